From an optimization exercise on the open Yosys and OpenROAD flow, aimed at small area, a short achievable clock period and few clock cycles; shortcuts taken in it are not production practice. Where RTL was checked, it was by simulation tests only, not by an equivalence proof against the original. Order is by start time. A run may have started before the one above it ended, and the first run may already hold edits. The series may have gaps, and a smaller design here may also do less where the tests do not look. Function not checked in runs 15 and 17: the RTL went through the layout flow alone.

==> design.v <==
typedef enum logic[3:0]{  
   F_A           = 4'b0000,
   F_A_PLUS_1    = 4'b0001,
   F_A_PLUS_B    = 4'b0010,
   F_A_PLUS_B_1  = 4'b0011,
   F_A_MINUS_B_1 = 4'b0100,
   F_A_MINUS_B   = 4'b0101,
   F_A_MINUS_1   = 4'b0110,
   F_B           = 4'b0111,
   F_A_NOT       = 4'b1000,
   F_A_AND_B     = 4'b1001,
   F_A_OR_B      = 4'b1010,
   F_A_XOR_B     = 4'b1011,
   F_A_SHL       = 4'b1100,
   F_A_ROL       = 4'b1101,
   F_A_LSHR      = 4'b1110,
   F_A_ASHR      = 4'b1111,
   F_UNDEF       = 4'bxxxx
   } alu_op_t;  
typedef enum logic [1:0]{  
   MUX_REG       = 2'b00,
   MUX_SP        = 2'b01,
   MUX_PC        = 2'b10,
   MUX_MDR       = 2'b11,
   MUX_UNDEF     = 2'bxx
} alu_mux_t;  
typedef enum logic [2:0]{  
   DEST_REG      = 3'b000,
   DEST_SP       = 3'b001,
   DEST_PC       = 3'b010,
   DEST_MDR      = 3'b011,
   DEST_MAR      = 3'b100,
   DEST_IR       = 3'b101,
   DEST_NONE     = 3'b111,
   DEST_UNDEF    = 3'bxxx
} dest_sel_t;  
typedef enum logic{  
   MEM_RD        = 1'b0,
   NO_RD         = 1'b1
} rd_cond_code_t;  
typedef enum logic{  
   MEM_WR        = 1'b0,
   NO_WR         = 1'b1
} wr_cond_code_t;  
typedef enum logic{  
   LOAD_CC       = 1'b0,
   NO_LOAD       = 1'b1
} cond_code_t;  
typedef enum logic [9:0] {
   FETCH  = 10'b00_0000_0000,
   FETCH1 = 10'b00_0000_0001,
   FETCH2 = 10'b00_0000_0010,
   DECODE = 10'b00_0000_0100,
   STOP   = 10'b00_1100_0000,
   STOP1  = 10'b00_1100_0001,
   MOV    = 10'b00_1110_1000,
   LDA    = 10'b00_0001_0000,
   LDA1   = 10'b00_0001_0001,
   LDA2   = 10'b00_0001_0010,
   LDA3   = 10'b00_0001_0011,
   LDA4   = 10'b00_0001_0100,
   LDR    = 10'b00_0010_0000,
   LDR1   = 10'b00_0010_0001,
   LDR2   = 10'b00_0010_0010,
   LDI    = 10'b00_0011_0000,
   LDI1   = 10'b00_0011_0001,
   LDI2   = 10'b00_0011_0010,
   STA    = 10'b00_0001_1000,
   STA1   = 10'b00_0001_1001,
   STA2   = 10'b00_0001_1010,
   STA3   = 10'b00_0001_1011,
   STA4   = 10'b00_0001_1100,
   STR    = 10'b00_0010_1000,
   STR1   = 10'b00_0010_1001,
   STR2   = 10'b00_0010_1010,
   BRA    = 10'b00_1010_0000,
   BRA1   = 10'b00_1010_0001,
   BRA2   = 10'b00_1010_0010,
   BRN    = 10'b00_1011_0000,
   BRN1   = 10'b00_1011_0001,
   BRN2   = 10'b00_1011_0010,
   BRN3   = 10'b00_1011_0011,
   BRZ    = 10'b00_1010_1000,
   BRZ1   = 10'b00_1010_1001,
   BRZ2   = 10'b00_1010_1010,
   BRZ3   = 10'b00_1010_1011,
   BRC    = 10'b01_0010_0000,
   BRC1   = 10'b01_0010_0001,
   BRC2   = 10'b01_0010_0010,
   BRC3   = 10'b01_0010_0011,
   BRV    = 10'b00_1011_1000,
   BRV1   = 10'b00_1011_1001,
   BRV2   = 10'b00_1011_1010,
   BRV3   = 10'b00_1011_1011,
   BRW    = 10'b00_1100_0110,
   ADD    = 10'b00_0011_1000,
   SUB    = 10'b00_0100_0000,
   INCR   = 10'b00_0101_0000,
   DECR   = 10'b00_0101_1000,
   NEG    = 10'b00_0100_1000,
   NEG1   = 10'b00_0100_1001,
   AND    = 10'b00_0110_1000,
   NOT    = 10'b00_0110_0000,
   OR     = 10'b00_0111_0000,
   XOR    = 10'b00_0111_1000,
   CMI    = 10'b01_0001_0000,
   CMI1   = 10'b01_0001_0001,
   CMI2   = 10'b01_0001_0010,
   CMR    = 10'b01_0001_1000,
   ASHR   = 10'b00_1001_1000,
   LSHL   = 10'b00_1000_0000,
   LSHR   = 10'b00_1001_0000,
   ROL    = 10'b00_1000_1000,
   JSR    = 10'b00_1101_1000,
   JSR1   = 10'b00_1101_1001,
   JSR2   = 10'b00_1101_1010,
   JSR3   = 10'b00_1101_1011,
   JSR4   = 10'b00_1101_1100,
   JSR5   = 10'b00_1101_1101,
   JSRW   = 10'b00_1100_0100,
   LDSF   = 10'b01_0000_0000,
   LDSF1  = 10'b01_0000_0001,
   LDSF2  = 10'b01_0000_0010,
   LDSF3  = 10'b01_0000_0011,
   LDSF4  = 10'b01_0000_0100,
   LDSP   = 10'b00_1111_0000,
   POP    = 10'b00_1101_0000,
   POP1   = 10'b00_1101_0001,
   POP2   = 10'b00_1101_0010,
   PUSH   = 10'b00_1100_1000,
   PUSH1  = 10'b00_1100_1001,
   PUSH2  = 10'b00_1100_1010,
   RTN    = 10'b00_1110_0000,
   RTN1   = 10'b00_1110_0001,
   RTN2   = 10'b00_1110_0010,
   RTNW   = 10'b00_1100_0101,
   STSF   = 10'b01_0000_1000,
   STSF1  = 10'b01_0000_1001,
   STSF2  = 10'b01_0000_1010,
   STSF3  = 10'b01_0000_1011,
   STSF4  = 10'b01_0000_1100,
   STSP   = 10'b00_1111_1000,
   ADDSP  = 10'b00_0011_1100,
   ADDSP1 = 10'b00_0011_1101,
   ADDSP2 = 10'b00_0011_1110,
   UNDEF  = 10'bxx_xxxx_xxxx
} opcode_t;
typedef struct packed 
{
   alu_op_t alu_op;
   alu_mux_t srcA;
   alu_mux_t srcB;
   dest_sel_t dest;
   cond_code_t lcc_L;
   rd_cond_code_t re_L;
   wr_cond_code_t we_L;
} controlPts;
module mux4to1 #(parameter WIDTH = 16) (
   input [WIDTH-1:0]      inA,
   input [WIDTH-1:0]      inB,
   input [WIDTH-1:0]      inC,
   input [WIDTH-1:0]      inD,
   output logic [WIDTH-1:0] out,
   input alu_mux_t sel);
   always_comb
     case(sel)
       MUX_REG: out = inA;
       MUX_SP: out = inB;
       MUX_PC: out = inC;
       MUX_MDR: out = inD;
       default: out = 'bx;
     endcase
endmodule
module mux8to1 #(parameter WIDTH = 16) (
   input  logic [WIDTH-1:0] inA, inB, inC, inD, inE, inF, inG, inH,
   output logic [WIDTH-1:0] out,
   input  logic [2:0] sel);
   always_comb
     case(sel)
       'b000: out = inA;
       'b001: out = inB;
       'b010: out = inC;
       'b011: out = inD;
       'b100: out = inE;
       'b101: out = inF;
       'b110: out = inG;
       'b111: out = inH;
       default: out = 'bx;
     endcase
endmodule
module mux32to1 #(parameter WIDTH = 16) (
   input  logic [WIDTH-1:0] inA, inB, inC, inD, inE, inF, inG, inH, inI, inJ, inK, inL, inM, inN, inO,
   input  logic [WIDTH-1:0] inP, inQ, inR, inS, inT, inU, inV, inW, inX, inY, inZ, inAA, inAB, inAC, inAD, inAE, inAF,
   output logic [WIDTH-1:0] out,
   input  logic [4:0] sel);
   always_comb
     case(sel)
       'b00000: out = inA;
       'b00001: out = inB;
       'b00010: out = inC;
       'b00011: out = inD;
       'b00100: out = inE;
       'b00101: out = inF;
       'b00110: out = inG;
       'b00111: out = inH;
       'b01000: out = inI;
       'b01001: out = inJ;
       'b01010: out = inK;
       'b01011: out = inL;
       'b01100: out = inM;
       'b01101: out = inN;
       'b01110: out = inO;
       'b01111: out = inP;
       'b10000: out = inQ;
       'b10001: out = inR;
       'b10010: out = inS;
       'b10011: out = inT;
       'b10100: out = inU;
       'b10101: out = inV;
       'b10110: out = inW;
       'b10111: out = inX;
       'b11000: out = inY;
       'b11001: out = inZ;
       'b11010: out = inAA;
       'b11011: out = inAB;
       'b11100: out = inAC;
       'b11101: out = inAD;
       'b11110: out = inAE;
       'b11111: out = inAF;
       default: out = 1'b0;
     endcase
endmodule
module demux #(parameter OUT_WIDTH = 8, IN_WIDTH = 3, DEFAULT = 0)(
   input                      in,
   input [IN_WIDTH-1:0]       sel,
   output logic [OUT_WIDTH-1:0] out);
   always_comb begin
      out = (DEFAULT==0)?'b0:(~('b0));
      out[sel] = in;
   end
endmodule
module register #(parameter WIDTH = 16) (
   output logic [WIDTH-1:0] out,
   input [WIDTH-1:0]      in,
   input                  load_L,
   input                  clock,
   input                  reset_L);
   always_ff @ (posedge clock, negedge reset_L) begin
      if(~reset_L)
         out <= 'h0000;
      else if (~load_L)
         out <= in;
   end
endmodule
module alu (
   output logic [15:0] out,
   output logic [3:0]  condCodes,
   input [15:0]      inA,
   input [15:0]      inB,
   input  alu_op_t      opcode);
   logic Z, C, N, V;
   always_comb begin
      Z = 0;
      C = 0;
      N = 0;
      V = 0;
      case (opcode)
         F_A : begin
            out = inA;                                 
         end
         F_A_PLUS_1 : begin
            {C, out} = inA + 1;                        
            V = (inA[15] & ~out[15]);
         end
         F_A_PLUS_B : begin
            {C, out} = inA + inB;                      
            V = (inA[15] & inB[15] & ~out[15]) | (~inA[15] & ~inB[15] & out[15]);
         end
         F_A_PLUS_B_1 : begin
            {C, out} = inA + inB + 1;                  
            V = (inA[15] & inB[15] & ~out[15]) | (~inA[15] & ~inB[15] & out[15]);
         end
         F_A_MINUS_B_1 : begin
            out = inA - inB - 1;                       
            C = ((inB + 1) >= inA);
            V = (inA[15] & ~inB[15] & ~out[15]) | (~inA[15] & inB[15] & out[15]);
         end
         F_A_MINUS_B : begin
            out = inA - inB;                           
            C = (inB >= inA);
            V = (inA[15] & ~inB[15] & ~out[15]) | (~inA[15] & inB[15] & out[15]);
         end
         F_A_MINUS_1 : begin
            {C, out} = inA - 1;                        
            V =  (~inA[15] & out[15]);
         end
         F_B : begin
            out = inB;                                 
         end
         F_A_NOT : begin
            out = ~inA;                                
         end
         F_A_AND_B : begin
            out = inA & inB;                           
         end
         F_A_OR_B : begin
            out = inA | inB;                           
         end
         F_A_XOR_B : begin
            out = inA ^ inB;                           
         end
         F_A_SHL : begin
            {C, out} = {inA[15:0], 1'b0};              
         end
         F_A_ROL : begin
            {C, out} = {inA[15:0], inA[15]};           
         end
         F_A_LSHR : begin
            {C, out} = {inA[0], 1'b0, inA[15:1]};     
         end
         F_A_ASHR : begin
            {C, out} = {inA[0], inA[15], inA[15:1]};  
         end
         default: out = inA;      	
      endcase
      N = out[15];
      Z = (out == 16'h0000)?1:0;
      condCodes = {Z, C, N, V};
   end
endmodule
module reg_file(
   output logic [15:0] outA,
   output logic [15:0] outB,
   output logic [127:0] outView,
   output logic      w_flag,
   input [15:0]      in,
   input [2:0]       selA,
   input [2:0]       selB,
   input             load_L, 
   input             increment_offset,
   input             decrement_offset,
   input             reset_L,
   input             clock);
   logic [15:0] r0, r1, r2, r3, r4, r5, r6, r7, r8, r9, r10, r11, r12, r13, r14, r15, r16, r17, r18, r19, r20, r21, r22, r23,r24, r25, r26, r27, r28, r29, r30, r31;
   logic [4:0]	offset;
   logic [4:0]	offset4;
   logic [31:0]  reg_enable_lines_L;
   logic [4:0] counter;
   assign counter= offset+increment_offset-decrement_offset;
   register #(.WIDTH(16)) reg0(.out(r0), .in(in), .load_L(reg_enable_lines_L[0]),
                               .clock(clock), .reset_L(reset_L));
   register #(.WIDTH(16)) reg1(.out(r1), .in(in), .load_L(reg_enable_lines_L[1]),
                               .clock(clock), .reset_L(reset_L));
   register #(.WIDTH(16)) reg2(.out(r2), .in(in), .load_L(reg_enable_lines_L[2]),
                               .clock(clock), .reset_L(reset_L));
   register #(.WIDTH(16)) reg3(.out(r3), .in(in), .load_L(reg_enable_lines_L[3]),
                               .clock(clock), .reset_L(reset_L));
   register #(.WIDTH(16)) reg4(.out(r4), .in(in), .load_L(reg_enable_lines_L[4]),
                               .clock(clock), .reset_L(reset_L));
   register #(.WIDTH(16)) reg5(.out(r5), .in(in), .load_L(reg_enable_lines_L[5]),
                               .clock(clock), .reset_L(reset_L));
   register #(.WIDTH(16)) reg6(.out(r6), .in(in), .load_L(reg_enable_lines_L[6]),
                               .clock(clock), .reset_L(reset_L));
   register #(.WIDTH(16)) reg7(.out(r7), .in(in), .load_L(reg_enable_lines_L[7]),
                               .clock(clock), .reset_L(reset_L));
   register #(.WIDTH(16)) reg8(.out(r8), .in(in), .load_L(reg_enable_lines_L[8]),
                               .clock(clock), .reset_L(reset_L));
   register #(.WIDTH(16)) reg9(.out(r9), .in(in), .load_L(reg_enable_lines_L[9]),
                               .clock(clock), .reset_L(reset_L));
   register #(.WIDTH(16)) reg10(.out(r10), .in(in), .load_L(reg_enable_lines_L[10]),
                               .clock(clock), .reset_L(reset_L));
   register #(.WIDTH(16)) reg11(.out(r11), .in(in), .load_L(reg_enable_lines_L[11]),
                               .clock(clock), .reset_L(reset_L));
   register #(.WIDTH(16)) reg12(.out(r12), .in(in), .load_L(reg_enable_lines_L[12]),
                               .clock(clock), .reset_L(reset_L));
   register #(.WIDTH(16)) reg13(.out(r13), .in(in), .load_L(reg_enable_lines_L[13]),
                               .clock(clock), .reset_L(reset_L));
   register #(.WIDTH(16)) reg14(.out(r14), .in(in), .load_L(reg_enable_lines_L[14]),
                               .clock(clock), .reset_L(reset_L));
   register #(.WIDTH(16)) reg15(.out(r15), .in(in), .load_L(reg_enable_lines_L[15]),
                               .clock(clock), .reset_L(reset_L));
   register #(.WIDTH(16)) reg16(.out(r16), .in(in), .load_L(reg_enable_lines_L[16]),
                               .clock(clock), .reset_L(reset_L));
   register #(.WIDTH(16)) reg17(.out(r17), .in(in), .load_L(reg_enable_lines_L[17]),
                               .clock(clock), .reset_L(reset_L));
   register #(.WIDTH(16)) reg18(.out(r18), .in(in), .load_L(reg_enable_lines_L[18]),
                               .clock(clock), .reset_L(reset_L));
   register #(.WIDTH(16)) reg19(.out(r19), .in(in), .load_L(reg_enable_lines_L[19]),
                               .clock(clock), .reset_L(reset_L));
   register #(.WIDTH(16)) reg20(.out(r20), .in(in), .load_L(reg_enable_lines_L[20]),
                               .clock(clock), .reset_L(reset_L));
   register #(.WIDTH(16)) reg21(.out(r21), .in(in), .load_L(reg_enable_lines_L[21]),
                               .clock(clock), .reset_L(reset_L));
   register #(.WIDTH(16)) reg22(.out(r22), .in(in), .load_L(reg_enable_lines_L[22]),
                               .clock(clock), .reset_L(reset_L));
   register #(.WIDTH(16)) reg23(.out(r23), .in(in), .load_L(reg_enable_lines_L[23]),
                               .clock(clock), .reset_L(reset_L));
   register #(.WIDTH(16)) reg24(.out(r24), .in(in), .load_L(reg_enable_lines_L[24]),
                               .clock(clock), .reset_L(reset_L));
   register #(.WIDTH(16)) reg25(.out(r25), .in(in), .load_L(reg_enable_lines_L[25]),
                               .clock(clock), .reset_L(reset_L));
   register #(.WIDTH(16)) reg26(.out(r26), .in(in), .load_L(reg_enable_lines_L[26]),
                               .clock(clock), .reset_L(reset_L));
   register #(.WIDTH(16)) reg27(.out(r27), .in(in), .load_L(reg_enable_lines_L[27]),
                               .clock(clock), .reset_L(reset_L));
   register #(.WIDTH(16)) reg28(.out(r28), .in(in), .load_L(reg_enable_lines_L[28]),
                               .clock(clock), .reset_L(reset_L));
   register #(.WIDTH(16)) reg29(.out(r29), .in(in), .load_L(reg_enable_lines_L[29]),
                               .clock(clock), .reset_L(reset_L));
   register #(.WIDTH(16)) reg30(.out(r30), .in(in), .load_L(reg_enable_lines_L[30]),
                               .clock(clock), .reset_L(reset_L));
   register #(.WIDTH(16)) reg31(.out(r31), .in(in), .load_L(reg_enable_lines_L[31]),
                               .clock(clock), .reset_L(reset_L));
   register #(.WIDTH(5)) regOffset(.out(offset), .in(counter), .load_L(1'b0),
                               .clock(clock), .reset_L(reset_L));
   demux #(.OUT_WIDTH(32), .IN_WIDTH(5), .DEFAULT(1))
         reg_en_decoder (.in(load_L), .sel(selA+offset4), .out(reg_enable_lines_L));
   mux32to1 #(.WIDTH(16)) muxA(.inA(r0), .inB(r1), .inC(r2), .inD(r3), .inE(r4), .inF(r5), .inG(r6), .inH(r7), 
				.inI(r8), .inJ(r9), .inK(r10), .inL(r11), .inM(r12), .inN(r13), .inO(r14), .inP(r15), 
				.inQ(r16), .inR(r17), .inS(r18), .inT(r19), .inU(r20), .inV(r21), .inW(r22), .inX(r23), 
				.inY(r24), .inZ(r25), .inAA(r26), .inAB(r27), .inAC(r28), .inAD(r29), .inAE(r30), .inAF(r31),
                              .out(outA), .sel(selA+offset4));
   mux32to1 #(.WIDTH(16)) muxB(.inA(r0), .inB(r1), .inC(r2), .inD(r3), .inE(r4), .inF(r5), .inG(r6), .inH(r7), 
				.inI(r8), .inJ(r9), .inK(r10), .inL(r11), .inM(r12), .inN(r13), .inO(r14), .inP(r15), 
				.inQ(r16), .inR(r17), .inS(r18), .inT(r19), .inU(r20), .inV(r21), .inW(r22), .inX(r23), 
				.inY(r24), .inZ(r25), .inAA(r26), .inAB(r27), .inAC(r28), .inAD(r29), .inAE(r30), .inAF(r31),
                              .out(outB), .sel(selB+offset4));
   assign offset4 = 4*offset;
   always_comb begin
     if(offset4 == 5'b00000) begin
       outView = {r7, r6, r5, r4, r3, r2, r1, r0};
		 w_flag = 0;
		 end
     else if(offset4 == 5'b00100) begin
       outView = {r11, r10, r9, r8, r7, r6, r5, r4};
		 w_flag = 0;
		 end
     else if(offset4 == 5'b01000) begin
       outView = {r15, r14, r13, r12, r11, r10, r9, r8};
		 w_flag = 0;
		 end
     else if(offset4 == 5'b01100) begin
       outView = {r19, r18, r17, r16, r15, r14, r13, r12};
		 w_flag = 0;
		 end
     else if(offset4 == 5'b10000) begin
       outView = {r23, r22, r21, r20, r19, r18, r17, r16};
		 w_flag = 0;
		 end
     else if(offset4 == 5'b10100) begin
       outView = {r27, r26, r25, r24, r23, r22, r21, r20};
		 w_flag = 0;
		 end
     else if(offset4 == 5'b11000) begin
       outView = {r31, r30, r29, r28, r27, r26, r25, r24};
       w_flag = 1;
     end 
     else begin
       outView = {r3, r2, r1, r0, r31, r30, r29, r28};
       w_flag = 1;
     end
   end
endmodule
module datapath (
   output [15:0] ir,
   output [15:0] sp,
   output [3:0]  condCodes,
   output [15:0] aluSrcA,
   output [15:0] aluSrcB,
   output [127:0] viewReg,  
   output [15:0] aluResult,
   output [15:0] pc,
   output [15:0] memAddr,
   output [15:0] memData,
   output [2:0]  regSelA,
   output [2:0]  regSelB,
   input controlPts  cPts,
   input         clock,
   input         reset_L,
   input	 increment_offset,
   input         decrement_offset,
   output logic w_flag,
   input  [15:0] memRData);
   logic [15:0] regA, regB;
   logic [15:0] memOut, MDRout;
   logic [3:0]  newCC;
   logic loadReg_L, loadSP_L, loadPC_L, loadMDR_L, writeMD_L, loadMAR_L, loadIR_L;
   logic [15:0] newMDR;
   assign loadMDR_L = writeMD_L & cPts.re_L;
   assign regSelA = ir[5:3];
   assign regSelB = ir[2:0];
   assign memData = MDRout;
   reg_file rfile(
           .outA(regA),
           .outB(regB),
           .outView(viewReg),
           .in(aluResult),
           .load_L(loadReg_L),
           .selA(ir[5:3]),
           .selB(ir[2:0]),
           .increment_offset(increment_offset),
           .decrement_offset(decrement_offset),
           .clock(clock),
           .reset_L(reset_L),
           .w_flag(w_flag));
   assign newMDR = (~writeMD_L) ? aluResult : memRData;
   mux4to1 #(.WIDTH(16)) MuxA(.inA(regA), .inB(sp), .inC(pc), .inD(MDRout),
                              .out(aluSrcA), .sel(cPts.srcA)),  
                         MuxB(.inA(regB), .inB(sp), .inC(pc), .inD(MDRout),
                              .out(aluSrcB), .sel(cPts.srcB)); 
   alu alu_dp(.out(aluResult), .condCodes(newCC), .inA(aluSrcA), .inB(aluSrcB),
              .opcode(cPts.alu_op));
   demux #(.OUT_WIDTH(6), .IN_WIDTH(3), .DEFAULT(1))
         reg_load_decoder (.in(1'b0), .sel(cPts.dest),
                .out({loadIR_L, loadMAR_L, writeMD_L, loadPC_L, loadSP_L, loadReg_L}));
   register #(.WIDTH(16)) pcReg(     .out(pc), .in(aluResult), .load_L(loadPC_L),
                                     .clock(clock), .reset_L(reset_L));
   register #(.WIDTH(16)) memDataReg(.out(MDRout), .in(newMDR), .load_L(loadMDR_L),
                                     .clock(clock), .reset_L(reset_L));
   register #(.WIDTH(16)) memAddrReg(.out(memAddr), .in(aluResult), .load_L(loadMAR_L),
                                     .clock(clock), .reset_L(reset_L));
   register #(.WIDTH(16)) instrReg(  .out(ir), .in(aluResult), .load_L(loadIR_L),
                                     .clock(clock), .reset_L(reset_L));
   register #(.WIDTH(16)) spReg(     .out(sp), .in(aluResult), .load_L(loadSP_L),
                                     .clock(clock), .reset_L(reset_L));
   register #(.WIDTH(4)) condCodeReg(.out(condCodes), .in(newCC), .load_L(cPts.lcc_L),
                                     .clock(clock), .reset_L(reset_L));
endmodule 
module controlpath (
   input [3:0]       CCin,
   input [15:0]      IRIn,
   output controlPts out,
   output opcode_t currState,
   output opcode_t nextState,
   input             clock,
   input             reset_L,
   output logic	     increment_offset,
   output logic	     decrement_offset,
   input             w_flag);
   always_ff @(posedge clock or negedge reset_L)
     if (~reset_L)
       currState <= FETCH;
     else
       currState <= nextState;
   always_comb begin
      increment_offset=0;
      decrement_offset=0;
      case (currState)
        FETCH: begin
           out = {F_A, MUX_PC, 2'bxx, DEST_MAR, NO_LOAD, NO_RD, NO_WR};
           nextState = FETCH1;
         end
        FETCH1: begin
           out = {F_A_PLUS_1, MUX_PC, 2'bxx, DEST_PC, NO_LOAD, MEM_RD, NO_WR};
           nextState = FETCH2;
         end
        FETCH2: begin
           out = {F_A, MUX_MDR, 2'bxx, DEST_IR, NO_LOAD, NO_RD, NO_WR};
           nextState = DECODE;
        end
        DECODE: begin
           out = {4'bxxxx, 2'bxx, 2'bxx, DEST_NONE, NO_LOAD, NO_RD, NO_WR};
           nextState = opcode_t'(IRIn[15:6]);
        end
        LDI: begin
           out = {F_A, MUX_PC, 2'bxx, DEST_MAR, NO_LOAD, NO_RD, NO_WR};
           nextState = LDI1;
        end
        LDI1: begin
           out = {F_A_PLUS_1, MUX_PC, 2'bxx, DEST_PC, NO_LOAD, MEM_RD, NO_WR};
           nextState = LDI2;
        end
        LDI2: begin
           out = {F_A, MUX_MDR, 2'bxx, DEST_REG, LOAD_CC, NO_RD, NO_WR};
           nextState = FETCH;
        end
        ADD: begin
           out = {F_A_PLUS_B, MUX_REG, MUX_REG, DEST_REG, LOAD_CC, NO_RD, NO_WR};
           nextState = FETCH;
        end
        SUB: begin
           out = {F_A_MINUS_B, MUX_REG, MUX_REG, DEST_REG, LOAD_CC, NO_RD, NO_WR};
           nextState = FETCH;
        end
        INCR: begin
           out = {F_A_PLUS_1, MUX_REG, 2'bxx, DEST_REG, LOAD_CC, NO_RD, NO_WR};
           nextState = FETCH;
        end
        DECR: begin
           out = {F_A_MINUS_1, MUX_REG, 2'bxx, DEST_REG, LOAD_CC, NO_RD, NO_WR};
           nextState = FETCH;
        end
        LDR: begin
         out = {F_B, 2'bxx, MUX_REG, DEST_MAR, NO_LOAD, NO_RD, NO_WR};
           nextState = LDR1;
        end
        LDR1: begin
           out = {4'bxxxx, 2'bxx,2'bxx, DEST_NONE, NO_LOAD, MEM_RD, NO_WR};
           nextState = LDR2;
        end
        LDR2: begin
           out = {F_A, MUX_MDR,2'bxx, DEST_REG, LOAD_CC, NO_RD, NO_WR};
           nextState = FETCH;
        end
        BRA: begin
           out = {F_A, MUX_PC,2'bxx, DEST_MAR, NO_LOAD, NO_RD, NO_WR};
           nextState = BRA1;
        end
        BRA1: begin
           out = {4'bxxxx, 2'bxx,2'bxx, DEST_NONE, NO_LOAD, MEM_RD, NO_WR};
           nextState = BRA2;
        end
        BRA2: begin
           out = {F_A, MUX_MDR,2'bxx, DEST_PC, NO_LOAD, NO_RD, NO_WR};
           nextState = FETCH;
        end
        BRN: begin
           out = {F_A, MUX_PC,2'bxx, DEST_MAR, NO_LOAD, NO_RD, NO_WR};
           if (CCin[1]) 
             nextState = BRN2;
           else 
             nextState = BRN1;
        end
        BRN1: begin
           out = {F_A_PLUS_1, MUX_PC,2'bxx, DEST_PC, NO_LOAD, NO_RD, NO_WR};
           nextState = FETCH;
        end
        BRN2: begin
           out = {4'bxxxx, 2'bxx,2'bxx, DEST_NONE, NO_LOAD, MEM_RD, NO_WR};
           nextState = BRN3;
        end
        BRN3: begin
           out = {F_A, MUX_MDR,2'bxx, DEST_PC, NO_LOAD, NO_RD, NO_WR};
           nextState = FETCH;
        end
        BRZ: begin
           out = {F_A, MUX_PC,2'bxx, DEST_MAR, NO_LOAD, NO_RD, NO_WR};
           if (CCin[3]) 
             nextState = BRZ2;
           else 
             nextState = BRZ1;
        end
        BRZ1: begin
           out = {F_A_PLUS_1, MUX_PC,2'bxx, DEST_PC, NO_LOAD, NO_RD, NO_WR};
           nextState = FETCH;
        end
        BRZ2: begin
           out = {4'bxxxx, 2'bxx,2'bxx, DEST_NONE, NO_LOAD, MEM_RD, NO_WR};
           nextState = BRZ3;
        end
        BRZ3: begin
           out = {F_A, MUX_MDR,2'bxx, DEST_PC, NO_LOAD, NO_RD, NO_WR};
           nextState = FETCH;
        end       
        STOP: begin
           out = {F_A_MINUS_1, MUX_PC, 2'bxx, DEST_PC, NO_LOAD, NO_RD, NO_WR};
           nextState = STOP1;
        end
        STOP1: begin
           out = {8'bxx, DEST_NONE, NO_LOAD, NO_RD, NO_WR};  
           nextState = STOP1;  
        end
        BRC: begin
           out = {F_A, MUX_PC,2'bxx, DEST_MAR, NO_LOAD, NO_RD, NO_WR};
           if (CCin[2]) 
             nextState = BRC2;
           else 
             nextState = BRC1;
        end
        BRC1: begin
           out = {F_A_PLUS_1, MUX_PC,2'bxx, DEST_PC, NO_LOAD, NO_RD, NO_WR};
           nextState = FETCH;
        end
        BRC2: begin
           out = {4'bxxxx, 2'bxx,2'bxx, DEST_NONE, NO_LOAD, MEM_RD, NO_WR};
           nextState = BRC3;
        end
        BRC3: begin
           out = {F_A, MUX_MDR,2'bxx, DEST_PC, NO_LOAD, NO_RD, NO_WR};
           nextState = FETCH;
        end
        BRV: begin
           out = {F_A, MUX_PC,2'bxx, DEST_MAR, NO_LOAD, NO_RD, NO_WR};
           if (CCin[0]) 
             nextState = BRV2;
           else 
             nextState = BRV1;
        end
        BRV1: begin
           out = {F_A_PLUS_1, MUX_PC,2'bxx, DEST_PC, NO_LOAD, NO_RD, NO_WR};
           nextState = FETCH;
        end
        BRV2: begin
           out = {4'bxxxx, 2'bxx,2'bxx, DEST_NONE, NO_LOAD, MEM_RD, NO_WR};
           nextState = BRV3;
        end
        BRV3: begin
           out = {F_A, MUX_MDR,2'bxx, DEST_PC, NO_LOAD, NO_RD, NO_WR};
           nextState = FETCH;
        end 
        BRW: begin
           out = {F_A, MUX_PC,2'bxx, DEST_MAR, NO_LOAD, NO_RD, NO_WR};
           if (w_flag)            
             nextState = BRV2;
           else
             nextState = BRV1;
        end
        AND: begin
           out = {F_A_AND_B, MUX_REG, MUX_REG, DEST_REG, LOAD_CC, NO_RD, NO_WR};
           nextState = FETCH;
        end
        NOT: begin
           out = {F_A_NOT, MUX_REG,2'bxx, DEST_REG, LOAD_CC, NO_RD, NO_WR};
           nextState = FETCH;
        end
        OR: begin
           out = {F_A_OR_B, MUX_REG, MUX_REG, DEST_REG, LOAD_CC, NO_RD, NO_WR};
           nextState = FETCH;
        end
        XOR: begin
           out = {F_A_XOR_B, MUX_REG, MUX_REG, DEST_REG, LOAD_CC, NO_RD, NO_WR};
           nextState = FETCH;
        end
        CMI: begin
           out = {F_A, MUX_PC, 2'bxx, DEST_MAR, NO_LOAD, NO_RD, NO_WR};
           nextState = CMI1;
        end
        CMI1: begin
           out = {F_A_PLUS_1, MUX_PC, 2'bxx, DEST_PC, NO_LOAD, MEM_RD, NO_WR};
           nextState = CMI2;
        end
        CMI2: begin
           out = {F_A_MINUS_B, MUX_REG, MUX_MDR, DEST_NONE, LOAD_CC, NO_RD, NO_WR};
           nextState = FETCH;
        end
        CMR: begin
           out = {F_A_MINUS_B, MUX_REG, MUX_REG, DEST_NONE, LOAD_CC, NO_RD, NO_WR};
           nextState = FETCH;
        end
        ASHR: begin
           out = {F_A_ASHR, MUX_REG,2'bxx, DEST_REG, LOAD_CC, NO_RD, NO_WR};
           nextState = FETCH;
        end
        LSHL: begin
           out = {F_A_SHL, MUX_REG,2'bxx, DEST_REG, LOAD_CC, NO_RD, NO_WR};
           nextState = FETCH;
        end
        LSHR: begin
           out = {F_A_LSHR, MUX_REG,2'bxx, DEST_REG, LOAD_CC, NO_RD, NO_WR};
           nextState = FETCH;
        end
        ROL: begin
           out = {F_A_ROL, MUX_REG,2'bxx, DEST_REG, LOAD_CC, NO_RD, NO_WR};
           nextState = FETCH;
        end
        MOV: begin
           out = {F_B, 2'bxx, MUX_REG, DEST_REG, NO_LOAD, NO_RD, NO_WR};
           nextState = FETCH;
        end
        LDA: begin
           out = {F_A, MUX_PC, 2'bxx, DEST_MAR, NO_LOAD, NO_RD, NO_WR};
           nextState = LDA1;
        end
        LDA1: begin
           out = {F_A_PLUS_1, MUX_PC, 2'bxx, DEST_PC, NO_LOAD, MEM_RD, NO_WR};
           nextState = LDA2;
        end
        LDA2: begin
           out = {F_A, MUX_MDR, 2'bxx, DEST_MAR, NO_LOAD, NO_RD, NO_WR};
           nextState = LDA3;
        end
        LDA3: begin
           out = {4'bxxxx, 2'bxx, 2'bxx, DEST_NONE, NO_LOAD, MEM_RD, NO_WR};
           nextState = LDA4;
        end
        LDA4: begin
           out = {F_A, MUX_MDR, 2'bxx, DEST_REG, LOAD_CC, NO_RD, NO_WR};
           nextState = FETCH;
        end
        STA: begin
           out = {F_A, MUX_PC, 2'bxx, DEST_MAR, NO_LOAD, NO_RD, NO_WR};
           nextState = STA1;
        end
        STA1: begin
           out = {F_A_PLUS_1, MUX_PC, 2'bxx, DEST_PC, NO_LOAD, MEM_RD, NO_WR};
           nextState = STA2;
        end
        STA2: begin
           out = {F_A, MUX_MDR, 2'bxx, DEST_MAR, NO_LOAD, NO_RD, NO_WR};
           nextState = STA3;
        end
        STA3: begin
           out = {F_B, 2'bxx, MUX_REG, DEST_MDR, NO_LOAD, NO_RD, NO_WR};
           nextState = STA4;
        end
        STA4: begin
           out = {4'bxxxx, 2'bxx, 2'bxx, DEST_NONE, NO_LOAD, NO_RD, MEM_WR};
           nextState = FETCH;
        end
        STR: begin
           out = {F_A, MUX_REG,2'bxx, DEST_MAR, NO_LOAD, NO_RD, NO_WR};
           nextState = STR1;
        end
        STR1: begin
           out = {F_B, 2'bxx, MUX_REG, DEST_MDR, NO_LOAD, NO_RD, NO_WR};
           nextState = STR2;
        end
        STR2: begin
           out = {4'bxxxx, 2'bxx,2'bxx, DEST_NONE, NO_LOAD, NO_LOAD, NO_RD, MEM_WR};
           nextState = FETCH;
        end
        JSR: begin
           out = {F_A_MINUS_1, MUX_SP,2'bxx, DEST_SP, NO_LOAD, NO_RD, NO_WR};
           nextState = JSR1;
        end
        JSR1: begin
           out = {F_A, MUX_SP,2'bxx, DEST_MAR, NO_LOAD, NO_RD, NO_WR};
           nextState = JSR2;
        end
        JSR2: begin
           out = {F_A_PLUS_1, MUX_PC,2'bxx, DEST_MDR, NO_LOAD, NO_RD, NO_WR};
           nextState = JSR3;
        end
        JSR3: begin
           out = {F_A, MUX_PC, 2'bxx, DEST_MAR, NO_LOAD, NO_RD, MEM_WR};
           nextState = JSR4;
        end
        JSR4: begin
           out = {4'bxxxx, 2'bxx,2'bxx, DEST_NONE, NO_LOAD, MEM_RD, NO_WR};
           nextState = JSR5;
        end
        JSR5: begin
           out = {F_A, MUX_MDR,2'bxx, DEST_PC, NO_LOAD, NO_RD, NO_WR};
           nextState = FETCH;
        end
        JSRW: begin
           out = {F_A_MINUS_1, MUX_SP,2'bxx, DEST_SP, NO_LOAD, NO_RD, NO_WR};
	   increment_offset=1;
           nextState = JSR1;
        end
        LDSF: begin
           out = {F_A, MUX_PC, 2'bxx, DEST_MAR, NO_LOAD, NO_RD, NO_WR};
           nextState = LDSF1;
        end
        LDSF1: begin
           out = {F_A_PLUS_1, MUX_PC, 2'bxx, DEST_PC, NO_LOAD, MEM_RD, NO_WR};
           nextState = LDSF2;
        end
        LDSF2: begin
           out = {F_A_PLUS_B, MUX_MDR, MUX_SP, DEST_MAR, NO_LOAD, NO_RD, NO_WR};
           nextState = LDSF3;
        end
        LDSF3: begin
           out = {4'bxxxx, 2'bxx,2'bxx, DEST_NONE, NO_LOAD, MEM_RD, NO_WR};
           nextState = LDSF4;
        end
        LDSF4: begin
           out = {F_A, MUX_MDR, 2'bxx, DEST_REG, NO_LOAD, NO_RD, NO_WR};
           nextState = FETCH;
        end
        LDSP: begin
           out = {F_A, MUX_REG, 2'bxx, DEST_SP, NO_LOAD, NO_RD, NO_WR};
           nextState = FETCH;
        end
        POP: begin
           out = {F_A, MUX_SP, 2'bxx, DEST_MAR, NO_LOAD, NO_RD, NO_WR};
           nextState = POP1;
        end
        POP1: begin
           out = {F_A_PLUS_1, MUX_SP, 2'bxx, DEST_SP, NO_LOAD, MEM_RD, NO_WR};
           nextState = POP2;
        end
        POP2: begin
           out = {F_A, MUX_MDR, 2'bxx, DEST_REG, NO_LOAD, NO_RD, NO_WR};
           nextState = FETCH;
        end
        PUSH: begin
           out = {F_A_MINUS_1, MUX_SP, 2'bxx, DEST_MAR, NO_LOAD, NO_RD, NO_WR};
           nextState = PUSH1;
        end
        PUSH1: begin
           out = {F_A, MUX_REG, 2'bxx, DEST_MDR, NO_LOAD, NO_RD, NO_WR};
           nextState = PUSH2;
        end
        PUSH2: begin
           out = {F_A_MINUS_1, MUX_SP, 2'bxx, DEST_SP, NO_LOAD, NO_RD, MEM_WR};
           nextState = FETCH;
        end
        RTN: begin
           out = {F_A, MUX_SP, 2'bxx, DEST_MAR, NO_LOAD, NO_RD, NO_WR};
           nextState = RTN1;
        end
        RTN1: begin
           out = {F_A_PLUS_1, MUX_SP, 2'bxx, DEST_SP, NO_LOAD, MEM_RD, NO_WR};
           nextState = RTN2;
        end
        RTN2: begin
           out = {F_A, MUX_MDR, 2'bxx, DEST_PC, NO_LOAD, NO_RD, NO_WR};
           nextState = FETCH;
        end
        RTNW: begin
           out = {F_A, MUX_SP, 2'bxx, DEST_MAR, NO_LOAD, NO_RD, NO_WR};
           decrement_offset=1;
	   nextState = RTN1;
        end
        STSF: begin
           out = {F_A, MUX_PC, 2'bxx, DEST_MAR, NO_LOAD, NO_RD, NO_WR};
           nextState = STSF1;
        end
        STSF1: begin
           out = {F_A_PLUS_1, MUX_PC, 2'bxx, DEST_PC, NO_LOAD, MEM_RD, NO_WR};
           nextState = STSF2;
        end
        STSF2: begin
           out = {F_A_PLUS_B, MUX_MDR, MUX_SP, DEST_MAR, NO_LOAD, NO_RD, NO_WR};
           nextState = STSF3;
        end
        STSF3: begin
           out = {F_A, MUX_REG, 2'bxx, DEST_MDR, NO_LOAD, NO_RD, NO_WR};
           nextState = STSF4;
        end
        STSF4: begin
           out = {4'bxxxx, 2'bxx, 2'bxx, DEST_NONE, NO_LOAD, NO_LOAD, NO_RD, MEM_WR};
           nextState = FETCH;
        end
        ADDSP: begin
           out = {F_A, MUX_PC, 2'bxx, DEST_MAR, NO_LOAD, NO_RD, NO_WR};
           nextState = ADDSP1;
        end
        ADDSP1: begin
           out = {F_A_PLUS_1, MUX_PC, 2'bxx, DEST_PC, NO_LOAD, MEM_RD, NO_WR};
           nextState = ADDSP2;
        end
        ADDSP2: begin
           out = {F_A_PLUS_B, MUX_MDR, MUX_SP, DEST_SP, NO_LOAD, NO_RD, NO_WR};
           nextState = FETCH;
        end
        STSP: begin
           out = {F_A, MUX_SP, 2'bxx, DEST_REG, NO_LOAD, NO_RD, NO_WR};
           nextState = FETCH;
        end
        NEG: begin
           out = {F_A_NOT, MUX_REG, 2'bxx, DEST_REG, NO_LOAD, NO_RD, NO_WR};
           nextState = NEG1;
        end
        NEG1: begin
           out = {F_A_PLUS_1, MUX_REG, 2'bxx, DEST_REG, NO_LOAD, NO_RD, NO_WR};
           nextState = FETCH;
        end
        default: begin
           out = 14'bx;
           nextState = FETCH;
        end
     endcase
   end
endmodule
module p18240_core (
  input  logic        clock,
  input  logic        reset_L,
  output logic [15:0] mem_addr,
  output logic [15:0] mem_wdata,
  output logic        mem_re,
  output logic        mem_we,
  input  logic [15:0] mem_rdata,
  output logic        halted);
  controlPts cPts;                        
  logic [3:0]  condCodes;                 
  logic [2:0]  regSelA, regSelB;          
  logic [15:0] aluSrc1, aluSrc2, aluOut, pc, ir, sp, memAddr, memData;
  logic [127:0] regView;
  logic increment_offset, decrement_offset, w_flag;
  opcode_t currState, nextState;
  controlpath cp(
                 .out(cPts),
                 .CCin(condCodes),
                 .IRIn(ir),
                 .clock(clock),
                 .reset_L(reset_L),
                 .currState(currState),
                 .nextState(nextState),
                 .increment_offset(increment_offset),
                 .decrement_offset(decrement_offset),
                 .w_flag(w_flag));
  datapath dp(
              .ir(ir),
              .sp(sp),
              .condCodes(condCodes),
              .aluSrcA(aluSrc1),
              .aluSrcB(aluSrc2),
              .viewReg(regView),
              .aluResult(aluOut),
              .pc(pc),
              .memAddr(memAddr),
              .memData(memData),
              .regSelA(regSelA),
              .regSelB(regSelB),
              .cPts(cPts),
              .clock(clock),
              .reset_L(reset_L),
              .increment_offset(increment_offset),
              .decrement_offset(decrement_offset),
              .w_flag(w_flag),
              .memRData(mem_rdata));
  assign mem_addr  = memAddr;
  assign mem_wdata = memData;
  assign mem_re    = (cPts.re_L == MEM_RD);
  assign mem_we    = (cPts.we_L == MEM_WR);
  assign halted    = (currState == STOP1);
endmodule
==> run.sh <==
#!/bin/bash
# synth_recipe.tcl (not shown) runs the flow's synth.tcl, then flattens the netlist and writes it again
# the make line also repeats each setting of config.mk as NAME=value (left out here)
make -C /OpenROAD-flow-scripts/flow DESIGN_CONFIG=/design/flow/config.mk WORK_HOME=/design/flow/orfs CLKGATE_MAP_FILE= SYNTH_SCRIPT=/design/flow/synth_recipe.tcl finish
==> config.mk <==
export PLATFORM = sky130hd
export DESIGN_NAME = p18240_core
export DESIGN_NICKNAME = p18240_core
export VERILOG_FILES = /design/flow/design.v
export SDC_FILE = /design/flow/constraint.sdc
export NUM_CORES = 4
export LEC_CHECK = 0
export CAP_MARGIN = 20
export CORE_MARGIN = 2
export CORE_UTILIZATION = 40
export PLACE_DENSITY = 0.6
export SLEW_MARGIN = 20
==> constraint.sdc <==
create_clock -name core_clock -period 10.0 [get_ports {clock}]
set_input_delay 2.0000 -clock core_clock [delete_from_list [all_inputs] [get_ports {clock}]]
set_output_delay 2.0000 -clock core_clock [all_outputs]
set_load 0.01 [all_outputs]
==> flow_metrics.env, run 1 <==
export IMPL_postCtsHoldBufs=0
export IMPL_worstSetupPathType="reg -> reg"
export IMPL_syn_inst=4088
export IMPL_hold_viol_final=0
export IMPL_vias=37400
export IMPL_port_buffers=52
export IMPL_max_stage_delay_ns=0.66
export IMPL_area_delta_synth_final_pct=12.7
export IMPL_clkSinkCount=609
export IMPL_skew_ns=0.0499
export IMPL_viasPerCell=7.04
export IMPL_grt_pass1_wl_um=259000
export IMPL_cts_resized=0
export IMPL_cp_max_fo=47
export IMPL_ant_nets=0
export IMPL_fill_cells=8879
export IMPL_final_min_clock_period_ns=8.74
export IMPL_fmax_mhz=114
export IMPL_clock_root_buffer="clkbuf_16"
export IMPL_die_h_um=310
export IMPL_hold_path_class="reg -> reg"
export IMPL_maxSlewHeadroom_pct=12.4
export IMPL_grt_usage_pct=37.7
export IMPL_holdWs_ns=0.483
export IMPL_clk_latency_ns=0.67
export IMPL_r2r_slack_ns=1.26
export IMPL_rsz0062_at_grt="no"
export IMPL_dieArea_um2=95900
export IMPL_syn_nets=4177
export IMPL_cts_max_level=3
export IMPL_dp_final_hpwl_um=122000
export IMPL_yosys_warnings=10
export IMPL_routed_wl_um=184000
export IMPL_synth_seq_cells=609
export IMPL_avgSynthCellArea_um2=9.14
export IMPL_clkTransAtPathRegs_ns=0.07
export IMPL_crit_required_ns=10.53
export IMPL_grt_start_max_net_pins=184
export IMPL_start_util_pct=40.2
export IMPL_cts_tree="done"
export IMPL_grt_pass1_vias=34700
export IMPL_routabilityCongestion=1.04
export IMPL_start_kind="register"
export IMPL_route_detailed_drc=0
export IMPL_core_area_um2=92900
export IMPL_crit_top_cell="o21bai_1"
export IMPL_status="complete, no violations"
export IMPL_tns_ns=0
export IMPL_synth_top_cell_by_area="dfrtp_1"
export IMPL_drive_above_1_share_pct=17.2
export IMPL_cts_buffer_depth=3
export IMPL_post_synth_top_area_fraction_pct=40.8
export IMPL_drt_iter0_drc=6425
export IMPL_nNetsFinal=4084
export IMPL_syn_area_um2=37400
export IMPL_ys_top_cells_by_area="dfrtp_1 (41%), mux2_2 (7.7%), nand2_1 (4.7%)"
export IMPL_wl_per_cell_um=34.6
export IMPL_setup_viol=0
export IMPL_post_cts_setup_buffers=0
export IMPL_synth_flop_cell="dfrtp_1"
export IMPL_synthArstFlopShare_pct=100
export IMPL_tightestPinTransition_ns=1.31
export IMPL_grt_ovfl_total=0
export IMPL_io_pin_count=53
export IMPL_antenna_found_initial=8
export IMPL_synth_edf_count=0
export IMPL_maxCapViolCount=0
export IMPL_seq_area_frac_synth_pct=40.8
export IMPL_synth_distinct_cells=119
export IMPL_drtPass1Iterations=10
export IMPL_num_rows=112
export IMPL_cts_made_buffers=71
export IMPL_crit_slowest_cell="ha_4"
export IMPL_arrival_ns=9.27
export IMPL_fin_crit_sh_pct=87.4
export IMPL_critPathCaptureType="register"
export IMPL_die_w_um=310
export IMPL_report_final_slew_viol_count=0
per-layer routing:
layer	share of wire (%)	vias up	GRT usage, %	routed length (um)
met2	41	3086	53.9	75200
met5	0.015	-	0	27
met3	14	1064	14.2	25200
met1	36	18100	46.4	66600
li1	-	15100	-	-
met4	9.3	4	27.5	17100
cells in the mapped netlist (68+ instances only):
| cell type | instances |
|---|---|
| nand4_1 | 75 |
| buf_2 | 82 |
| dfrtp_1 | 609 |
| a22oi_1 | 210 |
| nor2_1 | 222 |
| mux2_2 | 257 |
| mux2i_1 | 81 |
| inv_1 | 80 |
| a21oi_1 | 220 |
| nor3_1 | 74 |
| ha_1 | 68 |
| nand2_1 | 464 |
| clkbuf_1 | 262 |
| nand3_1 | 151 |
| o21ai_0 | 308 |
logic make-up (layout without fill, tap and decap cells):
kind of cell             count (synthesis)  count (layout)  synth area share, %
AO/OA/AOI/OAI                         1269            1269                 23.3
XOR/XNOR                                25              25                0.586
adder cells (fa/ha/maj)                 71              71                 2.44
buffers and inverters                  477             441                 5.41
flip-flops                             609             609                 40.8
multiplexers                           338             338                 9.92
other                                    0               8                    0
AND/OR/NAND/NOR                       1299            1299                 17.6
per-stage QoR:
stage | setup WS [ns] | instances | utilization [%] | cell area, um2
2_1_floorplan | 2.56 | 4088 | - | 37400
3_3_place_gp | 1.72 | 5174 | 42.6 | 39600
3_5_place_dp | 1.52 | 5174 | 42.6 | 39600
4_1_cts | 1.48 | 5304 | 45.2 | 42000
5_1_grt | 0.858 | 5306 | 45.3 | 42100
6_report | 1.26 | 5314 | 45.3 | 42100
placed cells by master, fill, tap and decap left out, types with 44 or more instances in the layout:
| cell type | instances |
|---|---|
| nand3_1 | 151 |
| mux2_2 | 257 |
| nor3_1 | 65 |
| clkdlybuf4s50_1 | 51 |
| dfrtp_1 | 609 |
| o21ai_0 | 308 |
| buf_4 | 172 |
| mux2i_1 | 81 |
| a22oi_1 | 210 |
| nor2_1 | 214 |
| nand4_1 | 75 |
| nand2_1 | 464 |
| a222oi_1 | 44 |
| a21oi_1 | 219 |
| a221oi_1 | 58 |
| ha_1 | 63 |
| inv_1 | 79 |
| clkbuf_16 | 71 |
worst max-delay path: cells and delay by family, from the launching register on:
| kind | cells | cell delay [ns] |
|---|---|---|
| AOI/OAI and AO/OA | 18 | 4.69 |
| adders and majority gates | 5 | 1.85 |
| and+or+nand+nor | 4 | 0.91 |
| buffers and inverters | 2 | 0.56 |
| DFF | 1 | 0.43 |
| xor gates and xnor gates | 1 | 0.15 |
path summary, 6_finish.rpt:
check                      cells past startpoint                      start                    end
max                                           30  dp.rfile.regOffset.out[0]  dp.condCodeReg.out[3]
min                                            2         dp.instrReg.out[9]     dp.instrReg.out[9]
max reg2reg                                   30  dp.rfile.regOffset.out[0]  dp.condCodeReg.out[3]
min reg2reg                                    2         dp.instrReg.out[9]     dp.instrReg.out[9]
max in group asynchronous                      3                    reset_L        cp.currState[6]
min in group asynchronous                      1                    reset_L  dp.rfile.reg14.out[1]
area by class of cell:
class	instances	area [um2]	area share (%)
Antenna cell	8	20.0	0.0475
Clock buffer	101	2080	4.94
Clock inverter	29	389	0.924
Inverter	83	313	0.743
Multi-Input combinational cell	3002	20600	48.9
Sequential cell	609	15200	36.2
Tap cell	1254	1570	3.73
Timing Repair Buffer	228	1910	4.54
Testbench counts, summed over its fixed seeds: cycles 102,261.
Power of run 1 is left out: the tool's default activity adds up to more than one toggle a clock period on the data nets, which glitch-free logic cannot reach.
==> run 2, diff against run 1 <==
==> design.v (replaced) <==
module p18240_core (
  input  logic        clock,
  input  logic        reset_L,
  output logic [15:0] mem_addr,
  output logic [15:0] mem_wdata,
  output logic        mem_re,
  output logic        mem_we,
  input  logic [15:0] mem_rdata,
  output logic        halted);
  localparam logic [1:0] S_F = 2'd0, S_FW = 2'd1, S_E1 = 2'd2, S_E2 = 2'd3;
  logic [1:0]  state, state_n;
  logic        halt_q, halt_n;
  logic [15:0] pc, pc_n, sp, sp_n, t, t_n;
  logic [3:0]  cc, cc_n;                   
  logic [2:0]  off, off_n;                 
  logic [9:0]  op;                         
  logic [4:0]  pa, pb;                     
  logic        ir_load;
  logic [15:0] rf [0:31];
  logic [15:0] ra, rb, rf_wd;
  logic        rf_we;
  assign ra = rf[pa];
  assign rb = rf[pb];
  always_ff @(posedge clock or negedge reset_L)
    if (~reset_L) begin
      for (int i = 0; i < 32; i++) rf[i] <= 16'h0000;
    end else if (rf_we)
      rf[pa] <= rf_wd;
  logic d_lda, d_sta, d_ldr, d_str, d_ldi, d_add, d_addsp, d_sub, d_neg, d_incr,
        d_decr, d_not, d_and, d_or, d_xor, d_lshl, d_rol, d_lshr, d_ashr, d_bra,
        d_brz, d_brn, d_brv, d_stop, d_jsrw, d_rtnw, d_brw, d_push, d_pop, d_jsr,
        d_rtn, d_mov, d_ldsp, d_stsp, d_ldsf, d_stsf, d_cmi, d_cmr, d_brc;
  assign d_lda   = op == 10'h010;
  assign d_sta   = op == 10'h018;
  assign d_ldr   = op == 10'h020;
  assign d_str   = op == 10'h028;
  assign d_ldi   = op == 10'h030;
  assign d_add   = op == 10'h038;
  assign d_addsp = op == 10'h03C;
  assign d_sub   = op == 10'h040;
  assign d_neg   = op == 10'h048;
  assign d_incr  = op == 10'h050;
  assign d_decr  = op == 10'h058;
  assign d_not   = op == 10'h060;
  assign d_and   = op == 10'h068;
  assign d_or    = op == 10'h070;
  assign d_xor   = op == 10'h078;
  assign d_lshl  = op == 10'h080;
  assign d_rol   = op == 10'h088;
  assign d_lshr  = op == 10'h090;
  assign d_ashr  = op == 10'h098;
  assign d_bra   = op == 10'h0A0;
  assign d_brz   = op == 10'h0A8;
  assign d_brn   = op == 10'h0B0;
  assign d_brv   = op == 10'h0B8;
  assign d_stop  = op == 10'h0C0;
  assign d_jsrw  = op == 10'h0C4;
  assign d_rtnw  = op == 10'h0C5;
  assign d_brw   = op == 10'h0C6;
  assign d_push  = op == 10'h0C8;
  assign d_pop   = op == 10'h0D0;
  assign d_jsr   = op == 10'h0D8;
  assign d_rtn   = op == 10'h0E0;
  assign d_mov   = op == 10'h0E8;
  assign d_ldsp  = op == 10'h0F0;
  assign d_stsp  = op == 10'h0F8;
  assign d_ldsf  = op == 10'h100;
  assign d_stsf  = op == 10'h108;
  assign d_cmi   = op == 10'h110;
  assign d_cmr   = op == 10'h118;
  assign d_brc   = op == 10'h120;
  logic is_br, br_taken;
  assign is_br = d_bra | d_brz | d_brn | d_brv | d_brc | d_brw;
  assign br_taken = d_bra | (d_brz & cc[3]) | (d_brc & cc[2]) | (d_brn & cc[1]) |
                    (d_brv & cc[0]) | (d_brw & off[2] & off[1]);
  logic [15:0] x, y, ysrc, alu_out, sum;
  logic        xinv, yen, yinv, cin, cout;
  logic        alu_c, alu_v;
  assign ysrc = (state == S_FW) ? t : rb;
  always_comb begin
    xinv = d_neg;
    yen  = d_add | d_sub | d_cmr | d_cmi;
    yinv = d_sub | d_cmr | d_cmi | d_decr;
    cin  = d_sub | d_cmr | d_cmi | d_incr | d_neg;
  end
  assign x = ra ^ {16{xinv}};
  assign y = (ysrc & {16{yen}}) ^ {16{yinv}};
  assign {cout, sum} = {1'b0, x} + {1'b0, y} + {16'h0000, cin};
  always_comb begin
    alu_c = 1'b0;
    alu_v = 1'b0;
    if (d_and)       alu_out = ra & rb;
    else if (d_or)   alu_out = ra | rb;
    else if (d_xor)  alu_out = ra ^ rb;
    else if (d_not)  alu_out = ~ra;
    else if (d_lshl) begin alu_out = {ra[14:0], 1'b0};   alu_c = ra[15]; end
    else if (d_rol)  begin alu_out = {ra[14:0], ra[15]}; alu_c = ra[15]; end
    else if (d_lshr) begin alu_out = {1'b0, ra[15:1]};   alu_c = ra[0];  end
    else if (d_ashr) begin alu_out = {ra[15], ra[15:1]}; alu_c = ra[0];  end
    else if (d_mov)  alu_out = rb;
    else if (d_stsp) alu_out = sp;
    else begin
      alu_out = sum;
      if (d_add) begin
        alu_c = cout;
        alu_v = (x[15] == y[15]) & (sum[15] != x[15]);
      end else if (d_incr) begin
        alu_c = cout;
        alu_v = ra[15] & ~sum[15];
      end else if (d_decr) begin
        alu_c = ~cout;
        alu_v = ~ra[15] & sum[15];
      end else begin                       
        alu_c = ~cout | (sum == 16'h0000);
        alu_v = (x[15] == y[15]) & (sum[15] != x[15]);
      end
    end
  end
  logic [15:0] pc_inc, pc_inc2, sp_inc, sp_dec, sp_imm;
  assign pc_inc  = pc + 16'd1;
  assign pc_inc2 = pc + 16'd2;
  assign sp_inc  = sp + 16'd1;
  assign sp_dec  = sp - 16'd1;
  assign sp_imm  = sp + mem_rdata;
  logic fetch, fetch_skip;
  always_comb begin
    state_n   = state;
    halt_n    = halt_q;
    pc_n      = pc;
    sp_n      = sp;
    t_n       = t;
    cc_n      = cc;
    off_n     = off;
    rf_we     = 1'b0;
    rf_wd     = alu_out;
    mem_re    = 1'b0;
    mem_we    = 1'b0;
    mem_addr  = pc;
    mem_wdata = rb;
    fetch     = 1'b0;
    fetch_skip = 1'b0;
    case (state)
      S_F: fetch = 1'b1;
      S_FW: begin
        fetch = 1'b1;
        rf_wd = t;
        if (d_ldi | d_lda | d_ldr) begin
          rf_we = 1'b1;
          cc_n  = {t == 16'h0000, 1'b0, t[15], 1'b0};
        end else if (d_pop | d_ldsf) begin
          rf_we = 1'b1;
        end else if (d_cmi) begin
          cc_n  = {sum == 16'h0000, alu_c, sum[15], alu_v};
        end
      end
      S_E1: begin
        if (d_ldi | d_cmi | d_lda | d_sta) begin
          mem_re = 1'b1;
          t_n    = mem_rdata;
          pc_n   = pc_inc;
          state_n = (d_lda | d_sta) ? S_E2 : S_FW;
        end else if (d_ldsf | d_stsf) begin
          mem_re = 1'b1;
          t_n    = sp_imm;
          pc_n   = pc_inc;
          state_n = S_E2;
        end else if (d_addsp) begin
          mem_re = 1'b1;
          sp_n   = sp_imm;
          pc_n   = pc_inc;
          state_n = S_F;
        end else if (d_ldr) begin
          mem_re   = 1'b1;
          mem_addr = rb;
          t_n      = mem_rdata;
          state_n  = S_FW;
        end else if (d_str) begin
          mem_we   = 1'b1;
          mem_addr = ra;
          state_n  = S_F;
        end else if (d_push) begin
          mem_we    = 1'b1;
          mem_addr  = sp_dec;
          mem_wdata = ra;
          sp_n      = sp_dec;
          state_n   = S_F;
        end else if (d_pop) begin
          mem_re   = 1'b1;
          mem_addr = sp;
          t_n      = mem_rdata;
          sp_n     = sp_inc;
          state_n  = S_FW;
        end else if (d_rtn | d_rtnw) begin
          mem_re   = 1'b1;
          mem_addr = sp;
          pc_n     = mem_rdata;
          sp_n     = sp_inc;
          if (d_rtnw) off_n = off - 3'd1;
          state_n  = S_F;
        end else if (d_jsr | d_jsrw) begin
          mem_we    = 1'b1;
          mem_addr  = sp_dec;
          mem_wdata = pc_inc;
          sp_n      = sp_dec;
          if (d_jsrw) off_n = off + 3'd1;
          state_n   = S_E2;
        end else if (is_br & br_taken) begin
          mem_re  = 1'b1;
          pc_n    = mem_rdata;
          state_n = S_F;
        end else if (d_stop) begin
          halt_n  = 1'b1;               
        end else begin
          fetch = 1'b1;
          fetch_skip = is_br;              
          if (d_add | d_sub | d_incr | d_decr | d_not | d_and | d_or | d_xor |
              d_lshl | d_rol | d_lshr | d_ashr) begin
            rf_we = 1'b1;
            cc_n  = {alu_out == 16'h0000, alu_c, alu_out[15], alu_v};
          end else if (d_neg | d_mov | d_stsp) begin
            rf_we = 1'b1;
          end else if (d_cmr) begin
            cc_n  = {alu_out == 16'h0000, alu_c, alu_out[15], alu_v};
          end else if (d_ldsp) begin
            sp_n  = ra;
          end
        end
      end
      S_E2: begin
        if (d_lda | d_ldsf) begin
          mem_re   = 1'b1;
          mem_addr = t;
          state_n  = S_FW;
          t_n      = mem_rdata;
        end else if (d_sta) begin
          mem_we   = 1'b1;
          mem_addr = t;
          state_n  = S_F;
        end else if (d_stsf) begin
          mem_we    = 1'b1;
          mem_addr  = t;
          mem_wdata = ra;
          state_n   = S_F;
        end else begin                     
          mem_re  = 1'b1;
          pc_n    = mem_rdata;
          state_n = S_F;
        end
      end
    endcase
    if (fetch) begin
      mem_re   = 1'b1;
      mem_addr = fetch_skip ? pc_inc : pc;
      pc_n     = fetch_skip ? pc_inc2 : pc_inc;
      state_n  = S_E1;
    end
    if (halt_q) begin
      mem_re  = 1'b0;
      mem_we  = 1'b0;
      rf_we   = 1'b0;
      state_n = state;
      pc_n    = pc;
      sp_n    = sp;
      cc_n    = cc;
      off_n   = off;
    end
  end
  assign ir_load = fetch & ~halt_q;
  assign halted  = halt_q;
  always_ff @(posedge clock or negedge reset_L)
    if (~reset_L) begin
      state  <= S_F;
      halt_q <= 1'b0;
      pc     <= 16'h0000;
      sp     <= 16'h0000;
      cc     <= 4'h0;
      off    <= 3'd0;
    end else begin
      state  <= state_n;
      halt_q <= halt_n;
      pc     <= pc_n;
      sp     <= sp_n;
      cc     <= cc_n;
      off    <= off_n;
    end
  always_ff @(posedge clock) begin
    t <= t_n;
    if (ir_load) begin
      op <= mem_rdata[15:6];
      pa <= {off + {2'b00, mem_rdata[5]}, mem_rdata[4:3]};
      pb <= {off + {2'b00, mem_rdata[2]}, mem_rdata[1:0]};
    end
  end
endmodule
==> run 2 against run 1 <==
Net effect: register-to-register slack better by 0.87 ns; die area increased by 3.2%; clock skew is 0.0097 ns lower.
==> flow_metrics.env, run 2 <==
export IMPL_status="complete, no violations"
export IMPL_routabilityCongestion=1.07
export IMPL_drt_iter0_drc=7126
export IMPL_grt_pass1_vias=39000
export IMPL_antenna_found_initial=16
export IMPL_final_cell_mix="nand2_1 (708), dfrtp_1 (554), nor2_1 (377), o21ai_1 (376), nand3_1 (270)"
export IMPL_hold_viol_final=0
export IMPL_dp_final_hpwl_um=166000
export IMPL_crit_required_ns=8.00
export IMPL_clkSinkCount=590
export IMPL_report_final_slew_viol_count=0
export IMPL_viasPerCell=7.03
export IMPL_synth_flop_cell="dfrtp_1"
export IMPL_dieArea_um2=99000
export IMPL_die_w_um=315
export IMPL_port_buffers=52
export IMPL_critPathBufInv=3
export IMPL_route_detailed_drc=0
export IMPL_num_rows=113
export IMPL_crit_slowest_cell="nor2_2"
export IMPL_arrival_ns=6.35
export IMPL_grt_ovfl_total=0
export IMPL_grt_pass1_wl_um=322000
export IMPL_drive_above_1_share_pct=10.1
export IMPL_cts_made_buffers=72
export IMPL_maxCapViolCount=0
export IMPL_final_min_clock_period_ns=8.35
export IMPL_syn_area_um2=38600
export IMPL_synth_seq_cells=590
export IMPL_hold_path_class="reg -> reg"
export IMPL_crit_path_cell_trace="nand2_1 -> nor2_2 -> buf_4 -> a22oi_1 -> nand4_1 -> nor4_1 -> nor2_2 -> inv_1 -> a2111oi_0 -> a221oi_1 -> o22ai_1 -> clkdlybuf4s50_1"
export IMPL_avgSynthCellArea_um2=8.08
export IMPL_postCtsHoldBufs=0
export IMPL_tightestPinTransition_ns=1.34
export IMPL_clkTransAtPathRegs_ns=0.07
export IMPL_seq_area_um2=14900
export IMPL_cts_tree="done"
export IMPL_tns_ns=0
export IMPL_max_stage_delay_ns=1.02
export IMPL_post_cts_setup_buffers=0
export IMPL_nNetsFinal=4786
export IMPL_yosys_warnings=2
export IMPL_syn_inst=4777
export IMPL_fmax_mhz=120
export IMPL_ys_top_cells_by_count="nand2_1 (710), dfrtp_1 (554), nor2_1 (403), o21ai_1 (378), nand3_1 (270)"
export IMPL_die_h_um=315
export IMPL_fill_cells=9740
export IMPL_setup_viol=0
export IMPL_cts_resized=0
export IMPL_fin_crit_sh_pct=83.5
export IMPL_synth_top_cell_by_area="dfrtp_1"
export IMPL_start_util_pct=40.5
export IMPL_final_common_cell="nand2_1"
export IMPL_skew_ns=0.0403
export IMPL_start_kind="register"
export IMPL_ant_nets=0
export IMPL_synth_most_common_cell="nand2_1"
export IMPL_largest_register_ffs=512
export IMPL_drtPass1Iterations=8
export IMPL_ys_top_cells_by_area="dfrtp_1 (36%), nand2_1 (6.9%), o21ai_1 (4.9%)"
export IMPL_clock_root_buffer="clkbuf_16"
export IMPL_worstSetupPathType="reg -> out"
export IMPL_wl_per_cell_um=39.0
export IMPL_cts_buffer_depth=3
export IMPL_regMostFlops="rf"
export IMPL_syn_nets=4875
export IMPL_multi_input_area_um2=21900
export IMPL_critPathCaptureType="primary output"
export IMPL_io_pin_count=53
export IMPL_vias=42300
export IMPL_cp_top_family="simple AND/OR/NAND/NOR gates"
export IMPL_synth_distinct_cells=102
export IMPL_seq_area_frac_synth_pct=38.7
export IMPL_synthArstFlopShare_pct=93.9
export IMPL_synth_edf_count=36
export IMPL_grt_start_max_net_pins=148
export IMPL_routed_wl_um=234000
export IMPL_core_area_um2=95300
export IMPL_maxSlewHeadroom_pct=10.5
export IMPL_grt_usage_pct=46.5
export IMPL_rsz0062_at_grt="no"
export IMPL_cts_max_level=3
export IMPL_crit_top_cell="nor2_2"
export IMPL_clk_latency_ns=0.69
export IMPL_cp_max_fo=11
export IMPL_post_synth_top_area_fraction_pct=35.9
export IMPL_area_delta_synth_final_pct=11.7
## run 2: cell count changes in the layout (fill, tap and decap cells not counted), moves of 55 or more
cell     change
o21ai_0    -129
xnor2_1     +63
dfrtp_1     -55
mux2_2     -238
nand3_1    +119
o21ai_1    +351
nand2_1    +244
nor2_1     +163
and3_1     +141
## run 2: area by class of cell
| class | count | area share (%) |
|---|---|---|
| antenna | 8 | 0.0464 |
| clock buffer | 99 | 4.72 |
| clock inverter | 31 | 0.902 |
| inverter | 75 | 0.653 |
| multi-input combinational | 3714 | 50.8 |
| sequential | 590 | 34.7 |
| tap | 1265 | 3.67 |
| timing repair buffer | 235 | 4.53 |
## run 2: kinds of logic (layout without fill, tap and decap cells)
group	after synthesis	count (layout)	synth area share, %
other	0	8	0
AND/OR/NAND/NOR	2006	2006	25.0
multiplexers	58	58	1.60
buffers and inverters	473	440	5.25
adder cells (fa/ha/maj)	80	80	2.67
AO/OA/AOI/OAI	1439	1439	23.8
XOR/XNOR	131	131	2.97
flip-flops	590	590	38.7
## run 2: path summary, 6_finish.rpt
check	start	to	depth (start not counted)	slack [ns]
max reg2reg	pb[0]	rf[19][7]	21	2.13
max	pa[1]	mem_addr[11]	12	1.65
min	cc[0]	cc[0]	1	0.50
min in group asynchronous	reset_L	rf[16][0]	1	1.32
max in group asynchronous	reset_L	rf[14][11]	2	7.19
min reg2reg	cc[0]	cc[0]	1	0.50
## run 2: worst reg2reg max path: cells and delay by family (launching register included)
family	cells	cell delay [ns]
XOR/XNOR	2	0.50
flip-flops	1	0.95
adder cells (fa/ha/maj)	1	0.28
buffers and inverters	2	0.51
AND/OR/NAND/NOR	6	2.25
AO/OA/AOI/OAI	10	3.25
## run 2: through the flow
step	util (%)	cell area, um2	instances	worst slack (ns)	hold slack, ns
2_1_floorplan	-	38600	4777	4.02	0.456
3_3_place_gp	42.6	40600	5877	2.18	0.470
3_5_place_dp	42.6	40600	5878	2.36	0.490
4_1_cts	45.2	43000	6008	2.01	0.505
5_1_grt	45.2	43100	6010	1.72	0.519
6_report	45.2	43100	6017	1.65	0.504
## run 2: layer usage
layer	track usage, %	share of wire (%)	vias up
met5	0	0.023	-
met4	27.1	7.4	8
met3	16.2	13	910
met2	64.1	40	3414
met1	62.6	40	20600
li1	-	-	17400
Testbench counts for the RTL of run 2, summed over its fixed seeds: cycles 26,403.
Power of run 2 is not shown: the default activity estimate is doubtful for this run.
==> run 3, diff against run 2 <==
==> design.v (replaced) <==
module p18240_core (
  input  logic        clock,
  input  logic        reset_L,
  output logic [15:0] mem_addr,
  output logic [15:0] mem_wdata,
  output logic        mem_re,
  output logic        mem_we,
  input  logic [15:0] mem_rdata,
  output logic        halted);
  localparam logic [2:0] S_F = 3'd0, S_FW = 3'd1, S_E1 = 3'd2, S_E2 = 3'd3, S_R = 3'd4;
  logic [2:0]  state, state_n;
  logic        halt_q, halt_n;
  logic [15:0] pc, pc_n, sp, sp_n, t, t_n;
  logic [3:0]  cc, cc_n;                   
  logic [2:0]  off, off_n;                 
  logic [2:0]  rcnt, rcnt_n;               
  logic        rot;                        
  logic        rot_n;
  logic        fetch, fetch_skip;
  typedef struct packed {
    logic [2:0] a, b;        
    logic one;               
    logic imm;               
    logic spimm;             
    logic addsp, ldr, str, push, pop, rtn, rtnw, jsr, jsrw, stop;
    logic e2rd;              
    logic sta, stsf;         
    logic br, bra, brz, brc, brn, brv, brw;
    logic wr_t;              
    logic cc_t;              
    logic cmi;
    logic wr_a;              
    logic wr_cc;             
    logic ldsp;
    logic xinv, yen, yinv, cin;
    logic r_sum, r_and, r_or, r_xor, r_sl, r_rol, r_sr, r_ashr, r_movb, r_sp;
    logic c_add, c_sub, c_inc, c_dec;  
  } ctrl_t;
  ctrl_t c, dec;
  always_comb begin
    logic [9:0] o;
    o = mem_rdata[15:6];
    dec = '0;
    dec.a = mem_rdata[5:3];
    dec.b = mem_rdata[2:0];
    case (o)
      10'h010: begin dec.imm = 1; dec.e2rd = 1; dec.wr_t = 1; dec.cc_t = 1; end  
      10'h018: begin dec.imm = 1; dec.sta = 1; end                              
      10'h020: begin dec.ldr = 1; dec.wr_t = 1; dec.cc_t = 1; end               
      10'h028: begin dec.str = 1; end                                           
      10'h030: begin dec.imm = 1; dec.wr_t = 1; dec.cc_t = 1; end               
      10'h038: begin dec.one = 1; dec.wr_a = 1; dec.wr_cc = 1; dec.yen = 1;     
                     dec.r_sum = 1; dec.c_add = 1; end
      10'h03C: begin dec.addsp = 1; end                                         
      10'h040: begin dec.one = 1; dec.wr_a = 1; dec.wr_cc = 1; dec.yen = 1;     
                     dec.yinv = 1; dec.cin = 1; dec.r_sum = 1; dec.c_sub = 1; end
      10'h048: begin dec.one = 1; dec.wr_a = 1; dec.xinv = 1; dec.cin = 1;      
                     dec.r_sum = 1; end
      10'h050: begin dec.one = 1; dec.wr_a = 1; dec.wr_cc = 1; dec.cin = 1;     
                     dec.r_sum = 1; dec.c_inc = 1; end
      10'h058: begin dec.one = 1; dec.wr_a = 1; dec.wr_cc = 1; dec.yinv = 1;    
                     dec.r_sum = 1; dec.c_dec = 1; end
      10'h060: begin dec.one = 1; dec.wr_a = 1; dec.wr_cc = 1; dec.xinv = 1;    
                     dec.r_sum = 1; end
      10'h068: begin dec.one = 1; dec.wr_a = 1; dec.wr_cc = 1; dec.r_and = 1; end  
      10'h070: begin dec.one = 1; dec.wr_a = 1; dec.wr_cc = 1; dec.r_or = 1; end   
      10'h078: begin dec.one = 1; dec.wr_a = 1; dec.wr_cc = 1; dec.r_xor = 1; end  
      10'h080: begin dec.one = 1; dec.wr_a = 1; dec.wr_cc = 1; dec.r_sl = 1; end   
      10'h088: begin dec.one = 1; dec.wr_a = 1; dec.wr_cc = 1; dec.r_sl = 1;       
                     dec.r_rol = 1; end
      10'h090: begin dec.one = 1; dec.wr_a = 1; dec.wr_cc = 1; dec.r_sr = 1; end   
      10'h098: begin dec.one = 1; dec.wr_a = 1; dec.wr_cc = 1; dec.r_sr = 1;       
                     dec.r_ashr = 1; end
      10'h0A0: begin dec.br = 1; dec.bra = 1; end
      10'h0A8: begin dec.br = 1; dec.brz = 1; end
      10'h0B0: begin dec.br = 1; dec.brn = 1; end
      10'h0B8: begin dec.br = 1; dec.brv = 1; end
      10'h120: begin dec.br = 1; dec.brc = 1; end
      10'h0C6: begin dec.br = 1; dec.brw = 1; end
      10'h0C0: begin dec.stop = 1; end
      10'h0C4: begin dec.jsr = 1; dec.jsrw = 1; end                             
      10'h0C5: begin dec.rtn = 1; dec.rtnw = 1; end                             
      10'h0C8: begin dec.push = 1; end
      10'h0D0: begin dec.pop = 1; dec.wr_t = 1; end
      10'h0D8: begin dec.jsr = 1; end
      10'h0E0: begin dec.rtn = 1; end
      10'h0E8: begin dec.one = 1; dec.wr_a = 1; dec.r_movb = 1; end             
      10'h0F0: begin dec.one = 1; dec.ldsp = 1; end                             
      10'h0F8: begin dec.one = 1; dec.wr_a = 1; dec.r_sp = 1; end               
      10'h100: begin dec.spimm = 1; dec.e2rd = 1; dec.wr_t = 1; end             
      10'h108: begin dec.spimm = 1; dec.stsf = 1; end                           
      10'h110: begin dec.imm = 1; dec.cmi = 1; dec.yinv = 1; dec.cin = 1;       
                     dec.yen = 1; dec.c_sub = 1; end
      10'h118: begin dec.one = 1; dec.wr_cc = 1; dec.yen = 1; dec.yinv = 1;     
                     dec.cin = 1; dec.r_sum = 1; dec.c_sub = 1; end
      default: begin dec.one = 1; end                                           
    endcase
  end
  always_ff @(posedge clock)
    if (fetch) c <= dec;
  logic [15:0] q [0:31];
  logic [31:0] v;
  logic [15:0] ra, rb, rf_wd;
  logic        rf_we;
  assign ra = v[c.a] ? q[c.a] : 16'h0000;
  assign rb = v[c.b] ? q[c.b] : 16'h0000;
  always_ff @(posedge clock) begin
    for (int p = 0; p < 32; p++) begin
      if (rot)
        q[p] <= q[(p + 4) % 32];
      else if (p < 8 && rf_we && c.a == p)
        q[p] <= rf_wd;
    end
  end
  always_ff @(posedge clock or negedge reset_L)
    if (~reset_L)
      v <= 32'h0;
    else if (rot)
      v <= {v[3:0], v[31:4]};
    else if (rf_we)
      v[c.a] <= 1'b1;
  logic [15:0] x, y, ysrc, sum, res, lres;
  logic        cout, zsum, zres, alu_c, alu_v;
  assign ysrc = (state == S_FW) ? t : rb;
  assign x = ra ^ {16{c.xinv}};
  assign y = (ysrc & {16{c.yen}}) ^ {16{c.yinv}};
  assign {cout, sum} = {1'b0, x} + {1'b0, y} + {16'h0000, c.cin};
  always_comb begin
    zsum = ((x[0] ^ y[0]) == c.cin);
    for (int i = 1; i < 16; i++)
      zsum = zsum & ((x[i] ^ y[i]) == (x[i-1] | y[i-1]));
  end
  always_comb begin
    lres = ({16{c.r_and}}  & (ra & rb))
         | ({16{c.r_or}}   & (ra | rb))
         | ({16{c.r_xor}}  & (ra ^ rb))
         | ({16{c.r_sl}}   & {ra[14:0], c.r_rol & ra[15]})
         | ({16{c.r_sr}}   & {c.r_ashr & ra[15], ra[15:1]})
         | ({16{c.r_movb}} & rb)
         | ({16{c.r_sp}}   & sp);
  end
  assign res  = c.r_sum ? sum : lres;
  assign zres = c.r_sum ? zsum : (lres == 16'h0000);
  always_comb begin
    alu_c = (c.c_add & cout) | (c.c_inc & cout) | (c.c_dec & ~cout) |
            (c.c_sub & (~cout | zsum)) |
            (c.r_sl & ra[15]) | (c.r_sr & ra[0]);
    alu_v = ((c.c_add | c.c_sub) & (x[15] == y[15]) & (sum[15] != x[15])) |
            (c.c_inc & ra[15] & ~sum[15]) |
            (c.c_dec & ~ra[15] & sum[15]);
  end
  logic [15:0] pc_inc, pc_inc2, sp_inc, sp_dec, sp_imm;
  logic        taken;
  assign pc_inc  = pc + 16'd1;
  assign pc_inc2 = pc + 16'd2;
  assign sp_inc  = sp + 16'd1;
  assign sp_dec  = sp - 16'd1;
  assign sp_imm  = sp + mem_rdata;
  assign taken = c.bra | (c.brz & cc[3]) | (c.brc & cc[2]) | (c.brn & cc[1]) |
                 (c.brv & cc[0]) | (c.brw & off[2] & off[1]);
  always_comb begin
    state_n   = state;
    halt_n    = halt_q;
    pc_n      = pc;
    sp_n      = sp;
    t_n       = t;
    cc_n      = cc;
    off_n     = off;
    rcnt_n    = rcnt;
    rf_we     = 1'b0;
    rf_wd     = res;
    mem_re    = 1'b0;
    mem_we    = 1'b0;
    mem_addr  = pc;
    mem_wdata = rb;
    fetch     = 1'b0;
    fetch_skip = 1'b0;
    case (state)
      S_F: fetch = 1'b1;
      S_FW: begin
        fetch = 1'b1;
        rf_wd = t;
        rf_we = c.wr_t;
        if (c.cc_t) cc_n = {t == 16'h0000, 1'b0, t[15], 1'b0};
        if (c.cmi)  cc_n = {zsum, alu_c, sum[15], alu_v};
      end
      S_E1: begin
        if (c.imm) begin
          mem_re  = 1'b1;
          t_n     = mem_rdata;
          pc_n    = pc_inc;
          state_n = (c.e2rd | c.sta) ? S_E2 : S_FW;
        end else if (c.spimm) begin
          mem_re  = 1'b1;
          t_n     = sp_imm;
          pc_n    = pc_inc;
          state_n = S_E2;
        end else if (c.addsp) begin
          mem_re  = 1'b1;
          sp_n    = sp_imm;
          pc_n    = pc_inc;
          state_n = S_F;
        end else if (c.ldr) begin
          mem_re   = 1'b1;
          mem_addr = rb;
          t_n      = mem_rdata;
          state_n  = S_FW;
        end else if (c.str) begin
          mem_we   = 1'b1;
          mem_addr = ra;
          state_n  = S_F;
        end else if (c.push) begin
          mem_we    = 1'b1;
          mem_addr  = sp_dec;
          mem_wdata = ra;
          sp_n      = sp_dec;
          state_n   = S_F;
        end else if (c.pop) begin
          mem_re   = 1'b1;
          mem_addr = sp;
          t_n      = mem_rdata;
          sp_n     = sp_inc;
          state_n  = S_FW;
        end else if (c.rtn) begin
          mem_re   = 1'b1;
          mem_addr = sp;
          pc_n     = mem_rdata;
          sp_n     = sp_inc;
          if (c.rtnw) begin
            off_n  = off - 3'd1;
            rcnt_n = 3'd5;
            state_n = S_R;
          end else
            state_n = S_F;
        end else if (c.jsr) begin
          mem_we    = 1'b1;
          mem_addr  = sp_dec;
          mem_wdata = pc_inc;
          sp_n      = sp_dec;
          if (c.jsrw) begin
            off_n = off + 3'd1;
          end
          state_n   = S_E2;
        end else if (c.br & taken) begin
          mem_re  = 1'b1;
          pc_n    = mem_rdata;
          state_n = S_F;
        end else if (c.stop) begin
          halt_n  = 1'b1;                
        end else begin
          fetch = 1'b1;
          fetch_skip = c.br;             
          rf_we = c.wr_a;
          if (c.wr_cc) cc_n = {zres, alu_c, res[15], alu_v};
          if (c.ldsp)  sp_n = ra;
        end
      end
      S_E2: begin
        if (c.e2rd) begin
          mem_re   = 1'b1;
          mem_addr = t;
          t_n      = mem_rdata;
          state_n  = S_FW;
        end else if (c.sta | c.stsf) begin
          mem_we    = 1'b1;
          mem_addr  = t;
          mem_wdata = c.stsf ? ra : rb;
          state_n   = S_F;
        end else begin                   
          mem_re  = 1'b1;
          pc_n    = mem_rdata;
          state_n = S_F;
        end
      end
      default: begin                     
        rcnt_n = rcnt - 3'd1;
        if (rcnt == 3'd0) fetch = 1'b1;
      end
    endcase
    if (fetch) begin
      mem_re   = 1'b1;
      mem_addr = fetch_skip ? pc_inc : pc;
      pc_n     = fetch_skip ? pc_inc2 : pc_inc;
      state_n  = S_E1;
    end
    if (halt_q) begin
      mem_re  = 1'b0;
      mem_we  = 1'b0;
      rf_we   = 1'b0;
      fetch   = 1'b0;
      state_n = state;
      pc_n    = pc;
      sp_n    = sp;
      cc_n    = cc;
      off_n   = off;
    end
  end
  assign halted = halt_q;
  assign rot_n = (state_n == S_R) | (fetch & (dec.jsrw | dec.rtnw));
  always_ff @(posedge clock or negedge reset_L)
    if (~reset_L) begin
      state  <= S_F;
      halt_q <= 1'b0;
      pc     <= 16'h0000;
      sp     <= 16'h0000;
      cc     <= 4'h0;
      off    <= 3'd0;
      rcnt   <= 3'd0;
      rot    <= 1'b0;
    end else begin
      state  <= state_n;
      halt_q <= halt_n;
      pc     <= pc_n;
      sp     <= sp_n;
      cc     <= cc_n;
      off    <= off_n;
      rcnt   <= rcnt_n;
      rot    <= rot_n;
    end
  always_ff @(posedge clock)
    t <= t_n;
endmodule
--- a/config.mk
+++ b/config.mk
@@ -7,2 +7,3 @@
 export LEC_CHECK = 0
+export ABC_CLOCK_PERIOD_IN_PS = 4000
 export CAP_MARGIN = 20
@@ -11,2 +12,3 @@
 export PLACE_DENSITY = 0.6
+export SETUP_SLACK_MARGIN = 5
 export SLEW_MARGIN = 20
==> run 3 against run 2 <==
Net effect: non-clock buffer count rose by 66; area after synthesis fell by 15%; flip-flop and latch count rose by 69; first-iteration DRC count fell by 57%; sequential share of layout area rose by 13 points; via count fell by 41%; synthesized cell count fell by 41%; hold slack got worse by 0.11 ns; register-to-register slack improved by 2.8 ns; cell count fell by 31%; fmax rose by 49%; die area fell by 15%; critical path type unchanged; largest cell class is now registers; highest routed layer is now met4.
==> flow_metrics.env, run 3 <==
export IMPL_ant_nets=0
export IMPL_vias=25100
export IMPL_hold_viol_final=0
export IMPL_synth_flop_cell="edfxtp_1"
export IMPL_ys_top_cells_by_count="edfxtp_1 (580), nand2_1 (283), a21oi_1 (170), nor2_1 (168), inv_1 (160)"
export IMPL_crit_required_ns=8.00
export IMPL_setup_viol=0
export IMPL_synth_distinct_cells=92
export IMPL_grt_start_max_net_pins=230
export IMPL_yosys_warnings=2
export IMPL_skew_ns=0.0513
export IMPL_dp_slack_ns=3.42
export IMPL_tightestPinTransition_ns=1.16
export IMPL_fmax_mhz=179
export IMPL_syn_inst=2818
export IMPL_fin_crit_sh_pct=55.9
export IMPL_clkSinkCount=659
export IMPL_maxCapViolCount=0
export IMPL_wl_per_cell_um=27.7
export IMPL_critPathCaptureType="primary output"
export IMPL_route_detailed_drc=0
export IMPL_synthSimpleGateAreaFrac_pct=10.5
export IMPL_start_kind="register"
export IMPL_multi_input_area_um2=13700
export IMPL_post_synth_top_area_fraction_pct=53.1
export IMPL_cp_max_fo=7
export IMPL_rsz0062_at_grt="yes"
export IMPL_regMostFlops="q"
export IMPL_routed_wl_um=114000
export IMPL_viasPerCell=6.09
export IMPL_core_area_um2=81600
export IMPL_largest_register_ffs=512
export IMPL_area_delta_synth_final_pct=23.2
export IMPL_whs_path_depth=0
export IMPL_ys_top_cells_by_area="edfxtp_1 (53%), dfrtp_1 (6.0%), ha_1 (3.4%)"
export IMPL_clkTransAtPathRegs_ns=0.06
export IMPL_tns_ns=0
export IMPL_synth_top_cell_by_area="edfxtp_1"
export IMPL_maxSlewHeadroom_pct=22.2
export IMPL_postCtsHoldBufs=0
export IMPL_num_rows=105
export IMPL_port_buffers=52
export IMPL_avgSynthCellArea_um2=11.6
export IMPL_grt_pass1_vias=23600
export IMPL_routabilityCongestion=0.956
export IMPL_grt_ovfl_total=0
export IMPL_clock_root_buffer="clkbuf_16"
export IMPL_final_cell_mix="edfxtp_1 (580), nand2_1 (258), buf_4 (180), inv_1 (150), a21oi_1 (149)"
export IMPL_report_final_slew_viol_count=0
export IMPL_status="complete, no violations"
export IMPL_syn_area_um2=32800
export IMPL_drtPass1Iterations=5
export IMPL_seq_area_frac_synth_pct=59.1
export IMPL_synthMuxAreaShare_pct=3.56
export IMPL_synth_compound_area_share_pct=15.3
export IMPL_drt_iter0_drc=3096
export IMPL_dp_final_hpwl_um=75400
export IMPL_synth_seq_cells=659
export IMPL_cts_buffer_depth=3
export IMPL_final_common_cell="edfxtp_1"
export IMPL_synth_xor_area_share_pct=3.63
export IMPL_grt_usage_pct=26.1
export IMPL_grt_pass1_wl_um=164000
export IMPL_cts_made_buffers=71
export IMPL_synth_top_family_by_area="compound AO/OA/AOI/OAI gates"
export IMPL_die_w_um=290
export IMPL_die_h_um=290
export IMPL_synth_most_common_cell="edfxtp_1"
export IMPL_worstSetupPathType="reg -> out"
export IMPL_largestRegisters="q: 512 flops, c: 52 flops, v: 32 flops"
export IMPL_fill_cells=7105
export IMPL_synth_edf_count=580
export IMPL_rr_worst_depth=25
export IMPL_clk_latency_ns=0.66
export IMPL_syn_nets=2930
export IMPL_seq_area_um2=19400
export IMPL_io_pin_count=53
export IMPL_arrival_ns=3.59
export IMPL_antenna_found_initial=3
export IMPL_start_util_pct=40.2
export IMPL_cts_max_level=3
export IMPL_dieArea_um2=84300
export IMPL_cts_tree="done"
export IMPL_fin_ws_ns=4.41
export IMPL_hold_path_class="reg -> reg"
export IMPL_drive_above_1_share_pct=24.0
export IMPL_synthArstFlopShare_pct=12.0
export IMPL_synth_adder_area_share_pct=3.71
export IMPL_nNetsFinal=3115
export IMPL_final_min_clock_period_ns=5.59
==> run 3: cell types whose count changed in the layout (fill, tap and decap cells not counted), moves of 157 or more <==
cell      delta
and3_1     -157
dfrtp_1    -488
edfxtp_1   +544
nand2_1    -450
nand3_1    -219
nor2_1     -235
o21ai_1    -365
==> run 3: area by class of cell <==
| cell class | instances | share of cell area [%] |
|---|---|---|
| multi-input cells | 1806 | 34.0 |
| flip-flops and latches | 659 | 48.0 |
| diodes | 1 | 0.00619 |
| repair buffers | 301 | 7.28 |
| clock buffers | 84 | 4.57 |
| inverters | 164 | 1.57 |
| well taps | 1070 | 3.31 |
| clock inverters | 44 | 1.23 |
==> run 3: logic make-up after synthesis <==
logic type / after synthesis
AO/OA/AOI/OAI: 740
XOR/XNOR: 135
adder cells (fa/ha/maj): 95
buffers and inverters: 355
flip-flops: 659
multiplexers: 97
AND/OR/NAND/NOR: 737
==> run 3: repair_timing <==
action	4_1_cts	5_1_grt
resized for setup	417	179
endpoints found under the setup margin	157	138
gates cloned	8	5
setup buffers	119	69
pin swaps	66	73
==> run 3: worst max-delay path, stage by stage (launching register included) <==
cell	delay [ns]
edfxtp_1	0.51
inv_2	0.13
ha_4	0.19
ha_4	0.19
or4_4	0.58
a31oi_4	0.29
and2_4	0.24
o2bb2ai_4	0.06
o31ai_2	0.25
a222oi_1	0.11
a21oi_1	0.22
buf_2	0.17
==> run 3: final timing paths <==
check	from	to	slack (ns)
max reg2reg	c[50]	q[4][14]	4.89
min	q[31][14]	q[27][14]	0.39
max in group asynchronous	reset_L	sp[5]	7.45
min reg2reg	q[31][14]	q[27][14]	0.39
max	c[51]	mem_addr[14]	4.41
min in group asynchronous	reset_L	state[0]	1.27
==> run 3: stage by stage <==
step / hold slack (ns) / utilization, % / cells / cell area [um2]
3_5_place_dp: 0.405 / 42.0 / 3797 / 34300
2_1_floorplan: 0.400 / - / 2818 / 32800
3_3_place_gp: 0.400 / 42.0 / 3797 / 34300
6_report: 0.393 / 49.5 / 4129 / 40400
4_1_cts: 0.395 / 47.7 / 4052 / 38900
5_1_grt: 0.401 / 49.5 / 4128 / 40400
==> run 3: routing by layer <==
layer	share of wire (%)	GRT usage [%]	wire, um
met5	0	0	0
met4	4.3	9.93	4880
met3	9.7	5.30	11100
met2	43	37.7	48800
met1	43	38.6	49600
Testbench counts for the RTL of run 3, summed over its fixed seeds: cycles 27,278.
Power of run 3 is not shown: the default activity estimate is doubtful for this run.
==> run 4, diff against run 3 <==
--- a/design.v
+++ b/design.v
@@ -9,4 +9,4 @@
   output logic        halted);
-  localparam logic [2:0] S_F = 3'd0, S_FW = 3'd1, S_E1 = 3'd2, S_E2 = 3'd3, S_R = 3'd4;
-  logic [2:0]  state, state_n;
+  localparam logic [1:0] S_F = 2'd0, S_FW = 2'd1, S_E1 = 2'd2, S_E2 = 2'd3;
+  logic [1:0]  state, state_n;
   logic        halt_q, halt_n;
@@ -15,5 +15,6 @@
   logic [2:0]  off, off_n;                 
-  logic [2:0]  rcnt, rcnt_n;               
-  logic        rot;                        
-  logic        rot_n;
+  logic        tog, tog_n;                 
+  logic [2:0]  k, k_n;                     
+  logic        pend, pend_n;               
+  logic        swreq, aligned, swap, rbk;
   logic        fetch, fetch_skip;
@@ -43,4 +44,4 @@
     dec = '0;
-    dec.a = mem_rdata[5:3];
-    dec.b = mem_rdata[2:0];
+    dec.a = {mem_rdata[5] ^ tog_n, mem_rdata[4:3]};    
+    dec.b = {mem_rdata[2] ^ tog_n, mem_rdata[1:0]};
     case (o)
@@ -100,14 +101,28 @@
     if (fetch) c <= dec;
-  logic [15:0] q [0:31];
-  logic [31:0] v;
+  logic [15:0] w [0:7];                    
+  logic [7:0]  wv;
+  logic [63:0] sg [0:5];                   
+  logic [3:0]  sv [0:5];
   logic [15:0] ra, rb, rf_wd;
   logic        rf_we;
-  assign ra = v[c.a] ? q[c.a] : 16'h0000;
-  assign rb = v[c.b] ? q[c.b] : 16'h0000;
+  assign ra = wv[c.a] ? w[c.a] : 16'h0000;
+  assign rb = wv[c.b] ? w[c.b] : 16'h0000;
+  assign swreq   = pend | ((state == S_E1) & (c.jsrw | c.rtnw) & ~halt_q);
+  assign aligned = c.jsrw ? (k == 3'd0) : (k == 3'd1);
+  assign swap    = swreq & aligned;
+  assign rbk     = c.jsrw ? tog : ~tog;    
+  assign tog_n   = tog ^ swap;
+  assign pend_n  = swreq & ~swap;
+  always_comb
+    if (swap)           k_n = c.jsrw ? 3'd0 : 3'd5;
+    else if (k == 3'd0) k_n = 3'd5;
+    else                k_n = k - 3'd1;
   always_ff @(posedge clock) begin
-    for (int p = 0; p < 32; p++) begin
-      if (rot)
-        q[p] <= q[(p + 4) % 32];
-      else if (p < 8 && rf_we && c.a == p)
-        q[p] <= rf_wd;
+    for (int i = 0; i < 5; i++) sg[i] <= sg[i+1];
+    sg[5] <= swap ? {w[{rbk, 2'd3}], w[{rbk, 2'd2}], w[{rbk, 2'd1}], w[{rbk, 2'd0}]} : sg[0];
+    for (int i = 0; i < 8; i++) begin
+      if (swap && rbk == i[2])
+        w[i] <= sg[0][16*i[1:0] +: 16];
+      else if (rf_we && c.a == i[2:0])
+        w[i] <= rf_wd;
     end
@@ -115,8 +130,15 @@
   always_ff @(posedge clock or negedge reset_L)
-    if (~reset_L)
-      v <= 32'h0;
-    else if (rot)
-      v <= {v[3:0], v[31:4]};
-    else if (rf_we)
-      v[c.a] <= 1'b1;
+    if (~reset_L) begin
+      for (int i = 0; i < 6; i++) sv[i] <= 4'h0;
+      wv <= 8'h00;
+    end else begin
+      for (int i = 0; i < 5; i++) sv[i] <= sv[i+1];
+      sv[5] <= swap ? wv[{rbk, 2'b00} +: 4] : sv[0];
+      for (int i = 0; i < 8; i++) begin
+        if (swap && rbk == i[2])
+          wv[i] <= sv[0][i[1:0]];
+        else if (rf_we && c.a == i[2:0])
+          wv[i] <= 1'b1;
+      end
+    end
   logic [15:0] x, y, ysrc, sum, res, lres;
@@ -168,3 +190,2 @@
     off_n     = off;
-    rcnt_n    = rcnt;
     rf_we     = 1'b0;
@@ -178,3 +199,3 @@
     case (state)
-      S_F: fetch = 1'b1;
+      S_F: fetch = ~pend | aligned;      
       S_FW: begin
@@ -228,8 +249,4 @@
           sp_n     = sp_inc;
-          if (c.rtnw) begin
-            off_n  = off - 3'd1;
-            rcnt_n = 3'd5;
-            state_n = S_R;
-          end else
-            state_n = S_F;
+          if (c.rtnw) off_n = off - 3'd1;
+          state_n  = S_F;
         end else if (c.jsr) begin
@@ -239,5 +256,3 @@
           sp_n      = sp_dec;
-          if (c.jsrw) begin
-            off_n = off + 3'd1;
-          end
+          if (c.jsrw) off_n = off + 3'd1;
           state_n   = S_E2;
@@ -274,6 +289,2 @@
       end
-      default: begin                     
-        rcnt_n = rcnt - 3'd1;
-        if (rcnt == 3'd0) fetch = 1'b1;
-      end
     endcase
@@ -298,3 +309,2 @@
   assign halted = halt_q;
-  assign rot_n = (state_n == S_R) | (fetch & (dec.jsrw | dec.rtnw));
   always_ff @(posedge clock or negedge reset_L)
@@ -307,4 +317,5 @@
       off    <= 3'd0;
-      rcnt   <= 3'd0;
-      rot    <= 1'b0;
+      tog    <= 1'b0;
+      k      <= 3'd0;
+      pend   <= 1'b0;
     end else begin
@@ -316,4 +327,5 @@
       off    <= off_n;
-      rcnt   <= rcnt_n;
-      rot    <= rot_n;
+      tog    <= tog_n;
+      k      <= k_n;
+      pend   <= pend_n;
     end
==> run 4 against run 3 <==
Net effect: via count is 9.2% higher; core utilization increased by 1.2 points; register-to-register slack worse by 0.22 ns; routed wire length rose by 6.8%; die area is 5.2% lower; design area is 3.0% lower; critical endpoint is now mem_addr[13].
==> flow_metrics.env, run 4 <==
export IMPL_drt_iter0_drc=3568
export IMPL_status="complete, no violations"
export IMPL_crit_required_ns=8.00
export IMPL_tns_ns=0
export IMPL_dieArea_um2=80000
export IMPL_dp_final_hpwl_um=81000
export IMPL_final_min_clock_period_ns=5.41
export IMPL_cts_max_level=3
export IMPL_grt_ovfl_total=0
export IMPL_final_cell_mix="nand2_1 (390), dfxtp_1 (384), buf_4 (265), nor2_1 (199), edfxtp_1 (196)"
export IMPL_report_final_slew_viol_count=0
export IMPL_viasPerCell=6.09
export IMPL_fmax_mhz=185
export IMPL_synth_distinct_cells=101
export IMPL_routabilityCongestion=1.00
export IMPL_maxSlewHeadroom_pct=25.9
export IMPL_start_util_pct=40.3
export IMPL_synth_top_cell_by_area="dfxtp_1"
export IMPL_grt_start_max_net_pins=91
export IMPL_syn_area_um2=31100
export IMPL_start_kind="register"
export IMPL_maxCapViolCount=0
export IMPL_synth_seq_cells=659
export IMPL_finalNonFillerCells=4507
export IMPL_cp_max_fo=10
export IMPL_synth_flop_cell="dfxtp_1"
export IMPL_cts_made_buffers=69
export IMPL_grt_pass1_vias=25400
export IMPL_setup_viol=0
export IMPL_core_area_um2=77200
export IMPL_ant_nets=0
export IMPL_rsz0062_at_grt="yes"
export IMPL_skew_ns=0.0229
export IMPL_final_common_cell="nand2_1"
export IMPL_nNetsFinal=3522
export IMPL_grt_pass1_wl_um=175000
export IMPL_avgSynthCellArea_um2=9.86
export IMPL_die_h_um=283
export IMPL_num_rows=102
export IMPL_vias=27500
export IMPL_hold_viol_final=0
export IMPL_tightestPinTransition_ns=1.10
export IMPL_clkTransAtPathRegs_ns=0.08
export IMPL_arrival_ns=3.41
export IMPL_seq_area_frac_synth_pct=50.0
export IMPL_regMostFlops="sg"
export IMPL_clk_latency_ns=0.64
export IMPL_critPathCaptureType="primary output"
export IMPL_hold_path_class="reg -> reg"
export IMPL_post_synth_top_area_fraction_pct=24.7
export IMPL_postCtsHoldBufs=0
export IMPL_dp_cells=4100
export IMPL_cts_buffer_depth=3
export IMPL_largest_register_ffs=384
export IMPL_worstSetupPathType="reg -> out"
export IMPL_ys_top_cells_by_count="nand2_1 (400), dfxtp_1 (384), nor2_1 (221), edfxtp_1 (196), o21ai_0 (161)"
export IMPL_clkSinkCount=659
export IMPL_route_detailed_drc=0
export IMPL_clock_root_buffer="clkbuf_16"
export IMPL_drive_above_1_share_pct=24.3
export IMPL_area_delta_synth_final_pct=26.2
export IMPL_antenna_found_initial=3
export IMPL_syn_nets=3262
export IMPL_largestRegisters="sg: 384 flops, w: 128 flops, c: 52 flops"
export IMPL_fin_crit_sh_pct=54.1
export IMPL_port_buffers=52
export IMPL_ys_top_cells_by_area="dfxtp_1 (25%), edfxtp_1 (19%), dfrtp_1 (6.4%)"
export IMPL_routed_wl_um=122000
export IMPL_syn_inst=3152
export IMPL_holdWs_ns=0.312
export IMPL_drtPass1Iterations=7
export IMPL_synth_edf_count=196
export IMPL_die_w_um=283
export IMPL_synth_most_common_cell="nand2_1"
export IMPL_grt_usage_pct=30.1
export IMPL_synthArstFlopShare_pct=12.0
export IMPL_yosys_warnings=4
export IMPL_io_pin_count=53
export IMPL_cts_tree="done"
export IMPL_wl_per_cell_um=27.1
-- run 4: cell types whose count changed in the layout (fill, tap and decap cells not counted), sizes merged, moves of 20 or more --
cell,before,now
a21o,35,64
a21oi,171,93
a31oi,29,93
buf,272,366
dfxtp,0,384
edfxtp,580,196
inv,161,111
mux2i,30,65
nand2,284,400
nand4,14,34
nor2,168,222
nor3,47,80
o21a,13,40
xor2,69,48
-- run 4: routing by layer --
metal | share of wire (%) | wire length [um] | global-route usage [%] | up-vias
li1 | - | - | - | 12000
met1 | 39 | 48100 | 39.5 | 13200
met5 | 0.011 | 13 | 0 | -
met3 | 10 | 12500 | 6.59 | 521
met2 | 43 | 52100 | 44.8 | 1728
met4 | 7.7 | 9420 | 19.3 | 2
-- run 4: kinds of logic after synthesis --
family	count (synthesis)	synth area share, %
buffers and inverters	320	4.17
AOI/OAI and AO/OA	823	18.6
muxes	119	4.68
adders and majority gates	92	3.80
xor gates and xnor gates	113	3.18
and+or+nand+nor	1026	15.5
DFF	659	50.0
-- run 4: path summary, 6_finish.rpt --
check / start / to / slack [ns] / depth (start not counted)
worst max-delay path: sp[12] / mem_addr[13] / 4.59 / 8
worst min-delay path: sg[1][30] / sg[0][30] / 0.31 / 0
worst max register to register: sp[1] / sp[14] / 4.67 / 33
worst min register to register: sg[1][30] / sg[0][30] / 0.31 / 0
max in group asynchronous: reset_L / sp[4] / 7.45 / 2
min in group asynchronous: reset_L / sp[15] / 1.29 / 1
-- run 4: area by class of cell --
type	count	area (um2)
antenna	1	2.50
clock buffer	97	2050
clock inverter	28	318
fill	6955	38000
inverter	112	463
multi-input combinational	2175	15800
sequential	659	15600
tap	1040	1300
timing repair buffer	395	3700
-- run 4: critical path, stage by stage (launching register included) --
cell	delay, ns
dfrtp_1	0.62
or4_4	0.69
nor4_4	0.28
xnor2_1	0.16
a221oi_2	0.30
a211oi_2	0.07
a211o_1	0.31
a31oi_1	0.18
buf_2	0.18
-- run 4: through the flow --
stage | utilization (%) | setup slack (ns) | cell area (um2)
5_1_grt | 50.8 | 4.57 | 39200
3_5_place_dp | 42.3 | 3.79 | 32600
6_report | 50.8 | 4.59 | 39200
2_1_floorplan | - | 5.12 | 31100
4_1_cts | 49.1 | 4.65 | 37900
3_3_place_gp | 42.3 | 3.87 | 32600
-- run 4: timing repair --
action / 4_1_cts / 5_1_grt
hold endpoints to repair: 0 / 0
gates cloned: 14 / 3
pin swaps: 78 / 92
setup buffers: 202 / 62
setup endpoints to repair: 133 / 256
gates resized for setup: 416 / 149
Testbench counts for the RTL of run 4, summed over its fixed seeds: cycles 26,823.
Power of run 4 is not shown: the default activity estimate is doubtful for this run.
==> run 5, diff against run 4 <==
--- a/config.mk
+++ b/config.mk
@@ -12,3 +12,3 @@
 export PLACE_DENSITY = 0.6
-export SETUP_SLACK_MARGIN = 5
+export SETUP_SLACK_MARGIN = 2.5
 export SLEW_MARGIN = 20
==> run 5 against run 4 <==
Net effect: core utilization decreased by 5.5 points; critical endpoint is now mem_wdata[11]; clock skew decreased by 0.0018 ns; critical path type unchanged; largest cell class is now registers; via count down 8.0%; sequential share of layout area up 4.7 points; die area unchanged; routed wire length decreased by 9.1%; still clean on timing, DRC and antenna; hold slack better by 0.0037 ns; design area is 11% lower.
==> flow_metrics.env, run 5 <==
export IMPL_status="complete, no violations"
export IMPL_final_min_clock_period_ns=6.62
export IMPL_cts_buffer_depth=3
export IMPL_grt_pass1_wl_um=162000
export IMPL_largest_register_ffs=384
export IMPL_whs_path_depth=0
export IMPL_multi_input_area_um2=14400
export IMPL_yosys_warnings=4
export IMPL_grt_start_max_net_pins=91
export IMPL_core_area_um2=77200
export IMPL_routed_wl_um=111000
export IMPL_post_cts_setup_buffers=0
export IMPL_maxCapViolCount=0
export IMPL_largestRegisters="sg: 384 flops, w: 128 flops, c: 52 flops"
export IMPL_routabilityCongestion=1.00
export IMPL_regMostFlops="sg"
export IMPL_drtPass1Iterations=6
export IMPL_synth_flop_cell="dfxtp_1"
export IMPL_tns_ns=0
export IMPL_fill_cells=7332
export IMPL_cts_max_level=3
export IMPL_port_buffers=52
export IMPL_io_pin_count=53
export IMPL_cts_resized=0
export IMPL_viasPerCell=5.98
export IMPL_diodes=0
export IMPL_maxSlewHeadroom_pct=28.1
export IMPL_synth_seq_cells=659
export IMPL_synth_distinct_cells=101
export IMPL_seq_area_frac_synth_pct=50.0
export IMPL_setup_viol=0
export IMPL_fmax_mhz=151
export IMPL_seq_area_um2=15500
export IMPL_post_synth_top_area_fraction_pct=24.7
export IMPL_r2r_slack_ns=3.64
export IMPL_syn_nets=3262
export IMPL_ys_top_cells_by_count="nand2_1 (400), dfxtp_1 (384), nor2_1 (221), edfxtp_1 (196), o21ai_0 (161)"
export IMPL_crit_required_ns=8.00
export IMPL_utilization_pct=45.3
export IMPL_ant_nets=0
export IMPL_cp_max_fo=66
export IMPL_hold_viol_final=0
export IMPL_avgSynthCellArea_um2=9.86
export IMPL_postCtsHoldBufs=0
export IMPL_fin_crit_sh_pct=66.2
export IMPL_drt_iter0_drc=3277
export IMPL_route_detailed_drc=0
export IMPL_arrival_ns=4.62
export IMPL_die_h_um=283
export IMPL_holdPathEnd="sg[0][30]"
export IMPL_tightestPinTransition_ns=1.07
export IMPL_rsz0062_at_grt="no"
export IMPL_drive_above_1_share_pct=9.92
export IMPL_crit_reg2reg_launch="c[49]"
export IMPL_die_w_um=283
export IMPL_dp_final_hpwl_um=81000
export IMPL_clock_root_buffer="clkbuf_16"
export IMPL_syn_area_um2=31100
export IMPL_ys_top_cells_by_area="dfxtp_1 (25%), edfxtp_1 (19%), dfrtp_1 (6.4%)"
export IMPL_synth_edf_count=196
export IMPL_vias=25300
export IMPL_final_cell_mix="nand2_1 (399), dfxtp_1 (384), nor2_1 (218), edfxtp_1 (196), o21ai_0 (152)"
export IMPL_start_kind="register"
export IMPL_antenna_found_initial=5
export IMPL_cts_made_buffers=69
export IMPL_final_common_cell="nand2_1"
export IMPL_grt_ovfl_total=0
export IMPL_r2r_end="w[2][14]"
export IMPL_grt_pass1_vias=23500
export IMPL_clk_latency_ns=0.63
export IMPL_dieArea_um2=80000
export IMPL_hp_start="sg[1][30]"
export IMPL_wl_per_cell_um=26.3
export IMPL_report_final_slew_viol_count=0
export IMPL_clkSinkCount=659
export IMPL_clkTransAtPathRegs_ns=0.07
export IMPL_start_util_pct=40.3
export IMPL_synth_most_common_cell="nand2_1"
export IMPL_synth_top_cell_by_area="dfxtp_1"
export IMPL_syn_inst=3152
export IMPL_critPathCaptureType="primary output"
export IMPL_grt_usage_pct=27.7
export IMPL_hold_path_class="reg -> reg"
export IMPL_area_delta_synth_final_pct=12.6
export IMPL_synthArstFlopShare_pct=12.0
export IMPL_holdWs_ns=0.316
export IMPL_nNetsFinal=3241
export IMPL_worstSetupPathType="reg -> out"
export IMPL_cts_tree="done"
export IMPL_num_rows=102
export IMPL_skew_ns=0.0210
export IMPL_rr_worst_depth=19
## run 5: logic make-up after synthesis
logic type                 share of synthesized area [%]
AOI/OAI and AO/OA                                   18.6
xor gates and xnor gates                            3.18
adders and majority gates                           3.80
buffers and inverters                               4.17
DFF                                                 50.0
muxes                                               4.68
and+or+nand+nor                                     15.5
## run 5: worst max path at each step
stage / to / slack (ns) / start / cells after the start
6_report: mem_wdata[11] / 3.38 / c[50] / 9
3_5_place_dp: w[2][14] / 3.79 / c[49] / 19
5_1_grt: w[6][14] / 3.12 / c[49] / 19
4_1_cts: mem_wdata[11] / 3.42 / c[50] / 9
3_3_place_gp: cc[3] / 3.87 / c[47] / 15
2_1_floorplan: w[0][14] / 5.12 / c[47] / 21
## run 5: final cells by class
| cell class | instances | area share, % |
|---|---|---|
| flip-flops and latches | 659 | 44.4 |
| well taps | 1040 | 3.72 |
| clock buffers | 97 | 5.85 |
| inverters | 112 | 1.20 |
| clock inverters | 28 | 0.908 |
| multi-input cells | 2173 | 41.0 |
| repair buffers | 116 | 2.85 |
## run 5: routing by layer
layer | track usage (%) | routed length, um | share of wire, % | up-vias
li1 | - | - | - | 11400
met5 | 0 | 22 | 0.020 | -
met1 | 37.8 | 47200 | 43 | 12200
met4 | 14.8 | 6360 | 5.7 | 4
met2 | 41.8 | 48000 | 43 | 1280
met3 | 4.97 | 9360 | 8.4 | 311
## run 5: metrics by stage
| step | cell area, um2 | setup slack, ns | std cells |
|---|---|---|---|
| after detailed placement | 32600 | 3.79 | 4100 |
| final | 35000 | 3.38 | 4225 |
| after CTS | 35000 | 3.42 | 4225 |
| after floorplan | 31100 | 5.12 | 3152 |
| after global routing | 35000 | 3.12 | 4225 |
| after global placement | 32600 | 3.87 | 4100 |
## run 5: worst max-delay path, cell delays in order, from the launching register on
cell	delay (ns)
edfxtp_1	0.32
buf_4	0.65
mux4_2	0.38
mux2_2	0.60
nand3_1	0.60
a32o_1	0.41
a21oi_1	0.14
o21ai_0	0.12
o31ai_1	0.12
clkdlybuf4s50_1	0.62
Power of run 5 is not shown: the default activity estimate is doubtful for this run.
==> run 6, diff against run 5 <==
==> design.v (replaced) <==
module p18240_core (
  input  logic        clock,
  input  logic        reset_L,
  output logic [15:0] mem_addr,
  output logic [15:0] mem_wdata,
  output logic        mem_re,
  output logic        mem_we,
  input  logic [15:0] mem_rdata,
  output logic        halted);
  function automatic logic [16:0] add16(input logic [15:0] a, input logic [15:0] b,
                                        input logic ci);
    logic [16:0] g, p, gn, pn;
    g[0] = ci;
    p[0] = 1'b0;
    for (int i = 0; i < 16; i++) begin
      g[i+1] = a[i] & b[i];
      p[i+1] = a[i] ^ b[i];
    end
    for (int d = 1; d < 17; d = d * 2) begin
      gn = g;
      pn = p;
      for (int j = d; j < 17; j++) begin
        gn[j] = g[j] | (p[j] & g[j-d]);
        pn[j] = p[j] & p[j-d];
      end
      g = gn;
      p = pn;
    end
    for (int i = 0; i < 16; i++)
      add16[i] = a[i] ^ b[i] ^ g[i];
    add16[16] = g[16];
  endfunction
  logic        st_f, st_fw, st_e1, st_e2;    
  logic        halt_q;
  logic [15:0] pc, pc_n, sp, sp_n, t, t_n;
  logic [3:0]  cc;                           
  logic [2:0]  off;                          
  logic        tog, tog_n;                   
  logic [2:0]  k, k_n;                       
  logic        pend, pend_n;                 
  logic        swreq, aligned, swap, rbk;
  logic        fetch, taken;
  typedef struct packed {
    logic [7:0] a, b;        
    logic one;               
    logic br;                
    logic imm;               
    logic spimm;             
    logic addsp, ldr, str, push, pop, rtn, rtnw, jsr, jsrw, stop, ldsp;
    logic to_fw;             
    logic to_e2;             
    logic e2rd;              
    logic e2we;              
    logic wd_ra;             
    logic bra, brz, brc, brn, brv, brw;
    logic wr_a;              
    logic wr_t;              
    logic cc_e1, cc_fw;      
    logic xinv, yen, yinv, cin;
    logic r_sum, r_and, r_or, r_xor, r_sl, r_rol, r_sr, r_ashr, r_movb, r_sp, r_t;
    logic c_add, c_sub, c_inc, c_dec;  
  } ctrl_t;
  ctrl_t c, dec;
  always_comb begin
    logic [9:0] o;
    o = mem_rdata[15:6];
    dec = '0;
    dec.a[{mem_rdata[5] ^ tog_n, mem_rdata[4:3]}] = 1'b1;
    dec.b[{mem_rdata[2] ^ tog_n, mem_rdata[1:0]}] = 1'b1;
    case (o)
      10'h010: begin dec.imm = 1; dec.to_e2 = 1; dec.e2rd = 1;                  
                     dec.wr_t = 1; dec.cc_fw = 1; dec.r_t = 1; end
      10'h018: begin dec.imm = 1; dec.to_e2 = 1; dec.e2we = 1; end              
      10'h020: begin dec.ldr = 1; dec.to_fw = 1;                                
                     dec.wr_t = 1; dec.cc_fw = 1; dec.r_t = 1; end
      10'h028: begin dec.str = 1; end                                           
      10'h030: begin dec.imm = 1; dec.to_fw = 1;                                
                     dec.wr_t = 1; dec.cc_fw = 1; dec.r_t = 1; end
      10'h038: begin dec.one = 1; dec.wr_a = 1; dec.cc_e1 = 1; dec.yen = 1;     
                     dec.r_sum = 1; dec.c_add = 1; end
      10'h03C: begin dec.addsp = 1; end                                         
      10'h040: begin dec.one = 1; dec.wr_a = 1; dec.cc_e1 = 1; dec.yen = 1;     
                     dec.yinv = 1; dec.cin = 1; dec.r_sum = 1; dec.c_sub = 1; end
      10'h048: begin dec.one = 1; dec.wr_a = 1; dec.xinv = 1; dec.cin = 1;      
                     dec.r_sum = 1; end
      10'h050: begin dec.one = 1; dec.wr_a = 1; dec.cc_e1 = 1; dec.cin = 1;     
                     dec.r_sum = 1; dec.c_inc = 1; end
      10'h058: begin dec.one = 1; dec.wr_a = 1; dec.cc_e1 = 1; dec.yinv = 1;    
                     dec.r_sum = 1; dec.c_dec = 1; end
      10'h060: begin dec.one = 1; dec.wr_a = 1; dec.cc_e1 = 1; dec.xinv = 1;    
                     dec.r_sum = 1; end
      10'h068: begin dec.one = 1; dec.wr_a = 1; dec.cc_e1 = 1; dec.r_and = 1; end  
      10'h070: begin dec.one = 1; dec.wr_a = 1; dec.cc_e1 = 1; dec.r_or = 1; end   
      10'h078: begin dec.one = 1; dec.wr_a = 1; dec.cc_e1 = 1; dec.r_xor = 1; end  
      10'h080: begin dec.one = 1; dec.wr_a = 1; dec.cc_e1 = 1; dec.r_sl = 1; end   
      10'h088: begin dec.one = 1; dec.wr_a = 1; dec.cc_e1 = 1; dec.r_sl = 1;       
                     dec.r_rol = 1; end
      10'h090: begin dec.one = 1; dec.wr_a = 1; dec.cc_e1 = 1; dec.r_sr = 1; end   
      10'h098: begin dec.one = 1; dec.wr_a = 1; dec.cc_e1 = 1; dec.r_sr = 1;       
                     dec.r_ashr = 1; end
      10'h0A0: begin dec.one = 1; dec.br = 1; dec.bra = 1; end
      10'h0A8: begin dec.one = 1; dec.br = 1; dec.brz = 1; end
      10'h0B0: begin dec.one = 1; dec.br = 1; dec.brn = 1; end
      10'h0B8: begin dec.one = 1; dec.br = 1; dec.brv = 1; end
      10'h120: begin dec.one = 1; dec.br = 1; dec.brc = 1; end
      10'h0C6: begin dec.one = 1; dec.br = 1; dec.brw = 1; end
      10'h0C0: begin dec.stop = 1; end
      10'h0C4: begin dec.jsr = 1; dec.jsrw = 1; dec.to_e2 = 1; end              
      10'h0C5: begin dec.rtn = 1; dec.rtnw = 1; end                             
      10'h0C8: begin dec.push = 1; dec.wd_ra = 1; end                           
      10'h0D0: begin dec.pop = 1; dec.to_fw = 1; dec.wr_t = 1; dec.r_t = 1; end  
      10'h0D8: begin dec.jsr = 1; dec.to_e2 = 1; end                            
      10'h0E0: begin dec.rtn = 1; end                                           
      10'h0E8: begin dec.one = 1; dec.wr_a = 1; dec.r_movb = 1; end             
      10'h0F0: begin dec.one = 1; dec.ldsp = 1; end                             
      10'h0F8: begin dec.one = 1; dec.wr_a = 1; dec.r_sp = 1; end               
      10'h100: begin dec.spimm = 1; dec.to_e2 = 1; dec.e2rd = 1;                
                     dec.wr_t = 1; dec.r_t = 1; end
      10'h108: begin dec.spimm = 1; dec.to_e2 = 1; dec.e2we = 1;                
                     dec.wd_ra = 1; end
      10'h110: begin dec.imm = 1; dec.to_fw = 1; dec.cc_fw = 1; dec.yen = 1;    
                     dec.yinv = 1; dec.cin = 1; dec.r_sum = 1; dec.c_sub = 1; end
      10'h118: begin dec.one = 1; dec.cc_e1 = 1; dec.yen = 1; dec.yinv = 1;     
                     dec.cin = 1; dec.r_sum = 1; dec.c_sub = 1; end
      default: begin dec.one = 1; end                                           
    endcase
  end
  always_ff @(posedge clock)
    if (fetch) c <= dec;
  logic [15:0] w [0:7];                      
  logic [7:0]  wv;
  logic [63:0] sg [0:5];                     
  logic [3:0]  sv [0:5];
  logic [15:0] ra, rb, res;
  logic [7:0]  asel, bsel;
  logic        rf_we;
  assign asel = c.a & wv;
  assign bsel = c.b & wv;
  always_comb begin
    ra = 16'h0000;
    rb = 16'h0000;
    for (int i = 0; i < 8; i++) begin
      ra = ra | (w[i] & {16{asel[i]}});
      rb = rb | (w[i] & {16{bsel[i]}});
    end
  end
  assign swreq   = pend | (st_e1 & (c.jsrw | c.rtnw));
  assign aligned = c.jsrw ? (k == 3'd0) : (k == 3'd1);
  assign swap    = swreq & aligned;
  assign rbk     = c.jsrw ? tog : ~tog;      
  assign tog_n   = tog ^ swap;
  assign pend_n  = swreq & ~swap;
  always_comb
    if (swap)           k_n = c.jsrw ? 3'd0 : 3'd5;
    else if (k == 3'd0) k_n = 3'd5;
    else                k_n = k - 3'd1;
  always_ff @(posedge clock) begin
    for (int i = 0; i < 5; i++) sg[i] <= sg[i+1];
    sg[5] <= swap ? {w[{rbk, 2'd3}], w[{rbk, 2'd2}], w[{rbk, 2'd1}], w[{rbk, 2'd0}]} : sg[0];
    for (int i = 0; i < 8; i++) begin
      if (swap && rbk == i[2])
        w[i] <= sg[0][16*i[1:0] +: 16];
      else if (rf_we && c.a[i])
        w[i] <= res;
    end
  end
  always_ff @(posedge clock or negedge reset_L)
    if (~reset_L) begin
      for (int i = 0; i < 6; i++) sv[i] <= 4'h0;
      wv <= 8'h00;
    end else begin
      for (int i = 0; i < 5; i++) sv[i] <= sv[i+1];
      sv[5] <= swap ? wv[{rbk, 2'b00} +: 4] : sv[0];
      for (int i = 0; i < 8; i++) begin
        if (swap && rbk == i[2])
          wv[i] <= sv[0][i[1:0]];
        else if (rf_we && c.a[i])
          wv[i] <= 1'b1;
      end
    end
  logic [15:0] x, y, ysrc, sum, lres;
  logic        cout, zsum, zres, alu_c, alu_v;
  assign ysrc = st_fw ? t : rb;              
  assign x = ra ^ {16{c.xinv}};
  assign y = (ysrc & {16{c.yen}}) ^ {16{c.yinv}};
  assign {cout, sum} = add16(x, y, c.cin);
  always_comb begin
    zsum = ((x[0] ^ y[0]) == c.cin);
    for (int i = 1; i < 16; i++)
      zsum = zsum & ((x[i] ^ y[i]) == (x[i-1] | y[i-1]));
  end
  always_comb begin
    lres = ({16{c.r_and}}  & (ra & rb))
         | ({16{c.r_or}}   & (ra | rb))
         | ({16{c.r_xor}}  & (ra ^ rb))
         | ({16{c.r_sl}}   & {ra[14:0], c.r_rol & ra[15]})
         | ({16{c.r_sr}}   & {c.r_ashr & ra[15], ra[15:1]})
         | ({16{c.r_movb}} & rb)
         | ({16{c.r_sp}}   & sp)
         | ({16{c.r_t}}    & t);
  end
  assign res  = c.r_sum ? sum : lres;
  assign zres = c.r_sum ? zsum : (lres == 16'h0000);
  always_comb begin
    alu_c = (c.c_add & cout) | (c.c_inc & cout) | (c.c_dec & ~cout) |
            (c.c_sub & (~cout | zsum)) |
            (c.r_sl & ra[15]) | (c.r_sr & ra[0]);
    alu_v = ((c.c_add | c.c_sub) & (x[15] == y[15]) & (sum[15] != x[15])) |
            (c.c_inc & ra[15] & ~sum[15]) |
            (c.c_dec & ~ra[15] & sum[15]);
  end
  logic [15:0] pc_inc, pc_inc2, sp_inc, sp_dec, sp_imm;
  assign pc_inc  = pc + 16'd1;
  assign pc_inc2 = pc + 16'd2;
  assign sp_inc  = sp + 16'd1;
  assign sp_dec  = sp - 16'd1;
  assign sp_imm  = add16(sp, mem_rdata, 1'b0);
  assign taken = c.bra | (c.brz & cc[3]) | (c.brc & cc[2]) | (c.brn & cc[1]) |
                 (c.brv & cc[0]) | (c.brw & off[2] & off[1]);
  logic btaken, skip;
  assign btaken = c.br & taken;
  assign skip   = st_e1 & c.br;              
  assign fetch  = st_fw | (st_f & (~pend | aligned)) | (st_e1 & c.one & ~btaken);
  assign mem_we = (st_e1 & (c.str | c.push | c.jsr)) | (st_e2 & c.e2we);
  assign mem_re = ~mem_we & ~(st_e1 & c.stop) & ~(st_f & pend & ~aligned);
  always_comb begin
    mem_addr = ({16{st_f | st_fw | (st_e1 & (c.one & ~c.br | c.imm | c.spimm | c.addsp | btaken))
                    | (st_e2 & c.jsr)}} & pc)
             | ({16{st_e1 & c.br & ~taken}}        & pc_inc)
             | ({16{st_e1 & c.str}}                & ra)
             | ({16{st_e1 & c.ldr}}                & rb)
             | ({16{st_e1 & (c.pop | c.rtn)}}      & sp)
             | ({16{st_e1 & (c.push | c.jsr)}}     & sp_dec)
             | ({16{st_e2 & ~c.jsr}}               & t);
    mem_wdata = c.wd_ra ? ra : (c.jsr ? pc_inc : rb);
  end
  assign rf_we = (st_e1 & c.wr_a) | (st_fw & c.wr_t);
  always_comb begin
    if (fetch)
      pc_n = skip ? pc_inc2 : pc_inc;
    else if (st_e1 & (c.imm | c.spimm | c.addsp))
      pc_n = pc_inc;
    else if ((st_e1 & (c.rtn | btaken)) | (st_e2 & c.jsr))
      pc_n = mem_rdata;
    else
      pc_n = pc;
    if (st_e1 & c.addsp)               sp_n = sp_imm;
    else if (st_e1 & (c.pop | c.rtn))  sp_n = sp_inc;
    else if (st_e1 & (c.push | c.jsr)) sp_n = sp_dec;
    else if (st_e1 & c.ldsp)           sp_n = ra;
    else                               sp_n = sp;
    if (st_e1 & c.spimm)               t_n = sp_imm;
    else if ((st_e1 & (c.imm | c.ldr | c.pop)) | (st_e2 & c.e2rd))
                                       t_n = mem_rdata;
    else                               t_n = t;
  end
  assign halted = halt_q;
  always_ff @(posedge clock or negedge reset_L)
    if (~reset_L) begin
      st_f   <= 1'b1;
      st_fw  <= 1'b0;
      st_e1  <= 1'b0;
      st_e2  <= 1'b0;
      halt_q <= 1'b0;
      pc     <= 16'h0000;
      sp     <= 16'h0000;
      cc     <= 4'h0;
      off    <= 3'd0;
      tog    <= 1'b0;
      k      <= 3'd0;
      pend   <= 1'b0;
    end else begin
      st_e1  <= fetch | (st_e1 & c.stop);
      st_fw  <= (st_e1 & c.to_fw) | (st_e2 & c.e2rd);
      st_e2  <= st_e1 & c.to_e2;
      st_f   <= (st_e1 & (c.addsp | c.str | c.push | c.rtn | btaken)) |
                (st_e2 & ~c.e2rd) | (st_f & ~fetch);
      halt_q <= halt_q | (st_e1 & c.stop);
      pc     <= pc_n;
      sp     <= sp_n;
      if ((st_e1 & c.cc_e1) | (st_fw & c.cc_fw))
        cc   <= {zres, alu_c, res[15], alu_v};
      if (st_e1 & c.jsrw) off <= off + 3'd1;
      if (st_e1 & c.rtnw) off <= off - 3'd1;
      tog    <= tog_n;
      k      <= k_n;
      pend   <= pend_n;
    end
  always_ff @(posedge clock)
    t <= t_n;
endmodule
--- a/config.mk
+++ b/config.mk
@@ -12,3 +12,3 @@
 export PLACE_DENSITY = 0.6
-export SETUP_SLACK_MARGIN = 2.5
+export SETUP_SLACK_MARGIN = 5
 export SLEW_MARGIN = 20
==> run 6 against run 5 <==
Net effect: clock skew up 0.0077 ns; global-route usage up 0.62 points; routed wire length down 2.9%; synthesized cell count down 9.7%; design area down 0.69%; core utilization up 2.5 points; still clean; critical path type unchanged; die area down 5.8%; first-iteration DRC count up 3.4%; critical path depth unchanged; area after synthesis down 5.9%.
==> flow_metrics.env, run 6 <==
export IMPL_clkTransAtPathRegs_ns=0.06
export IMPL_syn_nets=2959
export IMPL_synth_top_cell_by_area="dfxtp_1"
export IMPL_tns_ns=0
export IMPL_num_rows=99
export IMPL_drive_above_1_share_pct=16.3
export IMPL_grt_pass1_vias=22800
export IMPL_drt_iter0_drc=3390
export IMPL_critPathCaptureType="primary output"
export IMPL_grt_ovfl_total=0
export IMPL_grt_usage_pct=28.3
export IMPL_cts_buffer_depth=3
export IMPL_worstSetupPathType="reg -> out"
export IMPL_clock_root_buffer="clkbuf_16"
export IMPL_synth_seq_cells=673
export IMPL_die_h_um=274
export IMPL_synthArstFlopShare_pct=12.0
export IMPL_syn_inst=2847
export IMPL_fill_cells=6657
export IMPL_clk_latency_ns=0.63
export IMPL_synth_most_common_cell="dfxtp_1"
export IMPL_crit_path_cell_trace="buf_12 -> and2_4 -> a22o_1 -> or4_4 -> a222oi_1 -> o221ai_1 -> a21oi_1 -> o21ai_1 -> buf_2"
export IMPL_final_min_clock_period_ns=5.13
export IMPL_ant_nets=0
export IMPL_routed_wl_um=108000
export IMPL_whs_path_depth=0
export IMPL_r2r_slack_ns=5.17
export IMPL_post_synth_top_area_fraction_pct=26.3
export IMPL_antenna_found_initial=7
export IMPL_setup_viol=0
export IMPL_cts_max_level=3
export IMPL_routabilityCongestion=0.999
export IMPL_crit_required_ns=8.00
export IMPL_final_common_cell="dfxtp_1"
export IMPL_grt_pass1_wl_um=156000
export IMPL_maxSlewHeadroom_pct=27.2
export IMPL_hp_start="sg[1][27]"
export IMPL_nNetsFinal=3065
export IMPL_rr_worst_depth=18
export IMPL_cp_max_fo=3
export IMPL_viasPerCell=6.01
export IMPL_regMostFlops="sg"
export IMPL_final_cell_mix="dfxtp_1 (384), nand2_1 (285), edfxtp_1 (208), nand3_1 (166), o21ai_0 (158)"
export IMPL_grt_start_max_net_pins=81
export IMPL_holdPathEnd="sg[0][27]"
export IMPL_tightestPinTransition_ns=1.09
export IMPL_synth_edf_count=208
export IMPL_synth_distinct_cells=90
export IMPL_seq_area_um2=16000
export IMPL_synth_flop_cell="dfxtp_1"
export IMPL_vias=23900
export IMPL_postCtsHoldBufs=0
export IMPL_port_buffers=52
export IMPL_fin_crit_sh_pct=51.3
export IMPL_dieArea_um2=75300
export IMPL_core_area_um2=72700
export IMPL_cts_tree="done"
export IMPL_ys_top_cells_by_area="dfxtp_1 (26%), edfxtp_1 (21%), dfrtp_1 (6.8%)"
export IMPL_hold_path_class="reg -> reg"
export IMPL_crit_reg2reg_launch="wv[6]"
export IMPL_r2r_end="w[3][10]"
export IMPL_max_stage_delay_ns=0.60
export IMPL_largest_register_ffs=384
export IMPL_skew_ns=0.0287
export IMPL_yosys_warnings=4
export IMPL_arrival_ns=3.13
export IMPL_fmax_mhz=195
export IMPL_crit_slowest_cell="or4_4"
export IMPL_avgSynthCellArea_um2=10.3
export IMPL_route_detailed_drc=0
export IMPL_seq_area_frac_synth_pct=54.6
export IMPL_start_kind="register"
export IMPL_maxCapViolCount=0
export IMPL_die_w_um=274
export IMPL_drtPass1Iterations=7
export IMPL_ys_top_cells_by_count="dfxtp_1 (384), nand2_1 (292), edfxtp_1 (208), o21ai_0 (172), nand3_1 (168)"
export IMPL_utilization_pct=47.8
export IMPL_syn_area_um2=29200
export IMPL_report_final_slew_viol_count=0
export IMPL_multi_input_area_um2=12600
export IMPL_largestRegisters="sg: 384 flops, w: 128 flops, c: 64 flops"
export IMPL_wl_per_cell_um=27.1
export IMPL_hold_viol_final=0
export IMPL_status="complete, no violations"
export IMPL_start_util_pct=40.2
export IMPL_dp_final_hpwl_um=73400
export IMPL_cts_made_buffers=71
export IMPL_area_delta_synth_final_pct=18.9
export IMPL_io_pin_count=53
export IMPL_clkSinkCount=673
export IMPL_rsz0062_at_grt="yes"
-- run 6: cell count changes after synthesis, moves of 21 or more --
cell / before / now
a21o_1: 64 / 26
a22oi_1: 25 / 65
a31oi_1: 91 / 11
mux2_2: 37 / 13
mux2i_1: 64 / 85
nand2_1: 400 / 292
nand3_1: 68 / 168
nand4_1: 34 / 56
nor2_1: 221 / 160
nor3_1: 77 / 41
o21a_1: 40 / 91
o221ai_1: 35 / 14
or3_1: 33 / 9
-- run 6: critical path, delay by kind of cell (launching register included) --
kind                   cells  cell delay [ns]
buffers and inverters      2             0.29
AOI/OAI and AO/OA          5             1.01
DFF                        1             0.42
and+or+nand+nor            2             0.78
-- run 6: logic make-up after synthesis --
logic type,Yosys count,share of synthesized area (%)
DFF,673,54.6
xor gates and xnor gates,115,3.44
AOI/OAI and AO/OA,691,16.2
and+or+nand+nor,877,14.3
adders and majority gates,94,4.10
muxes,98,3.41
buffers and inverters,299,3.99
-- run 6: area by class of cell --
class	instances	area share (%)
diodes	2	0.0144
clock buffers	101	6.21
clock inverters	31	0.738
inverters	100	1.12
multi-input cells	1876	36.2
flip-flops and latches	673	46.0
well taps	959	3.45
repair buffers	231	6.19
-- run 6: how the worst max path moves through the flow --
stage                     startpoint           end  cells past startpoint
after floorplan                sp[5]  mem_addr[15]                      9
after global placement         wv[0]   mem_addr[2]                      8
after detailed placement       wv[0]   mem_addr[2]                      8
after CTS                      cc[1]   mem_addr[8]                      8
after global routing           cc[1]   mem_addr[3]                     10
final                          wv[7]  mem_addr[12]                      9
-- run 6: metrics by stage --
stage / std cells / instance area, um2 / hold WS [ns] / setup WS [ns]
final: 3973 / 34800 / 0.315 / 4.87
after global routing: 3971 / 34800 / 0.309 / 4.80
after CTS: 3959 / 34500 / 0.313 / 4.83
after detailed placement: 3704 / 30600 / 0.312 / 4.06
after global placement: 3702 / 30500 / 0.310 / 4.15
after floorplan: 2847 / 29200 / 0.310 / 5.77
-- run 6: per-layer routing --
layer,wire (um),track usage [%],share of wire (%),vias up
met2,43600,39.4,40,1386
met5,9,0,0.0084,-
met4,4820,11.5,4.5,2
met3,12300,7.04,11,302
met1,47000,41.6,44,11700
li1,-,-,-,10500
-- run 6: repair_timing --
item,in CTS,in global routing
gates resized for setup,216,56
pin swaps,36,23
hold endpoints to repair,0,0
cloned,6,0
setup buffers,117,10
setup endpoints to repair,124,58
Testbench counts for the RTL of run 6, summed over its fixed seeds: cycles 26,823.
Power of run 6 is not shown: the default activity estimate is doubtful for this run.
==> run 7, diff against run 6 <==
--- a/design.v
+++ b/design.v
@@ -59,3 +59,3 @@
     logic xinv, yen, yinv, cin;
-    logic r_sum, r_and, r_or, r_xor, r_sl, r_rol, r_sr, r_ashr, r_movb, r_sp, r_t;
+    logic r_sum, r_and, r_or, r_xor, r_sl, r_rol, r_sr, r_ashr, r_movb, r_sp;
     logic c_add, c_sub, c_inc, c_dec;  
@@ -71,9 +71,9 @@
       10'h010: begin dec.imm = 1; dec.to_e2 = 1; dec.e2rd = 1;                  
-                     dec.wr_t = 1; dec.cc_fw = 1; dec.r_t = 1; end
+                     dec.wr_t = 1; dec.cc_fw = 1; dec.r_movb = 1; end
       10'h018: begin dec.imm = 1; dec.to_e2 = 1; dec.e2we = 1; end              
       10'h020: begin dec.ldr = 1; dec.to_fw = 1;                                
-                     dec.wr_t = 1; dec.cc_fw = 1; dec.r_t = 1; end
+                     dec.wr_t = 1; dec.cc_fw = 1; dec.r_movb = 1; end
       10'h028: begin dec.str = 1; end                                           
       10'h030: begin dec.imm = 1; dec.to_fw = 1;                                
-                     dec.wr_t = 1; dec.cc_fw = 1; dec.r_t = 1; end
+                     dec.wr_t = 1; dec.cc_fw = 1; dec.r_movb = 1; end
       10'h038: begin dec.one = 1; dec.wr_a = 1; dec.cc_e1 = 1; dec.yen = 1;     
@@ -110,3 +110,3 @@
       10'h0C8: begin dec.push = 1; dec.wd_ra = 1; end                           
-      10'h0D0: begin dec.pop = 1; dec.to_fw = 1; dec.wr_t = 1; dec.r_t = 1; end  
+      10'h0D0: begin dec.pop = 1; dec.to_fw = 1; dec.wr_t = 1; dec.r_movb = 1; end  
       10'h0D8: begin dec.jsr = 1; dec.to_e2 = 1; end                            
@@ -117,3 +117,3 @@
       10'h100: begin dec.spimm = 1; dec.to_e2 = 1; dec.e2rd = 1;                
-                     dec.wr_t = 1; dec.r_t = 1; end
+                     dec.wr_t = 1; dec.r_movb = 1; end
       10'h108: begin dec.spimm = 1; dec.to_e2 = 1; dec.e2we = 1;                
@@ -137,6 +137,6 @@
   assign asel = c.a & wv;
-  assign bsel = c.b & wv;
+  assign bsel = c.b & wv & {8{~st_fw}};
   always_comb begin
     ra = 16'h0000;
-    rb = 16'h0000;
+    rb = t & {16{st_fw}};
     for (int i = 0; i < 8; i++) begin
@@ -180,7 +180,6 @@
     end
-  logic [15:0] x, y, ysrc, sum, lres;
+  logic [15:0] x, y, sum, lres;
   logic        cout, zsum, zres, alu_c, alu_v;
-  assign ysrc = st_fw ? t : rb;              
   assign x = ra ^ {16{c.xinv}};
-  assign y = (ysrc & {16{c.yen}}) ^ {16{c.yinv}};
+  assign y = (rb & {16{c.yen}}) ^ {16{c.yinv}};
   assign {cout, sum} = add16(x, y, c.cin);
@@ -198,4 +197,3 @@
          | ({16{c.r_movb}} & rb)
-         | ({16{c.r_sp}}   & sp)
-         | ({16{c.r_t}}    & t);
+         | ({16{c.r_sp}}   & sp);
   end
==> run 7 against run 6 <==
Net effect: register-to-register slack lost 0.09 ns; first-iteration DRC count shrank 16%; critical path depth shrank 2; critical path type unchanged; worst setup slack lost 0.034 ns.
==> flow_metrics.env, run 7 <==
export IMPL_status="complete, no violations"
export IMPL_cp_max_fo=6
export IMPL_start_util_pct=40.3
export IMPL_regMostFlops="sg"
export IMPL_stdcell_area_um2=34300
export IMPL_rr_worst_depth=19
export IMPL_hold_viol_final=0
export IMPL_ys_top_cells_by_area="dfxtp_1 (27%), edfxtp_1 (22%), dfrtp_1 (7.0%)"
export IMPL_diodes=0
export IMPL_crit_slowest_cell="or4_4"
export IMPL_max_stage_delay_ns=0.63
export IMPL_fin_ws_ns=4.84
export IMPL_routed_wl_um=101000
export IMPL_drt_iter0_drc=2862
export IMPL_crit_reg2reg_launch="st_fw"
export IMPL_dp_cells=3553
export IMPL_hold_path_class="reg -> reg"
export IMPL_tns_ns=0
export IMPL_syn_inst=2698
export IMPL_r2r_slack_ns=5.08
export IMPL_synth_seq_cells=673
export IMPL_area_delta_synth_final_pct=19.2
export IMPL_report_final_slew_viol_count=0
export IMPL_synth_distinct_cells=84
export IMPL_clock_root_buffer="clkbuf_16"
export IMPL_maxSlewHeadroom_pct=19.0
export IMPL_rsz0062_at_grt="yes"
export IMPL_arrival_ns=3.16
export IMPL_syn_nets=2810
export IMPL_fin_crit_sh_pct=51.6
export IMPL_ys_top_cells_by_count="dfxtp_1 (384), nand2_1 (352), edfxtp_1 (208), o21ai_0 (159), clkbuf_1 (140)"
export IMPL_grt_pass1_wl_um=146000
export IMPL_io_pin_count=53
export IMPL_avgSynthCellArea_um2=10.7
export IMPL_tightestPinTransition_ns=1.21
export IMPL_drtPass1Iterations=8
export IMPL_cts_tree="done"
export IMPL_post_synth_top_area_fraction_pct=26.7
export IMPL_critPathCaptureType="primary output"
export IMPL_port_buffers=52
export IMPL_maxCapViolCount=0
export IMPL_largest_register_ffs=384
export IMPL_dp_final_hpwl_um=67200
export IMPL_grt_start_max_net_pins=90
export IMPL_holdPathEnd="sg[3][17]"
export IMPL_routabilityCongestion=0.969
export IMPL_r2r_end="w[5][12]"
export IMPL_core_area_um2=71400
export IMPL_whs_path_depth=0
export IMPL_seq_area_frac_synth_pct=55.5
export IMPL_ant_nets=0
export IMPL_viasPerCell=5.90
export IMPL_num_rows=98
export IMPL_dieArea_um2=74000
export IMPL_cp_top_family="compound AO/OA/AOI/OAI gates"
export IMPL_cts_max_level=3
export IMPL_synthArstFlopShare_pct=12.0
export IMPL_skew_ns=0.0359
export IMPL_synth_flop_cell="dfxtp_1"
export IMPL_die_w_um=272
export IMPL_synth_edf_count=208
export IMPL_grt_ovfl_total=0
export IMPL_crit_path_cell_trace="buf_6 -> and2_4 -> a22o_1 -> or4_4 -> a222oi_1 -> o211ai_1 -> buf_2"
export IMPL_grt_usage_pct=26.6
export IMPL_nNetsFinal=2932
export IMPL_die_h_um=272
export IMPL_wl_per_cell_um=26.5
export IMPL_worstSetupPathType="reg -> out"
export IMPL_fmax_mhz=194
export IMPL_cts_made_buffers=71
export IMPL_route_detailed_drc=0
export IMPL_crit_required_ns=8.00
export IMPL_hp_start="sg[4][17]"
export IMPL_final_common_cell="dfxtp_1"
export IMPL_clkTransAtPathRegs_ns=0.06
export IMPL_finalNonFillerCells=3827
export IMPL_start_kind="register"
export IMPL_setup_viol=0
export IMPL_final_cell_mix="dfxtp_1 (384), nand2_1 (341), edfxtp_1 (208), o21ai_0 (149), buf_4 (146)"
export IMPL_synth_most_common_cell="dfxtp_1"
export IMPL_placedInstanceArea_um2=29900
export IMPL_antenna_found_initial=5
export IMPL_final_min_clock_period_ns=5.16
export IMPL_critPathBufInv=2
export IMPL_dp_slack_ns=4.28
export IMPL_cts_buffer_depth=3
export IMPL_largestRegisters="sg: 384 flops, w: 128 flops, c: 64 flops"
export IMPL_clkSinkCount=673
export IMPL_drive_above_1_share_pct=16.8
export IMPL_grt_pass1_vias=21700
export IMPL_yosys_warnings=4
export IMPL_syn_area_um2=28700
export IMPL_synth_top_cell_by_area="dfxtp_1"
export IMPL_clk_latency_ns=0.63
export IMPL_vias=22600
## run 7: cell types whose count changed in the layout (fill, tap and decap cells not counted), moves of 34 or more
cell | before | now
nand3_1 | 166 | 31
o21a_1 | 90 | 26
nand2_1 | 285 | 341
nand4_1 | 56 | 20
nor2_1 | 151 | 117
a22o_1 | 12 | 54
a21o_1 | 26 | 91
## run 7: kinds of logic after synthesis
kind of cell | synth area share, %
flops | 55.5
buf+inv | 4.01
fa+ha+maj | 4.21
simple gates | 11.6
mux | 3.10
compound gates | 17.8
xor+xnor | 3.72
## run 7: worst register-to-register path: stages, from the launching register on
cell	delay (ns)
dfrtp_2	0.42
buf_12	0.15
and3b_4	0.29
buf_4	0.17
buf_4	0.14
a222oi_1	0.38
nand3_2	0.12
buf_6	0.17
buf_4	0.18
nand2_1	0.11
xor2_2	0.25
ha_1	0.30
a211oi_1	0.34
o21bai_1	0.16
a221oi_2	0.35
nand2_1	0.17
a31oi_1	0.23
xor2_1	0.32
a211oi_1	0.21
a21o_1	0.22
## run 7: layout make-up
type | count | area [um2]
fillers | 6546 | 37100
flip-flops and latches | 673 | 16000
multi-input cells | 1753 | 12200
clock buffers | 90 | 2010
repair buffers | 227 | 2000
well taps | 950 | 1190
clock inverters | 40 | 463
inverters | 94 | 407
## run 7: worst max path at each step
stage          startpoint      endpoint  depth (start not counted)
2_1_floorplan       sp[1]  mem_addr[12]                         10
3_3_place_gp        sp[1]  mem_addr[12]                         10
3_5_place_dp        sp[1]  mem_addr[12]                         10
4_1_cts             st_fw  mem_wdata[6]                         10
5_1_grt             c[26]   mem_addr[7]                          7
6_report            c[57]  mem_addr[14]                          7
## run 7: per-stage QoR
step / utilization (%) / hold WS, ns
2_1_floorplan: - / 0.310
3_3_place_gp: 42.0 / 0.310
3_5_place_dp: 42.0 / 0.312
4_1_cts: 47.2 / 0.306
5_1_grt: 48.0 / 0.312
6_report: 48.0 / 0.303
## run 7: metal layers
| layer | vias to the layer above | GRT usage (%) | part of all wire, % |
|---|---|---|---|
| met3 | 285 | 5.84 | 9.9 |
| met4 | 4 | 13.1 | 5.1 |
| met1 | 11000 | 37.4 | 43 |
| met2 | 1289 | 38.7 | 42 |
| li1 | 10000 | - | - |
| met5 | - | 0 | 0.028 |
## run 7: what timing repair did
action,CTS,global route
buffers inserted,92,43
setup endpoints to repair,117,70
pin swaps,49,36
gates cloned,5,4
gates resized for setup,208,71
hold buffers,0,0
Testbench counts for the RTL of run 7, summed over its fixed seeds: cycles 26,823.
Power of run 7 is not shown: the default activity estimate is doubtful for this run.
==> run 8, diff against run 7 <==
--- a/config.mk
+++ b/config.mk
@@ -11,2 +11,4 @@
 export CORE_UTILIZATION = 40
+export CTS_BUF_LIST = sky130_fd_sc_hd__clkbuf_8
+export CTS_CLUSTER_SIZE = 24
 export PLACE_DENSITY = 0.6
==> run 8 against run 7 <==
Net effect: critical path depth increased by 1; count of clock-buffer cells in the layout up 42; sequential share of layout area is 0.70 points lower; routed wire length rose by 2.8%; non-clock buffer count grew 50; synthesized cell count is the same; design area up 1.5%; cell count up 3.2%; register-to-register slack got worse by 0.02 ns; largest cell class unchanged.
==> flow_metrics.env, run 8 <==
export IMPL_status="complete, no violations"
export IMPL_hold_viol_final=0
export IMPL_synth_top_cell_by_area="dfxtp_1"
export IMPL_syn_nets=2810
export IMPL_vias=23400
export IMPL_crit_top_cell="buf_12"
export IMPL_critPathCaptureType="primary output"
export IMPL_routabilityCongestion=0.969
export IMPL_hp_start="sg[5][49]"
export IMPL_drt_iter0_drc=3289
export IMPL_hold_path_class="reg -> reg"
export IMPL_crit_path_cell_trace="and2_4 -> buf_12 -> buf_12 -> a22o_1 -> or4_4 -> a222oi_1 -> o211ai_1 -> buf_2"
export IMPL_dp_final_hpwl_um=67200
export IMPL_report_final_slew_viol_count=0
export IMPL_drive_above_1_share_pct=20.9
export IMPL_maxSlewHeadroom_pct=21.8
export IMPL_port_buffers=52
export IMPL_nNetsFinal=3018
export IMPL_clkSinkCount=673
export IMPL_synthArstFlopShare_pct=12.0
export IMPL_rsz0062_at_grt="yes"
export IMPL_maxCapViolCount=0
export IMPL_arrival_ns=3.34
export IMPL_clkTransAtPathRegs_ns=0.06
export IMPL_syn_area_um2=28700
export IMPL_tightestPinTransition_ns=1.17
export IMPL_post_synth_top_area_fraction_pct=26.7
export IMPL_viasPerCell=5.93
export IMPL_seq_area_frac_synth_pct=55.5
export IMPL_cts_buffer_depth=3
export IMPL_drtPass1Iterations=9
export IMPL_grt_pass1_vias=22500
export IMPL_synth_most_common_cell="dfxtp_1"
export IMPL_tns_ns=0
export IMPL_area_delta_synth_final_pct=21.1
export IMPL_placedInstanceArea_um2=29900
export IMPL_r2r_slack_ns=5.06
export IMPL_syn_inst=2698
export IMPL_regMostFlops="sg"
export IMPL_rr_worst_depth=19
export IMPL_wl_per_cell_um=26.4
export IMPL_crit_end="mem_addr[14]"
export IMPL_io_pin_count=53
export IMPL_crit_required_ns=8.00
export IMPL_final_common_cell="dfxtp_1"
export IMPL_die_w_um=272
export IMPL_start_kind="register"
export IMPL_grt_start_max_net_pins=90
export IMPL_clk_latency_ns=0.78
export IMPL_worstSetupPathType="reg -> out"
export IMPL_setup_viol=0
export IMPL_synth_flop_cell="dfxtp_1"
export IMPL_routed_wl_um=104000
export IMPL_synth_edf_count=208
export IMPL_start_util_pct=40.3
export IMPL_route_detailed_drc=0
export IMPL_crit_slowest_cell="a222oi_1"
export IMPL_dp_slack_ns=4.28
export IMPL_grt_usage_pct=27.5
export IMPL_stdcell_area_um2=34800
export IMPL_ys_top_cells_by_area="dfxtp_1 (27%), edfxtp_1 (22%), dfrtp_1 (7.0%)"
export IMPL_synth_seq_cells=673
export IMPL_cp_depth=8
export IMPL_fin_crit_sh_pct=53.4
export IMPL_final_cell_mix="dfxtp_1 (384), nand2_1 (341), edfxtp_1 (208), buf_4 (177), o21ai_0 (146)"
export IMPL_largestRegisters="sg: 384 flops, w: 128 flops, c: 64 flops"
export IMPL_fin_ws_ns=4.66
export IMPL_die_h_um=272
export IMPL_cts_tree="done"
export IMPL_fmax_mhz=187
export IMPL_avgSynthCellArea_um2=10.7
export IMPL_largest_register_ffs=384
export IMPL_grt_ovfl_total=0
export IMPL_cts_max_level=3
export IMPL_skew_ns=0.0668
export IMPL_crit_reg2reg_launch="c[57]"
export IMPL_num_rows=98
export IMPL_antenna_found_initial=7
export IMPL_cp_max_fo=10
export IMPL_ys_top_cells_by_count="dfxtp_1 (384), nand2_1 (352), edfxtp_1 (208), o21ai_0 (159), clkbuf_1 (140)"
export IMPL_cp_top_family="compound AO/OA/AOI/OAI gates"
export IMPL_dieArea_um2=74000
export IMPL_r2r_end="w[0][14]"
export IMPL_final_min_clock_period_ns=5.34
export IMPL_clock_root_buffer="clkbuf_8"
export IMPL_critPathBufInv=3
export IMPL_utilization_pct=48.7
export IMPL_yosys_warnings=4
export IMPL_synth_distinct_cells=84
export IMPL_core_area_um2=71400
export IMPL_cts_made_buffers=106
export IMPL_worstSetupStartpoint="c[56]"
export IMPL_max_stage_delay_ns=0.56
export IMPL_grt_pass1_wl_um=150000
export IMPL_ant_nets=0
-- run 8: cell types whose count changed in the layout (fill, tap and decap cells not counted), moves of 9 or more --
cell,change
buf_2,+12
buf_4,+31
clkbuf_8,+129
inv_1,+33
buf_6,+15
clkinv_4,-9
clkbuf_16,-79
clkbuf_1,-10
-- run 8: worst reg2reg max path, delay by kind of cell (launching register included) --
kind	cells	cell delay, ns
compound gates	6	1.58
flops	1	0.43
buf+inv	6	0.90
xor+xnor	2	0.44
fa+ha+maj	1	0.31
simple gates	4	1.01
-- run 8: logic make-up (layout without fill, tap and decap cells) --
group / after synthesis / count (layout) / synth area share (%)
buffers and inverters: 277 / 571 / 4.01
other: 0 / 1 / 0
AO/OA/AOI/OAI: 725 / 725 / 17.8
multiplexers: 87 / 87 / 3.10
flip-flops: 673 / 673 / 55.5
adder cells (fa/ha/maj): 95 / 95 / 4.21
AND/OR/NAND/NOR: 719 / 725 / 11.6
XOR/XNOR: 122 / 122 / 3.72
-- run 8: area by class of cell --
type	count	area, um2
antenna	1	2.50
fill	6557	36600
multi-input combinational	1754	12400
sequential	673	16000
tap	950	1190
timing repair buffer	277	2430
inverter	94	414
clock buffer	132	1820
clock inverter	68	503
-- run 8: per-stage QoR --
step / hold WS [ns] / std cells
5_1_grt: 0.304 / 3949
3_5_place_dp: 0.312 / 3553
4_1_cts: 0.289 / 3899
3_3_place_gp: 0.310 / 3553
6_report: 0.288 / 3949
2_1_floorplan: 0.310 / 2698
-- run 8: worst min-delay path by stage --
stage,cells past startpoint,endpoint,slack (ns)
finish,0,sg[4][49],0.29
global route,0,sg[4][49],0.30
CTS,0,sg[4][49],0.29
global placement,0,sg[1][6],0.31
floorplan,0,sg[0][0],0.31
detailed placement,0,sg[0][53],0.31
-- run 8: per-layer routing --
layer  vias to the layer above  track usage [%]  routed length (um)
li1                      10200                -                   -
met1                     11400             38.0               43600
met2                      1475             39.3               43000
met3                       365             7.05               11300
met4                         4             15.1                6300
met5                         -                0                  27
-- run 8: timing repair --
item | 4_1_cts | 5_1_grt
gates resized for setup | 283 | 97
setup buffers | 138 | 48
hold buffers | 0 | 0
gates cloned | 8 | 1
pin swaps | 74 | 65
setup endpoints to repair | 119 | 73
Power of run 8 is not shown: the default activity estimate is doubtful for this run.
==> run 9, diff against run 8 <==
--- a/design.v
+++ b/design.v
@@ -136,4 +136,24 @@
   logic        rf_we;
-  assign asel = c.a & wv;
-  assign bsel = c.b & wv & {8{~st_fw}};
+  logic [7:0] wv_n, asel_n, bsel_n;
+  always_comb begin
+    for (int i = 0; i < 8; i++) begin
+      if (swap && rbk == i[2])
+        wv_n[i] = sv[0][i[1:0]];
+      else if (rf_we && c.a[i])
+        wv_n[i] = 1'b1;
+      else
+        wv_n[i] = wv[i];
+    end
+    if (fetch) begin
+      asel_n = dec.a & wv_n;
+      bsel_n = dec.b & wv_n;
+    end else begin
+      asel_n = asel;
+      bsel_n = (st_e1 & c.to_fw) | (st_e2 & c.e2rd) ? 8'h00 : bsel;
+    end
+  end
+  always_ff @(posedge clock) begin
+    asel <= asel_n;
+    bsel <= bsel_n;
+  end
   always_comb begin
@@ -173,8 +193,3 @@
       sv[5] <= swap ? wv[{rbk, 2'b00} +: 4] : sv[0];
-      for (int i = 0; i < 8; i++) begin
-        if (swap && rbk == i[2])
-          wv[i] <= sv[0][i[1:0]];
-        else if (rf_we && c.a[i])
-          wv[i] <= 1'b1;
-      end
+      wv <= wv_n;
     end
--- a/config.mk
+++ b/config.mk
@@ -11,4 +11,2 @@
 export CORE_UTILIZATION = 40
-export CTS_BUF_LIST = sky130_fd_sc_hd__clkbuf_8
-export CTS_CLUSTER_SIZE = 24
 export PLACE_DENSITY = 0.6
==> run 9 against run 8 <==
Net effect: register-to-register slack improved by 0.18 ns; critical path type unchanged; cell count fell by 1.6%; global-route usage fell by 1.5 points.
==> flow_metrics.env, run 9 <==
export IMPL_status="complete, no violations"
export IMPL_vias=23100
export IMPL_synth_edf_count=216
export IMPL_drive_above_1_share_pct=13.6
export IMPL_dieArea_um2=74300
export IMPL_max_stage_delay_ns=0.43
export IMPL_post_synth_top_area_fraction_pct=26.6
export IMPL_worstSetupPathType="reg -> out"
export IMPL_io_pin_count=53
export IMPL_synth_adder_area_share_pct=4.15
export IMPL_holdWs_ns=0.290
export IMPL_area_delta_synth_final_pct=18.2
export IMPL_synth_compound_area_share_pct=16.6
export IMPL_cts_max_level=3
export IMPL_avgSynthCellArea_um2=10.4
export IMPL_arrival_ns=3.04
export IMPL_crit_path_cell_trace="buf_4 -> clkbuf_16 -> a22oi_1 -> nand4_1 -> buf_4 -> a222oi_1 -> nand2_1 -> nor2_1 -> o311ai_0 -> dlymetal6s2s_1"
export IMPL_report_final_slew_viol_count=0
export IMPL_tns_ns=0
export IMPL_wl_per_cell_um=25.4
export IMPL_synth_flop_cell="dfxtp_1"
export IMPL_synth_most_common_cell="dfxtp_1"
export IMPL_rr_worst_depth=17
export IMPL_route_detailed_drc=0
export IMPL_clkTransAtPathRegs_ns=0.06
export IMPL_fmax_mhz=198
export IMPL_grt_usage_pct=26.1
export IMPL_clock_root_buffer="clkbuf_16"
export IMPL_syn_nets=2896
export IMPL_crit_slowest_cell="edfxtp_1"
export IMPL_ant_nets=0
export IMPL_skew_ns=0.0416
export IMPL_start_kind="register"
export IMPL_clkSinkCount=681
export IMPL_cts_made_buffers=71
export IMPL_die_h_um=273
export IMPL_drt_iter0_drc=2968
export IMPL_setup_viol=0
export IMPL_synthArstFlopShare_pct=11.9
export IMPL_largest_register_ffs=384
export IMPL_cts_buffer_depth=3
export IMPL_routabilityCongestion=0.937
export IMPL_cts_tree="done"
export IMPL_start_util_pct=40.4
export IMPL_syn_inst=2784
export IMPL_ys_top_cells_by_area="dfxtp_1 (27%), edfxtp_1 (22%), dfrtp_1 (6.9%)"
export IMPL_ys_top_cells_by_count="dfxtp_1 (384), nand2_1 (368), edfxtp_1 (216), nor2_1 (183), o21ai_0 (175)"
export IMPL_hold_path_class="reg -> reg"
export IMPL_routed_wl_um=98800
export IMPL_synth_top_family_by_area="compound AO/OA/AOI/OAI gates"
export IMPL_final_common_cell="dfxtp_1"
export IMPL_synth_distinct_cells=78
export IMPL_seq_area_frac_synth_pct=56.1
export IMPL_maxCapViolCount=0
export IMPL_dp_final_hpwl_um=67500
export IMPL_core_area_um2=71500
export IMPL_maxSlewHeadroom_pct=25.9
export IMPL_rsz0062_at_grt="yes"
export IMPL_die_w_um=273
export IMPL_antenna_found_initial=4
export IMPL_grt_start_max_net_pins=101
export IMPL_clk_latency_ns=0.65
export IMPL_viasPerCell=5.94
export IMPL_num_rows=98
export IMPL_syn_area_um2=28900
export IMPL_port_buffers=52
export IMPL_synthMuxAreaShare_pct=2.99
export IMPL_crit_top_cell="buf_4"
export IMPL_fin_crit_sh_pct=50.4
export IMPL_tightestPinTransition_ns=1.11
export IMPL_grt_pass1_wl_um=145000
export IMPL_critPathCaptureType="primary output"
export IMPL_synth_seq_cells=681
export IMPL_drtPass1Iterations=9
export IMPL_largestRegisters="sg: 384 flops, w: 128 flops, c: 56 flops"
export IMPL_synth_xor_area_share_pct=3.58
export IMPL_grt_pass1_vias=22000
export IMPL_final_cell_mix="dfxtp_1 (384), nand2_1 (364), edfxtp_1 (216), nor2_1 (175), o21ai_0 (170)"
export IMPL_synth_top_cell_by_area="dfxtp_1"
export IMPL_yosys_warnings=4
export IMPL_nNetsFinal=2990
export IMPL_grt_ovfl_total=0
export IMPL_hold_viol_final=0
export IMPL_whs_path_depth=0
export IMPL_final_min_clock_period_ns=5.04
export IMPL_crit_required_ns=8.00
export IMPL_synthSimpleGateAreaFrac_pct=12.9
export IMPL_cp_max_fo=7
export IMPL_regMostFlops="sg"
run 9: cell types whose count changed after synthesis, moves of 21 or more:
| cell | delta |
|---|---|
| nor2_1 | +63 |
| o21a_1 | +47 |
| nand3_1 | +27 |
| a211oi_1 | -21 |
| a21o_1 | -83 |
| a22o_1 | -35 |
| a22oi_1 | +45 |
| clkbuf_1 | +24 |
| nand4_1 | +22 |
run 9: repair_timing:
item | in CTS | in global routing
hold buffers | 0 | 0
cloned | 0 | 1
resized for setup | 98 | 66
endpoints found under the setup margin | 51 | 31
pin swaps | 32 | 30
endpoints found under the hold margin | 0 | 0
setup buffers | 79 | 25
run 9: critical path: cells and delay by family (launching register included):
family	cells	cell delay (ns)
flip-flops	1	0.43
AO/OA/AOI/OAI	3	0.70
buffers and inverters	4	0.74
AND/OR/NAND/NOR	3	0.53
run 9: per-layer routing:
layer,vias to the layer above,global-route usage [%],part of all wire (%)
li1,10200,-,-
met1,11300,35.2,42
met2,1330,40.1,44
met3,299,5.79,9.1
met4,6,11.6,4.6
met5,-,0,0.039
run 9: per-stage QoR:
step           util, %  setup slack [ns]  std cells  cell area (um2)
2_1_floorplan        -              5.83       2784            28900
6_report          47.7              4.96       3887            34100
5_1_grt           47.7              4.91       3886            34100
4_1_cts           47.3              4.77       3860            33800
3_3_place_gp      42.3              4.65       3648            30200
3_5_place_dp      42.4              4.65       3650            30300
run 9: kinds of logic after synthesis:
kind of cell,after synthesis
compound gates,703
simple gates,826
flops,681
mux,85
fa+ha+maj,94
xor+xnor,117
buf+inv,278
run 9: final timing paths:
path | startpoint | to | slack, ns
worst min-delay path | sg[4][41] | sg[3][41] | 0.29
worst min register to register | sg[4][41] | sg[3][41] | 0.29
worst max register to register | bsel[0] | cc[2] | 5.24
min in group asynchronous | reset_L | cc[2] | 1.22
worst max-delay path | asel[7] | mem_addr[11] | 4.96
max in group asynchronous | reset_L | pc[3] | 7.40
run 9: cell type report:
class / count / area, um2
antenna: 1 / 2.50
inverter: 94 / 355
fill: 6497 / 37400
clock inverter: 32 / 435
sequential: 681 / 16200
clock buffer: 99 / 2070
multi-input combinational: 1825 / 12000
timing repair buffer: 205 / 1830
tap: 950 / 1190
Testbench counts for the RTL of run 9, summed over its fixed seeds: cycles 26,823.
Power of run 9 is not shown: the default activity estimate is doubtful for this run.
==> run 10, diff against run 9 <==
--- a/config.mk
+++ b/config.mk
@@ -7,2 +7,3 @@
 export LEC_CHECK = 0
+export ABC_AREA = 1
 export ABC_CLOCK_PERIOD_IN_PS = 4000
==> run 10 against run 9 <==
Net effect: global-route usage down 1.2 points; die area increased by 3.9%; hold slack improved by 0.029 ns; area after synthesis grew 4.0%; register-to-register slack improved by 0.67 ns; routed wire length fell by 1.9%; worst setup slack better by 0.11 ns.
==> flow_metrics.env, run 10 <==
export IMPL_die_h_um=278
export IMPL_grt_pass1_vias=23600
export IMPL_tns_ns=0
export IMPL_hold_path_class="reg -> reg"
export IMPL_synth_adder_area_share_pct=3.99
export IMPL_synthMuxAreaShare_pct=0
export IMPL_wl_per_cell_um=20.7
export IMPL_ys_top_cells_by_area="dfxtp_1 (26%), edfxtp_1 (22%), nand2_1 (15%)"
export IMPL_regMostFlops="sg"
export IMPL_synth_top_family_by_area="simple AND/OR/NAND/NOR gates"
export IMPL_nNetsFinal=3774
export IMPL_synth_flop_cell="dfxtp_1"
export IMPL_synth_most_common_cell="nand2_1"
export IMPL_syn_nets=3683
export IMPL_clkSinkCount=681
export IMPL_arrival_ns=2.93
export IMPL_route_detailed_drc=0
export IMPL_fmax_mhz=203
export IMPL_multi_input_area_um2=12500
export IMPL_synth_xor_area_share_pct=2.54
export IMPL_core_area_um2=74300
export IMPL_vias=25100
export IMPL_cts_tree="done"
export IMPL_crit_required_ns=8.00
export IMPL_largest_register_ffs=384
export IMPL_setup_viol=0
export IMPL_dieArea_um2=77200
export IMPL_syn_area_um2=30000
export IMPL_start_kind="register"
export IMPL_clock_root_buffer="clkbuf_16"
export IMPL_synth_distinct_cells=60
export IMPL_status="complete, no violations"
export IMPL_grt_usage_pct=24.9
export IMPL_tightestPinTransition_ns=1.04
export IMPL_fin_crit_sh_pct=49.3
export IMPL_r2r_slack_ns=5.91
export IMPL_area_delta_synth_final_pct=17.2
export IMPL_grt_start_max_net_pins=58
export IMPL_worstSetupPathType="reg -> out"
export IMPL_port_buffers=52
export IMPL_ant_nets=0
export IMPL_cts_max_level=3
export IMPL_viasPerCell=5.36
export IMPL_synth_compound_area_share_pct=9.35
export IMPL_hold_viol_final=0
export IMPL_rsz0062_at_grt="yes"
export IMPL_drt_iter0_drc=3046
export IMPL_die_w_um=278
export IMPL_grt_pass1_wl_um=146000
export IMPL_io_pin_count=53
export IMPL_critPathCaptureType="primary output"
export IMPL_dp_final_hpwl_um=69500
export IMPL_avgSynthCellArea_um2=8.40
export IMPL_antenna_found_initial=2
export IMPL_synthArstFlopShare_pct=11.9
export IMPL_ys_top_cells_by_count="nand2_1 (1188), dfxtp_1 (384), inv_1 (328), nor2_1 (269), o21ai_0 (221)"
export IMPL_yosys_warnings=4
export IMPL_routabilityCongestion=0.991
export IMPL_drtPass1Iterations=8
export IMPL_final_min_clock_period_ns=4.93
export IMPL_synthSimpleGateAreaFrac_pct=23.9
export IMPL_seq_area_frac_synth_pct=54.0
export IMPL_final_cell_mix="nand2_1 (1175), dfxtp_1 (384), inv_1 (309), nor2_1 (262), edfxtp_1 (216)"
export IMPL_skew_ns=0.0312
export IMPL_synth_seq_cells=681
export IMPL_synth_top_cell_by_area="dfxtp_1"
export IMPL_maxSlewHeadroom_pct=30.6
export IMPL_final_common_cell="nand2_1"
export IMPL_diodes=0
export IMPL_largestRegisters="sg: 384 flops, w: 128 flops, c: 56 flops"
export IMPL_syn_inst=3571
export IMPL_cp_max_fo=12
export IMPL_cts_made_buffers=72
export IMPL_seq_area_um2=16200
export IMPL_cts_buffer_depth=3
export IMPL_clkTransAtPathRegs_ns=0.06
export IMPL_report_final_slew_viol_count=0
export IMPL_fill_cells=7213
export IMPL_num_rows=100
export IMPL_clk_latency_ns=0.62
export IMPL_post_synth_top_area_fraction_pct=25.6
export IMPL_routed_wl_um=97000
export IMPL_synth_edf_count=216
export IMPL_start_util_pct=40.4
export IMPL_grt_ovfl_total=0
export IMPL_drive_above_1_share_pct=9.89
export IMPL_maxCapViolCount=0
[run 10: timing repair]
action                                  CTS  global route
gates resized for setup                  86            55
endpoints found under the setup margin   32            25
hold buffers                              0             0
endpoints found under the hold margin     0             0
pin swaps                                 6            11
buffers inserted                         55            20
cloned                                    2             1
[run 10: worst max-delay path, cell delays in order, from the launching register on]
cell	delay [ns]
dfrtp_4	0.54
nand2_1	0.44
inv_1	0.28
a22oi_1	0.26
o2111ai_1	0.23
clkdlybuf4s50_1	0.57
[run 10: final timing paths]
path / depth (start not counted) / start / end
setup / recovery: 5 / st_e1 / mem_addr[1]
hold / removal: 0 / sg[2][18] / sg[1][18]
setup reg to reg: 18 / bsel[0] / w[4][14]
hold reg to reg: 0 / sg[2][18] / sg[1][18]
max in group asynchronous: 2 / reset_L / pc[6]
min in group asynchronous: 1 / reset_L / off[2]
[run 10: cell families after synthesis]
logic type,Yosys count
flip-flops,681
AND/OR/NAND/NOR,1754
adder cells (fa/ha/maj),94
AO/OA/AOI/OAI,480
XOR/XNOR,85
buffers and inverters,477
[run 10: metrics by stage]
stage | util, % | setup WS [ns] | instances | cell area (um2) | hold slack [ns]
after floorplan | - | 6.25 | 3571 | 30000 | 0.310
after global placement | 42.3 | 4.57 | 4478 | 31400 | 0.310
after detailed placement | 42.3 | 4.54 | 4478 | 31400 | 0.312
after CTS | 46.8 | 4.92 | 4668 | 34800 | 0.318
after global routing | 47.3 | 4.93 | 4690 | 35200 | 0.314
final | 47.3 | 5.07 | 4690 | 35200 | 0.319
[run 10: cell type report]
cell class                 instances  share of cell area, %
clock buffer                     108                   6.54
clock inverter                    25                  0.626
inverter                         341                   3.73
multi-input combinational       2414                   35.4
sequential                       681                   46.1
tap                              969                   3.45
timing repair buffer             150                   4.11
timing repair inverter             2                 0.0284
[run 10: layer usage]
| metal | track usage [%] | wire length, um | vias up |
|---|---|---|---|
| met3 | 4.33 | 8650 | 237 |
| met4 | 9.27 | 3690 | 4 |
| li1 | - | - | 11800 |
| met1 | 35.0 | 42300 | 11800 |
| met5 | 0 | 36 | - |
| met2 | 38.3 | 42300 | 1276 |
Power of run 10 is not shown: the default activity estimate is doubtful for this run.
==> run 11, diff against run 10 <==
==> flow/run.sh (new file) <==
#!/bin/bash
set -euo pipefail
bash standard.sh SETUP_SLACK_MARGIN=6.5 finish > standard.log 2>&1
==> standard.sh (new file) <==
#!/bin/bash
# synth_recipe.tcl (not shown) runs the flow's synth.tcl, then flattens the netlist and writes it again
# the make line also repeats each setting of config.mk as NAME=value (left out here)
make -C /OpenROAD-flow-scripts/flow DESIGN_CONFIG=/design/flow/config.mk WORK_HOME=/design/flow/orfs CLKGATE_MAP_FILE= SYNTH_SCRIPT=/design/flow/synth_recipe.tcl "${@:-finish}"
--- a/config.mk
+++ b/config.mk
@@ -7,3 +7,2 @@
 export LEC_CHECK = 0
-export ABC_AREA = 1
 export ABC_CLOCK_PERIOD_IN_PS = 4000
@@ -13,3 +12,2 @@
 export PLACE_DENSITY = 0.6
-export SETUP_SLACK_MARGIN = 5
 export SLEW_MARGIN = 20
removed: run.sh
==> run 11 against run 10 <==
Net effect: still clean; clock skew up 0.0039 ns; worst setup slack got worse by 0.096 ns; first-iteration DRC count fell by 7.6%; global-route usage is 2.3 points higher; routed wire length rose by 6.6%; design area rose by 7.6%; count of clock-buffer cells in the layout shrank 4; flip-flop and latch count stayed put; die area fell by 3.8%; critical path type unchanged.
==> flow_metrics.env, run 11 <==
export IMPL_start_kind="register"
export IMPL_ys_top_cells_by_area="dfxtp_1 (27%), edfxtp_1 (22%), dfrtp_1 (6.9%)"
export IMPL_utilization_pct=52.9
export IMPL_drt_iter0_drc=2813
export IMPL_seq_area_frac_synth_pct=56.1
export IMPL_clkTransAtPathRegs_ns=0.07
export IMPL_die_h_um=273
export IMPL_clkSinkCount=681
export IMPL_synthSimpleGateAreaFrac_pct=12.9
export IMPL_synth_distinct_cells=78
export IMPL_cts_made_buffers=72
export IMPL_cts_tree="done"
export IMPL_dp_final_hpwl_um=65300
export IMPL_grt_ovfl_total=0
export IMPL_synth_seq_cells=681
export IMPL_tns_ns=0
export IMPL_routabilityCongestion=0.929
export IMPL_skew_ns=0.0351
export IMPL_fill_cells=6100
export IMPL_wl_per_cell_um=25.4
export IMPL_cp_max_fo=4
export IMPL_cts_max_level=3
export IMPL_drive_above_1_share_pct=29.6
export IMPL_area_delta_synth_final_pct=31.2
export IMPL_grt_pass1_wl_um=151000
export IMPL_hold_viol_final=0
export IMPL_avgSynthCellArea_um2=10.4
export IMPL_grt_start_max_net_pins=109
export IMPL_antenna_found_initial=2
export IMPL_wl_met1_um=41300
export IMPL_max_stage_delay_ns=0.53
export IMPL_dr_wl_met2_um=44900
export IMPL_fin_crit_sh_pct=50.3
export IMPL_dieArea_um2=74300
export IMPL_worstSetupPathType="reg -> out"
export IMPL_r2r_slack_ns=5.44
export IMPL_port_buffers=52
export IMPL_synth_edf_count=216
export IMPL_syn_area_um2=28900
export IMPL_clock_root_buffer="clkbuf_16"
export IMPL_wl_met3_um=10700
export IMPL_top_layer="met5"
export IMPL_synth_most_common_cell="dfxtp_1"
export IMPL_crit_slowest_cell="a222oi_1"
export IMPL_synthArstFlopShare_pct=11.9
export IMPL_cts_buffer_depth=3
export IMPL_start_util_pct=40.4
export IMPL_clk_latency_ns=0.65
export IMPL_report_final_slew_viol_count=0
export IMPL_grt_pass1_vias=23400
export IMPL_drtPass1Iterations=12
export IMPL_largest_register_ffs=384
export IMPL_regMostFlops="sg"
export IMPL_setup_viol=0
export IMPL_routed_wl_um=103000
export IMPL_placedInstanceArea_um2=30600
export IMPL_stdcell_area_um2=37900
export IMPL_syn_inst=2784
export IMPL_post_synth_top_area_fraction_pct=26.6
export IMPL_arrival_ns=3.03
export IMPL_grt_usage_pct=27.2
export IMPL_final_common_cell="dfxtp_1"
export IMPL_holdWs_ns=0.318
export IMPL_fmax_mhz=199
export IMPL_synth_compound_area_share_pct=16.6
export IMPL_synthMuxAreaShare_pct=2.99
export IMPL_synth_adder_area_share_pct=4.15
export IMPL_synth_top_cell_by_area="dfxtp_1"
export IMPL_vias=23900
export IMPL_route_detailed_drc=0
export IMPL_io_pin_count=53
export IMPL_ant_nets=0
export IMPL_maxCapViolCount=0
export IMPL_largestRegisters="sg: 384 flops, w: 128 flops, c: 56 flops"
export IMPL_cp_top_family="compound AO/OA/AOI/OAI gates"
export IMPL_synth_flop_cell="dfxtp_1"
export IMPL_synth_top_family_by_area="compound AO/OA/AOI/OAI gates"
export IMPL_tightestPinTransition_ns=1.17
export IMPL_nNetsFinal=3176
export IMPL_crit_path_cell_trace="buf_12 -> a22oi_2 -> nand4_1 -> buf_6 -> a222oi_1 -> o211ai_1 -> a21oi_1 -> o21ai_2 -> buf_2"
export IMPL_synth_xor_area_share_pct=3.58
export IMPL_syn_nets=2896
export IMPL_maxSlewHeadroom_pct=22.2
export IMPL_ys_top_cells_by_count="dfxtp_1 (384), nand2_1 (368), edfxtp_1 (216), nor2_1 (183), o21ai_0 (175)"
export IMPL_final_cell_mix="dfxtp_1 (384), nand2_1 (314), buf_4 (218), edfxtp_1 (216), nor2_1 (147)"
export IMPL_final_min_clock_period_ns=5.03
export IMPL_hold_path_class="reg -> reg"
export IMPL_critPathBufInv=3
export IMPL_crit_required_ns=8.00
export IMPL_yosys_warnings=4
export IMPL_rsz0062_at_grt="yes"
export IMPL_postCtsHoldBufs=0
export IMPL_viasPerCell=5.88
export IMPL_num_rows=98
export IMPL_status="complete, no violations"
export IMPL_critPathCaptureType="primary output"
export IMPL_die_w_um=273
export IMPL_core_area_um2=71500
==> run 11: cell count changes after synthesis, sizes merged, moves of 40 or more <==
cell and delta:
xnor2 +41, o21ai -40, o21a +71, inv -247, nor2 -89, a22oi +106
mux2i +76, nand2 -829, o211ai -47, clkbuf +81, nand3 -119
==> run 11: routing by layer <==
metal,vias up,track usage [%]
met3,368,6.45
met1,11600,35.7
li1,10600,-
met4,2,15.3
met2,1406,41.3
met5,-,0
==> run 11: cells by family (layout without fill, tap and decap cells) <==
logic type,after synthesis,count (layout)
adders and majority gates,94,94
xor gates and xnor gates,117,117
other,0,1
and+or+nand+nor,826,827
muxes,85,85
DFF,681,681
buffers and inverters,278,616
AOI/OAI and AO/OA,703,703
==> run 11: repair_timing <==
action,4_1_cts,5_1_grt
buffers inserted,232,62
setup endpoints to repair,272,227
resized for setup,587,188
cloned,5,0
pin swaps,181,130
==> run 11: through the flow <==
stage | std cells | setup slack [ns]
after floorplan | 2784 | 5.97
after global placement | 3639 | 4.84
after detailed placement | 3640 | 4.84
after CTS | 4010 | 5.00
after global routing | 4073 | 4.87
final | 4074 | 4.97
==> run 11: path summary, 6_finish.rpt <==
check                                from            to  cells past startpoint
max in group asynchronous         reset_L         pc[3]                      2
worst min-delay path            sg[3][42]     sg[2][42]                      0
min in group asynchronous         reset_L        off[0]                      1
worst max register to register    bsel[2]         cc[2]                     18
worst min register to register  sg[3][42]     sg[2][42]                      0
worst max-delay path              asel[0]  mem_addr[12]                      9
==> run 11: layout make-up <==
| type | count | area, um2 | share of cell area, % |
|---|---|---|---|
| flip-flops and latches | 681 | 16200 | 42.9 |
| clock inverters | 29 | 357 | 0.942 |
| clock buffers | 104 | 2110 | 5.56 |
| diodes | 1 | 2.50 | 0.00661 |
| inverters | 94 | 362 | 0.955 |
| multi-input cells | 1826 | 14100 | 37.2 |
| well taps | 950 | 1190 | 3.14 |
| repair buffers | 389 | 3530 | 9.33 |
Power of run 11 is not shown: the default activity estimate is doubtful for this run.
==> run 12, diff against run 11 <==
==> run.sh (new file) <==
#!/bin/bash
# synth_recipe.tcl (not shown) runs the flow's synth.tcl, then flattens the netlist and writes it again
# the make line also repeats each setting of config.mk as NAME=value (left out here)
make -C /OpenROAD-flow-scripts/flow DESIGN_CONFIG=/design/flow/config.mk WORK_HOME=/design/flow/orfs CLKGATE_MAP_FILE= SYNTH_SCRIPT=/design/flow/synth_recipe.tcl finish
--- a/config.mk
+++ b/config.mk
@@ -11,3 +11,6 @@
 export CORE_UTILIZATION = 40
+export CTS_CLUSTER_DIAMETER = 60
+export CTS_CLUSTER_SIZE = 30
 export PLACE_DENSITY = 0.6
+export SETUP_SLACK_MARGIN = 5
 export SLEW_MARGIN = 20
removed: flow/run.sh
removed: standard.sh
==> run 12 against run 11 <==
Net effect: flip-flop and latch count stayed put; routed wire length down 5.2%; hold slack is essentially flat; area after synthesis stayed put; highest routed layer unchanged; critical path depth did not move; via count decreased by 4.5%; core utilization decreased by 6.2 points; global-route usage decreased by 1.3 points; synthesized cell count is the same; non-clock buffer count shrank 181.
==> flow_metrics.env, run 12 <==
export IMPL_status="complete, no violations"
export IMPL_num_rows=98
export IMPL_holdPathEnd="sg[4][13]"
export IMPL_drt_iter0_drc=2718
export IMPL_wl_per_cell_um=25.4
export IMPL_port_buffers=52
export IMPL_syn_nets=2896
export IMPL_maxCapViolCount=0
export IMPL_synth_distinct_cells=78
export IMPL_max_stage_delay_ns=0.61
export IMPL_crit_slowest_cell="a222oi_1"
export IMPL_avgSynthCellArea_um2=10.4
export IMPL_fill_cells=6560
export IMPL_post_synth_top_area_fraction_pct=26.6
export IMPL_hold_viol_final=0
export IMPL_tns_ns=0
export IMPL_regMostFlops="sg"
export IMPL_largestRegisters="sg: 384 flops, w: 128 flops, c: 56 flops"
export IMPL_utilization_pct=46.8
export IMPL_synth_edf_count=216
export IMPL_antenna_found_initial=7
export IMPL_nNetsFinal=2969
export IMPL_stdcell_area_um2=33400
export IMPL_grt_pass1_vias=21900
export IMPL_final_cell_mix="dfxtp_1 (384), nand2_1 (363), edfxtp_1 (216), nor2_1 (173), o21ai_0 (169)"
export IMPL_routed_wl_um=98000
export IMPL_yosys_warnings=4
export IMPL_ant_nets=0
export IMPL_cts_made_buffers=46
export IMPL_synth_most_common_cell="dfxtp_1"
export IMPL_synthArstFlopShare_pct=11.9
export IMPL_syn_inst=2784
export IMPL_final_common_cell="dfxtp_1"
export IMPL_io_pin_count=53
export IMPL_drive_above_1_share_pct=13.1
export IMPL_grt_start_max_net_pins=101
export IMPL_die_h_um=273
export IMPL_syn_area_um2=28900
export IMPL_route_detailed_drc=0
export IMPL_r2r_slack_ns=5.20
export IMPL_synth_top_cell_by_area="dfxtp_1"
export IMPL_tightestPinTransition_ns=1.08
export IMPL_grt_usage_pct=25.9
export IMPL_routabilityCongestion=0.937
export IMPL_ys_top_cells_by_area="dfxtp_1 (27%), edfxtp_1 (22%), dfrtp_1 (6.9%)"
export IMPL_setup_viol=0
export IMPL_cts_tree="done"
export IMPL_crit_path_cell_trace="buf_6 -> a22oi_1 -> nand4_1 -> buf_6 -> a222oi_1 -> nand2_1 -> a21oi_2 -> o221ai_2 -> buf_2"
export IMPL_cts_buffer_depth=3
export IMPL_placedInstanceArea_um2=30300
export IMPL_crit_reg2reg_launch="bsel[0]"
export IMPL_crit_required_ns=8.00
export IMPL_start_util_pct=40.4
export IMPL_report_final_slew_viol_count=0
export IMPL_dp_final_hpwl_um=67500
export IMPL_synth_flop_cell="dfxtp_1"
export IMPL_hold_path_class="reg -> reg"
export IMPL_cp_max_fo=5
export IMPL_r2r_end="cc[2]"
export IMPL_start_kind="register"
export IMPL_final_min_clock_period_ns=5.11
export IMPL_postCtsHoldBufs=0
export IMPL_clock_root_buffer="clkbuf_16"
export IMPL_largest_register_ffs=384
export IMPL_vias=22900
export IMPL_die_w_um=273
export IMPL_rr_worst_depth=17
export IMPL_worstSetupStartpoint="asel[3]"
export IMPL_rsz0062_at_grt="yes"
export IMPL_seq_area_frac_synth_pct=56.1
export IMPL_drtPass1Iterations=10
export IMPL_ys_top_cells_by_count="dfxtp_1 (384), nand2_1 (368), edfxtp_1 (216), nor2_1 (183), o21ai_0 (175)"
export IMPL_fin_crit_sh_pct=51.1
export IMPL_crit_top_cell="buf_6"
export IMPL_cts_max_level=2
export IMPL_clk_latency_ns=0.64
export IMPL_clkSinkCount=681
export IMPL_grt_pass1_wl_um=144000
export IMPL_worstSetupPathType="reg -> out"
export IMPL_skew_ns=0.0370
export IMPL_clkTransAtPathRegs_ns=0.11
export IMPL_synth_seq_cells=681
export IMPL_grt_ovfl_total=0
export IMPL_viasPerCell=5.93
export IMPL_hp_start="sg[5][13]"
export IMPL_critPathCaptureType="primary output"
export IMPL_seq_area_um2=16200
export IMPL_area_delta_synth_final_pct=15.9
export IMPL_dieArea_um2=74300
export IMPL_core_area_um2=71500
export IMPL_maxSlewHeadroom_pct=27.8
export IMPL_multi_input_area_um2=12000
export IMPL_arrival_ns=3.11
export IMPL_fmax_mhz=196
export IMPL_whs_path_depth=0
run 12: worst max path at each step:
stage	slack, ns	cells after the start	to
global placement	4.65	6	mem_addr[8]
finish	4.89	9	mem_addr[13]
CTS	4.87	8	mem_addr[11]
floorplan	5.83	17	cc[2]
detailed placement	4.65	6	mem_addr[11]
global route	4.92	9	mem_addr[13]
run 12: critical path, delay by kind of cell (launching register included):
family / cells / cell delay, ns
DFF: 1 / 0.51
AOI/OAI and AO/OA: 4 / 1.09
buffers and inverters: 3 / 0.54
and+or+nand+nor: 2 / 0.32
run 12: final cells by class:
type                       count  area share, %
inverter                      94           1.06
sequential                   681           48.5
multi-input combinational   1826           36.0
tap                          950           3.55
clock buffer                  52           3.79
clock inverter                34           1.66
antenna                        8         0.0599
timing repair buffer         208           5.36
run 12: per-stage QoR:
stage          setup slack (ns)  instances  hold slack, ns
4_1_cts                    4.87       3819           0.321
6_report                   4.89       3853           0.319
2_1_floorplan              5.83       2784           0.310
3_5_place_dp               4.65       3650           0.312
5_1_grt                    4.92       3845           0.324
3_3_place_gp               4.65       3648           0.310
run 12: kinds of logic (layout without fill, tap and decap cells):
logic type / Yosys count / count (layout) / share of synthesized area [%]
xor gates and xnor gates: 117 / 117 / 3.58
buffers and inverters: 278 / 388 / 3.63
other: 0 / 8 / 0
muxes: 85 / 85 / 2.99
and+or+nand+nor: 826 / 827 / 12.9
adders and majority gates: 94 / 94 / 4.15
DFF: 681 / 681 / 56.1
AOI/OAI and AO/OA: 703 / 703 / 16.6
run 12: timing repair:
item	4_1_cts	5_1_grt
pin swaps	30	27
resized for setup	112	65
buffers inserted	82	26
gates cloned	1	0
setup endpoints to repair	60	43
run 12: metal layers:
metal / GRT usage (%) / vias to the layer above / routed length, um / part of all wire, %
met1: 34.5 / 11100 / 40800 / 42
met3: 5.97 / 274 / 8930 / 9.1
met4: 11.5 / 6 / 4760 / 4.9
li1: - / 10200 / - / -
met2: 40.1 / 1324 / 43400 / 44
met5: 0 / - / 42 / 0.043
Power of run 12 is not shown: the default activity estimate is doubtful for this run.
==> run 13, diff against run 12 <==
--- a/design.v
+++ b/design.v
@@ -44,2 +44,3 @@
     logic [7:0] a, b;        
+    logic [2:0] ai;          
     logic one;               
@@ -54,3 +55,3 @@
     logic wd_ra;             
-    logic bra, brz, brc, brn, brv, brw;
+    logic [2:0] cond;        
     logic wr_a;              
@@ -59,3 +60,3 @@
     logic xinv, yen, yinv, cin;
-    logic r_sum, r_and, r_or, r_xor, r_sl, r_rol, r_sr, r_ashr, r_movb, r_sp;
+    logic r_sum, r_and, r_or, r_xor, r_sl, r_sr, r_fill, r_movb, r_sp;
     logic c_add, c_sub, c_inc, c_dec;  
@@ -68,2 +69,3 @@
     dec.a[{mem_rdata[5] ^ tog_n, mem_rdata[4:3]}] = 1'b1;
+    dec.ai = {mem_rdata[5] ^ tog_n, mem_rdata[4:3]};
     dec.b[{mem_rdata[2] ^ tog_n, mem_rdata[1:0]}] = 1'b1;
@@ -96,12 +98,12 @@
       10'h088: begin dec.one = 1; dec.wr_a = 1; dec.cc_e1 = 1; dec.r_sl = 1;       
-                     dec.r_rol = 1; end
+                     dec.r_fill = 1; end
       10'h090: begin dec.one = 1; dec.wr_a = 1; dec.cc_e1 = 1; dec.r_sr = 1; end   
       10'h098: begin dec.one = 1; dec.wr_a = 1; dec.cc_e1 = 1; dec.r_sr = 1;       
-                     dec.r_ashr = 1; end
-      10'h0A0: begin dec.one = 1; dec.br = 1; dec.bra = 1; end
-      10'h0A8: begin dec.one = 1; dec.br = 1; dec.brz = 1; end
-      10'h0B0: begin dec.one = 1; dec.br = 1; dec.brn = 1; end
-      10'h0B8: begin dec.one = 1; dec.br = 1; dec.brv = 1; end
-      10'h120: begin dec.one = 1; dec.br = 1; dec.brc = 1; end
-      10'h0C6: begin dec.one = 1; dec.br = 1; dec.brw = 1; end
+                     dec.r_fill = 1; end
+      10'h0A0: begin dec.one = 1; dec.br = 1; dec.cond = 3'd0; end
+      10'h0A8: begin dec.one = 1; dec.br = 1; dec.cond = 3'd1; end
+      10'h0B0: begin dec.one = 1; dec.br = 1; dec.cond = 3'd3; end
+      10'h0B8: begin dec.one = 1; dec.br = 1; dec.cond = 3'd4; end
+      10'h120: begin dec.one = 1; dec.br = 1; dec.cond = 3'd2; end
+      10'h0C6: begin dec.one = 1; dec.br = 1; dec.cond = 3'd5; end
       10'h0C0: begin dec.stop = 1; end
@@ -141,3 +143,3 @@
         wv_n[i] = sv[0][i[1:0]];
-      else if (rf_we && c.a[i])
+      else if (rf_we && c.ai == i[2:0])
         wv_n[i] = 1'b1;
@@ -182,3 +184,3 @@
         w[i] <= sg[0][16*i[1:0] +: 16];
-      else if (rf_we && c.a[i])
+      else if (rf_we && c.ai == i[2:0])
         w[i] <= res;
@@ -209,4 +211,4 @@
          | ({16{c.r_xor}}  & (ra ^ rb))
-         | ({16{c.r_sl}}   & {ra[14:0], c.r_rol & ra[15]})
-         | ({16{c.r_sr}}   & {c.r_ashr & ra[15], ra[15:1]})
+         | ({16{c.r_sl}}   & {ra[14:0], c.r_fill & ra[15]})
+         | ({16{c.r_sr}}   & {c.r_fill & ra[15], ra[15:1]})
          | ({16{c.r_movb}} & rb)
@@ -224,10 +226,16 @@
   end
-  logic [15:0] pc_inc, pc_inc2, sp_inc, sp_dec, sp_imm;
+  logic [15:0] pc_inc, pc_inc2, sp_pm, sp_imm;
   assign pc_inc  = pc + 16'd1;
   assign pc_inc2 = pc + 16'd2;
-  assign sp_inc  = sp + 16'd1;
-  assign sp_dec  = sp - 16'd1;
+  assign sp_pm   = sp + ((c.push | c.jsr) ? 16'hFFFF : 16'h0001);   
   assign sp_imm  = add16(sp, mem_rdata, 1'b0);
-  assign taken = c.bra | (c.brz & cc[3]) | (c.brc & cc[2]) | (c.brn & cc[1]) |
-                 (c.brv & cc[0]) | (c.brw & off[2] & off[1]);
+  always_comb
+    case (c.cond)
+      3'd0:    taken = 1'b1;
+      3'd1:    taken = cc[3];
+      3'd2:    taken = cc[2];
+      3'd3:    taken = cc[1];
+      3'd4:    taken = cc[0];
+      default: taken = off[2] & off[1];
+    endcase
   logic btaken, skip;
@@ -245,3 +253,3 @@
              | ({16{st_e1 & (c.pop | c.rtn)}}      & sp)
-             | ({16{st_e1 & (c.push | c.jsr)}}     & sp_dec)
+             | ({16{st_e1 & (c.push | c.jsr)}}     & sp_pm)
              | ({16{st_e2 & ~c.jsr}}               & t);
@@ -260,4 +268,4 @@
     if (st_e1 & c.addsp)               sp_n = sp_imm;
-    else if (st_e1 & (c.pop | c.rtn))  sp_n = sp_inc;
-    else if (st_e1 & (c.push | c.jsr)) sp_n = sp_dec;
+    else if (st_e1 & (c.pop | c.rtn))  sp_n = sp_pm;
+    else if (st_e1 & (c.push | c.jsr)) sp_n = sp_pm;
     else if (st_e1 & c.ldsp)           sp_n = ra;
--- a/config.mk
+++ b/config.mk
@@ -11,4 +11,2 @@
 export CORE_UTILIZATION = 40
-export CTS_CLUSTER_DIAMETER = 60
-export CTS_CLUSTER_SIZE = 30
 export PLACE_DENSITY = 0.6
==> run 13 against run 12 <==
Net effect: routed wire length is 3.9% lower; hold slack improved by 0.0017 ns; worst setup slack got worse by 0.50 ns; clock skew shrank 0.014 ns; count of clock-buffer cells in the layout is 42 higher; largest cell class unchanged.
==> flow_metrics.env, run 13 <==
export IMPL_die_h_um=271
export IMPL_synth_distinct_cells=85
export IMPL_multi_input_area_um2=12300
export IMPL_grt_pass1_vias=21900
export IMPL_syn_nets=2817
export IMPL_ys_top_cells_by_count="dfxtp_1 (384), nand2_1 (270), nor2_1 (212), edfxtp_1 (207), o21ai_0 (197)"
export IMPL_skew_ns=0.0228
export IMPL_report_final_slew_viol_count=0
export IMPL_viasPerCell=5.91
export IMPL_hold_path_class="reg -> reg"
export IMPL_core_area_um2=71100
export IMPL_cts_made_buffers=71
export IMPL_wl_per_cell_um=25.0
export IMPL_grt_start_max_net_pins=84
export IMPL_maxCapViolCount=0
export IMPL_route_detailed_drc=0
export IMPL_synth_top_cell_by_area="dfxtp_1"
export IMPL_synthArstFlopShare_pct=12.1
export IMPL_ant_nets=0
export IMPL_drtPass1Iterations=7
export IMPL_drt_iter0_drc=2603
export IMPL_vias=22300
export IMPL_grt_pass1_wl_um=141000
export IMPL_yosys_warnings=4
export IMPL_cts_tree="done"
export IMPL_synth_edf_count=207
export IMPL_synth_seq_cells=672
export IMPL_routabilityCongestion=0.969
export IMPL_final_min_clock_period_ns=5.61
export IMPL_dieArea_um2=73600
export IMPL_syn_area_um2=28600
export IMPL_synth_flop_cell="dfxtp_1"
export IMPL_largestRegisters="sg: 384 flops, w: 128 flops, c: 47 flops"
export IMPL_status="complete, no violations"
export IMPL_grt_usage_pct=25.3
export IMPL_die_w_um=271
export IMPL_ys_top_cells_by_area="dfxtp_1 (27%), edfxtp_1 (22%), dfrtp_1 (7.0%)"
export IMPL_cts_buffer_depth=3
export IMPL_avgSynthCellArea_um2=10.6
export IMPL_tns_ns=0
export IMPL_setup_viol=0
export IMPL_start_util_pct=40.2
export IMPL_seq_area_frac_synth_pct=55.7
export IMPL_tightestPinTransition_ns=1.18
export IMPL_r2r_slack_ns=5.37
export IMPL_clk_latency_ns=0.63
export IMPL_start_kind="register"
export IMPL_area_delta_synth_final_pct=17.3
export IMPL_syn_inst=2692
export IMPL_worstSetupPathType="reg -> out"
export IMPL_routed_wl_um=94200
export IMPL_maxSlewHeadroom_pct=19.3
export IMPL_rsz0062_at_grt="yes"
export IMPL_drive_above_1_share_pct=13.2
export IMPL_fmax_mhz=178
export IMPL_critPathCaptureType="primary output"
export IMPL_final_cell_mix="dfxtp_1 (384), nand2_1 (269), edfxtp_1 (207), nor2_1 (204), o21ai_0 (176)"
export IMPL_clkTransAtPathRegs_ns=0.06
export IMPL_nNetsFinal=2889
export IMPL_grt_ovfl_total=0
export IMPL_dp_final_hpwl_um=64400
export IMPL_synth_most_common_cell="dfxtp_1"
export IMPL_io_pin_count=53
export IMPL_post_synth_top_area_fraction_pct=26.9
export IMPL_cts_max_level=3
export IMPL_final_common_cell="dfxtp_1"
export IMPL_num_rows=98
export IMPL_fin_crit_sh_pct=56.1
export IMPL_regMostFlops="sg"
export IMPL_antenna_found_initial=1
export IMPL_clock_root_buffer="clkbuf_16"
export IMPL_hold_viol_final=0
export IMPL_fill_cells=6581
export IMPL_port_buffers=52
export IMPL_seq_area_um2=15900
export IMPL_crit_required_ns=8.00
export IMPL_arrival_ns=3.61
export IMPL_cp_max_fo=11
export IMPL_largest_register_ffs=384
export IMPL_clkSinkCount=672
[run 13: cell count changes after synthesis, sizes merged, moves of 10 or more]
| cell | change |
|---|---|
| nand2 | -98 |
| nand2b | +11 |
| clkbuf | -30 |
| nand3 | -13 |
| nand4 | -15 |
| nor2 | +30 |
| o22a | +10 |
| a22o | +15 |
| ha | +12 |
| a21o | +13 |
| a22oi | -10 |
[run 13: critical path: stages (launching register included)]
cell,delay (ns)
edfxtp_1,0.43
buf_12,0.16
nor2_4,0.12
clkinvlp_4,0.11
buf_12,0.16
buf_4,0.17
ha_4,0.29
nand3_1,0.08
or4b_4,0.56
a31oi_4,0.18
a21oi_2,0.08
mux2i_1,0.14
a221o_1,0.35
buf_2,0.15
[run 13: through the flow]
step | setup slack [ns] | utilization [%] | hold WS (ns) | cells | area (um2)
2_1_floorplan | 5.07 | - | 0.310 | 2692 | 28600
3_3_place_gp | 3.89 | 42.3 | 0.309 | 3583 | 30100
3_5_place_dp | 3.79 | 42.3 | 0.312 | 3583 | 30100
4_1_cts | 4.28 | 46.8 | 0.320 | 3757 | 33300
5_1_grt | 4.29 | 47.1 | 0.325 | 3772 | 33500
6_report | 4.39 | 47.1 | 0.320 | 3773 | 33500
[run 13: cell families (layout without fill, tap and decap cells)]
kind of cell             Yosys count  after routing  synth area share, %
flip-flops                       672            672                 55.7
AND/OR/NAND/NOR                  736            736                 11.9
multiplexers                      86             86                 3.05
adder cells (fa/ha/maj)          107            107                 4.79
other                              0              1                    0
buffers and inverters            251            381                 3.47
XOR/XNOR                         106            106                 3.30
AO/OA/AOI/OAI                    734            734                 17.8
[run 13: cell type report]
type	count	share of cell area (%)
Clock buffer	94	5.93
Tap cell	950	3.55
Inverter	93	1.05
Multi-Input combinational cell	1769	36.8
Antenna cell	1	0.00747
Clock inverter	37	1.08
Sequential cell	672	47.6
Timing Repair Buffer	157	4.02
[run 13: routing by layer]
| layer | GRT usage (%) | wire length, um | part of all wire (%) | vias to the layer above |
|---|---|---|---|---|
| li1 | - | - | - | 9940 |
| met4 | 12.9 | 4770 | 5.1 | 2 |
| met1 | 33.9 | 39000 | 41 | 10800 |
| met5 | 0 | 11 | 0.012 | - |
| met3 | 4.51 | 8520 | 9.0 | 267 |
| met2 | 39.3 | 41900 | 44 | 1266 |
[run 13: worst paths after layout]
path / from / endpoint / depth (start not counted)
min: sg[5][25] / sg[4][25] / 0
min in group asynchronous: reset_L / pc[6] / 1
max: c[32] / mem_addr[15] / 13
max in group asynchronous: reset_L / pc[4] / 2
max reg2reg: bsel[2] / w[2][15] / 15
min reg2reg: sg[5][25] / sg[4][25] / 0
[run 13: what timing repair did]
item / CTS / global route
resized for setup: 180 / 33
buffers inserted: 42 / 14
pin swaps: 31 / 29
hold buffers: 0 / 0
cloned: 1 / 0
setup endpoints to repair: 43 / 31
Testbench counts for the RTL of run 13, summed over its fixed seeds: cycles 26,823.
Power of run 13 is not shown: the default activity estimate is doubtful for this run.
==> run 14, diff against run 13 <==
--- a/design.v
+++ b/design.v
@@ -226,6 +226,7 @@
   end
-  logic [15:0] pc_inc, pc_inc2, sp_pm, sp_imm;
+  logic [15:0] pc_inc, pc_inc2, sp_inc, sp_dec, sp_imm;
   assign pc_inc  = pc + 16'd1;
   assign pc_inc2 = pc + 16'd2;
-  assign sp_pm   = sp + ((c.push | c.jsr) ? 16'hFFFF : 16'h0001);   
+  assign sp_inc  = sp + 16'd1;
+  assign sp_dec  = sp - 16'd1;
   assign sp_imm  = add16(sp, mem_rdata, 1'b0);
@@ -253,3 +254,3 @@
              | ({16{st_e1 & (c.pop | c.rtn)}}      & sp)
-             | ({16{st_e1 & (c.push | c.jsr)}}     & sp_pm)
+             | ({16{st_e1 & (c.push | c.jsr)}}     & sp_dec)
              | ({16{st_e2 & ~c.jsr}}               & t);
@@ -268,4 +269,4 @@
     if (st_e1 & c.addsp)               sp_n = sp_imm;
-    else if (st_e1 & (c.pop | c.rtn))  sp_n = sp_pm;
-    else if (st_e1 & (c.push | c.jsr)) sp_n = sp_pm;
+    else if (st_e1 & (c.pop | c.rtn))  sp_n = sp_inc;
+    else if (st_e1 & (c.push | c.jsr)) sp_n = sp_dec;
     else if (st_e1 & c.ldsp)           sp_n = ra;
==> run 14 against run 13 <==
Net effect: fmax up 7.2%; worst setup slack better by 0.38 ns; sequential share of layout area is 0.36 points lower; still clean; global-route usage grew 0.30 points; critical path depth shrank 3; clock skew grew 0.0055 ns; cell count is 1.7% higher; register-to-register slack lost 0.27 ns; non-clock buffer count is 76 higher; synthesized cell count increased by 0.63%.
==> flow_metrics.env, run 14 <==
export IMPL_io_pin_count=53
export IMPL_setup_viol=0
export IMPL_port_buffers=52
export IMPL_ys_top_cells_by_count="dfxtp_1 (384), nand2_1 (285), nor2_1 (266), edfxtp_1 (207), o21ai_0 (163)"
export IMPL_synth_distinct_cells=89
export IMPL_final_cell_mix="dfxtp_1 (384), nand2_1 (280), nor2_1 (264), edfxtp_1 (207), buf_4 (154)"
export IMPL_ant_nets=0
export IMPL_start_util_pct=40.5
export IMPL_cts_tree="done"
export IMPL_rsz0062_at_grt="yes"
export IMPL_grt_pass1_vias=21900
export IMPL_maxSlewHeadroom_pct=29.9
export IMPL_dieArea_um2=73200
export IMPL_nNetsFinal=2955
export IMPL_postCtsHoldBufs=0
export IMPL_num_rows=97
export IMPL_drive_above_1_share_pct=16.1
export IMPL_largest_register_ffs=384
export IMPL_clock_root_buffer="clkbuf_16"
export IMPL_final_min_clock_period_ns=5.23
export IMPL_routabilityCongestion=0.992
export IMPL_hold_viol_final=0
export IMPL_core_area_um2=70100
export IMPL_synth_edf_count=207
export IMPL_grt_ovfl_total=0
export IMPL_antenna_found_initial=1
export IMPL_worstSetupPathType="reg -> out"
export IMPL_grt_usage_pct=25.6
export IMPL_arrival_ns=3.23
export IMPL_tns_ns=0
export IMPL_routed_wl_um=96200
export IMPL_hold_path_class="reg -> reg"
export IMPL_final_common_cell="dfxtp_1"
export IMPL_synth_seq_cells=672
export IMPL_die_h_um=271
export IMPL_regMostFlops="sg"
export IMPL_viasPerCell=5.91
export IMPL_clkSinkCount=672
export IMPL_report_final_slew_viol_count=0
export IMPL_wl_per_cell_um=25.1
export IMPL_clk_latency_ns=0.62
export IMPL_synth_flop_cell="dfxtp_1"
export IMPL_clkTransAtPathRegs_ns=0.06
export IMPL_cts_max_level=3
export IMPL_diodes=0
export IMPL_start_kind="register"
export IMPL_synth_most_common_cell="dfxtp_1"
export IMPL_fin_crit_sh_pct=52.3
export IMPL_largestRegisters="sg: 384 flops, w: 128 flops, c: 47 flops"
export IMPL_area_delta_synth_final_pct=18.9
export IMPL_synthArstFlopShare_pct=12.1
export IMPL_maxCapViolCount=0
export IMPL_die_w_um=271
export IMPL_grt_start_max_net_pins=106
export IMPL_dp_final_hpwl_um=66100
export IMPL_syn_area_um2=28400
export IMPL_cts_buffer_depth=3
export IMPL_grt_pass1_wl_um=141000
export IMPL_crit_required_ns=8.00
export IMPL_drt_iter0_drc=3227
export IMPL_drtPass1Iterations=8
export IMPL_seq_area_frac_synth_pct=56.0
export IMPL_avgSynthCellArea_um2=10.5
export IMPL_cp_max_fo=6
export IMPL_syn_inst=2709
export IMPL_yosys_warnings=4
export IMPL_vias=22700
export IMPL_post_synth_top_area_fraction_pct=27.0
export IMPL_fill_cells=6528
export IMPL_cts_made_buffers=68
export IMPL_fmax_mhz=191
export IMPL_status="complete, no violations"
export IMPL_syn_nets=2821
export IMPL_tightestPinTransition_ns=1.04
export IMPL_skew_ns=0.0283
export IMPL_synth_top_cell_by_area="dfxtp_1"
export IMPL_critPathCaptureType="primary output"
export IMPL_ys_top_cells_by_area="dfxtp_1 (27%), edfxtp_1 (22%), dfrtp_1 (7.0%)"
export IMPL_route_detailed_drc=0
run 14: cell count changes in the layout (fill, tap and decap cells not counted), moves of 12 or more:
cell      before  now
xnor2_1       38   51
nor2_1       204  264
nand2b_1      30   14
buf_4         91  154
a22o_1        34   16
a22oi_2        4   17
o21a_1        66   52
o21ai_0      176  152
a21o_1        21    9
run 14: cell families after synthesis:
kind of cell,count (synthesis),share of synthesized area [%]
mux,91,3.26
flops,672,56.0
xor+xnor,117,3.70
buf+inv,260,3.60
fa+ha+maj,94,4.22
simple gates,816,13.0
compound gates,659,16.2
run 14: critical path: stages, from the launching register on:
cell	delay, ns
edfxtp_1	0.41
buf_8	0.16
buf_6	0.11
buf_6	0.11
a22oi_2	0.18
nand4_1	0.17
buf_6	0.18
a222oi_1	0.60
o221ai_1	0.24
a221o_1	0.31
buf_2	0.15
run 14: cell type report:
class / count / area, um2 / area share, %
flip-flops and latches: 672 / 16000 / 47.2
multi-input cells: 1778 / 12100 / 35.7
clock buffers: 98 / 2040 / 6.04
repair buffers: 233 / 2000 / 5.92
well taps: 940 / 1180 / 3.48
inverters: 90 / 340 / 1.01
clock inverters: 25 / 213 / 0.629
run 14: stage by stage:
stage	utilization, %	setup WS (ns)	hold WS (ns)	area [um2]	instances
after floorplan	-	5.75	0.310	28400	2709
after global placement	42.5	4.79	0.310	29800	3569
after detailed placement	42.5	4.74	0.312	29800	3569
after CTS	47.6	4.74	0.318	33400	3806
after global routing	48.2	4.74	0.319	33800	3836
final	48.2	4.77	0.313	33800	3836
run 14: worst paths after layout:
check | depth (start not counted) | slack (ns) | to | startpoint
worst min-delay path | 0 | 0.31 | sg[2][63] | sg[3][63]
worst max register to register | 18 | 5.10 | w[0][15] | bsel[6]
worst max-delay path | 10 | 4.77 | mem_addr[12] | asel[0]
worst min register to register | 0 | 0.31 | sg[2][63] | sg[3][63]
max in group asynchronous | 2 | 7.51 | sp[10] | reset_L
min in group asynchronous | 1 | 1.30 | pc[14] | reset_L
run 14: timing repair:
action                                  4_1_cts  5_1_grt
pin swaps                                    43       42
gates resized for setup                     157       72
cloned                                        2        0
setup buffers                               112       30
endpoints found under the setup margin       34       37
run 14: routing by layer:
layer	up-vias	global-route usage, %	routed length, um
met4	2	12.5	5050
met3	329	5.30	9340
li1	10000	-	-
met1	11000	34.0	39000
met5	-	0	10
met2	1348	39.8	42900
Testbench counts for the RTL of run 14, summed over its fixed seeds: cycles 26,823.
Power of run 14 is not shown: the default activity estimate is doubtful for this run.
==> run 15, diff against run 14 <==
--- a/design.v
+++ b/design.v
@@ -32,3 +32,3 @@
   endfunction
-  logic        st_f, st_fw, st_e1, st_e2;    
+  logic        st_f, st_fw, st_e1, st_e2, st_a;    
   logic        halt_q;
@@ -226,7 +226,6 @@
   end
-  logic [15:0] pc_inc, pc_inc2, sp_inc, sp_dec, sp_imm;
+  logic [15:0] pc_inc, pc_inc2, sp_pm, sp_imm;
   assign pc_inc  = pc + 16'd1;
   assign pc_inc2 = pc + 16'd2;
-  assign sp_inc  = sp + 16'd1;
-  assign sp_dec  = sp - 16'd1;
+  assign sp_pm   = sp + ((c.push | c.jsr) ? 16'hFFFF : 16'h0001);   
   assign sp_imm  = add16(sp, mem_rdata, 1'b0);
@@ -245,5 +244,9 @@
   assign fetch  = st_fw | (st_f & (~pend | aligned)) | (st_e1 & c.one & ~btaken);
+  logic [15:0] ma, wd;
+  logic        fwd_b, hazard;
+  assign fwd_b  = st_fw & c.wr_t & ({mem_rdata[2] ^ tog_n, mem_rdata[1:0]} == c.ai);
+  assign hazard = fetch & (dec.str | dec.push | (dec.ldr & ~fwd_b));
   assign mem_we = (st_e1 & (c.str | c.push | c.jsr)) | (st_e2 & c.e2we);
-  assign mem_re = ~mem_we & ~(st_e1 & c.stop) & ~(st_f & pend & ~aligned);
-  always_comb begin
+  assign mem_re = ~mem_we & ~(st_e1 & c.stop) & ~(st_f & pend & ~aligned) & ~st_a;
+  always_comb
     mem_addr = ({16{st_f | st_fw | (st_e1 & (c.one & ~c.br | c.imm | c.spimm | c.addsp | btaken))
@@ -251,8 +254,13 @@
              | ({16{st_e1 & c.br & ~taken}}        & pc_inc)
-             | ({16{st_e1 & c.str}}                & ra)
-             | ({16{st_e1 & c.ldr}}                & rb)
+             | ({16{st_e1 & (c.str | c.ldr)}}      & ma)
              | ({16{st_e1 & (c.pop | c.rtn)}}      & sp)
-             | ({16{st_e1 & (c.push | c.jsr)}}     & sp_dec)
+             | ({16{st_e1 & (c.push | c.jsr)}}     & sp_pm)
              | ({16{st_e2 & ~c.jsr}}               & t);
-    mem_wdata = c.wd_ra ? ra : (c.jsr ? pc_inc : rb);
+  assign mem_wdata = wd;
+  always_ff @(posedge clock) begin
+    if (fetch & dec.ldr & fwd_b)       ma <= t;
+    else if (st_a)                     ma <= c.ldr ? rb : ra;
+    if (fetch & dec.jsr)               wd <= pc_n + 16'd1;        
+    else if (st_a)                     wd <= c.str ? rb : ra;     
+    else if (st_e1 & c.e2we)           wd <= c.wd_ra ? ra : rb;   
   end
@@ -269,4 +277,4 @@
     if (st_e1 & c.addsp)               sp_n = sp_imm;
-    else if (st_e1 & (c.pop | c.rtn))  sp_n = sp_inc;
-    else if (st_e1 & (c.push | c.jsr)) sp_n = sp_dec;
+    else if (st_e1 & (c.pop | c.rtn))  sp_n = sp_pm;
+    else if (st_e1 & (c.push | c.jsr)) sp_n = sp_pm;
     else if (st_e1 & c.ldsp)           sp_n = ra;
@@ -285,2 +293,3 @@
       st_e2  <= 1'b0;
+      st_a   <= 1'b0;
       halt_q <= 1'b0;
@@ -294,3 +303,4 @@
     end else begin
-      st_e1  <= fetch | (st_e1 & c.stop);
+      st_e1  <= (fetch & ~hazard) | (st_e1 & c.stop) | st_a;
+      st_a   <= hazard;
       st_fw  <= (st_e1 & c.to_fw) | (st_e2 & c.e2rd);
==> flow/run.sh (new file) <==
#!/bin/bash
set -euo pipefail
bash standard.sh SETUP_SLACK_MARGIN=6.5 finish > standard.log 2>&1
==> standard.sh (new file) <==
#!/bin/bash
# synth_recipe.tcl (not shown) runs the flow's synth.tcl, then flattens the netlist and writes it again
# the make line also repeats each setting of config.mk as NAME=value (left out here)
make -C /OpenROAD-flow-scripts/flow DESIGN_CONFIG=/design/flow/config.mk WORK_HOME=/design/flow/orfs CLKGATE_MAP_FILE= SYNTH_SCRIPT=/design/flow/synth_recipe.tcl "${@:-finish}"
--- a/config.mk
+++ b/config.mk
@@ -12,3 +12,2 @@
 export PLACE_DENSITY = 0.6
-export SETUP_SLACK_MARGIN = 5
 export SLEW_MARGIN = 20
removed: run.sh
==> run 15 against run 14 <==
Net effect: hold slack improved by 0.0048 ns; clock skew decreased by 0.0028 ns; non-clock buffer count increased by 74; cell count increased by 8.3%; die area increased by 7.1%; synthesized cell count increased by 6.9%; critical endpoint is now mem_addr[15]; fmax decreased by 0.76%.
==> flow_metrics.env, run 15 <==
export IMPL_hold_viol_final=0
export IMPL_gr_usage_met2_pct=42.7
export IMPL_ys_top_cells_by_area="dfxtp_1 (25%), edfxtp_1 (24%), dfrtp_1 (6.6%)"
export IMPL_critPathBufInv=2
export IMPL_grt_ovfl_total=0
export IMPL_grt_start_max_net_pins=87
export IMPL_drive_above_1_share_pct=25.3
export IMPL_cts_tree="done"
export IMPL_seq_area_frac_synth_pct=55.5
export IMPL_grt_pass1_vias=24200
export IMPL_drt_iter0_drc=3315
export IMPL_core_area_um2=75700
export IMPL_port_buffers=52
export IMPL_final_common_cell="dfxtp_1"
export IMPL_crit_path_cell_trace="nor2_4 -> inv_6 -> ha_4 -> o21a_1 -> o21a_1 -> and3_4 -> a21oi_2 -> a211o_1 -> o21ai_2 -> and2_4 -> o2111a_1 -> a211o_1 -> buf_2"
export IMPL_synth_most_common_cell="dfxtp_1"
export IMPL_nNetsFinal=3238
export IMPL_antenna_found_initial=3
export IMPL_grt_usage_pct=27.4
export IMPL_worstSetupPathType="reg -> out"
export IMPL_avgSynthCellArea_um2=10.5
export IMPL_clk_latency_ns=0.64
export IMPL_final_min_clock_period_ns=5.27
export IMPL_met3_usage_pct=5.90
export IMPL_synthArstFlopShare_pct=11.6
export IMPL_cts_made_buffers=76
export IMPL_cp_top_family="compound AO/OA/AOI/OAI gates"
export IMPL_syn_area_um2=30500
export IMPL_dp_cells=3796
export IMPL_tightestPinTransition_ns=1.21
export IMPL_die_w_um=280
export IMPL_synth_edf_count=239
export IMPL_dieArea_um2=78400
export IMPL_tns_ns=0
export IMPL_grt_most_used_layer="met2"
export IMPL_largest_register_ffs=384
export IMPL_synth_distinct_cells=94
export IMPL_clock_root_buffer="clkbuf_16"
export IMPL_status="complete, no violations"
export IMPL_crit_slowest_cell="edfxtp_1"
export IMPL_routed_wl_um=110000
export IMPL_post_synth_top_area_fraction_pct=25.2
export IMPL_io_pin_count=53
export IMPL_dp_final_hpwl_um=73300
export IMPL_synth_top_cell_by_area="dfxtp_1"
export IMPL_wl_per_cell_um=26.5
export IMPL_vias=25100
export IMPL_setup_viol=0
export IMPL_regMostFlops="sg"
export IMPL_synth_flop_cell="dfxtp_1"
export IMPL_syn_nets=3023
export IMPL_area_delta_synth_final_pct=27.2
export IMPL_viasPerCell=6.05
export IMPL_crit_required_ns=8.00
export IMPL_finalNonFillerCells=4154
export IMPL_rsz0062_at_grt="yes"
export IMPL_synth_top_family_by_area="compound AO/OA/AOI/OAI gates"
export IMPL_skew_ns=0.0255
export IMPL_route_detailed_drc=0
export IMPL_grt_pass1_wl_um=160000
export IMPL_fmax_mhz=190
export IMPL_synthSimpleGateAreaFrac_pct=12.1
export IMPL_arrival_ns=3.27
export IMPL_cp_max_fo=8
export IMPL_ant_nets=0
export IMPL_maxCapViolCount=0
export IMPL_max_stage_delay_ns=0.44
export IMPL_cts_max_level=3
export IMPL_die_h_um=280
export IMPL_diodes=0
export IMPL_start_kind="register"
export IMPL_grtUsageMet1_pct=36.6
export IMPL_num_rows=101
export IMPL_critPathCaptureType="primary output"
export IMPL_hold_path_class="reg -> reg"
export IMPL_yosys_warnings=4
export IMPL_routabilityCongestion=1.00
export IMPL_start_util_pct=40.3
export IMPL_drtPass1Iterations=8
export IMPL_largestRegisters="sg: 384 flops, w: 128 flops, c: 47 flops"
export IMPL_fin_crit_sh_pct=52.7
export IMPL_ys_top_cells_by_count="dfxtp_1 (384), nand2_1 (326), edfxtp_1 (239), o21ai_0 (209), nor2_1 (202)"
export IMPL_final_cell_mix="dfxtp_1 (384), nand2_1 (293), edfxtp_1 (239), buf_4 (197), nor2_1 (169)"
export IMPL_report_final_slew_viol_count=0
export IMPL_maxSlewHeadroom_pct=19.2
export IMPL_synthMuxAreaShare_pct=3.33
export IMPL_synth_xor_area_share_pct=3.30
export IMPL_synth_compound_area_share_pct=17.7
export IMPL_cts_buffer_depth=3
export IMPL_syn_inst=2897
export IMPL_synth_seq_cells=705
export IMPL_synth_adder_area_share_pct=4.56
export IMPL_clkSinkCount=705
export IMPL_clkTransAtPathRegs_ns=0.06
-- run 15: layout make-up --
type | instances | area (um2)
clock buffers | 102 | 2230
well taps | 978 | 1220
flip-flops and latches | 705 | 16900
fillers | 6656 | 36900
inverters | 104 | 427
multi-input cells | 1917 | 14800
repair buffers | 307 | 2740
clock inverters | 40 | 398
repair inverters | 1 | 11.3
-- run 15: timing repair --
action / in CTS / in global routing
setup endpoints to repair: 294 / 213
pin swaps: 133 / 131
resized for setup: 445 / 183
buffers inserted: 138 / 72
hold endpoints to repair: 0 / 0
hold buffers: 0 / 0
cloned: 5 / 1
-- run 15: kinds of logic (layout without fill, tap and decap cells) --
group	Yosys count	in the layout
simple gates	807	809
fa+ha+maj	109	109
flops	705	705
compound gates	783	784
mux	100	100
xor+xnor	115	115
buf+inv	278	554
-- run 15: path summary, 6_finish.rpt --
check / depth (start not counted) / end / slack, ns / start
setup / recovery: 13 / mem_addr[15] / 4.73 / c[36]
hold / removal: 0 / sg[2][4] / 0.32 / sg[3][4]
setup reg to reg: 20 / w[2][14] / 5.75 / st_fw
hold reg to reg: 0 / sg[2][4] / 0.32 / sg[3][4]
max in group asynchronous: 2 / st_fw / 7.41 / reset_L
min in group asynchronous: 1 / pc[5] / 1.32 / reset_L
-- run 15: worst register-to-register path, cell delays in order, from the launching register on --
cell      delay, ns
dfrtp_2        0.49
buf_6          0.21
a22oi_2        0.20
nand3_1        0.10
a221o_2        0.39
nand2_2        0.12
xor2_2         0.22
ha_4           0.24
buf_6          0.11
buf_6          0.10
buf_6          0.10
buf_6          0.11
a21oi_4        0.19
o21bai_4       0.10
a21oi_4        0.23
buf_6          0.14
a211oi_4       0.08
nor4_4         0.32
o21ai_4        0.12
and3_4         0.26
a21o_1         0.16
-- run 15: per-stage QoR --
stage | hold slack, ns | instance area, um2 | setup WS, ns | util, %
detailed placement | 0.312 | 32400 | 4.74 | 42.8
global route | 0.325 | 38800 | 4.63 | 51.2
CTS | 0.317 | 37400 | 4.78 | 49.4
finish | 0.318 | 38800 | 4.73 | 51.2
global placement | 0.310 | 32400 | 4.76 | 42.8
floorplan | 0.310 | 31100 | 5.54 | -
-- run 15: metal layers --
layer / vias to the layer above / part of all wire (%)
met5: - / 0.032
met4: 6 / 5.2
met3: 365 / 9.6
met2: 1440 / 45
met1: 12300 / 41
li1: 11000 / -
Power of run 15 is not shown: the default activity estimate is doubtful for this run.
==> run 16, diff against run 15 <==
--- a/design.v
+++ b/design.v
@@ -32,3 +32,3 @@
   endfunction
-  logic        st_f, st_fw, st_e1, st_e2, st_a;    
+  logic        st_f, st_fw, st_e1, st_e2;    
   logic        halt_q;
@@ -244,9 +244,5 @@
   assign fetch  = st_fw | (st_f & (~pend | aligned)) | (st_e1 & c.one & ~btaken);
-  logic [15:0] ma, wd;
-  logic        fwd_b, hazard;
-  assign fwd_b  = st_fw & c.wr_t & ({mem_rdata[2] ^ tog_n, mem_rdata[1:0]} == c.ai);
-  assign hazard = fetch & (dec.str | dec.push | (dec.ldr & ~fwd_b));
   assign mem_we = (st_e1 & (c.str | c.push | c.jsr)) | (st_e2 & c.e2we);
-  assign mem_re = ~mem_we & ~(st_e1 & c.stop) & ~(st_f & pend & ~aligned) & ~st_a;
-  always_comb
+  assign mem_re = ~mem_we & ~(st_e1 & c.stop) & ~(st_f & pend & ~aligned);
+  always_comb begin
     mem_addr = ({16{st_f | st_fw | (st_e1 & (c.one & ~c.br | c.imm | c.spimm | c.addsp | btaken))
@@ -254,3 +250,4 @@
              | ({16{st_e1 & c.br & ~taken}}        & pc_inc)
-             | ({16{st_e1 & (c.str | c.ldr)}}      & ma)
+             | ({16{st_e1 & c.str}}                & ra)
+             | ({16{st_e1 & c.ldr}}                & rb)
              | ({16{st_e1 & (c.pop | c.rtn)}}      & sp)
@@ -258,9 +255,3 @@
              | ({16{st_e2 & ~c.jsr}}               & t);
-  assign mem_wdata = wd;
-  always_ff @(posedge clock) begin
-    if (fetch & dec.ldr & fwd_b)       ma <= t;
-    else if (st_a)                     ma <= c.ldr ? rb : ra;
-    if (fetch & dec.jsr)               wd <= pc_n + 16'd1;        
-    else if (st_a)                     wd <= c.str ? rb : ra;     
-    else if (st_e1 & c.e2we)           wd <= c.wd_ra ? ra : rb;   
+    mem_wdata = c.wd_ra ? ra : (c.jsr ? pc_inc : rb);
   end
@@ -293,3 +284,2 @@
       st_e2  <= 1'b0;
-      st_a   <= 1'b0;
       halt_q <= 1'b0;
@@ -303,4 +293,3 @@
     end else begin
-      st_e1  <= (fetch & ~hazard) | (st_e1 & c.stop) | st_a;
-      st_a   <= hazard;
+      st_e1  <= fetch | (st_e1 & c.stop);
       st_fw  <= (st_e1 & c.to_fw) | (st_e2 & c.e2rd);
==> run.sh (new file) <==
#!/bin/bash
# synth_recipe.tcl (not shown) runs the flow's synth.tcl, then flattens the netlist and writes it again
# the make line also repeats each setting of config.mk as NAME=value (left out here)
make -C /OpenROAD-flow-scripts/flow DESIGN_CONFIG=/design/flow/config.mk WORK_HOME=/design/flow/orfs CLKGATE_MAP_FILE= SYNTH_SCRIPT=/design/flow/synth_recipe.tcl finish
--- a/config.mk
+++ b/config.mk
@@ -10,4 +10,5 @@
 export CORE_MARGIN = 2
-export CORE_UTILIZATION = 40
-export PLACE_DENSITY = 0.6
+export CORE_UTILIZATION = 55
+export PLACE_DENSITY = 0.7
+export SETUP_SLACK_MARGIN = 5
 export SLEW_MARGIN = 20
removed: flow/run.sh
removed: standard.sh
==> run 16 against run 15 <==
Net effect: non-clock buffer count decreased by 117; flip-flop and latch count fell by 33; synthesized cell count fell by 7.1%; clock skew up 0.0076 ns; design area shrank 14%; die area shrank 31%; register-to-register slack lost 1.2 ns; via count is 10% lower; critical path depth did not move; worst setup slack lost 0.24 ns; count of clock-buffer cells in the layout down 15; largest cell class unchanged; cell count decreased by 15%.
==> flow_metrics.env, run 16 <==
export IMPL_routed_wl_um=89200
export IMPL_cp_max_fo=5
export IMPL_vias=22600
export IMPL_rsz0062_at_grt="yes"
export IMPL_final_common_cell="dfxtp_1"
export IMPL_port_buffers=52
export IMPL_ant_nets=0
export IMPL_fmax_mhz=182
export IMPL_dp_final_hpwl_um=59900
export IMPL_synth_flop_cell="dfxtp_1"
export IMPL_start_util_pct=55.7
export IMPL_dp_cells=3313
export IMPL_clkSinkCount=672
export IMPL_crit_required_ns=8.00
export IMPL_finalNonFillerCells=3530
export IMPL_clkTransAtPathRegs_ns=0.07
export IMPL_nNetsFinal=2920
export IMPL_cts_max_level=3
export IMPL_die_h_um=232
export IMPL_drt_iter0_drc=3108
export IMPL_antenna_found_initial=2
export IMPL_tns_ns=0
export IMPL_io_pin_count=53
export IMPL_worstSetupPathType="reg -> out"
export IMPL_die_w_um=232
export IMPL_regMostFlops="sg"
export IMPL_final_cell_mix="dfxtp_1 (384), nand2_1 (267), edfxtp_1 (207), nor2_1 (206), o21ai_0 (177)"
export IMPL_avgSynthCellArea_um2=10.6
export IMPL_hold_path_class="reg -> reg"
export IMPL_largest_register_ffs=384
export IMPL_status="complete, no violations"
export IMPL_setup_viol=0
export IMPL_synth_seq_cells=672
export IMPL_critPathCaptureType="primary output"
export IMPL_synth_top_cell_by_area="dfxtp_1"
export IMPL_grt_pass1_wl_um=134000
export IMPL_clk_latency_ns=0.63
export IMPL_postCtsHoldBufs=0
export IMPL_report_final_slew_viol_count=0
export IMPL_area_delta_synth_final_pct=16.9
export IMPL_synth_most_common_cell="dfxtp_1"
export IMPL_arrival_ns=3.51
export IMPL_core_area_um2=51300
export IMPL_grt_usage_pct=33.1
export IMPL_grt_start_max_net_pins=71
export IMPL_synth_edf_count=207
export IMPL_seq_area_frac_synth_pct=55.7
export IMPL_wl_per_cell_um=25.3
export IMPL_tightestPinTransition_ns=1.03
export IMPL_maxSlewHeadroom_pct=30.8
export IMPL_ys_top_cells_by_count="dfxtp_1 (384), nand2_1 (270), nor2_1 (212), edfxtp_1 (207), o21ai_0 (197)"
export IMPL_fin_crit_sh_pct=55.1
export IMPL_maxCapViolCount=0
export IMPL_ys_top_cells_by_area="dfxtp_1 (27%), edfxtp_1 (22%), dfrtp_1 (7.0%)"
export IMPL_drive_above_1_share_pct=14.7
export IMPL_skew_ns=0.0331
export IMPL_yosys_warnings=4
export IMPL_clock_root_buffer="clkbuf_16"
export IMPL_start_kind="register"
export IMPL_stdcell_area_um2=33400
export IMPL_route_detailed_drc=0
export IMPL_synth_distinct_cells=85
export IMPL_drtPass1Iterations=9
export IMPL_dieArea_um2=53800
export IMPL_syn_nets=2817
export IMPL_viasPerCell=6.40
export IMPL_syn_area_um2=28600
export IMPL_r2r_slack_ns=4.52
export IMPL_routabilityCongestion=1.04
export IMPL_hold_viol_final=0
export IMPL_syn_inst=2692
export IMPL_num_rows=83
export IMPL_grt_pass1_vias=22100
export IMPL_grt_ovfl_total=0
export IMPL_synthArstFlopShare_pct=12.1
export IMPL_largestRegisters="sg: 384 flops, w: 128 flops, c: 47 flops"
export IMPL_cts_made_buffers=68
export IMPL_cts_tree="done"
export IMPL_cts_buffer_depth=3
export IMPL_placedInstanceArea_um2=29700
export IMPL_final_min_clock_period_ns=5.51
export IMPL_post_synth_top_area_fraction_pct=26.9
[run 16: cell count changes in the layout (fill, tap and decap cells not counted), moves of 26 or more]
| cell | change |
|---|---|
| buf_6 | -43 |
| nor2_1 | +37 |
| buf_4 | -67 |
| a22o_1 | +28 |
| nand2_1 | -26 |
| o21ai_0 | +29 |
| edfxtp_1 | -32 |
[run 16: path summary, 6_finish.rpt]
check,depth (start not counted),to,startpoint
min in group asynchronous,1,st_fw,reset_L
max,13,mem_addr[15],c[32]
max in group asynchronous,2,sp[1],reset_L
min,0,sg[1][11],sg[2][11]
max reg2reg,32,sp[15],c[32]
min reg2reg,0,sg[1][11],sg[2][11]
[run 16: stage by stage]
step / hold WS, ns / util, % / setup WS, ns
floorplan: 0.310 / - / 5.07
global placement: 0.310 / 57.9 / 3.59
detailed placement: 0.312 / 57.9 / 3.58
CTS: 0.298 / 64.6 / 4.47
global route: 0.318 / 65.1 / 4.39
finish: 0.311 / 65.1 / 4.49
[run 16: what timing repair did]
| action | CTS | global route |
|---|---|---|
| resized for setup | 174 | 52 |
| pin swaps | 35 | 37 |
| gates cloned | 2 | 0 |
| setup buffers | 71 | 18 |
| endpoints found under the setup margin | 42 | 35 |
[run 16: cell families after synthesis]
| logic type | Yosys count | share of synthesized area (%) |
|---|---|---|
| simple gates | 736 | 11.9 |
| compound gates | 734 | 17.8 |
| flops | 672 | 55.7 |
| buf+inv | 251 | 3.47 |
| fa+ha+maj | 107 | 4.79 |
| xor+xnor | 106 | 3.30 |
| mux | 86 | 3.05 |
[run 16: per-layer routing]
layer  track usage, %  vias to the layer above  routed length [um]
met5                0                        -                   0
met1             44.1                    10800               35300
li1                 -                     9974                   -
met3             8.79                      361               10200
met4             16.2                        0                4690
met2             50.3                     1455               39000
[run 16: final cells by class]
class	instances	area [um2]
Fill cell	3998	17900
Sequential cell	672	15900
Multi-Input combinational cell	1769	12300
Clock buffer	87	1960
Timing Repair Buffer	190	1540
Tap cell	680	851
Clock inverter	37	392
Inverter	93	362
Timing Repair inverter	1	8.76
Antenna cell	1	2.50
[run 16: critical path: stages, from the launching register on]
cell      delay, ns
edfxtp_1       0.43
buf_12         0.15
nor2_4         0.11
buf_12         0.15
inv_12         0.05
ha_4           0.29
o21ai_4        0.07
o21ai_2        0.19
or4b_4         0.52
a31oi_4        0.19
a21oi_2        0.08
mux2i_1        0.15
a221o_1        0.33
buf_2          0.15
Testbench counts for the RTL of run 16, summed over its fixed seeds: cycles 26,823.
Power of run 16 is not shown: the default activity estimate is doubtful for this run.
==> run 17, diff against run 16 <==
--- a/design.v
+++ b/design.v
@@ -32,3 +32,3 @@
   endfunction
-  logic        st_f, st_fw, st_e1, st_e2;    
+  logic        st_f, st_fw, st_e1, st_e2, st_a;    
   logic        halt_q;
@@ -226,6 +226,7 @@
   end
-  logic [15:0] pc_inc, pc_inc2, sp_pm, sp_imm;
+  logic [15:0] pc_inc, pc_inc2, sp_inc, sp_dec, sp_imm;
   assign pc_inc  = pc + 16'd1;
   assign pc_inc2 = pc + 16'd2;
-  assign sp_pm   = sp + ((c.push | c.jsr) ? 16'hFFFF : 16'h0001);   
+  assign sp_inc  = sp + 16'd1;
+  assign sp_dec  = sp - 16'd1;
   assign sp_imm  = add16(sp, mem_rdata, 1'b0);
@@ -244,5 +245,9 @@
   assign fetch  = st_fw | (st_f & (~pend | aligned)) | (st_e1 & c.one & ~btaken);
+  logic [15:0] ma, wd;
+  logic        fwd_b, hazard;
+  assign fwd_b  = st_fw & c.wr_t & ({mem_rdata[2] ^ tog_n, mem_rdata[1:0]} == c.ai);
+  assign hazard = fetch & (dec.str | dec.push | (dec.ldr & ~fwd_b));
   assign mem_we = (st_e1 & (c.str | c.push | c.jsr)) | (st_e2 & c.e2we);
-  assign mem_re = ~mem_we & ~(st_e1 & c.stop) & ~(st_f & pend & ~aligned);
-  always_comb begin
+  assign mem_re = ~mem_we & ~(st_e1 & c.stop) & ~(st_f & pend & ~aligned) & ~st_a;
+  always_comb
     mem_addr = ({16{st_f | st_fw | (st_e1 & (c.one & ~c.br | c.imm | c.spimm | c.addsp | btaken))
@@ -250,8 +255,13 @@
              | ({16{st_e1 & c.br & ~taken}}        & pc_inc)
-             | ({16{st_e1 & c.str}}                & ra)
-             | ({16{st_e1 & c.ldr}}                & rb)
+             | ({16{st_e1 & (c.str | c.ldr)}}      & ma)
              | ({16{st_e1 & (c.pop | c.rtn)}}      & sp)
-             | ({16{st_e1 & (c.push | c.jsr)}}     & sp_pm)
+             | ({16{st_e1 & (c.push | c.jsr)}}     & sp_dec)
              | ({16{st_e2 & ~c.jsr}}               & t);
-    mem_wdata = c.wd_ra ? ra : (c.jsr ? pc_inc : rb);
+  assign mem_wdata = wd;
+  always_ff @(posedge clock) begin
+    if (fetch & dec.ldr & fwd_b)       ma <= t;
+    else if (st_a)                     ma <= c.ldr ? rb : ra;
+    if (fetch & dec.jsr)               wd <= pc_n + 16'd1;        
+    else if (st_a)                     wd <= c.str ? rb : ra;     
+    else if (st_e1 & c.e2we)           wd <= c.wd_ra ? ra : rb;   
   end
@@ -268,4 +278,4 @@
     if (st_e1 & c.addsp)               sp_n = sp_imm;
-    else if (st_e1 & (c.pop | c.rtn))  sp_n = sp_pm;
-    else if (st_e1 & (c.push | c.jsr)) sp_n = sp_pm;
+    else if (st_e1 & (c.pop | c.rtn))  sp_n = sp_inc;
+    else if (st_e1 & (c.push | c.jsr)) sp_n = sp_dec;
     else if (st_e1 & c.ldsp)           sp_n = ra;
@@ -284,2 +294,3 @@
       st_e2  <= 1'b0;
+      st_a   <= 1'b0;
       halt_q <= 1'b0;
@@ -293,3 +304,4 @@
     end else begin
-      st_e1  <= fetch | (st_e1 & c.stop);
+      st_e1  <= (fetch & ~hazard) | (st_e1 & c.stop) | st_a;
+      st_a   <= hazard;
       st_fw  <= (st_e1 & c.to_fw) | (st_e2 & c.e2rd);
==> flow/run.sh (new file) <==
#!/bin/bash
set -euo pipefail
bash standard.sh SETUP_SLACK_MARGIN=6.5 finish > standard.log 2>&1
==> standard.sh (new file) <==
#!/bin/bash
# synth_recipe.tcl (not shown) runs the flow's synth.tcl, then flattens the netlist and writes it again
# the make line also repeats each setting of config.mk as NAME=value (left out here)
make -C /OpenROAD-flow-scripts/flow DESIGN_CONFIG=/design/flow/config.mk WORK_HOME=/design/flow/orfs CLKGATE_MAP_FILE= SYNTH_SCRIPT=/design/flow/synth_recipe.tcl "${@:-finish}"
--- a/config.mk
+++ b/config.mk
@@ -10,5 +10,4 @@
 export CORE_MARGIN = 2
-export CORE_UTILIZATION = 55
-export PLACE_DENSITY = 0.7
-export SETUP_SLACK_MARGIN = 5
+export CORE_UTILIZATION = 40
+export PLACE_DENSITY = 0.6
 export SLEW_MARGIN = 20
removed: run.sh
==> run 17 against run 16 <==
Net effect: still clean; via count up 13%; register-to-register slack better by 1.3 ns; worst setup slack improved by 0.49 ns; non-clock buffer count up 185; first-iteration DRC count is 5.1% higher; critical path depth down 5; fmax increased by 9.7%; core utilization decreased by 13 points; global-route usage down 6.2 points; design area up 18%; flip-flop and latch count up 33; critical path type unchanged.
==> flow_metrics.env, run 17 <==
export IMPL_status="complete, no violations"
export IMPL_io_pin_count=53
export IMPL_skew_ns=0.0281
export IMPL_drt_iter0_drc=3267
export IMPL_grt_ovfl_total=0
export IMPL_critPathCaptureType="primary output"
export IMPL_synth_flop_cell="dfxtp_1"
export IMPL_avgSynthCellArea_um2=10.4
export IMPL_synthArstFlopShare_pct=11.6
export IMPL_die_w_um=279
export IMPL_diodes=0
export IMPL_final_common_cell="dfxtp_1"
export IMPL_finalNonFillerCells=4225
export IMPL_hold_viol_final=0
export IMPL_tns_ns=0
export IMPL_cp_max_fo=6
export IMPL_maxCapViolCount=0
export IMPL_ant_nets=0
export IMPL_grt_start_max_net_pins=92
export IMPL_hold_path_class="reg -> reg"
export IMPL_antenna_found_initial=0
export IMPL_cts_tree="done"
export IMPL_arrival_ns=3.02
export IMPL_synth_top_cell_by_area="dfxtp_1"
export IMPL_grt_usage_pct=27.0
export IMPL_synth_distinct_cells=93
export IMPL_yosys_warnings=4
export IMPL_core_area_um2=75600
export IMPL_cts_max_level=3
export IMPL_fin_crit_sh_pct=50.2
export IMPL_viasPerCell=6.02
export IMPL_final_cell_mix="dfxtp_1 (384), nand2_1 (312), edfxtp_1 (239), buf_4 (228), nor2_1 (180)"
export IMPL_synth_edf_count=239
export IMPL_start_kind="register"
export IMPL_grt_pass1_vias=24900
export IMPL_rsz0062_at_grt="yes"
export IMPL_regMostFlops="sg"
export IMPL_crit_required_ns=8.00
export IMPL_utilization_pct=52.0
export IMPL_route_detailed_drc=0
export IMPL_cts_buffer_depth=3
export IMPL_largestRegisters="sg: 384 flops, w: 128 flops, c: 47 flops"
export IMPL_start_util_pct=40.2
export IMPL_cts_made_buffers=73
export IMPL_max_stage_delay_ns=0.53
export IMPL_area_delta_synth_final_pct=29.5
export IMPL_drtPass1Iterations=13
export IMPL_clkTransAtPathRegs_ns=0.06
export IMPL_clock_root_buffer="clkbuf_16"
export IMPL_syn_inst=2925
export IMPL_syn_area_um2=30400
export IMPL_wl_per_cell_um=25.4
export IMPL_dp_slack_ns=4.51
export IMPL_report_final_slew_viol_count=0
export IMPL_largest_register_ffs=384
export IMPL_setup_viol=0
export IMPL_maxSlewHeadroom_pct=20.4
export IMPL_ys_top_cells_by_area="dfxtp_1 (25%), edfxtp_1 (24%), dfrtp_1 (6.7%)"
export IMPL_synth_most_common_cell="dfxtp_1"
export IMPL_die_h_um=279
export IMPL_routed_wl_um=107000
export IMPL_cp_top_family="simple AND/OR/NAND/NOR gates"
export IMPL_clkSinkCount=705
export IMPL_final_min_clock_period_ns=5.02
export IMPL_crit_path_cell_trace="or3_4 -> nor3_4 -> or4b_4 -> nor4_4 -> o21ai_2 -> nand2_1 -> o2111ai_1 -> buf_2"
export IMPL_dieArea_um2=78100
export IMPL_grt_pass1_wl_um=159000
export IMPL_port_buffers=52
export IMPL_clk_latency_ns=0.63
export IMPL_vias=25400
export IMPL_crit_slowest_cell="or4b_4"
export IMPL_drive_above_1_share_pct=27.2
export IMPL_routabilityCongestion=0.993
export IMPL_synth_seq_cells=705
export IMPL_syn_nets=3038
export IMPL_seq_area_frac_synth_pct=55.7
export IMPL_nNetsFinal=3303
export IMPL_dp_cells=3812
export IMPL_post_synth_top_area_fraction_pct=25.3
export IMPL_ys_top_cells_by_count="dfxtp_1 (384), nand2_1 (353), edfxtp_1 (239), nor2_1 (230), o21ai_0 (181)"
export IMPL_postCtsHoldBufs=0
export IMPL_critPathBufInv=1
export IMPL_num_rows=101
export IMPL_dp_final_hpwl_um=69600
export IMPL_worstSetupPathType="reg -> out"
export IMPL_fill_cells=6587
export IMPL_fin_ws_ns=4.98
export IMPL_fmax_mhz=199
export IMPL_tightestPinTransition_ns=1.19
run 17: through the flow:
| step | instance area, um2 | hold slack, ns |
|---|---|---|
| 3_3_place_gp | 32300 | 0.310 |
| 5_1_grt | 39300 | 0.327 |
| 2_1_floorplan | 31000 | 0.310 |
| 3_5_place_dp | 32300 | 0.312 |
| 4_1_cts | 38200 | 0.316 |
| 6_report | 39300 | 0.311 |
run 17: final timing paths:
kind / cells after the start / slack (ns) / from / endpoint
max in group asynchronous: 2 / 7.49 / reset_L / st_e1
worst max-delay path: 8 / 4.98 / sp[1] / mem_addr[15]
min in group asynchronous: 1 / 1.35 / reset_L / pc[14]
worst max register to register: 18 / 5.86 / bsel[7] / w[2][15]
worst min-delay path: 0 / 0.31 / sg[3][32] / sg[2][32]
worst min register to register: 0 / 0.31 / sg[3][32] / sg[2][32]
run 17: per-layer routing:
metal  wire length, um  track usage [%]
met2             47100             41.2
met1             43200             36.1
met4              6070             13.5
met3             10900             6.12
met5                 0                0
run 17: timing repair:
| item | 4_1_cts | 5_1_grt |
|---|---|---|
| buffers inserted | 214 | 56 |
| endpoints found under the setup margin | 290 | 222 |
| pin swaps | 151 | 107 |
| cloned | 10 | 1 |
| gates resized for setup | 514 | 165 |
run 17: cell families (layout without fill, tap and decap cells):
logic type,count (synthesis),after routing,synth area share [%]
AND/OR/NAND/NOR,886,887,13.4
AO/OA/AOI/OAI,727,727,16.6
flip-flops,705,705,55.7
buffers and inverters,303,624,3.83
XOR/XNOR,117,117,3.43
adder cells (fa/ha/maj),96,96,4.02
multiplexers,91,91,3.02
run 17: final cells by class:
class	instances	area [um2]	share of cell area (%)
inverter	117	475	1.21
clock buffer	105	2190	5.56
multi-input combinational	1918	14600	37.0
tap	978	1220	3.11
timing repair buffer	375	3640	9.27
clock inverter	27	288	0.732
sequential	705	16900	43.1
Power of run 17 is not shown: the default activity estimate is doubtful for this run.
==> run 18, diff against run 17 <==
--- a/design.v
+++ b/design.v
@@ -32,3 +32,3 @@
   endfunction
-  logic        st_f, st_fw, st_e1, st_e2, st_a;    
+  logic        st_f, st_fw, st_e1, st_e2;    
   logic        halt_q;
@@ -245,23 +245,34 @@
   assign fetch  = st_fw | (st_f & (~pend | aligned)) | (st_e1 & c.one & ~btaken);
-  logic [15:0] ma, wd;
-  logic        fwd_b, hazard;
-  assign fwd_b  = st_fw & c.wr_t & ({mem_rdata[2] ^ tog_n, mem_rdata[1:0]} == c.ai);
-  assign hazard = fetch & (dec.str | dec.push | (dec.ldr & ~fwd_b));
   assign mem_we = (st_e1 & (c.str | c.push | c.jsr)) | (st_e2 & c.e2we);
-  assign mem_re = ~mem_we & ~(st_e1 & c.stop) & ~(st_f & pend & ~aligned) & ~st_a;
-  always_comb
-    mem_addr = ({16{st_f | st_fw | (st_e1 & (c.one & ~c.br | c.imm | c.spimm | c.addsp | btaken))
-                    | (st_e2 & c.jsr)}} & pc)
-             | ({16{st_e1 & c.br & ~taken}}        & pc_inc)
-             | ({16{st_e1 & (c.str | c.ldr)}}      & ma)
-             | ({16{st_e1 & (c.pop | c.rtn)}}      & sp)
-             | ({16{st_e1 & (c.push | c.jsr)}}     & sp_dec)
-             | ({16{st_e2 & ~c.jsr}}               & t);
-  assign mem_wdata = wd;
-  always_ff @(posedge clock) begin
-    if (fetch & dec.ldr & fwd_b)       ma <= t;
-    else if (st_a)                     ma <= c.ldr ? rb : ra;
-    if (fetch & dec.jsr)               wd <= pc_n + 16'd1;        
-    else if (st_a)                     wd <= c.str ? rb : ra;     
-    else if (st_e1 & c.e2we)           wd <= c.wd_ra ? ra : rb;   
+  assign mem_re = ~mem_we & ~(st_e1 & c.stop) & ~(st_f & pend & ~aligned);
+  logic as_pc, as_br, as_ra, as_rb, as_sp, as_spd, as_t;
+  always_ff @(posedge clock or negedge reset_L)
+    if (~reset_L)
+      {as_pc, as_br, as_ra, as_rb, as_sp, as_spd, as_t} <= 7'b1000000;
+    else if (fetch) begin
+      as_pc  <= ~(dec.br | dec.str | dec.ldr | dec.pop | dec.rtn | dec.push | dec.jsr);
+      as_br  <= dec.br;
+      as_ra  <= dec.str;
+      as_rb  <= dec.ldr;
+      as_sp  <= dec.pop | dec.rtn;
+      as_spd <= dec.push | dec.jsr;
+      as_t   <= 1'b0;
+    end else begin
+      as_pc  <= ~(st_e1 & c.to_e2 & ~c.jsr);
+      as_br  <= 1'b0;
+      as_ra  <= 1'b0;
+      as_rb  <= 1'b0;
+      as_sp  <= 1'b0;
+      as_spd <= 1'b0;
+      as_t   <= st_e1 & c.to_e2 & ~c.jsr;    
+    end
+  always_comb begin
+    mem_addr = ({16{as_pc | (as_br & taken)}} & pc)
+             | ({16{as_br & ~taken}}          & pc_inc)
+             | ({16{as_ra}}                   & ra)
+             | ({16{as_rb}}                   & rb)
+             | ({16{as_sp}}                   & sp)
+             | ({16{as_spd}}                  & sp_dec)
+             | ({16{as_t}}                    & t);
+    mem_wdata = c.wd_ra ? ra : (c.jsr ? pc_inc : rb);
   end
@@ -294,3 +305,2 @@
       st_e2  <= 1'b0;
-      st_a   <= 1'b0;
       halt_q <= 1'b0;
@@ -304,4 +314,3 @@
     end else begin
-      st_e1  <= (fetch & ~hazard) | (st_e1 & c.stop) | st_a;
-      st_a   <= hazard;
+      st_e1  <= fetch | (st_e1 & c.stop);
       st_fw  <= (st_e1 & c.to_fw) | (st_e2 & c.e2rd);
==> run.sh (new file) <==
#!/bin/bash
# synth_recipe.tcl (not shown) runs the flow's synth.tcl, then flattens the netlist and writes it again
# the make line also repeats each setting of config.mk as NAME=value (left out here)
make -C /OpenROAD-flow-scripts/flow DESIGN_CONFIG=/design/flow/config.mk WORK_HOME=/design/flow/orfs CLKGATE_MAP_FILE= SYNTH_SCRIPT=/design/flow/synth_recipe.tcl finish
--- a/config.mk
+++ b/config.mk
@@ -12,2 +12,3 @@
 export PLACE_DENSITY = 0.6
+export SETUP_SLACK_MARGIN = 5
 export SLEW_MARGIN = 20
removed: flow/run.sh
removed: standard.sh
==> run 18 against run 17 <==
Net effect: routed wire length decreased by 6.0%; count of clock-buffer cells in the layout decreased by 5; non-clock buffer count decreased by 170; register-to-register slack got worse by 0.70 ns; area after synthesis decreased by 4.9%; synthesized cell count decreased by 4.9%; global-route usage decreased by 0.23 points; core utilization decreased by 4.6 points; critical path depth increased by 1; via count decreased by 8.1%; critical path type unchanged; largest cell class unchanged; highest routed layer is now met5.
==> flow_metrics.env, run 18 <==
export IMPL_hp_start="sg[4][43]"
export IMPL_antenna_found_initial=2
export IMPL_synth_distinct_cells=81
export IMPL_clock_root_buffer="clkbuf_16"
export IMPL_crit_reg2reg_launch="asel[2]"
export IMPL_drive_above_1_share_pct=13.0
export IMPL_fin_crit_sh_pct=50.6
export IMPL_cts_tree="done"
export IMPL_r2r_slack_ns=5.16
export IMPL_maxSlewHeadroom_pct=20.4
export IMPL_final_min_clock_period_ns=5.06
export IMPL_worstSetupStartpoint="asel[2]"
export IMPL_yosys_warnings=4
export IMPL_avgSynthCellArea_um2=10.4
export IMPL_largestRegisters="sg: 384 flops, w: 128 flops, c: 47 flops"
export IMPL_r2r_end="w[5][11]"
export IMPL_wl_per_cell_um=25.9
export IMPL_grt_usage_pct=26.8
export IMPL_final_cell_mix="dfxtp_1 (384), nand2_1 (313), nor2_1 (223), edfxtp_1 (207), o21ai_0 (174)"
export IMPL_synth_edf_count=207
export IMPL_skew_ns=0.0546
export IMPL_crit_slowest_cell="edfxtp_1"
export IMPL_die_h_um=273
export IMPL_clkTransAtPathRegs_ns=0.06
export IMPL_io_pin_count=53
export IMPL_cts_made_buffers=73
export IMPL_final_common_cell="dfxtp_1"
export IMPL_nNetsFinal=2993
export IMPL_status="complete, no violations"
export IMPL_arrival_ns=3.06
export IMPL_synth_most_common_cell="dfxtp_1"
export IMPL_rsz0062_at_grt="yes"
export IMPL_setup_viol=0
export IMPL_area_delta_synth_final_pct=17.4
export IMPL_critPathCaptureType="primary output"
export IMPL_ant_nets=0
export IMPL_synthArstFlopShare_pct=13.0
export IMPL_tightestPinTransition_ns=1.18
export IMPL_cts_max_level=3
export IMPL_clk_latency_ns=0.64
export IMPL_syn_area_um2=28900
export IMPL_cp_max_fo=9
export IMPL_crit_required_ns=8.00
export IMPL_drt_iter0_drc=3181
export IMPL_viasPerCell=6.00
export IMPL_clkSinkCount=679
export IMPL_cts_buffer_depth=3
export IMPL_routed_wl_um=101000
export IMPL_synth_top_cell_by_area="dfxtp_1"
export IMPL_route_detailed_drc=0
export IMPL_grt_ovfl_total=0
export IMPL_fmax_mhz=198
export IMPL_seq_area_frac_synth_pct=55.8
export IMPL_dp_final_hpwl_um=68800
export IMPL_drtPass1Iterations=7
export IMPL_holdPathEnd="sg[3][43]"
export IMPL_crit_path_cell_trace="buf_4 -> buf_4 -> a22oi_1 -> nand4_1 -> buf_6 -> a222oi_1 -> o211ai_1 -> a221o_1 -> dlygate4sd2_1"
export IMPL_grt_pass1_wl_um=148000
export IMPL_start_util_pct=40.4
export IMPL_ys_top_cells_by_area="dfxtp_1 (27%), edfxtp_1 (22%), dfrtp_1 (7.5%)"
export IMPL_post_synth_top_area_fraction_pct=26.6
export IMPL_worstSetupPathType="reg -> out"
export IMPL_crit_top_cell="buf_4"
export IMPL_syn_inst=2782
export IMPL_start_kind="register"
export IMPL_hold_path_class="reg -> reg"
export IMPL_hold_viol_final=0
export IMPL_max_stage_delay_ns=0.40
export IMPL_core_area_um2=71500
export IMPL_tns_ns=0
export IMPL_routabilityCongestion=0.937
export IMPL_synth_flop_cell="dfxtp_1"
export IMPL_synth_seq_cells=679
export IMPL_die_w_um=273
export IMPL_dieArea_um2=74300
export IMPL_largest_register_ffs=384
export IMPL_port_buffers=52
export IMPL_report_final_slew_viol_count=0
export IMPL_num_rows=98
export IMPL_rr_worst_depth=16
export IMPL_whs_path_depth=0
export IMPL_vias=23300
export IMPL_regMostFlops="sg"
export IMPL_postCtsHoldBufs=0
export IMPL_utilization_pct=47.4
export IMPL_ys_top_cells_by_count="dfxtp_1 (384), nand2_1 (315), nor2_1 (225), edfxtp_1 (207), o21ai_0 (184)"
export IMPL_syn_nets=2894
export IMPL_grt_start_max_net_pins=87
export IMPL_maxCapViolCount=0
export IMPL_grt_pass1_vias=22500
run 18: cell count changes after synthesis, sizes merged, moves of 11 or more:
cell	delta
a21oi	-21
a22o	+27
a22oi	-19
buf	+12
clkbuf	-17
edfxtp	-32
inv	-16
nand2	-38
nand4	-13
o21a	+11
run 18: cells by family after synthesis:
| kind of cell | after synthesis | synth area share [%] |
|---|---|---|
| and+or+nand+nor | 824 | 12.9 |
| DFF | 679 | 55.8 |
| buffers and inverters | 282 | 3.73 |
| xor gates and xnor gates | 114 | 3.46 |
| muxes | 87 | 3.05 |
| AOI/OAI and AO/OA | 701 | 16.9 |
| adders and majority gates | 95 | 4.19 |
run 18: how the worst max path moves through the flow:
| stage | to | slack (ns) | cells past startpoint |
|---|---|---|---|
| detailed placement | t[13] | 4.62 | 10 |
| floorplan | t[13] | 5.75 | 9 |
| finish | mem_addr[10] | 4.94 | 9 |
| global route | mem_addr[4] | 4.89 | 10 |
| CTS | mem_addr[13] | 4.95 | 10 |
| global placement | t[13] | 4.60 | 10 |
run 18: layout make-up:
class                   instances  area [um2]
flip-flops and latches        679       16100
fillers                      6541       37600
well taps                     950        1190
repair buffers                205        1700
diodes                          1        2.50
multi-input cells            1821       12100
inverters                     101         379
clock inverters                31         325
clock buffers                 100        2040
run 18: through the flow:
step	area (um2)	worst slack [ns]	hold slack, ns	std cells
6_report	33900	4.94	0.315	3888
5_1_grt	33900	4.89	0.323	3887
4_1_cts	33500	4.95	0.314	3856
3_5_place_dp	30200	4.62	0.312	3635
3_3_place_gp	30200	4.60	0.310	3635
2_1_floorplan	28900	5.75	0.310	2782
run 18: what timing repair did:
item	CTS	global route
resized for setup	105	33
endpoints found under the setup margin	40	40
cloned	0	0
pin swaps	26	27
buffers inserted	90	30
run 18: metal layers:
layer,global-route usage [%],wire length [um],part of all wire (%)
met1,35.9,41400,41
met2,41.3,44600,44
met3,5.57,9380,9.3
met4,12.7,5360,5.3
met5,0,11,0.011
run 18: worst max-delay path, delay by kind of cell, from the launching register on:
family	cells	cell delay, ns
compound gates	4	0.95
buf+inv	4	0.87
flops	1	0.40
simple gates	1	0.19
Testbench counts for the RTL of run 18, summed over its fixed seeds: cycles 26,823.
Power of run 18 is not shown: the default activity estimate is doubtful for this run.
==> run 19, diff against run 18 <==
==> flow/run.sh (new file) <==
#!/bin/bash
set -euo pipefail
bash standard.sh SETUP_SLACK_MARGIN=5.7 finish > standard.log 2>&1
==> standard.sh (new file) <==
#!/bin/bash
# synth_recipe.tcl (not shown) runs the flow's synth.tcl, then flattens the netlist and writes it again
# the make line also repeats each setting of config.mk as NAME=value (left out here)
make -C /OpenROAD-flow-scripts/flow DESIGN_CONFIG=/design/flow/config.mk WORK_HOME=/design/flow/orfs CLKGATE_MAP_FILE= SYNTH_SCRIPT=/design/flow/synth_recipe.tcl "${@:-finish}"
--- a/config.mk
+++ b/config.mk
@@ -12,3 +12,2 @@
 export PLACE_DENSITY = 0.6
-export SETUP_SLACK_MARGIN = 5
 export SLEW_MARGIN = 20
removed: run.sh
==> run 19 against run 18 <==
Net effect: critical path type unchanged; sequential share of layout area down 1.6 points; synthesized cell count unchanged; count of clock-buffer cells in the layout unchanged; critical path depth down 1; area after synthesis unchanged; worst setup slack better by 0.14 ns; cell count up 1.3%; clock skew down 0.00074 ns.
==> flow_metrics.env, run 19 <==
export IMPL_ys_top_cells_by_count="dfxtp_1 (384), nand2_1 (315), nor2_1 (225), edfxtp_1 (207), o21ai_0 (184)"
export IMPL_clk_latency_ns=0.64
export IMPL_dp_final_hpwl_um=68800
export IMPL_rsz0062_at_grt="yes"
export IMPL_synth_edf_count=207
export IMPL_hold_path_class="reg -> reg"
export IMPL_synth_distinct_cells=81
export IMPL_whs_path_depth=0
export IMPL_avgSynthCellArea_um2=10.4
export IMPL_drtPass1Iterations=8
export IMPL_routabilityCongestion=0.937
export IMPL_synth_top_cell_by_area="dfxtp_1"
export IMPL_regMostFlops="sg"
export IMPL_cts_made_buffers=73
export IMPL_fill_cells=6434
export IMPL_utilization_pct=49.0
export IMPL_cp_max_fo=3
export IMPL_synth_top_family_by_area="compound AO/OA/AOI/OAI gates"
export IMPL_drive_above_1_share_pct=19.1
export IMPL_synthSimpleGateAreaFrac_pct=12.9
export IMPL_max_stage_delay_ns=0.59
export IMPL_setup_viol=0
export IMPL_wl_per_cell_um=26.3
export IMPL_grt_ovfl_total=0
export IMPL_drt_iter0_drc=3272
export IMPL_finalNonFillerCells=3939
export IMPL_syn_inst=2782
export IMPL_synth_seq_cells=679
export IMPL_post_synth_top_area_fraction_pct=26.6
export IMPL_tightestPinTransition_ns=1.10
export IMPL_start_util_pct=40.4
export IMPL_io_pin_count=53
export IMPL_cts_tree="done"
export IMPL_grt_start_max_net_pins=87
export IMPL_fin_crit_sh_pct=49.2
export IMPL_viasPerCell=6.01
export IMPL_cp_top_family="compound AO/OA/AOI/OAI gates"
export IMPL_rr_worst_depth=18
export IMPL_hold_viol_final=0
export IMPL_grtUsageMet1_pct=36.1
export IMPL_clkTransAtPathRegs_ns=0.06
export IMPL_largest_register_ffs=384
export IMPL_largestRegisters="sg: 384 flops, w: 128 flops, c: 47 flops"
export IMPL_syn_nets=2894
export IMPL_die_w_um=273
export IMPL_num_rows=98
export IMPL_critPathBufInv=2
export IMPL_stdcell_area_um2=35100
export IMPL_crit_reg2reg_launch="bsel[5]"
export IMPL_die_h_um=273
export IMPL_crit_required_ns=8.00
export IMPL_cts_max_level=3
export IMPL_ys_top_cells_by_area="dfxtp_1 (27%), edfxtp_1 (22%), dfrtp_1 (7.5%)"
export IMPL_synth_flop_cell="dfxtp_1"
export IMPL_report_final_slew_viol_count=0
export IMPL_routed_wl_um=103000
export IMPL_crit_slowest_cell="or4_4"
export IMPL_antenna_found_initial=0
export IMPL_seq_area_frac_synth_pct=55.8
export IMPL_synth_xor_area_share_pct=3.46
export IMPL_holdPathEnd="sg[3][43]"
export IMPL_final_cell_mix="dfxtp_1 (384), nand2_1 (307), nor2_1 (215), edfxtp_1 (207), o21ai_0 (146)"
export IMPL_synthMuxAreaShare_pct=3.05
export IMPL_r2r_end="w[4][14]"
export IMPL_worstSetupPathType="reg -> out"
export IMPL_skew_ns=0.0539
export IMPL_nNetsFinal=3044
export IMPL_dieArea_um2=74300
export IMPL_final_min_clock_period_ns=4.92
export IMPL_met3_usage_pct=6.49
export IMPL_clkSinkCount=679
export IMPL_maxSlewHeadroom_pct=26.5
export IMPL_tns_ns=0
export IMPL_cts_buffer_depth=3
export IMPL_port_buffers=52
export IMPL_arrival_ns=2.92
export IMPL_core_area_um2=71500
export IMPL_synth_most_common_cell="dfxtp_1"
export IMPL_synthArstFlopShare_pct=13.0
export IMPL_syn_area_um2=28900
export IMPL_dp_cells=3635
export IMPL_grt_pass1_vias=23000
export IMPL_grt_pass1_wl_um=152000
export IMPL_synth_adder_area_share_pct=4.19
export IMPL_critPathCaptureType="primary output"
export IMPL_r2r_slack_ns=5.79
export IMPL_status="complete, no violations"
export IMPL_area_delta_synth_final_pct=21.5
export IMPL_final_common_cell="dfxtp_1"
export IMPL_start_kind="register"
export IMPL_hp_start="sg[4][43]"
export IMPL_gr_usage_met2_pct=42.4
export IMPL_ant_nets=0
export IMPL_placedInstanceArea_um2=30200
export IMPL_maxCapViolCount=0
export IMPL_fmax_mhz=203
export IMPL_yosys_warnings=4
export IMPL_crit_path_cell_trace="a22o_1 -> or4_4 -> buf_8 -> a222oi_1 -> o211ai_1 -> a21oi_2 -> o21ai_2 -> buf_2"
export IMPL_route_detailed_drc=0
export IMPL_vias=23700
export IMPL_grt_usage_pct=27.4
export IMPL_clock_root_buffer="clkbuf_16"
export IMPL_grt_most_used_layer="met2"
export IMPL_synth_compound_area_share_pct=16.9
==> run 19: cell count changes in the layout (fill, tap and decap cells not counted), sizes merged <==
| cell | change |
|---|---|
| inv | -1 |
| buf | +80 |
| clkbuf | -4 |
| clkinvlp | +1 |
| dlygate4sd2 | -9 |
| clkdlybuf4s15 | +1 |
| dlymetal6s2s | -2 |
| clkdlybuf4s50 | -15 |
==> run 19: logic make-up after synthesis <==
logic type      after synthesis
simple gates                824
fa+ha+maj                    95
flops                       679
buf+inv                     282
mux                          87
xor+xnor                    114
compound gates              701
==> run 19: what timing repair did <==
item / 4_1_cts / 5_1_grt
setup buffers: 150 / 20
resized for setup: 369 / 107
pin swaps: 77 / 55
hold buffers: 0 / 0
endpoints found under the setup margin: 137 / 136
==> run 19: worst max-delay path by stage <==
stage | startpoint | endpoint | slack [ns] | cells past startpoint
6_report | asel[3] | mem_addr[15] | 5.08 | 8
4_1_cts | asel[1] | mem_addr[3] | 5.16 | 9
3_5_place_dp | mem_rdata[9] | t[13] | 4.62 | 10
2_1_floorplan | mem_rdata[9] | t[13] | 5.75 | 9
5_1_grt | asel[1] | mem_addr[8] | 5.00 | 10
3_3_place_gp | mem_rdata[9] | t[13] | 4.60 | 10
==> run 19: per-stage QoR <==
stage / hold WS, ns / worst slack [ns]
after detailed placement: 0.312 / 4.62
after global routing: 0.323 / 5.00
final: 0.317 / 5.08
after CTS: 0.314 / 5.16
after floorplan: 0.310 / 5.75
after global placement: 0.310 / 4.60
==> run 19: worst register-to-register path, cell delays in order, from the launching register on <==
cell	delay (ns)
edfxtp_1	0.40
buf_6	0.16
buf_6	0.12
a222oi_1	0.40
nand3_2	0.23
buf_6	0.18
buf_6	0.12
buf_4	0.16
nand2_1	0.08
xnor2_1	0.10
ha_1	0.47
a21oi_1	0.18
o21ai_0	0.09
a31oi_1	0.18
o21ai_2	0.13
a21o_1	0.20
a211o_1	0.38
nand4_1	0.25
nand3_1	0.12
==> run 19: cell type report <==
| cell class | count | area [um2] | area share (%) |
|---|---|---|---|
| antenna | 1 | 2.50 | 0.00714 |
| clock buffer | 100 | 2040 | 5.82 |
| clock inverter | 31 | 325 | 0.928 |
| inverter | 101 | 388 | 1.11 |
| multi-input combinational | 1821 | 12700 | 36.3 |
| sequential | 679 | 16100 | 46.0 |
| tap | 950 | 1190 | 3.39 |
| timing repair buffer | 256 | 2250 | 6.42 |
==> run 19: routing by layer <==
metal	part of all wire (%)	up-vias	wire [um]
met3	9.6	355	9910
met2	44	1370	45400
met1	40	11600	41800
met4	6.1	0	6310
li1	-	10400	-
met5	0	-	0
Power of run 19 is not shown: the default activity estimate is doubtful for this run.
==> run 20, diff against run 19 <==
==> flow/run.sh (replaced) <==
#!/bin/bash
set -euo pipefail
bash standard.sh SETUP_SLACK_MARGIN=5.8 finish > standard.log 2>&1
--- a/config.mk
+++ b/config.mk
@@ -7,3 +7,3 @@
 export LEC_CHECK = 0
-export ABC_CLOCK_PERIOD_IN_PS = 4000
+export ABC_CLOCK_PERIOD_IN_PS = 2500
 export CAP_MARGIN = 20
==> run 20 against run 19 <==
Net effect: cell count increased by 0.58%; first-iteration DRC count decreased by 13%; via count decreased by 0.19%; core utilization increased by 1.1 points; critical path depth increased by 2; still clean on timing, DRC and antenna; flip-flop and latch count unchanged; critical endpoint is now mem_addr[3]; register-to-register slack got worse by 0.14 ns; critical path type unchanged; fmax decreased by 0.41%.
==> flow_metrics.env, run 20 <==
export IMPL_ys_top_cells_by_count="dfxtp_1 (384), nand2_1 (315), nor2_1 (225), edfxtp_1 (207), o21ai_0 (184)"
export IMPL_drt_iter0_drc=2862
export IMPL_clkTransAtPathRegs_ns=0.06
export IMPL_largestRegisters="sg: 384 flops, w: 128 flops, c: 47 flops"
export IMPL_fill_cells=6294
export IMPL_synth_top_cell_by_area="dfxtp_1"
export IMPL_maxSlewHeadroom_pct=19.8
export IMPL_worstSetupPathType="reg -> out"
export IMPL_post_synth_top_area_fraction_pct=26.6
export IMPL_clkSinkCount=679
export IMPL_synth_edf_count=207
export IMPL_syn_area_um2=28900
export IMPL_io_pin_count=53
export IMPL_synth_seq_cells=679
export IMPL_yosys_warnings=4
export IMPL_postCtsHoldBufs=0
export IMPL_cts_made_buffers=73
export IMPL_dieArea_um2=74300
export IMPL_rsz0062_at_grt="yes"
export IMPL_worstSetupStartpoint="asel[5]"
export IMPL_synth_distinct_cells=81
export IMPL_hold_viol_final=0
export IMPL_syn_nets=2894
export IMPL_synthArstFlopShare_pct=13.0
export IMPL_final_common_cell="dfxtp_1"
export IMPL_grt_ovfl_total=0
export IMPL_core_area_um2=71500
export IMPL_wl_per_cell_um=26.6
export IMPL_tightestPinTransition_ns=1.20
export IMPL_port_buffers=52
export IMPL_arrival_ns=2.94
export IMPL_grt_usage_pct=27.7
export IMPL_start_kind="register"
export IMPL_regMostFlops="sg"
export IMPL_largest_register_ffs=384
export IMPL_clk_latency_ns=0.64
export IMPL_syn_inst=2782
export IMPL_synth_top_family_by_area="compound AO/OA/AOI/OAI gates"
export IMPL_ant_nets=0
export IMPL_critPathCaptureType="primary output"
export IMPL_drive_above_1_share_pct=21.6
export IMPL_routed_wl_um=105000
export IMPL_synth_most_common_cell="dfxtp_1"
export IMPL_crit_required_ns=8.00
export IMPL_maxCapViolCount=0
export IMPL_grt_pass1_wl_um=153000
export IMPL_die_w_um=273
export IMPL_crit_reg2reg_launch="bsel[2]"
export IMPL_report_final_slew_viol_count=0
export IMPL_ys_top_cells_by_area="dfxtp_1 (27%), edfxtp_1 (22%), dfrtp_1 (7.5%)"
export IMPL_stdcell_area_um2=35900
export IMPL_drtPass1Iterations=6
export IMPL_avgSynthCellArea_um2=10.4
export IMPL_route_detailed_drc=0
export IMPL_synth_adder_area_share_pct=4.19
export IMPL_dp_slack_ns=4.50
export IMPL_setup_viol=0
export IMPL_grt_pass1_vias=23000
export IMPL_skew_ns=0.0520
export IMPL_cp_max_fo=11
export IMPL_dp_final_hpwl_um=68500
export IMPL_num_rows=98
export IMPL_synthMuxAreaShare_pct=3.05
export IMPL_final_cell_mix="dfxtp_1 (384), nand2_1 (305), nor2_1 (208), edfxtp_1 (207), o21ai_0 (148)"
export IMPL_fin_ws_ns=5.06
export IMPL_nNetsFinal=3064
export IMPL_synth_flop_cell="dfxtp_1"
export IMPL_synth_xor_area_share_pct=3.46
export IMPL_start_util_pct=40.4
export IMPL_vias=23600
export IMPL_hold_path_class="reg -> reg"
export IMPL_grt_start_max_net_pins=95
export IMPL_final_min_clock_period_ns=4.94
export IMPL_clock_root_buffer="clkbuf_16"
export IMPL_synth_compound_area_share_pct=16.9
export IMPL_tns_ns=0
export IMPL_cts_tree="done"
export IMPL_area_delta_synth_final_pct=24.3
export IMPL_placedInstanceArea_um2=30200
export IMPL_cts_buffer_depth=3
export IMPL_antenna_found_initial=2
export IMPL_fmax_mhz=202
export IMPL_hp_start="sg[1][30]"
export IMPL_fin_crit_sh_pct=49.4
export IMPL_seq_area_frac_synth_pct=55.8
export IMPL_routabilityCongestion=0.953
export IMPL_status="complete, no violations"
export IMPL_synthSimpleGateAreaFrac_pct=12.9
export IMPL_die_h_um=273
export IMPL_viasPerCell=5.97
export IMPL_cts_max_level=3
==> run 20: per-layer routing <==
metal / GRT usage [%] / vias to the layer above / wire (um)
li1: - / 10400 / -
met1: 35.7 / 11500 / 41700
met2: 43.1 / 1376 / 46900
met3: 6.34 / 372 / 9980
met4: 15.0 / 2 / 6690
met5: 0 / - / 13
==> run 20: kinds of logic (layout without fill, tap and decap cells) <==
logic type / after synthesis / after routing
simple gates: 824 / 824
compound gates: 701 / 701
flops: 679 / 679
buf+inv: 282 / 511
xor+xnor: 114 / 114
fa+ha+maj: 95 / 95
mux: 87 / 87
other cells: 0 / 1
==> run 20: area by class of cell <==
class                      count  area, um2  share of cell area [%]
sequential                   679      16100                    45.0
multi-input combinational   1821      13000                    36.2
timing repair buffer         276       2460                    6.87
clock buffer                 104       2290                    6.38
tap                          950       1190                    3.31
clock inverter                30        417                    1.16
inverter                     101        389                    1.08
antenna                        1       2.50                 0.00698
==> run 20: what timing repair did <==
action                                  CTS  global route
setup buffers                           148            39
pin swaps                                74            97
cloned                                    0             0
endpoints found under the hold margin     0             0
endpoints found under the setup margin  174           138
resized for setup                       390           180
==> run 20: final timing paths <==
kind / cells past startpoint / end / slack (ns)
worst max-delay path: 10 / mem_addr[3] / 5.06
min in group asynchronous: 1 / as_br / 1.39
worst min register to register: 0 / sg[0][30] / 0.29
worst min-delay path: 0 / sg[0][30] / 0.29
max in group asynchronous: 2 / sp[9] / 7.44
worst max register to register: 19 / w[7][9] / 5.65
==> run 20: worst max-delay path: stages (launching register included) <==
cell	delay (ns)
edfxtp_1	0.47
buf_6	0.17
buf_12	0.14
a22oi_2	0.19
nand4_1	0.14
buf_6	0.16
a222oi_1	0.28
nand2_1	0.21
a21oi_2	0.24
o311ai_2	0.14
buf_2	0.16
==> run 20: per-stage QoR <==
stage	util, %	std cells	hold WS (ns)
6_report	50.2	3962	0.294
5_1_grt	50.2	3961	0.299
4_1_cts	48.8	3921	0.295
3_5_place_dp	42.3	3639	0.312
3_3_place_gp	42.3	3638	0.310
2_1_floorplan	-	2782	0.310
Power of run 20 is not shown: the default activity estimate is doubtful for this run.
==> run 21, diff against run 20 <==
==> run.sh (new file) <==
#!/bin/bash
# synth_recipe.tcl (not shown) runs the flow's synth.tcl, then flattens the netlist and writes it again
# the make line also repeats each setting of config.mk as NAME=value (left out here)
make -C /OpenROAD-flow-scripts/flow DESIGN_CONFIG=/design/flow/config.mk WORK_HOME=/design/flow/orfs CLKGATE_MAP_FILE= SYNTH_SCRIPT=/design/flow/synth_recipe.tcl finish
--- a/config.mk
+++ b/config.mk
@@ -12,2 +12,3 @@
 export PLACE_DENSITY = 0.6
+export SETUP_SLACK_MARGIN = 5
 export SLEW_MARGIN = 20
removed: flow/run.sh
removed: standard.sh
==> run 21 against run 20 <==
Net effect: non-clock buffer count shrank 71; routed wire length down 4.3%; register-to-register slack got worse by 0.49 ns; fmax shrank 2.3%; worst setup slack lost 0.12 ns; hold slack improved by 0.021 ns; critical path depth is 1 lower; core utilization fell by 2.8 points; via count is 1.3% lower.
==> flow_metrics.env, run 21 <==
export IMPL_status="complete, no violations"
export IMPL_dp_cells=3635
export IMPL_hp_start="sg[4][43]"
export IMPL_cts_buffer_depth=3
export IMPL_maxSlewHeadroom_pct=20.4
export IMPL_final_cell_mix="dfxtp_1 (384), nand2_1 (313), nor2_1 (223), edfxtp_1 (207), o21ai_0 (174)"
export IMPL_synth_edf_count=207
export IMPL_tns_ns=0
export IMPL_syn_inst=2782
export IMPL_synth_seq_cells=679
export IMPL_largest_register_ffs=384
export IMPL_worstSetupStartpoint="asel[2]"
export IMPL_cts_max_level=3
export IMPL_critPathBufInv=4
export IMPL_regMostFlops="sg"
export IMPL_worstSetupPathType="reg -> out"
export IMPL_dp_final_hpwl_um=68800
export IMPL_setup_viol=0
export IMPL_routabilityCongestion=0.937
export IMPL_num_rows=98
export IMPL_fin_crit_sh_pct=50.6
export IMPL_vias=23300
export IMPL_nNetsFinal=2993
export IMPL_cp_max_fo=9
export IMPL_postCtsHoldBufs=0
export IMPL_grt_pass1_vias=22500
export IMPL_critPathCaptureType="primary output"
export IMPL_grt_pass1_wl_um=148000
export IMPL_area_delta_synth_final_pct=17.4
export IMPL_start_kind="register"
export IMPL_ys_top_cells_by_count="dfxtp_1 (384), nand2_1 (315), nor2_1 (225), edfxtp_1 (207), o21ai_0 (184)"
export IMPL_crit_top_cell="buf_4"
export IMPL_tightestPinTransition_ns=1.18
export IMPL_antenna_found_initial=2
export IMPL_maxCapViolCount=0
export IMPL_wl_per_cell_um=25.9
export IMPL_die_h_um=273
export IMPL_report_final_slew_viol_count=0
export IMPL_skew_ns=0.0546
export IMPL_fmax_mhz=198
export IMPL_synth_top_cell_by_area="dfxtp_1"
export IMPL_route_detailed_drc=0
export IMPL_largestRegisters="sg: 384 flops, w: 128 flops, c: 47 flops"
export IMPL_grt_ovfl_total=0
export IMPL_start_util_pct=40.4
export IMPL_drtPass1Iterations=7
export IMPL_final_common_cell="dfxtp_1"
export IMPL_synth_most_common_cell="dfxtp_1"
export IMPL_cts_tree="done"
export IMPL_crit_path_cell_trace="buf_4 -> buf_4 -> a22oi_1 -> nand4_1 -> buf_6 -> a222oi_1 -> o211ai_1 -> a221o_1 -> dlygate4sd2_1"
export IMPL_hold_viol_final=0
export IMPL_holdWs_ns=0.315
export IMPL_clk_latency_ns=0.64
export IMPL_seq_area_frac_synth_pct=55.8
export IMPL_crit_slowest_cell="edfxtp_1"
export IMPL_io_pin_count=53
export IMPL_drive_above_1_share_pct=13.0
export IMPL_syn_nets=2894
export IMPL_arrival_ns=3.06
export IMPL_cts_made_buffers=73
export IMPL_finalNonFillerCells=3888
export IMPL_avgSynthCellArea_um2=10.4
export IMPL_fin_ws_ns=4.94
export IMPL_whs_path_depth=0
export IMPL_post_synth_top_area_fraction_pct=26.6
export IMPL_clock_root_buffer="clkbuf_16"
export IMPL_rsz0062_at_grt="yes"
export IMPL_port_buffers=52
export IMPL_synth_flop_cell="dfxtp_1"
export IMPL_rr_worst_depth=16
export IMPL_synthArstFlopShare_pct=13.0
export IMPL_clkSinkCount=679
export IMPL_grt_start_max_net_pins=87
export IMPL_viasPerCell=6.00
export IMPL_die_w_um=273
export IMPL_clkTransAtPathRegs_ns=0.06
export IMPL_crit_reg2reg_launch="asel[2]"
export IMPL_yosys_warnings=4
export IMPL_core_area_um2=71500
export IMPL_hold_path_class="reg -> reg"
export IMPL_grt_usage_pct=26.8
export IMPL_cp_top_family="compound AO/OA/AOI/OAI gates"
export IMPL_dieArea_um2=74300
export IMPL_dp_slack_ns=4.62
export IMPL_ant_nets=0
export IMPL_r2r_slack_ns=5.16
export IMPL_max_stage_delay_ns=0.40
export IMPL_routed_wl_um=101000
export IMPL_final_min_clock_period_ns=5.06
export IMPL_holdPathEnd="sg[3][43]"
export IMPL_drt_iter0_drc=3181
export IMPL_synth_distinct_cells=81
export IMPL_r2r_end="w[5][11]"
export IMPL_syn_area_um2=28900
export IMPL_crit_required_ns=8.00
export IMPL_ys_top_cells_by_area="dfxtp_1 (27%), edfxtp_1 (22%), dfrtp_1 (7.5%)"
## run 21: cell counts after synthesis
No cell type changed its count.
## run 21: kinds of logic after synthesis
family	after synthesis	synth area share (%)
simple gates	824	12.9
flops	679	55.8
mux	87	3.05
xor+xnor	114	3.46
compound gates	701	16.9
buf+inv	282	3.73
fa+ha+maj	95	4.19
## run 21: layer usage
| layer | wire length [um] | track usage (%) | vias up | share of wire [%] |
|---|---|---|---|---|
| met1 | 41400 | 35.9 | 11400 | 41 |
| met3 | 9380 | 5.57 | 332 | 9.3 |
| met4 | 5360 | 12.7 | 2 | 5.3 |
| met5 | 11 | 0 | - | 0.011 |
| li1 | - | - | 10200 | - |
| met2 | 44600 | 41.3 | 1343 | 44 |
## run 21: worst max-delay path by stage
stage	to	depth (start not counted)	slack, ns
floorplan	t[13]	9	5.75
global placement	t[13]	10	4.60
detailed placement	t[13]	10	4.62
CTS	mem_addr[13]	10	4.95
global route	mem_addr[4]	10	4.89
finish	mem_addr[10]	9	4.94
## run 21: what timing repair did
item	in CTS	in global routing
gates resized for setup	105	33
setup endpoints to repair	40	40
buffers inserted	90	30
pin swaps	26	27
## run 21: area by class of cell
| type | instances | area, um2 |
|---|---|---|
| diodes | 1 | 2.50 |
| multi-input cells | 1821 | 12100 |
| inverters | 101 | 379 |
| well taps | 950 | 1190 |
| fillers | 6541 | 37600 |
| flip-flops and latches | 679 | 16100 |
| clock buffers | 100 | 2040 |
| repair buffers | 205 | 1700 |
| clock inverters | 31 | 325 |
## run 21: stage by stage
stage	instance area, um2	util, %
floorplan	28900	-
global placement	30200	42.3
detailed placement	30200	42.3
CTS	33500	46.9
global route	33900	47.4
finish	33900	47.4
## run 21: worst reg2reg max path, cell delays in order (launching register included)
cell and delay [ns]:
edfxtp_1 0.40, buf_4 0.18, buf_4 0.18, a22oi_1 0.20
nand4_1 0.19, buf_6 0.20, buf_4 0.18, buf_4 0.19
xor2_1 0.17, ha_1 0.43, a211o_1 0.34, o32ai_1 0.48
a21oi_1 0.14, xor2_1 0.19, mux2i_1 0.67, nor2_1 0.25
a21o_1 0.23
Power of run 21 is not shown: the default activity estimate is doubtful for this run.
==> run 22, diff against run 21 <==
--- a/config.mk
+++ b/config.mk
@@ -7,3 +7,2 @@
 export LEC_CHECK = 0
-export ABC_CLOCK_PERIOD_IN_PS = 2500
 export CAP_MARGIN = 20
@@ -11,2 +10,4 @@
 export CORE_UTILIZATION = 40
+export CTS_CLUSTER_DIAMETER = 60
+export CTS_CLUSTER_SIZE = 30
 export PLACE_DENSITY = 0.6
==> run 22 against run 21 <==
Net effect: still clean; area after synthesis unchanged; first-iteration DRC count increased by 2.9%; hold slack improved by 0.0051 ns; sequential share of layout area increased by 0.80 points; critical path type unchanged.
==> flow_metrics.env, run 22 <==
export IMPL_vias=23100
export IMPL_ant_nets=0
export IMPL_clkTransAtPathRegs_ns=0.11
export IMPL_fin_crit_sh_pct=50.9
export IMPL_grt_pass1_vias=22100
export IMPL_drt_iter0_drc=3272
export IMPL_clkSinkCount=679
export IMPL_multi_input_area_um2=12100
export IMPL_die_w_um=273
export IMPL_antenna_found_initial=1
export IMPL_tightestPinTransition_ns=1.11
export IMPL_holdWs_ns=0.320
export IMPL_synth_most_common_cell="dfxtp_1"
export IMPL_synth_edf_count=207
export IMPL_synth_compound_area_share_pct=16.9
export IMPL_synth_top_family_by_area="compound AO/OA/AOI/OAI gates"
export IMPL_final_cell_mix="dfxtp_1 (384), nand2_1 (313), nor2_1 (223), edfxtp_1 (207), o21ai_0 (174)"
export IMPL_maxSlewHeadroom_pct=24.1
export IMPL_routed_wl_um=100000
export IMPL_synth_seq_cells=679
export IMPL_fmax_mhz=196
export IMPL_synth_distinct_cells=81
export IMPL_arrival_ns=3.09
export IMPL_clk_latency_ns=0.64
export IMPL_cts_max_level=2
export IMPL_synthMuxAreaShare_pct=3.05
export IMPL_fill_cells=6558
export IMPL_num_rows=98
export IMPL_route_detailed_drc=0
export IMPL_routabilityCongestion=0.937
export IMPL_yosys_warnings=4
export IMPL_hold_path_class="reg -> reg"
export IMPL_max_stage_delay_ns=0.41
export IMPL_syn_nets=2894
export IMPL_synthSimpleGateAreaFrac_pct=12.9
export IMPL_largestRegisters="sg: 384 flops, w: 128 flops, c: 47 flops"
export IMPL_grt_start_max_net_pins=87
export IMPL_dp_final_hpwl_um=68800
export IMPL_drtPass1Iterations=12
export IMPL_synth_xor_area_share_pct=3.46
export IMPL_drive_above_1_share_pct=12.2
export IMPL_crit_required_ns=8.00
export IMPL_nNetsFinal=2968
export IMPL_grt_ovfl_total=0
export IMPL_die_h_um=273
export IMPL_report_final_slew_viol_count=0
export IMPL_syn_inst=2782
export IMPL_status="complete, no violations"
export IMPL_area_delta_synth_final_pct=15.4
export IMPL_tns_ns=0
export IMPL_synth_top_cell_by_area="dfxtp_1"
export IMPL_start_util_pct=40.4
export IMPL_grt_pass1_wl_um=147000
export IMPL_ys_top_cells_by_area="dfxtp_1 (27%), edfxtp_1 (22%), dfrtp_1 (7.5%)"
export IMPL_regMostFlops="sg"
export IMPL_core_area_um2=71500
export IMPL_synth_flop_cell="dfxtp_1"
export IMPL_synth_adder_area_share_pct=4.19
export IMPL_cts_made_buffers=46
export IMPL_rr_worst_depth=17
export IMPL_cts_tree="done"
export IMPL_seq_area_frac_synth_pct=55.8
export IMPL_cp_max_fo=8
export IMPL_syn_area_um2=28900
export IMPL_port_buffers=52
export IMPL_cts_buffer_depth=3
export IMPL_grt_usage_pct=26.5
export IMPL_viasPerCell=6.01
export IMPL_wl_per_cell_um=26.0
export IMPL_hold_viol_final=0
export IMPL_crit_path_cell_trace="buf_4 -> buf_4 -> a22oi_1 -> nand4_1 -> a222oi_1 -> nand2_1 -> a21oi_1 -> o311ai_1 -> dlygate4sd2_1"
export IMPL_largest_register_ffs=384
export IMPL_seq_area_um2=16100
export IMPL_clock_root_buffer="clkbuf_16"
export IMPL_rsz0062_at_grt="yes"
export IMPL_io_pin_count=53
export IMPL_start_kind="register"
export IMPL_setup_viol=0
export IMPL_post_synth_top_area_fraction_pct=26.6
export IMPL_worstSetupPathType="reg -> out"
export IMPL_final_common_cell="dfxtp_1"
export IMPL_synthArstFlopShare_pct=13.0
export IMPL_ys_top_cells_by_count="dfxtp_1 (384), nand2_1 (315), nor2_1 (225), edfxtp_1 (207), o21ai_0 (184)"
export IMPL_crit_top_cell="buf_4"
export IMPL_dieArea_um2=74300
export IMPL_avgSynthCellArea_um2=10.4
export IMPL_final_min_clock_period_ns=5.09
export IMPL_whs_path_depth=0
export IMPL_maxCapViolCount=0
export IMPL_skew_ns=0.0559
export IMPL_crit_slowest_cell="edfxtp_1"
export IMPL_critPathCaptureType="primary output"
run 22: timing repair:
action	in CTS	in global routing
buffers inserted	95	27
pin swaps	27	25
hold buffers	0	0
cloned	0	0
resized for setup	97	39
setup endpoints to repair	40	38
run 22: layout make-up:
cell class | instances | area share [%]
clock buffer | 54 | 3.74
timing repair buffer | 207 | 5.19
clock inverter | 32 | 1.60
multi-input combinational | 1821 | 36.3
sequential | 679 | 48.4
antenna | 2 | 0.0150
tap | 950 | 3.57
inverter | 101 | 1.14
run 22: metal layers:
layer	track usage [%]	part of all wire [%]
met2	41.0	44
met4	12.6	5.5
met3	5.31	9.8
met1	35.5	41
met5	0	0
run 22: stage by stage:
| step | setup WS [ns] | utilization, % | instances | instance area [um2] |
|---|---|---|---|---|
| 2_1_floorplan | 5.75 | - | 2782 | 28900 |
| 3_3_place_gp | 4.60 | 42.3 | 3635 | 30200 |
| 3_5_place_dp | 4.62 | 42.3 | 3635 | 30200 |
| 4_1_cts | 4.94 | 46.1 | 3816 | 33000 |
| 5_1_grt | 4.84 | 46.6 | 3844 | 33300 |
| 6_report | 4.91 | 46.6 | 3846 | 33300 |
run 22: final timing paths:
| kind | start | to | slack, ns |
|---|---|---|---|
| worst min-delay path | sg[2][0] | sg[1][0] | 0.32 |
| min in group asynchronous | reset_L | pc[3] | 1.33 |
| worst max-delay path | asel[5] | mem_addr[3] | 4.91 |
| max in group asynchronous | reset_L | sp[10] | 7.42 |
| worst min register to register | sg[2][0] | sg[1][0] | 0.32 |
| worst max register to register | asel[2] | w[2][11] | 5.12 |
run 22: worst max-delay path: cells and delay by family (launching register included):
kind,cells,cell delay [ns]
compound gates,4,0.90
buf+inv,3,0.65
simple gates,2,0.50
flops,1,0.41
run 22: kinds of logic (layout without fill, tap and decap cells):
family / after synthesis / after routing
AND/OR/NAND/NOR: 824 / 824
XOR/XNOR: 114 / 114
buffers and inverters: 282 / 394
flip-flops: 679 / 679
other: 0 / 2
adder cells (fa/ha/maj): 95 / 95
multiplexers: 87 / 87
AO/OA/AOI/OAI: 701 / 701
Power of run 22 is not shown: the default activity estimate is doubtful for this run.
==> run 23, diff against run 22 <==
--- a/config.mk
+++ b/config.mk
@@ -10,4 +10,4 @@
 export CORE_UTILIZATION = 40
-export CTS_CLUSTER_DIAMETER = 60
-export CTS_CLUSTER_SIZE = 30
+export CTS_CLUSTER_DIAMETER = 45
+export CTS_CLUSTER_SIZE = 24
 export PLACE_DENSITY = 0.6
==> run 23 against run 22 <==
Net effect: die area is the same; sequential share of layout area shrank 1.2 points; flip-flop and latch count is the same; worst setup slack gained 0.060 ns; critical path depth grew 1; design area grew 2.5%; fmax grew 1.2%.
==> flow_metrics.env, run 23 <==
export IMPL_route_detailed_drc=0
export IMPL_synth_edf_count=207
export IMPL_clkSinkCount=679
export IMPL_hold_viol_final=0
export IMPL_crit_required_ns=8.00
export IMPL_num_rows=98
export IMPL_port_buffers=52
export IMPL_cts_buffer_depth=3
export IMPL_cp_max_fo=6
export IMPL_grt_start_max_net_pins=87
export IMPL_synth_distinct_cells=81
export IMPL_synth_seq_cells=679
export IMPL_clk_latency_ns=0.65
export IMPL_routed_wl_um=101000
export IMPL_drive_above_1_share_pct=13.6
export IMPL_arrival_ns=3.03
export IMPL_max_stage_delay_ns=0.42
export IMPL_ant_nets=0
export IMPL_post_synth_top_area_fraction_pct=26.6
export IMPL_grt_ovfl_total=0
export IMPL_core_area_um2=71500
export IMPL_grt_pass1_wl_um=149000
export IMPL_tightestPinTransition_ns=1.18
export IMPL_antenna_found_initial=2
export IMPL_hold_path_class="reg -> reg"
export IMPL_maxSlewHeadroom_pct=20.3
export IMPL_wl_per_cell_um=26.0
export IMPL_grt_pass1_vias=22500
export IMPL_seq_area_frac_synth_pct=55.8
export IMPL_status="complete, no violations"
export IMPL_die_w_um=273
export IMPL_routabilityCongestion=0.937
export IMPL_drt_iter0_drc=3305
export IMPL_fmax_mhz=199
export IMPL_fin_crit_sh_pct=50.3
export IMPL_tns_ns=0
export IMPL_setup_viol=0
export IMPL_die_h_um=273
export IMPL_vias=23300
export IMPL_viasPerCell=6.01
export IMPL_synth_flop_cell="dfxtp_1"
export IMPL_final_common_cell="dfxtp_1"
export IMPL_yosys_warnings=4
export IMPL_synth_top_cell_by_area="dfxtp_1"
export IMPL_rsz0062_at_grt="yes"
export IMPL_dp_final_hpwl_um=68800
export IMPL_cts_made_buffers=77
export IMPL_clock_root_buffer="clkbuf_16"
export IMPL_regMostFlops="sg"
export IMPL_crit_slowest_cell="edfxtp_1"
export IMPL_start_kind="register"
export IMPL_crit_path_cell_trace="buf_6 -> buf_4 -> a22oi_2 -> nand4_1 -> buf_6 -> a222oi_1 -> nand2_1 -> a221oi_2 -> o21ai_1 -> dlygate4sd2_1"
export IMPL_grt_usage_pct=26.8
export IMPL_final_min_clock_period_ns=5.03
export IMPL_cts_max_level=3
export IMPL_io_pin_count=53
export IMPL_worstSetupPathType="reg -> out"
export IMPL_critPathCaptureType="primary output"
export IMPL_nNetsFinal=2982
export IMPL_largestRegisters="sg: 384 flops, w: 128 flops, c: 47 flops"
export IMPL_final_cell_mix="dfxtp_1 (384), nand2_1 (313), nor2_1 (223), edfxtp_1 (207), o21ai_0 (173)"
export IMPL_postCtsHoldBufs=0
export IMPL_maxCapViolCount=0
export IMPL_synthArstFlopShare_pct=13.0
export IMPL_skew_ns=0.0572
export IMPL_area_delta_synth_final_pct=18.2
export IMPL_clkTransAtPathRegs_ns=0.08
export IMPL_start_util_pct=40.4
export IMPL_avgSynthCellArea_um2=10.4
export IMPL_largest_register_ffs=384
export IMPL_ys_top_cells_by_area="dfxtp_1 (27%), edfxtp_1 (22%), dfrtp_1 (7.5%)"
export IMPL_syn_nets=2894
export IMPL_synth_most_common_cell="dfxtp_1"
export IMPL_dieArea_um2=74300
export IMPL_cts_tree="done"
export IMPL_crit_top_cell="buf_6"
export IMPL_syn_inst=2782
export IMPL_diodes=0
export IMPL_ys_top_cells_by_count="dfxtp_1 (384), nand2_1 (315), nor2_1 (225), edfxtp_1 (207), o21ai_0 (184)"
export IMPL_report_final_slew_viol_count=0
export IMPL_syn_area_um2=28900
export IMPL_drtPass1Iterations=7
## run 23: cell types whose count changed in the layout (fill, tap and decap cells not counted), sizes merged
cell,previous run,this run
clkbuf,60,96
bufinv,2,4
inv,114,131
dlymetal6s2s,10,7
clkinvlp,2,4
clkdlybuf4s15,2,0
diode,2,0
buf,155,138
clkinv,15,19
## run 23: cell type report
cell class                      count  area, um2
Clock inverter                     57        706
Fill cell                        6484      37400
Inverter                          101        379
Sequential cell                   679      16100
Timing Repair Buffer              190       1610
Clock buffer                       85       2000
Tap cell                          950       1190
Multi-Input combinational cell   1821      12100
## run 23: metal layers
metal,GRT usage (%),wire [um],vias to the layer above
met5,0,35,-
met4,12.7,5760,2
met3,5.34,9290,330
met2,41.5,44800,1393
met1,35.9,41200,11400
li1,-,-,10200
## run 23: repair_timing
| item | CTS | global route |
|---|---|---|
| buffers inserted | 86 | 18 |
| pin swaps | 31 | 31 |
| gates cloned | 0 | 1 |
| gates resized for setup | 103 | 59 |
| endpoints found under the setup margin | 40 | 37 |
## run 23: logic make-up (layout without fill, tap and decap cells)
kind of cell             after synthesis  in the layout  share of synthesized area, %
flip-flops                           679            679                          55.8
AND/OR/NAND/NOR                      824            824                          12.9
buffers and inverters                282            433                          3.73
multiplexers                          87             87                          3.05
adder cells (fa/ha/maj)               95             95                          4.19
XOR/XNOR                             114            114                          3.46
AO/OA/AOI/OAI                        701            701                          16.9
## run 23: worst paths after layout
check                          from  slack, ns  cells after the start           end
setup reg to reg              st_fw       5.12                     15      w[4][11]
hold / removal             sg[2][0]       0.29                      0      sg[1][0]
setup / recovery            asel[2]       4.97                     10  mem_addr[13]
hold reg to reg            sg[2][0]       0.29                      0      sg[1][0]
max in group asynchronous   reset_L       7.42                      2         sp[5]
min in group asynchronous   reset_L       1.30                      1         pc[3]
## run 23: worst max-delay path: cells and delay by family, from the launching register on
kind	cells	cell delay, ns
AND/OR/NAND/NOR	2	0.27
buffers and inverters	4	0.80
AO/OA/AOI/OAI	4	0.87
flip-flops	1	0.42
## run 23: per-stage QoR
stage               setup slack (ns)  instances  area [um2]  hold slack (ns)  util, %
CTS                             4.91       3863       33800            0.298     47.3
global route                    4.89       3883       34100            0.305     47.7
finish                          4.97       3883       34100            0.293     47.7
floorplan                       5.75       2782       28900            0.310        -
global placement                4.60       3635       30200            0.310     42.3
detailed placement              4.62       3635       30200            0.312     42.3
Power of run 23 is not shown: the default activity estimate is doubtful for this run.
==> run 24, diff against run 23 <==
--- a/config.mk
+++ b/config.mk
@@ -10,6 +10,4 @@
 export CORE_UTILIZATION = 40
-export CTS_CLUSTER_DIAMETER = 45
-export CTS_CLUSTER_SIZE = 24
 export PLACE_DENSITY = 0.6
-export SETUP_SLACK_MARGIN = 5
+export SETUP_SLACK_MARGIN = 4.8
 export SLEW_MARGIN = 20
==> run 24 against run 23 <==
Net effect: hold slack gained 0.020 ns; sequential share of layout area rose by 0.87 points; global-route usage is 0.36 points lower; highest routed layer unchanged; register-to-register slack better by 0.02 ns; routed wire length down 1.7%; synthesized cell count did not move.
==> flow_metrics.env, run 24 <==
export IMPL_status="complete, no violations"
export IMPL_drt_iter0_drc=3386
export IMPL_final_common_cell="dfxtp_1"
export IMPL_fin_crit_sh_pct=51.5
export IMPL_cts_tree="done"
export IMPL_maxCapViolCount=0
export IMPL_routabilityCongestion=0.937
export IMPL_cts_max_level=3
export IMPL_clk_latency_ns=0.64
export IMPL_route_detailed_drc=0
export IMPL_start_util_pct=40.4
export IMPL_port_buffers=52
export IMPL_multi_input_area_um2=12000
export IMPL_hold_viol_final=0
export IMPL_final_cell_mix="dfxtp_1 (384), nand2_1 (313), nor2_1 (223), edfxtp_1 (207), o21ai_0 (176)"
export IMPL_die_h_um=273
export IMPL_clkSinkCount=679
export IMPL_avgSynthCellArea_um2=10.4
export IMPL_syn_inst=2782
export IMPL_cts_made_buffers=73
export IMPL_antenna_found_initial=2
export IMPL_dp_cells=3635
export IMPL_synth_distinct_cells=81
export IMPL_start_kind="register"
export IMPL_arrival_ns=3.15
export IMPL_finalNonFillerCells=3850
export IMPL_synth_adder_area_share_pct=4.19
export IMPL_syn_nets=2894
export IMPL_synth_top_family_by_area="compound AO/OA/AOI/OAI gates"
export IMPL_tightestPinTransition_ns=1.18
export IMPL_largestRegisters="sg: 384 flops, w: 128 flops, c: 47 flops"
export IMPL_fmax_mhz=194
export IMPL_rsz0062_at_grt="yes"
export IMPL_tns_ns=0
export IMPL_final_min_clock_period_ns=5.15
export IMPL_seq_area_um2=16100
export IMPL_whs_path_depth=0
export IMPL_routed_wl_um=99300
export IMPL_wl_per_cell_um=25.8
export IMPL_grt_ovfl_total=0
export IMPL_cp_max_fo=12
export IMPL_r2r_slack_ns=5.14
export IMPL_vias=23000
export IMPL_skew_ns=0.0526
export IMPL_critPathCaptureType="primary output"
export IMPL_worstSetupStartpoint="st_fw"
export IMPL_setup_viol=0
export IMPL_clkTransAtPathRegs_ns=0.06
export IMPL_viasPerCell=5.98
export IMPL_drive_above_1_share_pct=11.2
export IMPL_synthArstFlopShare_pct=13.0
export IMPL_grt_start_max_net_pins=87
export IMPL_core_area_um2=71500
export IMPL_largest_register_ffs=384
export IMPL_worstSetupPathType="reg -> out"
export IMPL_syn_area_um2=28900
export IMPL_area_delta_synth_final_pct=16.1
export IMPL_num_rows=98
export IMPL_diodes=0
export IMPL_crit_end="mem_wdata[15]"
export IMPL_post_synth_top_area_fraction_pct=26.6
export IMPL_clock_root_buffer="clkbuf_16"
export IMPL_synth_edf_count=207
export IMPL_synthSimpleGateAreaFrac_pct=12.9
export IMPL_synth_top_cell_by_area="dfxtp_1"
export IMPL_grt_pass1_vias=22200
export IMPL_nNetsFinal=2956
export IMPL_ant_nets=0
export IMPL_ys_top_cells_by_count="dfxtp_1 (384), nand2_1 (315), nor2_1 (225), edfxtp_1 (207), o21ai_0 (184)"
export IMPL_fill_cells=6560
export IMPL_drtPass1Iterations=9
export IMPL_synthMuxAreaShare_pct=3.05
export IMPL_synth_compound_area_share_pct=16.9
export IMPL_dieArea_um2=74300
export IMPL_r2r_end="w[1][15]"
export IMPL_synth_seq_cells=679
export IMPL_synth_xor_area_share_pct=3.46
export IMPL_grt_pass1_wl_um=147000
export IMPL_hold_path_class="reg -> reg"
export IMPL_cts_buffer_depth=3
export IMPL_crit_required_ns=8.00
export IMPL_grt_usage_pct=26.4
export IMPL_crit_reg2reg_launch="bsel[1]"
export IMPL_dp_final_hpwl_um=68800
export IMPL_yosys_warnings=4
export IMPL_io_pin_count=53
export IMPL_seq_area_frac_synth_pct=55.8
export IMPL_rr_worst_depth=18
export IMPL_regMostFlops="sg"
export IMPL_report_final_slew_viol_count=0
export IMPL_die_w_um=273
export IMPL_synth_most_common_cell="dfxtp_1"
export IMPL_ys_top_cells_by_area="dfxtp_1 (27%), edfxtp_1 (22%), dfrtp_1 (7.5%)"
export IMPL_synth_flop_cell="dfxtp_1"
export IMPL_maxSlewHeadroom_pct=20.6
## run 24: cell counts after synthesis
No cell type changed its count.
## run 24: kinds of logic after synthesis
kind of cell	count (synthesis)
buffers and inverters	282
AND/OR/NAND/NOR	824
flip-flops	679
adder cells (fa/ha/maj)	95
XOR/XNOR	114
AO/OA/AOI/OAI	701
multiplexers	87
## run 24: worst min path at each step
stage	startpoint	to
after floorplan	sg[1][0]	sg[0][0]
after global placement	sg[4][21]	sg[3][21]
after detailed placement	sg[1][18]	sg[0][18]
after CTS	sg[5][9]	sg[4][9]
after global routing	sg[5][38]	sg[4][38]
final	sg[4][43]	sg[3][43]
## run 24: final cells by class
type | count | share of cell area, %
multi-input cells | 1821 | 35.8
clock inverters | 31 | 0.971
inverters | 101 | 1.13
flip-flops and latches | 679 | 48.1
clock buffers | 100 | 6.09
well taps | 950 | 3.55
repair buffers | 168 | 4.28
## run 24: per-stage QoR
stage | hold WS [ns] | setup WS (ns) | area [um2] | util [%]
4_1_cts | 0.314 | 4.73 | 33300 | 46.5
5_1_grt | 0.323 | 4.76 | 33500 | 46.9
3_5_place_dp | 0.312 | 4.62 | 30200 | 42.3
3_3_place_gp | 0.310 | 4.60 | 30200 | 42.3
2_1_floorplan | 0.310 | 5.75 | 28900 | -
6_report | 0.313 | 4.85 | 33500 | 46.9
## run 24: routing by layer
layer	share of wire (%)	GRT usage, %	vias to the layer above
li1	-	-	10200
met1	41	35.8	11300
met2	45	41.3	1300
met3	8.8	4.81	280
met4	5.2	11.7	4
met5	0.023	0	-
## run 24: critical path: stages (launching register included)
cell             delay, ns
dfrtp_2               0.51
buf_4                 0.25
a221oi_1              0.39
nand3_2               0.33
nor2_1                0.19
a21oi_1               0.06
nor2_1                0.13
a21oi_1               0.08
clkdlybuf4s50_1       0.57
## run 24: repair_timing
item | CTS | global route
endpoints found under the setup margin | 32 | 28
gates resized for setup | 61 | 22
buffers inserted | 63 | 20
cloned | 0 | 0
hold buffers | 0 | 0
pin swaps | 11 | 19
Power of run 24 is not shown: the default activity estimate is doubtful for this run.
==> run 25, diff against run 24 <==
--- a/design.v
+++ b/design.v
@@ -50,2 +50,3 @@
     logic addsp, ldr, str, push, pop, rtn, rtnw, jsr, jsrw, stop, ldsp;
+    logic spd;               
     logic to_fw;             
@@ -109,7 +110,7 @@
       10'h0C0: begin dec.stop = 1; end
-      10'h0C4: begin dec.jsr = 1; dec.jsrw = 1; dec.to_e2 = 1; end              
+      10'h0C4: begin dec.jsr = 1; dec.jsrw = 1; dec.to_e2 = 1; dec.spd = 1; end              
       10'h0C5: begin dec.rtn = 1; dec.rtnw = 1; end                             
-      10'h0C8: begin dec.push = 1; dec.wd_ra = 1; end                           
+      10'h0C8: begin dec.push = 1; dec.wd_ra = 1; dec.spd = 1; end                           
       10'h0D0: begin dec.pop = 1; dec.to_fw = 1; dec.wr_t = 1; dec.r_movb = 1; end  
-      10'h0D8: begin dec.jsr = 1; dec.to_e2 = 1; end                            
+      10'h0D8: begin dec.jsr = 1; dec.to_e2 = 1; dec.spd = 1; end                            
       10'h0E0: begin dec.rtn = 1; end                                           
@@ -226,7 +227,6 @@
   end
-  logic [15:0] pc_inc, pc_inc2, sp_inc, sp_dec, sp_imm;
+  logic [15:0] pc_inc, pc_inc2, sp_pm, sp_imm;
   assign pc_inc  = pc + 16'd1;
   assign pc_inc2 = pc + 16'd2;
-  assign sp_inc  = sp + 16'd1;
-  assign sp_dec  = sp - 16'd1;
+  assign sp_pm   = sp + {{15{c.spd}}, 1'b1};    
   assign sp_imm  = add16(sp, mem_rdata, 1'b0);
@@ -274,3 +274,3 @@
              | ({16{as_sp}}                   & sp)
-             | ({16{as_spd}}                  & sp_dec)
+             | ({16{as_spd}}                  & sp_pm)
              | ({16{as_t}}                    & t);
@@ -289,4 +289,4 @@
     if (st_e1 & c.addsp)               sp_n = sp_imm;
-    else if (st_e1 & (c.pop | c.rtn))  sp_n = sp_inc;
-    else if (st_e1 & (c.push | c.jsr)) sp_n = sp_dec;
+    else if (st_e1 & (c.pop | c.rtn))  sp_n = sp_pm;
+    else if (st_e1 & (c.push | c.jsr)) sp_n = sp_pm;
     else if (st_e1 & c.ldsp)           sp_n = ra;
--- a/config.mk
+++ b/config.mk
@@ -10,4 +10,6 @@
 export CORE_UTILIZATION = 40
+export CTS_CLUSTER_DIAMETER = 60
+export CTS_CLUSTER_SIZE = 30
 export PLACE_DENSITY = 0.6
-export SETUP_SLACK_MARGIN = 4.8
+export SETUP_SLACK_MARGIN = 5
 export SLEW_MARGIN = 20
==> run 25 against run 24 <==
Net effect: largest cell class unchanged; critical path depth up 3; register-to-register slack better by 0.25 ns; hold slack worse by 0.0084 ns; still clean on timing, DRC and antenna; core utilization down 0.095 points; synthesized cell count down 2.3%; first-iteration DRC count down 20%; critical endpoint is now mem_addr[14]; cell count down 1.8%; clock skew down 0.017 ns; area after synthesis down 0.91%; flip-flop and latch count up 1; design area down 0.72%.
==> flow_metrics.env, run 25 <==
export IMPL_status="complete, no violations"
export IMPL_rr_worst_depth=18
export IMPL_grt_ovfl_total=0
export IMPL_setup_viol=0
export IMPL_cts_max_level=2
export IMPL_synth_edf_count=208
export IMPL_synth_seq_cells=680
export IMPL_viasPerCell=5.75
export IMPL_hold_path_class="reg -> reg"
export IMPL_largestRegisters="sg: 384 flops, w: 128 flops, c: 48 flops"
export IMPL_clkTransAtPathRegs_ns=0.10
export IMPL_synthArstFlopShare_pct=12.9
export IMPL_crit_slowest_cell="edfxtp_1"
export IMPL_vias=21700
export IMPL_r2r_end="w[0][15]"
export IMPL_crit_required_ns=8.00
export IMPL_drtPass1Iterations=6
export IMPL_routabilityCongestion=0.964
export IMPL_clock_root_buffer="clkbuf_16"
export IMPL_cts_buffer_depth=3
export IMPL_cp_max_fo=6
export IMPL_drt_iter0_drc=2710
export IMPL_final_min_clock_period_ns=5.20
export IMPL_rsz0062_at_grt="yes"
export IMPL_route_detailed_drc=0
export IMPL_core_area_um2=71100
export IMPL_drive_above_1_share_pct=13.5
export IMPL_report_final_slew_viol_count=0
export IMPL_maxSlewHeadroom_pct=26.1
export IMPL_worstSetupStartpoint="c[29]"
export IMPL_crit_end="mem_addr[14]"
export IMPL_io_pin_count=53
export IMPL_crit_reg2reg_launch="asel[2]"
export IMPL_fmax_mhz=192
export IMPL_max_stage_delay_ns=0.45
export IMPL_synth_most_common_cell="dfxtp_1"
export IMPL_ys_top_cells_by_area="dfxtp_1 (27%), edfxtp_1 (22%), dfrtp_1 (7.5%)"
export IMPL_post_synth_top_area_fraction_pct=26.9
export IMPL_crit_path_cell_trace="buf_12 -> fa_2 -> a21o_1 -> a21oi_2 -> nor2b_2 -> o2111ai_2 -> buf_4 -> a31oi_1 -> xor2_1 -> a221o_1 -> buf_2"
export IMPL_port_buffers=52
export IMPL_arrival_ns=3.20
export IMPL_nNetsFinal=2917
export IMPL_antenna_found_initial=2
export IMPL_synth_top_cell_by_area="dfxtp_1"
export IMPL_holdWs_ns=0.304
export IMPL_maxCapViolCount=0
export IMPL_r2r_slack_ns=5.39
export IMPL_skew_ns=0.0357
export IMPL_yosys_warnings=4
export IMPL_die_h_um=271
export IMPL_clk_latency_ns=0.63
export IMPL_dieArea_um2=73700
export IMPL_dp_final_hpwl_um=59900
export IMPL_wl_per_cell_um=23.2
export IMPL_ant_nets=0
export IMPL_syn_area_um2=28600
export IMPL_utilization_pct=46.8
export IMPL_tightestPinTransition_ns=1.11
export IMPL_start_kind="register"
export IMPL_worstSetupPathType="reg -> out"
export IMPL_ys_top_cells_by_count="dfxtp_1 (384), nand2_1 (350), edfxtp_1 (208), nor2_1 (188), o21ai_0 (169)"
export IMPL_syn_nets=2842
export IMPL_grt_usage_pct=23.3
export IMPL_regMostFlops="sg"
export IMPL_grt_pass1_vias=21200
export IMPL_syn_inst=2717
export IMPL_seq_area_frac_synth_pct=56.4
export IMPL_synth_distinct_cells=78
export IMPL_num_rows=98
export IMPL_critPathCaptureType="primary output"
export IMPL_final_common_cell="dfxtp_1"
export IMPL_start_util_pct=40.2
export IMPL_tns_ns=0
export IMPL_grt_pass1_wl_um=133000
export IMPL_synth_flop_cell="dfxtp_1"
export IMPL_die_w_um=271
export IMPL_area_delta_synth_final_pct=16.3
export IMPL_fill_cells=6547
export IMPL_clkSinkCount=680
export IMPL_routed_wl_um=87600
export IMPL_cts_made_buffers=45
export IMPL_postCtsHoldBufs=0
export IMPL_largest_register_ffs=384
export IMPL_avgSynthCellArea_um2=10.5
export IMPL_fin_crit_sh_pct=52.0
export IMPL_grt_start_max_net_pins=90
export IMPL_cts_tree="done"
export IMPL_final_cell_mix="dfxtp_1 (384), nand2_1 (345), edfxtp_1 (208), nor2_1 (179), o21ai_0 (161)"
export IMPL_hold_viol_final=0
-- run 25: cell types whose count changed after synthesis, sizes merged, moves of 10 or more --
cell,before,now
ha,91,103
nand3,81,53
o21ai,187,176
nor2,226,188
a21oi,82,100
a2bb2oi,1,12
nand4b,10,0
nand2,315,350
a22o,35,18
clkbuf,153,142
-- run 25: worst min-delay path by stage --
| stage | to | depth (start not counted) | slack [ns] | from |
|---|---|---|---|---|
| 2_1_floorplan | sg[0][0] | 0 | 0.31 | sg[1][0] |
| 3_3_place_gp | sg[2][9] | 0 | 0.31 | sg[3][9] |
| 3_5_place_dp | sg[0][14] | 0 | 0.31 | sg[1][14] |
| 4_1_cts | sg[1][7] | 0 | 0.31 | sg[2][7] |
| 5_1_grt | sg[1][7] | 0 | 0.31 | sg[2][7] |
| 6_report | sg[1][7] | 0 | 0.30 | sg[2][7] |
-- run 25: repair_timing --
action,4_1_cts,5_1_grt
setup buffers,59,29
endpoints found under the setup margin,32,24
gates resized for setup,166,49
pin swaps,65,46
cloned,1,3
-- run 25: final cells by class --
cell class | count | area [um2] | area share, %
sequential | 680 | 16100 | 48.5
antenna | 1 | 2.50 | 0.00752
clock inverter | 32 | 488 | 1.47
timing repair buffer | 192 | 1800 | 5.41
inverter | 101 | 379 | 1.14
multi-input combinational | 1772 | 12100 | 36.2
tap | 950 | 1190 | 3.57
clock buffer | 52 | 1200 | 3.62
-- run 25: worst max-delay path: cells and delay by family, from the launching register on --
| kind | cells | cell delay, ns |
|---|---|---|
| XOR/XNOR | 1 | 0.21 |
| AND/OR/NAND/NOR | 1 | 0.09 |
| flip-flops | 1 | 0.45 |
| AO/OA/AOI/OAI | 5 | 1.02 |
| adder cells (fa/ha/maj) | 1 | 0.34 |
| buffers and inverters | 3 | 0.49 |
-- run 25: logic make-up (layout without fill, tap and decap cells) --
group           after synthesis  in the layout  synth area share, %
simple gates                777            777                 12.1
other cells                   0              1                    0
fa+ha+maj                   107            107                 4.79
flops                       680            680                 56.4
xor+xnor                    112            112                 3.51
compound gates              691            691                 16.6
buf+inv                     265            377                 3.53
mux                          85             85                 3.02
-- run 25: layer usage --
metal,global-route usage (%),up-vias,routed length [um]
met5,0,-,89
met4,7.78,4,3140
met3,4.77,203,7730
met2,36.1,1062,38800
met1,32.7,10600,37900
li1,-,9889,-
-- run 25: stage by stage --
stage,area (um2),setup slack [ns],instances
2_1_floorplan,28600,5.47,2717
4_1_cts,32800,4.82,3746
6_report,33300,4.80,3780
3_5_place_dp,30100,4.58,3602
3_3_place_gp,30100,4.56,3602
5_1_grt,33300,4.71,3779
Testbench counts for the RTL of run 25, summed over its fixed seeds: cycles 26,823.
Power of run 25 is not shown: the default activity estimate is doubtful for this run.
==> run 26, diff against run 25 <==
--- a/config.mk
+++ b/config.mk
@@ -9,6 +9,6 @@
 export CORE_MARGIN = 2
-export CORE_UTILIZATION = 40
+export CORE_UTILIZATION = 55
 export CTS_CLUSTER_DIAMETER = 60
 export CTS_CLUSTER_SIZE = 30
-export PLACE_DENSITY = 0.6
+export PLACE_DENSITY = 0.7
 export SETUP_SLACK_MARGIN = 5
==> run 26 against run 25 <==
Net effect: worst setup slack lost 0.044 ns; highest routed layer is now met4; flip-flop and latch count is the same; still clean; area after synthesis unchanged.
==> flow_metrics.env, run 26 <==
export IMPL_status="complete, no violations"
export IMPL_setup_viol=0
export IMPL_io_pin_count=53
export IMPL_final_min_clock_period_ns=5.24
export IMPL_report_final_slew_viol_count=0
export IMPL_worstSetupPathType="reg -> out"
export IMPL_crit_end="mem_addr[12]"
export IMPL_skew_ns=0.0320
export IMPL_yosys_warnings=4
export IMPL_ys_top_cells_by_area="dfxtp_1 (27%), edfxtp_1 (22%), dfrtp_1 (7.5%)"
export IMPL_final_common_cell="dfxtp_1"
export IMPL_drtPass1Iterations=6
export IMPL_synth_flop_cell="dfxtp_1"
export IMPL_hold_viol_final=0
export IMPL_grt_pass1_wl_um=128000
export IMPL_routabilityCongestion=0.996
export IMPL_regMostFlops="sg"
export IMPL_fin_crit_sh_pct=52.4
export IMPL_r2r_slack_ns=5.41
export IMPL_cts_buffer_depth=3
export IMPL_cp_max_fo=16
export IMPL_r2r_end="w[1][15]"
export IMPL_clkSinkCount=680
export IMPL_seq_area_um2=16100
export IMPL_critPathCaptureType="primary output"
export IMPL_final_cell_mix="dfxtp_1 (384), nand2_1 (342), edfxtp_1 (208), nor2_1 (182), o21ai_0 (158)"
export IMPL_largestRegisters="sg: 384 flops, w: 128 flops, c: 48 flops"
export IMPL_nNetsFinal=2887
export IMPL_routed_wl_um=83700
export IMPL_synth_top_cell_by_area="dfxtp_1"
export IMPL_rr_worst_depth=16
export IMPL_fill_cells=4062
export IMPL_clk_latency_ns=0.62
export IMPL_largest_register_ffs=384
export IMPL_synth_distinct_cells=78
export IMPL_die_h_um=232
export IMPL_syn_inst=2717
export IMPL_core_area_um2=51400
export IMPL_cts_made_buffers=42
export IMPL_port_buffers=52
export IMPL_syn_area_um2=28600
export IMPL_postCtsHoldBufs=0
export IMPL_maxCapViolCount=0
export IMPL_drt_iter0_drc=2929
export IMPL_grt_ovfl_total=0
export IMPL_grt_usage_pct=31.2
export IMPL_wl_per_cell_um=24.1
export IMPL_cts_max_level=2
export IMPL_seq_area_frac_synth_pct=56.4
export IMPL_tns_ns=0
export IMPL_multi_input_area_um2=11900
export IMPL_route_detailed_drc=0
export IMPL_fmax_mhz=191
export IMPL_drive_above_1_share_pct=11.5
export IMPL_avgSynthCellArea_um2=10.5
export IMPL_cts_tree="done"
export IMPL_clock_root_buffer="clkbuf_16"
export IMPL_arrival_ns=3.24
export IMPL_start_kind="register"
export IMPL_antenna_found_initial=0
export IMPL_num_rows=83
export IMPL_grt_start_max_net_pins=99
export IMPL_start_util_pct=55.6
export IMPL_ys_top_cells_by_count="dfxtp_1 (384), nand2_1 (350), edfxtp_1 (208), nor2_1 (188), o21ai_0 (169)"
export IMPL_dp_final_hpwl_um=57600
export IMPL_synth_most_common_cell="dfxtp_1"
export IMPL_vias=21800
export IMPL_syn_nets=2842
export IMPL_crit_reg2reg_launch="bsel[1]"
export IMPL_synthArstFlopShare_pct=12.9
export IMPL_crit_required_ns=8.00
export IMPL_synth_seq_cells=680
export IMPL_post_synth_top_area_fraction_pct=26.9
export IMPL_worstSetupStartpoint="asel[0]"
export IMPL_hold_path_class="reg -> reg"
export IMPL_rsz0062_at_grt="yes"
export IMPL_dieArea_um2=53800
export IMPL_area_delta_synth_final_pct=13.4
export IMPL_ant_nets=0
export IMPL_viasPerCell=6.28
export IMPL_diodes=0
export IMPL_clkTransAtPathRegs_ns=0.10
export IMPL_tightestPinTransition_ns=1.11
export IMPL_die_w_um=232
export IMPL_synth_edf_count=208
export IMPL_maxSlewHeadroom_pct=25.9
export IMPL_grt_pass1_vias=21200
[run 26: cell count changes in the layout (fill, tap and decap cells not counted), sizes merged, moves of 3 or more]
| cell | before | now |
|---|---|---|
| clkbuf | 56 | 52 |
| bufinv | 0 | 3 |
| clkinv | 14 | 10 |
| dlymetal6s2s | 2 | 6 |
| buf | 149 | 122 |
| inv | 118 | 112 |
[run 26: kinds of logic (layout without fill, tap and decap cells)]
kind of cell               Yosys count  count (layout)  share of synthesized area (%)
and+or+nand+nor                    777             777                           12.1
xor gates and xnor gates           112             112                           3.51
DFF                                680             680                           56.4
muxes                               85              85                           3.02
adders and majority gates          107             107                           4.79
AOI/OAI and AO/OA                  691             691                           16.6
buffers and inverters              265             344                           3.53
[run 26: stage by stage]
stage	util, %	cell area, um2	hold slack, ns	setup WS [ns]	instances
floorplan	-	28600	0.310	5.47	2717
global placement	57.7	29700	0.310	4.62	3324
detailed placement	57.7	29700	0.312	4.60	3324
CTS	62.5	32100	0.311	4.80	3454
global route	63.1	32400	0.309	4.65	3476
finish	63.1	32400	0.309	4.76	3476
[run 26: layer usage]
layer	share of wire [%]	global-route usage (%)	vias to the layer above
met3	11	5.87	219
met2	44	47.1	1301
met4	3.8	11.6	0
met1	42	44.7	10500
met5	0	0	-
li1	-	-	9835
[run 26: critical path, cell delays in order, from the launching register on]
cell and delay, ns:
edfxtp_1 0.39, buf_4 0.24, a22oi_1 0.23, nand4_1 0.44, a222oi_1 0.63, o211ai_1 0.22
a221o_1 0.32, buf_2 0.15
[run 26: cell type report]
cell class                      count  share of cell area (%)
Clock inverter                     27                    1.37
Sequential cell                   680                    49.8
Multi-Input combinational cell   1772                    36.8
Inverter                          101                    1.17
Tap cell                          680                    2.62
Clock buffer                       51                    3.64
Timing Repair Buffer              165                    4.65
[run 26: worst min path at each step]
| stage | start | endpoint | slack (ns) | depth (start not counted) |
|---|---|---|---|---|
| after global routing | sg[2][44] | sg[1][44] | 0.31 | 0 |
| after CTS | sg[2][44] | sg[1][44] | 0.31 | 0 |
| after global placement | sg[1][1] | sg[0][1] | 0.31 | 0 |
| after floorplan | sg[1][0] | sg[0][0] | 0.31 | 0 |
| after detailed placement | sg[2][30] | sg[1][30] | 0.31 | 0 |
| final | sg[2][44] | sg[1][44] | 0.31 | 0 |
[run 26: what timing repair did]
| item | 4_1_cts | 5_1_grt |
|---|---|---|
| setup endpoints to repair | 32 | 26 |
| setup buffers | 51 | 21 |
| pin swaps | 52 | 50 |
| cloned | 1 | 0 |
| resized for setup | 129 | 37 |
Power of run 26 is not shown: the default activity estimate is doubtful for this run.
==> run 27, diff against run 26 <==
--- a/design.v
+++ b/design.v
@@ -50,3 +50,2 @@
     logic addsp, ldr, str, push, pop, rtn, rtnw, jsr, jsrw, stop, ldsp;
-    logic spd;               
     logic to_fw;             
@@ -110,7 +109,7 @@
       10'h0C0: begin dec.stop = 1; end
-      10'h0C4: begin dec.jsr = 1; dec.jsrw = 1; dec.to_e2 = 1; dec.spd = 1; end              
+      10'h0C4: begin dec.jsr = 1; dec.jsrw = 1; dec.to_e2 = 1; end              
       10'h0C5: begin dec.rtn = 1; dec.rtnw = 1; end                             
-      10'h0C8: begin dec.push = 1; dec.wd_ra = 1; dec.spd = 1; end                           
+      10'h0C8: begin dec.push = 1; dec.wd_ra = 1; end                           
       10'h0D0: begin dec.pop = 1; dec.to_fw = 1; dec.wr_t = 1; dec.r_movb = 1; end  
-      10'h0D8: begin dec.jsr = 1; dec.to_e2 = 1; dec.spd = 1; end                            
+      10'h0D8: begin dec.jsr = 1; dec.to_e2 = 1; end                            
       10'h0E0: begin dec.rtn = 1; end                                           
@@ -227,6 +226,7 @@
   end
-  logic [15:0] pc_inc, pc_inc2, sp_pm, sp_imm;
+  logic [15:0] pc_inc, pc_inc2, sp_inc, sp_dec, sp_imm;
   assign pc_inc  = pc + 16'd1;
   assign pc_inc2 = pc + 16'd2;
-  assign sp_pm   = sp + {{15{c.spd}}, 1'b1};    
+  assign sp_inc  = sp + 16'd1;
+  assign sp_dec  = sp - 16'd1;
   assign sp_imm  = add16(sp, mem_rdata, 1'b0);
@@ -274,3 +274,3 @@
              | ({16{as_sp}}                   & sp)
-             | ({16{as_spd}}                  & sp_pm)
+             | ({16{as_spd}}                  & sp_dec)
              | ({16{as_t}}                    & t);
@@ -289,4 +289,4 @@
     if (st_e1 & c.addsp)               sp_n = sp_imm;
-    else if (st_e1 & (c.pop | c.rtn))  sp_n = sp_pm;
-    else if (st_e1 & (c.push | c.jsr)) sp_n = sp_pm;
+    else if (st_e1 & (c.pop | c.rtn))  sp_n = sp_inc;
+    else if (st_e1 & (c.push | c.jsr)) sp_n = sp_dec;
     else if (st_e1 & c.ldsp)           sp_n = ra;
==> run 27 against run 26 <==
Net effect: still clean; routed wire length grew 15%; fmax grew 3.5%; cell count grew 3.1%; via count grew 5.6%; synthesized cell count grew 2.4%; non-clock buffer count grew 59; flip-flop and latch count shrank 1; die area grew 0.91%; core utilization grew 1.0 points; first-iteration DRC count grew 11%; global-route usage grew 4.0 points; critical path depth grew 1; critical path type unchanged; critical endpoint is now mem_wdata[9].
==> flow_metrics.env, run 27 <==
export IMPL_ys_top_cells_by_count="dfxtp_1 (384), nand2_1 (315), nor2_1 (225), edfxtp_1 (207), o21ai_0 (184)"
export IMPL_antenna_found_initial=2
export IMPL_grtUsageMet1_pct=46.8
export IMPL_synth_most_common_cell="dfxtp_1"
export IMPL_fin_crit_sh_pct=50.6
export IMPL_dp_cells=3369
export IMPL_final_common_cell="dfxtp_1"
export IMPL_setup_viol=0
export IMPL_diodes=0
export IMPL_route_detailed_drc=0
export IMPL_tightestPinTransition_ns=1.03
export IMPL_synth_flop_cell="dfxtp_1"
export IMPL_grt_start_max_net_pins=97
export IMPL_placedInstanceArea_um2=29900
export IMPL_crit_top_cell="a21oi_1"
export IMPL_final_cell_mix="dfxtp_1 (384), nand2_1 (313), nor2_1 (222), edfxtp_1 (207), o21ai_0 (169)"
export IMPL_port_buffers=52
export IMPL_vias=23000
export IMPL_clock_root_buffer="clkbuf_16"
export IMPL_drtPass1Iterations=9
export IMPL_critPathCaptureType="primary output"
export IMPL_clkSinkCount=679
export IMPL_skew_ns=0.0479
export IMPL_start_kind="register"
export IMPL_regMostFlops="sg"
export IMPL_ant_nets=0
export IMPL_cts_made_buffers=43
export IMPL_crit_slowest_cell="clkdlybuf4s50_1"
export IMPL_die_h_um=233
export IMPL_core_area_um2=51600
export IMPL_met3_usage_pct=7.19
export IMPL_viasPerCell=6.42
export IMPL_num_rows=83
export IMPL_max_stage_delay_ns=0.61
export IMPL_crit_path_cell_trace="ha_2 -> and3_2 -> nand3_1 -> xor2_1 -> a21oi_1 -> nor2_1 -> a21oi_1 -> clkdlybuf4s50_1"
export IMPL_largestRegisters="sg: 384 flops, w: 128 flops, c: 47 flops"
export IMPL_routed_wl_um=96400
export IMPL_hold_path_class="reg -> reg"
export IMPL_synth_top_cell_by_area="dfxtp_1"
export IMPL_worstSetupPathType="reg -> out"
export IMPL_wl_per_cell_um=26.9
export IMPL_report_final_slew_viol_count=0
export IMPL_cts_tree="done"
export IMPL_clk_latency_ns=0.63
export IMPL_cts_max_level=2
export IMPL_seq_area_frac_synth_pct=55.8
export IMPL_stdcell_area_um2=33100
export IMPL_clkTransAtPathRegs_ns=0.09
export IMPL_rsz0062_at_grt="yes"
export IMPL_io_pin_count=53
export IMPL_syn_nets=2894
export IMPL_maxSlewHeadroom_pct=31.1
export IMPL_syn_area_um2=28900
export IMPL_fill_cells=4145
export IMPL_hold_viol_final=0
export IMPL_die_w_um=233
export IMPL_largest_register_ffs=384
export IMPL_drive_above_1_share_pct=13.8
export IMPL_arrival_ns=3.06
export IMPL_fmax_mhz=198
export IMPL_crit_required_ns=8.00
export IMPL_nNetsFinal=2982
export IMPL_yosys_warnings=4
export IMPL_final_min_clock_period_ns=5.06
export IMPL_grt_pass1_wl_um=142000
export IMPL_status="complete, no violations"
export IMPL_tns_ns=0
export IMPL_avgSynthCellArea_um2=10.4
export IMPL_synth_distinct_cells=81
export IMPL_grt_usage_pct=35.2
export IMPL_ys_top_cells_by_area="dfxtp_1 (27%), edfxtp_1 (22%), dfrtp_1 (7.5%)"
export IMPL_synth_seq_cells=679
export IMPL_post_synth_top_area_fraction_pct=26.6
export IMPL_syn_inst=2782
export IMPL_postCtsHoldBufs=0
export IMPL_finalNonFillerCells=3585
export IMPL_start_util_pct=55.9
export IMPL_cp_max_fo=6
export IMPL_dieArea_um2=54300
export IMPL_synthArstFlopShare_pct=13.0
export IMPL_area_delta_synth_final_pct=14.7
export IMPL_cts_buffer_depth=3
export IMPL_synth_edf_count=207
export IMPL_routabilityCongestion=1.01
export IMPL_maxCapViolCount=0
export IMPL_utilization_pct=64.1
export IMPL_grt_ovfl_total=0
export IMPL_drt_iter0_drc=3238
export IMPL_grt_most_used_layer="met2"
export IMPL_dp_final_hpwl_um=66200
export IMPL_gr_usage_met2_pct=54.2
export IMPL_grt_pass1_vias=21800
## run 27: cell count changes after synthesis, moves of 11 or more
cell / previous run / this run
a2bb2oi_1: 12 / 1
a21oi_1: 98 / 82
ha_1: 103 / 91
a22o_1: 18 / 35
nor2_1: 188 / 225
nand2_1: 350 / 315
o21ai_0: 169 / 184
nand3_1: 53 / 80
## run 27: what timing repair did
| item | 4_1_cts | 5_1_grt |
|---|---|---|
| setup buffers | 94 | 42 |
| resized for setup | 109 | 73 |
| pin swaps | 27 | 43 |
| endpoints found under the setup margin | 32 | 67 |
| gates cloned | 0 | 0 |
## run 27: metrics by stage
step | hold slack, ns | setup slack, ns
6_report | 0.320 | 4.94
5_1_grt | 0.324 | 4.88
4_1_cts | 0.319 | 4.90
3_5_place_dp | 0.312 | 4.65
3_3_place_gp | 0.309 | 4.61
2_1_floorplan | 0.310 | 5.75
## run 27: cells by family after synthesis
| group | count (synthesis) | synth area share (%) |
|---|---|---|
| flip-flops | 679 | 55.8 |
| buffers and inverters | 282 | 3.73 |
| adder cells (fa/ha/maj) | 95 | 4.19 |
| AO/OA/AOI/OAI | 701 | 16.9 |
| XOR/XNOR | 114 | 3.46 |
| AND/OR/NAND/NOR | 824 | 12.9 |
| multiplexers | 87 | 3.05 |
## run 27: area by class of cell
cell class                 count  area (um2)  share of cell area (%)
sequential                   679       16100                    48.8
multi-input combinational   1821       12200                    36.8
timing repair buffer         224        1910                    5.78
clock buffer                  49        1160                    3.51
tap                          680         851                    2.57
clock inverter                31         474                    1.43
inverter                     101         379                    1.15
## run 27: final timing paths
kind / start / end / slack, ns / depth (start not counted)
max: pc[1] / mem_wdata[9] / 4.94 / 8
min: sg[2][39] / sg[1][39] / 0.32 / 0
max reg2reg: bsel[2] / w[7][9] / 5.31 / 16
min reg2reg: sg[2][39] / sg[1][39] / 0.32 / 0
max in group asynchronous: reset_L / sp[5] / 7.37 / 2
min in group asynchronous: reset_L / pc[14] / 1.41 / 1
## run 27: critical path, delay by kind of cell, from the launching register on
family | cells | cell delay (ns)
xor+xnor | 1 | 0.24
compound gates | 2 | 0.48
flops | 1 | 0.46
buf+inv | 1 | 0.61
fa+ha+maj | 1 | 0.25
simple gates | 3 | 0.42
## run 27: metal layers
metal  wire length (um)  up-vias  share of wire, %
met5                 32        -             0.033
li1                   -    10200                 -
met4               6020        4               6.2
met2              42500     1488                44
met1              38100    11000                39
met3               9820      346                10
Testbench counts for the RTL of run 27, summed over its fixed seeds: cycles 26,823.
Power of run 27 is not shown: the default activity estimate is doubtful for this run.
==> run 28, diff against run 27 <==
--- a/config.mk
+++ b/config.mk
@@ -9,7 +9,8 @@
 export CORE_MARGIN = 2
-export CORE_UTILIZATION = 55
+export CORE_UTILIZATION = 40
 export CTS_CLUSTER_DIAMETER = 60
 export CTS_CLUSTER_SIZE = 30
-export PLACE_DENSITY = 0.7
+export PLACE_DENSITY = 0.6
 export SETUP_SLACK_MARGIN = 5
 export SLEW_MARGIN = 20
+export TNS_END_PERCENT = 30
==> run 28 against run 27 <==
Net effect: still clean on timing, DRC and antenna; cell count rose by 6.6%; fmax fell by 1.4%; count of clock-buffer cells in the layout rose by 5; non-clock buffer count fell by 40; hold slack got worse by 0.00083 ns; design area fell by 0.11%; flip-flop and latch count did not move; core utilization fell by 18 points; area after synthesis did not move; die area rose by 37%; critical path type unchanged.
==> flow_metrics.env, run 28 <==
export IMPL_whs_path_depth=0
export IMPL_dieArea_um2=74300
export IMPL_hold_viol_final=0
export IMPL_cp_max_fo=9
export IMPL_critPathBufInv=1
export IMPL_wl_met1_um=40900
export IMPL_rr_worst_depth=17
export IMPL_critPathCaptureType="primary output"
export IMPL_grt_pass1_vias=22000
export IMPL_final_min_clock_period_ns=5.14
export IMPL_seq_area_um2=16100
export IMPL_final_common_cell="dfxtp_1"
export IMPL_antenna_found_initial=3
export IMPL_area_delta_synth_final_pct=14.6
export IMPL_synth_edf_count=207
export IMPL_io_pin_count=53
export IMPL_wl_per_cell_um=26.0
export IMPL_synth_distinct_cells=81
export IMPL_cts_made_buffers=46
export IMPL_largest_register_ffs=384
export IMPL_cts_buffer_depth=3
export IMPL_maxSlewHeadroom_pct=24.2
export IMPL_synth_most_common_cell="dfxtp_1"
export IMPL_fmax_mhz=195
export IMPL_route_detailed_drc=0
export IMPL_regMostFlops="sg"
export IMPL_synth_seq_cells=679
export IMPL_grt_pass1_wl_um=146000
export IMPL_fill_cells=6574
export IMPL_drt_iter0_drc=3346
export IMPL_syn_inst=2782
export IMPL_syn_area_um2=28900
export IMPL_core_area_um2=71500
export IMPL_postCtsHoldBufs=0
export IMPL_yosys_warnings=4
export IMPL_clkTransAtPathRegs_ns=0.09
export IMPL_dr_wl_met2_um=43900
export IMPL_report_final_slew_viol_count=0
export IMPL_crit_path_cell_trace="ha_2 -> and3_2 -> and3_1 -> nand3_1 -> xor2_1 -> nand2_1 -> o21ai_0 -> o21ai_0 -> clkdlybuf4s50_1"
export IMPL_multi_input_area_um2=12000
export IMPL_worstSetupPathType="reg -> out"
export IMPL_ys_top_cells_by_count="dfxtp_1 (384), nand2_1 (315), nor2_1 (225), edfxtp_1 (207), o21ai_0 (184)"
export IMPL_clk_latency_ns=0.64
export IMPL_fin_crit_sh_pct=51.4
export IMPL_rsz0062_at_grt="yes"
export IMPL_viasPerCell=6.02
export IMPL_cts_max_level=2
export IMPL_crit_required_ns=8.00
export IMPL_cp_top_family="simple AND/OR/NAND/NOR gates"
export IMPL_start_util_pct=40.4
export IMPL_start_kind="register"
export IMPL_synth_flop_cell="dfxtp_1"
export IMPL_clkSinkCount=679
export IMPL_nNetsFinal=2945
export IMPL_setup_viol=0
export IMPL_drive_above_1_share_pct=11.2
export IMPL_routabilityCongestion=0.937
export IMPL_status="complete, no violations"
export IMPL_die_w_um=273
export IMPL_crit_top_cell="o21ai_0"
export IMPL_tightestPinTransition_ns=1.12
export IMPL_port_buffers=52
export IMPL_dp_final_hpwl_um=68800
export IMPL_vias=23000
export IMPL_seq_area_frac_synth_pct=55.8
export IMPL_grt_ovfl_total=0
export IMPL_crit_slowest_cell="clkdlybuf4s50_1"
export IMPL_post_synth_top_area_fraction_pct=26.6
export IMPL_largestRegisters="sg: 384 flops, w: 128 flops, c: 47 flops"
export IMPL_grt_usage_pct=26.3
export IMPL_cp_depth=9
export IMPL_drtPass1Iterations=9
export IMPL_synth_top_cell_by_area="dfxtp_1"
export IMPL_hold_path_class="reg -> reg"
export IMPL_final_cell_mix="dfxtp_1 (384), nand2_1 (313), nor2_1 (223), edfxtp_1 (207), o21ai_0 (176)"
export IMPL_ys_top_cells_by_area="dfxtp_1 (27%), edfxtp_1 (22%), dfrtp_1 (7.5%)"
export IMPL_arrival_ns=3.14
export IMPL_cts_tree="done"
export IMPL_tns_ns=0
export IMPL_syn_nets=2894
export IMPL_max_stage_delay_ns=0.59
export IMPL_routed_wl_um=99400
export IMPL_wl_met3_um=9330
export IMPL_num_rows=98
export IMPL_synthArstFlopShare_pct=13.0
export IMPL_top_layer="met5"
export IMPL_die_h_um=273
export IMPL_avgSynthCellArea_um2=10.4
export IMPL_ant_nets=0
export IMPL_clock_root_buffer="clkbuf_16"
export IMPL_maxCapViolCount=0
export IMPL_skew_ns=0.0541
export IMPL_grt_start_max_net_pins=87
[run 28: cell counts after synthesis]
No cell type changed its count.
[run 28: logic make-up after synthesis]
group | Yosys count | share of synthesized area, %
AOI/OAI and AO/OA | 701 | 16.9
xor gates and xnor gates | 114 | 3.46
adders and majority gates | 95 | 4.19
buffers and inverters | 282 | 3.73
DFF | 679 | 55.8
muxes | 87 | 3.05
and+or+nand+nor | 824 | 12.9
[run 28: worst paths after layout]
| kind | startpoint | end | slack (ns) |
|---|---|---|---|
| max reg2reg | asel[2] | w[2][11] | 5.12 |
| max in group asynchronous | reset_L | sp[5] | 7.40 |
| min | sg[2][0] | sg[1][0] | 0.32 |
| max | pc[2] | mem_wdata[13] | 4.86 |
| min reg2reg | sg[2][0] | sg[1][0] | 0.32 |
| min in group asynchronous | reset_L | pc[8] | 1.33 |
[run 28: layer usage]
metal	global-route usage (%)	vias to the layer above
met1	35.6	11300
met5	0	-
met3	4.97	294
met2	40.7	1320
li1	-	10100
met4	12.2	6
[run 28: final cells by class]
cell class              count  area share (%)
flip-flops and latches    679            48.8
clock buffers              54            3.77
well taps                 950            3.59
clock inverters            32            1.61
repair buffers            184            4.67
multi-input cells        1821            36.4
diodes                      2          0.0151
inverters                 101            1.15
[run 28: through the flow]
step	std cells	hold WS [ns]	area (um2)	utilization (%)	worst slack, ns
CTS	3802	0.318	32800	45.9	4.82
floorplan	2782	0.310	28900	-	5.75
finish	3823	0.319	33100	46.3	4.86
global placement	3635	0.310	30200	42.3	4.60
detailed placement	3635	0.312	30200	42.3	4.62
global route	3821	0.328	33100	46.2	4.72
[run 28: worst reg2reg max path: cells and delay by family, from the launching register on]
family	cells	cell delay, ns
AO/OA/AOI/OAI	5	1.38
adder cells (fa/ha/maj)	1	0.43
AND/OR/NAND/NOR	2	0.43
XOR/XNOR	2	0.36
flip-flops	1	0.40
buffers and inverters	6	1.04
multiplexers	1	0.62
[run 28: timing repair]
action,4_1_cts,5_1_grt
cloned,0,0
buffers inserted,81,18
resized for setup,84,23
endpoints found under the hold margin,0,0
setup endpoints to repair,40,42
pin swaps,20,10
Power of run 28 is not shown: the default activity estimate is doubtful for this run.
==> run 29, diff against run 28 <==
--- a/config.mk
+++ b/config.mk
@@ -15,2 +15,2 @@
 export SLEW_MARGIN = 20
-export TNS_END_PERCENT = 30
+export TNS_END_PERCENT = 10
==> run 29 against run 28 <==
Net effect: design area decreased by 0.89%; flip-flop and latch count unchanged; critical endpoint is now mem_addr[9]; hold slack got worse by 0.0025 ns; synthesized cell count unchanged; non-clock buffer count decreased by 26; still clean; critical path depth unchanged; die area unchanged; global-route usage decreased by 0.18 points; largest cell class unchanged.
==> flow_metrics.env, run 29 <==
export IMPL_viasPerCell=5.99
export IMPL_fill_cells=6586
export IMPL_start_kind="register"
export IMPL_grt_ovfl_total=0
export IMPL_skew_ns=0.0564
export IMPL_regMostFlops="sg"
export IMPL_avgSynthCellArea_um2=10.4
export IMPL_clk_latency_ns=0.64
export IMPL_syn_nets=2894
export IMPL_route_detailed_drc=0
export IMPL_die_h_um=273
export IMPL_ys_top_cells_by_area="dfxtp_1 (27%), edfxtp_1 (22%), dfrtp_1 (7.5%)"
export IMPL_cts_max_level=2
export IMPL_start_util_pct=40.4
export IMPL_wl_per_cell_um=25.9
export IMPL_post_synth_top_area_fraction_pct=26.6
export IMPL_nNetsFinal=2919
export IMPL_grt_start_max_net_pins=87
export IMPL_report_final_slew_viol_count=0
export IMPL_hold_viol_final=0
export IMPL_holdWs_ns=0.317
export IMPL_synth_top_cell_by_area="dfxtp_1"
export IMPL_drt_iter0_drc=3151
export IMPL_syn_area_um2=28900
export IMPL_clkSinkCount=679
export IMPL_clkTransAtPathRegs_ns=0.11
export IMPL_maxSlewHeadroom_pct=24.5
export IMPL_seq_area_frac_synth_pct=55.8
export IMPL_synth_edf_count=207
export IMPL_fin_crit_sh_pct=52.1
export IMPL_fmax_mhz=192
export IMPL_worstSetupPathType="reg -> out"
export IMPL_multi_input_area_um2=12000
export IMPL_grt_pass1_vias=21800
export IMPL_syn_inst=2782
export IMPL_dp_final_hpwl_um=68800
export IMPL_rsz0062_at_grt="yes"
export IMPL_grt_pass1_wl_um=145000
export IMPL_area_delta_synth_final_pct=13.5
export IMPL_antenna_found_initial=2
export IMPL_seq_area_um2=16100
export IMPL_cts_made_buffers=46
export IMPL_met3_usage_pct=4.51
export IMPL_cts_buffer_depth=3
export IMPL_setup_viol=0
export IMPL_status="complete, no violations"
export IMPL_maxCapViolCount=0
export IMPL_hold_path_class="reg -> reg"
export IMPL_final_cell_mix="dfxtp_1 (384), nand2_1 (313), nor2_1 (223), edfxtp_1 (207), o21ai_0 (176)"
export IMPL_routed_wl_um=98400
export IMPL_vias=22700
export IMPL_die_w_um=273
export IMPL_grt_usage_pct=26.1
export IMPL_port_buffers=52
export IMPL_final_common_cell="dfxtp_1"
export IMPL_critPathCaptureType="primary output"
export IMPL_grt_most_used_layer="met2"
export IMPL_synth_most_common_cell="dfxtp_1"
export IMPL_tns_ns=0
export IMPL_synth_flop_cell="dfxtp_1"
export IMPL_largestRegisters="sg: 384 flops, w: 128 flops, c: 47 flops"
export IMPL_clock_root_buffer="clkbuf_16"
export IMPL_core_area_um2=71500
export IMPL_io_pin_count=53
export IMPL_drive_above_1_share_pct=9.81
export IMPL_num_rows=98
export IMPL_routabilityCongestion=0.937
export IMPL_dieArea_um2=74300
export IMPL_synth_seq_cells=679
export IMPL_arrival_ns=3.21
export IMPL_drtPass1Iterations=7
export IMPL_cp_max_fo=6
export IMPL_tightestPinTransition_ns=1.12
export IMPL_largest_register_ffs=384
export IMPL_synth_distinct_cells=81
export IMPL_crit_required_ns=8.00
export IMPL_synthArstFlopShare_pct=13.0
export IMPL_ant_nets=0
export IMPL_ys_top_cells_by_count="dfxtp_1 (384), nand2_1 (315), nor2_1 (225), edfxtp_1 (207), o21ai_0 (184)"
export IMPL_final_min_clock_period_ns=5.21
export IMPL_yosys_warnings=4
export IMPL_cts_tree="done"
export IMPL_gr_usage_met2_pct=40.6
export IMPL_grtUsageMet1_pct=35.5
run 29: metal layers:
layer	vias to the layer above	wire length, um
met2	1266	43800
met5	-	0
met4	0	4930
met1	11100	40500
li1	10100	-
met3	274	9090
run 29: path summary, 6_finish.rpt:
check	endpoint	cells after the start	start	slack [ns]
setup reg to reg	w[6][15]	15	bsel[6]	5.08
min in group asynchronous	pc[3]	1	reset_L	1.33
setup / recovery	mem_addr[9]	9	asel[5]	4.79
hold reg to reg	sg[1][0]	0	sg[2][0]	0.32
hold / removal	sg[1][0]	0	sg[2][0]	0.32
max in group asynchronous	sp[10]	2	reset_L	7.41
run 29: final cells by class:
class                   instances  share of cell area [%]
repair buffers                158                    4.04
inverters                     101                    1.16
well taps                     950                    3.63
diodes                          1                 0.00764
clock buffers                  54                    3.80
clock inverters                32                    1.62
multi-input cells            1821                    36.5
flip-flops and latches        679                    49.2
run 29: what timing repair did:
item | 4_1_cts | 5_1_grt
hold buffers | 0 | 0
cloned | 0 | 0
resized for setup | 69 | 7
buffers inserted | 61 | 12
endpoints found under the setup margin | 40 | 42
pin swaps | 14 | 3
run 29: per-stage QoR:
stage                     cell area (um2)  cells  utilization (%)  setup slack [ns]
final                               32800   3796             45.8              4.79
after global routing                32800   3795             45.8              4.71
after CTS                           32600   3782             45.7              4.81
after detailed placement            30200   3635             42.3              4.62
after global placement              30200   3635             42.3              4.60
after floorplan                     28900   2782                -              5.75
run 29: cells by family (layout without fill, tap and decap cells):
family / count (synthesis) / after routing / synth area share (%)
AO/OA/AOI/OAI: 701 / 701 / 16.9
XOR/XNOR: 114 / 114 / 3.46
adder cells (fa/ha/maj): 95 / 95 / 4.19
buffers and inverters: 282 / 345 / 3.73
flip-flops: 679 / 679 / 55.8
multiplexers: 87 / 87 / 3.05
other: 0 / 1 / 0
AND/OR/NAND/NOR: 824 / 824 / 12.9
run 29: critical path: stages, from the launching register on:
cell and delay [ns]:
edfxtp_1 0.45, buf_4 0.17, buf_4 0.16, a22oi_1 0.18
nand4_1 0.29, a222oi_1 0.39, nand2_1 0.16, a221oi_2 0.25
o21ai_0 0.19, dlygate4sd2_1 0.33
Power of run 29 is not shown: the default activity estimate is doubtful for this run.
==> run 30, diff against run 29 <==
--- a/config.mk
+++ b/config.mk
@@ -15,2 +15,2 @@
 export SLEW_MARGIN = 20
-export TNS_END_PERCENT = 10
+export TNS_END_PERCENT = 0
==> run 30 against run 29 <==
Net effect: area after synthesis is the same; highest routed layer is now met5; routed wire length is essentially flat; critical endpoint is now mem_wdata[15]; hold slack lost 0.0023 ns.
==> flow_metrics.env, run 30 <==
export IMPL_status="complete, no violations"
export IMPL_crit_end="mem_wdata[15]"
export IMPL_die_h_um=273
export IMPL_critPathCaptureType="primary output"
export IMPL_nNetsFinal=2915
export IMPL_clkSinkCount=679
export IMPL_crit_required_ns=8.00
export IMPL_clk_latency_ns=0.64
export IMPL_worstSetupStartpoint="bsel[6]"
export IMPL_final_min_clock_period_ns=5.23
export IMPL_setup_viol=0
export IMPL_maxSlewHeadroom_pct=25.0
export IMPL_rr_worst_depth=15
export IMPL_crit_reg2reg_launch="bsel[6]"
export IMPL_yosys_warnings=4
export IMPL_viasPerCell=6.00
export IMPL_fmax_mhz=191
export IMPL_post_synth_top_area_fraction_pct=26.6
export IMPL_routabilityCongestion=0.937
export IMPL_syn_inst=2782
export IMPL_ys_top_cells_by_area="dfxtp_1 (27%), edfxtp_1 (22%), dfrtp_1 (7.5%)"
export IMPL_cts_tree="done"
export IMPL_synth_top_cell_by_area="dfxtp_1"
export IMPL_ant_nets=0
export IMPL_synthArstFlopShare_pct=13.0
export IMPL_core_area_um2=71500
export IMPL_crit_path_cell_trace="buf_4 -> a22o_1 -> a221oi_1 -> nand3_2 -> nor2_1 -> a21oi_1 -> nor2_1 -> a21oi_1 -> clkdlybuf4s50_1"
export IMPL_gr_usage_met2_pct=40.7
export IMPL_drt_iter0_drc=3199
export IMPL_tns_ns=0
export IMPL_grt_ovfl_total=0
export IMPL_arrival_ns=3.23
export IMPL_cts_max_level=2
export IMPL_num_rows=98
export IMPL_synth_flop_cell="dfxtp_1"
export IMPL_synth_seq_cells=679
export IMPL_final_common_cell="dfxtp_1"
export IMPL_wl_per_cell_um=26.0
export IMPL_grtUsageMet1_pct=35.7
export IMPL_io_pin_count=53
export IMPL_port_buffers=52
export IMPL_grt_most_used_layer="met2"
export IMPL_grt_usage_pct=26.1
export IMPL_crit_slowest_cell="edfxtp_1"
export IMPL_grt_start_max_net_pins=87
export IMPL_seq_area_um2=16100
export IMPL_postCtsHoldBufs=0
export IMPL_drive_above_1_share_pct=9.71
export IMPL_hold_path_class="reg -> reg"
export IMPL_largestRegisters="sg: 384 flops, w: 128 flops, c: 47 flops"
export IMPL_seq_area_frac_synth_pct=55.8
export IMPL_ys_top_cells_by_count="dfxtp_1 (384), nand2_1 (315), nor2_1 (225), edfxtp_1 (207), o21ai_0 (184)"
export IMPL_multi_input_area_um2=12000
export IMPL_synth_most_common_cell="dfxtp_1"
export IMPL_hold_viol_final=0
export IMPL_synth_edf_count=207
export IMPL_die_w_um=273
export IMPL_cp_max_fo=9
export IMPL_synth_distinct_cells=81
export IMPL_final_cell_mix="dfxtp_1 (384), nand2_1 (313), nor2_1 (223), edfxtp_1 (207), o21ai_0 (176)"
export IMPL_grt_pass1_vias=21800
export IMPL_drtPass1Iterations=9
export IMPL_start_util_pct=40.4
export IMPL_area_delta_synth_final_pct=13.5
export IMPL_r2r_slack_ns=5.12
export IMPL_avgSynthCellArea_um2=10.4
export IMPL_dieArea_um2=74300
export IMPL_report_final_slew_viol_count=0
export IMPL_grt_pass1_wl_um=145000
export IMPL_rsz0062_at_grt="yes"
export IMPL_worstSetupPathType="reg -> out"
export IMPL_syn_nets=2894
export IMPL_antenna_found_initial=2
export IMPL_skew_ns=0.0512
export IMPL_fill_cells=6585
export IMPL_route_detailed_drc=0
export IMPL_dp_final_hpwl_um=68800
export IMPL_fin_crit_sh_pct=52.3
export IMPL_tightestPinTransition_ns=1.11
export IMPL_start_kind="register"
export IMPL_maxCapViolCount=0
export IMPL_cts_made_buffers=46
export IMPL_r2r_end="w[1][15]"
export IMPL_largest_register_ffs=384
export IMPL_max_stage_delay_ns=0.58
export IMPL_met3_usage_pct=4.38
export IMPL_clkTransAtPathRegs_ns=0.09
export IMPL_vias=22700
export IMPL_clock_root_buffer="clkbuf_16"
export IMPL_routed_wl_um=98400
export IMPL_syn_area_um2=28900
export IMPL_regMostFlops="sg"
export IMPL_cts_buffer_depth=3
-- run 30: changes by cell type in the layout (fill, tap and decap cells not counted) --
cell and delta:
a221oi_1 -1, a221oi_2 +1, buf_4 -3, buf_6 -1, clkdlybuf4s50_1 +3, diode_2 +1, dlygate4sd2_1 -3
-- run 30: how the worst min path moves through the flow --
stage / from / slack [ns] / endpoint / cells after the start
finish: sg[2][0] / 0.31 / sg[1][0] / 0
global route: sg[4][47] / 0.33 / sg[3][47] / 0
CTS: sg[3][12] / 0.32 / sg[2][12] / 0
detailed placement: sg[1][18] / 0.31 / sg[0][18] / 0
global placement: sg[4][21] / 0.31 / sg[3][21] / 0
floorplan: sg[1][0] / 0.31 / sg[0][0] / 0
-- run 30: critical path: cells and delay by family, from the launching register on --
family | cells | cell delay, ns
compound gates | 4 | 0.62
buf+inv | 2 | 0.80
flops | 1 | 0.58
simple gates | 3 | 0.61
-- run 30: cell type report --
| cell class | instances | area share (%) |
|---|---|---|
| Sequential cell | 679 | 49.2 |
| Timing Repair Buffer | 154 | 3.95 |
| Clock inverter | 32 | 1.62 |
| Antenna cell | 2 | 0.0153 |
| Clock buffer | 54 | 3.80 |
| Tap cell | 950 | 3.63 |
| Multi-Input combinational cell | 1821 | 36.6 |
| Inverter | 101 | 1.16 |
-- run 30: per-stage QoR --
stage / area (um2) / hold slack [ns] / instances / worst slack, ns / util [%]
2_1_floorplan: 28900 / 0.310 / 2782 / 5.75 / -
3_3_place_gp: 30200 / 0.310 / 3635 / 4.60 / 42.3
3_5_place_dp: 30200 / 0.312 / 3635 / 4.62 / 42.3
4_1_cts: 32700 / 0.318 / 3782 / 4.81 / 45.7
5_1_grt: 32700 / 0.326 / 3791 / 4.71 / 45.8
6_report: 32800 / 0.314 / 3793 / 4.77 / 45.8
-- run 30: logic make-up (layout without fill, tap and decap cells) --
logic type | count (synthesis) | in the layout | synth area share [%]
compound gates | 701 | 701 | 16.9
xor+xnor | 114 | 114 | 3.46
fa+ha+maj | 95 | 95 | 4.19
buf+inv | 282 | 341 | 3.73
flops | 679 | 679 | 55.8
mux | 87 | 87 | 3.05
other cells | 0 | 2 | 0
simple gates | 824 | 824 | 12.9
-- run 30: metal layers --
| layer | share of wire [%] | vias to the layer above | routed length [um] |
|---|---|---|---|
| li1 | - | 10000 | - |
| met1 | 41 | 11100 | 40600 |
| met2 | 45 | 1277 | 44100 |
| met3 | 9.1 | 284 | 8970 |
| met4 | 4.8 | 2 | 4760 |
| met5 | 0.010 | - | 10 |
-- run 30: timing repair --
action / CTS / global route
endpoints found under the setup margin: 40 / 42
pin swaps: 13 / 5
buffers inserted: 61 / 8
resized for setup: 66 / 7
Power of run 30 is not shown: the default activity estimate is doubtful for this run.
==> run 31, diff against run 30 <==
--- a/design.v
+++ b/design.v
@@ -149,4 +149,4 @@
     if (fetch) begin
-      asel_n = dec.a & wv_n;
-      bsel_n = dec.b & wv_n;
+      asel_n = (dec.ldr ? dec.b : dec.a) & wv_n;
+      bsel_n = (dec.wd_ra ? dec.a : dec.b) & wv_n;
     end else begin
@@ -247,6 +247,6 @@
   assign mem_re = ~mem_we & ~(st_e1 & c.stop) & ~(st_f & pend & ~aligned);
-  logic as_pc, as_br, as_ra, as_rb, as_sp, as_spd, as_t;
+  logic as_pc, as_br, as_ra, as_sp, as_spd, as_t;
   always_ff @(posedge clock or negedge reset_L)
     if (~reset_L)
-      {as_pc, as_br, as_ra, as_rb, as_sp, as_spd, as_t} <= 7'b1000000;
+      {as_pc, as_br, as_ra, as_sp, as_spd, as_t} <= 6'b100000;
     else if (fetch) begin
@@ -254,4 +254,3 @@
       as_br  <= dec.br;
-      as_ra  <= dec.str;
-      as_rb  <= dec.ldr;
+      as_ra  <= dec.str | dec.ldr;
       as_sp  <= dec.pop | dec.rtn;
@@ -263,3 +262,2 @@
       as_ra  <= 1'b0;
-      as_rb  <= 1'b0;
       as_sp  <= 1'b0;
@@ -272,3 +270,2 @@
              | ({16{as_ra}}                   & ra)
-             | ({16{as_rb}}                   & rb)
              | ({16{as_sp}}                   & sp)
@@ -276,3 +273,3 @@
              | ({16{as_t}}                    & t);
-    mem_wdata = c.wd_ra ? ra : (c.jsr ? pc_inc : rb);
+    mem_wdata = c.jsr ? pc_inc : rb;
   end
--- a/config.mk
+++ b/config.mk
@@ -15,2 +15 @@
 export SLEW_MARGIN = 20
-export TNS_END_PERCENT = 0
==> run 31 against run 30 <==
Net effect: still clean on timing, DRC and antenna; count of clock-buffer cells in the layout rose by 2; via count down 2.5%; area after synthesis up 0.12%; flip-flop and latch count shrank 2; synthesized cell count down 1.7%; register-to-register slack improved by 0.15 ns; worst setup slack gained 0.071 ns; fmax increased by 1.4%; non-clock buffer count up 23; hold slack got worse by 0.011 ns.
==> flow_metrics.env, run 31 <==
export IMPL_status="complete, no violations"
export IMPL_die_h_um=273
export IMPL_core_area_um2=71500
export IMPL_maxSlewHeadroom_pct=28.0
export IMPL_tightestPinTransition_ns=1.08
export IMPL_met3_usage_pct=4.51
export IMPL_gr_usage_met2_pct=38.1
export IMPL_io_pin_count=53
export IMPL_ant_nets=0
export IMPL_start_util_pct=40.4
export IMPL_cp_top_family="simple AND/OR/NAND/NOR gates"
export IMPL_synthSimpleGateAreaFrac_pct=12.5
export IMPL_drive_above_1_share_pct=12.3
export IMPL_post_synth_top_area_fraction_pct=26.6
export IMPL_cts_made_buffers=48
export IMPL_critPathBufInv=1
export IMPL_vias=22200
export IMPL_cp_max_fo=6
export IMPL_tns_ns=0
export IMPL_clk_latency_ns=0.65
export IMPL_final_min_clock_period_ns=5.15
export IMPL_cts_max_level=2
export IMPL_ys_top_cells_by_count="dfxtp_1 (384), nand2_1 (299), nor2_1 (214), edfxtp_1 (206), clkbuf_1 (137)"
export IMPL_port_buffers=52
export IMPL_grt_ovfl_total=0
export IMPL_area_delta_synth_final_pct=15.2
export IMPL_synth_seq_cells=677
export IMPL_synth_adder_area_share_pct=4.18
export IMPL_synth_most_common_cell="dfxtp_1"
export IMPL_syn_nets=2847
export IMPL_rsz0062_at_grt="yes"
export IMPL_synth_top_family_by_area="compound AO/OA/AOI/OAI gates"
export IMPL_arrival_ns=3.15
export IMPL_crit_reg2reg_launch="bsel[6]"
export IMPL_dp_final_hpwl_um=63600
export IMPL_die_w_um=273
export IMPL_drt_iter0_drc=2671
export IMPL_critPathCaptureType="primary output"
export IMPL_avgSynthCellArea_um2=10.6
export IMPL_largest_register_ffs=384
export IMPL_synth_xor_area_share_pct=3.77
export IMPL_grtUsageMet1_pct=33.7
export IMPL_fmax_mhz=194
export IMPL_synthArstFlopShare_pct=12.9
export IMPL_clkSinkCount=677
export IMPL_final_cell_mix="dfxtp_1 (384), nand2_1 (297), nor2_1 (206), edfxtp_1 (206), buf_4 (108)"
export IMPL_worstSetupStartpoint="sp[7]"
export IMPL_synth_distinct_cells=88
export IMPL_start_kind="register"
export IMPL_report_final_slew_viol_count=0
export IMPL_syn_inst=2735
export IMPL_crit_slowest_cell="clkdlybuf4s50_1"
export IMPL_synth_compound_area_share_pct=16.9
export IMPL_dieArea_um2=74400
export IMPL_viasPerCell=5.87
export IMPL_syn_area_um2=28900
export IMPL_num_rows=98
export IMPL_regMostFlops="sg"
export IMPL_nNetsFinal=2901
export IMPL_worstSetupPathType="reg -> out"
export IMPL_final_common_cell="dfxtp_1"
export IMPL_routed_wl_um=94400
export IMPL_clkTransAtPathRegs_ns=0.10
export IMPL_setup_viol=0
export IMPL_ys_top_cells_by_area="dfxtp_1 (27%), edfxtp_1 (21%), dfrtp_1 (7.4%)"
export IMPL_max_stage_delay_ns=0.62
export IMPL_grt_pass1_vias=21600
export IMPL_cts_tree="done"
export IMPL_drtPass1Iterations=11
export IMPL_hold_path_class="reg -> reg"
export IMPL_antenna_found_initial=3
export IMPL_crit_path_cell_trace="nor4_2 -> nand3b_1 -> nor3_2 -> xor2_1 -> a21boi_2 -> o311ai_0 -> clkdlybuf4s50_1"
export IMPL_skew_ns=0.0467
export IMPL_seq_area_frac_synth_pct=55.6
export IMPL_crit_required_ns=8.00
export IMPL_grt_pass1_wl_um=139000
export IMPL_diodes=0
export IMPL_wl_per_cell_um=25.0
export IMPL_synth_edf_count=206
export IMPL_cts_buffer_depth=3
export IMPL_synth_flop_cell="dfxtp_1"
export IMPL_largestRegisters="sg: 384 flops, w: 128 flops, c: 46 flops"
export IMPL_grt_most_used_layer="met2"
export IMPL_synthMuxAreaShare_pct=3.09
export IMPL_routabilityCongestion=0.954
export IMPL_clock_root_buffer="clkbuf_16"
export IMPL_hp_start="sg[2][38]"
export IMPL_grt_start_max_net_pins=77
export IMPL_fin_crit_sh_pct=51.5
export IMPL_synth_top_cell_by_area="dfxtp_1"
export IMPL_hold_viol_final=0
export IMPL_postCtsHoldBufs=0
export IMPL_route_detailed_drc=0
export IMPL_yosys_warnings=4
export IMPL_grt_usage_pct=24.9
export IMPL_maxCapViolCount=0
==> run 31: cell types whose count changed after synthesis, sizes merged, moves of 10 or more <==
| cell | previous run | this run |
|---|---|---|
| o21ai | 187 | 157 |
| nor3 | 33 | 46 |
| clkbuf | 153 | 137 |
| nor2 | 226 | 214 |
| nand2 | 315 | 299 |
| xnor2 | 49 | 60 |
| nand3 | 81 | 71 |
| a21oi | 82 | 102 |
| a221o | 8 | 18 |
| a22o | 35 | 22 |
==> run 31: path summary, 6_finish.rpt <==
check / to / slack (ns) / depth (start not counted)
min in group asynchronous: pc[7] / 1.30 / 1
hold reg to reg: sg[1][38] / 0.30 / 0
setup reg to reg: w[1][14] / 5.27 / 17
setup / recovery: mem_addr[11] / 4.85 / 7
max in group asynchronous: sp[3] / 7.39 / 2
hold / removal: sg[1][38] / 0.30 / 0
==> run 31: through the flow <==
stage | std cells | setup slack (ns) | instance area (um2) | hold slack [ns] | util (%)
after floorplan | 2735 | 5.83 | 28900 | 0.310 | -
after global placement | 3593 | 4.57 | 30200 | 0.310 | 42.2
after detailed placement | 3593 | 4.61 | 30200 | 0.312 | 42.2
after CTS | 3762 | 4.83 | 33000 | 0.302 | 46.2
after global routing | 3778 | 4.75 | 33300 | 0.299 | 46.6
final | 3778 | 4.85 | 33300 | 0.303 | 46.6
==> run 31: routing by layer <==
metal | up-vias | share of wire (%)
met5 | - | 0.029
met4 | 4 | 5.8
met3 | 272 | 9.2
met2 | 1161 | 44
met1 | 10800 | 41
li1 | 9965 | -
==> run 31: logic make-up (layout without fill, tap and decap cells) <==
family	count (synthesis)	count (layout)
multiplexers	88	88
AO/OA/AOI/OAI	693	693
XOR/XNOR	120	120
adder cells (fa/ha/maj)	95	95
flip-flops	677	677
AND/OR/NAND/NOR	784	784
buffers and inverters	278	371
==> run 31: area by class of cell <==
class / instances / area [um2]
multi-input combinational: 1780 / 12200
sequential: 677 / 16100
clock buffer: 56 / 1310
fill: 6505 / 38200
clock inverter: 33 / 505
timing repair buffer: 177 / 1660
inverter: 105 / 394
tap: 950 / 1190
==> run 31: timing repair <==
action | in CTS | in global routing
endpoints found under the hold margin | 0 | 0
endpoints found under the setup margin | 47 | 31
resized for setup | 75 | 31
setup buffers | 80 | 16
pin swaps | 24 | 13
Testbench counts for the RTL of run 31, summed over its fixed seeds: cycles 26,823.
Power of run 31 is not shown: the default activity estimate is doubtful for this run.

==> afterwards: timing with drivers on the ports <==
In the flow no input, the clock included, has a driving cell. The finished layouts below were timed again as built, in two steps.
Step 1, drivers: a clkbuf_16 drives clock and a buf_2 each remaining input, both assumed.
Step 2 moves the port delays by t, midway between the first and last clock arrival at a register: inputs arrive t later, outputs are due t later. That takes back most of the time a late clock gives input paths.
Slacks: no drivers / after step 1 / after step 2; pairs: no drivers / after step 1.
run	shift t [ns]	setup slack, ns	worst hold slack (ns)	slew at the worst register clock pin (ns)
run 1	0.712	1.263 / 1.263 / 1.263	0.483 / 0.483 / 0.483	0.07 / 0.07
run 2	0.742	1.648 / 1.575 / 2.131	0.504 / 0.504 / 0.504	0.08 / 0.08
run 3	0.706	4.412 / 4.342 / 4.372	0.393 / 0.393 / 0.393	0.07 / 0.07
run 4	0.692	4.592 / 4.525 / 4.500	0.312 / 0.312 / 0.312	0.08 / 0.08
run 5	0.683	3.380 / 3.315 / 3.637	0.316 / 0.316 / 0.316	0.07 / 0.07
run 6	0.678	4.869 / 4.803 / 4.606	0.315 / 0.315 / 0.315	0.08 / 0.08
run 7	0.679	4.835 / 4.770 / 4.668	0.303 / 0.303 / 0.303	0.07 / 0.07
run 8	0.807	4.661 / 4.598 / 4.691	0.288 / 0.288 / 0.288	0.07 / 0.07
run 9	0.692	4.958 / 4.891 / 4.552	0.290 / 0.290 / 0.290	0.08 / 0.08
run 10	0.665	5.069 / 5.005 / 5.084	0.319 / 0.319 / 0.319	0.07 / 0.07
run 11	0.696	4.973 / 4.909 / 5.442	0.318 / 0.318 / 0.318	0.07 / 0.07
run 12	0.690	4.890 / 4.825 / 4.552	0.319 / 0.319 / 0.319	0.11 / 0.11
run 13	0.684	4.393 / 4.329 / 4.675	0.320 / 0.320 / 0.320	0.07 / 0.07
run 14	0.669	4.770 / 4.706 / 4.797	0.313 / 0.313 / 0.313	0.07 / 0.07
run 15	0.696	4.730 / 4.665 / 5.361	0.318 / 0.318 / 0.318	0.07 / 0.07
run 16	0.682	4.492 / 4.427 / 4.519	0.311 / 0.311 / 0.311	0.07 / 0.07
run 17	0.689	4.982 / 4.907 / 5.526	0.311 / 0.311 / 0.311	0.08 / 0.08
run 18	0.685	4.945 / 4.874 / 4.627	0.315 / 0.315 / 0.315	0.07 / 0.07
run 19	0.686	5.081 / 5.009 / 5.117	0.317 / 0.317 / 0.317	0.07 / 0.07
run 20	0.686	5.061 / 4.990 / 5.255	0.294 / 0.294 / 0.294	0.07 / 0.07
run 21	0.685	4.945 / 4.874 / 4.627	0.315 / 0.315 / 0.315	0.07 / 0.07
run 22	0.682	4.905 / 4.837 / 4.576	0.320 / 0.320 / 0.320	0.11 / 0.11
run 23	0.695	4.965 / 4.895 / 4.598	0.293 / 0.293 / 0.293	0.08 / 0.08
run 24	0.681	4.854 / 4.785 / 4.557	0.313 / 0.313 / 0.313	0.07 / 0.07
run 25	0.676	4.804 / 4.738 / 4.566	0.304 / 0.304 / 0.304	0.12 / 0.12
run 26	0.663	4.760 / 4.702 / 4.549	0.309 / 0.309 / 0.309	0.10 / 0.10
run 27	0.667	4.937 / 4.870 / 4.658	0.320 / 0.320 / 0.320	0.10 / 0.10
run 28	0.685	4.863 / 4.791 / 4.510	0.319 / 0.319 / 0.319	0.11 / 0.11
run 29	0.681	4.787 / 4.718 / 4.515	0.317 / 0.317 / 0.317	0.11 / 0.11
run 30	0.683	4.775 / 4.706 / 4.530	0.314 / 0.314 / 0.314	0.11 / 0.11
run 31	0.690	4.845 / 4.776 / 4.575	0.303 / 0.303 / 0.303	0.11 / 0.11
After both steps setup and hold are still met in every run listed. For run 9, which loses most, drivers alone change the setup slack by -0.067 ns; drivers and shift together by -0.406 ns.
